From an optimization exercise on the open Yosys and OpenROAD flow, aimed at small area, a short achievable clock period and few clock cycles per item; shortcuts taken in it are not production practice. Function was checked by simulation only, so behaviour that the tests miss may differ from the original. The runs stand in the order in which they began. Some may have run side by side, so a run need not build on the results above it, and the first need not be the original design. Some runs may be left out. An edit can pass the tests and still lose a function that they never use. Power is estimated from default activity; no workload was simulated.

===== config.mk =====
export PLATFORM = sky130hd
export DESIGN_NAME = viterbi_decoder
export DESIGN_NICKNAME = viterbi_decoder
export VERILOG_FILES = /design/flow/design.v
export SDC_FILE = /design/flow/constraint.sdc
export NUM_CORES = 4
export LEC_CHECK = 0
export CAP_MARGIN = 20
export CORE_MARGIN = 2
export CORE_UTILIZATION = 40
export SLEW_MARGIN = 20

===== constraint.sdc =====
create_clock -name core_clock -period 10.0 [get_ports {clk}]
set_input_delay 2.0000 -clock core_clock [delete_from_list [all_inputs] [get_ports {clk}]]
set_output_delay 2.0000 -clock core_clock [all_outputs]
set_load 0.01 [all_outputs]

===== design.v =====
module viterbi_16bit (
    input clk,reset,start,
	input [15:0]code_in,
	output [7:0] data_out,
	output reg done
);
	parameter START 	= 4'd0,
			  STATE_1   = 4'd1,
			  STATE_2	= 4'd2,
			  STATE_3   = 4'd3,
			  STATE_4	= 4'd4,
			  STATE_5   = 4'd5,
			  STATE_6	= 4'd6,
			  STATE_7   = 4'd7,
			  STATE_8	= 4'd8,
			  BACK		= 4'd9,
			  DONE      = 4'd10;
	parameter NODE_1    = 3'd0,
			  NODE_2	= 3'd1,
			  NODE_3	= 3'd2,
			  NODE_4	= 3'd3;
	wire [15:0] encode;
	reg [7:0]node[0:3];
	reg [7:0]node_temp[0:3];
	reg [7:0] state,next_state; 
	reg [1:0]value;
	reg [7:0]value_state[7:0];
	reg flag_1,flag_2,flag_3,flag_4;
	reg [7:0] index,index_next;
	reg [2:0] back_path [0:7][0:3];
	reg [2:0] bp_next [0:3];
	reg decode_bit;
	reg [2:0] min_track,min_track_temp;
	reg [7:0] data_decode;
	reg [7:0]counter,next_counter;
	assign data_out = data_decode;
	assign encode = code_in;
	always@(posedge clk or negedge reset)begin
		if(!reset)begin
			state 		<= 0; 
			index 		<= 0;
			node[0]		<= 0;
			node[3]		<= 0;
			node[2]		<= 0;
			node[1]		<= 0;
			counter     <= 7;
			min_track   <= 0;
			done        <= 0;
		end else begin
			index		<= index_next;
			state		<= next_state;
			counter     <= next_counter;
			node[0]		<= node_temp[0];
			node[1]		<= node_temp[1];
			node[2]		<= node_temp[2];
			node[3]		<= node_temp[3];
			min_track   <= min_track_temp;
			done        <= (state==DONE)?1:0;
		end
	end
	always @(posedge clk) begin
		if (state >= STATE_1 && state <= STATE_8) begin
			back_path[index[2:0]][0] <= bp_next[0];
			back_path[index[2:0]][1] <= bp_next[1];
			back_path[index[2:0]][2] <= bp_next[2];
			back_path[index[2:0]][3] <= bp_next[3];
		end
		if (state == BACK)
			data_decode[counter[2:0]] <= decode_bit;
	end
	always @(*)begin
		next_state 		= state;
		index_next 		= index;
		bp_next[0] = 0;
		bp_next[1] = 0;
		bp_next[2] = 0;
		bp_next[3] = 0;
		decode_bit = 0;
		value 			= encode[2*index +: 2];
		node_temp[0] = 0;
        node_temp[1] = 0;
        node_temp[2] = 0;
        node_temp[3] = 0;
		next_counter = counter;
		min_track_temp = min_track;
		case(state)
			START :begin
				if(start)begin
					next_state = STATE_1;
					index_next = 0;
					min_track_temp  = 0; 
				end
			end
			STATE_1:begin
				node_temp[0] = {7'd0,value[1]^0} + {7'd0,value[0]^0} + node[0];
				node_temp[1] = {7'd0,value[1]^1} + {7'd0,value[0]^1} + node[0] ;
				node_temp[2] = 0;
				node_temp[3] = 0;
				bp_next[0] = NODE_1;
				bp_next[1] = NODE_1;
				bp_next[2] = 0;
				bp_next[3] = 0;
				next_state   = STATE_2; 
				index_next   = index_next + 1; 
			end
			STATE_2:begin
				node_temp[0] = {7'd0,value[1]^0} + {7'd0,value[0]^0} + node[0];
				node_temp[1] = {7'd0,value[1]^1} + {7'd0,value[0]^1} + node[0];
				node_temp[2] = {7'd0,value[1]^0} + {7'd0,value[0]^1} + node[1];
				node_temp[3] = {7'd0,value[1]^1} + {7'd0,value[0]^0} + node[1];
				next_state   = STATE_3; 
				bp_next[0] = NODE_1;
				bp_next[1] = NODE_1;
				bp_next[2] = NODE_2;
				bp_next[3] = NODE_2;
				index_next   = index_next + 1; 
			end
			STATE_3:begin
				node_temp[0] = (({7'd0,value[1]^0} + {7'd0,value[0]^0} + node[0])<=({7'd0,value[1]^1} + {7'd0,value[0]^1} + node[2]))?({7'd0,value[1]^0} + {7'd0,value[0]^0} + node[0]):({7'd0,value[1]^1} + {7'd0,value[0]^1} + node[2]);
				node_temp[1] = (({7'd0,value[1]^1} + {7'd0,value[0]^1} + node[0])<=({7'd0,value[1]^0} + {7'd0,value[0]^0} + node[2]))?({7'd0,value[1]^1} + {7'd0,value[0]^1} + node[0]):({7'd0,value[1]^0} + {7'd0,value[0]^0} + node[2]);
				node_temp[2] = (({7'd0,value[1]^0} + {7'd0,value[0]^1} + node[1])<=({7'd0,value[1]^1} + {7'd0,value[0]^0} + node[3]))?({7'd0,value[1]^0} + {7'd0,value[0]^1} + node[1]):({7'd0,value[1]^1} + {7'd0,value[0]^0} + node[3]);
				node_temp[3] = (({7'd0,value[1]^1} + {7'd0,value[0]^0} + node[1])<=({7'd0,value[1]^0} + {7'd0,value[0]^1} + node[3]))?({7'd0,value[1]^1} + {7'd0,value[0]^0} + node[1]):({7'd0,value[1]^0} + {7'd0,value[0]^1} + node[3]);
				next_state   = STATE_4; 
				bp_next[0] = (({7'd0,value[1]^0} + {7'd0,value[0]^0} + node[0])<=({7'd0,value[1]^1} + {7'd0,value[0]^1} + node[2]))?NODE_1:NODE_3;
				bp_next[1] = (({7'd0,value[1]^1} + {7'd0,value[0]^1} + node[0])<=({7'd0,value[1]^0} + {7'd0,value[0]^0} + node[2]))?NODE_1:NODE_3;
				bp_next[2] = (({7'd0,value[1]^0} + {7'd0,value[0]^1} + node[1])<=({7'd0,value[1]^1} + {7'd0,value[0]^0} + node[3]))?NODE_2:NODE_4;
				bp_next[3] = (({7'd0,value[1]^1} + {7'd0,value[0]^0} + node[1])<=({7'd0,value[1]^0} + {7'd0,value[0]^1} + node[3]))?NODE_2:NODE_4;
				index_next   = index_next + 1; 
			end
			STATE_4:begin
				node_temp[0] = (({7'd0,value[1]^0} + {7'd0,value[0]^0} + node[0])<=({7'd0,value[1]^1} + {7'd0,value[0]^1} + node[2]))?({7'd0,value[1]^0} + {7'd0,value[0]^0} + node[0]):({7'd0,value[1]^1} + {7'd0,value[0]^1} + node[2]);
				node_temp[1] = (({7'd0,value[1]^1} + {7'd0,value[0]^1} + node[0])<=({7'd0,value[1]^0} + {7'd0,value[0]^0} + node[2]))?({7'd0,value[1]^1} + {7'd0,value[0]^1} + node[0]):({7'd0,value[1]^0} + {7'd0,value[0]^0} + node[2]);
				node_temp[2] = (({7'd0,value[1]^0} + {7'd0,value[0]^1} + node[1])<=({7'd0,value[1]^1} + {7'd0,value[0]^0} + node[3]))?({7'd0,value[1]^0} + {7'd0,value[0]^1} + node[1]):({7'd0,value[1]^1} + {7'd0,value[0]^0} + node[3]);
				node_temp[3] = (({7'd0,value[1]^1} + {7'd0,value[0]^0} + node[1])<=({7'd0,value[1]^0} + {7'd0,value[0]^1} + node[3]))?({7'd0,value[1]^1} + {7'd0,value[0]^0} + node[1]):({7'd0,value[1]^0} + {7'd0,value[0]^1} + node[3]);
				index_next   = index_next + 1; 
				bp_next[0] = (({7'd0,value[1]^0} + {7'd0,value[0]^0} + node[0])<=({7'd0,value[1]^1} + {7'd0,value[0]^1} + node[2]))?NODE_1:NODE_3;
				bp_next[1] = (({7'd0,value[1]^1} + {7'd0,value[0]^1} + node[0])<=({7'd0,value[1]^0} + {7'd0,value[0]^0} + node[2]))?NODE_1:NODE_3;
				bp_next[2] = (({7'd0,value[1]^0} + {7'd0,value[0]^1} + node[1])<=({7'd0,value[1]^1} + {7'd0,value[0]^0} + node[3]))?NODE_2:NODE_4;
				bp_next[3] = (({7'd0,value[1]^1} + {7'd0,value[0]^0} + node[1])<=({7'd0,value[1]^0} + {7'd0,value[0]^1} + node[3]))?NODE_2:NODE_4;
				next_state   = STATE_5;
			end
			STATE_5:begin
				node_temp[0] = (({7'd0,value[1]^0} + {7'd0,value[0]^0} + node[0])<=({7'd0,value[1]^1} + {7'd0,value[0]^1} + node[2]))?({7'd0,value[1]^0} + {7'd0,value[0]^0} + node[0]):({7'd0,value[1]^1} + {7'd0,value[0]^1} + node[2]);
				node_temp[1] = (({7'd0,value[1]^1} + {7'd0,value[0]^1} + node[0])<=({7'd0,value[1]^0} + {7'd0,value[0]^0} + node[2]))?({7'd0,value[1]^1} + {7'd0,value[0]^1} + node[0]):({7'd0,value[1]^0} + {7'd0,value[0]^0} + node[2]);
				node_temp[2] = (({7'd0,value[1]^0} + {7'd0,value[0]^1} + node[1])<=({7'd0,value[1]^1} + {7'd0,value[0]^0} + node[3]))?({7'd0,value[1]^0} + {7'd0,value[0]^1} + node[1]):({7'd0,value[1]^1} + {7'd0,value[0]^0} + node[3]);
				node_temp[3] = (({7'd0,value[1]^1} + {7'd0,value[0]^0} + node[1])<=({7'd0,value[1]^0} + {7'd0,value[0]^1} + node[3]))?({7'd0,value[1]^1} + {7'd0,value[0]^0} + node[1]):({7'd0,value[1]^0} + {7'd0,value[0]^1} + node[3]);
				index_next   = index_next + 1; 
				bp_next[0] = (({7'd0,value[1]^0} + {7'd0,value[0]^0} + node[0])<=({7'd0,value[1]^1} + {7'd0,value[0]^1} + node[2]))?NODE_1:NODE_3;
				bp_next[1] = (({7'd0,value[1]^1} + {7'd0,value[0]^1} + node[0])<=({7'd0,value[1]^0} + {7'd0,value[0]^0} + node[2]))?NODE_1:NODE_3;
				bp_next[2] = (({7'd0,value[1]^0} + {7'd0,value[0]^1} + node[1])<=({7'd0,value[1]^1} + {7'd0,value[0]^0} + node[3]))?NODE_2:NODE_4;
				bp_next[3] = (({7'd0,value[1]^1} + {7'd0,value[0]^0} + node[1])<=({7'd0,value[1]^0} + {7'd0,value[0]^1} + node[3]))?NODE_2:NODE_4;
				next_state   = STATE_6;
			end
			STATE_6:begin
				node_temp[0] = (({7'd0,value[1]^0} + {7'd0,value[0]^0} + node[0])<=({7'd0,value[1]^1} + {7'd0,value[0]^1} + node[2]))?({7'd0,value[1]^0} + {7'd0,value[0]^0} + node[0]):({7'd0,value[1]^1} + {7'd0,value[0]^1} + node[2]);
				node_temp[1] = (({7'd0,value[1]^1} + {7'd0,value[0]^1} + node[0])<=({7'd0,value[1]^0} + {7'd0,value[0]^0} + node[2]))?({7'd0,value[1]^1} + {7'd0,value[0]^1} + node[0]):({7'd0,value[1]^0} + {7'd0,value[0]^0} + node[2]);
				node_temp[2] = (({7'd0,value[1]^0} + {7'd0,value[0]^1} + node[1])<=({7'd0,value[1]^1} + {7'd0,value[0]^0} + node[3]))?({7'd0,value[1]^0} + {7'd0,value[0]^1} + node[1]):({7'd0,value[1]^1} + {7'd0,value[0]^0} + node[3]);
				node_temp[3] = (({7'd0,value[1]^1} + {7'd0,value[0]^0} + node[1])<=({7'd0,value[1]^0} + {7'd0,value[0]^1} + node[3]))?({7'd0,value[1]^1} + {7'd0,value[0]^0} + node[1]):({7'd0,value[1]^0} + {7'd0,value[0]^1} + node[3]);
				index_next   = index_next + 1; 
				bp_next[0] = (({7'd0,value[1]^0} + {7'd0,value[0]^0} + node[0])<=({7'd0,value[1]^1} + {7'd0,value[0]^1} + node[2]))?NODE_1:NODE_3;
				bp_next[1] = (({7'd0,value[1]^1} + {7'd0,value[0]^1} + node[0])<=({7'd0,value[1]^0} + {7'd0,value[0]^0} + node[2]))?NODE_1:NODE_3;
				bp_next[2] = (({7'd0,value[1]^0} + {7'd0,value[0]^1} + node[1])<=({7'd0,value[1]^1} + {7'd0,value[0]^0} + node[3]))?NODE_2:NODE_4;
				bp_next[3] = (({7'd0,value[1]^1} + {7'd0,value[0]^0} + node[1])<=({7'd0,value[1]^0} + {7'd0,value[0]^1} + node[3]))?NODE_2:NODE_4;
				next_state   = STATE_7;
			end
			STATE_7:begin
				node_temp[0] = (({7'd0,value[1]^0} + {7'd0,value[0]^0} + node[0])<=({7'd0,value[1]^1} + {7'd0,value[0]^1} + node[2]))?({7'd0,value[1]^0} + {7'd0,value[0]^0} + node[0]):({7'd0,value[1]^1} + {7'd0,value[0]^1} + node[2]);
				node_temp[1] = (({7'd0,value[1]^1} + {7'd0,value[0]^1} + node[0])<=({7'd0,value[1]^0} + {7'd0,value[0]^0} + node[2]))?({7'd0,value[1]^1} + {7'd0,value[0]^1} + node[0]):({7'd0,value[1]^0} + {7'd0,value[0]^0} + node[2]);
				node_temp[2] = (({7'd0,value[1]^0} + {7'd0,value[0]^1} + node[1])<=({7'd0,value[1]^1} + {7'd0,value[0]^0} + node[3]))?({7'd0,value[1]^0} + {7'd0,value[0]^1} + node[1]):({7'd0,value[1]^1} + {7'd0,value[0]^0} + node[3]);
				node_temp[3] = (({7'd0,value[1]^1} + {7'd0,value[0]^0} + node[1])<=({7'd0,value[1]^0} + {7'd0,value[0]^1} + node[3]))?({7'd0,value[1]^1} + {7'd0,value[0]^0} + node[1]):({7'd0,value[1]^0} + {7'd0,value[0]^1} + node[3]);
				index_next   = index_next + 1; 
				bp_next[0] = (({7'd0,value[1]^0} + {7'd0,value[0]^0} + node[0])<=({7'd0,value[1]^1} + {7'd0,value[0]^1} + node[2]))?NODE_1:NODE_3;
				bp_next[1] = (({7'd0,value[1]^1} + {7'd0,value[0]^1} + node[0])<=({7'd0,value[1]^0} + {7'd0,value[0]^0} + node[2]))?NODE_1:NODE_3;
				bp_next[2] = (({7'd0,value[1]^0} + {7'd0,value[0]^1} + node[1])<=({7'd0,value[1]^1} + {7'd0,value[0]^0} + node[3]))?NODE_2:NODE_4;
				bp_next[3] = (({7'd0,value[1]^1} + {7'd0,value[0]^0} + node[1])<=({7'd0,value[1]^0} + {7'd0,value[0]^1} + node[3]))?NODE_2:NODE_4;
				next_state   = STATE_8;
			end
			STATE_8:begin
				node_temp[0] = (({7'd0,value[1]^0} + {7'd0,value[0]^0} + node[0])<=({7'd0,value[1]^1} + {7'd0,value[0]^1} + node[2]))?({7'd0,value[1]^0} + {7'd0,value[0]^0} + node[0]):({7'd0,value[1]^1} + {7'd0,value[0]^1} + node[2]);
				node_temp[1] = (({7'd0,value[1]^1} + {7'd0,value[0]^1} + node[0])<=({7'd0,value[1]^0} + {7'd0,value[0]^0} + node[2]))?({7'd0,value[1]^1} + {7'd0,value[0]^1} + node[0]):({7'd0,value[1]^0} + {7'd0,value[0]^0} + node[2]);
				node_temp[2] = (({7'd0,value[1]^0} + {7'd0,value[0]^1} + node[1])<=({7'd0,value[1]^1} + {7'd0,value[0]^0} + node[3]))?({7'd0,value[1]^0} + {7'd0,value[0]^1} + node[1]):({7'd0,value[1]^1} + {7'd0,value[0]^0} + node[3]);
				node_temp[3] = (({7'd0,value[1]^1} + {7'd0,value[0]^0} + node[1])<=({7'd0,value[1]^0} + {7'd0,value[0]^1} + node[3]))?({7'd0,value[1]^1} + {7'd0,value[0]^0} + node[1]):({7'd0,value[1]^0} + {7'd0,value[0]^1} + node[3]);
				index_next   = index_next + 1; 
				bp_next[0] = (({7'd0,value[1]^0} + {7'd0,value[0]^0} + node[0])<=({7'd0,value[1]^1} + {7'd0,value[0]^1} + node[2]))?NODE_1:NODE_3;
				bp_next[1] = (({7'd0,value[1]^1} + {7'd0,value[0]^1} + node[0])<=({7'd0,value[1]^0} + {7'd0,value[0]^0} + node[2]))?NODE_1:NODE_3;
				bp_next[2] = (({7'd0,value[1]^0} + {7'd0,value[0]^1} + node[1])<=({7'd0,value[1]^1} + {7'd0,value[0]^0} + node[3]))?NODE_2:NODE_4;
				bp_next[3] = (({7'd0,value[1]^1} + {7'd0,value[0]^0} + node[1])<=({7'd0,value[1]^0} + {7'd0,value[0]^1} + node[3]))?NODE_2:NODE_4;
				next_state   = BACK ;
				min_track_temp = (node_temp[0] <= node_temp[1] && node_temp[0] <= node_temp[2] && node_temp[0] <= node_temp[3]) ? NODE_1 :
                            (node_temp[1] <= node_temp[2] && node_temp[1] <= node_temp[3]) ? NODE_2 :
                            (node_temp[2] <= node_temp[3]) ? NODE_3 : NODE_4;
			end
			BACK: begin 
                decode_bit = (min_track == NODE_1 || min_track == NODE_3) ? 1'b0 : 1'b1;
                min_track_temp = back_path[counter][min_track];
                if (counter == 0) begin
                    next_state   = DONE;
                    next_counter = 7;
                end else begin
                    next_counter = counter - 1;
                    next_state   = BACK;
                end
            end 
			DONE:begin
				index_next     = 0;
				next_state     = START;
			end
		endcase
	end
endmodule 
module viterbi_decoder(
	input clk,reset,start,
	input [383:0] code_in,
	output [191:0] data_out, 
	output done 
);
	wire [23:0]done_temp;
	assign done = done_temp[0];
	genvar i;
	generate
		for(i = 0; i < 24;i = i + 1)begin :decoder
			viterbi_16bit decoder(
				.clk(clk),
				.reset(reset),
				.start(start),
				.code_in(code_in[16*i +: 16]),
				.data_out(data_out[8*i +: 8]),
				.done(done_temp[i])
			);
		end
	endgenerate
endmodule

===== run.sh =====
#!/bin/bash
# synth_recipe.tcl (not shown) runs the flow's synth.tcl, then flattens the netlist and writes it again
# the make line also repeats each setting of config.mk as NAME=value (left out here)
make -C /OpenROAD-flow-scripts/flow DESIGN_CONFIG=/design/flow/config.mk WORK_HOME=/design/flow/orfs CLKGATE_MAP_FILE= SYNTH_SCRIPT=/design/flow/synth_recipe.tcl finish

==> impl_metrics.env, run 1 <==
export IMPL_run_status="timing/DRC/antenna clean"
export IMPL_grt_setup_unrepaired="false"
export IMPL_cts_hold_buffers=0
export IMPL_synthCells=20305
export IMPL_rrSetupSlack_ns=1.78
export IMPL_gp_congestion=0.9056
export IMPL_hpwl_mm=398.1
export IMPL_grt_max_degree=143
export IMPL_multi_input_area_mm2=0.1179
export IMPL_via_count=151715
export IMPL_layout_min_cycle_time_ns=8.710
export IMPL_worstReg2RegEnd="decoder[18].decoder.min_track[0]"
export IMPL_post_synth_top_count_cell="ha_1"
export IMPL_synth_edf_count=1152
export IMPL_critPathMaxStageDelay_ns=0.46
export IMPL_timing_startpoint_of_the_critical_path="code_in[189]"
export IMPL_yosys_top_cells_area="edfxtp_1 18%, dfrtp_1 15%, ha_1 14%"
export IMPL_setup_viol=0
export IMPL_area_growth_synth_to_final_pct=12.20
export IMPL_core_area_mm2=0.4777
export IMPL_r2r_worst_path_cells=36
export IMPL_floorplan_initialDensity_pct=40.08
export IMPL_synth_sequential_area_ratio_pct=34.13
export IMPL_ant_nets=0
export IMPL_placement_rows=254
export IMPL_cts_setup_buffers=0
export IMPL_drt_wirelength_per_cell_um=19.01
export IMPL_synth_area_leader_cell="edfxtp_1"
export IMPL_timing_hold_worst_class="flip-flop to flip-flop"
export IMPL_fillers=45570
export IMPL_floorplan_io_pins=580
export IMPL_number_of_buffers_inserted_by_port_buffering=579
export IMPL_worst_skew_pair_late_latency_ns=0.95
export IMPL_setup_worst_path_end_class="flip-flop"
export IMPL_cts_root_buffer="clkbuf_16"
export IMPL_fin_nets=23259
export IMPL_fraction_of_final_layout_cells_sized_beyond_drive_strength_1_pct=7.916
export IMPL_post_synth_top_area_fraction_pct=18.07
export IMPL_global_route_overflow=0
export IMPL_final_seq_area_mm2=0.06534
export IMPL_end_of_the_critical_path="decoder[11].decoder.min_track[1]"
export IMPL_cp_data_arrival_time_ns=9.48
export IMPL_postSynthRegisterBits=2377
export IMPL_drt_pass1_iterations=8
export IMPL_gr_usage_all_layers_pct=20.81
export IMPL_critical_path_class="primary input to flip-flop"
export IMPL_setup_total_negative_slack_ns=0
export IMPL_initial_antenna_violation_count=6
export IMPL_cts_tree="built"
export IMPL_cts_inserted_buffers=296
export IMPL_yosys_warnings=4
export IMPL_crit_path_start_kind="primary input"
export IMPL_synthesis_nets=22881
export IMPL_chipWidth_um=695.8
export IMPL_fin_worst_skew_ns=0.05110
export IMPL_syn_area_mm2=0.1915
export IMPL_critical_path_slowest_cell="mux4_2"
export IMPL_r2r_start="decoder[18].decoder.index[0]"
export IMPL_max_freq_mhz=114.8
export IMPL_postSynthAreaPerCell_um2=9.429
export IMPL_timing_max_cap_violations=0
export IMPL_detail_route_wirelength_mm=519.8
export IMPL_clock_tree_buffer_depth=4
export IMPL_grt_pass1_wl_mm=826.9
export IMPL_synth_cell_types=108
export IMPL_async_flop_share_pct=51.54
export IMPL_cts_resized=0
export IMPL_grt_pass1_vias=149168
export IMPL_dominantRegCellSynth="dfrtp_1"
export IMPL_detailed_route_iter0_violations=10098
export IMPL_report_final_hold_viol_count=0
export IMPL_drc=0
export IMPL_critical_path_max_fanout=11
export IMPL_dieHeight_um=695.8
export IMPL_max_slew_margin_pct=22.62
export IMPL_final_min_period_over_clock_period_pct=87.10
export IMPL_route_detailed_vias_per_inst=5.550
export IMPL_die_area_mm2=0.4842
export IMPL_clock_sinks=2377
export IMPL_max_slew_worst_pin_slew_ns=1.153
export IMPL_cts_clk_slew_worst_paths_ns=0.06
export IMPL_h_tree_depth=5
export IMPL_timing_final_max_slew_violations=0
export IMPL_synth_top_cells_by_count="2179 x ha_1, 1791 x nand2_1, 1434 x inv_1"
export IMPL_required_ns=10.77
[flip-flops by register name, indices dropped and copies added (netlist names)]
signal / count
decoder.decoder.done: 1
decoder.decoder.state: 96
decoder.decoder.back_path: 960
decoder.decoder.node: 768
decoder.decoder.index: 120
decoder.decoder.data_decode: 192
decoder.decoder.counter: 192
decoder.decoder.min_track: 48
[layout by cell type, fill, tap and decap left out, drive strengths merged, types with 52 or more instances in the layout]
master / synthesis / final
buf: 44 / 288
nor4: 139 / 139
nand2b: 334 / 334
nor3: 402 / 402
a22o: 81 / 81
nand3b: 155 / 155
nor3b: 52 / 52
clkinv: 10 / 118
nand3: 575 / 575
o21ai: 1405 / 1405
maj3: 108 / 108
nor2: 1291 / 1291
and2: 94 / 94
mux2: 351 / 351
or3: 148 / 148
xnor2: 1011 / 1011
nand4: 323 / 323
ha: 2179 / 2179
o22ai: 440 / 440
inv: 1437 / 1456
a211oi: 150 / 150
o21a: 96 / 96
clkdlybuf4s50: 0 / 577
a221oi: 70 / 70
dfstp: 72 / 72
and3: 158 / 158
a21o: 457 / 457
a21oi: 1024 / 1024
nand2: 1791 / 1791
clkbuf: 741 / 367
xor2: 742 / 742
edfxtp: 1152 / 1152
nor2b: 480 / 480
o31ai: 93 / 93
mux4: 381 / 381
mux2i: 401 / 401
and4: 108 / 108
dfrtp: 1153 / 1153
[routing by layer]
layer,vias up,global-route usage (%),routed length [um]
li1,74452,-,-
met1,73547,29.04,243800
met4,2,4.782,11740
met5,-,0,11
met2,3066,34.79,242800
met3,648,1.979,21400
[per-stage QoR]
| step | cell area [um^2] | utilization [%] | setup slack (ns) | cells | hold slack, ns |
|---|---|---|---|---|---|
| 2_1_floorplan | 191500 | - | 1.293 | 20305 | 0.4507 |
| 3_3_place_gp | 204700 | 42.85 | 0.5228 | 26784 | 0.4753 |
| 3_5_place_dp | 204700 | 42.85 | 0.4795 | 26784 | 0.4880 |
| 4_1_cts | 214800 | 44.96 | 1.468 | 27332 | 0.4968 |
| 5_1_grt | 214800 | 44.97 | 0.7689 | 27334 | 0.5281 |
| 6_report | 214800 | 44.97 | 1.290 | 27336 | 0.4910 |
[layout make-up]
cell class / count / share of cell area (%)
clock inverter: 181 / 0.9559
multi-input combinational: 15696 / 54.88
inverter: 1447 / 2.529
sequential: 2377 / 30.42
timing repair buffer: 865 / 3.747
antenna: 3 / 0.003495
clock buffer: 367 / 3.737
tap: 6400 / 3.728
[cell families after synthesis]
logic type / Yosys count / synth area share (%)
adders and majority gates: 2297 / 14.91
buffers and inverters: 2232 / 4.391
xor gates and xnor gates: 1758 / 8.080
AOI/OAI and AO/OA: 4307 / 13.83
and+or+nand+nor: 6201 / 16.02
DFF: 2377 / 34.13
muxes: 1133 / 8.645
[worst max-delay path, delay by kind of cell]
family,cells,cell delay (ns)
AO/OA/AOI/OAI,14,2.74
adder cells (fa/ha/maj),5,1.52
AND/OR/NAND/NOR,10,1.36
buffers and inverters,5,0.89
multiplexers,2,0.69
XOR/XNOR,1,0.26
[how the worst min path moves through the flow]
stage                     slack [ns]                            from  depth (start not counted)                              to
after floorplan                 0.45  decoder[13].decoder.counter[5]                          1  decoder[13].decoder.counter[5]
after global placement          0.48  decoder[11].decoder.counter[6]                          2  decoder[11].decoder.counter[6]
after detailed placement        0.49  decoder[11].decoder.counter[6]                          2  decoder[11].decoder.counter[6]
after CTS                       0.50  decoder[13].decoder.counter[5]                          1  decoder[13].decoder.counter[5]
after global routing            0.53    decoder[18].decoder.index[3]                          1    decoder[18].decoder.index[3]
final                           0.49  decoder[11].decoder.counter[6]                          2  decoder[11].decoder.counter[6]
Testbench counts, summed over its fixed seeds: cycles 6,912, items 384.
Power of run 1 is left out: the tool's default activity adds up to more than one toggle a clock period on the data nets, which glitch-free logic cannot reach.
==> inputs of run 2 (changes only) <==
==> design.v (replaced) <==
module viterbi_16bit (input [15:0] code_in, output [7:0] data_out);
  wire new_n25, new_n26, new_n27, new_n28, new_n29, new_n30, new_n31,
    new_n32, new_n33, new_n34, new_n35, new_n36, new_n37, new_n38, new_n39,
    new_n40, new_n41, new_n42, new_n43, new_n44, new_n45, new_n46, new_n47,
    new_n48, new_n49, new_n50, new_n51, new_n52, new_n53, new_n54, new_n55,
    new_n56, new_n57, new_n58, new_n59, new_n60, new_n61, new_n62, new_n63,
    new_n64, new_n65, new_n66, new_n67, new_n68, new_n69, new_n70, new_n71,
    new_n72, new_n73, new_n74, new_n75, new_n76, new_n77, new_n78, new_n79,
    new_n80, new_n81, new_n82, new_n83, new_n84, new_n85, new_n86, new_n87,
    new_n88, new_n89, new_n90, new_n91, new_n92, new_n93, new_n94, new_n95,
    new_n96, new_n97, new_n98, new_n99, new_n100, new_n101, new_n102,
    new_n103, new_n104, new_n105, new_n106, new_n107, new_n108, new_n109,
    new_n110, new_n111, new_n112, new_n113, new_n114, new_n115, new_n116,
    new_n117, new_n118, new_n119, new_n120, new_n121, new_n122, new_n123,
    new_n124, new_n125, new_n126, new_n127, new_n128, new_n129, new_n130,
    new_n131, new_n132, new_n133, new_n134, new_n135, new_n136, new_n137,
    new_n138, new_n139, new_n140, new_n141, new_n142, new_n143, new_n144,
    new_n145, new_n146, new_n147, new_n148, new_n149, new_n150, new_n151,
    new_n152, new_n153, new_n154, new_n155, new_n156, new_n157, new_n158,
    new_n159, new_n160, new_n161, new_n162, new_n163, new_n164, new_n165,
    new_n166, new_n167, new_n168, new_n169, new_n170, new_n171, new_n172,
    new_n173, new_n175, new_n176, new_n177, new_n178, new_n179, new_n180,
    new_n182, new_n183, new_n184, new_n185, new_n186, new_n187, new_n188,
    new_n189, new_n190, new_n191, new_n192, new_n193, new_n195, new_n196,
    new_n197, new_n198, new_n199, new_n200, new_n201, new_n202, new_n203,
    new_n204, new_n205, new_n206, new_n207, new_n208, new_n209, new_n210,
    new_n211, new_n212, new_n213, new_n214, new_n215, new_n216, new_n217,
    new_n218, new_n219, new_n220, new_n221, new_n223, new_n224, new_n225,
    new_n226, new_n227, new_n228, new_n229, new_n230, new_n231, new_n232,
    new_n233, new_n234, new_n235, new_n236, new_n237, new_n238, new_n239,
    new_n240, new_n242, new_n243, new_n244, new_n245, new_n246, new_n247,
    new_n248, new_n250, new_n251, new_n253, new_n254;
  assign new_n25 = ~code_in[0] & ~code_in[1];
  assign new_n26 = code_in[2] & new_n25;
  assign new_n27 = code_in[0] & code_in[1];
  assign new_n28 = ~code_in[2] & new_n27;
  assign new_n29 = ~new_n26 & ~new_n28;
  assign new_n30 = ~code_in[4] & ~code_in[5];
  assign new_n31 = code_in[4] & code_in[5];
  assign new_n32 = ~new_n30 & ~new_n31;
  assign new_n33 = ~new_n29 & new_n32;
  assign new_n34 = ~code_in[2] & ~code_in[4];
  assign new_n35 = code_in[2] & code_in[4];
  assign new_n36 = ~new_n34 & ~new_n35;
  assign new_n37 = ~code_in[10] & ~code_in[11];
  assign new_n38 = code_in[10] & code_in[11];
  assign new_n39 = ~new_n37 & ~new_n38;
  assign new_n40 = ~new_n25 & ~new_n27;
  assign new_n41 = new_n32 & ~new_n40;
  assign new_n42 = new_n29 & ~new_n41;
  assign new_n43 = ~new_n33 & ~new_n42;
  assign new_n44 = ~new_n40 & ~new_n43;
  assign new_n45 = code_in[3] & ~new_n32;
  assign new_n46 = ~code_in[3] & new_n32;
  assign new_n47 = ~new_n45 & ~new_n46;
  assign new_n48 = ~new_n44 & ~new_n47;
  assign new_n49 = ~code_in[2] & ~code_in[7];
  assign new_n50 = code_in[2] & code_in[7];
  assign new_n51 = ~new_n49 & ~new_n50;
  assign new_n52 = code_in[5] & ~new_n51;
  assign new_n53 = ~code_in[5] & new_n51;
  assign new_n54 = ~new_n52 & ~new_n53;
  assign new_n55 = ~code_in[3] & ~code_in[6];
  assign new_n56 = code_in[3] & code_in[6];
  assign new_n57 = ~new_n55 & ~new_n56;
  assign new_n58 = ~new_n54 & ~new_n57;
  assign new_n59 = new_n54 & new_n57;
  assign new_n60 = ~new_n58 & ~new_n59;
  assign new_n61 = new_n40 & ~new_n60;
  assign new_n62 = new_n48 & ~new_n61;
  assign new_n63 = ~code_in[6] & ~code_in[7];
  assign new_n64 = code_in[6] & code_in[7];
  assign new_n65 = ~new_n63 & ~new_n64;
  assign new_n66 = new_n36 & ~new_n65;
  assign new_n67 = ~new_n36 & new_n65;
  assign new_n68 = ~new_n66 & ~new_n67;
  assign new_n69 = ~new_n60 & new_n68;
  assign new_n70 = code_in[1] & ~new_n51;
  assign new_n71 = ~code_in[1] & new_n51;
  assign new_n72 = ~new_n70 & ~new_n71;
  assign new_n73 = new_n69 & new_n72;
  assign new_n74 = code_in[3] & ~code_in[7];
  assign new_n75 = ~code_in[3] & code_in[7];
  assign new_n76 = ~new_n74 & ~new_n75;
  assign new_n77 = ~new_n69 & new_n76;
  assign new_n78 = ~new_n73 & ~new_n77;
  assign new_n79 = ~code_in[8] & ~code_in[9];
  assign new_n80 = code_in[8] & code_in[9];
  assign new_n81 = ~new_n79 & ~new_n80;
  assign new_n82 = ~new_n78 & ~new_n81;
  assign new_n83 = new_n78 & new_n81;
  assign new_n84 = ~new_n82 & ~new_n83;
  assign new_n85 = new_n44 & new_n47;
  assign new_n86 = new_n84 & new_n85;
  assign new_n87 = ~new_n62 & ~new_n86;
  assign new_n88 = ~code_in[12] & ~code_in[13];
  assign new_n89 = code_in[12] & code_in[13];
  assign new_n90 = ~new_n88 & ~new_n89;
  assign new_n91 = code_in[11] & ~new_n90;
  assign new_n92 = ~code_in[11] & new_n90;
  assign new_n93 = ~new_n91 & ~new_n92;
  assign new_n94 = new_n43 & new_n60;
  assign new_n95 = ~new_n36 & new_n43;
  assign new_n96 = new_n36 & ~new_n43;
  assign new_n97 = ~new_n95 & ~new_n96;
  assign new_n98 = ~new_n62 & new_n97;
  assign new_n99 = new_n57 & new_n62;
  assign new_n100 = ~new_n98 & ~new_n99;
  assign new_n101 = code_in[9] & ~new_n62;
  assign new_n102 = ~code_in[8] & new_n62;
  assign new_n103 = ~new_n101 & ~new_n102;
  assign new_n104 = new_n100 & ~new_n103;
  assign new_n105 = ~new_n100 & new_n103;
  assign new_n106 = ~new_n104 & ~new_n105;
  assign new_n107 = ~new_n39 & ~new_n106;
  assign new_n108 = new_n39 & new_n106;
  assign new_n109 = ~new_n107 & ~new_n108;
  assign new_n110 = ~new_n43 & ~new_n68;
  assign new_n111 = ~new_n94 & ~new_n110;
  assign new_n112 = ~new_n48 & new_n111;
  assign new_n113 = ~new_n62 & ~new_n112;
  assign new_n114 = ~new_n84 & ~new_n113;
  assign new_n115 = ~new_n68 & ~new_n84;
  assign new_n116 = ~new_n85 & new_n115;
  assign new_n117 = ~new_n43 & new_n113;
  assign new_n118 = ~new_n116 & new_n117;
  assign new_n119 = ~new_n114 & ~new_n118;
  assign new_n120 = ~new_n109 & ~new_n119;
  assign new_n121 = ~new_n94 & ~new_n120;
  assign new_n122 = ~new_n78 & new_n121;
  assign new_n123 = ~new_n81 & ~new_n121;
  assign new_n124 = ~new_n122 & ~new_n123;
  assign new_n125 = new_n93 & ~new_n124;
  assign new_n126 = ~new_n93 & new_n124;
  assign new_n127 = ~new_n125 & ~new_n126;
  assign new_n128 = ~new_n87 & new_n127;
  assign new_n129 = new_n109 & ~new_n112;
  assign new_n130 = ~new_n119 & new_n129;
  assign new_n131 = ~new_n128 & new_n130;
  assign new_n132 = ~new_n60 & new_n109;
  assign new_n133 = new_n60 & new_n68;
  assign new_n134 = ~new_n115 & ~new_n133;
  assign new_n135 = ~new_n132 & new_n134;
  assign new_n136 = new_n119 & ~new_n135;
  assign new_n137 = ~code_in[14] & ~code_in[15];
  assign new_n138 = code_in[14] & code_in[15];
  assign new_n139 = ~new_n137 & ~new_n138;
  assign new_n140 = new_n39 & new_n119;
  assign new_n141 = new_n106 & ~new_n119;
  assign new_n142 = ~new_n140 & ~new_n141;
  assign new_n143 = code_in[13] & new_n142;
  assign new_n144 = ~code_in[13] & ~new_n142;
  assign new_n145 = ~new_n143 & ~new_n144;
  assign new_n146 = ~new_n139 & ~new_n145;
  assign new_n147 = new_n139 & new_n145;
  assign new_n148 = ~new_n146 & ~new_n147;
  assign new_n149 = new_n85 & new_n109;
  assign new_n150 = new_n148 & new_n149;
  assign new_n151 = new_n136 & ~new_n150;
  assign new_n152 = ~new_n131 & ~new_n151;
  assign new_n153 = new_n113 & new_n148;
  assign new_n154 = new_n152 & ~new_n153;
  assign new_n155 = code_in[15] & ~new_n90;
  assign new_n156 = ~code_in[15] & new_n90;
  assign new_n157 = ~new_n155 & ~new_n156;
  assign new_n158 = ~new_n154 & new_n157;
  assign new_n159 = ~new_n120 & ~new_n136;
  assign new_n160 = new_n127 & ~new_n159;
  assign new_n161 = ~new_n158 & new_n160;
  assign new_n162 = ~new_n131 & new_n145;
  assign new_n163 = ~new_n120 & ~new_n162;
  assign new_n164 = ~new_n148 & ~new_n163;
  assign new_n165 = ~new_n157 & ~new_n164;
  assign new_n166 = new_n127 & new_n133;
  assign new_n167 = ~new_n165 & ~new_n166;
  assign new_n168 = new_n146 & new_n152;
  assign new_n169 = ~new_n167 & new_n168;
  assign new_n170 = ~new_n161 & ~new_n169;
  assign new_n171 = new_n120 & ~new_n127;
  assign new_n172 = ~new_n139 & ~new_n171;
  assign new_n173 = ~new_n160 & new_n162;
  assign data_out[6] = ~new_n172 & ~new_n173;
  assign new_n175 = ~code_in[13] & ~data_out[6];
  assign new_n176 = code_in[13] & data_out[6];
  assign new_n177 = ~new_n175 & ~new_n176;
  assign new_n178 = new_n170 & new_n177;
  assign new_n179 = ~new_n130 & ~new_n142;
  assign new_n180 = ~new_n170 & new_n179;
  assign data_out[4] = new_n178 | new_n180;
  assign new_n182 = ~new_n39 & data_out[4];
  assign new_n183 = new_n39 & ~data_out[4];
  assign new_n184 = ~new_n182 & ~new_n183;
  assign new_n185 = new_n111 & ~new_n132;
  assign new_n186 = ~new_n81 & ~new_n185;
  assign new_n187 = ~new_n78 & ~new_n113;
  assign new_n188 = ~new_n186 & ~new_n187;
  assign new_n189 = ~new_n184 & new_n188;
  assign new_n190 = ~new_n93 & ~new_n170;
  assign new_n191 = new_n93 & new_n170;
  assign new_n192 = ~new_n190 & ~new_n191;
  assign new_n193 = new_n184 & new_n192;
  assign data_out[3] = new_n189 | new_n193;
  assign new_n195 = new_n65 & new_n85;
  assign new_n196 = new_n54 & new_n195;
  assign new_n197 = new_n81 & ~new_n196;
  assign new_n198 = ~new_n44 & ~new_n65;
  assign new_n199 = new_n54 & ~new_n198;
  assign new_n200 = ~new_n58 & ~new_n199;
  assign new_n201 = new_n100 & ~new_n200;
  assign new_n202 = ~new_n197 & new_n201;
  assign new_n203 = ~code_in[9] & data_out[4];
  assign new_n204 = code_in[9] & ~data_out[4];
  assign new_n205 = ~new_n203 & ~new_n204;
  assign new_n206 = new_n197 & ~new_n205;
  assign new_n207 = ~new_n202 & ~new_n206;
  assign new_n208 = data_out[3] & new_n207;
  assign new_n209 = new_n98 & new_n114;
  assign new_n210 = ~new_n54 & ~new_n62;
  assign new_n211 = ~new_n57 & ~new_n210;
  assign new_n212 = ~new_n54 & new_n195;
  assign new_n213 = ~new_n81 & ~new_n212;
  assign new_n214 = ~new_n54 & new_n198;
  assign new_n215 = ~new_n98 & ~new_n214;
  assign new_n216 = ~new_n213 & new_n215;
  assign new_n217 = ~new_n211 & new_n216;
  assign new_n218 = ~new_n205 & new_n213;
  assign new_n219 = ~new_n217 & ~new_n218;
  assign new_n220 = ~data_out[3] & new_n219;
  assign new_n221 = ~new_n209 & ~new_n220;
  assign data_out[2] = ~new_n208 & new_n221;
  assign new_n223 = ~new_n36 & ~data_out[2];
  assign new_n224 = new_n36 & data_out[2];
  assign new_n225 = ~new_n223 & ~new_n224;
  assign new_n226 = ~code_in[7] & data_out[3];
  assign new_n227 = code_in[7] & ~data_out[3];
  assign new_n228 = ~new_n226 & ~new_n227;
  assign new_n229 = new_n68 & ~new_n228;
  assign new_n230 = ~new_n225 & ~new_n229;
  assign new_n231 = ~new_n68 & new_n228;
  assign new_n232 = ~code_in[3] & new_n68;
  assign new_n233 = ~new_n231 & ~new_n232;
  assign new_n234 = ~new_n230 & new_n233;
  assign new_n235 = new_n228 & new_n232;
  assign new_n236 = ~new_n32 & ~new_n60;
  assign new_n237 = new_n29 & ~new_n61;
  assign new_n238 = ~new_n236 & ~new_n237;
  assign new_n239 = ~new_n235 & new_n238;
  assign new_n240 = ~new_n225 & new_n239;
  assign data_out[1] = new_n234 | new_n240;
  assign new_n242 = ~new_n225 & ~data_out[1];
  assign new_n243 = new_n32 & new_n225;
  assign new_n244 = ~new_n44 & ~new_n243;
  assign new_n245 = ~new_n242 & new_n244;
  assign new_n246 = ~new_n33 & ~new_n245;
  assign new_n247 = code_in[2] & ~new_n246;
  assign new_n248 = ~code_in[2] & new_n246;
  assign data_out[0] = ~new_n247 & ~new_n248;
  assign new_n250 = ~new_n90 & ~new_n170;
  assign new_n251 = new_n90 & new_n170;
  assign data_out[5] = new_n250 | new_n251;
  assign new_n253 = new_n157 & ~new_n170;
  assign new_n254 = new_n165 & new_n170;
  assign data_out[7] = new_n253 | new_n254;
endmodule
module viterbi_decoder(
    input clk, reset, start,
    input [383:0] code_in,
    output reg [191:0] data_out,
    output reg done
);
    wire [191:0] dec;
    genvar i;
    generate
        for (i = 0; i < 24; i = i + 1) begin : decoder
            viterbi_16bit decoder (
                .code_in(code_in[16*i +: 16]),
                .data_out(dec[8*i +: 8])
            );
        end
    endgenerate
    always @(posedge clk or negedge reset)
        if (!reset) done <= 1'b0;
        else        done <= start;
    always @(posedge clk)
        data_out <= dec;
endmodule
--- a/config.mk
+++ b/config.mk
@@ -7,5 +7,6 @@
 export LEC_CHECK = 0
+export ABC_AREA = 1
 export CAP_MARGIN = 20
 export CORE_MARGIN = 2
-export CORE_UTILIZATION = 40
+export CORE_UTILIZATION = 60
 export SLEW_MARGIN = 20
==> run 2 against run 1 <==
Against the previous run: synthesized area down 83%; final cell count down 73%; first-iteration DRC count down 72%; global-route usage up 15 points; flip-flop and latch count down 2184; routed wire length down 80%; largest cell class unchanged; still clean; via count down 74%; critical path depth down 1; clock-buffer cell count down 345; maximum frequency up 31%.
==> impl_metrics.env, run 2 <==
export IMPL_run_status="timing/DRC/antenna clean"
export IMPL_syn_area_mm2=0.03267
export IMPL_synthesis_nets=6450
export IMPL_gp_congestion=1.030
export IMPL_die_area_mm2=0.05634
export IMPL_synth_edf_count=0
export IMPL_floorplan_io_pins=580
export IMPL_ant_nets=0
export IMPL_cts_setup_buffers=0
export IMPL_yosys_top_cells_area="nand2_1 24%, nand3_1 16%, dfxtp_1 12%"
export IMPL_cts_root_buffer="clkbuf_16"
export IMPL_max_slew_margin_pct=51.51
export IMPL_post_synth_top_count_cell="nand2_1"
export IMPL_drt_wirelength_per_cell_um=14.19
export IMPL_timing_hold_worst_class="primary input to asynchronous set/reset pin"
export IMPL_placement_rows=85
export IMPL_max_freq_mhz=150.3
export IMPL_grt_max_degree=17
export IMPL_max_slew_worst_pin_slew_ns=0.7250
export IMPL_layout_min_cycle_time_ns=6.655
export IMPL_drt_pass1_iterations=7
export IMPL_setup_worst_path_end_class="flip-flop"
export IMPL_clock_tree_buffer_depth=2
export IMPL_cts_tree="built"
export IMPL_cp_data_arrival_time_ns=7.06
export IMPL_combinational_family_with_the_most_area_after_synthesis="simple AND/OR/NAND/NOR gates"
export IMPL_dominantRegCellSynth="dfxtp_1"
export IMPL_share_of_the_synthesized_netlist_area_taken_by_xor_and_xnor_gates_pct=10.59
export IMPL_critPathMaxStageDelay_ns=0.55
export IMPL_critical_path_class="primary input to flip-flop"
export IMPL_dieHeight_um=237.4
export IMPL_post_synth_top_area_fraction_pct=23.71
export IMPL_synth_cell_types=41
export IMPL_synth_area_leader_cell="nand2_1"
export IMPL_detailed_route_iter0_violations=2874
export IMPL_synth_area_in_simple_gates_pct=53.93
export IMPL_grt_pass1_wl_mm=166.5
export IMPL_number_of_buffers_inserted_by_port_buffering=579
export IMPL_synth_top_cells_by_count="2064 x nand2_1, 1049 x nand3_1, 916 x inv_1"
export IMPL_cts_hold_buffers=0
export IMPL_setup_viol=0
export IMPL_final_common_cell="nand2_1"
export IMPL_global_route_overflow=0
export IMPL_postSynthAreaPerCell_um2=5.453
export IMPL_clock_sinks=193
export IMPL_final_min_period_over_clock_period_pct=66.55
export IMPL_final_core_util_pct=73.49
export IMPL_setup_total_negative_slack_ns=0
export IMPL_crit_path_start_kind="primary input"
export IMPL_synthAdderAreaFrac_pct=2.757
export IMPL_synth_sequential_area_ratio_pct=11.84
export IMPL_postSynthRegisterBits=193
export IMPL_timing_max_cap_violations=0
export IMPL_required_ns=10.41
export IMPL_h_tree_depth=4
export IMPL_cp_common_cell="nand2_1"
export IMPL_floorplan_initialDensity_pct=60.71
export IMPL_synth_compound_area_share_pct=8.081
export IMPL_power_mw=8.426
export IMPL_grt_setup_unrepaired="false"
export IMPL_core_area_mm2=0.05381
export IMPL_cts_clk_slew_worst_paths_ns=0.07
export IMPL_fin_nets=6980
export IMPL_final_cell_mix="2064 x nand2_1, 1049 x nand3_1, 916 x inv_1, 579 x clkdlybuf4s50_1, 322 x nand2_2"
export IMPL_critical_path_slowest_cell="clkdlybuf4s50_1"
export IMPL_hpwl_mm=87.23
export IMPL_via_count=39204
export IMPL_detail_route_wirelength_mm=102.9
export IMPL_yosys_warnings=1
export IMPL_cts_resized=0
export IMPL_largest_reg_flops=192
export IMPL_power_leakage_nw=21.95
export IMPL_synthCells=5991
export IMPL_route_detailed_vias_per_inst=5.407
export IMPL_critical_path_max_fanout=6
export IMPL_initial_antenna_violation_count=30
export IMPL_gr_usage_all_layers_pct=35.47
export IMPL_finalHoldWorstSlack_ns=1.624
export IMPL_grt_pass1_vias=35377
export IMPL_power_per_cell_area_mw_per_mm2=213.1
export IMPL_report_final_hold_viol_count=0
export IMPL_fraction_of_final_layout_cells_sized_beyond_drive_strength_1_pct=8.601
export IMPL_timing_final_max_slew_violations=0
export IMPL_chipWidth_um=237.4
export IMPL_async_flop_share_pct=0.5181
export IMPL_cts_inserted_buffers=17
export IMPL_ir_worst_vdd_uv=162.3
export IMPL_drc=0
export IMPL_area_growth_synth_to_final_pct=21.05
export IMPL_synth_mux_area_share_pct=0
run 2: metal layers:
metal / up-vias / track usage (%) / routed length (um)
met4: 24 / 17.48 / 4973
met5: - / 0 / 146
met1: 17432 / 41.74 / 41550
li1: 20058 / - / -
met2: 1404 / 60.56 / 47470
met3: 286 / 8.199 / 8740
run 2: final timing paths:
check                      slack [ns]   startpoint  cells after the start      endpoint
min in group core_clock          1.92        start                      1          done
worst max-delay path             3.35  code_in[97]                     36  data_out[48]
worst min-delay path             1.62        reset                      1          done
max in group asynchronous        8.28        reset                      1          done
run 2: cell type report:
class                      instances  area [um^2]
antenna                           21        52.55
fill                            4927        14260
clock buffer                      22        474.2
inverter                        1001         3757
clock inverter                    10        108.9
tap                              696        870.8
multi-input combinational       4729        24620
sequential                       193         3869
timing repair buffer             579         5796
run 2: critical path: cells and delay by family:
family	cells	cell delay, ns
AND/OR/NAND/NOR	23	2.39
AO/OA/AOI/OAI	5	0.92
buffers and inverters	5	0.86
adder cells (fa/ha/maj)	2	0.58
XOR/XNOR	1	0.29
run 2: through the flow:
stage / setup slack [ns] / instance area, um^2 / instances
global placement: 3.015 / 38910 / 7198
detailed placement: 2.899 / 38910 / 7198
CTS: 3.390 / 39500 / 7230
global route: 2.840 / 39530 / 7244
finish: 3.345 / 39550 / 7251
floorplan: 4.135 / 32670 / 5991
run 2: report_power, final:
group	leakage [nW]	switching [mW]	internal, mW	total, mW
clock network	0.286	0.359	0.386	0.745
logic	20.0	3.91	2.43	6.33
registers	1.63	0.157	1.19	1.35
run 2: logic make-up (layout without fill, tap and decap cells):
group                    Yosys count  count (layout)
buffers and inverters           1069            1612
AO/OA/AOI/OAI                    402             402
flip-flops                       193             193
adder cells (fa/ha/maj)           72              72
other                              0              21
XOR/XNOR                         390             390
AND/OR/NAND/NOR                 3865            3865
Testbench counts for the RTL of run 2, summed over its fixed seeds: cycles 384, items 384.
==> inputs of run 3 (changes only) <==
--- a/config.mk
+++ b/config.mk
@@ -7,3 +7,2 @@
 export LEC_CHECK = 0
-export ABC_AREA = 1
 export CAP_MARGIN = 20
==> run 3 against run 2 <==
Against the previous run: still clean; sequential share of layout area fell by 2.4 points; synthesized cell count rose by 9.0%; worst hold slack got worse by 0.013 ns; final cell count rose by 9.2%; global-route usage rose by 0.41 points; critical path depth fell by 14; synthesized area rose by 39%; flip-flop and latch count did not move; maximum frequency fell by 24%; first-iteration DRC count rose by 83%; die area rose by 38%.
==> impl_metrics.env, run 3 <==
export IMPL_setup_viol=0
export IMPL_critical_path_class="primary input to flip-flop"
export IMPL_setup_total_negative_slack_ns=0
export IMPL_largest_reg_flops=192
export IMPL_core_area_mm2=0.07457
export IMPL_drt_wirelength_per_cell_um=18.64
export IMPL_h_tree_depth=4
export IMPL_cts_inserted_buffers=17
export IMPL_grt_setup_unrepaired="false"
export IMPL_multi_input_area_mm2=0.03932
export IMPL_detail_route_wirelength_mm=147.7
export IMPL_cp_data_arrival_time_ns=9.21
export IMPL_yosys_top_cells_area="xnor2_1 9.6%, dfxtp_1 8.5%, nand2_1 5.0%"
export IMPL_grt_max_degree=26
export IMPL_synthesis_nets=6992
export IMPL_placement_rows=100
export IMPL_post_synth_top_count_cell="nand2_1"
export IMPL_dieHeight_um=278.9
export IMPL_max_freq_mhz=114.0
export IMPL_run_status="timing/DRC/antenna clean"
export IMPL_cts_resized=0
export IMPL_final_cell_mix="600 x nand2_1, 579 x clkdlybuf4s50_1, 568 x nor2_1, 498 x xnor2_1, 397 x o21ai_0"
export IMPL_report_final_hold_viol_count=0
export IMPL_final_common_cell="nand2_1"
export IMPL_gr_usage_all_layers_pct=35.87
export IMPL_postSynthAreaPerCell_um2=6.940
export IMPL_dominantRegCellSynth="dfxtp_1"
export IMPL_layout_min_cycle_time_ns=8.771
export IMPL_drt_pass1_iterations=8
export IMPL_gp_congestion=1.001
export IMPL_number_of_buffers_inserted_by_port_buffering=579
export IMPL_initial_antenna_violation_count=36
export IMPL_timing_hold_worst_class="primary input to asynchronous set/reset pin"
export IMPL_fillers=6492
export IMPL_synth_cell_types=118
export IMPL_power_leakage_nw=20.27
export IMPL_grt_pass1_wl_mm=237.6
export IMPL_drc=0
export IMPL_syn_area_mm2=0.04534
export IMPL_floorplan_io_pins=580
export IMPL_timing_final_max_slew_violations=0
export IMPL_route_detailed_vias_per_inst=6.650
export IMPL_async_flop_share_pct=0.5181
export IMPL_chipWidth_um=278.9
export IMPL_synth_sequential_area_ratio_pct=8.532
export IMPL_via_count=52675
export IMPL_post_synth_top_area_fraction_pct=9.620
export IMPL_synth_area_leader_cell="xnor2_1"
export IMPL_timing_max_cap_violations=0
export IMPL_synth_top_cells_by_count="600 x nand2_1, 568 x nor2_1, 498 x xnor2_1"
export IMPL_cts_root_buffer="clkbuf_16"
export IMPL_synth_edf_count=0
export IMPL_power_per_cell_area_mw_per_mm2=200.6
export IMPL_max_slew_margin_pct=28.45
export IMPL_fin_nets=7367
export IMPL_floorplan_initialDensity_pct=60.80
export IMPL_max_slew_worst_pin_slew_ns=1.063
export IMPL_fraction_of_final_layout_cells_sized_beyond_drive_strength_1_pct=5.419
export IMPL_crit_path_start_kind="primary input"
export IMPL_clock_sinks=193
export IMPL_cts_setup_buffers=0
export IMPL_detailed_route_iter0_violations=5257
export IMPL_final_core_util_pct=70.31
export IMPL_cts_tree="built"
export IMPL_cts_hold_buffers=0
export IMPL_die_area_mm2=0.07778
export IMPL_required_ns=10.43
export IMPL_ant_nets=0
export IMPL_grt_pass1_vias=47543
export IMPL_synthCells=6533
export IMPL_power_mw=10.52
export IMPL_postSynthRegisterBits=193
export IMPL_final_min_period_over_clock_period_pct=87.71
export IMPL_global_route_overflow=0
export IMPL_critical_path_max_fanout=9
export IMPL_ir_worst_vdd_uv=123.4
export IMPL_yosys_warnings=1
export IMPL_area_growth_synth_to_final_pct=15.64
export IMPL_hpwl_mm=115.5
export IMPL_setup_worst_path_end_class="flip-flop"
export IMPL_final_seq_area_mm2=0.003869
export IMPL_cts_clk_slew_worst_paths_ns=0.08
export IMPL_clock_tree_buffer_depth=2
## run 3: metrics by stage
step | instances | hold slack [ns] | setup slack [ns] | area, um^2
6_report | 7921 | 1.612 | 1.229 | 52430
4_1_cts | 7888 | 1.602 | 1.320 | 52350
2_1_floorplan | 6533 | 1.704 | 2.186 | 45340
3_3_place_gp | 7857 | 2.165 | 0.8965 | 51760
5_1_grt | 7913 | 1.608 | 0.7135 | 52410
3_5_place_dp | 7857 | 2.162 | 0.8121 | 51760
## run 3: final cells by class
class | count | area share, %
well taps | 969 | 2.312
multi-input cells | 5796 | 75.00
inverters | 224 | 1.604
clock buffers | 21 | 0.8782
flip-flops and latches | 193 | 7.379
diodes | 32 | 0.1527
repair buffers | 676 | 12.44
clock inverters | 10 | 0.2363
## run 3: cell families (layout without fill, tap and decap cells)
logic type / count (synthesis) / after routing / share of synthesized area (%)
other: 0 / 32 / 0
flip-flops: 193 / 193 / 8.532
adder cells (fa/ha/maj): 72 / 72 / 1.987
multiplexers: 294 / 294 / 6.885
XOR/XNOR: 763 / 763 / 16.25
AND/OR/NAND/NOR: 2527 / 2527 / 28.14
AO/OA/AOI/OAI: 2140 / 2140 / 33.47
buffers and inverters: 544 / 931 / 4.741
## run 3: worst max-delay path, cell delays in order
cell and delay [ns]:
clkdlybuf4s50_1 0.70, xor2_1 0.60, mux2_2 0.43, a22o_1 0.20, a22o_1 0.22, o31ai_1 0.42
a21oi_1 0.26, nor2_1 0.35, mux2_2 0.40, xnor2_1 0.20, ha_1 0.31, a32o_1 0.26
o311ai_0 0.31, o221ai_1 0.21, a32oi_1 0.49, nor3_1 0.12, a31oi_1 0.16, o211a_2 0.24
mux2i_1 0.53, xor2_1 0.22, or4_1 0.43, o2111ai_1 0.13
## run 3: final timing paths
check | startpoint | end | slack (ns) | cells after the start
max in group asynchronous | reset | done | 8.29 | 1
min | reset | done | 1.61 | 1
min in group core_clock | start | done | 1.92 | 1
max | code_in[71] | data_out[32] | 1.23 | 22
## run 3: per-layer routing
layer / vias up / routed length [um] / GRT usage (%)
met5: - / 125 / 0
met4: 20 / 6742 / 17.67
met3: 404 / 12620 / 7.623
met2: 2345 / 66730 / 57.77
met1: 24440 / 61440 / 45.36
li1: 25466 / - / -
## run 3: power breakdown
group	internal (mW)	switching (mW)	leakage, nW
Combinational	3.58	4.80	18.4
Clock	0.384	0.395	0.281
Sequential	1.20	0.164	1.63
Total	5.16	5.36	20.3
==> inputs of run 4 (changes only) <==
==> flow/run.sh (new file) <==
#!/bin/bash
# The standard layout (standard.sh, unchanged synthesis), with the port
# buffers that buffer_ports inserts on every input and output made the
# minimum-size buffer instead of the delay buffer it picks by default.
set -uo pipefail
export BUFFER_PORTS_ARGS="-buffer_cell sky130_fd_sc_hd__buf_1"
bash standard.sh finish > standard_flow.log 2>&1
rc=$?
tail -n 40 standard_flow.log
exit $rc
==> standard.sh (new file) <==
#!/bin/bash
# synth_recipe.tcl (not shown) runs the flow's synth.tcl, then flattens the netlist and writes it again
# the make line also repeats each setting of config.mk as NAME=value (left out here)
make -C /OpenROAD-flow-scripts/flow DESIGN_CONFIG=/design/flow/config.mk WORK_HOME=/design/flow/orfs CLKGATE_MAP_FILE= SYNTH_SCRIPT=/design/flow/synth_recipe.tcl "${@:-finish}"
--- a/config.mk
+++ b/config.mk
@@ -7,2 +7,3 @@
 export LEC_CHECK = 0
+export ABC_AREA = 1
 export CAP_MARGIN = 20
removed: run.sh
==> run 4 against run 3 <==
Against the previous run: still clean on timing, DRC and antenna; worst hold slack got worse by 0.38 ns; sequential share of layout area rose by 3.4 points; clock-buffer cell count increased by 2; worst setup slack improved by 2.5 ns; total power is 26% lower; utilization decreased by 3.6 points; via count is 27% lower; sequential power about the same; cell area decreased by 31%; flip-flop and latch count is the same; die area fell by 28%; global-route usage shrank 1.7 points; critical path type unchanged; largest cell class unchanged; highest routed layer unchanged.
==> impl_metrics.env, run 4 <==
export IMPL_run_status="timing/DRC/antenna clean"
export IMPL_critical_path_max_fanout=6
export IMPL_floorplan_initialDensity_pct=60.71
export IMPL_final_common_cell="nand2_1"
export IMPL_async_flop_share_pct=0.5181
export IMPL_yosys_top_cells_area="nand2_1 24%, nand3_1 16%, dfxtp_1 12%"
export IMPL_cts_setup_buffers=0
export IMPL_fraction_of_final_layout_cells_sized_beyond_drive_strength_1_pct=8.602
export IMPL_cts_tree="built"
export IMPL_synthesis_nets=6450
export IMPL_gr_usage_all_layers_pct=34.21
export IMPL_setup_worst_path_end_class="flip-flop"
export IMPL_grt_setup_unrepaired="false"
export IMPL_synth_top_cells_by_count="2064 x nand2_1, 1049 x nand3_1, 916 x inv_1"
export IMPL_fillers=5558
export IMPL_synth_sequential_area_ratio_pct=11.84
export IMPL_synth_cell_types=41
export IMPL_post_synth_top_count_cell="nand2_1"
export IMPL_via_count=38506
export IMPL_max_freq_mhz=159.3
export IMPL_detail_route_wirelength_mm=99.61
export IMPL_final_core_util_pct=66.75
export IMPL_cp_common_cell="nand2_1"
export IMPL_ant_nets=0
export IMPL_syn_area_mm2=0.03267
export IMPL_synth_edf_count=0
export IMPL_power_leakage_nw=20.38
export IMPL_power_per_cell_area_mw_per_mm2=216.8
export IMPL_dominantRegCellSynth="dfxtp_1"
export IMPL_final_seq_area_mm2=0.003869
export IMPL_finish_instance_area_mm2=0.03592
export IMPL_cts_clk_slew_worst_paths_ns=0.07
export IMPL_report_final_hold_viol_count=0
export IMPL_placement_cell_area_mm2=0.03529
export IMPL_gp_congestion=1.038
export IMPL_cts_hold_buffers=0
export IMPL_required_ns=10.42
export IMPL_synthCells=5991
export IMPL_final_cell_count_no_fill=7251
export IMPL_yosys_warnings=1
export IMPL_crit_path_start_kind="primary input"
export IMPL_postSynthAreaPerCell_um2=5.453
export IMPL_clock_sinks=193
export IMPL_detailed_route_iter0_violations=2311
export IMPL_setup_total_negative_slack_ns=0
export IMPL_power_mw=7.789
export IMPL_synth_area_leader_cell="nand2_1"
export IMPL_grt_max_degree=17
export IMPL_cp_top_family="simple AND/OR/NAND/NOR gates"
export IMPL_place_ws_ns=3.294
export IMPL_switching_power_mw=4.380
export IMPL_floorplan_io_pins=580
export IMPL_cts_root_buffer="clkbuf_16"
export IMPL_multi_input_area_mm2=0.02462
export IMPL_area_growth_synth_to_final_pct=9.946
export IMPL_timing_final_ws_setup_ns=3.722
export IMPL_timing_final_max_slew_violations=0
export IMPL_drc=0
export IMPL_die_area_mm2=0.05634
export IMPL_route_detailed_vias_per_inst=5.310
export IMPL_timing_max_cap_violations=0
export IMPL_layout_min_cycle_time_ns=6.278
export IMPL_cp_buffers_inverters=5
export IMPL_chipWidth_um=237.4
export IMPL_finalHoldWorstSlack_ns=1.231
export IMPL_clock_tree_buffer_depth=2
export IMPL_max_slew_worst_pin_slew_ns=0.5639
export IMPL_h_tree_depth=4
export IMPL_dieHeight_um=237.4
export IMPL_final_cell_mix="2064 x nand2_1, 1049 x nand3_1, 916 x inv_1, 579 x buf_1, 322 x nand2_2"
export IMPL_largest_reg_flops=192
export IMPL_placement_rows=85
export IMPL_final_min_period_over_clock_period_pct=62.78
export IMPL_grt_pass1_vias=34300
export IMPL_cts_resized=0
export IMPL_cp_data_arrival_time_ns=6.69
export IMPL_initial_antenna_violation_count=36
export IMPL_critPathMaxStageDelay_ns=0.31
export IMPL_timing_hold_worst_class="primary input to asynchronous set/reset pin"
export IMPL_critical_path_slowest_cell="ha_1"
export IMPL_clkPwrFrac_pct=9.4
export IMPL_fin_nets=6980
export IMPL_drt_pass1_iterations=8
export IMPL_cp_depth=36
export IMPL_critical_path_class="primary input to flip-flop"
export IMPL_setup_viol=0
export IMPL_core_area_mm2=0.05381
export IMPL_p_comb_share_pct=73.3
export IMPL_max_slew_margin_pct=62.14
export IMPL_ir_worst_vdd_uv=183.7
export IMPL_cts_inserted_buffers=17
export IMPL_hpwl_mm=84.98
export IMPL_grt_pass1_wl_mm=160.6
export IMPL_global_route_overflow=0
export IMPL_intPower_mw=3.408
export IMPL_drt_wirelength_per_cell_um=13.74
export IMPL_number_of_buffers_inserted_by_port_buffering=579
export IMPL_postSynthRegisterBits=193
export IMPL_placed_instances=7198
export IMPL_netSwitchingFraction_pct=56.24
export IMPL_post_synth_top_area_fraction_pct=23.71
export IMPL_power_frac_seq_pct=17.2
## run 4: final cells by class
type | count | area share [%]
multi-input combinational | 4729 | 68.54
sequential | 193 | 10.77
inverter | 1001 | 10.46
timing repair buffer | 579 | 6.050
tap | 696 | 2.424
clock buffer | 23 | 1.386
clock inverter | 8 | 0.2125
antenna | 22 | 0.1533
## run 4: per-layer routing
metal,global-route usage [%],up-vias,wire length [um]
met2,57.22,1224,44930
met3,8.268,257,7881
met5,0,-,225
met4,16.96,34,4761
met1,40.94,16952,41810
li1,-,20039,-
## run 4: kinds of logic (layout without fill, tap and decap cells)
logic type / count (synthesis) / in the layout / share of synthesized area, %
XOR/XNOR: 390 / 390 / 10.59
buffers and inverters: 1069 / 1611 / 12.80
AND/OR/NAND/NOR: 3865 / 3865 / 53.93
flip-flops: 193 / 193 / 11.84
AO/OA/AOI/OAI: 402 / 402 / 8.081
adder cells (fa/ha/maj): 72 / 72 / 2.757
other: 0 / 22 / 0
## run 4: power by group through the flow
stage | sequential [mW] | clock (mW) | combinational, mW
after global placement | 1.35 | 0 | 5.55
after floorplan | 1.52 | 0 | 4.10
after CTS | 1.34 | 0.755 | 5.65
after global routing | 1.37 | 0.776 | 6.47
final | 1.34 | 0.736 | 5.71
after detailed placement | 1.35 | 0 | 5.63
## run 4: how the worst max path moves through the flow
| stage | startpoint | to | slack (ns) |
|---|---|---|---|
| after CTS | code_in[39] | data_out[16] | 3.83 |
| after global routing | code_in[97] | data_out[48] | 3.17 |
| after floorplan | code_in[240] | data_out[120] | 4.13 |
| final | code_in[97] | data_out[48] | 3.72 |
| after detailed placement | code_in[39] | data_out[16] | 3.29 |
| after global placement | code_in[39] | data_out[16] | 3.35 |
==> inputs of run 5 (changes only) <==
==> design.v (replaced) <==
module viterbi_16bit (input [15:0] code_in, output [7:0] data_out);
  wire new_n25, new_n26, new_n27, new_n28, new_n29, new_n30, new_n31,
    new_n32, new_n33, new_n34, new_n35, new_n36, new_n37, new_n38, new_n39,
    new_n40, new_n41, new_n42, new_n43, new_n44, new_n45, new_n46, new_n47,
    new_n48, new_n49, new_n50, new_n51, new_n52, new_n53, new_n54, new_n55,
    new_n56, new_n57, new_n58, new_n59, new_n60, new_n61, new_n62, new_n63,
    new_n64, new_n65, new_n66, new_n67, new_n68, new_n69, new_n70, new_n71,
    new_n72, new_n73, new_n74, new_n75, new_n76, new_n77, new_n78, new_n79,
    new_n80, new_n81, new_n82, new_n83, new_n84, new_n85, new_n86, new_n87,
    new_n88, new_n89, new_n90, new_n91, new_n92, new_n93, new_n94, new_n95,
    new_n96, new_n97, new_n98, new_n99, new_n100, new_n101, new_n102,
    new_n103, new_n104, new_n105, new_n106, new_n107, new_n108, new_n109,
    new_n110, new_n111, new_n112, new_n113, new_n114, new_n115, new_n116,
    new_n117, new_n118, new_n119, new_n120, new_n121, new_n122, new_n123,
    new_n124, new_n125, new_n126, new_n127, new_n128, new_n129, new_n130,
    new_n131, new_n132, new_n133, new_n134, new_n135, new_n136, new_n137,
    new_n138, new_n139, new_n140, new_n141, new_n142, new_n143, new_n144,
    new_n145, new_n146, new_n147, new_n148, new_n149, new_n150, new_n151,
    new_n152, new_n153, new_n154, new_n155, new_n156, new_n157, new_n158,
    new_n159, new_n160, new_n161, new_n162, new_n163, new_n164, new_n165,
    new_n166, new_n168, new_n169, new_n170, new_n171, new_n173, new_n174,
    new_n175, new_n176, new_n177, new_n178, new_n180, new_n181, new_n182,
    new_n183, new_n184, new_n185, new_n186, new_n187, new_n188, new_n189,
    new_n190, new_n191, new_n193, new_n194, new_n195, new_n196, new_n197,
    new_n198, new_n199, new_n200, new_n201, new_n202, new_n203, new_n204,
    new_n205, new_n206, new_n207, new_n209, new_n210, new_n211, new_n212,
    new_n213, new_n214, new_n215, new_n216, new_n217, new_n218, new_n219,
    new_n220, new_n221, new_n222, new_n223, new_n224, new_n225, new_n226,
    new_n227, new_n228, new_n229, new_n230, new_n231, new_n232, new_n233,
    new_n234, new_n235, new_n236, new_n237, new_n238, new_n239, new_n240,
    new_n242, new_n243, new_n244, new_n245, new_n246, new_n247, new_n248,
    new_n249, new_n250, new_n251, new_n252, new_n253, new_n254, new_n255,
    new_n257, new_n258, new_n259;
  assign new_n25 = code_in[0] & code_in[1];
  assign new_n26 = ~code_in[0] & ~code_in[1];
  assign new_n27 = ~new_n25 & ~new_n26;
  assign new_n28 = code_in[4] & ~code_in[5];
  assign new_n29 = ~code_in[4] & code_in[5];
  assign new_n30 = ~new_n28 & ~new_n29;
  assign new_n31 = code_in[2] & ~new_n26;
  assign new_n32 = ~code_in[2] & ~new_n25;
  assign new_n33 = ~new_n31 & ~new_n32;
  assign new_n34 = ~new_n27 & ~new_n33;
  assign new_n35 = ~new_n30 & ~new_n34;
  assign new_n36 = new_n30 & ~new_n33;
  assign new_n37 = ~new_n35 & ~new_n36;
  assign new_n38 = ~new_n27 & ~new_n37;
  assign new_n39 = code_in[2] & ~code_in[4];
  assign new_n40 = ~code_in[2] & code_in[4];
  assign new_n41 = ~new_n39 & ~new_n40;
  assign new_n42 = code_in[6] & ~code_in[7];
  assign new_n43 = ~code_in[6] & code_in[7];
  assign new_n44 = ~new_n42 & ~new_n43;
  assign new_n45 = ~new_n41 & new_n44;
  assign new_n46 = new_n41 & ~new_n44;
  assign new_n47 = ~new_n45 & ~new_n46;
  assign new_n48 = ~new_n27 & new_n47;
  assign new_n49 = code_in[3] & ~new_n48;
  assign new_n50 = new_n33 & new_n47;
  assign new_n51 = ~new_n49 & ~new_n50;
  assign new_n52 = ~code_in[7] & new_n51;
  assign new_n53 = code_in[7] & ~new_n51;
  assign new_n54 = ~new_n52 & ~new_n53;
  assign new_n55 = code_in[8] & ~code_in[9];
  assign new_n56 = ~code_in[8] & code_in[9];
  assign new_n57 = ~new_n55 & ~new_n56;
  assign new_n58 = new_n54 & new_n57;
  assign new_n59 = ~new_n54 & ~new_n57;
  assign new_n60 = ~new_n58 & ~new_n59;
  assign new_n61 = ~new_n37 & new_n41;
  assign new_n62 = new_n37 & ~new_n41;
  assign new_n63 = ~new_n61 & ~new_n62;
  assign new_n64 = code_in[3] & ~new_n30;
  assign new_n65 = ~code_in[3] & new_n30;
  assign new_n66 = ~new_n64 & ~new_n65;
  assign new_n67 = ~new_n38 & new_n66;
  assign new_n68 = ~new_n63 & ~new_n67;
  assign new_n69 = new_n38 & ~new_n66;
  assign new_n70 = new_n44 & ~new_n69;
  assign new_n71 = ~new_n68 & ~new_n70;
  assign new_n72 = ~new_n60 & ~new_n71;
  assign new_n73 = code_in[12] & ~code_in[13];
  assign new_n74 = ~code_in[12] & code_in[13];
  assign new_n75 = ~new_n73 & ~new_n74;
  assign new_n76 = ~code_in[11] & ~new_n75;
  assign new_n77 = code_in[11] & new_n75;
  assign new_n78 = ~new_n76 & ~new_n77;
  assign new_n79 = code_in[10] & ~code_in[11];
  assign new_n80 = ~code_in[10] & code_in[11];
  assign new_n81 = ~new_n79 & ~new_n80;
  assign new_n82 = new_n60 & new_n71;
  assign new_n83 = ~new_n60 & new_n63;
  assign new_n84 = ~new_n82 & ~new_n83;
  assign new_n85 = code_in[9] & new_n84;
  assign new_n86 = ~code_in[9] & ~new_n84;
  assign new_n87 = ~new_n85 & ~new_n86;
  assign new_n88 = ~new_n81 & new_n87;
  assign new_n89 = new_n81 & ~new_n87;
  assign new_n90 = ~new_n88 & ~new_n89;
  assign new_n91 = new_n47 & ~new_n66;
  assign new_n92 = ~new_n90 & ~new_n91;
  assign new_n93 = ~new_n37 & new_n91;
  assign new_n94 = ~new_n92 & ~new_n93;
  assign new_n95 = new_n54 & ~new_n94;
  assign new_n96 = ~new_n57 & new_n94;
  assign new_n97 = ~new_n95 & ~new_n96;
  assign new_n98 = new_n78 & new_n97;
  assign new_n99 = ~new_n78 & ~new_n97;
  assign new_n100 = ~new_n98 & ~new_n99;
  assign new_n101 = new_n37 & new_n91;
  assign new_n102 = ~new_n47 & new_n66;
  assign new_n103 = ~new_n91 & ~new_n102;
  assign new_n104 = ~new_n38 & ~new_n103;
  assign new_n105 = ~new_n37 & ~new_n104;
  assign new_n106 = ~new_n48 & new_n105;
  assign new_n107 = ~new_n60 & new_n106;
  assign new_n108 = ~new_n47 & new_n69;
  assign new_n109 = ~new_n67 & ~new_n108;
  assign new_n110 = new_n106 & new_n109;
  assign new_n111 = new_n60 & ~new_n110;
  assign new_n112 = ~new_n107 & ~new_n111;
  assign new_n113 = ~new_n101 & ~new_n112;
  assign new_n114 = new_n90 & new_n113;
  assign new_n115 = ~new_n100 & new_n114;
  assign new_n116 = code_in[15] & ~new_n75;
  assign new_n117 = ~code_in[15] & new_n75;
  assign new_n118 = ~new_n116 & ~new_n117;
  assign new_n119 = ~new_n90 & ~new_n104;
  assign new_n120 = ~new_n113 & ~new_n119;
  assign new_n121 = ~new_n91 & ~new_n106;
  assign new_n122 = new_n120 & new_n121;
  assign new_n123 = ~new_n90 & new_n113;
  assign new_n124 = ~new_n122 & ~new_n123;
  assign new_n125 = new_n100 & new_n124;
  assign new_n126 = code_in[13] & ~new_n81;
  assign new_n127 = ~code_in[13] & new_n81;
  assign new_n128 = ~new_n126 & ~new_n127;
  assign new_n129 = new_n123 & ~new_n128;
  assign new_n130 = ~new_n60 & new_n69;
  assign new_n131 = new_n106 & ~new_n130;
  assign new_n132 = ~new_n100 & ~new_n109;
  assign new_n133 = new_n123 & ~new_n132;
  assign new_n134 = ~new_n131 & new_n133;
  assign new_n135 = new_n128 & ~new_n134;
  assign new_n136 = ~new_n129 & ~new_n135;
  assign new_n137 = ~new_n125 & new_n136;
  assign new_n138 = ~new_n115 & ~new_n122;
  assign new_n139 = ~new_n134 & new_n138;
  assign new_n140 = code_in[14] & ~code_in[15];
  assign new_n141 = ~code_in[14] & code_in[15];
  assign new_n142 = ~new_n140 & ~new_n141;
  assign new_n143 = ~new_n139 & new_n142;
  assign new_n144 = ~new_n125 & ~new_n143;
  assign new_n145 = ~new_n137 & ~new_n144;
  assign new_n146 = new_n118 & new_n145;
  assign new_n147 = new_n90 & ~new_n106;
  assign new_n148 = code_in[13] & new_n142;
  assign new_n149 = ~code_in[13] & ~new_n142;
  assign new_n150 = ~new_n148 & ~new_n149;
  assign new_n151 = new_n87 & ~new_n150;
  assign new_n152 = ~new_n87 & new_n150;
  assign new_n153 = ~new_n151 & ~new_n152;
  assign new_n154 = ~new_n147 & new_n153;
  assign new_n155 = new_n100 & ~new_n154;
  assign new_n156 = ~new_n120 & new_n155;
  assign new_n157 = ~new_n92 & new_n156;
  assign new_n158 = new_n145 & new_n157;
  assign new_n159 = ~new_n146 & ~new_n158;
  assign new_n160 = ~new_n115 & ~new_n159;
  assign new_n161 = new_n87 & new_n113;
  assign new_n162 = new_n109 & new_n113;
  assign new_n163 = new_n81 & ~new_n162;
  assign new_n164 = ~new_n161 & ~new_n163;
  assign new_n165 = new_n160 & new_n164;
  assign new_n166 = ~new_n115 & new_n142;
  assign data_out[6] = ~new_n137 & ~new_n166;
  assign new_n168 = code_in[13] & data_out[6];
  assign new_n169 = ~code_in[13] & ~data_out[6];
  assign new_n170 = ~new_n168 & ~new_n169;
  assign new_n171 = ~new_n160 & new_n170;
  assign data_out[4] = new_n165 | new_n171;
  assign new_n173 = code_in[10] & ~data_out[4];
  assign new_n174 = ~code_in[10] & data_out[4];
  assign new_n175 = ~new_n173 & ~new_n174;
  assign new_n176 = ~code_in[11] & new_n175;
  assign new_n177 = new_n75 & new_n160;
  assign new_n178 = ~new_n75 & ~new_n160;
  assign data_out[5] = new_n177 | new_n178;
  assign new_n180 = new_n176 & data_out[5];
  assign new_n181 = code_in[11] & ~new_n175;
  assign new_n182 = ~data_out[5] & new_n181;
  assign new_n183 = ~new_n180 & ~new_n182;
  assign new_n184 = new_n90 & new_n103;
  assign new_n185 = ~new_n93 & ~new_n184;
  assign new_n186 = new_n57 & new_n185;
  assign new_n187 = ~new_n121 & new_n185;
  assign new_n188 = ~new_n54 & ~new_n187;
  assign new_n189 = ~new_n186 & ~new_n188;
  assign new_n190 = ~new_n181 & new_n189;
  assign new_n191 = ~new_n176 & new_n190;
  assign data_out[3] = ~new_n183 | new_n191;
  assign new_n193 = new_n57 & ~data_out[3];
  assign new_n194 = ~new_n57 & data_out[3];
  assign new_n195 = ~new_n193 & ~new_n194;
  assign new_n196 = ~new_n72 & new_n195;
  assign new_n197 = ~new_n60 & new_n196;
  assign new_n198 = new_n68 & new_n134;
  assign new_n199 = code_in[9] & data_out[4];
  assign new_n200 = ~code_in[9] & ~data_out[4];
  assign new_n201 = ~new_n199 & ~new_n200;
  assign new_n202 = ~new_n195 & new_n201;
  assign new_n203 = ~new_n198 & new_n202;
  assign new_n204 = ~new_n197 & ~new_n203;
  assign new_n205 = ~new_n91 & ~new_n196;
  assign new_n206 = new_n63 & ~new_n104;
  assign new_n207 = ~new_n205 & new_n206;
  assign data_out[2] = ~new_n204 | new_n207;
  assign new_n209 = ~code_in[6] & ~data_out[3];
  assign new_n210 = code_in[6] & data_out[3];
  assign new_n211 = ~new_n209 & ~new_n210;
  assign new_n212 = data_out[2] & ~new_n211;
  assign new_n213 = new_n44 & new_n211;
  assign new_n214 = ~new_n212 & ~new_n213;
  assign new_n215 = code_in[1] & ~code_in[5];
  assign new_n216 = ~code_in[2] & new_n215;
  assign new_n217 = ~code_in[1] & code_in[5];
  assign new_n218 = code_in[2] & new_n217;
  assign new_n219 = ~new_n216 & ~new_n218;
  assign new_n220 = ~new_n104 & ~new_n219;
  assign new_n221 = ~code_in[3] & new_n44;
  assign new_n222 = new_n30 & new_n63;
  assign new_n223 = ~code_in[4] & ~new_n25;
  assign new_n224 = code_in[4] & ~new_n26;
  assign new_n225 = ~new_n223 & ~new_n224;
  assign new_n226 = ~new_n222 & ~new_n225;
  assign new_n227 = ~new_n221 & new_n226;
  assign new_n228 = ~new_n220 & ~new_n227;
  assign new_n229 = ~new_n214 & ~new_n228;
  assign new_n230 = code_in[3] & ~new_n44;
  assign new_n231 = ~new_n213 & ~new_n230;
  assign new_n232 = ~new_n34 & ~new_n36;
  assign new_n233 = new_n41 & ~new_n232;
  assign new_n234 = ~new_n231 & ~new_n233;
  assign new_n235 = ~new_n221 & new_n225;
  assign new_n236 = new_n61 & new_n235;
  assign new_n237 = ~new_n234 & ~new_n236;
  assign new_n238 = data_out[2] & new_n211;
  assign new_n239 = ~new_n220 & new_n238;
  assign new_n240 = ~new_n237 & ~new_n239;
  assign data_out[1] = new_n229 | new_n240;
  assign new_n242 = ~new_n38 & data_out[1];
  assign new_n243 = ~code_in[5] & ~data_out[2];
  assign new_n244 = code_in[5] & data_out[2];
  assign new_n245 = ~new_n243 & ~new_n244;
  assign new_n246 = ~new_n30 & new_n245;
  assign new_n247 = ~code_in[2] & new_n30;
  assign new_n248 = ~new_n246 & ~new_n247;
  assign new_n249 = new_n242 & ~new_n248;
  assign new_n250 = new_n30 & ~new_n34;
  assign new_n251 = ~new_n25 & ~new_n31;
  assign new_n252 = ~new_n250 & new_n251;
  assign new_n253 = ~new_n245 & new_n250;
  assign new_n254 = ~new_n252 & ~new_n253;
  assign new_n255 = ~new_n242 & new_n254;
  assign data_out[0] = new_n249 | new_n255;
  assign new_n257 = new_n136 & ~new_n142;
  assign new_n258 = new_n118 & ~new_n257;
  assign new_n259 = ~new_n158 & ~new_n258;
  assign data_out[7] = ~new_n146 & ~new_n259;
endmodule
module viterbi_decoder(
    input clk, reset, start,
    input [383:0] code_in,
    output reg [191:0] data_out,
    output reg done
);
    wire [191:0] dec;
    genvar i;
    generate
        for (i = 0; i < 24; i = i + 1) begin : decoder
            viterbi_16bit decoder (
                .code_in(code_in[16*i +: 16]),
                .data_out(dec[8*i +: 8])
            );
        end
    endgenerate
    always @(posedge clk or negedge reset)
        if (!reset) done <= 1'b0;
        else        done <= start;
    always @(posedge clk)
        data_out <= dec;
endmodule
==> run 5 against run 4 <==
Against the previous run: worst setup slack improved by 0.15 ns; routed wire length decreased by 7.3%; utilization increased by 0.74 points; worst hold slack got worse by 0.0064 ns; combinational power decreased by 17%; total power decreased by 13%; maximum frequency increased by 2.4%; sequential share of layout area increased by 0.45 points; die area decreased by 5.6%; clock-buffer cell count decreased by 2; synthesized cell count decreased by 7.0%; sequential power decreased by 4%; critical endpoint is now data_out[72].
==> impl_metrics.env, run 5 <==
export IMPL_run_status="timing/DRC/antenna clean"
export IMPL_cts_tree="built"
export IMPL_power_leakage_nw=19.16
export IMPL_power_frac_seq_pct=19.2
export IMPL_timing_final_max_slew_violations=0
export IMPL_chipWidth_um=230.7
export IMPL_postSynthRegisterBits=193
export IMPL_top_layer="met5"
export IMPL_critical_path_class="primary input to flip-flop"
export IMPL_critical_path_max_fanout=6
export IMPL_core_area_mm2=0.05109
export IMPL_largest_reg_flops=192
export IMPL_synth_edf_count=0
export IMPL_report_final_hold_viol_count=0
export IMPL_detailed_route_iter0_violations=2224
export IMPL_drt_wirelength_per_cell_um=13.40
export IMPL_gp_congestion=0.9999
export IMPL_cp_top_family="simple AND/OR/NAND/NOR gates"
export IMPL_ir_worst_vdd_uv=162.0
export IMPL_cp_common_cell="nand2_2"
export IMPL_drt_pass1_iterations=8
export IMPL_final_cell_mix="1909 x nand2_1, 904 x nand3_1, 758 x inv_1, 579 x buf_1, 315 x nand2_2"
export IMPL_placement_rows=83
export IMPL_grt_pass1_wl_mm=149.7
export IMPL_synth_area_leader_cell="nand2_1"
export IMPL_wl_met1_mm=39.20
export IMPL_drc=0
export IMPL_final_common_cell="nand2_1"
export IMPL_cp_buffers_inverters=6
export IMPL_postSynthAreaPerCell_um2=5.531
export IMPL_max_freq_mhz=163.1
export IMPL_via_count=36824
export IMPL_global_route_overflow=0
export IMPL_critPathMaxStageDelay_ns=0.34
export IMPL_cts_root_buffer="clkbuf_16"
export IMPL_synth_sequential_area_ratio_pct=12.55
export IMPL_floorplan_initialDensity_pct=60.32
export IMPL_fillers=5052
export IMPL_synthesis_nets=6056
export IMPL_post_synth_top_area_fraction_pct=23.25
export IMPL_cts_clk_slew_worst_paths_ns=0.08
export IMPL_die_area_mm2=0.05320
export IMPL_final_min_period_over_clock_period_pct=61.31
export IMPL_fraction_of_final_layout_cells_sized_beyond_drive_strength_1_pct=11.15
export IMPL_timing_hold_worst_class="primary input to asynchronous set/reset pin"
export IMPL_hpwl_mm=78.63
export IMPL_synth_top_cells_by_count="1909 x nand2_1, 904 x nand3_1, 758 x inv_1"
export IMPL_synthCells=5573
export IMPL_setup_total_negative_slack_ns=0
export IMPL_dieHeight_um=230.7
export IMPL_grt_pass1_vias=32464
export IMPL_layout_min_cycle_time_ns=6.131
export IMPL_switching_power_mw=3.635
export IMPL_clock_sinks=193
export IMPL_clock_tree_buffer_depth=2
export IMPL_setup_viol=0
export IMPL_number_of_buffers_inserted_by_port_buffering=579
export IMPL_cts_hold_buffers=0
export IMPL_power_per_cell_area_mw_per_mm2=195.6
export IMPL_setup_worst_path_end_class="flip-flop"
export IMPL_max_slew_worst_pin_slew_ns=0.6349
export IMPL_yosys_top_cells_area="nand2_1 23%, nand3_1 15%, dfxtp_1 12%"
export IMPL_yosys_warnings=1
export IMPL_route_detailed_vias_per_inst=5.341
export IMPL_ant_nets=0
export IMPL_floorplan_io_pins=580
export IMPL_cp_data_arrival_time_ns=6.55
export IMPL_netSwitchingFraction_pct=53.90
export IMPL_fin_nets=6649
export IMPL_syn_area_mm2=0.03082
export IMPL_met2WireLength_mm=40.79
export IMPL_crit_path_start_kind="primary input"
export IMPL_h_tree_depth=4
export IMPL_power_mw=6.744
export IMPL_async_flop_share_pct=0.5181
export IMPL_detail_route_wirelength_mm=92.38
export IMPL_synth_cell_types=48
export IMPL_dominantRegCellSynth="dfxtp_1"
export IMPL_area_growth_synth_to_final_pct=11.88
export IMPL_timing_max_cap_violations=0
export IMPL_cts_inserted_buffers=17
export IMPL_post_synth_top_count_cell="nand2_1"
export IMPL_grt_setup_unrepaired="false"
export IMPL_cts_resized=0
export IMPL_grt_max_degree=17
export IMPL_gr_usage_all_layers_pct=33.49
export IMPL_intPower_mw=3.109
export IMPL_initial_antenna_violation_count=40
export IMPL_max_slew_margin_pct=57.37
export IMPL_clkPwrFrac_pct=10.8
export IMPL_required_ns=10.42
export IMPL_cts_setup_buffers=0
export IMPL_route_met3_wl_mm=7.767
export IMPL_critical_path_slowest_cell="ha_1"
export IMPL_p_comb_share_pct=70.0
-- run 5: cell count changes after synthesis, moves of 31 or more --
cell      before   now
inv_1        916   758
nand2_1     2064  1909
nand3_1     1049   904
xor2_1       245   124
nand3b_1     105    13
a21oi_1       14    94
o21ai_1       75    11
nand3_2       37    88
o211ai_1      20    68
a22oi_1       41     0
o22ai_1        2    42
or2_2          1    40
o21ai_0      178   210
buf_4         31     0
-- run 5: cells by family after synthesis --
| logic type | Yosys count | synth area share (%) |
|---|---|---|
| AOI/OAI and AO/OA | 538 | 11.20 |
| xor gates and xnor gates | 264 | 7.770 |
| adders and majority gates | 96 | 3.897 |
| buffers and inverters | 877 | 10.73 |
| DFF | 193 | 12.55 |
| and+or+nand+nor | 3605 | 53.85 |
-- run 5: power by group through the flow --
| stage | Combinational [mW] | Sequential (mW) | Clock, mW |
|---|---|---|---|
| 6_report | 4.72 | 1.29 | 0.729 |
| 5_1_grt | 5.33 | 1.31 | 0.764 |
| 4_1_cts | 4.68 | 1.29 | 0.743 |
| 3_5_place_dp | 4.65 | 1.30 | 0 |
| 3_3_place_gp | 4.61 | 1.30 | 0 |
| 2_1_floorplan | 3.35 | 1.47 | 0 |
-- run 5: cell type report --
cell class | instances | area [um^2] | area share, %
antenna | 35 | 87.58 | 0.2540
clock inverter | 11 | 106.4 | 0.3084
multi-input combinational | 4503 | 23650 | 68.57
inverter | 872 | 3281 | 9.514
clock buffer | 21 | 470.5 | 1.364
timing repair buffer | 579 | 2173 | 6.303
sequential | 193 | 3869 | 11.22
tap | 680 | 850.8 | 2.467
-- run 5: per-layer routing --
layer | GRT usage [%] | up-vias
met5 | 0 | -
met3 | 8.720 | 247
li1 | - | 19159
met4 | 16.96 | 22
met2 | 54.67 | 1210
met1 | 40.61 | 16186
-- run 5: how the worst max path moves through the flow --
stage,start,end,slack (ns),cells past startpoint
after global routing,code_in[209],data_out[104],3.26,44
after CTS,code_in[145],data_out[72],3.90,44
after global placement,code_in[145],data_out[72],3.46,44
final,code_in[145],data_out[72],3.87,44
after detailed placement,code_in[145],data_out[72],3.39,44
after floorplan,code_in[144],data_out[72],4.10,42
-- run 5: metrics by stage --
step | cell area, um^2 | worst slack, ns | std cells | utilization, % | hold WS (ns)
2_1_floorplan | 30820 | 4.101 | 5573 | - | 1.704
3_3_place_gp | 33820 | 3.459 | 6827 | 66.19 | 1.765
3_5_place_dp | 33820 | 3.388 | 6827 | 66.19 | 1.767
4_1_cts | 34400 | 3.904 | 6859 | 67.32 | 1.203
5_1_grt | 34450 | 3.261 | 6880 | 67.42 | 1.218
6_report | 34480 | 3.869 | 6894 | 67.49 | 1.225
Testbench counts for the RTL of run 5, summed over its fixed seeds: cycles 384, items 384.
==> inputs of run 6 (changes only) <==
--- a/config.mk
+++ b/config.mk
@@ -10,3 +10,4 @@
 export CORE_MARGIN = 2
-export CORE_UTILIZATION = 60
+export CORE_UTILIZATION = 75
+export CTS_BUF_LIST = sky130_fd_sc_hd__clkbuf_4 sky130_fd_sc_hd__clkbuf_8
 export SLEW_MARGIN = 20
==> run 6 against run 5 <==
Against the previous run: sequential power about the same; utilization increased by 16 points; synthesized cell count unchanged; clock power decreased by 19%; critical endpoint is now data_out[168]; highest routed layer unchanged; die area decreased by 20%; final cell count decreased by 2.1%; critical path depth unchanged; non-clock buffer count unchanged; routed wire length increased by 5.6%; combinational power increased by 2%; global-route usage increased by 10 points.
==> impl_metrics.env, run 6 <==
export IMPL_die_area_mm2=0.04273
export IMPL_syn_area_mm2=0.03082
export IMPL_clock_tree_buffer_depth=2
export IMPL_dieHeight_um=206.7
export IMPL_synth_top_cells_by_count="1909 x nand2_1, 904 x nand3_1, 758 x inv_1"
export IMPL_hpwl_mm=80.09
export IMPL_cts_inserted_buffers=17
export IMPL_max_slew_worst_pin_slew_ns=0.6582
export IMPL_synthesis_nets=6056
export IMPL_synthCells=5573
export IMPL_cts_clk_slew_worst_paths_ns=0.12
export IMPL_grt_pass1_vias=34776
export IMPL_cts_hold_buffers=0
export IMPL_grt_setup_unrepaired="false"
export IMPL_crit_path_start_kind="primary input"
export IMPL_intPower_mw=2.976
export IMPL_final_min_period_over_clock_period_pct=62.54
export IMPL_clock_sinks=193
export IMPL_yosys_warnings=1
export IMPL_cts_setup_buffers=0
export IMPL_chipWidth_um=206.7
export IMPL_finish_instance_area_mm2=0.03412
export IMPL_drt_wirelength_per_cell_um=14.45
export IMPL_report_final_hold_viol_count=0
export IMPL_fin_nets=6649
export IMPL_max_freq_mhz=159.9
export IMPL_power_frac_seq_pct=19.5
export IMPL_synth_sequential_area_ratio_pct=12.55
export IMPL_clkPwrFrac_pct=8.7
export IMPL_route_detailed_vias_per_inst=5.791
export IMPL_power_leakage_nw=19.08
export IMPL_grt_max_degree=17
export IMPL_ant_nets=0
export IMPL_setup_total_negative_slack_ns=0
export IMPL_gr_usage_all_layers_pct=43.72
export IMPL_h_tree_depth=4
export IMPL_cts_tree="built"
export IMPL_timing_max_cap_violations=0
export IMPL_end_of_the_critical_path="data_out[168]"
export IMPL_cp_data_arrival_time_ns=6.79
export IMPL_timing_hold_worst_class="primary input to asynchronous set/reset pin"
export IMPL_floorplan_initialDensity_pct=75.66
export IMPL_critPathMaxStageDelay_ns=0.34
export IMPL_postSynthRegisterBits=193
export IMPL_layout_min_cycle_time_ns=6.254
export IMPL_placement_rows=74
export IMPL_setup_viol=0
export IMPL_final_common_cell="nand2_1"
export IMPL_fillers=3077
export IMPL_p_comb_share_pct=71.7
export IMPL_timing_startpoint_of_the_critical_path="code_in[336]"
export IMPL_multi_input_area_mm2=0.02365
export IMPL_fraction_of_final_layout_cells_sized_beyond_drive_strength_1_pct=11.15
export IMPL_switching_power_mw=3.755
export IMPL_via_count=39092
export IMPL_post_synth_top_area_fraction_pct=23.25
export IMPL_critical_path_max_fanout=6
export IMPL_yosys_top_cells_area="nand2_1 23%, nand3_1 15%, dfxtp_1 12%"
export IMPL_largest_reg_flops=192
export IMPL_postSynthAreaPerCell_um2=5.531
export IMPL_required_ns=10.54
export IMPL_timing_final_max_slew_violations=0
export IMPL_netSwitchingFraction_pct=55.79
export IMPL_gp_congestion=1.072
export IMPL_drc=0
export IMPL_detail_route_wirelength_mm=97.54
export IMPL_cts_resized=0
export IMPL_placed_instances=6679
export IMPL_drt_pass1_iterations=9
export IMPL_setup_worst_path_end_class="flip-flop"
export IMPL_run_status="timing/DRC/antenna clean"
export IMPL_final_seq_area_mm2=0.003869
export IMPL_critical_path_class="primary input to flip-flop"
export IMPL_number_of_buffers_inserted_by_port_buffering=579
export IMPL_detailed_route_iter0_violations=4123
export IMPL_critical_path_slowest_cell="ha_1"
export IMPL_core_area_mm2=0.04074
export IMPL_area_growth_synth_to_final_pct=10.70
export IMPL_cp_common_cell="nand2_1"
export IMPL_synth_area_leader_cell="nand2_1"
export IMPL_cts_root_buffer="clkbuf_8"
export IMPL_post_synth_top_count_cell="nand2_1"
export IMPL_floorplan_io_pins=580
export IMPL_power_mw=6.731
export IMPL_finalHoldWorstSlack_ns=1.090
export IMPL_power_per_cell_area_mw_per_mm2=197.3
export IMPL_dominantRegCellSynth="dfxtp_1"
export IMPL_placement_cell_area_mm2=0.03363
export IMPL_final_cell_count_no_fill=6750
export IMPL_initial_antenna_violation_count=36
export IMPL_ir_worst_vdd_uv=170.3
export IMPL_synth_cell_types=48
export IMPL_grt_pass1_wl_mm=154.7
export IMPL_final_cell_mix="1909 x nand2_1, 904 x nand3_1, 758 x inv_1, 579 x buf_1, 315 x nand2_2"
export IMPL_global_route_overflow=0
export IMPL_max_slew_margin_pct=55.80
export IMPL_async_flop_share_pct=0.5181
export IMPL_synth_edf_count=0
-- run 6: power groups by stage --
stage	combinational (mW)	sequential [mW]	clock [mW]
6_report	4.83	1.31	0.588
5_1_grt	5.38	1.33	0.610
4_1_cts	4.71	1.30	0.582
3_5_place_dp	4.67	1.32	0
3_3_place_gp	4.54	1.31	0
2_1_floorplan	3.35	1.47	0
-- run 6: final cells by class --
cell class / instances / area share (%)
clock buffers: 19 / 0.7480
multi-input cells: 4503 / 69.30
well taps: 532 / 1.951
clock inverters: 12 / 0.3887
repair buffers: 579 / 6.369
flip-flops and latches: 193 / 11.34
inverters: 872 / 9.615
diodes: 40 / 0.2934
-- run 6: logic make-up (layout without fill, tap and decap cells) --
logic type               Yosys count  after routing  share of synthesized area, %
AO/OA/AOI/OAI                    538            538                         11.20
XOR/XNOR                         264            264                         7.770
adder cells (fa/ha/maj)           96             96                         3.897
buffers and inverters            877           1482                         10.73
flip-flops                       193            193                         12.55
other                              0             40                             0
AND/OR/NAND/NOR                 3605           3605                         53.85
-- run 6: how the worst min path moves through the flow --
| stage | start | endpoint | slack, ns | cells after the start |
|---|---|---|---|---|
| final | reset | done | 1.09 | 1 |
| after global routing | reset | done | 1.09 | 1 |
| after CTS | reset | done | 1.09 | 1 |
| after detailed placement | reset | done | 1.78 | 1 |
| after global placement | reset | done | 1.76 | 1 |
| after floorplan | reset | done | 1.70 | 0 |
-- run 6: layer usage --
layer | vias to the layer above | track usage, % | share of wire [%]
met5 | - | 0 | 0.10
met4 | 14 | 30.17 | 6.8
met3 | 483 | 14.98 | 11
met2 | 2078 | 71.08 | 45
met1 | 17333 | 48.11 | 37
li1 | 19184 | - | -
-- run 6: through the flow --
step	utilization, %	setup slack, ns
2_1_floorplan	-	4.101
3_5_place_dp	82.56	3.334
4_1_cts	83.51	3.999
6_report	83.76	3.746
5_1_grt	83.68	3.286
3_3_place_gp	82.56	3.446
-- run 6: worst max-delay path: cells and delay by family --
| family | cells | cell delay (ns) |
|---|---|---|
| AND/OR/NAND/NOR | 36 | 3.38 |
| adder cells (fa/ha/maj) | 2 | 0.64 |
| buffers and inverters | 5 | 0.56 |
| AO/OA/AOI/OAI | 1 | 0.20 |
==> inputs of run 7 (changes only) <==
==> design.v (replaced) <==
module viterbi_16bit (input [15:0] code_in, output [7:0] data_out);
  wire new_n25, new_n26, new_n27, new_n28, new_n29, new_n30, new_n31,
    new_n32, new_n33, new_n34, new_n35, new_n36, new_n37, new_n38, new_n39,
    new_n40, new_n41, new_n42, new_n43, new_n44, new_n45, new_n46, new_n47,
    new_n48, new_n49, new_n50, new_n51, new_n52, new_n53, new_n54, new_n55,
    new_n56, new_n57, new_n58, new_n59, new_n60, new_n61, new_n62, new_n63,
    new_n64, new_n65, new_n66, new_n67, new_n68, new_n69, new_n70, new_n71,
    new_n72, new_n73, new_n74, new_n75, new_n76, new_n77, new_n78, new_n79,
    new_n80, new_n81, new_n82, new_n83, new_n84, new_n85, new_n86, new_n87,
    new_n88, new_n89, new_n90, new_n91, new_n92, new_n93, new_n94, new_n95,
    new_n96, new_n97, new_n98, new_n99, new_n100, new_n101, new_n102,
    new_n103, new_n104, new_n105, new_n106, new_n107, new_n108, new_n109,
    new_n110, new_n111, new_n112, new_n113, new_n114, new_n115, new_n116,
    new_n117, new_n118, new_n119, new_n120, new_n121, new_n122, new_n123,
    new_n124, new_n125, new_n126, new_n127, new_n128, new_n129, new_n130,
    new_n131, new_n132, new_n133, new_n134, new_n135, new_n136, new_n137,
    new_n138, new_n139, new_n140, new_n141, new_n142, new_n143, new_n144,
    new_n145, new_n146, new_n147, new_n148, new_n149, new_n150, new_n151,
    new_n152, new_n153, new_n154, new_n155, new_n156, new_n157, new_n158,
    new_n159, new_n160, new_n161, new_n162, new_n163, new_n164, new_n165,
    new_n166, new_n167, new_n168, new_n169, new_n170, new_n171, new_n172,
    new_n173, new_n174, new_n175, new_n176, new_n177, new_n178, new_n179,
    new_n181, new_n182, new_n183, new_n184, new_n186, new_n187, new_n188,
    new_n189, new_n190, new_n191, new_n192, new_n193, new_n194, new_n195,
    new_n197, new_n198, new_n199, new_n200, new_n201, new_n202, new_n203,
    new_n204, new_n205, new_n206, new_n207, new_n208, new_n209, new_n210,
    new_n211, new_n212, new_n213, new_n214, new_n215, new_n216, new_n217,
    new_n219, new_n220, new_n221, new_n222, new_n223, new_n224, new_n225,
    new_n226, new_n227, new_n228, new_n229, new_n230, new_n231, new_n232,
    new_n233, new_n234, new_n235, new_n236, new_n237, new_n238, new_n239,
    new_n240, new_n241, new_n242, new_n243, new_n244, new_n245, new_n246,
    new_n247, new_n248, new_n249, new_n250, new_n251, new_n253, new_n254,
    new_n255, new_n256, new_n257, new_n258, new_n259, new_n260, new_n261,
    new_n262, new_n263, new_n264, new_n266, new_n267, new_n269, new_n270,
    new_n271, new_n272, new_n273, new_n274;
  assign new_n25 = ~code_in[4] & ~code_in[5];
  assign new_n26 = code_in[4] & code_in[5];
  assign new_n27 = ~new_n25 & ~new_n26;
  assign new_n28 = ~code_in[2] & ~code_in[4];
  assign new_n29 = code_in[2] & code_in[4];
  assign new_n30 = ~new_n28 & ~new_n29;
  assign new_n31 = ~code_in[8] & ~code_in[9];
  assign new_n32 = code_in[8] & code_in[9];
  assign new_n33 = ~new_n31 & ~new_n32;
  assign new_n34 = ~code_in[10] & ~code_in[11];
  assign new_n35 = code_in[10] & code_in[11];
  assign new_n36 = ~new_n34 & ~new_n35;
  assign new_n37 = ~code_in[6] & ~code_in[7];
  assign new_n38 = code_in[6] & code_in[7];
  assign new_n39 = ~new_n37 & ~new_n38;
  assign new_n40 = ~code_in[0] & ~code_in[1];
  assign new_n41 = code_in[0] & code_in[1];
  assign new_n42 = ~code_in[2] & ~code_in[3];
  assign new_n43 = code_in[2] & code_in[3];
  assign new_n44 = ~new_n42 & ~new_n43;
  assign new_n45 = ~new_n41 & ~new_n44;
  assign new_n46 = ~new_n40 & ~new_n45;
  assign new_n47 = code_in[5] & ~new_n46;
  assign new_n48 = ~code_in[5] & new_n46;
  assign new_n49 = ~new_n47 & ~new_n48;
  assign new_n50 = new_n39 & ~new_n49;
  assign new_n51 = ~new_n39 & new_n49;
  assign new_n52 = new_n30 & ~new_n51;
  assign new_n53 = ~new_n50 & ~new_n52;
  assign new_n54 = code_in[9] & ~new_n53;
  assign new_n55 = ~code_in[9] & new_n53;
  assign new_n56 = ~new_n54 & ~new_n55;
  assign new_n57 = ~new_n36 & ~new_n56;
  assign new_n58 = new_n36 & new_n56;
  assign new_n59 = ~new_n57 & ~new_n58;
  assign new_n60 = ~new_n50 & ~new_n51;
  assign new_n61 = code_in[3] & ~code_in[6];
  assign new_n62 = ~code_in[3] & code_in[6];
  assign new_n63 = ~new_n61 & ~new_n62;
  assign new_n64 = new_n30 & new_n63;
  assign new_n65 = ~new_n30 & ~new_n63;
  assign new_n66 = ~new_n64 & ~new_n65;
  assign new_n67 = new_n33 & new_n66;
  assign new_n68 = ~new_n33 & ~new_n66;
  assign new_n69 = ~new_n67 & ~new_n68;
  assign new_n70 = code_in[3] & ~new_n27;
  assign new_n71 = ~code_in[3] & new_n27;
  assign new_n72 = ~new_n70 & ~new_n71;
  assign new_n73 = ~new_n30 & new_n39;
  assign new_n74 = new_n30 & ~new_n39;
  assign new_n75 = ~new_n73 & ~new_n74;
  assign new_n76 = new_n72 & new_n75;
  assign new_n77 = new_n69 & ~new_n76;
  assign new_n78 = ~new_n60 & new_n77;
  assign new_n79 = ~new_n59 & ~new_n78;
  assign new_n80 = ~new_n69 & new_n76;
  assign new_n81 = ~new_n77 & ~new_n80;
  assign new_n82 = ~new_n60 & new_n81;
  assign new_n83 = new_n60 & new_n77;
  assign new_n84 = ~new_n82 & ~new_n83;
  assign new_n85 = ~new_n40 & ~new_n41;
  assign new_n86 = ~new_n72 & new_n85;
  assign new_n87 = ~new_n41 & new_n44;
  assign new_n88 = ~new_n40 & ~new_n44;
  assign new_n89 = ~new_n87 & ~new_n88;
  assign new_n90 = ~new_n86 & ~new_n89;
  assign new_n91 = ~new_n76 & ~new_n90;
  assign new_n92 = new_n84 & ~new_n91;
  assign new_n93 = new_n59 & new_n92;
  assign new_n94 = ~new_n79 & ~new_n93;
  assign new_n95 = new_n60 & new_n90;
  assign new_n96 = ~new_n69 & ~new_n90;
  assign new_n97 = new_n75 & new_n89;
  assign new_n98 = new_n96 & ~new_n97;
  assign new_n99 = new_n84 & ~new_n98;
  assign new_n100 = ~new_n95 & new_n99;
  assign new_n101 = new_n33 & ~new_n100;
  assign new_n102 = ~new_n66 & new_n76;
  assign new_n103 = ~new_n60 & new_n102;
  assign new_n104 = ~new_n101 & ~new_n103;
  assign new_n105 = ~code_in[12] & ~code_in[13];
  assign new_n106 = code_in[12] & code_in[13];
  assign new_n107 = ~new_n105 & ~new_n106;
  assign new_n108 = code_in[11] & ~new_n107;
  assign new_n109 = ~code_in[11] & new_n107;
  assign new_n110 = ~new_n108 & ~new_n109;
  assign new_n111 = ~new_n104 & ~new_n110;
  assign new_n112 = new_n104 & new_n110;
  assign new_n113 = ~new_n111 & ~new_n112;
  assign new_n114 = ~new_n60 & ~new_n90;
  assign new_n115 = ~new_n33 & ~new_n95;
  assign new_n116 = ~new_n114 & new_n115;
  assign new_n117 = ~new_n69 & new_n97;
  assign new_n118 = new_n59 & ~new_n117;
  assign new_n119 = ~new_n59 & new_n117;
  assign new_n120 = ~new_n118 & ~new_n119;
  assign new_n121 = ~new_n76 & ~new_n120;
  assign new_n122 = new_n116 & new_n121;
  assign new_n123 = ~new_n113 & ~new_n122;
  assign new_n124 = new_n113 & new_n122;
  assign new_n125 = ~new_n123 & ~new_n124;
  assign new_n126 = ~new_n94 & ~new_n125;
  assign new_n127 = code_in[13] & ~new_n36;
  assign new_n128 = ~code_in[13] & new_n36;
  assign new_n129 = ~new_n127 & ~new_n128;
  assign new_n130 = ~new_n99 & ~new_n129;
  assign new_n131 = new_n99 & new_n129;
  assign new_n132 = ~new_n130 & ~new_n131;
  assign new_n133 = code_in[14] & ~code_in[15];
  assign new_n134 = ~code_in[14] & code_in[15];
  assign new_n135 = ~new_n133 & ~new_n134;
  assign new_n136 = new_n132 & new_n135;
  assign new_n137 = new_n94 & ~new_n136;
  assign new_n138 = new_n129 & new_n135;
  assign new_n139 = ~new_n129 & ~new_n135;
  assign new_n140 = ~new_n138 & ~new_n139;
  assign new_n141 = new_n59 & ~new_n140;
  assign new_n142 = new_n99 & ~new_n141;
  assign new_n143 = ~new_n97 & ~new_n140;
  assign new_n144 = ~new_n82 & new_n143;
  assign new_n145 = ~new_n142 & ~new_n144;
  assign new_n146 = ~new_n121 & new_n145;
  assign new_n147 = new_n113 & new_n146;
  assign new_n148 = new_n69 & ~new_n75;
  assign new_n149 = new_n90 & ~new_n148;
  assign new_n150 = ~new_n90 & new_n148;
  assign new_n151 = ~new_n149 & ~new_n150;
  assign new_n152 = ~new_n60 & ~new_n151;
  assign new_n153 = ~new_n97 & ~new_n152;
  assign new_n154 = ~new_n66 & new_n110;
  assign new_n155 = new_n66 & ~new_n110;
  assign new_n156 = ~new_n154 & ~new_n155;
  assign new_n157 = ~new_n153 & ~new_n156;
  assign new_n158 = new_n60 & new_n151;
  assign new_n159 = new_n156 & ~new_n158;
  assign new_n160 = ~new_n157 & ~new_n159;
  assign new_n161 = new_n121 & new_n160;
  assign new_n162 = ~code_in[15] & ~new_n107;
  assign new_n163 = code_in[15] & new_n107;
  assign new_n164 = ~new_n162 & ~new_n163;
  assign new_n165 = ~new_n161 & new_n164;
  assign new_n166 = ~new_n147 & ~new_n165;
  assign new_n167 = ~new_n137 & ~new_n166;
  assign new_n168 = ~new_n126 & new_n167;
  assign new_n169 = new_n82 & ~new_n91;
  assign new_n170 = ~new_n36 & ~new_n169;
  assign new_n171 = ~new_n56 & ~new_n99;
  assign new_n172 = ~new_n170 & ~new_n171;
  assign new_n173 = new_n168 & new_n172;
  assign new_n174 = new_n126 & new_n130;
  assign new_n175 = new_n126 & new_n129;
  assign new_n176 = new_n94 & ~new_n132;
  assign new_n177 = ~new_n161 & new_n176;
  assign new_n178 = ~new_n135 & ~new_n177;
  assign new_n179 = ~new_n175 & new_n178;
  assign data_out[6] = new_n174 | new_n179;
  assign new_n181 = ~code_in[13] & ~data_out[6];
  assign new_n182 = code_in[13] & data_out[6];
  assign new_n183 = ~new_n168 & ~new_n182;
  assign new_n184 = ~new_n181 & new_n183;
  assign data_out[4] = new_n173 | new_n184;
  assign new_n186 = ~new_n36 & data_out[4];
  assign new_n187 = new_n36 & ~data_out[4];
  assign new_n188 = ~new_n186 & ~new_n187;
  assign new_n189 = new_n116 & new_n120;
  assign new_n190 = new_n104 & ~new_n189;
  assign new_n191 = ~new_n188 & new_n190;
  assign new_n192 = ~new_n110 & ~new_n168;
  assign new_n193 = new_n110 & new_n168;
  assign new_n194 = ~new_n192 & ~new_n193;
  assign new_n195 = new_n188 & new_n194;
  assign data_out[3] = ~new_n191 & ~new_n195;
  assign new_n197 = ~new_n33 & data_out[3];
  assign new_n198 = new_n33 & ~data_out[3];
  assign new_n199 = ~new_n60 & new_n97;
  assign new_n200 = ~new_n198 & ~new_n199;
  assign new_n201 = ~new_n197 & new_n200;
  assign new_n202 = ~new_n39 & ~new_n89;
  assign new_n203 = ~new_n96 & ~new_n202;
  assign new_n204 = new_n30 & ~new_n69;
  assign new_n205 = ~new_n203 & ~new_n204;
  assign new_n206 = new_n49 & ~new_n86;
  assign new_n207 = ~new_n96 & new_n206;
  assign new_n208 = ~new_n51 & ~new_n207;
  assign new_n209 = ~new_n205 & new_n208;
  assign new_n210 = ~new_n201 & new_n209;
  assign new_n211 = code_in[9] & data_out[4];
  assign new_n212 = new_n49 & ~new_n151;
  assign new_n213 = ~new_n99 & new_n212;
  assign new_n214 = ~code_in[9] & ~data_out[4];
  assign new_n215 = ~new_n213 & ~new_n214;
  assign new_n216 = ~new_n211 & new_n215;
  assign new_n217 = new_n201 & new_n216;
  assign data_out[2] = new_n210 | new_n217;
  assign new_n219 = ~new_n30 & data_out[2];
  assign new_n220 = new_n30 & ~data_out[2];
  assign new_n221 = ~new_n219 & ~new_n220;
  assign new_n222 = new_n27 & ~new_n221;
  assign new_n223 = new_n60 & new_n85;
  assign new_n224 = code_in[2] & new_n40;
  assign new_n225 = ~code_in[2] & new_n41;
  assign new_n226 = ~new_n224 & ~new_n225;
  assign new_n227 = ~new_n223 & new_n226;
  assign new_n228 = new_n30 & new_n227;
  assign new_n229 = new_n27 & new_n30;
  assign new_n230 = ~code_in[3] & ~new_n39;
  assign new_n231 = ~new_n229 & new_n230;
  assign new_n232 = ~new_n228 & ~new_n231;
  assign new_n233 = data_out[2] & new_n232;
  assign new_n234 = ~new_n30 & new_n227;
  assign new_n235 = new_n27 & ~new_n30;
  assign new_n236 = ~code_in[3] & new_n39;
  assign new_n237 = ~new_n235 & new_n236;
  assign new_n238 = ~new_n234 & ~new_n237;
  assign new_n239 = new_n39 & new_n238;
  assign new_n240 = ~new_n233 & ~new_n239;
  assign new_n241 = ~code_in[6] & ~data_out[3];
  assign new_n242 = code_in[6] & data_out[3];
  assign new_n243 = ~new_n241 & ~new_n242;
  assign new_n244 = ~new_n240 & ~new_n243;
  assign new_n245 = ~new_n39 & new_n243;
  assign new_n246 = new_n76 & new_n238;
  assign new_n247 = ~new_n245 & ~new_n246;
  assign new_n248 = new_n232 & ~new_n247;
  assign new_n249 = new_n238 & new_n243;
  assign new_n250 = ~data_out[2] & new_n249;
  assign new_n251 = ~new_n248 & ~new_n250;
  assign data_out[1] = new_n244 | ~new_n251;
  assign new_n253 = new_n221 & ~data_out[1];
  assign new_n254 = ~new_n222 & ~new_n253;
  assign new_n255 = ~new_n27 & new_n40;
  assign new_n256 = ~code_in[2] & ~new_n255;
  assign new_n257 = ~new_n27 & new_n41;
  assign new_n258 = ~new_n256 & ~new_n257;
  assign new_n259 = new_n254 & new_n258;
  assign new_n260 = new_n27 & new_n40;
  assign new_n261 = code_in[2] & ~new_n260;
  assign new_n262 = new_n27 & new_n41;
  assign new_n263 = ~new_n261 & ~new_n262;
  assign new_n264 = ~new_n254 & new_n263;
  assign data_out[0] = ~new_n259 & ~new_n264;
  assign new_n266 = ~new_n107 & ~new_n168;
  assign new_n267 = new_n107 & new_n168;
  assign data_out[5] = ~new_n266 & ~new_n267;
  assign new_n269 = ~code_in[14] & ~data_out[5];
  assign new_n270 = code_in[14] & data_out[5];
  assign new_n271 = ~new_n269 & ~new_n270;
  assign new_n272 = new_n179 & ~new_n271;
  assign new_n273 = new_n135 & ~new_n174;
  assign new_n274 = new_n271 & new_n273;
  assign data_out[7] = new_n272 | new_n274;
endmodule
module viterbi_decoder(
    input clk, reset, start,
    input [383:0] code_in,
    output reg [191:0] data_out,
    output reg done
);
    wire [191:0] dec;
    genvar i;
    generate
        for (i = 0; i < 24; i = i + 1) begin : decoder
            viterbi_16bit decoder (
                .code_in(code_in[16*i +: 16]),
                .data_out(dec[8*i +: 8])
            );
        end
    endgenerate
    always @(posedge clk or negedge reset)
        if (!reset) done <= 1'b0;
        else        done <= start;
    always @(posedge clk)
        data_out <= dec;
endmodule
--- a/config.mk
+++ b/config.mk
@@ -10,4 +10,3 @@
 export CORE_MARGIN = 2
-export CORE_UTILIZATION = 75
-export CTS_BUF_LIST = sky130_fd_sc_hd__clkbuf_4 sky130_fd_sc_hd__clkbuf_8
+export CORE_UTILIZATION = 60
 export SLEW_MARGIN = 20
==> run 7 against run 6 <==
Against the previous run: critical path type unchanged; clock power rose by 31%; highest routed layer unchanged; maximum frequency rose by 7.6%; critical path depth fell by 13; largest cell class unchanged; combinational power rose by 3%; cell area rose by 1.9%; via count fell by 5.3%; largest power group unchanged; global-route usage fell by 10 points; sequential power barely moved; final cell count rose by 2.6%; clock-buffer cell count rose by 3.
==> impl_metrics.env, run 7 <==
export IMPL_number_of_buffers_inserted_by_port_buffering=579
export IMPL_hpwl_mm=79.34
export IMPL_cp_data_arrival_time_ns=6.22
export IMPL_layout_min_cycle_time_ns=5.813
export IMPL_fin_nets=6724
export IMPL_max_slew_worst_pin_slew_ns=0.6121
export IMPL_gp_congestion=1.043
export IMPL_synth_cell_types=43
export IMPL_placement_cell_area_mm2=0.03415
export IMPL_post_synth_top_area_fraction_pct=23.60
export IMPL_post_synth_top_count_cell="nand2_1"
export IMPL_final_min_period_over_clock_period_pct=58.13
export IMPL_via_count=37012
export IMPL_cts_clk_slew_worst_paths_ns=0.07
export IMPL_power_leakage_nw=19.21
export IMPL_cts_hold_buffers=0
export IMPL_gr_usage_all_layers_pct=33.49
export IMPL_dominantRegCellSynth="dfxtp_1"
export IMPL_floorplan_io_pins=580
export IMPL_ant_nets=0
export IMPL_critPathMaxStageDelay_ns=0.45
export IMPL_met2WireLength_mm=42.74
export IMPL_detail_route_wirelength_mm=93.98
export IMPL_max_freq_mhz=172.0
export IMPL_core_area_mm2=0.05141
export IMPL_drt_wirelength_per_cell_um=13.57
export IMPL_timing_final_max_slew_violations=0
export IMPL_drc=0
export IMPL_grt_pass1_vias=32583
export IMPL_timing_max_cap_violations=0
export IMPL_h_tree_depth=4
export IMPL_yosys_warnings=1
export IMPL_cp_common_cell="nand2_1"
export IMPL_cts_resized=0
export IMPL_synth_top_cells_by_count="1963 x nand2_1, 860 x inv_1, 831 x nand3_1"
export IMPL_wl_met1_mm=39.98
export IMPL_timing_final_ws_setup_ns=4.187
export IMPL_fillers=5152
export IMPL_setup_total_negative_slack_ns=0
export IMPL_synth_edf_count=0
export IMPL_setup_viol=0
export IMPL_clock_tree_buffer_depth=2
export IMPL_synthesis_nets=6143
export IMPL_grt_setup_unrepaired="false"
export IMPL_cts_root_buffer="clkbuf_16"
export IMPL_chipWidth_um=232.1
export IMPL_fraction_of_final_layout_cells_sized_beyond_drive_strength_1_pct=5.587
export IMPL_placement_rows=83
export IMPL_async_flop_share_pct=0.5181
export IMPL_grt_pass1_wl_mm=150.4
export IMPL_top_layer="met5"
export IMPL_yosys_top_cells_area="nand2_1 24%, nand3_1 13%, dfxtp_1 12%"
export IMPL_clock_sinks=193
export IMPL_route_met3_wl_mm=7.159
export IMPL_final_common_cell="nand2_1"
export IMPL_synthCells=5636
export IMPL_synth_sequential_area_ratio_pct=12.39
export IMPL_max_slew_margin_pct=59.06
export IMPL_place_ws_ns=3.769
export IMPL_postSynthRegisterBits=193
export IMPL_critical_path_class="primary input to flip-flop"
export IMPL_timing_hold_worst_class="primary input to asynchronous set/reset pin"
export IMPL_die_area_mm2=0.05388
export IMPL_postSynthAreaPerCell_um2=5.540
export IMPL_finalHoldWorstSlack_ns=1.273
export IMPL_crit_path_start_kind="primary input"
export IMPL_power_mw=7.089
export IMPL_ir_worst_vdd_uv=146.7
export IMPL_setup_worst_path_end_class="flip-flop"
export IMPL_run_status="timing/DRC/antenna clean"
export IMPL_area_growth_synth_to_final_pct=11.39
export IMPL_cts_setup_buffers=0
export IMPL_floorplan_initialDensity_pct=60.74
export IMPL_finish_instance_area_mm2=0.03478
export IMPL_route_detailed_vias_per_inst=5.343
export IMPL_report_final_hold_viol_count=0
export IMPL_initial_antenna_violation_count=20
export IMPL_dieHeight_um=232.1
export IMPL_cts_tree="built"
export IMPL_drt_pass1_iterations=6
export IMPL_critical_path_slowest_cell="xor2_1"
export IMPL_global_route_overflow=0
export IMPL_critical_path_max_fanout=7
export IMPL_syn_area_mm2=0.03122
export IMPL_grt_max_degree=17
export IMPL_power_per_cell_area_mw_per_mm2=203.8
export IMPL_cts_inserted_buffers=17
export IMPL_synth_area_leader_cell="nand2_1"
export IMPL_final_cell_mix="1963 x nand2_1, 860 x inv_1, 831 x nand3_1, 579 x buf_1, 274 x o21ai_0"
export IMPL_largest_reg_flops=192
export IMPL_required_ns=10.41
export IMPL_detailed_route_iter0_violations=2440
-- run 7: per-stage QoR --
stage	cells	utilization, %
3_5_place_dp	6878	66.43
4_1_cts	6909	67.57
6_report	6927	67.66
5_1_grt	6919	67.62
3_3_place_gp	6878	66.43
2_1_floorplan	5636	-
-- run 7: cell type report --
type	count	area [um^2]	share of cell area (%)
Multi-Input combinational cell	4537	23920	68.76
Sequential cell	193	3869	11.12
Inverter	889	3338	9.598
Timing Repair Buffer	579	2173	6.249
Tap cell	680	850.8	2.446
Clock buffer	22	454.2	1.306
Clock inverter	9	133.9	0.3849
Antenna cell	18	45.04	0.1295
-- run 7: layer usage --
layer,GRT usage [%],up-vias
met5,0,-
met4,16.11,18
met3,7.060,224
met2,55.61,1169
met1,41.10,16391
li1,-,19210
-- run 7: worst max-delay path: cells and delay by family --
kind,cells,cell delay [ns]
buf+inv,4,0.54
compound gates,2,0.22
simple gates,22,2.37
fa+ha+maj,2,0.64
xor+xnor,1,0.45
-- run 7: path summary, 6_finish.rpt --
kind | to | slack (ns) | start
min in group core_clock | done | 1.59 | start
worst max-delay path | data_out[40] | 4.19 | code_in[82]
worst min-delay path | done | 1.27 | reset
max in group asynchronous | done | 8.58 | reset
-- run 7: logic make-up (layout without fill, tap and decap cells) --
| logic type | Yosys count | after routing | share of synthesized area (%) |
|---|---|---|---|
| other | 0 | 18 | 0 |
| buffers and inverters | 906 | 1499 | 11.01 |
| XOR/XNOR | 430 | 430 | 12.95 |
| AND/OR/NAND/NOR | 3492 | 3492 | 49.63 |
| adder cells (fa/ha/maj) | 120 | 120 | 4.809 |
| flip-flops | 193 | 193 | 12.39 |
| AO/OA/AOI/OAI | 495 | 495 | 9.209 |
-- run 7: where the power goes --
group | switching [mW] | internal (mW)
combinational | 3.31 | 1.68
clock | 0.372 | 0.399
sequential | 0.156 | 1.18
total | 3.83 | 3.26
Testbench counts for the RTL of run 7, summed over its fixed seeds: cycles 384, items 384.
==> inputs of run 8 (changes only) <==
--- a/config.mk
+++ b/config.mk
@@ -11,2 +11,3 @@
 export CORE_UTILIZATION = 60
+export SETUP_SLACK_MARGIN = 4.5
 export SLEW_MARGIN = 20
==> run 8 against run 7 <==
Against the previous run: critical endpoint is now data_out[104]; utilization grew 7.8 points; critical path depth is 1 higher; global-route usage increased by 0.11 points; routed wire length is 8.7% higher; flip-flop and latch count is the same; highest routed layer unchanged; worst hold slack worse by 0.0051 ns.
==> impl_metrics.env, run 8 <==
export IMPL_run_status="timing/DRC/antenna clean"
export IMPL_detailed_route_iter0_violations=2855
export IMPL_cts_root_buffer="clkbuf_16"
export IMPL_syn_area_mm2=0.03122
export IMPL_fin_nets=6861
export IMPL_intPower_mw=3.546
export IMPL_postSynthAreaPerCell_um2=5.540
export IMPL_via_count=38584
export IMPL_synth_edf_count=0
export IMPL_layout_min_cycle_time_ns=5.317
export IMPL_power_per_cell_area_mw_per_mm2=199.0
export IMPL_cp_data_arrival_time_ns=5.74
export IMPL_post_synth_top_count_cell="nand2_1"
export IMPL_final_cell_mix="1785 x nand2_1, 817 x inv_1, 764 x nand3_1, 480 x buf_1, 287 x nand2_2"
export IMPL_synth_area_leader_cell="nand2_1"
export IMPL_timing_final_ws_setup_ns=4.683
export IMPL_setup_viol=0
export IMPL_p_comb_share_pct=72.6
export IMPL_place_ws_ns=3.769
export IMPL_power_frac_seq_pct=17.3
export IMPL_critical_path_max_fanout=5
export IMPL_clock_tree_buffer_depth=2
export IMPL_die_area_mm2=0.05388
export IMPL_dominantRegCellSynth="dfxtp_1"
export IMPL_grt_pass1_vias=32618
export IMPL_power_mw=7.719
export IMPL_async_flop_share_pct=0.5181
export IMPL_critPathMaxStageDelay_ns=0.32
export IMPL_netSwitchingFraction_pct=54.06
export IMPL_post_synth_top_area_fraction_pct=23.60
export IMPL_power_leakage_nw=20.93
export IMPL_timing_final_max_slew_violations=0
export IMPL_setup_total_negative_slack_ns=0
export IMPL_core_area_mm2=0.05141
export IMPL_cts_inserted_buffers=17
export IMPL_synth_top_cells_by_count="1963 x nand2_1, 860 x inv_1, 831 x nand3_1"
export IMPL_h_tree_depth=4
export IMPL_ir_worst_vdd_uv=148.2
export IMPL_number_of_buffers_inserted_by_port_buffering=579
export IMPL_global_route_overflow=0
export IMPL_synthesis_nets=6143
export IMPL_final_min_period_over_clock_period_pct=53.17
export IMPL_cts_tree="built"
export IMPL_max_slew_margin_pct=59.45
export IMPL_fraction_of_final_layout_cells_sized_beyond_drive_strength_1_pct=16.02
export IMPL_required_ns=10.42
export IMPL_chipWidth_um=232.1
export IMPL_switching_power_mw=4.173
export IMPL_ant_nets=0
export IMPL_critical_path_class="primary input to flip-flop"
export IMPL_drt_wirelength_per_cell_um=14.46
export IMPL_area_growth_synth_to_final_pct=24.24
export IMPL_drt_pass1_iterations=9
export IMPL_detail_route_wirelength_mm=102.2
export IMPL_clock_sinks=193
export IMPL_grt_setup_unrepaired="true"
export IMPL_crit_path_start_kind="primary input"
export IMPL_route_detailed_vias_per_inst=5.461
export IMPL_grt_pass1_wl_mm=150.7
export IMPL_cp_top_family="simple AND/OR/NAND/NOR gates"
export IMPL_yosys_warnings=1
export IMPL_clkPwrFrac_pct=10.1
export IMPL_postSynthRegisterBits=193
export IMPL_gp_congestion=1.043
export IMPL_gr_usage_all_layers_pct=33.60
export IMPL_drc=0
export IMPL_critical_path_slowest_cell="ha_1"
export IMPL_cp_common_cell="nand2_1"
export IMPL_placement_rows=83
export IMPL_report_final_hold_viol_count=0
export IMPL_timing_max_cap_violations=0
export IMPL_setup_worst_path_end_class="flip-flop"
export IMPL_hpwl_mm=79.34
export IMPL_cts_clk_slew_worst_paths_ns=0.08
export IMPL_max_freq_mhz=188.1
export IMPL_grt_max_degree=17
export IMPL_floorplan_initialDensity_pct=60.74
export IMPL_synth_cell_types=43
export IMPL_max_slew_worst_pin_slew_ns=0.6062
export IMPL_timing_hold_worst_class="primary input to asynchronous set/reset pin"
export IMPL_synthCells=5636
export IMPL_floorplan_io_pins=580
export IMPL_final_common_cell="nand2_1"
export IMPL_cp_buffers_inverters=4
export IMPL_dieHeight_um=232.1
export IMPL_largest_reg_flops=192
export IMPL_yosys_top_cells_area="nand2_1 24%, nand3_1 13%, dfxtp_1 12%"
export IMPL_initial_antenna_violation_count=21
export IMPL_synth_sequential_area_ratio_pct=12.39
## run 8: cell type report
class                           instances  area [um^2]
Clock inverter                          9        133.9
Sequential cell                       193         3869
Inverter                              889         3338
Timing Repair Buffer                  716         3426
Antenna cell                           19        47.55
Multi-Input combinational cell       4537        26670
Fill cell                            4443        12610
Clock buffer                           22        454.2
Tap cell                              680        850.8
## run 8: cell families (layout without fill, tap and decap cells)
group	count (synthesis)	in the layout	share of synthesized area, %
flip-flops	193	193	12.39
other	0	19	0
AO/OA/AOI/OAI	495	495	9.209
XOR/XNOR	430	430	12.95
AND/OR/NAND/NOR	3492	3492	49.63
buffers and inverters	906	1636	11.01
adder cells (fa/ha/maj)	120	120	4.809
## run 8: worst max path at each step
stage,from,end,slack (ns),cells after the start
6_report,code_in[212],data_out[104],4.68,32
5_1_grt,code_in[212],data_out[104],4.31,35
4_1_cts,code_in[84],data_out[40],4.47,31
3_5_place_dp,code_in[82],data_out[40],3.77,31
3_3_place_gp,code_in[242],data_out[120],3.82,34
2_1_floorplan,code_in[338],data_out[168],4.54,32
## run 8: power by group through the flow
stage / clock network (mW) / logic, mW / registers [mW]
global route: 0.804 / 6.26 / 1.36
CTS: 0.780 / 4.95 / 1.33
global placement: 0 / 4.85 / 1.34
floorplan: 0 / 3.53 / 1.50
finish: 0.776 / 5.60 / 1.34
detailed placement: 0 / 4.91 / 1.34
## run 8: layer usage
layer / wire length (um) / part of all wire, % / global-route usage, %
met3: 7948 / 7.8 / 7.146
met5: 109 / 0.11 / 0
met1: 41040 / 40 / 41.24
met4: 5032 / 4.9 / 15.63
met2: 48020 / 47 / 55.98
## run 8: per-stage QoR
step / hold slack [ns] / util [%] / instance area (um^2) / std cells
floorplan: 1.704 / - / 31220 / 5636
global placement: 1.816 / 66.43 / 34150 / 6878
detailed placement: 1.807 / 66.43 / 34150 / 6878
CTS: 1.255 / 67.93 / 34920 / 6918
global route: 1.258 / 75.42 / 38770 / 7056
finish: 1.268 / 75.46 / 38790 / 7065
## run 8: repair_timing
action | CTS | global route
cloned | 0 | 0
gates resized for setup | 25 | 722
setup buffers | 9 | 128
pin swaps | 10 | 122
hold buffers | 0 | 0
endpoints found under the setup margin | 18 | 70
==> inputs of run 9 (changes only) <==
--- a/config.mk
+++ b/config.mk
@@ -10,4 +10,3 @@
 export CORE_MARGIN = 2
-export CORE_UTILIZATION = 60
-export SETUP_SLACK_MARGIN = 4.5
+export CORE_UTILIZATION = 75
 export SLEW_MARGIN = 20
==> run 9 against run 8 <==
Against the previous run: worst hold slack got worse by 0.050 ns; critical endpoint is now data_out[88]; via count increased by 0.82%; flip-flop and latch count unchanged; sequential share of layout area increased by 1.2 points; final cell count shrank 3.9%; total power is 6.2% lower; clock-buffer cell count decreased by 3; largest power group unchanged; utilization increased by 9.2 points; still clean.
==> impl_metrics.env, run 9 <==
export IMPL_gp_congestion=1.061
export IMPL_floorplan_io_pins=580
export IMPL_chipWidth_um=208.0
export IMPL_cp_common_cell="nand2_1"
export IMPL_drt_wirelength_per_cell_um=14.48
export IMPL_syn_area_mm2=0.03122
export IMPL_post_synth_top_count_cell="nand2_1"
export IMPL_cts_clk_slew_worst_paths_ns=0.08
export IMPL_max_slew_margin_pct=59.53
export IMPL_setup_worst_path_end_class="flip-flop"
export IMPL_timing_max_cap_violations=0
export IMPL_synth_area_leader_cell="nand2_1"
export IMPL_timing_hold_worst_class="primary input to asynchronous set/reset pin"
export IMPL_final_seq_area_mm2=0.003869
export IMPL_cts_inserted_buffers=17
export IMPL_ir_worst_vdd_uv=164.2
export IMPL_place_ws_ns=3.755
export IMPL_critPathMaxStageDelay_ns=0.50
export IMPL_grt_pass1_wl_mm=161.2
export IMPL_power_mw=7.237
export IMPL_required_ns=10.44
export IMPL_critical_path_max_fanout=7
export IMPL_run_status="timing/DRC/antenna clean"
export IMPL_route_detailed_vias_per_inst=5.728
export IMPL_clock_tree_buffer_depth=2
export IMPL_synthesis_nets=6143
export IMPL_drt_pass1_iterations=14
export IMPL_synth_top_cells_by_count="1963 x nand2_1, 860 x inv_1, 831 x nand3_1"
export IMPL_grt_pass1_vias=35907
export IMPL_hpwl_mm=79.81
export IMPL_clock_sinks=193
export IMPL_crit_path_start_kind="primary input"
export IMPL_drc=0
export IMPL_synth_sequential_area_ratio_pct=12.39
export IMPL_fillers=2967
export IMPL_global_route_overflow=0
export IMPL_critical_path_slowest_cell="xnor2_1"
export IMPL_critical_path_class="primary input to flip-flop"
export IMPL_finish_instance_area_mm2=0.03466
export IMPL_final_core_util_pct=84.69
export IMPL_via_count=38902
export IMPL_timing_final_max_slew_violations=0
export IMPL_cts_resized=0
export IMPL_post_synth_top_area_fraction_pct=23.60
export IMPL_cts_tree="built"
export IMPL_yosys_top_cells_area="nand2_1 24%, nand3_1 13%, dfxtp_1 12%"
export IMPL_dominantRegCellSynth="dfxtp_1"
export IMPL_area_growth_synth_to_final_pct=11.01
export IMPL_async_flop_share_pct=0.5181
export IMPL_initial_antenna_violation_count=32
export IMPL_largest_reg_flops=192
export IMPL_setup_total_negative_slack_ns=0
export IMPL_yosys_warnings=1
export IMPL_ant_nets=0
export IMPL_grt_setup_unrepaired="false"
export IMPL_cp_data_arrival_time_ns=6.26
export IMPL_postSynthAreaPerCell_um2=5.540
export IMPL_placement_rows=74
export IMPL_multi_input_area_mm2=0.02392
export IMPL_power_leakage_nw=19.25
export IMPL_floorplan_initialDensity_pct=76.29
export IMPL_cts_setup_buffers=0
export IMPL_synth_edf_count=0
export IMPL_setup_viol=0
export IMPL_layout_min_cycle_time_ns=5.822
export IMPL_cp_buffers_inverters=4
export IMPL_timing_final_ws_setup_ns=4.178
export IMPL_placed_instances=6730
export IMPL_synth_cell_types=43
export IMPL_cts_hold_buffers=0
export IMPL_dieHeight_um=208.0
export IMPL_postSynthRegisterBits=193
export IMPL_grt_max_degree=18
export IMPL_report_final_hold_viol_count=0
export IMPL_finalHoldWorstSlack_ns=1.218
export IMPL_power_per_cell_area_mw_per_mm2=208.8
export IMPL_fraction_of_final_layout_cells_sized_beyond_drive_strength_1_pct=5.666
export IMPL_detail_route_wirelength_mm=98.33
export IMPL_cp_top_family="simple AND/OR/NAND/NOR gates"
export IMPL_fin_nets=6724
export IMPL_final_cell_count_no_fill=6791
export IMPL_die_area_mm2=0.04328
export IMPL_final_min_period_over_clock_period_pct=58.22
export IMPL_detailed_route_iter0_violations=3871
export IMPL_max_slew_worst_pin_slew_ns=0.6050
export IMPL_cts_root_buffer="clkbuf_16"
export IMPL_max_freq_mhz=171.8
export IMPL_final_common_cell="nand2_1"
export IMPL_final_cell_mix="1963 x nand2_1, 860 x inv_1, 831 x nand3_1, 579 x buf_1, 274 x o21ai_0"
export IMPL_core_area_mm2=0.04092
export IMPL_gr_usage_all_layers_pct=43.96
export IMPL_synthCells=5636
export IMPL_placement_cell_area_mm2=0.03396
export IMPL_h_tree_depth=4
export IMPL_number_of_buffers_inserted_by_port_buffering=579
-- run 9: worst max path at each step --
stage,from,endpoint,slack [ns],cells past startpoint
after detailed placement,code_in[178],data_out[88],3.75,35
after global routing,code_in[178],data_out[88],3.64,37
after floorplan,code_in[338],data_out[168],4.54,32
after global placement,code_in[178],data_out[88],3.96,31
final,code_in[178],data_out[88],4.18,35
after CTS,code_in[178],data_out[88],4.30,35
-- run 9: logic make-up after synthesis --
kind of cell,after synthesis,synth area share (%)
AO/OA/AOI/OAI,495,9.209
XOR/XNOR,430,12.95
adder cells (fa/ha/maj),120,4.809
buffers and inverters,906,11.01
flip-flops,193,12.39
AND/OR/NAND/NOR,3492,49.63
-- run 9: routing by layer --
metal	part of all wire [%]	up-vias	GRT usage, %
met5	0.13	-	0
met4	7.0	18	29.98
met3	11	533	15.32
met2	45	2053	72.31
met1	37	17067	47.58
li1	-	19231	-
-- run 9: final cells by class --
cell class	count	area share, %
Multi-Input combinational cell	4537	69.00
Sequential cell	193	11.16
Inverter	889	9.631
Timing Repair Buffer	579	6.270
Tap cell	532	1.920
Clock buffer	19	1.307
Clock inverter	13	0.5018
Antenna cell	29	0.2094
-- run 9: where the power goes --
group          switching [mW]  total (mW)  internal [mW]
clock network           0.385       0.796          0.411
logic                    3.43        5.11           1.68
registers               0.154        1.33           1.18
==> inputs of run 10 (changes only) <==
--- a/config.mk
+++ b/config.mk
@@ -10,3 +10,4 @@
 export CORE_MARGIN = 2
-export CORE_UTILIZATION = 75
+export CORE_UTILIZATION = 60
+export SETUP_SLACK_MARGIN = 4.25
 export SLEW_MARGIN = 20
==> run 10 against run 9 <==
Against the previous run: combinational power increased by 2%; first-iteration DRC count shrank 35%; global-route usage shrank 10 points; cell area increased by 6.4%; largest cell class unchanged.
==> impl_metrics.env, run 10 <==
export IMPL_yosys_warnings=1
export IMPL_power_per_cell_area_mw_per_mm2=198.3
export IMPL_synth_cell_types=43
export IMPL_final_cell_mix="1934 x nand2_1, 832 x inv_1, 817 x nand3_1, 501 x buf_1, 271 x o21ai_0"
export IMPL_h_tree_depth=4
export IMPL_setup_viol=0
export IMPL_grt_pass1_wl_mm=150.4
export IMPL_fraction_of_final_layout_cells_sized_beyond_drive_strength_1_pct=10.50
export IMPL_largest_reg_flops=192
export IMPL_cts_hold_buffers=0
export IMPL_cts_root_buffer="clkbuf_16"
export IMPL_critical_path_max_fanout=7
export IMPL_detail_route_wirelength_mm=97.84
export IMPL_cts_tree="built"
export IMPL_run_status="timing/DRC/antenna clean"
export IMPL_power_leakage_nw=20.22
export IMPL_placement_rows=83
export IMPL_floorplan_io_pins=580
export IMPL_cts_clk_slew_worst_paths_ns=0.07
export IMPL_clock_tree_buffer_depth=2
export IMPL_cts_inserted_buffers=17
export IMPL_hpwl_mm=79.34
export IMPL_route_detailed_vias_per_inst=5.381
export IMPL_fin_nets=6782
export IMPL_ant_nets=0
export IMPL_report_final_hold_viol_count=0
export IMPL_synth_top_cells_by_count="1963 x nand2_1, 860 x inv_1, 831 x nand3_1"
export IMPL_dominantRegCellSynth="dfxtp_1"
export IMPL_post_synth_top_area_fraction_pct=23.60
export IMPL_cp_top_family="simple AND/OR/NAND/NOR gates"
export IMPL_critPathMaxStageDelay_ns=0.34
export IMPL_async_flop_share_pct=0.5181
export IMPL_die_area_mm2=0.05388
export IMPL_timing_hold_worst_class="primary input to asynchronous set/reset pin"
export IMPL_crit_path_start_kind="primary input"
export IMPL_yosys_top_cells_area="nand2_1 24%, nand3_1 13%, dfxtp_1 12%"
export IMPL_via_count=37589
export IMPL_synthCells=5636
export IMPL_number_of_buffers_inserted_by_port_buffering=579
export IMPL_grt_max_degree=17
export IMPL_critical_path_class="primary input to flip-flop"
export IMPL_drt_wirelength_per_cell_um=14.01
export IMPL_max_slew_worst_pin_slew_ns=0.6298
export IMPL_max_freq_mhz=182.0
export IMPL_final_min_period_over_clock_period_pct=54.94
export IMPL_cp_buffers_inverters=4
export IMPL_cp_common_cell="nand2_1"
export IMPL_timing_final_max_slew_violations=0
export IMPL_global_route_overflow=0
export IMPL_synth_edf_count=0
export IMPL_gp_congestion=1.043
export IMPL_cp_data_arrival_time_ns=5.90
export IMPL_critical_path_slowest_cell="xnor2_2"
export IMPL_layout_min_cycle_time_ns=5.494
export IMPL_area_growth_synth_to_final_pct=18.12
export IMPL_setup_worst_path_end_class="flip-flop"
export IMPL_grt_setup_unrepaired="true"
export IMPL_final_common_cell="nand2_1"
export IMPL_drc=0
export IMPL_detailed_route_iter0_violations=2512
export IMPL_synth_sequential_area_ratio_pct=12.39
export IMPL_synthesis_nets=6143
export IMPL_synth_area_leader_cell="nand2_1"
export IMPL_gr_usage_all_layers_pct=33.49
export IMPL_core_area_mm2=0.05141
export IMPL_max_slew_margin_pct=57.87
export IMPL_initial_antenna_violation_count=20
export IMPL_postSynthAreaPerCell_um2=5.540
export IMPL_clock_sinks=193
export IMPL_final_core_util_pct=71.74
export IMPL_chipWidth_um=232.1
export IMPL_postSynthRegisterBits=193
export IMPL_required_ns=10.41
export IMPL_post_synth_top_count_cell="nand2_1"
export IMPL_drt_pass1_iterations=7
export IMPL_grt_pass1_vias=32583
export IMPL_timing_max_cap_violations=0
export IMPL_floorplan_initialDensity_pct=60.74
export IMPL_setup_total_negative_slack_ns=0
export IMPL_dieHeight_um=232.1
export IMPL_syn_area_mm2=0.03122
export IMPL_ir_worst_vdd_uv=146.7
[run 10: changes by cell type in the layout (fill, tap and decap cells not counted), moves of 29 or more]
| cell | previous run | this run |
|---|---|---|
| buf_4 | 0 | 60 |
| xnor2_2 | 13 | 42 |
| buf_1 | 579 | 501 |
| clkbuf_2 | 0 | 50 |
| nand2_1 | 1963 | 1934 |
| xnor2_4 | 0 | 36 |
| xnor2_1 | 189 | 124 |
| nand2_2 | 113 | 142 |
[run 10: final timing paths]
check,start,to,slack (ns),depth (start not counted)
worst max-delay path,code_in[306],data_out[152],4.51,36
worst min-delay path,reset,done,1.27,1
max in group asynchronous,reset,done,8.59,1
min in group core_clock,start,done,1.60,1
[run 10: kinds of logic after synthesis]
logic type      count (synthesis)  share of synthesized area [%]
fa+ha+maj                     120                          4.809
buf+inv                       906                          11.01
xor+xnor                      430                          12.95
simple gates                 3492                          49.63
flops                         193                          12.39
compound gates                495                          9.209
[run 10: metal layers]
| metal | share of wire, % | routed length, um | vias up | global-route usage [%] |
|---|---|---|---|---|
| li1 | - | - | 19363 | - |
| met2 | 46 | 45340 | 1241 | 55.61 |
| met1 | 41 | 40310 | 16716 | 41.10 |
| met3 | 7.8 | 7648 | 253 | 7.060 |
| met5 | 0.11 | 105 | - | 0 |
| met4 | 4.5 | 4439 | 16 | 16.11 |
[run 10: report_power, final]
| group | total, mW | leakage (nW) | internal [mW] | switching, mW |
|---|---|---|---|---|
| combinational | 5.21 | 18.3 | 1.78 | 3.42 |
| sequential | 1.34 | 1.63 | 1.18 | 0.159 |
| clock | 0.769 | 0.273 | 0.399 | 0.370 |
[run 10: area by class of cell]
class,instances,area (um^2)
Antenna cell,18,45.04
Clock buffer,22,454.2
Clock inverter,9,133.9
Fill cell,4796,14530
Inverter,889,3338
Multi-Input combinational cell,4537,25440
Sequential cell,193,3869
Tap cell,680,850.8
Timing Repair Buffer,637,2751
[run 10: metrics by stage]
stage,total power [mW],instances,instance area [um^2],worst slack (ns),hold WS [ns]
final,7.313,6985,36880,4.506,1.272
after detailed placement,6.252,6878,34150,3.769,1.807
after global routing,8.037,6978,36860,4.158,1.259
after floorplan,5.034,5636,31220,4.540,1.704
after CTS,7.045,6909,34730,4.283,1.255
after global placement,6.190,6878,34150,3.821,1.816
[run 10: timing repair]
action / in CTS / in global routing
buffers inserted: 0 / 58
resized for setup: 0 / 373
setup endpoints to repair: 0 / 53
==> inputs of run 11 (changes only) <==
==> design.v (replaced) <==
module viterbi_16bit (input [15:0] code_in, output [7:0] data_out);
  wire new_n25, new_n26, new_n27, new_n28, new_n29, new_n30, new_n31,
    new_n32, new_n33, new_n34, new_n35, new_n36, new_n37, new_n38, new_n39,
    new_n40, new_n41, new_n42, new_n43, new_n44, new_n45, new_n46, new_n47,
    new_n48, new_n49, new_n50, new_n51, new_n52, new_n53, new_n54, new_n55,
    new_n56, new_n57, new_n58, new_n59, new_n60, new_n61, new_n62, new_n63,
    new_n64, new_n65, new_n66, new_n67, new_n68, new_n69, new_n70, new_n71,
    new_n72, new_n73, new_n74, new_n75, new_n76, new_n77, new_n78, new_n79,
    new_n80, new_n81, new_n82, new_n83, new_n84, new_n85, new_n86, new_n87,
    new_n88, new_n89, new_n90, new_n91, new_n92, new_n93, new_n94, new_n95,
    new_n96, new_n97, new_n98, new_n99, new_n100, new_n101, new_n102,
    new_n103, new_n104, new_n105, new_n106, new_n107, new_n108, new_n109,
    new_n110, new_n111, new_n112, new_n113, new_n114, new_n115, new_n116,
    new_n117, new_n118, new_n119, new_n120, new_n121, new_n122, new_n123,
    new_n124, new_n125, new_n126, new_n127, new_n128, new_n129, new_n130,
    new_n131, new_n132, new_n133, new_n134, new_n135, new_n136, new_n137,
    new_n138, new_n139, new_n140, new_n141, new_n142, new_n143, new_n144,
    new_n145, new_n146, new_n147, new_n148, new_n149, new_n150, new_n151,
    new_n152, new_n154, new_n155, new_n156, new_n157, new_n158, new_n159,
    new_n160, new_n161, new_n162, new_n163, new_n164, new_n165, new_n166,
    new_n167, new_n168, new_n169, new_n170, new_n171, new_n172, new_n173,
    new_n175, new_n176, new_n177, new_n178, new_n179, new_n180, new_n181,
    new_n182, new_n183, new_n184, new_n185, new_n186, new_n188, new_n189,
    new_n190, new_n191, new_n192, new_n193, new_n194, new_n195, new_n196,
    new_n197, new_n198, new_n199, new_n200, new_n201, new_n202, new_n203,
    new_n204, new_n205, new_n207, new_n208, new_n209, new_n210, new_n211,
    new_n212, new_n213, new_n214, new_n215, new_n216, new_n217, new_n218,
    new_n219, new_n220, new_n221, new_n222, new_n223, new_n224, new_n225,
    new_n226, new_n227, new_n228, new_n229, new_n230, new_n231, new_n232,
    new_n233, new_n234, new_n235, new_n236, new_n237, new_n238, new_n239,
    new_n240, new_n241, new_n242, new_n243, new_n245, new_n247, new_n248,
    new_n250, new_n251, new_n252, new_n253, new_n254, new_n255;
  assign new_n25 = code_in[0] & code_in[1];
  assign new_n26 = ~code_in[0] & ~code_in[1];
  assign new_n27 = ~new_n25 & ~new_n26;
  assign new_n28 = ~code_in[2] & ~code_in[4];
  assign new_n29 = code_in[2] & code_in[4];
  assign new_n30 = ~new_n28 & ~new_n29;
  assign new_n31 = ~code_in[6] & ~code_in[7];
  assign new_n32 = code_in[6] & code_in[7];
  assign new_n33 = ~new_n31 & ~new_n32;
  assign new_n34 = ~new_n30 & ~new_n33;
  assign new_n35 = new_n30 & new_n33;
  assign new_n36 = ~new_n34 & ~new_n35;
  assign new_n37 = ~code_in[8] & ~code_in[9];
  assign new_n38 = code_in[8] & code_in[9];
  assign new_n39 = ~new_n37 & ~new_n38;
  assign new_n40 = ~code_in[2] & ~code_in[3];
  assign new_n41 = code_in[2] & code_in[3];
  assign new_n42 = ~new_n40 & ~new_n41;
  assign new_n43 = code_in[4] & ~code_in[6];
  assign new_n44 = ~code_in[4] & code_in[6];
  assign new_n45 = ~new_n43 & ~new_n44;
  assign new_n46 = new_n42 & new_n45;
  assign new_n47 = ~new_n42 & ~new_n45;
  assign new_n48 = ~new_n46 & ~new_n47;
  assign new_n49 = new_n39 & new_n48;
  assign new_n50 = ~new_n39 & ~new_n48;
  assign new_n51 = ~new_n49 & ~new_n50;
  assign new_n52 = new_n36 & new_n51;
  assign new_n53 = ~new_n26 & new_n42;
  assign new_n54 = ~new_n25 & ~new_n42;
  assign new_n55 = ~new_n53 & ~new_n54;
  assign new_n56 = ~new_n27 & ~new_n55;
  assign new_n57 = ~code_in[4] & ~code_in[5];
  assign new_n58 = code_in[4] & code_in[5];
  assign new_n59 = ~new_n57 & ~new_n58;
  assign new_n60 = code_in[3] & new_n59;
  assign new_n61 = ~code_in[3] & ~new_n59;
  assign new_n62 = ~new_n60 & ~new_n61;
  assign new_n63 = ~new_n55 & new_n62;
  assign new_n64 = ~new_n56 & ~new_n63;
  assign new_n65 = new_n52 & ~new_n64;
  assign new_n66 = ~new_n52 & new_n64;
  assign new_n67 = ~new_n65 & ~new_n66;
  assign new_n68 = ~new_n36 & ~new_n62;
  assign new_n69 = ~new_n26 & ~new_n54;
  assign new_n70 = code_in[5] & ~new_n69;
  assign new_n71 = ~code_in[5] & new_n69;
  assign new_n72 = ~new_n70 & ~new_n71;
  assign new_n73 = new_n33 & new_n72;
  assign new_n74 = ~new_n33 & ~new_n72;
  assign new_n75 = ~new_n73 & ~new_n74;
  assign new_n76 = ~new_n68 & new_n75;
  assign new_n77 = new_n51 & new_n76;
  assign new_n78 = new_n68 & ~new_n75;
  assign new_n79 = ~new_n51 & ~new_n76;
  assign new_n80 = ~new_n78 & ~new_n79;
  assign new_n81 = ~new_n77 & new_n80;
  assign new_n82 = ~new_n67 & new_n81;
  assign new_n83 = ~code_in[10] & ~code_in[11];
  assign new_n84 = code_in[10] & code_in[11];
  assign new_n85 = ~new_n83 & ~new_n84;
  assign new_n86 = ~code_in[14] & ~code_in[15];
  assign new_n87 = code_in[14] & code_in[15];
  assign new_n88 = ~new_n86 & ~new_n87;
  assign new_n89 = ~new_n34 & ~new_n72;
  assign new_n90 = new_n35 & new_n62;
  assign new_n91 = ~new_n89 & ~new_n90;
  assign new_n92 = ~code_in[9] & ~new_n91;
  assign new_n93 = code_in[9] & new_n91;
  assign new_n94 = ~new_n92 & ~new_n93;
  assign new_n95 = new_n85 & ~new_n94;
  assign new_n96 = ~new_n85 & new_n94;
  assign new_n97 = ~new_n95 & ~new_n96;
  assign new_n98 = ~new_n77 & ~new_n97;
  assign new_n99 = ~new_n64 & ~new_n68;
  assign new_n100 = ~new_n81 & ~new_n99;
  assign new_n101 = new_n97 & new_n100;
  assign new_n102 = ~new_n98 & ~new_n101;
  assign new_n103 = ~code_in[12] & ~code_in[13];
  assign new_n104 = code_in[12] & code_in[13];
  assign new_n105 = ~new_n103 & ~new_n104;
  assign new_n106 = code_in[11] & ~new_n105;
  assign new_n107 = ~code_in[11] & new_n105;
  assign new_n108 = ~new_n106 & ~new_n107;
  assign new_n109 = ~new_n36 & new_n56;
  assign new_n110 = ~new_n75 & ~new_n109;
  assign new_n111 = ~new_n81 & ~new_n110;
  assign new_n112 = new_n39 & ~new_n111;
  assign new_n113 = ~new_n39 & new_n111;
  assign new_n114 = ~new_n112 & ~new_n113;
  assign new_n115 = new_n108 & ~new_n114;
  assign new_n116 = ~new_n108 & new_n114;
  assign new_n117 = ~new_n115 & ~new_n116;
  assign new_n118 = ~new_n102 & new_n117;
  assign new_n119 = code_in[13] & ~new_n85;
  assign new_n120 = ~code_in[13] & new_n85;
  assign new_n121 = ~new_n119 & ~new_n120;
  assign new_n122 = new_n88 & new_n121;
  assign new_n123 = ~new_n88 & ~new_n121;
  assign new_n124 = ~new_n122 & ~new_n123;
  assign new_n125 = new_n97 & new_n124;
  assign new_n126 = new_n111 & ~new_n125;
  assign new_n127 = ~new_n68 & new_n97;
  assign new_n128 = ~new_n111 & new_n127;
  assign new_n129 = new_n110 & new_n124;
  assign new_n130 = new_n64 & ~new_n81;
  assign new_n131 = ~new_n129 & ~new_n130;
  assign new_n132 = ~new_n128 & new_n131;
  assign new_n133 = ~new_n126 & new_n132;
  assign new_n134 = new_n118 & new_n133;
  assign new_n135 = ~new_n88 & ~new_n134;
  assign new_n136 = ~new_n67 & new_n75;
  assign new_n137 = new_n48 & new_n108;
  assign new_n138 = ~new_n48 & ~new_n108;
  assign new_n139 = ~new_n137 & ~new_n138;
  assign new_n140 = ~new_n109 & new_n139;
  assign new_n141 = ~new_n136 & new_n140;
  assign new_n142 = ~new_n75 & ~new_n139;
  assign new_n143 = new_n67 & new_n142;
  assign new_n144 = ~new_n141 & ~new_n143;
  assign new_n145 = new_n128 & ~new_n144;
  assign new_n146 = new_n81 & ~new_n121;
  assign new_n147 = ~new_n81 & new_n121;
  assign new_n148 = ~new_n146 & ~new_n147;
  assign new_n149 = new_n102 & ~new_n148;
  assign new_n150 = ~new_n145 & new_n149;
  assign new_n151 = new_n118 & new_n121;
  assign new_n152 = ~new_n150 & ~new_n151;
  assign data_out[6] = ~new_n135 & new_n152;
  assign new_n154 = code_in[13] & data_out[6];
  assign new_n155 = new_n88 & new_n102;
  assign new_n156 = ~new_n145 & ~new_n155;
  assign new_n157 = ~new_n149 & new_n156;
  assign new_n158 = ~new_n117 & new_n133;
  assign new_n159 = new_n157 & new_n158;
  assign new_n160 = code_in[15] & ~new_n105;
  assign new_n161 = ~code_in[15] & new_n105;
  assign new_n162 = ~new_n160 & ~new_n161;
  assign new_n163 = ~new_n159 & new_n162;
  assign new_n164 = ~new_n118 & new_n157;
  assign new_n165 = ~new_n163 & new_n164;
  assign new_n166 = ~code_in[13] & ~data_out[6];
  assign new_n167 = ~new_n165 & ~new_n166;
  assign new_n168 = ~new_n154 & new_n167;
  assign new_n169 = new_n81 & new_n94;
  assign new_n170 = new_n81 & ~new_n99;
  assign new_n171 = ~new_n85 & ~new_n170;
  assign new_n172 = ~new_n169 & ~new_n171;
  assign new_n173 = new_n165 & new_n172;
  assign data_out[4] = new_n168 | new_n173;
  assign new_n175 = new_n85 & ~data_out[4];
  assign new_n176 = ~new_n85 & data_out[4];
  assign new_n177 = ~new_n175 & ~new_n176;
  assign new_n178 = new_n77 & new_n97;
  assign new_n179 = ~new_n97 & new_n99;
  assign new_n180 = ~new_n178 & ~new_n179;
  assign new_n181 = ~new_n114 & new_n180;
  assign new_n182 = ~new_n177 & new_n181;
  assign new_n183 = new_n108 & ~new_n165;
  assign new_n184 = ~new_n108 & new_n165;
  assign new_n185 = ~new_n183 & ~new_n184;
  assign new_n186 = new_n177 & new_n185;
  assign data_out[3] = new_n182 | new_n186;
  assign new_n188 = ~new_n39 & data_out[3];
  assign new_n189 = new_n39 & ~data_out[3];
  assign new_n190 = ~new_n62 & new_n109;
  assign new_n191 = ~new_n189 & ~new_n190;
  assign new_n192 = ~new_n188 & new_n191;
  assign new_n193 = ~new_n82 & new_n192;
  assign new_n194 = new_n72 & ~new_n109;
  assign new_n195 = new_n67 & ~new_n194;
  assign new_n196 = new_n81 & new_n195;
  assign new_n197 = ~new_n91 & ~new_n196;
  assign new_n198 = ~new_n72 & new_n109;
  assign new_n199 = new_n81 & new_n198;
  assign new_n200 = ~new_n197 & ~new_n199;
  assign new_n201 = ~new_n193 & new_n200;
  assign new_n202 = ~code_in[9] & data_out[4];
  assign new_n203 = code_in[9] & ~data_out[4];
  assign new_n204 = ~new_n202 & ~new_n203;
  assign new_n205 = new_n192 & new_n204;
  assign data_out[2] = ~new_n201 & ~new_n205;
  assign new_n207 = ~new_n30 & ~data_out[2];
  assign new_n208 = new_n30 & data_out[2];
  assign new_n209 = ~new_n207 & ~new_n208;
  assign new_n210 = ~new_n27 & new_n209;
  assign new_n211 = ~code_in[5] & ~data_out[2];
  assign new_n212 = code_in[5] & data_out[2];
  assign new_n213 = ~new_n211 & ~new_n212;
  assign new_n214 = ~new_n210 & ~new_n213;
  assign new_n215 = ~new_n25 & ~new_n209;
  assign new_n216 = ~new_n26 & ~new_n215;
  assign new_n217 = ~new_n214 & new_n216;
  assign new_n218 = new_n27 & new_n75;
  assign new_n219 = ~code_in[2] & new_n26;
  assign new_n220 = code_in[2] & new_n25;
  assign new_n221 = ~new_n219 & ~new_n220;
  assign new_n222 = ~new_n218 & new_n221;
  assign new_n223 = ~new_n209 & ~new_n222;
  assign new_n224 = ~new_n33 & ~data_out[2];
  assign new_n225 = new_n33 & data_out[2];
  assign new_n226 = ~new_n224 & ~new_n225;
  assign new_n227 = ~new_n223 & ~new_n226;
  assign new_n228 = new_n36 & new_n59;
  assign new_n229 = ~code_in[3] & ~new_n228;
  assign new_n230 = ~new_n227 & new_n229;
  assign new_n231 = ~code_in[7] & data_out[3];
  assign new_n232 = code_in[7] & ~data_out[3];
  assign new_n233 = ~new_n231 & ~new_n232;
  assign new_n234 = ~new_n226 & new_n233;
  assign new_n235 = new_n223 & new_n226;
  assign new_n236 = ~new_n234 & ~new_n235;
  assign new_n237 = ~new_n230 & new_n236;
  assign new_n238 = code_in[2] & new_n237;
  assign new_n239 = ~code_in[2] & ~new_n237;
  assign new_n240 = new_n26 & ~new_n213;
  assign new_n241 = ~new_n209 & ~new_n240;
  assign new_n242 = ~new_n239 & new_n241;
  assign new_n243 = ~new_n238 & new_n242;
  assign data_out[0] = new_n217 | new_n243;
  assign new_n245 = new_n60 & new_n109;
  assign data_out[1] = new_n237 | new_n245;
  assign new_n247 = ~new_n105 & ~new_n165;
  assign new_n248 = new_n105 & new_n165;
  assign data_out[5] = ~new_n247 & ~new_n248;
  assign new_n250 = code_in[14] & ~data_out[5];
  assign new_n251 = ~code_in[14] & data_out[5];
  assign new_n252 = ~new_n250 & ~new_n251;
  assign new_n253 = ~data_out[6] & new_n252;
  assign new_n254 = data_out[6] & ~new_n252;
  assign new_n255 = ~new_n163 & ~new_n254;
  assign data_out[7] = ~new_n253 & new_n255;
endmodule
module viterbi_decoder(
    input clk, reset, start,
    input [383:0] code_in,
    output reg [191:0] data_out,
    output reg done
);
    wire [191:0] dec;
    genvar i;
    generate
        for (i = 0; i < 24; i = i + 1) begin : decoder
            viterbi_16bit decoder (
                .code_in(code_in[16*i +: 16]),
                .data_out(dec[8*i +: 8])
            );
        end
    endgenerate
    always @(posedge clk or negedge reset)
        if (!reset) done <= 1'b0;
        else        done <= start;
    always @(posedge clk)
        data_out <= dec;
endmodule
--- a/config.mk
+++ b/config.mk
@@ -11,3 +11,2 @@
 export CORE_UTILIZATION = 60
-export SETUP_SLACK_MARGIN = 4.25
 export SLEW_MARGIN = 20
==> run 11 against run 10 <==
Against the previous run: via count is 11% lower; total power grew 3.0%; largest cell class unchanged; clock-buffer cell count decreased by 3; maximum frequency decreased by 0.22%; still clean; highest routed layer unchanged; synthesized cell count down 7.9%; final cell count fell by 7.3%.
==> impl_metrics.env, run 11 <==
export IMPL_power_per_cell_area_mw_per_mm2=224.4
export IMPL_grt_pass1_vias=29674
export IMPL_cts_root_buffer="clkbuf_16"
export IMPL_die_area_mm2=0.05163
export IMPL_critPathMaxStageDelay_ns=0.42
export IMPL_setup_total_negative_slack_ns=0
export IMPL_cp_common_cell="nand2_1"
export IMPL_chipWidth_um=227.2
export IMPL_clock_sinks=193
export IMPL_detail_route_wirelength_mm=86.85
export IMPL_post_synth_top_area_fraction_pct=20.26
export IMPL_finish_instance_area_mm2=0.03355
export IMPL_power_leakage_nw=18.26
export IMPL_initial_antenna_violation_count=22
export IMPL_via_count=33619
export IMPL_cts_setup_buffers=0
export IMPL_final_cell_mix="1614 x nand2_1, 785 x inv_1, 749 x nand3_1, 579 x buf_1, 292 x xor2_1"
export IMPL_gp_congestion=0.9847
export IMPL_gr_usage_met1_pct=40.19
export IMPL_detailed_route_iter0_violations=2097
export IMPL_yosys_top_cells_area="nand2_1 20%, dfxtp_1 13%, nand3_1 13%"
export IMPL_ant_nets=0
export IMPL_core_area_mm2=0.04905
export IMPL_synth_top_cells_by_count="1614 x nand2_1, 785 x inv_1, 749 x nand3_1"
export IMPL_ir_worst_vdd_uv=140.4
export IMPL_area_growth_synth_to_final_pct=12.21
export IMPL_drt_pass1_iterations=8
export IMPL_drt_wirelength_per_cell_um=13.41
export IMPL_synth_cell_types=50
export IMPL_layout_min_cycle_time_ns=5.506
export IMPL_drc=0
export IMPL_timing_final_max_slew_violations=0
export IMPL_placement_rows=81
export IMPL_final_common_cell="nand2_1"
export IMPL_timing_startpoint_of_the_critical_path="code_in[7]"
export IMPL_report_final_hold_viol_count=0
export IMPL_groute_layer_met2_usage_pct=53.98
export IMPL_timing_hold_worst_class="primary input to asynchronous set/reset pin"
export IMPL_grt_pass1_wl_mm=138.2
export IMPL_max_freq_mhz=181.6
export IMPL_max_slew_margin_pct=59.75
export IMPL_postSynthRegisterBits=193
export IMPL_h_tree_depth=4
export IMPL_critical_path_class="primary input to flip-flop"
export IMPL_fin_nets=6291
export IMPL_synth_edf_count=0
export IMPL_global_route_overflow=0
export IMPL_cts_inserted_buffers=17
export IMPL_synth_sequential_area_ratio_pct=12.94
export IMPL_gr_usage_all_layers_pct=32.52
export IMPL_critical_path_slowest_cell="xnor2_1"
export IMPL_cts_tree="built"
export IMPL_crit_path_start_kind="primary input"
export IMPL_fraction_of_final_layout_cells_sized_beyond_drive_strength_1_pct=9.298
export IMPL_hpwl_mm=73.84
export IMPL_clock_tree_buffer_depth=2
export IMPL_finalHoldWorstSlack_ns=1.254
export IMPL_floorplan_initialDensity_pct=60.95
export IMPL_cp_data_arrival_time_ns=5.91
export IMPL_post_synth_top_count_cell="nand2_1"
export IMPL_number_of_buffers_inserted_by_port_buffering=579
export IMPL_floorplan_io_pins=580
export IMPL_syn_area_mm2=0.02990
export IMPL_synthesis_nets=5698
export IMPL_yosys_warnings=1
export IMPL_route_detailed_vias_per_inst=5.190
export IMPL_grt_util_met3_pct=7.395
export IMPL_final_min_period_over_clock_period_pct=55.06
export IMPL_required_ns=10.40
export IMPL_postSynthAreaPerCell_um2=5.759
export IMPL_timing_max_cap_violations=0
export IMPL_synthCells=5191
export IMPL_run_status="timing/DRC/antenna clean"
export IMPL_setup_worst_path_end_class="flip-flop"
export IMPL_cts_resized=0
export IMPL_largest_reg_flops=192
export IMPL_grt_max_degree=17
export IMPL_max_slew_worst_pin_slew_ns=0.5974
export IMPL_synth_area_leader_cell="nand2_1"
export IMPL_setup_viol=0
export IMPL_cts_hold_buffers=0
export IMPL_grt_setup_unrepaired="false"
export IMPL_async_flop_share_pct=0.5181
export IMPL_dieHeight_um=227.2
export IMPL_critical_path_max_fanout=7
export IMPL_dominantRegCellSynth="dfxtp_1"
export IMPL_cts_clk_slew_worst_paths_ns=0.07
export IMPL_placement_cell_area_mm2=0.03288
export IMPL_grt_busiest_layer="met2"
## run 11: cell types whose count changed in the layout (fill, tap and decap cells not counted), moves of 70 or more
| cell | delta |
|---|---|
| nand2_1 | -320 |
| buf_1 | +78 |
| xor2_1 | +107 |
| nand4_1 | -70 |
| o21ai_0 | -181 |
| a21oi_1 | +70 |
| nand2_2 | +105 |
## run 11: cell type report
type / count / area, um^2
Inverter: 880 / 3303
Sequential cell: 193 / 3869
Tap cell: 664 / 830.8
Fill cell: 4873 / 15500
Clock inverter: 13 / 185.2
Multi-Input combinational cell: 4113 / 22700
Clock buffer: 19 / 442.9
Timing Repair Buffer: 579 / 2173
Antenna cell: 17 / 42.54
## run 11: power by group
part / internal [mW] / switching, mW / total, mW
clock network: 0.425 / 0.360 / 0.784
registers: 1.18 / 0.140 / 1.32
logic: 1.83 / 3.59 / 5.42
total: 3.44 / 4.09 / 7.53
## run 11: kinds of logic after synthesis
logic type / Yosys count / share of synthesized area (%)
AND/OR/NAND/NOR: 3100 / 47.98
buffers and inverters: 885 / 11.13
XOR/XNOR: 501 / 15.08
AO/OA/AOI/OAI: 391 / 7.818
flip-flops: 193 / 12.94
adder cells (fa/ha/maj): 120 / 5.022
multiplexers: 1 / 0.03348
## run 11: metal layers
metal  routed length [um]  part of all wire, %
met5                  106                 0.12
met4                 3530                  4.1
met3                 6432                  7.4
met2                39120                   45
met1                37660                   43
## run 11: worst max-delay path: cells and delay by family
kind	cells	cell delay (ns)
xor gates and xnor gates	1	0.42
adders and majority gates	1	0.39
buffers and inverters	4	0.43
and+or+nand+nor	28	2.67
## run 11: per-stage QoR
step           instances  util [%]  power, mW  setup WS [ns]
6_report            6478     68.39      7.529          4.494
3_5_place_dp        6429     67.02      6.683          4.038
2_1_floorplan       5191         -      5.441          4.750
4_1_cts             6461     68.30      7.504          4.563
3_3_place_gp        6429     67.02      6.634          4.076
5_1_grt             6473     68.37      8.334          3.999
## run 11: worst max path at each step
stage / endpoint / cells after the start
2_1_floorplan: data_out[184] / 35
3_3_place_gp: data_out[24] / 31
3_5_place_dp: data_out[24] / 31
4_1_cts: data_out[0] / 32
5_1_grt: data_out[184] / 34
6_report: data_out[0] / 34
Testbench counts for the RTL of run 11, summed over its fixed seeds: cycles 384, items 384.
==> inputs of run 12 (changes only) <==
==> design.v (replaced) <==
module viterbi_16bit (input [15:0] code_in, output [7:0] data_out);
  wire new_n25, new_n26, new_n27, new_n28, new_n29, new_n30, new_n31,
    new_n32, new_n33, new_n34, new_n35, new_n36, new_n37, new_n38, new_n39,
    new_n40, new_n41, new_n42, new_n43, new_n44, new_n45, new_n46, new_n47,
    new_n48, new_n49, new_n50, new_n51, new_n52, new_n53, new_n54, new_n55,
    new_n56, new_n57, new_n58, new_n59, new_n60, new_n61, new_n62, new_n63,
    new_n64, new_n65, new_n66, new_n67, new_n68, new_n69, new_n70, new_n71,
    new_n72, new_n73, new_n74, new_n75, new_n76, new_n77, new_n78, new_n79,
    new_n80, new_n81, new_n82, new_n83, new_n84, new_n85, new_n86, new_n87,
    new_n88, new_n89, new_n90, new_n91, new_n92, new_n93, new_n94, new_n95,
    new_n96, new_n97, new_n98, new_n99, new_n100, new_n101, new_n102,
    new_n103, new_n104, new_n105, new_n106, new_n107, new_n108, new_n109,
    new_n110, new_n111, new_n112, new_n113, new_n114, new_n115, new_n116,
    new_n117, new_n118, new_n119, new_n120, new_n121, new_n122, new_n123,
    new_n124, new_n125, new_n126, new_n127, new_n128, new_n129, new_n130,
    new_n131, new_n132, new_n133, new_n134, new_n135, new_n136, new_n137,
    new_n138, new_n139, new_n140, new_n141, new_n142, new_n143, new_n144,
    new_n145, new_n146, new_n147, new_n148, new_n149, new_n150, new_n151,
    new_n152, new_n153, new_n154, new_n155, new_n157, new_n158, new_n159,
    new_n160, new_n162, new_n163, new_n164, new_n165, new_n166, new_n167,
    new_n168, new_n169, new_n170, new_n171, new_n172, new_n173, new_n174,
    new_n175, new_n176, new_n178, new_n179, new_n180, new_n181, new_n182,
    new_n183, new_n184, new_n185, new_n186, new_n187, new_n188, new_n189,
    new_n190, new_n191, new_n192, new_n193, new_n194, new_n195, new_n196,
    new_n198, new_n199, new_n200, new_n201, new_n202, new_n203, new_n204,
    new_n205, new_n206, new_n207, new_n208, new_n209, new_n210, new_n211,
    new_n212, new_n213, new_n214, new_n215, new_n216, new_n217, new_n218,
    new_n219, new_n220, new_n221, new_n222, new_n223, new_n224, new_n225,
    new_n226, new_n227, new_n228, new_n229, new_n231, new_n232, new_n233,
    new_n234, new_n235, new_n236, new_n237, new_n238, new_n239, new_n240,
    new_n241, new_n243, new_n244, new_n246, new_n247, new_n248, new_n249,
    new_n250;
  assign new_n25 = code_in[2] & ~code_in[4];
  assign new_n26 = ~code_in[2] & code_in[4];
  assign new_n27 = ~new_n25 & ~new_n26;
  assign new_n28 = code_in[6] & ~code_in[7];
  assign new_n29 = ~code_in[6] & code_in[7];
  assign new_n30 = ~new_n28 & ~new_n29;
  assign new_n31 = new_n27 & new_n30;
  assign new_n32 = ~new_n27 & ~new_n30;
  assign new_n33 = ~new_n31 & ~new_n32;
  assign new_n34 = code_in[4] & ~code_in[5];
  assign new_n35 = ~code_in[4] & code_in[5];
  assign new_n36 = ~new_n34 & ~new_n35;
  assign new_n37 = ~code_in[3] & ~new_n36;
  assign new_n38 = code_in[3] & new_n36;
  assign new_n39 = ~new_n37 & ~new_n38;
  assign new_n40 = ~new_n33 & new_n39;
  assign new_n41 = code_in[0] & code_in[1];
  assign new_n42 = ~code_in[0] & ~code_in[1];
  assign new_n43 = code_in[2] & ~code_in[3];
  assign new_n44 = ~code_in[2] & code_in[3];
  assign new_n45 = ~new_n43 & ~new_n44;
  assign new_n46 = ~new_n42 & ~new_n45;
  assign new_n47 = ~new_n41 & ~new_n46;
  assign new_n48 = code_in[5] & new_n47;
  assign new_n49 = ~code_in[5] & ~new_n47;
  assign new_n50 = ~new_n48 & ~new_n49;
  assign new_n51 = ~new_n30 & new_n50;
  assign new_n52 = new_n30 & ~new_n50;
  assign new_n53 = ~new_n51 & ~new_n52;
  assign new_n54 = ~new_n40 & new_n53;
  assign new_n55 = code_in[8] & ~code_in[9];
  assign new_n56 = ~code_in[8] & code_in[9];
  assign new_n57 = ~new_n55 & ~new_n56;
  assign new_n58 = ~new_n45 & new_n57;
  assign new_n59 = new_n45 & ~new_n57;
  assign new_n60 = ~new_n58 & ~new_n59;
  assign new_n61 = ~code_in[4] & code_in[6];
  assign new_n62 = code_in[4] & ~code_in[6];
  assign new_n63 = ~new_n61 & ~new_n62;
  assign new_n64 = new_n60 & ~new_n63;
  assign new_n65 = ~new_n60 & new_n63;
  assign new_n66 = ~new_n64 & ~new_n65;
  assign new_n67 = new_n54 & new_n66;
  assign new_n68 = ~new_n54 & ~new_n66;
  assign new_n69 = ~new_n67 & ~new_n68;
  assign new_n70 = ~new_n41 & new_n45;
  assign new_n71 = ~new_n46 & ~new_n70;
  assign new_n72 = ~new_n41 & ~new_n42;
  assign new_n73 = ~new_n71 & ~new_n72;
  assign new_n74 = ~new_n53 & ~new_n73;
  assign new_n75 = new_n69 & ~new_n74;
  assign new_n76 = ~new_n39 & ~new_n71;
  assign new_n77 = code_in[12] & ~code_in[13];
  assign new_n78 = ~code_in[12] & code_in[13];
  assign new_n79 = ~new_n77 & ~new_n78;
  assign new_n80 = ~code_in[11] & ~new_n79;
  assign new_n81 = code_in[11] & new_n79;
  assign new_n82 = ~new_n80 & ~new_n81;
  assign new_n83 = ~new_n57 & new_n82;
  assign new_n84 = new_n57 & ~new_n82;
  assign new_n85 = ~new_n83 & ~new_n84;
  assign new_n86 = ~new_n76 & new_n85;
  assign new_n87 = new_n75 & new_n86;
  assign new_n88 = code_in[10] & ~code_in[11];
  assign new_n89 = ~code_in[10] & code_in[11];
  assign new_n90 = ~new_n88 & ~new_n89;
  assign new_n91 = ~new_n32 & new_n50;
  assign new_n92 = ~new_n31 & ~new_n91;
  assign new_n93 = code_in[9] & new_n92;
  assign new_n94 = ~code_in[9] & ~new_n92;
  assign new_n95 = ~new_n93 & ~new_n94;
  assign new_n96 = ~new_n90 & new_n95;
  assign new_n97 = new_n90 & ~new_n95;
  assign new_n98 = ~new_n96 & ~new_n97;
  assign new_n99 = ~new_n40 & new_n98;
  assign new_n100 = new_n39 & ~new_n53;
  assign new_n101 = ~new_n74 & ~new_n100;
  assign new_n102 = ~new_n69 & new_n101;
  assign new_n103 = code_in[14] & ~code_in[15];
  assign new_n104 = ~code_in[14] & code_in[15];
  assign new_n105 = ~new_n103 & ~new_n104;
  assign new_n106 = code_in[13] & ~new_n90;
  assign new_n107 = ~code_in[13] & new_n90;
  assign new_n108 = ~new_n106 & ~new_n107;
  assign new_n109 = new_n105 & ~new_n108;
  assign new_n110 = ~new_n105 & new_n108;
  assign new_n111 = ~new_n109 & ~new_n110;
  assign new_n112 = ~new_n102 & new_n111;
  assign new_n113 = new_n40 & ~new_n53;
  assign new_n114 = new_n69 & ~new_n113;
  assign new_n115 = ~new_n73 & ~new_n76;
  assign new_n116 = ~new_n40 & ~new_n115;
  assign new_n117 = ~new_n114 & ~new_n116;
  assign new_n118 = new_n112 & ~new_n117;
  assign new_n119 = ~new_n85 & ~new_n102;
  assign new_n120 = new_n101 & new_n119;
  assign new_n121 = ~new_n118 & ~new_n120;
  assign new_n122 = ~new_n99 & ~new_n121;
  assign new_n123 = code_in[15] & ~new_n79;
  assign new_n124 = ~code_in[15] & new_n79;
  assign new_n125 = ~new_n123 & ~new_n124;
  assign new_n126 = ~new_n122 & ~new_n125;
  assign new_n127 = new_n98 & new_n117;
  assign new_n128 = ~new_n67 & ~new_n98;
  assign new_n129 = ~new_n127 & ~new_n128;
  assign new_n130 = ~new_n111 & ~new_n120;
  assign new_n131 = ~new_n87 & new_n130;
  assign new_n132 = ~new_n112 & ~new_n131;
  assign new_n133 = new_n105 & new_n132;
  assign new_n134 = new_n129 & ~new_n133;
  assign new_n135 = ~new_n126 & ~new_n134;
  assign new_n136 = new_n73 & new_n127;
  assign new_n137 = ~new_n132 & new_n136;
  assign new_n138 = ~new_n135 & ~new_n137;
  assign new_n139 = new_n85 & new_n102;
  assign new_n140 = ~new_n129 & ~new_n139;
  assign new_n141 = ~new_n119 & new_n140;
  assign new_n142 = ~new_n138 & ~new_n141;
  assign new_n143 = ~new_n95 & new_n114;
  assign new_n144 = new_n114 & ~new_n116;
  assign new_n145 = new_n90 & ~new_n144;
  assign new_n146 = ~new_n143 & ~new_n145;
  assign new_n147 = new_n142 & ~new_n146;
  assign new_n148 = new_n85 & ~new_n129;
  assign new_n149 = new_n118 & new_n148;
  assign new_n150 = new_n105 & ~new_n149;
  assign new_n151 = ~new_n132 & ~new_n148;
  assign new_n152 = new_n132 & new_n148;
  assign new_n153 = ~new_n151 & ~new_n152;
  assign new_n154 = new_n108 & ~new_n129;
  assign new_n155 = new_n153 & ~new_n154;
  assign data_out[6] = ~new_n150 & ~new_n155;
  assign new_n157 = ~code_in[13] & data_out[6];
  assign new_n158 = code_in[13] & ~data_out[6];
  assign new_n159 = ~new_n157 & ~new_n158;
  assign new_n160 = ~new_n142 & new_n159;
  assign data_out[4] = ~new_n147 & ~new_n160;
  assign new_n162 = ~new_n90 & data_out[4];
  assign new_n163 = new_n90 & ~data_out[4];
  assign new_n164 = ~new_n162 & ~new_n163;
  assign new_n165 = new_n67 & new_n98;
  assign new_n166 = ~new_n98 & new_n116;
  assign new_n167 = new_n57 & new_n102;
  assign new_n168 = ~new_n57 & ~new_n102;
  assign new_n169 = ~new_n167 & ~new_n168;
  assign new_n170 = ~new_n166 & ~new_n169;
  assign new_n171 = ~new_n165 & new_n170;
  assign new_n172 = new_n164 & new_n171;
  assign new_n173 = new_n82 & new_n142;
  assign new_n174 = ~new_n82 & ~new_n142;
  assign new_n175 = ~new_n173 & ~new_n174;
  assign new_n176 = ~new_n164 & ~new_n175;
  assign data_out[3] = new_n172 | new_n176;
  assign new_n178 = new_n57 & ~data_out[3];
  assign new_n179 = ~new_n57 & data_out[3];
  assign new_n180 = ~new_n178 & ~new_n179;
  assign new_n181 = ~new_n87 & ~new_n180;
  assign new_n182 = new_n76 & new_n92;
  assign new_n183 = ~new_n75 & new_n182;
  assign new_n184 = new_n92 & ~new_n114;
  assign new_n185 = new_n75 & ~new_n182;
  assign new_n186 = ~new_n184 & ~new_n185;
  assign new_n187 = ~new_n50 & ~new_n186;
  assign new_n188 = ~new_n183 & ~new_n187;
  assign new_n189 = ~new_n181 & new_n188;
  assign new_n190 = new_n32 & new_n39;
  assign new_n191 = new_n73 & new_n190;
  assign new_n192 = ~code_in[9] & data_out[4];
  assign new_n193 = code_in[9] & ~data_out[4];
  assign new_n194 = ~new_n192 & ~new_n193;
  assign new_n195 = ~new_n191 & new_n194;
  assign new_n196 = ~new_n180 & new_n195;
  assign data_out[2] = ~new_n189 & ~new_n196;
  assign new_n198 = new_n27 & data_out[2];
  assign new_n199 = ~new_n27 & ~data_out[2];
  assign new_n200 = ~new_n198 & ~new_n199;
  assign new_n201 = new_n53 & new_n72;
  assign new_n202 = code_in[2] & new_n41;
  assign new_n203 = ~code_in[2] & new_n42;
  assign new_n204 = ~new_n202 & ~new_n203;
  assign new_n205 = ~new_n201 & new_n204;
  assign new_n206 = new_n27 & ~new_n205;
  assign new_n207 = ~data_out[2] & ~new_n206;
  assign new_n208 = code_in[3] & ~new_n30;
  assign new_n209 = ~new_n205 & ~new_n208;
  assign new_n210 = ~new_n27 & new_n209;
  assign new_n211 = ~code_in[3] & new_n30;
  assign new_n212 = ~new_n27 & ~new_n36;
  assign new_n213 = new_n211 & ~new_n212;
  assign new_n214 = code_in[7] & data_out[3];
  assign new_n215 = ~new_n28 & ~new_n214;
  assign new_n216 = code_in[6] & data_out[3];
  assign new_n217 = ~new_n191 & ~new_n216;
  assign new_n218 = ~new_n215 & new_n217;
  assign new_n219 = ~new_n213 & ~new_n218;
  assign new_n220 = ~new_n210 & new_n219;
  assign new_n221 = ~new_n207 & ~new_n220;
  assign new_n222 = new_n27 & ~new_n36;
  assign new_n223 = ~new_n208 & ~new_n222;
  assign new_n224 = ~new_n206 & ~new_n211;
  assign new_n225 = ~new_n223 & new_n224;
  assign new_n226 = ~code_in[6] & ~data_out[3];
  assign new_n227 = new_n215 & ~new_n226;
  assign new_n228 = ~data_out[2] & ~new_n227;
  assign new_n229 = ~new_n225 & new_n228;
  assign data_out[1] = ~new_n221 & ~new_n229;
  assign new_n231 = ~new_n36 & data_out[1];
  assign new_n232 = new_n36 & ~data_out[1];
  assign new_n233 = ~new_n231 & ~new_n232;
  assign new_n234 = new_n200 & ~new_n233;
  assign new_n235 = code_in[5] & ~new_n27;
  assign new_n236 = ~code_in[5] & new_n27;
  assign new_n237 = ~new_n235 & ~new_n236;
  assign new_n238 = new_n234 & ~new_n237;
  assign new_n239 = ~new_n41 & new_n237;
  assign new_n240 = ~new_n42 & ~new_n239;
  assign new_n241 = ~new_n234 & ~new_n240;
  assign data_out[0] = ~new_n238 & ~new_n241;
  assign new_n243 = new_n79 & new_n142;
  assign new_n244 = ~new_n79 & ~new_n142;
  assign data_out[5] = new_n243 | new_n244;
  assign new_n246 = ~new_n125 & new_n142;
  assign new_n247 = new_n125 & ~new_n142;
  assign new_n248 = ~new_n246 & ~new_n247;
  assign new_n249 = ~new_n149 & ~new_n155;
  assign new_n250 = ~new_n150 & ~new_n249;
  assign data_out[7] = ~new_n248 & ~new_n250;
endmodule
module viterbi_decoder(
    input clk, reset, start,
    input [383:0] code_in,
    output reg [191:0] data_out,
    output reg done
);
    wire [191:0] dec;
    genvar i;
    generate
        for (i = 0; i < 24; i = i + 1) begin : decoder
            viterbi_16bit decoder (
                .code_in(code_in[16*i +: 16]),
                .data_out(dec[8*i +: 8])
            );
        end
    endgenerate
    always @(posedge clk or negedge reset)
        if (!reset) done <= 1'b0;
        else        done <= start;
    always @(posedge clk)
        data_out <= dec;
endmodule
==> run 12 against run 11 <==
Against the previous run: still clean; combinational power fell by 7.6%; routed wire length is 2.7% higher; first-iteration DRC count is 9.6% higher; clock-buffer cell count is 1 higher; synthesized area increased by 3.4%; total power down 6.0%; final cell count increased by 3.3%; worst setup slack gained 0.20 ns; synthesized cell count rose by 5.0%; critical path type unchanged.
==> impl_metrics.env, run 12 <==
export IMPL_run_status="timing/DRC/antenna clean"
export IMPL_placement_rows=83
export IMPL_critical_path_max_fanout=7
export IMPL_h_tree_depth=4
export IMPL_synth_top_cells_by_count="1633 x nand2_1, 904 x nand3_1, 900 x inv_1"
export IMPL_hpwl_mm=76.07
export IMPL_power_leakage_nw=19.00
export IMPL_synth_area_leader_cell="nand2_1"
export IMPL_timing_final_max_slew_violations=0
export IMPL_route_detailed_vias_per_inst=5.254
export IMPL_grt_pass1_wl_mm=142.9
export IMPL_clock_sinks=193
export IMPL_synthCells=5453
export IMPL_drc=0
export IMPL_cts_clk_slew_worst_paths_ns=0.07
export IMPL_drt_pass1_iterations=6
export IMPL_max_slew_worst_pin_slew_ns=0.6200
export IMPL_max_freq_mhz=188.5
export IMPL_global_route_overflow=0
export IMPL_floorplan_io_pins=580
export IMPL_cts_tree="built"
export IMPL_detailed_route_iter0_violations=2298
export IMPL_fraction_of_final_layout_cells_sized_beyond_drive_strength_1_pct=9.335
export IMPL_critical_path_class="primary input to flip-flop"
export IMPL_setup_viol=0
export IMPL_grt_pass1_vias=30716
export IMPL_report_final_hold_viol_count=0
export IMPL_cts_hold_buffers=0
export IMPL_postSynthRegisterBits=193
export IMPL_critical_path_slowest_cell="buf_1"
export IMPL_cts_root_buffer="clkbuf_16"
export IMPL_synth_sequential_area_ratio_pct=12.52
export IMPL_postSynthAreaPerCell_um2=5.667
export IMPL_drt_wirelength_per_cell_um=13.32
export IMPL_cp_common_cell="nand2_1"
export IMPL_final_cell_mix="1633 x nand2_1, 904 x nand3_1, 900 x inv_1, 579 x buf_1"
export IMPL_async_flop_share_pct=0.5181
export IMPL_fin_nets=6446
export IMPL_synth_cell_types=42
export IMPL_gp_congestion=1.005
export IMPL_post_synth_top_area_fraction_pct=19.84
export IMPL_post_synth_top_count_cell="nand2_1"
export IMPL_crit_path_start_kind="primary input"
export IMPL_synthesis_nets=5912
export IMPL_max_slew_margin_pct=58.37
export IMPL_core_area_mm2=0.05109
export IMPL_clock_tree_buffer_depth=2
export IMPL_critPathMaxStageDelay_ns=0.38
export IMPL_chipWidth_um=230.9
export IMPL_cts_inserted_buffers=17
export IMPL_ir_worst_vdd_uv=146.1
export IMPL_cts_resized=0
export IMPL_dominantRegCellSynth="dfxtp_1"
export IMPL_cts_setup_buffers=0
export IMPL_timing_hold_worst_class="primary input to asynchronous set/reset pin"
export IMPL_floorplan_initialDensity_pct=60.48
export IMPL_number_of_buffers_inserted_by_port_buffering=579
export IMPL_synth_edf_count=0
export IMPL_largest_reg_flops=192
export IMPL_syn_area_mm2=0.03090
export IMPL_initial_antenna_violation_count=21
export IMPL_grt_setup_unrepaired="false"
export IMPL_layout_min_cycle_time_ns=5.306
export IMPL_area_growth_synth_to_final_pct=10.16
export IMPL_cp_data_arrival_time_ns=5.71
export IMPL_dieHeight_um=230.9
export IMPL_timing_max_cap_violations=0
export IMPL_required_ns=10.40
export IMPL_setup_worst_path_end_class="flip-flop"
export IMPL_grt_max_degree=17
export IMPL_detail_route_wirelength_mm=89.16
export IMPL_via_count=35168
export IMPL_ant_nets=0
export IMPL_yosys_top_cells_area="nand2_1 20%, nand3_1 15%, dfxtp_1 12%"
export IMPL_final_common_cell="nand2_1"
export IMPL_setup_total_negative_slack_ns=0
export IMPL_power_mw=7.081
export IMPL_gr_usage_all_layers_pct=32.27
export IMPL_die_area_mm2=0.05333
export IMPL_power_per_cell_area_mw_per_mm2=208.0
export IMPL_final_min_period_over_clock_period_pct=53.06
export IMPL_yosys_warnings=1
## run 12: where the power goes
part	internal [mW]	switching [mW]	leakage, nW	total (mW)
registers	1.18	0.148	1.63	1.33
logic	1.69	3.32	17.1	5.01
clock network	0.375	0.361	0.277	0.736
## run 12: logic make-up (layout without fill, tap and decap cells)
logic type	Yosys count	after routing	synth area share (%)
other cells	0	14	0
buf+inv	1051	1597	13.61
simple gates	3278	3278	49.08
fa+ha+maj	72	72	2.915
flops	193	193	12.52
compound gates	439	439	8.633
xor+xnor	420	420	13.24
## run 12: final cells by class
cell class / instances / area [um^2]
multi-input cells: 4209 / 22830
fillers: 5182 / 17060
flip-flops and latches: 193 / 3869
inverters: 987 / 3706
repair buffers: 579 / 2173
well taps: 680 / 850.8
clock buffers: 20 / 446.7
clock inverters: 11 / 132.6
diodes: 14 / 35.03
## run 12: through the flow
stage,hold WS (ns),setup slack (ns),instances,area [um^2],util [%]
final,1.236,4.694,6693,34040,66.62
after global routing,1.217,4.171,6687,34020,66.59
after CTS,1.205,4.769,6679,34000,66.55
after detailed placement,1.769,4.215,6648,33420,65.42
after global placement,1.762,4.210,6648,33420,65.42
after floorplan,1.704,4.956,5453,30900,-
## run 12: metal layers
layer	vias up	share of wire, %	track usage (%)
met1	15441	43	39.60
li1	18387	-	-
met5	-	0.17	0
met2	1089	45	53.56
met4	22	4.6	15.24
met3	229	7.4	7.090
## run 12: worst max path at each step
stage	from	endpoint	slack [ns]	depth (start not counted)
after global routing	code_in[258]	data_out[128]	4.17	34
final	code_in[98]	data_out[48]	4.69	36
after global placement	code_in[98]	data_out[48]	4.21	36
after floorplan	code_in[176]	data_out[88]	4.96	36
after detailed placement	code_in[98]	data_out[48]	4.22	36
after CTS	code_in[98]	data_out[48]	4.77	36
## run 12: worst max-delay path: cells and delay by family
kind / cells / cell delay, ns
AND/OR/NAND/NOR: 30 / 2.62
buffers and inverters: 5 / 0.72
adder cells (fa/ha/maj): 1 / 0.37
Testbench counts for the RTL of run 12, summed over its fixed seeds: cycles 384, items 384.
==> inputs of run 13 (changes only) <==
==> design.v (replaced) <==
module viterbi_16bit (input [15:0] code_in, output [7:0] data_out);
  wire new_n25, new_n26, new_n27, new_n28, new_n29, new_n30, new_n31,
    new_n32, new_n33, new_n34, new_n35, new_n36, new_n37, new_n38, new_n39,
    new_n40, new_n41, new_n42, new_n43, new_n44, new_n45, new_n46, new_n47,
    new_n48, new_n49, new_n50, new_n51, new_n52, new_n53, new_n54, new_n55,
    new_n56, new_n57, new_n58, new_n59, new_n60, new_n61, new_n62, new_n63,
    new_n64, new_n65, new_n66, new_n67, new_n68, new_n69, new_n70, new_n71,
    new_n72, new_n73, new_n74, new_n75, new_n76, new_n77, new_n78, new_n79,
    new_n80, new_n81, new_n82, new_n83, new_n84, new_n85, new_n86, new_n87,
    new_n88, new_n89, new_n90, new_n91, new_n92, new_n93, new_n94, new_n95,
    new_n96, new_n97, new_n98, new_n99, new_n100, new_n101, new_n102,
    new_n103, new_n104, new_n105, new_n106, new_n107, new_n108, new_n109,
    new_n110, new_n111, new_n112, new_n113, new_n114, new_n115, new_n116,
    new_n117, new_n118, new_n119, new_n120, new_n121, new_n122, new_n123,
    new_n124, new_n125, new_n126, new_n127, new_n128, new_n129, new_n130,
    new_n131, new_n132, new_n133, new_n134, new_n135, new_n136, new_n137,
    new_n138, new_n139, new_n140, new_n141, new_n142, new_n143, new_n144,
    new_n145, new_n146, new_n147, new_n148, new_n149, new_n150, new_n151,
    new_n152, new_n153, new_n154, new_n155, new_n156, new_n157, new_n158,
    new_n159, new_n160, new_n162, new_n163, new_n164, new_n165, new_n167,
    new_n168, new_n169, new_n170, new_n171, new_n172, new_n173, new_n174,
    new_n175, new_n176, new_n177, new_n178, new_n179, new_n180, new_n181,
    new_n183, new_n184, new_n185, new_n186, new_n187, new_n188, new_n189,
    new_n190, new_n191, new_n192, new_n193, new_n194, new_n195, new_n196,
    new_n197, new_n198, new_n199, new_n200, new_n201, new_n202, new_n203,
    new_n204, new_n205, new_n206, new_n207, new_n208, new_n209, new_n210,
    new_n212, new_n213, new_n214, new_n215, new_n216, new_n217, new_n218,
    new_n219, new_n220, new_n221, new_n222, new_n223, new_n224, new_n225,
    new_n226, new_n228, new_n229, new_n230, new_n231, new_n233, new_n234,
    new_n236, new_n237, new_n238, new_n239, new_n240, new_n241;
  assign new_n25 = ~code_in[0] & ~code_in[1];
  assign new_n26 = ~code_in[4] & ~code_in[5];
  assign new_n27 = code_in[4] & code_in[5];
  assign new_n28 = ~new_n26 & ~new_n27;
  assign new_n29 = code_in[0] & code_in[1];
  assign new_n30 = code_in[2] & ~code_in[3];
  assign new_n31 = ~code_in[2] & code_in[3];
  assign new_n32 = ~new_n30 & ~new_n31;
  assign new_n33 = ~new_n29 & new_n32;
  assign new_n34 = ~new_n25 & ~new_n32;
  assign new_n35 = ~new_n33 & ~new_n34;
  assign new_n36 = ~new_n25 & ~new_n29;
  assign new_n37 = ~new_n35 & ~new_n36;
  assign new_n38 = ~code_in[6] & ~code_in[7];
  assign new_n39 = code_in[6] & code_in[7];
  assign new_n40 = ~new_n38 & ~new_n39;
  assign new_n41 = ~new_n25 & ~new_n33;
  assign new_n42 = code_in[5] & ~new_n41;
  assign new_n43 = ~code_in[5] & new_n41;
  assign new_n44 = ~new_n42 & ~new_n43;
  assign new_n45 = ~new_n40 & new_n44;
  assign new_n46 = new_n40 & ~new_n44;
  assign new_n47 = ~new_n45 & ~new_n46;
  assign new_n48 = new_n37 & ~new_n47;
  assign new_n49 = ~code_in[2] & ~code_in[4];
  assign new_n50 = code_in[2] & code_in[4];
  assign new_n51 = ~new_n49 & ~new_n50;
  assign new_n52 = ~new_n40 & ~new_n51;
  assign new_n53 = new_n40 & new_n51;
  assign new_n54 = ~new_n52 & ~new_n53;
  assign new_n55 = code_in[10] & ~code_in[11];
  assign new_n56 = ~code_in[10] & code_in[11];
  assign new_n57 = ~new_n55 & ~new_n56;
  assign new_n58 = ~code_in[8] & ~code_in[9];
  assign new_n59 = code_in[8] & code_in[9];
  assign new_n60 = ~new_n58 & ~new_n59;
  assign new_n61 = code_in[3] & ~code_in[6];
  assign new_n62 = ~code_in[3] & code_in[6];
  assign new_n63 = ~new_n61 & ~new_n62;
  assign new_n64 = new_n60 & ~new_n63;
  assign new_n65 = ~new_n60 & new_n63;
  assign new_n66 = ~new_n64 & ~new_n65;
  assign new_n67 = new_n51 & ~new_n66;
  assign new_n68 = ~new_n51 & new_n66;
  assign new_n69 = ~new_n67 & ~new_n68;
  assign new_n70 = ~new_n35 & ~new_n54;
  assign new_n71 = ~new_n47 & ~new_n70;
  assign new_n72 = new_n69 & new_n71;
  assign new_n73 = ~code_in[3] & ~new_n28;
  assign new_n74 = code_in[3] & new_n28;
  assign new_n75 = ~new_n73 & ~new_n74;
  assign new_n76 = ~new_n35 & new_n75;
  assign new_n77 = new_n44 & ~new_n76;
  assign new_n78 = ~new_n40 & new_n76;
  assign new_n79 = ~new_n77 & ~new_n78;
  assign new_n80 = ~code_in[9] & new_n57;
  assign new_n81 = code_in[9] & ~new_n57;
  assign new_n82 = ~new_n80 & ~new_n81;
  assign new_n83 = new_n79 & new_n82;
  assign new_n84 = ~new_n79 & ~new_n82;
  assign new_n85 = ~new_n83 & ~new_n84;
  assign new_n86 = ~new_n72 & ~new_n85;
  assign new_n87 = new_n47 & new_n54;
  assign new_n88 = ~new_n37 & ~new_n69;
  assign new_n89 = new_n87 & ~new_n88;
  assign new_n90 = ~new_n76 & ~new_n89;
  assign new_n91 = ~new_n69 & ~new_n71;
  assign new_n92 = ~new_n72 & ~new_n91;
  assign new_n93 = ~new_n37 & new_n47;
  assign new_n94 = new_n92 & ~new_n93;
  assign new_n95 = new_n90 & ~new_n94;
  assign new_n96 = new_n85 & new_n95;
  assign new_n97 = ~new_n86 & ~new_n96;
  assign new_n98 = ~new_n87 & ~new_n93;
  assign new_n99 = ~new_n92 & new_n98;
  assign new_n100 = code_in[12] & ~code_in[13];
  assign new_n101 = ~code_in[12] & code_in[13];
  assign new_n102 = ~new_n100 & ~new_n101;
  assign new_n103 = ~code_in[11] & ~new_n102;
  assign new_n104 = code_in[11] & new_n102;
  assign new_n105 = ~new_n103 & ~new_n104;
  assign new_n106 = ~new_n60 & new_n105;
  assign new_n107 = new_n60 & ~new_n105;
  assign new_n108 = ~new_n106 & ~new_n107;
  assign new_n109 = new_n99 & ~new_n108;
  assign new_n110 = ~new_n99 & new_n108;
  assign new_n111 = ~new_n109 & ~new_n110;
  assign new_n112 = ~new_n97 & ~new_n111;
  assign new_n113 = code_in[13] & ~new_n57;
  assign new_n114 = ~code_in[13] & new_n57;
  assign new_n115 = ~new_n113 & ~new_n114;
  assign new_n116 = ~code_in[14] & ~code_in[15];
  assign new_n117 = code_in[14] & code_in[15];
  assign new_n118 = ~new_n116 & ~new_n117;
  assign new_n119 = new_n115 & ~new_n118;
  assign new_n120 = new_n76 & ~new_n108;
  assign new_n121 = new_n47 & ~new_n76;
  assign new_n122 = new_n108 & new_n121;
  assign new_n123 = ~new_n120 & ~new_n122;
  assign new_n124 = new_n94 & new_n123;
  assign new_n125 = ~new_n115 & new_n118;
  assign new_n126 = ~new_n124 & ~new_n125;
  assign new_n127 = ~new_n119 & new_n126;
  assign new_n128 = ~new_n99 & new_n115;
  assign new_n129 = ~new_n118 & ~new_n128;
  assign new_n130 = new_n97 & new_n129;
  assign new_n131 = ~new_n127 & new_n130;
  assign new_n132 = ~new_n112 & ~new_n131;
  assign new_n133 = ~new_n95 & ~new_n99;
  assign new_n134 = ~new_n85 & new_n133;
  assign new_n135 = ~new_n47 & new_n108;
  assign new_n136 = new_n70 & new_n135;
  assign new_n137 = ~new_n127 & ~new_n136;
  assign new_n138 = ~new_n134 & new_n137;
  assign new_n139 = new_n48 & ~new_n54;
  assign new_n140 = new_n85 & new_n139;
  assign new_n141 = new_n127 & ~new_n140;
  assign new_n142 = ~new_n138 & ~new_n141;
  assign new_n143 = ~new_n132 & new_n142;
  assign new_n144 = code_in[15] & new_n102;
  assign new_n145 = ~code_in[15] & ~new_n102;
  assign new_n146 = ~new_n144 & ~new_n145;
  assign new_n147 = ~new_n143 & new_n146;
  assign new_n148 = ~new_n132 & ~new_n147;
  assign new_n149 = new_n90 & new_n97;
  assign new_n150 = new_n57 & ~new_n149;
  assign new_n151 = code_in[13] & new_n97;
  assign new_n152 = ~new_n150 & ~new_n151;
  assign new_n153 = new_n148 & ~new_n152;
  assign new_n154 = ~new_n112 & ~new_n127;
  assign new_n155 = new_n118 & ~new_n154;
  assign new_n156 = new_n85 & ~new_n125;
  assign new_n157 = new_n133 & ~new_n156;
  assign new_n158 = new_n115 & new_n154;
  assign new_n159 = ~new_n85 & ~new_n158;
  assign new_n160 = new_n157 & ~new_n159;
  assign data_out[6] = new_n155 | new_n160;
  assign new_n162 = code_in[13] & ~data_out[6];
  assign new_n163 = ~code_in[13] & data_out[6];
  assign new_n164 = ~new_n162 & ~new_n163;
  assign new_n165 = ~new_n148 & new_n164;
  assign data_out[4] = ~new_n153 & ~new_n165;
  assign new_n167 = ~new_n57 & data_out[4];
  assign new_n168 = new_n57 & ~data_out[4];
  assign new_n169 = ~new_n167 & ~new_n168;
  assign new_n170 = new_n105 & ~new_n148;
  assign new_n171 = ~new_n105 & new_n148;
  assign new_n172 = ~new_n170 & ~new_n171;
  assign new_n173 = ~new_n169 & new_n172;
  assign new_n174 = ~new_n60 & ~new_n99;
  assign new_n175 = new_n72 & new_n85;
  assign new_n176 = ~new_n60 & ~new_n175;
  assign new_n177 = new_n99 & ~new_n176;
  assign new_n178 = ~new_n85 & ~new_n90;
  assign new_n179 = ~new_n177 & ~new_n178;
  assign new_n180 = new_n169 & new_n179;
  assign new_n181 = ~new_n174 & new_n180;
  assign data_out[3] = new_n173 | new_n181;
  assign new_n183 = code_in[7] & ~data_out[3];
  assign new_n184 = ~code_in[7] & data_out[3];
  assign new_n185 = ~new_n183 & ~new_n184;
  assign new_n186 = ~new_n54 & ~new_n185;
  assign new_n187 = ~new_n48 & ~new_n186;
  assign new_n188 = ~new_n35 & ~new_n93;
  assign new_n189 = ~code_in[3] & new_n188;
  assign new_n190 = ~new_n187 & ~new_n189;
  assign new_n191 = ~new_n28 & ~new_n190;
  assign new_n192 = new_n28 & new_n190;
  assign new_n193 = ~new_n191 & ~new_n192;
  assign new_n194 = new_n77 & new_n94;
  assign new_n195 = new_n60 & ~data_out[3];
  assign new_n196 = ~new_n60 & data_out[3];
  assign new_n197 = ~new_n195 & ~new_n196;
  assign new_n198 = ~code_in[9] & data_out[4];
  assign new_n199 = code_in[9] & ~data_out[4];
  assign new_n200 = ~new_n198 & ~new_n199;
  assign new_n201 = ~new_n140 & new_n200;
  assign new_n202 = new_n197 & new_n201;
  assign new_n203 = ~new_n40 & ~new_n67;
  assign new_n204 = ~new_n94 & new_n203;
  assign new_n205 = ~new_n77 & ~new_n204;
  assign new_n206 = new_n94 & ~new_n203;
  assign new_n207 = new_n76 & new_n206;
  assign new_n208 = new_n205 & ~new_n207;
  assign new_n209 = ~new_n197 & ~new_n208;
  assign new_n210 = ~new_n202 & ~new_n209;
  assign data_out[2] = ~new_n194 & new_n210;
  assign new_n212 = new_n51 & data_out[2];
  assign new_n213 = ~new_n51 & ~data_out[2];
  assign new_n214 = ~new_n212 & ~new_n213;
  assign new_n215 = ~new_n193 & ~new_n214;
  assign new_n216 = new_n25 & ~new_n215;
  assign new_n217 = new_n29 & ~new_n215;
  assign new_n218 = ~new_n28 & new_n214;
  assign new_n219 = ~new_n87 & ~new_n190;
  assign new_n220 = ~new_n191 & ~new_n219;
  assign new_n221 = ~new_n214 & new_n220;
  assign new_n222 = ~new_n218 & ~new_n221;
  assign new_n223 = ~code_in[2] & new_n222;
  assign new_n224 = code_in[2] & ~new_n222;
  assign new_n225 = ~new_n223 & ~new_n224;
  assign new_n226 = ~new_n217 & ~new_n225;
  assign data_out[0] = ~new_n216 & ~new_n226;
  assign new_n228 = ~code_in[3] & ~new_n54;
  assign new_n229 = new_n54 & new_n185;
  assign new_n230 = new_n214 & ~new_n229;
  assign new_n231 = ~new_n228 & new_n230;
  assign data_out[1] = new_n221 | new_n231;
  assign new_n233 = new_n102 & new_n148;
  assign new_n234 = ~new_n102 & ~new_n148;
  assign data_out[5] = new_n233 | new_n234;
  assign new_n236 = ~code_in[14] & ~data_out[6];
  assign new_n237 = code_in[14] & data_out[6];
  assign new_n238 = ~new_n236 & ~new_n237;
  assign new_n239 = data_out[5] & new_n238;
  assign new_n240 = ~data_out[5] & ~new_n238;
  assign new_n241 = ~new_n239 & ~new_n240;
  assign data_out[7] = ~new_n147 & new_n241;
endmodule
module viterbi_decoder(
    input clk, reset, start,
    input [383:0] code_in,
    output reg [191:0] data_out,
    output reg done
);
    wire [191:0] dec;
    genvar i;
    generate
        for (i = 0; i < 24; i = i + 1) begin : decoder
            viterbi_16bit decoder (
                .code_in(code_in[16*i +: 16]),
                .data_out(dec[8*i +: 8])
            );
        end
    endgenerate
    always @(posedge clk or negedge reset)
        if (!reset) done <= 1'b0;
        else        done <= start;
    always @(posedge clk)
        data_out <= dec;
endmodule
==> run 13 against run 12 <==
Against the previous run: still clean; global-route usage fell by 0.60 points; synthesized area fell by 4.4%; sequential share of layout area rose by 0.28 points; cell area fell by 2.4%; utilization rose by 1.5 points; non-clock buffer count did not move; critical path type unchanged; critical endpoint is now data_out[160]; largest cell class unchanged; highest routed layer unchanged.
==> impl_metrics.env, run 13 <==
export IMPL_final_seq_area_mm2=0.003869
export IMPL_gr_usage_all_layers_pct=31.67
export IMPL_timing_startpoint_of_the_critical_path="code_in[329]"
export IMPL_cp_common_cell="nand2_1"
export IMPL_hpwl_mm=70.35
export IMPL_cts_hold_buffers=0
export IMPL_p_comb_share_pct=72.0
export IMPL_setup_worst_path_end_class="flip-flop"
export IMPL_clock_tree_buffer_depth=2
export IMPL_final_cell_mix="1526 x nand2_1, 768 x inv_1, 699 x nand3_1, 579 x buf_1, 268 x nand2_2"
export IMPL_number_of_buffers_inserted_by_port_buffering=579
export IMPL_gr_usage_met1_pct=38.48
export IMPL_synth_top_cells_by_count="1526 x nand2_1, 768 x inv_1, 699 x nand3_1"
export IMPL_grt_busiest_layer="met2"
export IMPL_groute_layer_met2_usage_pct=51.99
export IMPL_drt_pass1_iterations=6
export IMPL_drc=0
export IMPL_final_min_period_over_clock_period_pct=53.58
export IMPL_grt_pass1_vias=28574
export IMPL_chipWidth_um=225.9
export IMPL_grt_max_degree=17
export IMPL_cts_tree="built"
export IMPL_yosys_warnings=1
export IMPL_core_area_mm2=0.04875
export IMPL_critPathMaxStageDelay_ns=0.40
export IMPL_die_area_mm2=0.05104
export IMPL_power_mw=7.490
export IMPL_power_per_cell_area_mw_per_mm2=225.4
export IMPL_post_synth_top_count_cell="nand2_1"
export IMPL_initial_antenna_violation_count=36
export IMPL_critical_path_max_fanout=7
export IMPL_dieHeight_um=225.9
export IMPL_max_slew_margin_pct=59.02
export IMPL_timing_final_ws_setup_ns=4.642
export IMPL_critical_path_slowest_cell="xnor2_2"
export IMPL_place_ws_ns=4.165
export IMPL_required_ns=10.41
export IMPL_synth_area_leader_cell="nand2_1"
export IMPL_gp_congestion=0.9510
export IMPL_max_freq_mhz=186.6
export IMPL_floorplan_io_pins=580
export IMPL_synth_sequential_area_ratio_pct=13.09
export IMPL_layout_min_cycle_time_ns=5.358
export IMPL_finalHoldWorstSlack_ns=1.230
export IMPL_crit_path_start_kind="primary input"
export IMPL_yosys_top_cells_area="nand2_1 19%, dfxtp_1 13%, nand3_1 12%"
export IMPL_synth_cell_types=54
export IMPL_synth_edf_count=0
export IMPL_dominantRegCellSynth="dfxtp_1"
export IMPL_setup_total_negative_slack_ns=0
export IMPL_grt_util_met3_pct=8.119
export IMPL_cts_setup_buffers=0
export IMPL_clock_sinks=193
export IMPL_grt_setup_unrepaired="false"
export IMPL_multi_input_area_mm2=0.02248
export IMPL_ir_worst_vdd_uv=148.3
export IMPL_cts_inserted_buffers=17
export IMPL_setup_viol=0
export IMPL_drt_wirelength_per_cell_um=13.19
export IMPL_cp_buffers_inverters=5
export IMPL_via_count=31994
export IMPL_async_flop_share_pct=0.5181
export IMPL_route_detailed_vias_per_inst=5.124
export IMPL_postSynthRegisterBits=193
export IMPL_critical_path_class="primary input to flip-flop"
export IMPL_report_final_hold_viol_count=0
export IMPL_cts_resized=0
export IMPL_detail_route_wirelength_mm=82.36
export IMPL_netSwitchingFraction_pct=54.16
export IMPL_timing_final_max_slew_violations=0
export IMPL_syn_area_mm2=0.02955
export IMPL_max_slew_worst_pin_slew_ns=0.6103
export IMPL_postSynthAreaPerCell_um2=5.973
export IMPL_grt_pass1_wl_mm=133.0
export IMPL_timing_hold_worst_class="primary input to asynchronous set/reset pin"
export IMPL_synthesis_nets=5454
export IMPL_floorplan_initialDensity_pct=60.61
export IMPL_cts_root_buffer="clkbuf_16"
export IMPL_switching_power_mw=4.057
export IMPL_h_tree_depth=4
export IMPL_fin_nets=6052
export IMPL_final_core_util_pct=68.17
export IMPL_largest_reg_flops=192
export IMPL_fraction_of_final_layout_cells_sized_beyond_drive_strength_1_pct=13.24
export IMPL_fillers=4702
export IMPL_area_growth_synth_to_final_pct=12.46
export IMPL_cp_top_family="simple AND/OR/NAND/NOR gates"
export IMPL_run_status="timing/DRC/antenna clean"
export IMPL_power_frac_seq_pct=17.7
export IMPL_post_synth_top_area_fraction_pct=19.39
export IMPL_synthCells=4947
export IMPL_detailed_route_iter0_violations=1804
export IMPL_cp_data_arrival_time_ns=5.77
export IMPL_cts_clk_slew_worst_paths_ns=0.08
export IMPL_ant_nets=0
export IMPL_global_route_overflow=0
export IMPL_final_common_cell="nand2_1"
export IMPL_intPower_mw=3.433
export IMPL_placement_rows=81
export IMPL_timing_max_cap_violations=0
export IMPL_power_leakage_nw=18.34
export IMPL_clkPwrFrac_pct=10.3
==> run 13: cell types whose count changed in the layout (fill, tap and decap cells not counted), sizes merged, moves of 44 or more <==
cell / delta
inv: -134
nand3: -129
o21ai: -127
a21oi: +78
nand2: -77
ha: +48
o31ai: +45
nor2: -44
==> run 13: cell families after synthesis <==
kind of cell	Yosys count	synth area share, %
xor+xnor	404	13.86
flops	193	13.09
buf+inv	852	10.83
compound gates	394	8.977
simple gates	2984	48.16
fa+ha+maj	120	5.082
==> run 13: cell type report <==
type	instances	area share (%)
inverter	852	9.628
multi-input combinational	3902	67.65
clock inverter	11	0.4594
timing repair buffer	579	6.540
sequential	193	11.64
clock buffer	21	1.416
antenna	22	0.1657
tap	664	2.500
==> run 13: stage by stage <==
stage | cell area, um^2 | instances
floorplan | 29550 | 4947
global placement | 32550 | 6190
detailed placement | 32550 | 6190
CTS | 33170 | 6222
global route | 33210 | 6238
finish | 33230 | 6244
==> run 13: per-layer routing <==
metal	vias up	wire (um)
met5	-	202
met4	32	3745
met3	199	5865
met2	850	37020
met1	14050	35520
li1	16863	-
==> run 13: final timing paths <==
path	to	cells past startpoint	slack (ns)
max in group asynchronous	done	1	8.68
min	done	1	1.23
min in group core_clock	done	1	1.58
max	data_out[160]	35	4.64
==> run 13: power groups by stage <==
stage	combinational (mW)	clock, mW	sequential (mW)
after floorplan	3.92	0	1.52
after global placement	5.28	0	1.34
after detailed placement	5.33	0	1.34
after CTS	5.36	0.791	1.32
after global routing	6.12	0.820	1.36
final	5.39	0.772	1.33
Testbench counts for the RTL of run 13, summed over its fixed seeds: cycles 384, items 384.
==> inputs of run 14 (changes only) <==
==> design.v (replaced) <==
module viterbi_16bit (input [15:0] code_in, output [7:0] data_out);
  wire new_n25, new_n26, new_n27, new_n28, new_n29, new_n30, new_n31,
    new_n32, new_n33, new_n34, new_n35, new_n36, new_n37, new_n38, new_n39,
    new_n40, new_n41, new_n42, new_n43, new_n44, new_n45, new_n46, new_n47,
    new_n48, new_n49, new_n50, new_n51, new_n52, new_n53, new_n54, new_n55,
    new_n56, new_n57, new_n58, new_n59, new_n60, new_n61, new_n62, new_n63,
    new_n64, new_n65, new_n66, new_n67, new_n68, new_n69, new_n70, new_n71,
    new_n72, new_n73, new_n74, new_n75, new_n76, new_n77, new_n78, new_n79,
    new_n80, new_n81, new_n82, new_n83, new_n84, new_n85, new_n86, new_n87,
    new_n88, new_n89, new_n90, new_n91, new_n92, new_n93, new_n94, new_n95,
    new_n96, new_n97, new_n98, new_n99, new_n100, new_n101, new_n102,
    new_n103, new_n104, new_n105, new_n106, new_n107, new_n108, new_n109,
    new_n110, new_n111, new_n112, new_n113, new_n114, new_n115, new_n116,
    new_n117, new_n118, new_n119, new_n120, new_n121, new_n122, new_n123,
    new_n124, new_n125, new_n126, new_n127, new_n128, new_n129, new_n130,
    new_n131, new_n132, new_n133, new_n134, new_n135, new_n136, new_n137,
    new_n138, new_n139, new_n140, new_n141, new_n142, new_n144, new_n145,
    new_n146, new_n147, new_n148, new_n149, new_n150, new_n151, new_n152,
    new_n153, new_n154, new_n155, new_n156, new_n157, new_n158, new_n159,
    new_n160, new_n161, new_n162, new_n164, new_n165, new_n166, new_n167,
    new_n168, new_n169, new_n170, new_n171, new_n172, new_n173, new_n174,
    new_n175, new_n176, new_n177, new_n179, new_n180, new_n181, new_n182,
    new_n183, new_n184, new_n185, new_n186, new_n187, new_n188, new_n189,
    new_n190, new_n191, new_n192, new_n193, new_n194, new_n196, new_n197,
    new_n198, new_n199, new_n200, new_n201, new_n202, new_n203, new_n204,
    new_n205, new_n206, new_n207, new_n208, new_n209, new_n210, new_n211,
    new_n212, new_n213, new_n214, new_n215, new_n216, new_n218, new_n219,
    new_n220, new_n221, new_n223, new_n224, new_n226, new_n227, new_n228,
    new_n229;
  assign new_n25 = code_in[0] & code_in[1];
  assign new_n26 = ~code_in[2] & ~code_in[3];
  assign new_n27 = code_in[2] & code_in[3];
  assign new_n28 = ~new_n26 & ~new_n27;
  assign new_n29 = ~new_n25 & ~new_n28;
  assign new_n30 = ~code_in[0] & ~code_in[1];
  assign new_n31 = new_n28 & ~new_n30;
  assign new_n32 = ~new_n29 & ~new_n31;
  assign new_n33 = ~code_in[4] & ~code_in[5];
  assign new_n34 = code_in[4] & code_in[5];
  assign new_n35 = ~new_n33 & ~new_n34;
  assign new_n36 = code_in[3] & ~new_n35;
  assign new_n37 = ~code_in[3] & new_n35;
  assign new_n38 = ~new_n36 & ~new_n37;
  assign new_n39 = ~new_n32 & ~new_n38;
  assign new_n40 = ~new_n25 & ~new_n30;
  assign new_n41 = ~new_n32 & ~new_n40;
  assign new_n42 = ~code_in[6] & ~code_in[7];
  assign new_n43 = code_in[6] & code_in[7];
  assign new_n44 = ~new_n42 & ~new_n43;
  assign new_n45 = ~code_in[2] & ~code_in[4];
  assign new_n46 = code_in[2] & code_in[4];
  assign new_n47 = ~new_n45 & ~new_n46;
  assign new_n48 = new_n44 & ~new_n47;
  assign new_n49 = ~new_n44 & new_n47;
  assign new_n50 = ~new_n48 & ~new_n49;
  assign new_n51 = ~new_n25 & ~new_n31;
  assign new_n52 = ~code_in[5] & new_n51;
  assign new_n53 = code_in[5] & ~new_n51;
  assign new_n54 = ~new_n52 & ~new_n53;
  assign new_n55 = new_n44 & new_n54;
  assign new_n56 = ~new_n44 & ~new_n54;
  assign new_n57 = ~new_n55 & ~new_n56;
  assign new_n58 = ~new_n50 & new_n57;
  assign new_n59 = code_in[8] & ~code_in[9];
  assign new_n60 = ~code_in[8] & code_in[9];
  assign new_n61 = ~new_n59 & ~new_n60;
  assign new_n62 = ~code_in[4] & ~code_in[6];
  assign new_n63 = code_in[4] & code_in[6];
  assign new_n64 = ~new_n62 & ~new_n63;
  assign new_n65 = new_n28 & ~new_n64;
  assign new_n66 = ~new_n28 & new_n64;
  assign new_n67 = ~new_n65 & ~new_n66;
  assign new_n68 = new_n61 & new_n67;
  assign new_n69 = ~new_n61 & ~new_n67;
  assign new_n70 = ~new_n68 & ~new_n69;
  assign new_n71 = ~new_n41 & new_n70;
  assign new_n72 = new_n58 & ~new_n71;
  assign new_n73 = ~code_in[12] & ~code_in[13];
  assign new_n74 = code_in[12] & code_in[13];
  assign new_n75 = ~new_n73 & ~new_n74;
  assign new_n76 = code_in[11] & ~new_n75;
  assign new_n77 = ~code_in[11] & new_n75;
  assign new_n78 = ~new_n76 & ~new_n77;
  assign new_n79 = new_n61 & new_n78;
  assign new_n80 = ~new_n61 & ~new_n78;
  assign new_n81 = ~new_n79 & ~new_n80;
  assign new_n82 = new_n72 & new_n81;
  assign new_n83 = ~new_n32 & new_n50;
  assign new_n84 = ~new_n57 & ~new_n83;
  assign new_n85 = ~new_n70 & new_n84;
  assign new_n86 = ~new_n41 & new_n57;
  assign new_n87 = new_n70 & ~new_n84;
  assign new_n88 = ~new_n86 & ~new_n87;
  assign new_n89 = ~new_n85 & new_n88;
  assign new_n90 = ~new_n82 & new_n89;
  assign new_n91 = ~new_n72 & ~new_n90;
  assign new_n92 = ~new_n39 & new_n91;
  assign new_n93 = ~new_n39 & ~new_n54;
  assign new_n94 = ~new_n44 & ~new_n58;
  assign new_n95 = ~new_n93 & ~new_n94;
  assign new_n96 = ~code_in[10] & ~code_in[11];
  assign new_n97 = code_in[10] & code_in[11];
  assign new_n98 = ~new_n96 & ~new_n97;
  assign new_n99 = code_in[9] & ~new_n98;
  assign new_n100 = ~code_in[9] & new_n98;
  assign new_n101 = ~new_n99 & ~new_n100;
  assign new_n102 = new_n95 & new_n101;
  assign new_n103 = ~new_n95 & ~new_n101;
  assign new_n104 = ~new_n102 & ~new_n103;
  assign new_n105 = ~new_n85 & new_n104;
  assign new_n106 = ~new_n92 & new_n105;
  assign new_n107 = new_n92 & ~new_n104;
  assign new_n108 = ~new_n105 & ~new_n107;
  assign new_n109 = ~new_n39 & new_n108;
  assign new_n110 = ~new_n72 & new_n109;
  assign new_n111 = ~new_n84 & new_n110;
  assign new_n112 = ~new_n106 & ~new_n111;
  assign new_n113 = new_n41 & new_n112;
  assign new_n114 = new_n38 & ~new_n113;
  assign new_n115 = ~new_n39 & ~new_n114;
  assign new_n116 = ~new_n86 & new_n91;
  assign new_n117 = new_n108 & ~new_n116;
  assign new_n118 = ~code_in[14] & ~code_in[15];
  assign new_n119 = code_in[14] & code_in[15];
  assign new_n120 = ~new_n118 & ~new_n119;
  assign new_n121 = code_in[13] & ~new_n120;
  assign new_n122 = ~code_in[13] & new_n120;
  assign new_n123 = ~new_n121 & ~new_n122;
  assign new_n124 = new_n98 & new_n123;
  assign new_n125 = ~new_n98 & ~new_n123;
  assign new_n126 = ~new_n124 & ~new_n125;
  assign new_n127 = ~new_n117 & ~new_n126;
  assign new_n128 = ~new_n81 & ~new_n116;
  assign new_n129 = ~new_n109 & new_n128;
  assign new_n130 = new_n90 & new_n126;
  assign new_n131 = ~new_n129 & new_n130;
  assign new_n132 = ~new_n127 & ~new_n131;
  assign new_n133 = new_n108 & ~new_n132;
  assign new_n134 = new_n93 & new_n133;
  assign new_n135 = new_n81 & new_n116;
  assign new_n136 = ~new_n128 & ~new_n135;
  assign new_n137 = ~new_n108 & new_n136;
  assign new_n138 = new_n120 & ~new_n132;
  assign new_n139 = ~new_n137 & new_n138;
  assign new_n140 = ~new_n112 & ~new_n132;
  assign new_n141 = new_n129 & new_n140;
  assign new_n142 = ~new_n120 & ~new_n141;
  assign data_out[6] = ~new_n139 & ~new_n142;
  assign new_n144 = code_in[13] & data_out[6];
  assign new_n145 = ~new_n120 & new_n133;
  assign new_n146 = ~new_n137 & ~new_n145;
  assign new_n147 = new_n107 & new_n132;
  assign new_n148 = new_n113 & new_n147;
  assign new_n149 = new_n81 & new_n140;
  assign new_n150 = code_in[15] & ~new_n75;
  assign new_n151 = ~code_in[15] & new_n75;
  assign new_n152 = ~new_n150 & ~new_n151;
  assign new_n153 = ~new_n149 & new_n152;
  assign new_n154 = ~new_n148 & new_n153;
  assign new_n155 = ~new_n146 & ~new_n154;
  assign new_n156 = ~code_in[13] & ~data_out[6];
  assign new_n157 = ~new_n155 & ~new_n156;
  assign new_n158 = ~new_n144 & new_n157;
  assign new_n159 = code_in[13] & new_n108;
  assign new_n160 = ~new_n98 & ~new_n110;
  assign new_n161 = ~new_n159 & ~new_n160;
  assign new_n162 = new_n155 & new_n161;
  assign data_out[4] = new_n158 | new_n162;
  assign new_n164 = new_n98 & ~data_out[4];
  assign new_n165 = ~new_n98 & data_out[4];
  assign new_n166 = ~new_n164 & ~new_n165;
  assign new_n167 = ~new_n78 & new_n155;
  assign new_n168 = new_n78 & ~new_n155;
  assign new_n169 = ~new_n167 & ~new_n168;
  assign new_n170 = new_n166 & new_n169;
  assign new_n171 = new_n84 & ~new_n110;
  assign new_n172 = new_n61 & ~new_n171;
  assign new_n173 = new_n116 & ~new_n172;
  assign new_n174 = new_n61 & ~new_n116;
  assign new_n175 = ~new_n106 & ~new_n174;
  assign new_n176 = ~new_n173 & new_n175;
  assign new_n177 = ~new_n166 & new_n176;
  assign data_out[3] = new_n170 | new_n177;
  assign new_n179 = new_n61 & ~data_out[3];
  assign new_n180 = ~new_n61 & data_out[3];
  assign new_n181 = ~new_n179 & ~new_n180;
  assign new_n182 = ~new_n134 & ~new_n181;
  assign new_n183 = code_in[9] & data_out[4];
  assign new_n184 = ~code_in[9] & ~data_out[4];
  assign new_n185 = ~new_n183 & ~new_n184;
  assign new_n186 = new_n182 & new_n185;
  assign new_n187 = new_n41 & new_n114;
  assign new_n188 = new_n182 & ~new_n187;
  assign new_n189 = new_n54 & ~new_n86;
  assign new_n190 = ~new_n171 & new_n189;
  assign new_n191 = ~new_n91 & ~new_n190;
  assign new_n192 = new_n91 & ~new_n95;
  assign new_n193 = ~new_n191 & ~new_n192;
  assign new_n194 = ~new_n188 & new_n193;
  assign data_out[2] = new_n186 | new_n194;
  assign new_n196 = ~new_n47 & data_out[2];
  assign new_n197 = new_n47 & ~data_out[2];
  assign new_n198 = ~new_n196 & ~new_n197;
  assign new_n199 = ~new_n35 & ~new_n198;
  assign new_n200 = ~code_in[3] & ~new_n32;
  assign new_n201 = ~new_n86 & new_n200;
  assign new_n202 = ~code_in[7] & data_out[3];
  assign new_n203 = code_in[7] & ~data_out[3];
  assign new_n204 = ~new_n202 & ~new_n203;
  assign new_n205 = new_n50 & ~new_n204;
  assign new_n206 = new_n35 & new_n58;
  assign new_n207 = ~new_n113 & ~new_n206;
  assign new_n208 = ~new_n205 & new_n207;
  assign new_n209 = ~new_n201 & ~new_n208;
  assign new_n210 = new_n198 & new_n209;
  assign new_n211 = ~new_n199 & ~new_n210;
  assign new_n212 = ~code_in[2] & ~new_n211;
  assign new_n213 = code_in[2] & new_n211;
  assign new_n214 = ~new_n212 & ~new_n213;
  assign new_n215 = ~new_n115 & ~new_n214;
  assign new_n216 = ~new_n51 & new_n115;
  assign data_out[0] = new_n215 | new_n216;
  assign new_n218 = ~new_n50 & new_n204;
  assign new_n219 = ~code_in[3] & new_n50;
  assign new_n220 = ~new_n218 & ~new_n219;
  assign new_n221 = ~new_n198 & new_n220;
  assign data_out[1] = new_n210 | new_n221;
  assign new_n223 = ~new_n75 & ~new_n155;
  assign new_n224 = new_n75 & new_n155;
  assign data_out[5] = ~new_n223 & ~new_n224;
  assign new_n226 = ~new_n141 & ~new_n152;
  assign new_n227 = new_n155 & ~new_n226;
  assign new_n228 = ~new_n138 & new_n226;
  assign new_n229 = ~new_n155 & new_n228;
  assign data_out[7] = new_n227 | new_n229;
endmodule
module viterbi_decoder(
    input clk, reset, start,
    input [383:0] code_in,
    output reg [191:0] data_out,
    output reg done
);
    wire [191:0] dec;
    genvar i;
    generate
        for (i = 0; i < 24; i = i + 1) begin : decoder
            viterbi_16bit decoder (
                .code_in(code_in[16*i +: 16]),
                .data_out(dec[8*i +: 8])
            );
        end
    endgenerate
    always @(posedge clk or negedge reset)
        if (!reset) done <= 1'b0;
        else        done <= start;
    always @(posedge clk)
        data_out <= dec;
endmodule
==> run 14 against run 13 <==
Against the previous run: still clean on timing, DRC and antenna; die area is 4.6% lower; critical path depth is 3 lower; flip-flop and latch count stayed put; worst hold slack better by 0.014 ns.
==> impl_metrics.env, run 14 <==
export IMPL_cts_root_buffer="clkbuf_16"
export IMPL_power_leakage_nw=17.47
export IMPL_synthCells=4770
export IMPL_detail_route_wirelength_mm=82.08
export IMPL_synth_sequential_area_ratio_pct=13.74
export IMPL_critical_path_class="primary input to flip-flop"
export IMPL_place_ws_ns=4.004
export IMPL_gr_usage_all_layers_pct=32.49
export IMPL_area_growth_synth_to_final_pct=12.45
export IMPL_cts_setup_buffers=0
export IMPL_global_route_overflow=0
export IMPL_dominantRegCellSynth="dfxtp_1"
export IMPL_floorplan_initialDensity_pct=60.59
export IMPL_placement_cell_area_mm2=0.03104
export IMPL_fraction_of_final_layout_cells_sized_beyond_drive_strength_1_pct=11.33
export IMPL_async_flop_share_pct=0.5181
export IMPL_timing_max_cap_violations=0
export IMPL_largest_reg_flops=192
export IMPL_report_final_hold_viol_count=0
export IMPL_cp_common_cell="nand2_1"
export IMPL_critical_path_max_fanout=6
export IMPL_final_common_cell="nand2_1"
export IMPL_floorplan_io_pins=580
export IMPL_fin_nets=5820
export IMPL_clock_tree_buffer_depth=2
export IMPL_synth_cell_types=50
export IMPL_timing_hold_worst_class="primary input to asynchronous set/reset pin"
export IMPL_setup_viol=0
export IMPL_grt_max_degree=17
export IMPL_post_synth_top_count_cell="nand2_1"
export IMPL_finalHoldWorstSlack_ns=1.244
export IMPL_layout_min_cycle_time_ns=5.484
export IMPL_timing_final_ws_setup_ns=4.516
export IMPL_critPathMaxStageDelay_ns=0.44
export IMPL_drc=0
export IMPL_chipWidth_um=220.6
export IMPL_post_synth_top_area_fraction_pct=19.10
export IMPL_max_freq_mhz=182.3
export IMPL_setup_total_negative_slack_ns=0
export IMPL_cts_clk_slew_worst_paths_ns=0.08
export IMPL_max_slew_worst_pin_slew_ns=0.6263
export IMPL_gp_congestion=1.014
export IMPL_postSynthAreaPerCell_um2=5.901
export IMPL_cts_inserted_buffers=17
export IMPL_clock_sinks=193
export IMPL_synth_top_cells_by_count="1432 x nand2_1, 806 x nand3_1, 745 x inv_1"
export IMPL_synthesis_nets=5229
export IMPL_via_count=31520
export IMPL_route_detailed_vias_per_inst=5.252
export IMPL_grt_setup_unrepaired="false"
export IMPL_run_status="timing/DRC/antenna clean"
export IMPL_power_per_cell_area_mw_per_mm2=211.5
export IMPL_setup_worst_path_end_class="flip-flop"
export IMPL_ant_nets=0
export IMPL_synth_area_leader_cell="nand2_1"
export IMPL_ir_worst_vdd_uv=141.3
export IMPL_max_slew_margin_pct=57.95
export IMPL_drt_pass1_iterations=7
export IMPL_cts_resized=0
export IMPL_synth_edf_count=0
export IMPL_timing_final_max_slew_violations=0
export IMPL_hpwl_mm=70.30
export IMPL_h_tree_depth=4
export IMPL_placement_rows=79
export IMPL_die_area_mm2=0.04866
export IMPL_yosys_top_cells_area="nand2_1 19%, nand3_1 14%, dfxtp_1 14%"
export IMPL_final_cell_mix="1432 x nand2_1, 806 x nand3_1, 745 x inv_1, 579 x buf_1, 278 x xor2_1"
export IMPL_detailed_route_iter0_violations=2136
export IMPL_core_area_mm2=0.04646
export IMPL_postSynthRegisterBits=193
export IMPL_crit_path_start_kind="primary input"
export IMPL_required_ns=10.42
export IMPL_cts_hold_buffers=0
export IMPL_syn_area_mm2=0.02815
export IMPL_grt_pass1_wl_mm=129.3
export IMPL_number_of_buffers_inserted_by_port_buffering=579
export IMPL_finish_instance_area_mm2=0.03166
export IMPL_cp_data_arrival_time_ns=5.90
export IMPL_yosys_warnings=1
export IMPL_cts_tree="built"
export IMPL_fillers=4553
export IMPL_final_min_period_over_clock_period_pct=54.84
export IMPL_dieHeight_um=220.6
export IMPL_initial_antenna_violation_count=24
export IMPL_critical_path_slowest_cell="xnor2_1"
export IMPL_power_mw=6.697
export IMPL_drt_wirelength_per_cell_um=13.68
export IMPL_grt_pass1_vias=27790
run 14: cell types whose count changed in the layout (fill, tap and decap cells not counted), moves of 53 or more:
cell | before | now
nand2_1 | 1526 | 1432
nand3_1 | 699 | 806
xor2_1 | 225 | 278
o21ai_0 | 50 | 132
nand2_2 | 268 | 206
a21oi_1 | 152 | 37
run 14: power by group:
group,leakage [nW],internal [mW],switching [mW],total [mW]
Combinational,15.6,1.57,3.14,4.71
Clock,0.270,0.346,0.351,0.697
Sequential,1.63,1.16,0.132,1.29
Total,17.5,3.08,3.62,6.70
run 14: area by class of cell:
type | count | area [um^2] | share of cell area [%]
clock inverter | 10 | 76.32 | 0.2411
sequential | 193 | 3869 | 12.22
multi-input combinational | 3782 | 21280 | 67.23
tap | 607 | 759.5 | 2.399
timing repair buffer | 579 | 2173 | 6.866
clock buffer | 22 | 484.2 | 1.530
inverter | 788 | 2960 | 9.352
antenna | 20 | 50.05 | 0.1581
run 14: kinds of logic (layout without fill, tap and decap cells):
kind of cell / count (synthesis) / after routing / share of synthesized area [%]
adder cells (fa/ha/maj): 72 / 72 / 3.200
multiplexers: 4 / 4 / 0.1600
AND/OR/NAND/NOR: 2971 / 2971 / 51.28
other: 0 / 20 / 0
AO/OA/AOI/OAI: 302 / 302 / 6.556
XOR/XNOR: 433 / 433 / 14.41
flip-flops: 193 / 193 / 13.74
buffers and inverters: 795 / 1399 / 10.65
run 14: routing by layer:
metal	up-vias	GRT usage, %	routed length (um)
met4	14	14.36	3378
met3	200	8.371	6125
li1	16391	-	-
met5	-	0	96
met1	13970	38.77	34610
met2	945	54.89	37870
run 14: through the flow:
stage,std cells,util (%)
after floorplan,4770,-
after global placement,5949,66.82
after detailed placement,5949,66.82
after CTS,5981,68.03
after global routing,5992,68.09
final,6001,68.14
run 14: worst max-delay path: cells and delay by family:
family                     cells  cell delay [ns]
adders and majority gates      1             0.17
AOI/OAI and AO/OA              1             0.25
xor gates and xnor gates       2             0.66
and+or+nand+nor               23             2.38
buffers and inverters          5             0.43
run 14: final timing paths:
path | startpoint | endpoint | slack, ns | cells after the start
min | reset | done | 1.24 | 1
max | code_in[265] | data_out[128] | 4.52 | 32
min in group core_clock | start | done | 1.58 | 1
max in group asynchronous | reset | done | 8.65 | 1
Testbench counts for the RTL of run 14, summed over its fixed seeds: cycles 384, items 384.
==> inputs of run 15 (changes only) <==
==> design.v (replaced) <==
module viterbi_16bit (input [15:0] code_in, output [7:0] data_out);
  wire new_n25, new_n26, new_n27, new_n28, new_n29, new_n30, new_n31,
    new_n32, new_n33, new_n34, new_n35, new_n36, new_n37, new_n38, new_n39,
    new_n40, new_n41, new_n42, new_n43, new_n44, new_n45, new_n46, new_n47,
    new_n48, new_n49, new_n50, new_n51, new_n52, new_n53, new_n54, new_n55,
    new_n56, new_n57, new_n58, new_n59, new_n60, new_n61, new_n62, new_n63,
    new_n64, new_n65, new_n66, new_n67, new_n68, new_n69, new_n70, new_n71,
    new_n72, new_n73, new_n74, new_n75, new_n76, new_n77, new_n78, new_n79,
    new_n80, new_n81, new_n82, new_n83, new_n84, new_n85, new_n86, new_n87,
    new_n88, new_n89, new_n90, new_n91, new_n92, new_n93, new_n94, new_n95,
    new_n96, new_n97, new_n98, new_n99, new_n100, new_n101, new_n102,
    new_n103, new_n104, new_n105, new_n106, new_n107, new_n108, new_n109,
    new_n110, new_n111, new_n112, new_n113, new_n114, new_n115, new_n116,
    new_n117, new_n118, new_n119, new_n120, new_n121, new_n122, new_n123,
    new_n124, new_n125, new_n126, new_n127, new_n128, new_n129, new_n130,
    new_n131, new_n132, new_n133, new_n134, new_n135, new_n136, new_n137,
    new_n138, new_n139, new_n140, new_n141, new_n142, new_n143, new_n144,
    new_n145, new_n146, new_n147, new_n148, new_n149, new_n150, new_n151,
    new_n152, new_n153, new_n154, new_n155, new_n156, new_n157, new_n158,
    new_n160, new_n161, new_n162, new_n163, new_n165, new_n166, new_n167,
    new_n168, new_n169, new_n170, new_n171, new_n172, new_n173, new_n174,
    new_n175, new_n176, new_n177, new_n178, new_n180, new_n181, new_n182,
    new_n183, new_n184, new_n185, new_n186, new_n187, new_n188, new_n189,
    new_n190, new_n191, new_n192, new_n193, new_n194, new_n195, new_n197,
    new_n198, new_n199, new_n200, new_n201, new_n202, new_n203, new_n204,
    new_n205, new_n206, new_n207, new_n208, new_n209, new_n210, new_n211,
    new_n212, new_n213, new_n214, new_n215, new_n216, new_n218, new_n219,
    new_n220, new_n221, new_n223, new_n224, new_n226, new_n227, new_n228,
    new_n229;
  assign new_n25 = ~code_in[0] & ~code_in[1];
  assign new_n26 = code_in[2] & ~code_in[3];
  assign new_n27 = ~code_in[2] & code_in[3];
  assign new_n28 = ~new_n26 & ~new_n27;
  assign new_n29 = ~new_n25 & ~new_n28;
  assign new_n30 = code_in[0] & code_in[1];
  assign new_n31 = ~new_n29 & ~new_n30;
  assign new_n32 = new_n28 & ~new_n30;
  assign new_n33 = ~new_n29 & ~new_n32;
  assign new_n34 = code_in[4] & ~code_in[5];
  assign new_n35 = ~code_in[4] & code_in[5];
  assign new_n36 = ~new_n34 & ~new_n35;
  assign new_n37 = ~code_in[3] & ~new_n36;
  assign new_n38 = code_in[3] & new_n36;
  assign new_n39 = ~new_n37 & ~new_n38;
  assign new_n40 = ~new_n33 & ~new_n39;
  assign new_n41 = ~new_n25 & ~new_n30;
  assign new_n42 = ~new_n33 & ~new_n41;
  assign new_n43 = code_in[6] & ~code_in[7];
  assign new_n44 = ~code_in[6] & code_in[7];
  assign new_n45 = ~new_n43 & ~new_n44;
  assign new_n46 = code_in[2] & ~code_in[4];
  assign new_n47 = ~code_in[2] & code_in[4];
  assign new_n48 = ~new_n46 & ~new_n47;
  assign new_n49 = new_n45 & ~new_n48;
  assign new_n50 = ~new_n45 & new_n48;
  assign new_n51 = ~new_n49 & ~new_n50;
  assign new_n52 = ~code_in[5] & ~new_n31;
  assign new_n53 = code_in[5] & new_n31;
  assign new_n54 = ~new_n52 & ~new_n53;
  assign new_n55 = ~new_n45 & new_n54;
  assign new_n56 = new_n45 & ~new_n54;
  assign new_n57 = ~new_n55 & ~new_n56;
  assign new_n58 = ~new_n51 & ~new_n57;
  assign new_n59 = ~code_in[4] & ~code_in[6];
  assign new_n60 = code_in[4] & code_in[6];
  assign new_n61 = ~new_n59 & ~new_n60;
  assign new_n62 = ~code_in[8] & ~code_in[9];
  assign new_n63 = code_in[8] & code_in[9];
  assign new_n64 = ~new_n62 & ~new_n63;
  assign new_n65 = ~new_n61 & new_n64;
  assign new_n66 = new_n61 & ~new_n64;
  assign new_n67 = ~new_n65 & ~new_n66;
  assign new_n68 = new_n28 & ~new_n67;
  assign new_n69 = ~new_n28 & new_n67;
  assign new_n70 = ~new_n68 & ~new_n69;
  assign new_n71 = ~new_n42 & ~new_n70;
  assign new_n72 = new_n58 & ~new_n71;
  assign new_n73 = ~new_n33 & new_n51;
  assign new_n74 = new_n57 & ~new_n73;
  assign new_n75 = new_n70 & new_n74;
  assign new_n76 = code_in[12] & ~code_in[13];
  assign new_n77 = ~code_in[12] & code_in[13];
  assign new_n78 = ~new_n76 & ~new_n77;
  assign new_n79 = ~code_in[11] & ~new_n78;
  assign new_n80 = code_in[11] & new_n78;
  assign new_n81 = ~new_n79 & ~new_n80;
  assign new_n82 = ~new_n64 & new_n81;
  assign new_n83 = new_n64 & ~new_n81;
  assign new_n84 = ~new_n82 & ~new_n83;
  assign new_n85 = new_n72 & new_n84;
  assign new_n86 = ~new_n42 & ~new_n57;
  assign new_n87 = ~new_n70 & ~new_n74;
  assign new_n88 = ~new_n86 & ~new_n87;
  assign new_n89 = ~new_n85 & new_n88;
  assign new_n90 = ~new_n75 & new_n89;
  assign new_n91 = ~new_n72 & ~new_n90;
  assign new_n92 = ~new_n40 & new_n91;
  assign new_n93 = ~new_n40 & new_n54;
  assign new_n94 = new_n45 & ~new_n58;
  assign new_n95 = ~new_n93 & ~new_n94;
  assign new_n96 = code_in[10] & ~code_in[11];
  assign new_n97 = ~code_in[10] & code_in[11];
  assign new_n98 = ~new_n96 & ~new_n97;
  assign new_n99 = ~code_in[9] & new_n98;
  assign new_n100 = code_in[9] & ~new_n98;
  assign new_n101 = ~new_n99 & ~new_n100;
  assign new_n102 = new_n95 & new_n101;
  assign new_n103 = ~new_n95 & ~new_n101;
  assign new_n104 = ~new_n102 & ~new_n103;
  assign new_n105 = ~new_n75 & ~new_n104;
  assign new_n106 = ~new_n92 & new_n105;
  assign new_n107 = new_n92 & new_n104;
  assign new_n108 = ~new_n105 & ~new_n107;
  assign new_n109 = ~new_n40 & new_n108;
  assign new_n110 = ~new_n72 & new_n109;
  assign new_n111 = ~new_n74 & new_n110;
  assign new_n112 = ~new_n106 & ~new_n111;
  assign new_n113 = new_n42 & new_n112;
  assign new_n114 = new_n39 & ~new_n113;
  assign new_n115 = ~new_n40 & ~new_n114;
  assign new_n116 = new_n31 & new_n115;
  assign new_n117 = ~new_n86 & new_n91;
  assign new_n118 = new_n108 & ~new_n117;
  assign new_n119 = code_in[14] & ~code_in[15];
  assign new_n120 = ~code_in[14] & code_in[15];
  assign new_n121 = ~new_n119 & ~new_n120;
  assign new_n122 = code_in[13] & ~new_n98;
  assign new_n123 = ~code_in[13] & new_n98;
  assign new_n124 = ~new_n122 & ~new_n123;
  assign new_n125 = new_n121 & ~new_n124;
  assign new_n126 = ~new_n121 & new_n124;
  assign new_n127 = ~new_n125 & ~new_n126;
  assign new_n128 = ~new_n118 & new_n127;
  assign new_n129 = ~new_n84 & ~new_n117;
  assign new_n130 = ~new_n109 & new_n129;
  assign new_n131 = new_n90 & ~new_n130;
  assign new_n132 = ~new_n127 & new_n131;
  assign new_n133 = ~new_n128 & ~new_n132;
  assign new_n134 = new_n108 & ~new_n133;
  assign new_n135 = new_n93 & new_n134;
  assign new_n136 = new_n84 & new_n117;
  assign new_n137 = ~new_n129 & ~new_n136;
  assign new_n138 = ~new_n108 & new_n137;
  assign new_n139 = new_n121 & new_n134;
  assign new_n140 = ~new_n138 & ~new_n139;
  assign new_n141 = new_n107 & new_n133;
  assign new_n142 = new_n113 & new_n141;
  assign new_n143 = ~new_n112 & ~new_n133;
  assign new_n144 = new_n84 & new_n143;
  assign new_n145 = code_in[15] & ~new_n78;
  assign new_n146 = ~code_in[15] & new_n78;
  assign new_n147 = ~new_n145 & ~new_n146;
  assign new_n148 = ~new_n144 & ~new_n147;
  assign new_n149 = ~new_n142 & new_n148;
  assign new_n150 = ~new_n140 & ~new_n149;
  assign new_n151 = code_in[13] & new_n108;
  assign new_n152 = new_n98 & ~new_n110;
  assign new_n153 = ~new_n151 & ~new_n152;
  assign new_n154 = new_n150 & ~new_n153;
  assign new_n155 = ~new_n121 & ~new_n133;
  assign new_n156 = ~new_n138 & new_n155;
  assign new_n157 = new_n130 & new_n143;
  assign new_n158 = new_n121 & ~new_n157;
  assign data_out[6] = ~new_n156 & ~new_n158;
  assign new_n160 = code_in[13] & data_out[6];
  assign new_n161 = ~code_in[13] & ~data_out[6];
  assign new_n162 = ~new_n160 & ~new_n161;
  assign new_n163 = ~new_n150 & ~new_n162;
  assign data_out[4] = ~new_n154 & ~new_n163;
  assign new_n165 = ~new_n98 & data_out[4];
  assign new_n166 = new_n98 & ~data_out[4];
  assign new_n167 = ~new_n165 & ~new_n166;
  assign new_n168 = new_n81 & ~new_n150;
  assign new_n169 = ~new_n81 & new_n150;
  assign new_n170 = ~new_n168 & ~new_n169;
  assign new_n171 = ~new_n167 & new_n170;
  assign new_n172 = new_n74 & ~new_n110;
  assign new_n173 = ~new_n64 & new_n117;
  assign new_n174 = ~new_n172 & new_n173;
  assign new_n175 = new_n64 & ~new_n117;
  assign new_n176 = ~new_n174 & ~new_n175;
  assign new_n177 = ~new_n106 & ~new_n176;
  assign new_n178 = new_n167 & new_n177;
  assign data_out[3] = new_n171 | new_n178;
  assign new_n180 = ~new_n64 & ~data_out[3];
  assign new_n181 = new_n64 & data_out[3];
  assign new_n182 = ~new_n180 & ~new_n181;
  assign new_n183 = ~new_n135 & ~new_n182;
  assign new_n184 = new_n42 & new_n114;
  assign new_n185 = new_n183 & ~new_n184;
  assign new_n186 = ~new_n86 & ~new_n91;
  assign new_n187 = ~new_n54 & new_n186;
  assign new_n188 = ~new_n172 & new_n187;
  assign new_n189 = new_n91 & new_n95;
  assign new_n190 = ~new_n188 & ~new_n189;
  assign new_n191 = ~new_n185 & ~new_n190;
  assign new_n192 = ~code_in[9] & ~data_out[4];
  assign new_n193 = code_in[9] & data_out[4];
  assign new_n194 = new_n183 & ~new_n193;
  assign new_n195 = ~new_n192 & new_n194;
  assign data_out[2] = new_n191 | new_n195;
  assign new_n197 = new_n48 & ~data_out[2];
  assign new_n198 = ~new_n48 & data_out[2];
  assign new_n199 = ~new_n197 & ~new_n198;
  assign new_n200 = new_n36 & new_n199;
  assign new_n201 = ~code_in[3] & ~new_n86;
  assign new_n202 = ~new_n33 & new_n201;
  assign new_n203 = ~new_n36 & new_n58;
  assign new_n204 = code_in[7] & ~data_out[3];
  assign new_n205 = ~code_in[7] & data_out[3];
  assign new_n206 = ~new_n204 & ~new_n205;
  assign new_n207 = new_n51 & ~new_n206;
  assign new_n208 = ~new_n113 & ~new_n207;
  assign new_n209 = ~new_n203 & new_n208;
  assign new_n210 = ~new_n202 & ~new_n209;
  assign new_n211 = ~new_n199 & new_n210;
  assign new_n212 = ~new_n200 & ~new_n211;
  assign new_n213 = code_in[2] & new_n212;
  assign new_n214 = ~code_in[2] & ~new_n212;
  assign new_n215 = ~new_n213 & ~new_n214;
  assign new_n216 = ~new_n115 & new_n215;
  assign data_out[0] = ~new_n116 & ~new_n216;
  assign new_n218 = ~new_n51 & new_n206;
  assign new_n219 = ~code_in[3] & new_n51;
  assign new_n220 = ~new_n218 & ~new_n219;
  assign new_n221 = new_n199 & new_n220;
  assign data_out[1] = new_n211 | new_n221;
  assign new_n223 = new_n78 & new_n150;
  assign new_n224 = ~new_n78 & ~new_n150;
  assign data_out[5] = new_n223 | new_n224;
  assign new_n226 = new_n147 & ~new_n157;
  assign new_n227 = new_n150 & new_n226;
  assign new_n228 = ~new_n155 & new_n226;
  assign new_n229 = ~new_n150 & ~new_n228;
  assign data_out[7] = ~new_n227 & ~new_n229;
endmodule
module viterbi_decoder(
    input clk, reset, start,
    input [383:0] code_in,
    output reg [191:0] data_out,
    output reg done
);
    wire [191:0] dec;
    genvar i;
    generate
        for (i = 0; i < 24; i = i + 1) begin : decoder
            viterbi_16bit decoder (
                .code_in(code_in[16*i +: 16]),
                .data_out(dec[8*i +: 8])
            );
        end
    endgenerate
    always @(posedge clk or negedge reset)
        if (!reset) done <= 1'b0;
        else        done <= start;
    always @(posedge clk)
        data_out <= dec;
endmodule
==> run 15 against run 14 <==
Against the previous run: synthesized cell count grew 2.9%; via count increased by 3.2%; global-route usage grew 0.34 points; cell area up 2.6%; flip-flop and latch count stayed put; maximum frequency grew 4.5%; critical path depth up 1; final cell count rose by 2.4%; non-clock buffer count stayed put; routed wire length is 3.1% higher; combinational power is 3% lower.
==> impl_metrics.env, run 15 <==
export IMPL_run_status="timing/DRC/antenna clean"
export IMPL_final_common_cell="nand2_1"
export IMPL_area_growth_synth_to_final_pct=12.05
export IMPL_required_ns=10.40
export IMPL_cts_clk_slew_worst_paths_ns=0.07
export IMPL_detail_route_wirelength_mm=84.60
export IMPL_max_freq_mhz=190.6
export IMPL_grt_pass1_wl_mm=136.2
export IMPL_critPathMaxStageDelay_ns=0.35
export IMPL_gp_congestion=0.9790
export IMPL_largest_reg_flops=192
export IMPL_synth_cell_types=44
export IMPL_ir_worst_vdd_uv=140.6
export IMPL_fin_nets=5959
export IMPL_core_area_mm2=0.04775
export IMPL_async_flop_share_pct=0.5181
export IMPL_end_of_the_critical_path="data_out[32]"
export IMPL_detailed_route_iter0_violations=1921
export IMPL_timing_hold_worst_class="primary input to asynchronous set/reset pin"
export IMPL_fillers=4738
export IMPL_synth_sequential_area_ratio_pct=13.35
export IMPL_grt_pass1_vias=29331
export IMPL_ant_nets=0
export IMPL_cp_data_arrival_time_ns=5.65
export IMPL_fraction_of_final_layout_cells_sized_beyond_drive_strength_1_pct=12.61
export IMPL_cts_resized=0
export IMPL_layout_min_cycle_time_ns=5.246
export IMPL_initial_antenna_violation_count=21
export IMPL_drt_wirelength_per_cell_um=13.77
export IMPL_power_mw=6.563
export IMPL_power_leakage_nw=17.73
export IMPL_synthCells=4910
export IMPL_post_synth_top_area_fraction_pct=20.78
export IMPL_timing_startpoint_of_the_critical_path="code_in[68]"
export IMPL_syn_area_mm2=0.02898
export IMPL_yosys_top_cells_area="nand2_1 21%, nand3_1 14%, dfxtp_1 13%"
export IMPL_cp_buffers_inverters=3
export IMPL_grt_setup_unrepaired="false"
export IMPL_critical_path_class="primary input to flip-flop"
export IMPL_cts_setup_buffers=0
export IMPL_synth_edf_count=0
export IMPL_hpwl_mm=72.66
export IMPL_synthesis_nets=5369
export IMPL_via_count=32521
export IMPL_postSynthRegisterBits=193
export IMPL_cts_tree="built"
export IMPL_post_synth_top_count_cell="nand2_1"
export IMPL_crit_path_start_kind="primary input"
export IMPL_max_slew_margin_pct=58.29
export IMPL_clock_tree_buffer_depth=2
export IMPL_drc=0
export IMPL_number_of_buffers_inserted_by_port_buffering=579
export IMPL_placement_rows=80
export IMPL_floorplan_io_pins=580
export IMPL_power_per_cell_area_mw_per_mm2=202.1
export IMPL_postSynthAreaPerCell_um2=5.902
export IMPL_gr_usage_all_layers_pct=32.83
export IMPL_setup_worst_path_end_class="flip-flop"
export IMPL_dominantRegCellSynth="dfxtp_1"
export IMPL_final_min_period_over_clock_period_pct=52.46
export IMPL_cts_root_buffer="clkbuf_16"
export IMPL_chipWidth_um=223.8
export IMPL_global_route_overflow=0
export IMPL_cp_top_family="simple AND/OR/NAND/NOR gates"
export IMPL_dieHeight_um=223.8
export IMPL_max_slew_worst_pin_slew_ns=0.6212
export IMPL_h_tree_depth=4
export IMPL_critical_path_slowest_cell="xor2_1"
export IMPL_setup_viol=0
export IMPL_grt_max_degree=17
export IMPL_cp_common_cell="nand2_1"
export IMPL_yosys_warnings=1
export IMPL_synth_top_cells_by_count="1604 x nand2_1, 806 x nand3_1, 671 x inv_1"
export IMPL_cts_inserted_buffers=17
export IMPL_synth_area_leader_cell="nand2_1"
export IMPL_floorplan_initialDensity_pct=60.69
export IMPL_route_detailed_vias_per_inst=5.293
export IMPL_cts_hold_buffers=0
export IMPL_clock_sinks=193
export IMPL_critical_path_max_fanout=6
export IMPL_setup_total_negative_slack_ns=0
export IMPL_timing_final_max_slew_violations=0
export IMPL_timing_max_cap_violations=0
export IMPL_die_area_mm2=0.05007
export IMPL_drt_pass1_iterations=5
export IMPL_cp_depth=33
export IMPL_final_cell_mix="1604 x nand2_1, 806 x nand3_1, 671 x inv_1, 579 x buf_1, 260 x nand2_2"
export IMPL_report_final_hold_viol_count=0
run 15: changes by cell type after synthesis, sizes merged, moves of 7 or more:
cell	previous run	this run
nor2	155	121
nand3b	60	115
a21oi	40	47
or2	87	67
inv	788	723
nand3	918	908
nand4	75	99
xor2	294	241
o21a	10	17
nand2	1660	1888
o21ai	191	231
a21boi	17	2
o32ai	8	0
a31oi	9	0
run 15: how the worst min path moves through the flow:
stage | from | cells past startpoint | end | slack (ns)
floorplan | reset | 0 | done | 1.70
global placement | reset | 1 | done | 1.76
detailed placement | reset | 1 | done | 1.77
CTS | reset | 1 | done | 1.21
global route | reset | 1 | done | 1.23
finish | reset | 1 | done | 1.25
run 15: layout make-up:
class	instances	area, um^2	share of cell area [%]
Inverter	723	2714	8.358
Clock inverter	9	83.83	0.2582
Sequential cell	193	3869	11.91
Timing Repair Buffer	579	2173	6.693
Tap cell	615	769.5	2.370
Antenna cell	17	42.54	0.1310
Multi-Input combinational cell	3986	22340	68.81
Clock buffer	22	474.2	1.460
run 15: logic make-up after synthesis:
logic type	synth area share (%)
buf+inv	9.546
flops	13.35
simple gates	54.38
xor+xnor	12.50
compound gates	6.835
fa+ha+maj	3.109
mux	0.2720
run 15: stage by stage:
step                hold WS [ns]  cells  util, %  setup WS (ns)  instance area (um^2)
finish                     1.247   6144    68.01          4.754                 32470
global route               1.228   6139    67.98          4.246                 32460
detailed placement         1.765   6096    66.75          4.278                 31870
floorplan                  1.704   4910        -          4.936                 28980
CTS                        1.211   6127    67.92          4.820                 32430
global placement           1.762   6096    66.75          4.350                 31870
run 15: power breakdown:
part           total (mW)  leakage [nW]  switching (mW)  internal (mW)
registers            1.27          1.63           0.119           1.15
logic                4.59          15.8            3.06           1.53
clock network       0.706         0.264           0.346          0.360
total                6.56          17.7            3.52           3.04
run 15: per-layer routing:
metal	up-vias	track usage [%]	share of wire, %
li1	16941	-	-
met1	14449	39.57	43
met2	928	55.14	46
met3	187	7.791	7.3
met4	16	15.46	4.3
met5	-	0	0.12
Testbench counts for the RTL of run 15, summed over its fixed seeds: cycles 384, items 384.
==> inputs of run 16 (changes only) <==
==> design.v (replaced) <==
module viterbi_16bit (input [15:0] code_in, output [7:0] data_out);
  wire new_n25, new_n26, new_n27, new_n28, new_n29, new_n30, new_n31,
    new_n32, new_n33, new_n34, new_n35, new_n36, new_n37, new_n38, new_n39,
    new_n40, new_n41, new_n42, new_n43, new_n44, new_n45, new_n46, new_n47,
    new_n48, new_n49, new_n50, new_n51, new_n52, new_n53, new_n54, new_n55,
    new_n56, new_n57, new_n58, new_n59, new_n60, new_n61, new_n62, new_n63,
    new_n64, new_n65, new_n66, new_n67, new_n68, new_n69, new_n70, new_n71,
    new_n72, new_n73, new_n74, new_n75, new_n76, new_n77, new_n78, new_n79,
    new_n80, new_n81, new_n82, new_n83, new_n84, new_n85, new_n86, new_n87,
    new_n88, new_n89, new_n90, new_n91, new_n92, new_n93, new_n94, new_n95,
    new_n96, new_n97, new_n98, new_n99, new_n100, new_n101, new_n102,
    new_n103, new_n104, new_n105, new_n106, new_n107, new_n108, new_n109,
    new_n110, new_n111, new_n112, new_n113, new_n114, new_n115, new_n116,
    new_n117, new_n118, new_n119, new_n120, new_n121, new_n122, new_n123,
    new_n124, new_n125, new_n126, new_n127, new_n128, new_n129, new_n130,
    new_n131, new_n132, new_n133, new_n134, new_n135, new_n136, new_n137,
    new_n138, new_n139, new_n140, new_n141, new_n142, new_n143, new_n144,
    new_n145, new_n146, new_n147, new_n148, new_n149, new_n150, new_n151,
    new_n152, new_n153, new_n154, new_n155, new_n156, new_n157, new_n158,
    new_n159, new_n160, new_n161, new_n162, new_n163, new_n164, new_n165,
    new_n167, new_n168, new_n169, new_n170, new_n172, new_n173, new_n174,
    new_n175, new_n176, new_n177, new_n178, new_n179, new_n180, new_n181,
    new_n182, new_n184, new_n185, new_n186, new_n187, new_n189, new_n190,
    new_n191, new_n192, new_n193, new_n194, new_n195, new_n196, new_n197,
    new_n198, new_n199, new_n200, new_n201, new_n202, new_n203, new_n204,
    new_n205, new_n206, new_n207, new_n208, new_n209, new_n210, new_n211,
    new_n212, new_n213, new_n214, new_n215, new_n216, new_n217, new_n218,
    new_n219, new_n221, new_n222, new_n223, new_n224, new_n225, new_n226,
    new_n227, new_n228, new_n229, new_n230, new_n231, new_n233, new_n234,
    new_n235, new_n236, new_n238, new_n239, new_n240;
  assign new_n25 = ~code_in[2] & ~code_in[4];
  assign new_n26 = code_in[2] & code_in[4];
  assign new_n27 = ~new_n25 & ~new_n26;
  assign new_n28 = code_in[5] & new_n27;
  assign new_n29 = ~code_in[5] & ~new_n27;
  assign new_n30 = ~new_n28 & ~new_n29;
  assign new_n31 = code_in[0] & code_in[1];
  assign new_n32 = new_n30 & new_n31;
  assign new_n33 = ~code_in[10] & ~code_in[11];
  assign new_n34 = code_in[10] & code_in[11];
  assign new_n35 = ~new_n33 & ~new_n34;
  assign new_n36 = ~code_in[6] & ~code_in[7];
  assign new_n37 = code_in[6] & code_in[7];
  assign new_n38 = ~new_n36 & ~new_n37;
  assign new_n39 = ~code_in[2] & ~code_in[3];
  assign new_n40 = code_in[2] & code_in[3];
  assign new_n41 = ~new_n39 & ~new_n40;
  assign new_n42 = ~new_n31 & ~new_n41;
  assign new_n43 = ~code_in[0] & ~code_in[1];
  assign new_n44 = ~new_n42 & ~new_n43;
  assign new_n45 = code_in[5] & ~new_n44;
  assign new_n46 = ~code_in[5] & new_n44;
  assign new_n47 = ~new_n45 & ~new_n46;
  assign new_n48 = new_n38 & ~new_n47;
  assign new_n49 = ~new_n38 & new_n47;
  assign new_n50 = ~new_n48 & ~new_n49;
  assign new_n51 = ~code_in[8] & ~code_in[9];
  assign new_n52 = code_in[8] & code_in[9];
  assign new_n53 = ~new_n51 & ~new_n52;
  assign new_n54 = new_n41 & ~new_n53;
  assign new_n55 = ~new_n41 & new_n53;
  assign new_n56 = ~new_n54 & ~new_n55;
  assign new_n57 = ~code_in[4] & code_in[6];
  assign new_n58 = code_in[4] & ~code_in[6];
  assign new_n59 = ~new_n57 & ~new_n58;
  assign new_n60 = new_n56 & ~new_n59;
  assign new_n61 = ~new_n56 & new_n59;
  assign new_n62 = ~new_n60 & ~new_n61;
  assign new_n63 = new_n41 & ~new_n43;
  assign new_n64 = ~new_n42 & ~new_n63;
  assign new_n65 = new_n27 & ~new_n38;
  assign new_n66 = ~new_n27 & new_n38;
  assign new_n67 = ~new_n65 & ~new_n66;
  assign new_n68 = ~new_n64 & new_n67;
  assign new_n69 = new_n62 & ~new_n68;
  assign new_n70 = ~new_n50 & new_n69;
  assign new_n71 = code_in[9] & ~new_n35;
  assign new_n72 = ~code_in[9] & new_n35;
  assign new_n73 = ~new_n71 & ~new_n72;
  assign new_n74 = ~code_in[4] & ~code_in[5];
  assign new_n75 = code_in[4] & code_in[5];
  assign new_n76 = ~new_n74 & ~new_n75;
  assign new_n77 = ~code_in[3] & ~new_n76;
  assign new_n78 = code_in[3] & new_n76;
  assign new_n79 = ~new_n77 & ~new_n78;
  assign new_n80 = ~new_n64 & new_n79;
  assign new_n81 = new_n47 & ~new_n80;
  assign new_n82 = ~new_n38 & new_n80;
  assign new_n83 = ~new_n81 & ~new_n82;
  assign new_n84 = ~new_n73 & new_n83;
  assign new_n85 = new_n73 & ~new_n83;
  assign new_n86 = ~new_n84 & ~new_n85;
  assign new_n87 = new_n70 & ~new_n86;
  assign new_n88 = ~new_n31 & ~new_n43;
  assign new_n89 = ~new_n64 & ~new_n88;
  assign new_n90 = new_n62 & ~new_n67;
  assign new_n91 = ~new_n89 & ~new_n90;
  assign new_n92 = new_n50 & ~new_n91;
  assign new_n93 = ~new_n80 & ~new_n92;
  assign new_n94 = ~new_n50 & new_n68;
  assign new_n95 = new_n67 & new_n89;
  assign new_n96 = ~new_n94 & ~new_n95;
  assign new_n97 = ~new_n62 & ~new_n96;
  assign new_n98 = ~new_n70 & ~new_n97;
  assign new_n99 = ~new_n50 & new_n98;
  assign new_n100 = new_n93 & ~new_n99;
  assign new_n101 = new_n86 & ~new_n100;
  assign new_n102 = ~new_n87 & ~new_n101;
  assign new_n103 = ~code_in[12] & ~code_in[13];
  assign new_n104 = code_in[12] & code_in[13];
  assign new_n105 = ~new_n103 & ~new_n104;
  assign new_n106 = code_in[11] & ~new_n53;
  assign new_n107 = ~code_in[11] & new_n53;
  assign new_n108 = ~new_n106 & ~new_n107;
  assign new_n109 = ~new_n105 & ~new_n108;
  assign new_n110 = new_n105 & new_n108;
  assign new_n111 = ~new_n109 & ~new_n110;
  assign new_n112 = ~new_n98 & ~new_n111;
  assign new_n113 = new_n98 & new_n111;
  assign new_n114 = ~new_n112 & ~new_n113;
  assign new_n115 = new_n102 & new_n114;
  assign new_n116 = code_in[13] & ~new_n35;
  assign new_n117 = ~code_in[13] & new_n35;
  assign new_n118 = ~new_n116 & ~new_n117;
  assign new_n119 = new_n98 & ~new_n118;
  assign new_n120 = ~new_n102 & ~new_n119;
  assign new_n121 = ~code_in[14] & ~code_in[15];
  assign new_n122 = code_in[14] & code_in[15];
  assign new_n123 = ~new_n121 & ~new_n122;
  assign new_n124 = new_n62 & new_n89;
  assign new_n125 = new_n50 & new_n124;
  assign new_n126 = ~new_n99 & ~new_n125;
  assign new_n127 = new_n80 & new_n111;
  assign new_n128 = ~new_n80 & ~new_n111;
  assign new_n129 = new_n50 & new_n128;
  assign new_n130 = ~new_n127 & ~new_n129;
  assign new_n131 = ~new_n126 & new_n130;
  assign new_n132 = new_n118 & new_n123;
  assign new_n133 = ~new_n118 & ~new_n123;
  assign new_n134 = ~new_n132 & ~new_n133;
  assign new_n135 = ~new_n131 & new_n134;
  assign new_n136 = ~new_n123 & ~new_n135;
  assign new_n137 = new_n120 & new_n136;
  assign new_n138 = ~new_n115 & ~new_n137;
  assign new_n139 = code_in[15] & ~new_n105;
  assign new_n140 = ~code_in[15] & new_n105;
  assign new_n141 = ~new_n139 & ~new_n140;
  assign new_n142 = new_n94 & ~new_n111;
  assign new_n143 = ~new_n86 & ~new_n100;
  assign new_n144 = new_n98 & new_n143;
  assign new_n145 = ~new_n135 & ~new_n144;
  assign new_n146 = ~new_n142 & new_n145;
  assign new_n147 = ~new_n88 & new_n94;
  assign new_n148 = new_n86 & new_n147;
  assign new_n149 = new_n135 & ~new_n148;
  assign new_n150 = ~new_n146 & ~new_n149;
  assign new_n151 = new_n141 & ~new_n150;
  assign new_n152 = ~new_n138 & ~new_n151;
  assign new_n153 = new_n93 & ~new_n102;
  assign new_n154 = ~new_n35 & ~new_n153;
  assign new_n155 = code_in[13] & ~new_n102;
  assign new_n156 = ~new_n154 & ~new_n155;
  assign new_n157 = new_n152 & new_n156;
  assign new_n158 = new_n98 & new_n120;
  assign new_n159 = new_n123 & new_n145;
  assign new_n160 = ~new_n158 & new_n159;
  assign new_n161 = ~new_n134 & new_n144;
  assign new_n162 = ~new_n160 & ~new_n161;
  assign new_n163 = ~new_n115 & ~new_n162;
  assign new_n164 = new_n123 & new_n163;
  assign new_n165 = ~new_n123 & ~new_n163;
  assign data_out[6] = ~new_n164 & ~new_n165;
  assign new_n167 = ~code_in[13] & data_out[6];
  assign new_n168 = code_in[13] & ~data_out[6];
  assign new_n169 = ~new_n167 & ~new_n168;
  assign new_n170 = ~new_n152 & ~new_n169;
  assign data_out[4] = new_n157 | new_n170;
  assign new_n172 = new_n35 & data_out[4];
  assign new_n173 = ~new_n35 & ~data_out[4];
  assign new_n174 = ~new_n172 & ~new_n173;
  assign new_n175 = ~new_n53 & ~new_n143;
  assign new_n176 = new_n98 & ~new_n175;
  assign new_n177 = ~new_n87 & ~new_n97;
  assign new_n178 = new_n175 & ~new_n177;
  assign new_n179 = ~new_n176 & ~new_n178;
  assign new_n180 = new_n174 & new_n179;
  assign new_n181 = ~new_n105 & new_n152;
  assign new_n182 = new_n105 & ~new_n152;
  assign data_out[5] = new_n181 | new_n182;
  assign new_n184 = ~code_in[11] & data_out[5];
  assign new_n185 = code_in[11] & ~data_out[5];
  assign new_n186 = ~new_n184 & ~new_n185;
  assign new_n187 = ~new_n174 & new_n186;
  assign data_out[3] = ~new_n180 & ~new_n187;
  assign new_n189 = code_in[7] & data_out[3];
  assign new_n190 = ~code_in[7] & ~data_out[3];
  assign new_n191 = ~new_n189 & ~new_n190;
  assign new_n192 = ~code_in[3] & ~new_n96;
  assign new_n193 = new_n67 & ~new_n192;
  assign new_n194 = new_n191 & new_n193;
  assign new_n195 = code_in[3] & new_n89;
  assign new_n196 = ~new_n50 & new_n195;
  assign new_n197 = ~new_n67 & new_n76;
  assign new_n198 = new_n50 & new_n197;
  assign new_n199 = ~new_n196 & ~new_n198;
  assign new_n200 = ~new_n194 & new_n199;
  assign new_n201 = ~new_n53 & data_out[3];
  assign new_n202 = new_n53 & ~data_out[3];
  assign new_n203 = ~new_n201 & ~new_n202;
  assign new_n204 = new_n80 & new_n203;
  assign new_n205 = new_n38 & new_n80;
  assign new_n206 = ~new_n47 & ~new_n205;
  assign new_n207 = ~new_n126 & ~new_n206;
  assign new_n208 = ~new_n204 & new_n207;
  assign new_n209 = ~code_in[9] & ~data_out[4];
  assign new_n210 = code_in[9] & data_out[4];
  assign new_n211 = ~new_n209 & ~new_n210;
  assign new_n212 = ~new_n148 & ~new_n211;
  assign new_n213 = new_n203 & new_n212;
  assign new_n214 = new_n27 & ~new_n62;
  assign new_n215 = ~new_n38 & ~new_n214;
  assign new_n216 = new_n126 & new_n215;
  assign new_n217 = ~new_n81 & ~new_n216;
  assign new_n218 = ~new_n203 & ~new_n217;
  assign new_n219 = ~new_n213 & ~new_n218;
  assign data_out[2] = ~new_n208 & new_n219;
  assign new_n221 = ~new_n27 & data_out[2];
  assign new_n222 = new_n27 & ~data_out[2];
  assign new_n223 = ~new_n221 & ~new_n222;
  assign new_n224 = ~new_n200 & new_n223;
  assign new_n225 = ~new_n76 & ~new_n223;
  assign new_n226 = ~new_n224 & ~new_n225;
  assign new_n227 = code_in[2] & new_n226;
  assign new_n228 = ~code_in[2] & ~new_n226;
  assign new_n229 = ~new_n227 & ~new_n228;
  assign new_n230 = ~new_n30 & new_n43;
  assign new_n231 = ~new_n229 & ~new_n230;
  assign data_out[0] = new_n32 | new_n231;
  assign new_n233 = ~new_n67 & ~new_n191;
  assign new_n234 = ~code_in[3] & new_n67;
  assign new_n235 = ~new_n233 & ~new_n234;
  assign new_n236 = ~new_n223 & new_n235;
  assign data_out[1] = new_n224 | new_n236;
  assign new_n238 = new_n138 & new_n162;
  assign new_n239 = ~new_n141 & ~new_n238;
  assign new_n240 = new_n141 & ~new_n152;
  assign data_out[7] = ~new_n239 & ~new_n240;
endmodule
module viterbi_decoder(
    input clk, reset, start,
    input [383:0] code_in,
    output reg [191:0] data_out,
    output reg done
);
    wire [191:0] dec;
    genvar i;
    generate
        for (i = 0; i < 24; i = i + 1) begin : decoder
            viterbi_16bit decoder (
                .code_in(code_in[16*i +: 16]),
                .data_out(dec[8*i +: 8])
            );
        end
    endgenerate
    always @(posedge clk or negedge reset)
        if (!reset) done <= 1'b0;
        else        done <= start;
    always @(posedge clk)
        data_out <= dec;
endmodule
==> run 16 against run 15 <==
Against the previous run: still clean; die area is 4.2% higher; utilization is 0.90 points lower; flip-flop and latch count stayed put; worst setup slack better by 0.16 ns; critical endpoint is now data_out[168].
==> impl_metrics.env, run 16 <==
export IMPL_drc=0
export IMPL_report_final_hold_viol_count=0
export IMPL_chipWidth_um=228.5
export IMPL_p_comb_share_pct=70.0
export IMPL_drt_pass1_iterations=6
export IMPL_max_slew_worst_pin_slew_ns=0.6161
export IMPL_cts_resized=0
export IMPL_critical_path_max_fanout=7
export IMPL_gr_usage_all_layers_pct=32.95
export IMPL_post_synth_top_area_fraction_pct=19.25
export IMPL_grt_pass1_wl_mm=143.4
export IMPL_setup_total_negative_slack_ns=0
export IMPL_timing_max_cap_violations=0
export IMPL_timing_final_max_slew_violations=0
export IMPL_critical_path_slowest_cell="o21ai_0"
export IMPL_required_ns=10.42
export IMPL_post_synth_top_count_cell="nand2_1"
export IMPL_synth_top_cells_by_count="1550 x nand2_1, 836 x nand3_1, 614 x inv_1"
export IMPL_initial_antenna_violation_count=28
export IMPL_drt_wirelength_per_cell_um=13.68
export IMPL_grt_max_degree=18
export IMPL_hpwl_mm=75.31
export IMPL_switching_power_mw=3.654
export IMPL_fillers=4943
export IMPL_via_count=34009
export IMPL_number_of_buffers_inserted_by_port_buffering=579
export IMPL_area_growth_synth_to_final_pct=10.91
export IMPL_cts_setup_buffers=0
export IMPL_synthesis_nets=5650
export IMPL_floorplan_initialDensity_pct=60.50
export IMPL_postSynthAreaPerCell_um2=5.797
export IMPL_setup_viol=0
export IMPL_clock_tree_buffer_depth=2
export IMPL_global_route_overflow=0
export IMPL_h_tree_depth=4
export IMPL_grt_pass1_vias=30370
export IMPL_cp_data_arrival_time_ns=5.50
export IMPL_synth_edf_count=0
export IMPL_largest_reg_flops=192
export IMPL_postSynthRegisterBits=193
export IMPL_intPower_mw=3.055
export IMPL_max_slew_margin_pct=58.79
export IMPL_critical_path_class="primary input to flip-flop"
export IMPL_power_frac_seq_pct=19.5
export IMPL_yosys_top_cells_area="nand2_1 19%, nand3_1 14%, dfxtp_1 13%"
export IMPL_core_area_mm2=0.04997
export IMPL_final_min_period_over_clock_period_pct=50.84
export IMPL_cts_hold_buffers=0
export IMPL_ir_worst_vdd_uv=154.5
export IMPL_fraction_of_final_layout_cells_sized_beyond_drive_strength_1_pct=14.06
export IMPL_dieHeight_um=228.5
export IMPL_clock_sinks=193
export IMPL_finalHoldWorstSlack_ns=1.222
export IMPL_final_cell_mix="1550 x nand2_1, 836 x nand3_1, 614 x inv_1, 579 x buf_1, 333 x nand2_2"
export IMPL_detailed_route_iter0_violations=2060
export IMPL_dominantRegCellSynth="dfxtp_1"
export IMPL_max_freq_mhz=196.7
export IMPL_yosys_warnings=1
export IMPL_crit_path_start_kind="primary input"
export IMPL_fin_nets=6206
export IMPL_power_per_cell_area_mw_per_mm2=200.1
export IMPL_grt_setup_unrepaired="false"
export IMPL_final_common_cell="nand2_1"
export IMPL_clkPwrFrac_pct=10.5
export IMPL_placement_rows=82
export IMPL_ant_nets=0
export IMPL_timing_hold_worst_class="primary input to asynchronous set/reset pin"
export IMPL_setup_worst_path_end_class="flip-flop"
export IMPL_syn_area_mm2=0.03023
export IMPL_synth_area_leader_cell="nand2_1"
export IMPL_netSwitchingFraction_pct=54.47
export IMPL_layout_min_cycle_time_ns=5.084
export IMPL_synth_sequential_area_ratio_pct=12.80
export IMPL_cts_clk_slew_worst_paths_ns=0.08
export IMPL_final_core_util_pct=67.11
export IMPL_gp_congestion=1.001
export IMPL_detail_route_wirelength_mm=88.58
export IMPL_critPathMaxStageDelay_ns=0.24
export IMPL_cp_buffers_inverters=4
export IMPL_async_flop_share_pct=0.5181
export IMPL_cp_top_family="simple AND/OR/NAND/NOR gates"
export IMPL_synth_cell_types=43
export IMPL_synthCells=5215
export IMPL_cts_tree="built"
export IMPL_run_status="timing/DRC/antenna clean"
export IMPL_cts_root_buffer="clkbuf_16"
export IMPL_route_detailed_vias_per_inst=5.252
export IMPL_power_leakage_nw=17.92
export IMPL_floorplan_io_pins=580
export IMPL_cts_inserted_buffers=17
export IMPL_die_area_mm2=0.05220
export IMPL_cp_common_cell="nand2_1"
[run 16: stage by stage]
step	instances	setup WS, ns	power [mW]	cell area, um^2
global placement	6424	4.449	5.916	32930
global route	6471	4.354	7.362	33520
floorplan	5215	5.095	4.836	30230
detailed placement	6424	4.415	5.950	32930
CTS	6456	4.958	6.686	33480
finish	6476	4.916	6.708	33530
[run 16: final cells by class]
type,instances,area (um^2),share of cell area (%)
inverter,771,2914,8.691
sequential,193,3869,11.54
multi-input combinational,4209,23130,68.99
timing repair buffer,579,2173,6.482
clock buffer,19,442.9,1.321
tap,672,840.8,2.508
antenna,20,50.05,0.1493
clock inverter,13,106.4,0.3172
[run 16: logic make-up (layout without fill, tap and decap cells)]
group | Yosys count | count (layout) | share of synthesized area [%]
AO/OA/AOI/OAI | 449 | 449 | 8.745
AND/OR/NAND/NOR | 3273 | 3273 | 51.85
adder cells (fa/ha/maj) | 48 | 48 | 1.987
XOR/XNOR | 439 | 439 | 13.94
buffers and inverters | 813 | 1382 | 10.68
other | 0 | 20 | 0
flip-flops | 193 | 193 | 12.80
[run 16: final timing paths]
| path | slack (ns) | startpoint | to | depth (start not counted) |
|---|---|---|---|---|
| hold / removal | 1.22 | reset | done | 1 |
| max in group asynchronous | 8.68 | reset | done | 1 |
| setup / recovery | 4.92 | code_in[336] | data_out[168] | 33 |
| min in group core_clock | 1.57 | start | done | 1 |
[run 16: routing by layer]
layer	routed length (um)	GRT usage [%]	vias up
met5	142	0	-
met4	3549	15.03	22
met3	6289	7.710	191
met2	40170	54.55	904
met1	38430	40.53	15113
li1	-	-	17779
[run 16: power groups by stage]
stage / logic, mW / registers [mW] / clock network, mW
5_1_grt: 5.28 / 1.33 / 0.749
3_5_place_dp: 4.63 / 1.32 / 0
3_3_place_gp: 4.60 / 1.32 / 0
4_1_cts: 4.66 / 1.31 / 0.723
2_1_floorplan: 3.35 / 1.48 / 0
6_report: 4.69 / 1.31 / 0.704
Testbench counts for the RTL of run 16, summed over its fixed seeds: cycles 384, items 384.
==> inputs of run 17 (changes only) <==
==> design.v (replaced) <==
module viterbi_16bit (input [15:0] code_in, output [7:0] data_out);
  wire new_n25, new_n26, new_n27, new_n28, new_n29, new_n30, new_n31,
    new_n32, new_n33, new_n34, new_n35, new_n36, new_n37, new_n38, new_n39,
    new_n40, new_n41, new_n42, new_n43, new_n44, new_n45, new_n46, new_n47,
    new_n48, new_n49, new_n50, new_n51, new_n52, new_n53, new_n54, new_n55,
    new_n56, new_n57, new_n58, new_n59, new_n60, new_n61, new_n62, new_n63,
    new_n64, new_n65, new_n66, new_n67, new_n68, new_n69, new_n70, new_n71,
    new_n72, new_n73, new_n74, new_n75, new_n76, new_n77, new_n78, new_n79,
    new_n80, new_n81, new_n82, new_n83, new_n84, new_n85, new_n86, new_n87,
    new_n88, new_n89, new_n90, new_n91, new_n92, new_n93, new_n94, new_n95,
    new_n96, new_n97, new_n98, new_n99, new_n100, new_n101, new_n102,
    new_n103, new_n104, new_n105, new_n106, new_n107, new_n108, new_n109,
    new_n110, new_n111, new_n112, new_n113, new_n114, new_n115, new_n116,
    new_n117, new_n118, new_n119, new_n120, new_n121, new_n122, new_n123,
    new_n124, new_n125, new_n126, new_n127, new_n128, new_n129, new_n130,
    new_n131, new_n132, new_n133, new_n134, new_n135, new_n136, new_n137,
    new_n138, new_n139, new_n140, new_n141, new_n142, new_n143, new_n144,
    new_n145, new_n146, new_n147, new_n148, new_n149, new_n150, new_n151,
    new_n152, new_n153, new_n154, new_n155, new_n156, new_n157, new_n158,
    new_n159, new_n160, new_n161, new_n162, new_n163, new_n164, new_n165,
    new_n166, new_n167, new_n169, new_n170, new_n171, new_n172, new_n174,
    new_n175, new_n176, new_n177, new_n178, new_n179, new_n180, new_n181,
    new_n182, new_n183, new_n184, new_n186, new_n187, new_n188, new_n189,
    new_n191, new_n192, new_n193, new_n194, new_n195, new_n196, new_n197,
    new_n198, new_n199, new_n200, new_n201, new_n202, new_n203, new_n204,
    new_n205, new_n206, new_n207, new_n208, new_n209, new_n210, new_n211,
    new_n212, new_n213, new_n214, new_n215, new_n216, new_n217, new_n218,
    new_n219, new_n220, new_n222, new_n223, new_n224, new_n225, new_n226,
    new_n227, new_n228, new_n229, new_n230, new_n231, new_n233, new_n234,
    new_n235, new_n236, new_n238, new_n239, new_n240;
  assign new_n25 = code_in[0] & code_in[1];
  assign new_n26 = code_in[4] & ~code_in[5];
  assign new_n27 = ~code_in[4] & code_in[5];
  assign new_n28 = ~new_n26 & ~new_n27;
  assign new_n29 = code_in[2] & ~new_n28;
  assign new_n30 = ~code_in[2] & new_n28;
  assign new_n31 = ~new_n29 & ~new_n30;
  assign new_n32 = new_n25 & new_n31;
  assign new_n33 = ~code_in[0] & ~code_in[1];
  assign new_n34 = ~new_n31 & new_n33;
  assign new_n35 = code_in[2] & ~code_in[4];
  assign new_n36 = ~code_in[2] & code_in[4];
  assign new_n37 = ~new_n35 & ~new_n36;
  assign new_n38 = code_in[6] & ~code_in[7];
  assign new_n39 = ~code_in[6] & code_in[7];
  assign new_n40 = ~new_n38 & ~new_n39;
  assign new_n41 = ~new_n37 & new_n40;
  assign new_n42 = new_n37 & ~new_n40;
  assign new_n43 = ~new_n41 & ~new_n42;
  assign new_n44 = code_in[2] & ~code_in[3];
  assign new_n45 = ~code_in[2] & code_in[3];
  assign new_n46 = ~new_n44 & ~new_n45;
  assign new_n47 = ~new_n25 & new_n46;
  assign new_n48 = ~new_n33 & ~new_n46;
  assign new_n49 = ~new_n47 & ~new_n48;
  assign new_n50 = new_n43 & ~new_n49;
  assign new_n51 = ~new_n25 & ~new_n48;
  assign new_n52 = code_in[5] & new_n51;
  assign new_n53 = ~code_in[5] & ~new_n51;
  assign new_n54 = ~new_n52 & ~new_n53;
  assign new_n55 = ~new_n40 & new_n54;
  assign new_n56 = new_n40 & ~new_n54;
  assign new_n57 = ~new_n55 & ~new_n56;
  assign new_n58 = new_n50 & new_n57;
  assign new_n59 = ~new_n25 & ~new_n33;
  assign new_n60 = new_n50 & ~new_n59;
  assign new_n61 = ~new_n58 & ~new_n60;
  assign new_n62 = ~code_in[3] & ~new_n61;
  assign new_n63 = code_in[10] & ~code_in[11];
  assign new_n64 = ~code_in[10] & code_in[11];
  assign new_n65 = ~new_n63 & ~new_n64;
  assign new_n66 = code_in[8] & ~code_in[9];
  assign new_n67 = ~code_in[8] & code_in[9];
  assign new_n68 = ~new_n66 & ~new_n67;
  assign new_n69 = ~new_n46 & new_n68;
  assign new_n70 = new_n46 & ~new_n68;
  assign new_n71 = ~new_n69 & ~new_n70;
  assign new_n72 = ~code_in[4] & code_in[6];
  assign new_n73 = code_in[4] & ~code_in[6];
  assign new_n74 = ~new_n72 & ~new_n73;
  assign new_n75 = new_n71 & ~new_n74;
  assign new_n76 = ~new_n71 & new_n74;
  assign new_n77 = ~new_n75 & ~new_n76;
  assign new_n78 = new_n57 & new_n77;
  assign new_n79 = ~new_n50 & new_n78;
  assign new_n80 = ~code_in[3] & ~new_n28;
  assign new_n81 = code_in[3] & new_n28;
  assign new_n82 = ~new_n80 & ~new_n81;
  assign new_n83 = ~new_n49 & ~new_n82;
  assign new_n84 = new_n54 & ~new_n83;
  assign new_n85 = new_n40 & new_n83;
  assign new_n86 = ~new_n84 & ~new_n85;
  assign new_n87 = ~code_in[9] & new_n65;
  assign new_n88 = code_in[9] & ~new_n65;
  assign new_n89 = ~new_n87 & ~new_n88;
  assign new_n90 = new_n86 & new_n89;
  assign new_n91 = ~new_n86 & ~new_n89;
  assign new_n92 = ~new_n90 & ~new_n91;
  assign new_n93 = new_n79 & ~new_n92;
  assign new_n94 = ~new_n49 & ~new_n59;
  assign new_n95 = ~new_n43 & new_n77;
  assign new_n96 = ~new_n94 & ~new_n95;
  assign new_n97 = ~new_n57 & ~new_n96;
  assign new_n98 = ~new_n83 & ~new_n97;
  assign new_n99 = ~new_n61 & ~new_n77;
  assign new_n100 = ~new_n79 & ~new_n99;
  assign new_n101 = new_n57 & new_n100;
  assign new_n102 = new_n98 & ~new_n101;
  assign new_n103 = new_n92 & ~new_n102;
  assign new_n104 = ~new_n93 & ~new_n103;
  assign new_n105 = code_in[12] & ~code_in[13];
  assign new_n106 = ~code_in[12] & code_in[13];
  assign new_n107 = ~new_n105 & ~new_n106;
  assign new_n108 = code_in[11] & ~new_n68;
  assign new_n109 = ~code_in[11] & new_n68;
  assign new_n110 = ~new_n108 & ~new_n109;
  assign new_n111 = new_n107 & new_n110;
  assign new_n112 = ~new_n107 & ~new_n110;
  assign new_n113 = ~new_n111 & ~new_n112;
  assign new_n114 = ~new_n100 & new_n113;
  assign new_n115 = new_n100 & ~new_n113;
  assign new_n116 = ~new_n114 & ~new_n115;
  assign new_n117 = new_n104 & ~new_n116;
  assign new_n118 = code_in[13] & ~new_n65;
  assign new_n119 = ~code_in[13] & new_n65;
  assign new_n120 = ~new_n118 & ~new_n119;
  assign new_n121 = code_in[14] & ~code_in[15];
  assign new_n122 = ~code_in[14] & code_in[15];
  assign new_n123 = ~new_n121 & ~new_n122;
  assign new_n124 = ~new_n120 & new_n123;
  assign new_n125 = new_n120 & ~new_n123;
  assign new_n126 = ~new_n124 & ~new_n125;
  assign new_n127 = new_n83 & new_n113;
  assign new_n128 = new_n77 & new_n94;
  assign new_n129 = ~new_n57 & new_n128;
  assign new_n130 = ~new_n101 & ~new_n129;
  assign new_n131 = ~new_n57 & ~new_n113;
  assign new_n132 = ~new_n83 & new_n131;
  assign new_n133 = ~new_n130 & ~new_n132;
  assign new_n134 = ~new_n127 & new_n133;
  assign new_n135 = ~new_n126 & ~new_n134;
  assign new_n136 = new_n100 & new_n120;
  assign new_n137 = ~new_n104 & ~new_n136;
  assign new_n138 = new_n123 & new_n137;
  assign new_n139 = ~new_n135 & new_n138;
  assign new_n140 = ~new_n117 & ~new_n139;
  assign new_n141 = new_n58 & ~new_n113;
  assign new_n142 = ~new_n92 & ~new_n102;
  assign new_n143 = new_n100 & new_n142;
  assign new_n144 = ~new_n135 & ~new_n143;
  assign new_n145 = ~new_n141 & new_n144;
  assign new_n146 = new_n57 & new_n60;
  assign new_n147 = new_n92 & new_n146;
  assign new_n148 = new_n135 & ~new_n147;
  assign new_n149 = ~new_n145 & ~new_n148;
  assign new_n150 = code_in[15] & ~new_n107;
  assign new_n151 = ~code_in[15] & new_n107;
  assign new_n152 = ~new_n150 & ~new_n151;
  assign new_n153 = ~new_n149 & ~new_n152;
  assign new_n154 = ~new_n140 & ~new_n153;
  assign new_n155 = new_n98 & ~new_n104;
  assign new_n156 = new_n65 & ~new_n155;
  assign new_n157 = code_in[13] & ~new_n104;
  assign new_n158 = ~new_n156 & ~new_n157;
  assign new_n159 = new_n154 & ~new_n158;
  assign new_n160 = new_n126 & new_n143;
  assign new_n161 = new_n100 & new_n137;
  assign new_n162 = ~new_n123 & new_n144;
  assign new_n163 = ~new_n161 & new_n162;
  assign new_n164 = ~new_n160 & ~new_n163;
  assign new_n165 = ~new_n117 & ~new_n164;
  assign new_n166 = ~new_n123 & new_n165;
  assign new_n167 = new_n123 & ~new_n165;
  assign data_out[6] = ~new_n166 & ~new_n167;
  assign new_n169 = code_in[13] & ~data_out[6];
  assign new_n170 = ~code_in[13] & data_out[6];
  assign new_n171 = ~new_n169 & ~new_n170;
  assign new_n172 = ~new_n154 & new_n171;
  assign data_out[4] = ~new_n159 & ~new_n172;
  assign new_n174 = new_n65 & data_out[4];
  assign new_n175 = ~new_n65 & ~data_out[4];
  assign new_n176 = ~new_n174 & ~new_n175;
  assign new_n177 = new_n68 & ~new_n142;
  assign new_n178 = new_n100 & ~new_n177;
  assign new_n179 = ~new_n93 & ~new_n99;
  assign new_n180 = new_n177 & ~new_n179;
  assign new_n181 = ~new_n178 & ~new_n180;
  assign new_n182 = ~new_n176 & new_n181;
  assign new_n183 = new_n107 & new_n154;
  assign new_n184 = ~new_n107 & ~new_n154;
  assign data_out[5] = new_n183 | new_n184;
  assign new_n186 = ~code_in[11] & ~data_out[5];
  assign new_n187 = code_in[11] & data_out[5];
  assign new_n188 = ~new_n186 & ~new_n187;
  assign new_n189 = new_n176 & ~new_n188;
  assign data_out[3] = ~new_n182 & ~new_n189;
  assign new_n191 = ~code_in[7] & data_out[3];
  assign new_n192 = code_in[7] & ~data_out[3];
  assign new_n193 = ~new_n191 & ~new_n192;
  assign new_n194 = ~new_n62 & ~new_n193;
  assign new_n195 = new_n43 & new_n194;
  assign new_n196 = ~new_n28 & ~new_n43;
  assign new_n197 = ~new_n57 & ~new_n196;
  assign new_n198 = code_in[3] & new_n94;
  assign new_n199 = new_n57 & ~new_n198;
  assign new_n200 = ~new_n197 & ~new_n199;
  assign new_n201 = ~new_n195 & ~new_n200;
  assign new_n202 = ~new_n37 & ~new_n77;
  assign new_n203 = new_n40 & new_n130;
  assign new_n204 = ~new_n202 & new_n203;
  assign new_n205 = ~new_n84 & ~new_n204;
  assign new_n206 = ~new_n68 & data_out[3];
  assign new_n207 = new_n68 & ~data_out[3];
  assign new_n208 = ~new_n206 & ~new_n207;
  assign new_n209 = ~new_n205 & new_n208;
  assign new_n210 = ~new_n147 & ~new_n208;
  assign new_n211 = ~code_in[9] & data_out[4];
  assign new_n212 = code_in[9] & ~data_out[4];
  assign new_n213 = ~new_n211 & ~new_n212;
  assign new_n214 = new_n210 & new_n213;
  assign new_n215 = ~new_n209 & ~new_n214;
  assign new_n216 = new_n83 & ~new_n208;
  assign new_n217 = ~new_n40 & new_n83;
  assign new_n218 = ~new_n54 & ~new_n217;
  assign new_n219 = ~new_n216 & ~new_n218;
  assign new_n220 = ~new_n130 & new_n219;
  assign data_out[2] = new_n215 & ~new_n220;
  assign new_n222 = ~new_n37 & data_out[2];
  assign new_n223 = new_n37 & ~data_out[2];
  assign new_n224 = ~new_n222 & ~new_n223;
  assign new_n225 = ~new_n201 & ~new_n224;
  assign new_n226 = new_n28 & new_n224;
  assign new_n227 = ~new_n225 & ~new_n226;
  assign new_n228 = ~code_in[2] & new_n227;
  assign new_n229 = code_in[2] & ~new_n227;
  assign new_n230 = ~new_n228 & ~new_n229;
  assign new_n231 = ~new_n34 & new_n230;
  assign data_out[0] = new_n32 | new_n231;
  assign new_n233 = ~code_in[3] & new_n43;
  assign new_n234 = ~new_n43 & new_n193;
  assign new_n235 = new_n224 & ~new_n234;
  assign new_n236 = ~new_n233 & new_n235;
  assign data_out[1] = new_n225 | new_n236;
  assign new_n238 = new_n140 & new_n164;
  assign new_n239 = new_n152 & new_n238;
  assign new_n240 = ~new_n152 & new_n154;
  assign data_out[7] = new_n239 | new_n240;
endmodule
module viterbi_decoder(
    input clk, reset, start,
    input [383:0] code_in,
    output reg [191:0] data_out,
    output reg done
);
    wire [191:0] dec;
    genvar i;
    generate
        for (i = 0; i < 24; i = i + 1) begin : decoder
            viterbi_16bit decoder (
                .code_in(code_in[16*i +: 16]),
                .data_out(dec[8*i +: 8])
            );
        end
    endgenerate
    always @(posedge clk or negedge reset)
        if (!reset) done <= 1'b0;
        else        done <= start;
    always @(posedge clk)
        data_out <= dec;
endmodule
==> run 17 against run 16 <==
Against the previous run: still clean; sequential share of layout area fell by 0.36 points; flip-flop and latch count is the same; synthesized area is 3.5% higher; critical endpoint is now data_out[176]; largest power group unchanged.
==> impl_metrics.env, run 17 <==
export IMPL_run_status="timing/DRC/antenna clean"
export IMPL_final_common_cell="nand2_1"
export IMPL_syn_area_mm2=0.03128
export IMPL_timing_final_ws_setup_ns=4.978
export IMPL_final_seq_area_mm2=0.003869
export IMPL_power_frac_seq_pct=19.2
export IMPL_setup_total_negative_slack_ns=0
export IMPL_fraction_of_final_layout_cells_sized_beyond_drive_strength_1_pct=15.86
export IMPL_finalHoldWorstSlack_ns=1.241
export IMPL_cp_data_arrival_time_ns=5.43
export IMPL_final_cell_mix="1643 x nand2_1, 777 x inv_1, 717 x nand3_1, 579 x buf_1, 337 x nand2_2"
export IMPL_fillers=5068
export IMPL_setup_worst_path_end_class="flip-flop"
export IMPL_via_count=34956
export IMPL_ir_worst_vdd_uv=141.4
export IMPL_intPower_mw=3.013
export IMPL_switching_power_mw=3.577
export IMPL_initial_antenna_violation_count=35
export IMPL_route_detailed_vias_per_inst=5.205
export IMPL_synth_edf_count=0
export IMPL_drc=0
export IMPL_max_freq_mhz=199.1
export IMPL_async_flop_share_pct=0.5181
export IMPL_dieHeight_um=232.3
export IMPL_critical_path_class="primary input to flip-flop"
export IMPL_ant_nets=0
export IMPL_cts_inserted_buffers=17
export IMPL_detailed_route_iter0_violations=2051
export IMPL_multi_input_area_mm2=0.02354
export IMPL_cp_common_cell="nand2_1"
export IMPL_max_slew_margin_pct=60.31
export IMPL_timing_max_cap_violations=0
export IMPL_setup_viol=0
export IMPL_yosys_top_cells_area="nand2_1 20%, dfxtp_1 12%, nand3_1 11%"
export IMPL_synthesis_nets=5881
export IMPL_clock_sinks=193
export IMPL_cts_tree="built"
export IMPL_gr_usage_all_layers_pct=32.42
export IMPL_grt_setup_unrepaired="false"
export IMPL_number_of_buffers_inserted_by_port_buffering=579
export IMPL_fin_nets=6437
export IMPL_die_area_mm2=0.05397
export IMPL_floorplan_io_pins=580
export IMPL_critical_path_slowest_cell="buf_1"
export IMPL_max_slew_worst_pin_slew_ns=0.5911
export IMPL_cts_setup_buffers=0
export IMPL_synth_area_leader_cell="nand2_1"
export IMPL_finish_instance_area_mm2=0.03461
export IMPL_place_ws_ns=4.498
export IMPL_p_comb_share_pct=69.6
export IMPL_synth_sequential_area_ratio_pct=12.37
export IMPL_synthCells=5446
export IMPL_postSynthAreaPerCell_um2=5.743
export IMPL_placement_cell_area_mm2=0.03396
export IMPL_critPathMaxStageDelay_ns=0.32
export IMPL_post_synth_top_area_fraction_pct=19.72
export IMPL_report_final_hold_viol_count=0
export IMPL_power_mw=6.590
export IMPL_netSwitchingFraction_pct=54.28
export IMPL_floorplan_initialDensity_pct=60.84
export IMPL_dominantRegCellSynth="dfxtp_1"
export IMPL_post_synth_top_count_cell="nand2_1"
export IMPL_cts_root_buffer="clkbuf_16"
export IMPL_drt_wirelength_per_cell_um=13.53
export IMPL_grt_max_degree=17
export IMPL_clkPwrFrac_pct=11.2
export IMPL_crit_path_start_kind="primary input"
export IMPL_global_route_overflow=0
export IMPL_power_per_cell_area_mw_per_mm2=190.4
export IMPL_timing_hold_worst_class="primary input to asynchronous set/reset pin"
export IMPL_critical_path_max_fanout=7
export IMPL_area_growth_synth_to_final_pct=10.65
export IMPL_synth_top_cells_by_count="1643 x nand2_1, 777 x inv_1, 717 x nand3_1"
export IMPL_timing_final_max_slew_violations=0
export IMPL_postSynthRegisterBits=193
export IMPL_required_ns=10.41
export IMPL_cts_hold_buffers=0
export IMPL_synth_cell_types=45
export IMPL_cts_resized=0
export IMPL_chipWidth_um=232.3
export IMPL_clock_tree_buffer_depth=2
export IMPL_power_leakage_nw=18.91
export IMPL_final_min_period_over_clock_period_pct=50.22
export IMPL_grt_pass1_wl_mm=144.6
export IMPL_gp_congestion=0.9928
export IMPL_yosys_warnings=1
export IMPL_core_area_mm2=0.05141
export IMPL_cts_clk_slew_worst_paths_ns=0.07
export IMPL_placement_rows=83
export IMPL_largest_reg_flops=192
export IMPL_grt_pass1_vias=30655
export IMPL_hpwl_mm=77.67
export IMPL_drt_pass1_iterations=8
export IMPL_h_tree_depth=4
export IMPL_detail_route_wirelength_mm=90.88
export IMPL_layout_min_cycle_time_ns=5.022
export IMPL_timing_startpoint_of_the_critical_path="code_in[354]"
## run 17: worst max path at each step
stage                     to  slack (ns)
6_report       data_out[176]        4.98
4_1_cts        data_out[176]        5.05
3_5_place_dp   data_out[176]        4.50
5_1_grt        data_out[128]        4.49
2_1_floorplan   data_out[80]        5.22
3_3_place_gp   data_out[176]        4.55
## run 17: cells by family (layout without fill, tap and decap cells)
logic type      after synthesis  after routing  synth area share (%)
simple gates               3409           3409                 53.56
other cells                   0             21                     0
buf+inv                     980           1549                 12.37
compound gates              457            457                 9.609
xor+xnor                    359            359                 10.17
fa+ha+maj                    48             48                 1.920
flops                       193            193                 12.37
## run 17: final cells by class
class                      count  share of cell area, %
clock inverter                11                 0.3796
clock buffer                  21                  1.330
sequential                   193                  11.18
antenna                       21                 0.1518
multi-input combinational   4273                  68.02
timing repair buffer         579                  6.280
inverter                     938                  10.20
tap                          680                  2.458
## run 17: metrics by stage
stage,util [%],instances
detailed placement,66.07,6663
global route,67.29,6709
global placement,66.07,6663
finish,67.32,6716
CTS,67.22,6695
floorplan,-,5446
## run 17: routing by layer
layer  wire (um)  global-route usage [%]  up-vias  part of all wire [%]
li1            -                       -    18390                     -
met1       38910                   39.51    15343                    43
met2       40930                   53.71      980                    45
met3        7284                   8.522      209                   8.0
met4        3535                   13.66       34                   3.9
met5         214                       0        -                  0.24
## run 17: power groups by stage
stage / Clock (mW) / Sequential, mW / Combinational [mW]
floorplan: 0 / 1.44 / 3.28
global placement: 0 / 1.27 / 4.48
detailed placement: 0 / 1.28 / 4.52
CTS: 0.764 / 1.27 / 4.55
global route: 0.788 / 1.29 / 5.15
finish: 0.740 / 1.26 / 4.59
## run 17: worst max-delay path, delay by kind of cell
family                 cells  cell delay [ns]
XOR/XNOR                   1             0.29
buffers and inverters      2             0.37
AO/OA/AOI/OAI              2             0.17
AND/OR/NAND/NOR           28             2.60
Testbench counts for the RTL of run 17, summed over its fixed seeds: cycles 384, items 384.

separate check: timing with driven ports:
In the flow no input, the clock included, has a driving cell. The finished layouts below were timed again as built, in two steps. Step 1, drivers: a clkbuf_16 drives clk and a buf_2 each remaining input, both assumed. Step 2 also shifts input and output timing later by t, the mid clock arrival at the registers, as if the neighbouring blocks saw the same clock. a / b / c = ideal / step 1 / step 2; a / b = the first two.
run	t (ns)	setup slack, ns	pins driven straight from the clock port
run 1	1.031	1.290 / 1.373 / 0.342	1
run 2	0.582	3.345 / 3.379 / 2.797	1
run 3	0.593	1.229 / 1.208 / 0.615	1
run 4	0.587	3.722 / 3.738 / 3.150	1
run 5	0.579	3.869 / 3.877 / 3.298	1
run 6	0.698	3.746 / 3.782 / 3.084	1
run 7	0.575	4.187 / 4.158 / 3.583	1
run 8	0.581	4.683 / 4.657 / 4.076	1
run 9	0.595	4.178 / 4.205 / 3.609	1
run 10	0.573	4.506 / 4.535 / 3.963	1
run 11	0.573	4.494 / 4.532 / 3.959	1
run 12	0.573	4.694 / 4.686 / 4.113	1
run 13	0.574	4.642 / 4.686 / 4.112	1
run 14	0.579	4.516 / 4.543 / 3.965	1
run 15	0.573	4.754 / 4.791 / 4.218	1
run 16	0.586	4.916 / 4.891 / 4.305	1
run 17	0.562	4.978 / 4.975 / 4.413	1
After both steps setup and hold are still met in every run listed. For run 1, which loses most, drivers alone change the setup slack by +0.083 ns; drivers and shift together by -0.948 ns.
